What follows belongs to an exercise in optimizing a design on an open flow for small area, a short achievable clock period and few clock cycles; a production flow would make more cautious choices. RTL that was checked went through simulation tests only; none was proved equivalent to the original. The runs stand in the order in which they began. Some may have run side by side, so a run need not build on the results above it, and the first need not be the original design. Some runs may be left out. An edit can pass the tests and still lose a function that they never use. The RTL of runs 6 to 13, 19 to 21, 23, 24, 26, 28, 29, 36, 37, 41 and 45 was laid out without a check of its function. In runs 6 to 45 the design's own scripts or RTL, not TritonCTS, make the clock network. No driver is modelled on the clock port, so clock power and skew are understated where the tree is cut down; a real chip needs a root buffer or a tree. No activity file was given, so power comes from the tool's default toggle rates.

==> flow/design.v <==
`timescale 1ps/1ps
module Conv(
    input clk,
    input rst,
	input in_st,
    input [7:0] din,
    output reg [15:0] dout ,
    output reg out_st
);
reg start_conv, load_data_status;
reg [7:0] input_feature [0:63];
reg [5:0] data_counter ;
reg [19:0] conv_result [0:35];  
reg [19:0] temp[0:8];
reg [2:0] line, row;
reg cycle ;
reg [5:0] output_counter ;
reg output_data_status;
wire [7:0] fixed_kernel [0:8] ;
assign fixed_kernel[0] = 8'b00001000;  
assign fixed_kernel[1] = 8'b00010000;  
assign fixed_kernel[2] = 8'b00001000;  
assign fixed_kernel[3] = 8'b00010000;  
assign fixed_kernel[4] = 8'b00100000;  
assign fixed_kernel[5] = 8'b00010000;  
assign fixed_kernel[6] = 8'b00001000;  
assign fixed_kernel[7] = 8'b00010000;  
assign fixed_kernel[8] = 8'b00001000;  
always @(posedge clk) begin
	if( load_data_status == 1'b1 ) begin
        input_feature[data_counter] <= din;
    end
end
always @ (posedge clk) begin
    if (start_conv == 1'b1) begin
        if (cycle == 0) begin
            temp[0] <= input_feature[line*8+row] * fixed_kernel[0];
            temp[1] <= input_feature[line*8+row+1] * fixed_kernel[1];
            temp[2] <= input_feature[line*8+row+2] * fixed_kernel[2];
            temp[3] <= input_feature[(line+1)*8+row] * fixed_kernel[3];
            temp[4] <= input_feature[(line+1)*8+row+1] * fixed_kernel[4];
            temp[5] <= input_feature[(line+1)*8+row+2] * fixed_kernel[5];
            temp[6] <= input_feature[(line+2)*8+row] * fixed_kernel[6];
            temp[7] <= input_feature[(line+2)*8+row+1] * fixed_kernel[7];
            temp[8] <= input_feature[(line+2)*8+row+2] * fixed_kernel[8];
        end
        else begin
            conv_result[line*6+row] <= temp[0] + temp[1] + temp[2] + temp[3] + temp[4] + temp[5] + temp[6] + temp[7] + temp[8];
        end
    end
end
always @(posedge clk) begin
    if (rst) begin
        load_data_status <= 1'b0;
        start_conv <= 1'b0;
        data_counter <= 6'b000000;
        line <= 3'b000;
        row <= 3'b000;
        cycle <= 1'b0;
        out_st <= 1'b0;
        output_data_status <= 1'b0;
        output_counter <= 6'b000000;
    end
    else begin
        if( load_data_status == 1'b1 ) begin  
            if (data_counter == 63) begin
                data_counter <= 6'b000000;
                load_data_status <= 1'b0;
                start_conv <= 1'b1;
            end
            else begin
                data_counter <= data_counter + 1;
            end
        end
        else if ( in_st == 1'b1 && start_conv == 1'b0 ) begin  
            load_data_status <= 1'b1;
            data_counter <= 6'b000000;
            line <= 3'b000;
            row <= 3'b000;
            cycle <= 1'b0;
        end
        if (start_conv == 1'b1) begin
            if (cycle == 1) begin
                if (row < 5) begin
                    row <= row + 1;
                end
                else begin
                    row <= 0;
                    if (line < 5) begin
                        line <= line + 1;
                    end
                    else begin
                        line <= 0;
                        start_conv <= 1'b0;
                        out_st <= 1'b1;
                        output_data_status <= 1'b1;
                        output_counter <= 6'b000000;
                    end
                end
                cycle <= 0;
            end
            else begin
                cycle <= 1;
            end
        end
        if ( output_data_status == 1'b1 ) begin
            output_counter <= output_counter + 1;
            out_st <= 1'b0;
            if (output_counter == 35) begin  
                output_counter <= 6'b000000;
                output_data_status <= 1'b0;
            end
        end
    end
end
always @(posedge clk) begin
    if ( output_data_status == 1'b1 && !rst ) begin
        dout <= conv_result[output_counter][19:4];
    end
end
endmodule
==> flow/run.sh <==
#!/bin/bash
# synth_recipe.tcl (not shown) runs the flow's synth.tcl, then flattens the netlist and writes it again
# the make line also repeats each setting of config.mk as NAME=value (left out here)
make -C /OpenROAD-flow-scripts/flow DESIGN_CONFIG=/design/flow/config.mk WORK_HOME=/design/flow/orfs CLKGATE_MAP_FILE= SYNTH_SCRIPT=/design/flow/synth_recipe.tcl finish
==> flow/config.mk <==
export PLATFORM = sky130hd
export DESIGN_NAME = Conv
export DESIGN_NICKNAME = Conv
export VERILOG_FILES = /design/flow/design.v
export SDC_FILE = /design/flow/constraint.sdc
export NUM_CORES = 4
export LEC_CHECK = 0
export CAP_MARGIN = 20
export CORE_MARGIN = 2
export CORE_UTILIZATION = 40
export SLEW_MARGIN = 20
==> flow/constraint.sdc <==
create_clock -name core_clock -period 6.0 [get_ports {clk}]
set_input_delay 1.2000 -clock core_clock [delete_from_list [all_inputs] [get_ports {clk}]]
set_output_delay 1.2000 -clock core_clock [all_outputs]
set_load 0.01 [all_outputs]
==> flow_metrics.py, run 1 <==
metrics = {
    "worst_setup_path": {
        "r2r_cells": 16,
        "cp.arrival_ns": 5.45,
        "endpoint": "conv_result[18][14]",
        "critPathKind": "register to register",
        "startpoint": "temp[6][6]",
        "start_kind": "register",
        "endpoint_kind": "register",
        "rrSetupSlack_ns": 1.10,
        "cp_max_fo": 36,
        "r2r_start": "temp[6][6]",
        "timing.rr.end": "conv_result[18][14]",
        "cp.required_ns": 6.54,
    },
    "grt": {
        "grt_use_total_pct": 23.1,
        "grt_antenna_before_repair": 4,
        "grt_pass1_vias": 29600,
        "grt-ovfl-total": 0,
        "grt_max_degree": 119,
        "grt_pass1_wl_um": 224000,
    },
    "clocking": {
        "cts_setup_buffers": 0,
        "htree_levels": 3,
        "cts-root-buf": "clkbuf_16",
        "cts_inserted_buffers": 110,
        "cts_sinks": 1051,
        "clk_path_buf_depth": 3,
        "cts_hold_buf": 0,
        "path_clk_slew_ns": 0.06,
        "cts_tree": "yes",
        "clkLatencyLatePin_ns": 0.80,
        "post_cts_resized": 0,
    },
    "final_layout": {
        "area_delta_synth_final_pct": 11.7,
        "layout-drive-gt1-share_pct": 28.0,
        "fillers": 11300,
        "regArea_um2": 31400,
        "multi_input_area_um2": 20300,
        "layout.nets": 3292,
    },
    "placement": {
        "dpl.hpwl_um": 108000,
        "io_buffer_count": 23,
        "gpl.final_weighted_congestion": 1.03,
    },
    "sta": {
        "setup_viol_count_final": 0,
        "rsz0062_at_grt": "no",
        "max_slew_margin_pct": 26.1,
        "drv_slew": 0,
        "finalCritPeriodShare_pct": 81.7,
        "min_period_ns": 4.90,
        "hold_viol_final": 0,
        "finalSetupTns_ns": 0,
        "fin_skew_ns": 0.0742,
        "tightestPinTransition_ns": 1.11,
        "fmax_mhz": 204,
    },
    "detailed_routing": {
        "drtIter0Drc": 4410,
        "viasPerCell": 6.08,
        "wl_um": 156000,
        "drc": 0,
        "vias": 30700,
        "dr.pass1.iters": 6,
        "wire_per_inst_um": 31.0,
        "ant_nets": 0,
    },
    "logic_synthesis": {
        "ys.flop_type": "edfxtp_1",
        "syn_inst": 3151,
        "mappedNetlistArea_um2": 52900,
        "yosysUniqueCellTypes": 56,
        "synth-seq-cells": 1051,
        "synthArstFlopShare_pct": 0,
        "synth-edff-count": 1028,
        "yosys_warnings": 2,
        "seq_area_frac_synth_pct": 59.2,
        "syn_area_per_cell_um2": 16.8,
    },
    "run_status": {
        "status": "no timing/DRC/antenna violations",
    },
    "floorplanning": {
        "die_area_um2": 135000,
        "die_x_um": 368,
        "core_area_um2": 131000,
        "io_pins": 28,
        "start_util_pct": 40.3,
        "die_h_um": 368,
        "rows": 133,
    },
    "run": {
        "drv_cap": 0,
    },
    "worst_hold_path": {
        "min_path_type": "register to register",
    },
}
[critical path, cell delays in order, from the launching register on]
cell and delay [ns]:
edfxtp_1 0.41, fa_1 0.59, fa_1 0.45, fa_1 0.54, inv_1 0.05, fa_1 0.42, inv_1 0.07, ha_1 0.17
inv_1 0.07, fa_1 0.48, nor2b_1 0.13, o21ai_0 0.11, a21boi_0 0.35, o21ai_0 0.16, a21oi_1 0.24, xor2_2 0.15
buf_4 0.32
[layer usage]
metal	GRT usage [%]	part of all wire (%)	up-vias
met3	4.60	8.1	251
li1	-	-	12800
met5	0	0	-
met2	35.4	46	1355
met4	8.20	3.8	0
met1	32.9	42	16300
[synth_stat cells, types with 22 or more instances]
cell      number  share of area (%)
edfxtp_1    1028                 58
mux4_2       497                 21
nand2_1      292                2.1
nor2_1       188                1.3
mux2i_1      146                2.8
inv_1        106               0.75
o21ai_0       85               0.80
clkbuf_1      84               0.60
mux2_2        71                1.5
buf_2         56               0.53
fa_1          55                2.1
nand3_1       52               0.49
a21oi_1       51               0.48
o211ai_1      42               0.60
o221ai_1      35               0.58
xnor2_1       28               0.46
ha_1          27               0.64
buf_1         26               0.18
buf_4         26               0.37
o22a_1        26               0.43
dfxtp_1       23               0.87
a22oi_1       22               0.31
[cells by family (layout without fill, tap and decap cells)]
kind of cell,after synthesis,count (layout),synth area share (%)
and+or+nand+nor,617,617,4.91
buffers and inverters,321,456,2.89
other,1,5,0.00708
muxes,721,721,25.6
xor gates and xnor gates,40,40,0.676
AOI/OAI and AO/OA,318,318,4.01
adders and majority gates,82,82,2.72
DFF,1051,1051,59.2
[worst min-delay path by stage]
stage                       from      to  slack [ns]  cells past startpoint
after detailed placement  out_st  out_st        0.54                      2
after floorplan           out_st  out_st        0.51                      2
after global routing      out_st  out_st        0.58                      2
final                     out_st  out_st        0.54                      2
after global placement    out_st  out_st        0.51                      2
after CTS                 out_st  out_st        0.55                      2
[final cells by class]
| class | instances | area share (%) |
|---|---|---|
| diodes | 1 | 0.00423 |
| clock buffers | 121 | 4.72 |
| clock inverters | 81 | 1.56 |
| inverters | 108 | 0.690 |
| multi-input cells | 1782 | 34.3 |
| flip-flops and latches | 1051 | 53.0 |
| well taps | 1755 | 3.71 |
| repair buffers | 146 | 2.03 |
[sequential cells by signal (all words and copies together) (netlist names)]
signal	flops
load_data_status	1
data_counter	6
dout	12
conv_result	432
start_conv	1
output_counter	6
line	3
cycle	1
out_st	1
output_data_status	1
row	3
temp	72
input_feature	512
[cell usage in the layout, fill, tap and decap left out, types with 55 or more instances in the layout]
cell and instances:
mux2i_1 146, buf_4 116, inv_1 104, mux2_2 71, edfxtp_1 1028, o21ai_0 85, nand2_1 292, nor2_1 180
mux4_2 497, fa_1 55, clkbuf_16 110
[through the flow]
stage | cell area, um^2 | utilization [%] | hold slack [ns] | setup slack [ns] | std cells
after global placement | 55400 | 42.1 | 0.514 | 1.07 | 4839
after detailed placement | 55400 | 42.1 | 0.539 | 0.949 | 4840
after CTS | 59100 | 45.0 | 0.548 | 0.982 | 5042
final | 59100 | 45.0 | 0.543 | 1.10 | 5045
after floorplan | 52900 | - | 0.510 | 0.770 | 3154
after global routing | 59100 | 45.0 | 0.579 | 0.773 | 5044
Testbench counts, summed over its fixed seeds: cycles 13,536.
Power of run 1 is not shown: the default activity estimate is doubtful for this run.
==> run 2: changes to the inputs <==
==> flow/design.v (replaced) <==
`timescale 1ps/1ps
module Conv(
    input clk,
    input rst,
    input in_st,
    input [7:0] din,
    output reg [15:0] dout,
    output reg out_st
);
reg [7:0] pix [0:16];
reg [9:0] vreg, va, vb;
reg [10:0] r_sr [0:10];
reg [6:0] cnt;
integer i;
always @(posedge clk) begin
    pix[0] <= din;
    for (i = 1; i < 17; i = i + 1)
        pix[i] <= pix[i-1];
    vreg <= {2'b00, pix[0]} + {1'b0, pix[8], 1'b0} + {2'b00, pix[16]};
    va <= vreg;
    vb <= va;
    r_sr[0] <= ({2'b00, vreg} + {1'b0, va, 1'b0} + {2'b00, vb}) >> 1;
    for (i = 1; i < 11; i = i + 1)
        r_sr[i] <= r_sr[i-1];
end
reg [10:0] rsel;
always @(*) begin
    if (cnt >= 7'd32 && cnt < 7'd38)      rsel = r_sr[10];
    else if (cnt >= 7'd38 && cnt < 7'd44) rsel = r_sr[8];
    else if (cnt >= 7'd44 && cnt < 7'd50) rsel = r_sr[6];
    else if (cnt >= 7'd50 && cnt < 7'd56) rsel = r_sr[4];
    else if (cnt >= 7'd56 && cnt < 7'd62) rsel = r_sr[2];
    else                                   rsel = r_sr[0];
end
always @(posedge clk) begin
    dout <= {5'b00000, rsel};
end
always @(posedge clk) begin
    if (rst) begin
        cnt <= 7'd0;
        out_st <= 1'b0;
    end
    else begin
        if (in_st)
            cnt <= 7'd1;
        else if (cnt != 7'd0)
            cnt <= cnt + 7'd1;
        out_st <= (cnt == 7'd31);
    end
end
endmodule
==> flow_metrics.py, run 2 <==
metrics = {
    "clocking": {
        "clkLatencyLatePin_ns": 0.52,
        "cts_sinks": 306,
        "cts_hold_buf": 0,
        "htree_levels": 1,
        "cts_inserted_buffers": 27,
        "post_cts_resized": 0,
        "cts_setup_buffers": 0,
        "clk_path_buf_depth": 3,
        "path_clk_slew_ns": 0.06,
        "cts-root-buf": "clkbuf_16",
        "cts_tree": "yes",
    },
    "logic_synthesis": {
        "yosysUniqueCellTypes": 46,
        "synth_compound_gate_area_share_pct": 6.24,
        "syn_area_per_cell_um2": 14.8,
        "synth.top_cell.area_share_pct": 76.4,
        "ys.flop_type": "dfxtp_1",
        "synthMuxAreaShare_pct": 1.50,
        "synth-seq-cells": 306,
        "synth_most_common_cell": "dfxtp_1",
        "synth_common_cells": "dfxtp_1 (306), nor2_1 (32), a21oi_1 (22)",
        "yosys_warnings": 3,
        "syn_inst": 543,
        "synth-xor-area-share_pct": 1.75,
        "netlist.top_cell.by_area": "dfxtp_1",
        "synthSimpleGateAreaFrac_pct": 4.32,
        "synthArstFlopShare_pct": 0,
        "seq_area_frac_synth_pct": 76.4,
        "synth_area_leaders": "dfxtp_1 (76%), fa_1 (4.5%), ha_1 (3.3%)",
        "synth_top_family_by_area": "adder cells",
        "synthAdderAreaFrac_pct": 7.77,
        "mappedNetlistArea_um2": 8020,
        "synth-edff-count": 0,
    },
    "placement": {
        "gpl.final_weighted_congestion": 0.716,
        "placed_cells": 821,
        "placed_area_um2": 8490,
        "io_buffer_count": 22,
        "dp_slack_ns": 3.46,
        "dpl.hpwl_um": 6660,
    },
    "sta": {
        "drv_slew": 0,
        "max_slew_margin_pct": 50.3,
        "rsz0062_at_grt": "no",
        "finalCritPeriodShare_pct": 43.0,
        "hold_ws_ns": 0.321,
        "setup_viol_count_final": 0,
        "setup_ws_ns": 3.42,
        "fmax_mhz": 388,
        "hold_viol_final": 0,
        "fin_skew_ns": 0.0118,
        "finalSetupTns_ns": 0,
        "tightestPinTransition_ns": 0.743,
        "min_period_ns": 2.58,
    },
    "final_layout": {
        "layout-drive-gt1-share_pct": 10.3,
        "fin_util_pct": 48.3,
        "reg_top3": "pix: 136 flops, r_sr: 121 flops, dout: 11 flops",
        "layout_commonest_cell": "dfxtp_1",
        "design_area_um2": 9470,
        "layout.nets": 635,
        "area_delta_synth_final_pct": 18.1,
        "final_cells": 869,
        "top_register": "pix",
        "largest_register_ffs": 136,
        "n_antenna_cell": 0,
        "final_cell_mix": "dfxtp_1 (306), nor2_1 (32), clkbuf_16 (27)",
    },
    "detailed_routing": {
        "wire_per_inst_um": 11.9,
        "wl_met2_um": 4700,
        "viasPerCell": 4.29,
        "routed.top_layer": "met4",
        "wl_met3_um": 477,
        "wl_um": 10400,
        "wl_met1_um": 4860,
        "ant_nets": 0,
        "vias": 3724,
        "drtIter0Drc": 124,
        "dr.pass1.iters": 4,
        "drc": 0,
    },
    "worst_setup_path": {
        "r2r_cells": 9,
        "cpLargestDelayFamily": "buffers and inverters",
        "cp_max_fo": 1,
        "cp_cell_sequence": "clkdlybuf4s50_1",
        "cp.buffers_inverters": 1,
        "endpoint_kind": "primary output",
        "cp.required_ns": 4.80,
        "cpPeakStageDelay_ns": 0.53,
        "cp_num_cells": 1,
        "cp_slowest_cell": "clkdlybuf4s50_1",
        "critPathKind": "register to primary output",
        "start_kind": "register",
        "cp.arrival_ns": 1.38,
    },
    "grt": {
        "grt_pass1_wl_um": 18100,
        "grt_use_total_pct": 10.1,
        "grt-ovfl-total": 0,
        "grt_max_degree": 23,
        "grt_pass1_vias": 3935,
        "grt_antenna_before_repair": 0,
    },
    "worst_hold_path": {
        "whs_path_depth": 0,
        "min_path_type": "register to register",
    },
    "power": {
        "power_density_nw_per_um2": 599,
        "finalPower_mw": 5.67,
        "p_clk_share_pct": 31.9,
        "netSwitchingPower_mw": 1.42,
        "p_leak_nw": 3.86,
        "p_seq_share_pct": 50.2,
        "pwr-share-comb_pct": 17.9,
        "switching_share_pct": 25.0,
        "vdd_drop_max_uv": 293,
        "power.internal_mw": 4.25,
    },
    "floorplanning": {
        "start_util_pct": 40.9,
        "rows": 51,
        "die_x_um": 146,
        "die_h_um": 146,
        "die_area_um2": 21200,
        "io_pins": 28,
        "core_area_um2": 19600,
    },
    "run": {
        "drv_cap": 0,
    },
    "run_status": {
        "status": "no timing/DRC/antenna violations",
    },
}
[run 2: cell count changes after synthesis, sizes merged, moves of 78 or more]
cell	previous run	this run
nor2	188	32
clkbuf	84	1
buf	129	13
o21ai	91	7
inv	107	16
dfxtp	23	306
mux2	78	0
edfxtp	1028	0
mux4	497	0
mux2i	146	12
nand2	292	12
[run 2: power by group through the flow]
stage                     clock network [mW]  logic, mW  registers (mW)
after global routing                    1.95       1.15            2.92
after detailed placement                   0      0.998            2.90
after CTS                               1.86       1.02            2.86
after floorplan                            0      0.731            2.85
after global placement                     0      0.979            2.86
final                                   1.81       1.02            2.85
[run 2: routing by layer]
layer | up-vias | track usage (%)
met2 | 73 | 16.8
met5 | - | 0
met4 | 0 | 4.12
met1 | 1744 | 12.3
met3 | 30 | 3.01
li1 | 1877 | -
[run 2: cells by family (layout without fill, tap and decap cells)]
logic type                 after synthesis  in the layout
DFF                                    306            306
and+or+nand+nor                         69             69
buffers and inverters                   30             87
adders and majority gates               39             39
xor gates and xnor gates                16             16
AOI/OAI and AO/OA                       70             70
other                                    1              5
muxes                                   12             12
[run 2: area by class of cell]
class	instances	area, um^2
fillers	1726	10100
flip-flops and latches	306	6130
multi-input cells	211	1750
clock buffers	37	813
well taps	265	332
repair buffers	23	228
clock inverters	11	161
inverters	16	60.1
[run 2: worst paths after layout]
kind / endpoint / slack, ns / from
worst max register to register: r_sr[0][8] / 3.44 / vreg[1]
worst min-delay path: r_sr[4][1] / 0.32 / r_sr[3][1]
worst max-delay path: dout[3] / 3.42 / dout[3]
worst min register to register: r_sr[4][1] / 0.32 / r_sr[3][1]
Testbench counts for the RTL of run 2, summed over its fixed seeds: cycles 6,272.
==> run 3: changes to the inputs <==
--- a/flow/config.mk
+++ b/flow/config.mk
@@ -9,3 +9,4 @@
 export CORE_MARGIN = 2
 export CORE_UTILIZATION = 40
+export SETUP_SLACK_MARGIN = 4.0
 export SLEW_MARGIN = 20
==> flow_metrics.py, run 3 <==
metrics = {
    "detailed_routing": {
        "dr.pass1.iters": 4,
        "drc": 0,
        "viasPerCell": 4.28,
        "ant_nets": 0,
        "vias": 3761,
        "wl_um": 10500,
        "drtIter0Drc": 94,
        "wire_per_inst_um": 12.0,
    },
    "final_layout": {
        "area_delta_synth_final_pct": 20.3,
        "layout_commonest_cell": "dfxtp_1",
        "layout.nets": 642,
        "largest_register_ffs": 136,
        "fillers": 1700,
        "n_antenna_cell": 0,
        "top_register": "pix",
        "reg_top3": "pix: 136 flops, r_sr: 121 flops, dout: 11 flops",
        "multi_input_area_um2": 1850,
        "layout-drive-gt1-share_pct": 18.8,
        "regArea_um2": 6140,
        "final_cell_mix": "dfxtp_1 (297), nor2_1 (29), clkbuf_16 (27)",
    },
    "sta": {
        "hold_viol_final": 0,
        "rsz0062_at_grt": "yes",
        "tightestPinTransition_ns": 0.680,
        "max_slew_margin_pct": 54.7,
        "fin_skew_ns": 0.00810,
        "drv_slew": 0,
        "fmax_mhz": 450,
        "min_period_ns": 2.22,
        "finalSetupTns_ns": 0,
        "setup_viol_count_final": 0,
        "finalCritPeriodShare_pct": 37.1,
    },
    "clocking": {
        "cts_sinks": 306,
        "cts_inserted_buffers": 27,
        "clkLatencyLatePin_ns": 0.52,
        "path_clk_slew_ns": 0.06,
        "cts_tree": "yes",
        "cts_hold_buf": 0,
        "clk_path_buf_depth": 3,
        "htree_levels": 1,
        "cts-root-buf": "clkbuf_16",
    },
    "power": {
        "vdd_drop_max_uv": 295,
        "p_leak_nw": 3.92,
        "finalPower_mw": 5.87,
        "power_density_nw_per_um2": 609,
    },
    "logic_synthesis": {
        "yosysUniqueCellTypes": 46,
        "netlist.top_cell.by_area": "dfxtp_1",
        "synth-edff-count": 0,
        "yosys_warnings": 3,
        "syn_inst": 543,
        "synth.top_cell.area_share_pct": 76.4,
        "seq_area_frac_synth_pct": 76.4,
        "mappedNetlistArea_um2": 8020,
        "synth_most_common_cell": "dfxtp_1",
        "synthArstFlopShare_pct": 0,
        "synth_area_leaders": "dfxtp_1 (76%), fa_1 (4.5%), ha_1 (3.3%)",
        "ys.flop_type": "dfxtp_1",
        "synth_common_cells": "dfxtp_1 (306), nor2_1 (32), a21oi_1 (22)",
        "syn_area_per_cell_um2": 14.8,
        "synth-seq-cells": 306,
    },
    "grt": {
        "grt_max_degree": 23,
        "grt_pass1_vias": 3900,
        "grt_pass1_wl_um": 18000,
        "grt_use_total_pct": 10.2,
        "grt_antenna_before_repair": 0,
        "grt-ovfl-total": 0,
    },
    "run_status": {
        "status": "no timing/DRC/antenna violations",
    },
    "worst_setup_path": {
        "cpLargestDelayFamily": "adder cells",
        "cp_cell_sequence": "fa_1 > ha_2 > inv_2 > fa_2 > nor2b_2 > o21ai_2 > a21boi_2 > o31a_1 > o22a_1",
        "cpPeakStageDelay_ns": 0.54,
        "cp_slowest_cell": "fa_1",
        "start_kind": "register",
        "cp.arrival_ns": 2.69,
        "cp.required_ns": 6.47,
        "endpoint_kind": "register",
        "cp.buffers_inverters": 1,
        "critPathKind": "register to register",
        "cp_max_fo": 3,
    },
    "placement": {
        "gpl.final_weighted_congestion": 0.709,
        "io_buffer_count": 22,
        "dpl.hpwl_um": 6550,
    },
    "floorplanning": {
        "die_h_um": 146,
        "die_x_um": 146,
        "core_area_um2": 19600,
        "die_area_um2": 21200,
        "io_pins": 28,
        "start_util_pct": 40.9,
        "rows": 51,
    },
    "run": {
        "drv_cap": 0,
    },
    "worst_hold_path": {
        "min_path_type": "register to register",
    },
}
run 3: worst paths after layout:
path / startpoint / endpoint / slack [ns] / cells after the start
max: pix[16][1] / vreg[9] / 3.78 / 9
min: r_sr[3][3] / r_sr[4][3] / 0.32 / 0
max reg2reg: pix[16][1] / vreg[9] / 3.78 / 9
min reg2reg: r_sr[3][3] / r_sr[4][3] / 0.32 / 0
run 3: layout make-up:
cell class / count / share of cell area (%)
Sequential cell: 306 / 63.7
Clock inverter: 14 / 2.41
Clock buffer: 36 / 7.98
Timing Repair Buffer: 30 / 2.71
Inverter: 16 / 0.623
Multi-Input combinational cell: 211 / 19.2
Tap cell: 265 / 3.44
run 3: logic make-up after synthesis:
kind of cell | count (synthesis) | share of synthesized area [%]
other | 1 | 0.0468
and+or+nand+nor | 69 | 4.32
xor gates and xnor gates | 16 | 1.75
muxes | 12 | 1.50
buffers and inverters | 30 | 1.95
DFF | 306 | 76.4
AOI/OAI and AO/OA | 70 | 6.24
adders and majority gates | 39 | 7.77
run 3: timing repair:
action	in CTS	in global routing
resized for setup	61	18
setup endpoints to repair	34	23
pin swaps	26	9
buffers inserted	6	1
run 3: metal layers:
metal	share of wire (%)	routed length [um]	vias to the layer above	track usage [%]
li1	-	-	1899	-
met1	48	5060	1775	12.9
met2	44	4610	58	16.3
met3	4.5	471	29	3.04
met4	3.4	353	0	4.12
met5	0	0	-	0
run 3: metrics by stage:
step | hold WS (ns) | worst slack [ns] | std cells | cell area (um^2) | util, %
2_1_floorplan | 0.310 | 3.92 | 547 | 8060 | -
3_3_place_gp | 0.310 | 3.79 | 821 | 8520 | 43.5
3_5_place_dp | 0.312 | 3.76 | 821 | 8520 | 43.5
4_1_cts | 0.325 | 3.77 | 877 | 9570 | 48.9
5_1_grt | 0.330 | 3.67 | 878 | 9640 | 49.2
6_report | 0.322 | 3.78 | 878 | 9640 | 49.2
run 3: report_power, final:
group          total, mW  internal [mW]  switching, mW  leakage [nW]
registers           2.85           2.64          0.206          2.58
clock network       1.87           1.16          0.709         0.489
logic               1.15          0.577          0.575         0.856
total               5.87           4.38           1.49          3.92
==> run 4: changes to the inputs <==
--- a/flow/config.mk
+++ b/flow/config.mk
@@ -9,4 +9,6 @@
 export CORE_MARGIN = 2
 export CORE_UTILIZATION = 40
+export CTS_BUF_LIST = sky130_fd_sc_hd__clkbuf_8
+export CTS_CLUSTER_SIZE = 30
 export SETUP_SLACK_MARGIN = 4.0
 export SLEW_MARGIN = 20
==> flow_metrics.py, run 4 <==
metrics = {
    "worst_hold_path": {
        "whs_path_depth": 0,
        "hp-start": "r_sr[1][5]",
        "min_path_type": "register to register",
        "holdPathEnd": "r_sr[2][5]",
    },
    "sta": {
        "setup_ws_ns": 3.75,
        "min_period_ns": 2.25,
        "hold_ws_ns": 0.312,
        "tightestPinTransition_ns": 0.668,
        "setup_viol_count_final": 0,
        "fin_skew_ns": 0.0183,
        "rsz0062_at_grt": "yes",
        "drv_slew": 0,
        "hold_viol_final": 0,
        "fmax_mhz": 445,
        "finalCritPeriodShare_pct": 37.5,
        "finalSetupTns_ns": 0,
        "max_slew_margin_pct": 55.4,
    },
    "final_layout": {
        "top_register": "pix",
        "fillers": 1732,
        "layout.nets": 657,
        "reg_top3": "pix: 136 flops, r_sr: 121 flops, dout: 11 flops",
        "area_delta_synth_final_pct": 19.5,
        "final_cell_mix": "dfxtp_1 (296), clkbuf_8 (58), nor2_1 (31)",
        "layout-drive-gt1-share_pct": 20.7,
        "largest_register_ffs": 136,
        "n_antenna_cell": 0,
        "layout_commonest_cell": "dfxtp_1",
        "design_area_um2": 9580,
    },
    "worst_setup_path": {
        "cpPeakStageDelay_ns": 0.54,
        "r2r_cells": 9,
        "critPathKind": "register to register",
        "cp.buffers_inverters": 1,
        "r2r_start": "pix[16][1]",
        "cp.arrival_ns": 2.70,
        "cp_max_fo": 3,
        "endpoint_kind": "register",
        "rrSetupSlack_ns": 3.75,
        "cpLargestDelayFamily": "adder cells",
        "timing.rr.end": "vreg[9]",
        "cp.required_ns": 6.45,
        "cp_slowest_cell": "fa_1",
        "cp_cell_sequence": "fa_1 > ha_2 > inv_2 > fa_2 > nor2b_2 > o21ai_2 > a21boi_2 > o31a_1 > o22a_1",
        "start_kind": "register",
    },
    "clocking": {
        "htree_levels": 2,
        "cts_hold_buf": 0,
        "cts_inserted_buffers": 44,
        "cts-root-buf": "clkbuf_8",
        "cts_tree": "yes",
        "cts_sinks": 306,
        "clkLatencyLatePin_ns": 0.53,
        "path_clk_slew_ns": 0.06,
        "clk_path_buf_depth": 3,
    },
    "logic_synthesis": {
        "synth-seq-cells": 306,
        "syn_inst": 543,
        "mappedNetlistArea_um2": 8020,
        "syn_area_per_cell_um2": 14.8,
        "netlist.top_cell.by_area": "dfxtp_1",
        "yosysUniqueCellTypes": 46,
        "synth_common_cells": "dfxtp_1 (306), nor2_1 (32), a21oi_1 (22)",
        "synth.top_cell.area_share_pct": 76.4,
        "synth-edff-count": 0,
        "synthArstFlopShare_pct": 0,
        "yosys_warnings": 3,
        "synth_most_common_cell": "dfxtp_1",
        "seq_area_frac_synth_pct": 76.4,
        "synth_area_leaders": "dfxtp_1 (76%), fa_1 (4.5%), ha_1 (3.3%)",
        "ys.flop_type": "dfxtp_1",
    },
    "placement": {
        "dpl.hpwl_um": 6550,
        "io_buffer_count": 22,
        "placed_area_um2": 8520,
        "gpl.final_weighted_congestion": 0.709,
        "dp_slack_ns": 3.76,
    },
    "detailed_routing": {
        "drc": 0,
        "wire_per_inst_um": 11.7,
        "viasPerCell": 4.23,
        "dr.pass1.iters": 4,
        "wl_met1_um": 5000,
        "wl_um": 10600,
        "wl_met2_um": 4880,
        "wl_met3_um": 448,
        "drtIter0Drc": 96,
        "vias": 3828,
        "routed.top_layer": "met4",
        "ant_nets": 0,
    },
    "grt": {
        "grt_max_degree": 23,
        "grt_pass1_wl_um": 18300,
        "grt_antenna_before_repair": 0,
        "grt_use_total_pct": 10.5,
        "grt_pass1_vias": 4076,
        "grt-ovfl-total": 0,
    },
    "floorplanning": {
        "io_pins": 28,
        "core_area_um2": 19600,
        "die_x_um": 146,
        "rows": 51,
        "die_h_um": 146,
        "die_area_um2": 21200,
        "start_util_pct": 40.9,
    },
    "run": {
        "drv_cap": 0,
    },
    "run_status": {
        "status": "no timing/DRC/antenna violations",
    },
    "power": {
        "vdd_drop_max_uv": 242,
        "power_density_nw_per_um2": 598,
        "p_leak_nw": 3.96,
    },
}
run 4: metrics by stage:
stage	power [mW]	std cells	utilization (%)
final	5.72	904	48.9
after global routing	6.08	904	48.9
after CTS	5.75	903	48.6
after detailed placement	3.93	821	43.5
after global placement	3.88	821	43.5
after floorplan	3.62	547	-
run 4: worst max path at each step:
stage,endpoint,depth (start not counted),start
4_1_cts,r_sr[0][6],9,vb[1]
3_3_place_gp,vreg[9],9,pix[0][1]
5_1_grt,vreg[9],9,pix[16][1]
3_5_place_dp,vreg[9],9,pix[0][1]
6_report,vreg[9],9,pix[16][1]
2_1_floorplan,vreg[9],9,pix[0][1]
run 4: routing by layer:
metal,track usage [%],vias to the layer above
met3,3.29,26
li1,-,1937
met2,16.8,57
met4,5.64,0
met5,0,-
met1,12.6,1808
run 4: worst reg2reg max path, cell delays in order (launching register included):
cell and delay (ns):
dfxtp_2 0.32, fa_1 0.54, ha_2 0.19, inv_2 0.04, fa_2 0.34, nor2b_2 0.16
o21ai_2 0.08, a21boi_2 0.17, o31a_1 0.18, o22a_1 0.15
run 4: cell families after synthesis:
group                    after synthesis  synth area share [%]
flip-flops                           306                  76.4
AO/OA/AOI/OAI                         70                  6.24
AND/OR/NAND/NOR                       69                  4.32
adder cells (fa/ha/maj)               39                  7.77
multiplexers                          12                  1.50
buffers and inverters                 30                  1.95
XOR/XNOR                              16                  1.75
other                                  1                0.0468
run 4: area by class of cell:
| class | count | area [um^2] | area share (%) |
|---|---|---|---|
| sequential | 306 | 6140 | 64.1 |
| multi-input combinational | 211 | 1850 | 19.3 |
| timing repair buffer | 28 | 236 | 2.47 |
| inverter | 16 | 60.1 | 0.627 |
| clock buffer | 58 | 798 | 8.33 |
| tap | 265 | 332 | 3.46 |
| clock inverter | 20 | 168 | 1.75 |
run 4: power by group:
| part | switching [mW] | internal, mW |
|---|---|---|
| Clock | 0.706 | 0.996 |
| Sequential | 0.206 | 2.64 |
| Combinational | 0.576 | 0.598 |
run 4: timing repair:
item                                    4_1_cts  5_1_grt
endpoints found under the setup margin       34       23
setup buffers                                 4        1
gates cloned                                  0        0
resized for setup                            62       12
pin swaps                                    26       12
==> run 5: changes to the inputs <==
--- a/flow/config.mk
+++ b/flow/config.mk
@@ -9,6 +9,7 @@
 export CORE_MARGIN = 2
 export CORE_UTILIZATION = 40
-export CTS_BUF_LIST = sky130_fd_sc_hd__clkbuf_8
-export CTS_CLUSTER_SIZE = 30
+export CTS_BUF_LIST = sky130_fd_sc_hd__clkbuf_4 sky130_fd_sc_hd__clkbuf_8 sky130_fd_sc_hd__clkbuf_16
+export CTS_CLUSTER_DIAMETER = 60
+export CTS_CLUSTER_SIZE = 25
 export SETUP_SLACK_MARGIN = 4.0
 export SLEW_MARGIN = 20
==> flow_metrics.py, run 5 <==
metrics = {
    "sta": {
        "max_slew_margin_pct": 55.6,
        "hold_viol_final": 0,
        "tightestPinTransition_ns": 0.666,
        "drv_slew": 0,
        "setup_viol_count_final": 0,
        "fin_skew_ns": 0.0139,
        "min_period_ns": 2.20,
        "rsz0062_at_grt": "yes",
        "finalCritPeriodShare_pct": 36.7,
        "fmax_mhz": 454,
        "finalSetupTns_ns": 0,
    },
    "grt": {
        "grt_use_total_pct": 9.72,
        "grt-busiest-layer": "met2",
        "grt_pass1_wl_um": 17300,
        "use_met2_pct": 16.1,
        "grt-ovfl-total": 0,
        "grt_max_degree": 26,
        "use_met1_pct": 12.5,
        "grt_pass1_vias": 3739,
        "grt_use_met3_pct": 2.54,
        "grt_antenna_before_repair": 0,
    },
    "logic_synthesis": {
        "mappedNetlistArea_um2": 8020,
        "netlist.top_cell.by_area": "dfxtp_1",
        "synth.top_cell.area_share_pct": 76.4,
        "synth-edff-count": 0,
        "ys.flop_type": "dfxtp_1",
        "synthArstFlopShare_pct": 0,
        "yosysUniqueCellTypes": 46,
        "synth-seq-cells": 306,
        "syn_area_per_cell_um2": 14.8,
        "synth_area_leaders": "dfxtp_1 (76%), fa_1 (4.5%), ha_1 (3.3%)",
        "synth_most_common_cell": "dfxtp_1",
        "syn_inst": 543,
        "synth_common_cells": "dfxtp_1 (306), nor2_1 (32), a21oi_1 (22)",
        "seq_area_frac_synth_pct": 76.4,
        "yosys_warnings": 3,
    },
    "clocking": {
        "cts_tree": "yes",
        "path_clk_slew_ns": 0.09,
        "cts-root-buf": "clkbuf_16",
        "cts_inserted_buffers": 16,
        "clk_path_buf_depth": 3,
        "clkLatencyLatePin_ns": 0.48,
        "cts_sinks": 306,
        "htree_levels": 1,
    },
    "placement": {
        "placed_area_um2": 8520,
        "dpl.hpwl_um": 6550,
        "io_buffer_count": 22,
        "gpl.final_weighted_congestion": 0.709,
    },
    "final_layout": {
        "top_register": "pix",
        "layout-drive-gt1-share_pct": 14.7,
        "final_cell_mix": "dfxtp_1 (296), nor2_1 (30), a21oi_1 (20)",
        "reg_top3": "pix: 136 flops, r_sr: 121 flops, dout: 11 flops",
        "largest_register_ffs": 136,
        "layout.nets": 630,
        "layout_commonest_cell": "dfxtp_1",
        "area_delta_synth_final_pct": 13.8,
        "design_area_um2": 9120,
        "n_antenna_cell": 0,
        "fillers": 1756,
    },
    "detailed_routing": {
        "viasPerCell": 4.32,
        "vias": 3665,
        "ant_nets": 0,
        "dr.pass1.iters": 4,
        "drc": 0,
        "wire_per_inst_um": 11.9,
        "drtIter0Drc": 93,
        "wl_um": 10100,
    },
    "floorplanning": {
        "die_area_um2": 21200,
        "rows": 51,
        "die_x_um": 146,
        "start_util_pct": 40.9,
        "io_pins": 28,
        "die_h_um": 146,
        "core_area_um2": 19600,
    },
    "power": {
        "power_density_nw_per_um2": 565,
        "vdd_drop_max_uv": 276,
        "p_leak_nw": 3.67,
    },
    "worst_setup_path": {
        "cp_max_fo": 3,
        "critPathKind": "register to register",
        "endpoint_kind": "register",
        "start_kind": "register",
        "cp.required_ns": 6.43,
        "cp.arrival_ns": 2.63,
    },
    "run": {
        "drv_cap": 0,
    },
    "worst_hold_path": {
        "min_path_type": "register to register",
    },
    "run_status": {
        "status": "no timing/DRC/antenna violations",
    },
}
==> run 5: cell counts after synthesis <==
No cell type changed its count.
==> run 5: worst max-delay path, stage by stage (launching register included) <==
cell	delay, ns
dfxtp_2	0.33
fa_1	0.54
ha_2	0.19
inv_2	0.04
fa_2	0.34
nor2b_2	0.16
o21ai_2	0.08
a21boi_2	0.17
o31a_1	0.17
o22a_1	0.13
==> run 5: timing repair <==
item / CTS / global route
endpoints found under the hold margin: 0 / 0
hold buffers: 0 / 0
pin swaps: 25 / 15
setup buffers: 4 / 2
setup endpoints to repair: 34 / 23
gates resized for setup: 64 / 10
==> run 5: routing by layer <==
layer | wire length [um] | vias up
met5 | 0 | -
met4 | 286 | 0
met3 | 354 | 19
met2 | 4580 | 50
met1 | 4890 | 1731
li1 | - | 1865
==> run 5: worst paths after layout <==
check	end	cells after the start	start	slack, ns
worst max register to register	vreg[9]	9	pix[16][1]	3.80
worst min-delay path	r_sr[2][3]	0	r_sr[1][3]	0.32
worst min register to register	r_sr[2][3]	0	r_sr[1][3]	0.32
worst max-delay path	vreg[9]	9	pix[16][1]	3.80
==> run 5: final cells by class <==
cell class / instances / area [um^2] / share of cell area [%]
inverters: 16 / 60.1 / 0.659
clock buffers: 18 / 433 / 4.75
clock inverters: 4 / 75.1 / 0.823
multi-input cells: 211 / 1840 / 20.2
repair buffers: 29 / 244 / 2.68
flip-flops and latches: 306 / 6140 / 67.3
well taps: 265 / 332 / 3.64
==> run 5: report_power, final <==
part | switching (mW) | total (mW) | leakage [nW] | internal, mW
Sequential | 0.205 | 2.84 | 2.58 | 2.64
Clock | 0.580 | 1.19 | 0.243 | 0.606
Combinational | 0.568 | 1.13 | 0.850 | 0.561
==> run 5: cell families (layout without fill, tap and decap cells) <==
family / Yosys count / in the layout / synth area share, %
fa+ha+maj: 39 / 39 / 7.77
compound gates: 70 / 70 / 6.24
other cells: 1 / 5 / 0.0468
xor+xnor: 16 / 16 / 1.75
mux: 12 / 12 / 1.50
buf+inv: 30 / 67 / 1.95
simple gates: 69 / 69 / 4.32
flops: 306 / 306 / 76.4
==> run 5: metrics by stage <==
step	utilization [%]	hold WS, ns	setup slack [ns]	cells	power (mW)
2_1_floorplan	-	0.310	3.92	547	3.62
3_3_place_gp	43.5	0.310	3.79	821	3.88
3_5_place_dp	43.5	0.312	3.76	821	3.93
4_1_cts	46.3	0.316	3.78	847	5.19
5_1_grt	46.6	0.324	3.69	849	5.48
6_report	46.6	0.320	3.80	849	5.16
==> run 6: changes to the inputs <==
--- a/flow/design.v
+++ b/flow/design.v
@@ -8,6 +8,7 @@
     output reg out_st
 );
-reg [7:0] pix [0:16];
-reg [9:0] vreg, va, vb;
+reg [7:0] pix [0:15];
+reg [9:0] upart, vreg, va;
+reg [11:0] hpart;
 reg [10:0] r_sr [0:10];
 reg [6:0] cnt;
@@ -15,10 +16,11 @@
 always @(posedge clk) begin
     pix[0] <= din;
-    for (i = 1; i < 17; i = i + 1)
+    for (i = 1; i < 16; i = i + 1)
         pix[i] <= pix[i-1];
-    vreg <= {2'b00, pix[0]} + {1'b0, pix[8], 1'b0} + {2'b00, pix[16]};
+    upart <= {1'b0, pix[7], 1'b0} + {2'b00, pix[15]};
+    vreg <= upart + {2'b00, pix[0]};
     va <= vreg;
-    vb <= va;
-    r_sr[0] <= ({2'b00, vreg} + {1'b0, va, 1'b0} + {2'b00, vb}) >> 1;
+    hpart <= {1'b0, vreg, 1'b0} + {2'b00, va};
+    r_sr[0] <= (hpart + {2'b00, vreg}) >> 1;
     for (i = 1; i < 11; i = i + 1)
         r_sr[i] <= r_sr[i-1];
==> flow/flow/run.sh (new file) <==
#!/bin/bash
# Standard ORFS layout, except that the clock tree is built by flow/mantree.tcl
# (one root buffer driving a few leaf buffers) instead of ORFS's CTS.
set -euo pipefail
HERE=$(cd "$(dirname "${BASH_SOURCE[0]}")" && pwd)
export PRE_CTS_TCL=$HERE/pre_cts.tcl
export MT_NX=2 MT_NY=5 MT_LEAF=sky130_fd_sc_hd__clkbuf_16
bash standard.sh finish > orfs_flow.log 2>&1
==> flow/flow/mantree.tcl (new file) <==
# Two-level clock tree built by hand: the clock port drives one root buffer,
# which drives NLEAF leaf buffers, each feeding a balanced cluster of flip-flops
# (split by x into columns, then by y within each column).
proc mantree_build {} {
  set nleafx [expr {[info exists ::env(MT_NX)] ? $::env(MT_NX) : 2}]
  set nleafy [expr {[info exists ::env(MT_NY)] ? $::env(MT_NY) : 5}]
  set leafm  [expr {[info exists ::env(MT_LEAF)] ? $::env(MT_LEAF) : "sky130_fd_sc_hd__clkbuf_16"}]
  set rootm  [expr {[info exists ::env(MT_ROOT)] ? $::env(MT_ROOT) : "sky130_fd_sc_hd__clkbuf_16"}]
  set db [ord::get_db]
  set block [ord::get_db_block]
  set clknet [$block findNet clk]
  set vdd [$block findNet VDD]
  set vss [$block findNet VSS]
  set sinks {}
  foreach it [$clknet getITerms] {
    set inst [$it getInst]
    set bb [$inst getBBox]
    set x [expr {([$bb xMin] + [$bb xMax]) / 2}]
    set y [expr {([$bb yMin] + [$bb yMax]) / 2}]
    lappend sinks [list $x $y $it]
  }
  set n [llength $sinks]
  puts "mantree: $n clock sinks, $nleafx x $nleafy leaves"
  # columns by x
  set sx [lsort -integer -index 0 $sinks]
  set groups {}
  for {set c 0} {$c < $nleafx} {incr c} {
    set a [expr {$c * $n / $nleafx}]
    set b [expr {($c + 1) * $n / $nleafx - 1}]
    set col [lsort -integer -index 1 [lrange $sx $a $b]]
    set m [llength $col]
    for {set r 0} {$r < $nleafy} {incr r} {
      set a2 [expr {$r * $m / $nleafy}]
      set b2 [expr {($r + 1) * $m / $nleafy - 1}]
      lappend groups [lrange $col $a2 $b2]
    }
  }
  set lm [$db findMaster $leafm]
  set rm [$db findMaster $rootm]
  set rootnet [odb::dbNet_create $block clknet_root]
  $rootnet setSigType CLOCK
  set k 0
  set sumx 0; set sumy 0
  foreach g $groups {
    set gx 0; set gy 0
    foreach s $g { incr gx [lindex $s 0]; incr gy [lindex $s 1] }
    set gx [expr {$gx / [llength $g]}]
    set gy [expr {$gy / [llength $g]}]
    set buf [odb::dbInst_create $block $lm clkbuf_leaf_$k]
    $buf setLocation [expr {$gx - [$lm getWidth] / 2}] [expr {$gy - [$lm getHeight] / 2}]
    $buf setPlacementStatus PLACED
    [$buf findITerm VPWR] connect $vdd
    [$buf findITerm VPB] connect $vdd
    [$buf findITerm VGND] connect $vss
    [$buf findITerm VNB] connect $vss
    set net [odb::dbNet_create $block clknet_leaf_$k]
    $net setSigType CLOCK
    [$buf findITerm A] connect $rootnet
    [$buf findITerm X] connect $net
    foreach s $g {
      set it [lindex $s 2]
      $it disconnect
      $it connect $net
    }
    incr sumx $gx; incr sumy $gy
    incr k
  }
  set rx [expr {$sumx / $k}]
  set ry [expr {$sumy / $k}]
  set root [odb::dbInst_create $block $rm clkbuf_root]
  $root setLocation [expr {$rx - [$rm getWidth] / 2}] [expr {$ry - [$rm getHeight] / 2}]
  $root setPlacementStatus PLACED
  [$root findITerm VPWR] connect $vdd
  [$root findITerm VPB] connect $vdd
  [$root findITerm VGND] connect $vss
  [$root findITerm VNB] connect $vss
  [$root findITerm A] connect $clknet
  [$root findITerm X] connect $rootnet
  $clknet setSigType CLOCK
  puts "mantree: root at $rx $ry, $k leaves"
}
==> flow/flow/pre_cts.tcl (new file) <==
# Runs before ORFS's CTS step: build the two-level clock tree by hand, then
# make the step's clock_tree_synthesis call only switch to propagated clocks.
source [file join [file dirname [info script]] mantree.tcl]
mantree_build
rename clock_tree_synthesis {}
proc clock_tree_synthesis {args} {
  puts "clock tree built by mantree.tcl; skipping clock_tree_synthesis $args"
  set_propagated_clock [all_clocks]
}
==> flow/standard.sh (new file) <==
#!/bin/bash
# synth_recipe.tcl (not shown) runs the flow's synth.tcl, then flattens the netlist and writes it again
# the make line also repeats each setting of config.mk as NAME=value (left out here)
make -C /OpenROAD-flow-scripts/flow DESIGN_CONFIG=/design/flow/config.mk WORK_HOME=/design/flow/orfs CLKGATE_MAP_FILE= SYNTH_SCRIPT=/design/flow/synth_recipe.tcl "${@:-finish}"
--- a/flow/config.mk
+++ b/flow/config.mk
@@ -9,7 +9,4 @@
 export CORE_MARGIN = 2
 export CORE_UTILIZATION = 40
-export CTS_BUF_LIST = sky130_fd_sc_hd__clkbuf_4 sky130_fd_sc_hd__clkbuf_8 sky130_fd_sc_hd__clkbuf_16
-export CTS_CLUSTER_DIAMETER = 60
-export CTS_CLUSTER_SIZE = 25
 export SETUP_SLACK_MARGIN = 4.0
 export SLEW_MARGIN = 20
removed: flow/run.sh
==> flow_metrics.py, run 6 <==
metrics = {
    "sta": {
        "setup_viol_count_final": 0,
        "fmax_mhz": 486,
        "fin_skew_ns": 0.00933,
        "hold_ws_ns": 0.331,
        "tightestPinTransition_ns": 0.518,
        "rsz0062_at_grt": "yes",
        "finalSetupTns_ns": 0,
        "max_slew_margin_pct": 65.4,
        "min_period_ns": 2.06,
        "hold_viol_final": 0,
        "finalCritPeriodShare_pct": 34.3,
        "drv_slew": 0,
    },
    "worst_setup_path": {
        "endpoint_kind": "primary output",
        "cpLargestDelayFamily": "flip-flops",
        "start_kind": "register",
        "cp.required_ns": 4.80,
        "cp_cell_sequence": "buf_6",
        "cp.buffers_inverters": 1,
        "cp_max_fo": 1,
        "cpPeakStageDelay_ns": 0.34,
        "cp.arrival_ns": 0.86,
        "cp_slowest_cell": "dfxtp_2",
        "critPathKind": "register to primary output",
    },
    "worst_hold_path": {
        "min_path_type": "register to register",
    },
    "run_status": {
        "status": "no timing/DRC/antenna violations",
    },
    "logic_synthesis": {
        "synthArstFlopShare_pct": 0,
        "synth_compound_gate_area_share_pct": 8.44,
        "yosys_warnings": 3,
        "synth_common_cells": "dfxtp_1 (310), nor2_1 (42), ha_1 (35)",
        "synth-edff-count": 0,
        "synth.top_cell.area_share_pct": 72.7,
        "synth_area_leaders": "dfxtp_1 (73%), ha_1 (5.1%), xnor2_1 (2.4%)",
        "yosysUniqueCellTypes": 50,
        "synth-seq-cells": 310,
        "syn_area_per_cell_um2": 13.4,
        "synthSimpleGateAreaFrac_pct": 5.85,
        "mappedNetlistArea_um2": 8540,
        "synth_top_family_by_area": "compound AO/OA/AOI/OAI gates",
        "seq_area_frac_synth_pct": 72.7,
        "netlist.top_cell.by_area": "dfxtp_1",
        "synthMuxAreaShare_pct": 1.76,
        "ys.flop_type": "dfxtp_1",
        "synth_most_common_cell": "dfxtp_1",
        "synthAdderAreaFrac_pct": 6.07,
        "synth-xor-area-share_pct": 3.38,
        "syn_inst": 638,
    },
    "power": {
        "p_leak_nw": 3.85,
        "switching_share_pct": 26.7,
        "power_density_nw_per_um2": 518,
        "vdd_drop_max_uv": 207,
        "power.internal_mw": 3.56,
        "p_clk_share_pct": 18.0,
        "p_seq_share_pct": 60.0,
        "pwr-share-comb_pct": 22.0,
        "netSwitchingPower_mw": 1.29,
    },
    "final_layout": {
        "largest_register_ffs": 128,
        "layout.nets": 716,
        "final_cell_mix": "dfxtp_1 (303), nor2_1 (42), ha_1 (35)",
        "layout-drive-gt1-share_pct": 8.89,
        "layout_commonest_cell": "dfxtp_1",
        "top_register": "pix",
        "multi_input_area_um2": 2240,
        "area_delta_synth_final_pct": 9.65,
        "fillers": 1886,
        "regArea_um2": 6210,
        "reg_top3": "pix: 128 flops, r_sr: 121 flops, hpart: 12 flops",
        "n_antenna_cell": 0,
    },
    "detailed_routing": {
        "drtIter0Drc": 125,
        "wire_per_inst_um": 12.1,
        "ant_nets": 0,
        "wl_um": 11400,
        "dr.pass1.iters": 4,
        "vias": 4227,
        "viasPerCell": 4.50,
        "drc": 0,
    },
    "placement": {
        "io_buffer_count": 22,
        "gpl.final_weighted_congestion": 0.766,
        "dpl.hpwl_um": 7920,
    },
    "grt": {
        "grt_antenna_before_repair": 0,
        "grt_pass1_wl_um": 19300,
        "grt_use_total_pct": 10.0,
        "grt_pass1_vias": 4234,
        "grt_max_degree": 32,
        "grt-ovfl-total": 0,
    },
    "floorplanning": {
        "core_area_um2": 21000,
        "start_util_pct": 40.6,
        "io_pins": 28,
        "die_area_um2": 22500,
        "die_h_um": 150,
        "rows": 53,
        "die_x_um": 150,
    },
    "clocking": {
        "clkLatencyLatePin_ns": 0.41,
        "path_clk_slew_ns": 0.11,
        "cts_hold_buf": 0,
    },
    "run": {
        "drv_cap": 0,
    },
}
-- run 6: cell types whose count changed in the layout (fill, tap and decap cells not counted), sizes merged, moves of 6 or more --
cell    delta
nor3       +6
nand2      +7
fa        -14
a21oi     +14
xor2       +8
ha        +14
a211o      +7
o22a       -9
nor2      +10
xnor2      +9
o21ai      +9
o221a      -8
clkbuf     -7
o22ai      +7
-- run 6: repair_timing --
item                                    in CTS  in global routing
buffers inserted                             2                  1
endpoints found under the setup margin      25                 21
resized for setup                           60                 10
pin swaps                                    4                  3
cloned                                       0                  0
hold endpoints to repair                     0                  0
-- run 6: path summary, 6_finish.rpt --
check / from / end / slack (ns) / cells after the start
hold / removal: r_sr[7][6] / r_sr[8][6] / 0.33 / 0
setup reg to reg: vreg[0] / r_sr[0][9] / 4.02 / 7
hold reg to reg: r_sr[7][6] / r_sr[8][6] / 0.33 / 0
setup / recovery: dout[8] / dout[8] / 3.94 / 1
-- run 6: kinds of logic (layout without fill, tap and decap cells) --
family	after synthesis	in the layout
DFF	310	310
and+or+nand+nor	103	103
other	1	5
xor gates and xnor gates	33	33
adders and majority gates	39	39
AOI/OAI and AO/OA	107	107
buffers and inverters	30	52
muxes	15	15
-- run 6: metrics by stage --
| stage | util, % | cell area, um^2 | setup WS, ns | total power, mW | std cells |
|---|---|---|---|---|---|
| 3_3_place_gp | 43.0 | 9040 | 3.76 | 3.96 | 925 |
| 5_1_grt | 44.6 | 9370 | 3.89 | 5.16 | 939 |
| 2_1_floorplan | - | 8570 | 4.06 | 3.71 | 642 |
| 6_report | 44.6 | 9370 | 3.94 | 4.85 | 939 |
| 4_1_cts | 44.4 | 9330 | 3.90 | 4.89 | 938 |
| 3_5_place_dp | 43.1 | 9050 | 3.87 | 4.02 | 925 |
-- run 6: layout make-up --
type | instances | area share [%]
plain buffers | 11 | 2.94
inverters | 14 | 0.561
multi-input cells | 302 | 23.9
flip-flops and latches | 310 | 66.4
well taps | 275 | 3.67
repair buffers | 27 | 2.58
-- run 6: per-layer routing --
metal  share of wire, %  global-route usage (%)
met1                 48                    12.8
met2                 47                    18.6
met3                2.7                   0.848
met4                2.2                    2.08
met5                  0                       0
-- run 6: power by group through the flow --
stage / sequential (mW) / clock, mW / combinational, mW
3_3_place_gp: 2.94 / 0 / 1.02
5_1_grt: 2.98 / 0.986 / 1.20
4_1_cts: 2.92 / 0.910 / 1.06
6_report: 2.91 / 0.873 / 1.07
2_1_floorplan: 2.90 / 0 / 0.805
3_5_place_dp: 2.96 / 0 / 1.06
==> run 7: changes to the inputs <==
--- a/flow/flow/run.sh
+++ b/flow/flow/run.sh
@@ -5,4 +5,4 @@
 HERE=$(cd "$(dirname "${BASH_SOURCE[0]}")" && pwd)
 export PRE_CTS_TCL=$HERE/pre_cts.tcl
-export MT_NX=2 MT_NY=5 MT_LEAF=sky130_fd_sc_hd__clkbuf_16
+export MT_NX=4 MT_NY=4 MT_LEAF=sky130_fd_sc_hd__clkbuf_8
 bash standard.sh finish > orfs_flow.log 2>&1
==> flow_metrics.py, run 7 <==
metrics = {
    "run_status": {
        "status": "no timing/DRC/antenna violations",
    },
    "final_layout": {
        "layout.nets": 722,
        "reg_top3": "pix: 128 flops, r_sr: 121 flops, hpart: 12 flops",
        "n_antenna_cell": 0,
        "layout_commonest_cell": "dfxtp_1",
        "final_cell_mix": "dfxtp_1 (303), nor2_1 (42), ha_1 (35)",
        "layout-drive-gt1-share_pct": 9.55,
        "area_delta_synth_final_pct": 9.27,
        "top_register": "pix",
        "largest_register_ffs": 128,
    },
    "grt": {
        "grt_pass1_vias": 4295,
        "grt_use_total_pct": 10.1,
        "grt-ovfl-total": 0,
        "grt_pass1_wl_um": 19400,
        "grt_antenna_before_repair": 0,
        "grt_max_degree": 23,
    },
    "run": {
        "drv_cap": 0,
    },
    "sta": {
        "finalSetupTns_ns": 0,
        "drv_slew": 0,
        "finalCritPeriodShare_pct": 34.4,
        "hold_viol_final": 0,
        "setup_viol_count_final": 0,
        "tightestPinTransition_ns": 0.530,
        "min_period_ns": 2.07,
        "fin_skew_ns": 0.0165,
        "rsz0062_at_grt": "yes",
        "fmax_mhz": 484,
        "max_slew_margin_pct": 64.5,
    },
    "power": {
        "power.internal_mw": 3.50,
        "p_clk_share_pct": 17.0,
        "p_seq_share_pct": 60.8,
        "netSwitchingPower_mw": 1.30,
        "switching_share_pct": 27.0,
        "power_density_nw_per_um2": 513,
        "vdd_drop_max_uv": 219,
        "finalPower_mw": 4.79,
        "p_leak_nw": 3.84,
        "pwr-share-comb_pct": 22.3,
    },
    "logic_synthesis": {
        "synth_most_common_cell": "dfxtp_1",
        "syn_inst": 638,
        "seq_area_frac_synth_pct": 72.7,
        "synthAdderAreaFrac_pct": 6.07,
        "yosys_warnings": 3,
        "syn_area_per_cell_um2": 13.4,
        "synthSimpleGateAreaFrac_pct": 5.85,
        "ys.flop_type": "dfxtp_1",
        "synth-xor-area-share_pct": 3.38,
        "netlist.top_cell.by_area": "dfxtp_1",
        "synth_area_leaders": "dfxtp_1 (73%), ha_1 (5.1%), xnor2_1 (2.4%)",
        "synthArstFlopShare_pct": 0,
        "synthMuxAreaShare_pct": 1.76,
        "synth_top_family_by_area": "compound AO/OA/AOI/OAI gates",
        "synth-edff-count": 0,
        "synth_common_cells": "dfxtp_1 (310), nor2_1 (42), ha_1 (35)",
        "yosysUniqueCellTypes": 50,
        "synth.top_cell.area_share_pct": 72.7,
        "synth_compound_gate_area_share_pct": 8.44,
        "synth-seq-cells": 310,
        "mappedNetlistArea_um2": 8540,
    },
    "worst_setup_path": {
        "cp_slowest_cell": "dfxtp_2",
        "cpLargestDelayFamily": "flip-flops",
        "cp.required_ns": 4.80,
        "cpPeakStageDelay_ns": 0.34,
        "cp.arrival_ns": 0.87,
        "critPathKind": "register to primary output",
        "cp_max_fo": 1,
        "cp_num_cells": 1,
        "r2r_cells": 7,
        "endpoint": "dout[8]",
        "r2r_start": "vreg[0]",
        "start_kind": "register",
        "cp.buffers_inverters": 1,
        "endpoint_kind": "primary output",
        "cp_cell_sequence": "buf_6",
        "timing.rr.end": "r_sr[0][9]",
        "rrSetupSlack_ns": 4.02,
        "startpoint": "dout[8]",
    },
    "floorplanning": {
        "io_pins": 28,
        "die_x_um": 150,
        "core_area_um2": 21000,
        "rows": 53,
        "die_area_um2": 22500,
        "die_h_um": 150,
        "start_util_pct": 40.6,
    },
    "detailed_routing": {
        "ant_nets": 0,
        "wire_per_inst_um": 12.2,
        "drtIter0Drc": 136,
        "drc": 0,
        "viasPerCell": 4.51,
        "wl_um": 11500,
        "vias": 4262,
        "dr.pass1.iters": 5,
    },
    "clocking": {
        "cts_hold_buf": 0,
        "path_clk_slew_ns": 0.11,
        "clkLatencyLatePin_ns": 0.42,
    },
    "placement": {
        "io_buffer_count": 22,
        "dpl.hpwl_um": 7920,
        "gpl.final_weighted_congestion": 0.766,
    },
    "worst_hold_path": {
        "min_path_type": "register to register",
    },
}
==> run 7: worst min path at each step <==
stage                from         end  slack, ns  cells after the start
6_report       pix[11][7]  pix[12][7]       0.33                      0
5_1_grt        pix[12][2]  pix[13][2]       0.33                      0
3_3_place_gp   r_sr[7][3]  r_sr[8][3]       0.31                      0
4_1_cts        pix[12][2]  pix[13][2]       0.33                      0
2_1_floorplan       va[0]    hpart[0]       0.31                      0
3_5_place_dp   pix[11][0]  pix[12][0]       0.31                      0
==> run 7: timing repair <==
| action | 4_1_cts | 5_1_grt |
|---|---|---|
| gates cloned | 0 | 0 |
| pin swaps | 4 | 2 |
| endpoints found under the hold margin | 0 | 0 |
| setup endpoints to repair | 25 | 20 |
| gates resized for setup | 61 | 8 |
| setup buffers | 2 | 1 |
==> run 7: power groups by stage <==
| stage | sequential (mW) | clock [mW] | combinational [mW] |
|---|---|---|---|
| 2_1_floorplan | 2.90 | 0 | 0.805 |
| 3_3_place_gp | 2.94 | 0 | 1.02 |
| 3_5_place_dp | 2.96 | 0 | 1.06 |
| 4_1_cts | 2.92 | 0.859 | 1.06 |
| 5_1_grt | 2.98 | 0.929 | 1.20 |
| 6_report | 2.91 | 0.812 | 1.07 |
==> run 7: cell families after synthesis <==
| logic type | Yosys count |
|---|---|
| buffers and inverters | 30 |
| muxes | 15 |
| DFF | 310 |
| and+or+nand+nor | 103 |
| other | 1 |
| xor gates and xnor gates | 33 |
| AOI/OAI and AO/OA | 107 |
| adders and majority gates | 39 |
==> run 7: layer usage <==
| metal | vias up | part of all wire, % | track usage (%) |
|---|---|---|---|
| met5 | - | 0 | 0 |
| met4 | 0 | 3.1 | 2.64 |
| met3 | 29 | 3.0 | 1.00 |
| met2 | 49 | 47 | 18.6 |
| met1 | 1988 | 47 | 12.7 |
| li1 | 2196 | - | - |
==> run 7: metrics by stage <==
stage / hold slack [ns] / cells / setup WS, ns / utilization [%] / instance area (um^2)
2_1_floorplan: 0.310 / 642 / 4.06 / - / 8570
3_3_place_gp: 0.310 / 925 / 3.76 / 43.0 / 9040
3_5_place_dp: 0.312 / 925 / 3.87 / 43.1 / 9050
4_1_cts: 0.325 / 944 / 3.90 / 44.3 / 9300
5_1_grt: 0.335 / 945 / 3.89 / 44.4 / 9330
6_report: 0.331 / 945 / 3.93 / 44.4 / 9330
==> run 7: area by class of cell <==
class | count | area, um^2
plain buffers | 17 | 245
fillers | 1890 | 11700
inverters | 14 | 52.6
well taps | 275 | 344
multi-input cells | 302 | 2230
repair buffers | 27 | 241
flip-flops and latches | 310 | 6210
==> run 7: worst reg2reg max path: stages (launching register included) <==
cell      delay, ns
dfxtp_2        0.35
and2_1         0.16
fa_2           0.35
a211oi_2       0.19
o21bai_1       0.11
or4_4          0.43
a41oi_2        0.20
xnor2_1        0.13
==> run 8: changes to the inputs <==
--- a/flow/flow/run.sh
+++ b/flow/flow/run.sh
@@ -5,4 +5,4 @@
 HERE=$(cd "$(dirname "${BASH_SOURCE[0]}")" && pwd)
 export PRE_CTS_TCL=$HERE/pre_cts.tcl
-export MT_NX=4 MT_NY=4 MT_LEAF=sky130_fd_sc_hd__clkbuf_8
+export MT_NX=4 MT_NY=4 MT_NROOT=4 MT_LEAF=sky130_fd_sc_hd__clkbuf_8 MT_ROOT=sky130_fd_sc_hd__clkbuf_8
 bash standard.sh finish > orfs_flow.log 2>&1
--- a/flow/flow/mantree.tcl
+++ b/flow/flow/mantree.tcl
@@ -1,5 +1,2 @@
-# Two-level clock tree built by hand: the clock port drives one root buffer,
-# which drives NLEAF leaf buffers, each feeding a balanced cluster of flip-flops
-# (split by x into columns, then by y within each column).
 proc mantree_build {} {
   set nleafx [expr {[info exists ::env(MT_NX)] ? $::env(MT_NX) : 2}]
@@ -7,4 +4,5 @@
   set leafm  [expr {[info exists ::env(MT_LEAF)] ? $::env(MT_LEAF) : "sky130_fd_sc_hd__clkbuf_16"}]
   set rootm  [expr {[info exists ::env(MT_ROOT)] ? $::env(MT_ROOT) : "sky130_fd_sc_hd__clkbuf_16"}]
+  set nroot  [expr {[info exists ::env(MT_NROOT)] ? $::env(MT_NROOT) : 1}]
   set db [ord::get_db]
   set block [ord::get_db_block]
@@ -38,9 +36,15 @@
   set lm [$db findMaster $leafm]
   set rm [$db findMaster $rootm]
-  set rootnet [odb::dbNet_create $block clknet_root]
-  $rootnet setSigType CLOCK
+  set rootnets {}
+  for {set q 0} {$q < $nroot} {incr q} {
+    set rn [odb::dbNet_create $block clknet_root_$q]
+    $rn setSigType CLOCK
+    lappend rootnets $rn
+    set sumx($q) 0; set sumy($q) 0; set cnt($q) 0
+  }
   set k 0
-  set sumx 0; set sumy 0
   foreach g $groups {
+    set q [expr {($k / $nleafy) * $nroot / $nleafx}]
+    set rootnet [lindex $rootnets $q]
     set gx 0; set gy 0
     foreach s $g { incr gx [lindex $s 0]; incr gy [lindex $s 1] }
@@ -63,10 +67,12 @@
       $it connect $net
     }
-    incr sumx $gx; incr sumy $gy
+    incr sumx($q) $gx; incr sumy($q) $gy; incr cnt($q)
     incr k
   }
-  set rx [expr {$sumx / $k}]
-  set ry [expr {$sumy / $k}]
-  set root [odb::dbInst_create $block $rm clkbuf_root]
+  for {set q 0} {$q < $nroot} {incr q} {
+  set rootnet [lindex $rootnets $q]
+  set rx [expr {$sumx($q) / $cnt($q)}]
+  set ry [expr {$sumy($q) / $cnt($q)}]
+  set root [odb::dbInst_create $block $rm clkbuf_root_$q]
   $root setLocation [expr {$rx - [$rm getWidth] / 2}] [expr {$ry - [$rm getHeight] / 2}]
   $root setPlacementStatus PLACED
@@ -77,5 +83,6 @@
   [$root findITerm A] connect $clknet
   [$root findITerm X] connect $rootnet
+  puts "mantree: root $q at $rx $ry, $cnt($q) leaves"
+  }
   $clknet setSigType CLOCK
-  puts "mantree: root at $rx $ry, $k leaves"
 }
--- a/flow/config.mk
+++ b/flow/config.mk
@@ -8,5 +8,5 @@
 export CAP_MARGIN = 20
 export CORE_MARGIN = 2
-export CORE_UTILIZATION = 40
-export SETUP_SLACK_MARGIN = 4.0
+export CORE_UTILIZATION = 55
+export SETUP_SLACK_MARGIN = 4.3
 export SLEW_MARGIN = 20
==> flow_metrics.py, run 8 <==
metrics = {
    "logic_synthesis": {
        "yosys_warnings": 3,
        "netlist.top_cell.by_area": "dfxtp_1",
        "syn_area_per_cell_um2": 13.4,
        "synthArstFlopShare_pct": 0,
        "synth_area_leaders": "dfxtp_1 (73%), ha_1 (5.1%), xnor2_1 (2.4%)",
        "yosysUniqueCellTypes": 50,
        "seq_area_frac_synth_pct": 72.7,
        "ys.flop_type": "dfxtp_1",
        "synth-seq-cells": 310,
        "synth_common_cells": "dfxtp_1 (310), nor2_1 (42), ha_1 (35)",
        "synth.top_cell.area_share_pct": 72.7,
        "synth-edff-count": 0,
        "mappedNetlistArea_um2": 8540,
        "synth_most_common_cell": "dfxtp_1",
        "syn_inst": 638,
    },
    "detailed_routing": {
        "vias": 4360,
        "wl_met2_um": 5860,
        "wl_um": 12200,
        "dr.pass1.iters": 4,
        "wire_per_inst_um": 13.9,
        "routed.top_layer": "met4",
        "viasPerCell": 4.99,
        "ant_nets": 0,
        "drtIter0Drc": 103,
        "drc": 0,
        "wl_met3_um": 251,
        "wl_met1_um": 5540,
    },
    "final_layout": {
        "layout_commonest_cell": "dfxtp_1",
        "area_delta_synth_final_pct": 12.1,
        "n_antenna_cell": 0,
        "largest_register_ffs": 128,
        "layout-drive-gt1-share_pct": 18.1,
        "reg_top3": "pix: 128 flops, r_sr: 121 flops, hpart: 12 flops",
        "fillers": 1156,
        "layout.nets": 737,
        "final_cell_mix": "dfxtp_1 (288), nor2_1 (41), ha_1 (27)",
        "top_register": "pix",
        "fin_util_pct": 63.0,
    },
    "worst_setup_path": {
        "startpoint": "dout[9]",
        "cpPeakStageDelay_ns": 0.34,
        "cp_slowest_cell": "dfxtp_2",
        "cp.buffers_inverters": 1,
        "r2r_start": "vreg[0]",
        "cpLargestDelayFamily": "flip-flops",
        "cp_max_fo": 1,
        "start_kind": "register",
        "critPathKind": "register to primary output",
        "cp.required_ns": 4.80,
        "cp_cell_sequence": "buf_6",
        "cp.arrival_ns": 0.78,
        "endpoint_kind": "primary output",
    },
    "grt": {
        "grt_pass1_wl_um": 20200,
        "grt-ovfl-total": 0,
        "grt_antenna_before_repair": 0,
        "grt_pass1_vias": 4407,
        "grt_use_total_pct": 14.6,
        "grt_max_degree": 23,
    },
    "power": {
        "netSwitchingPower_mw": 1.32,
        "p_seq_share_pct": 59.5,
        "pwr-share-comb_pct": 23.6,
        "vdd_drop_max_uv": 269,
        "switching_share_pct": 26.9,
        "p_leak_nw": 3.93,
        "p_clk_share_pct": 17.0,
        "power.internal_mw": 3.59,
        "power_density_nw_per_um2": 513,
    },
    "floorplanning": {
        "core_area_um2": 15200,
        "start_util_pct": 56.2,
        "rows": 45,
        "io_pins": 28,
        "die_x_um": 129,
        "die_area_um2": 16500,
        "die_h_um": 129,
    },
    "worst_hold_path": {
        "min_path_type": "register to register",
        "hp-start": "pix[11][4]",
    },
    "sta": {
        "drv_slew": 0,
        "hold_viol_final": 0,
        "setup_viol_count_final": 0,
        "finalSetupTns_ns": 0,
        "rsz0062_at_grt": "yes",
        "fmax_mhz": 505,
        "finalCritPeriodShare_pct": 33.0,
        "fin_skew_ns": 0.0278,
        "min_period_ns": 1.98,
    },
    "run_status": {
        "status": "no timing/DRC/antenna violations",
    },
    "run": {
        "drv_cap": 0,
    },
    "placement": {
        "gpl.final_weighted_congestion": 0.752,
        "io_buffer_count": 22,
        "dpl.hpwl_um": 7710,
    },
    "clocking": {
        "cts_hold_buf": 0,
        "clkLatencyLatePin_ns": 0.33,
        "path_clk_slew_ns": 0.11,
    },
}
[run 8: cell counts after synthesis]
Identical to the previous run, type by type.
[run 8: metal layers]
layer | vias up | track usage [%]
met4 | 0 | 5.37
met2 | 63 | 27.0
met5 | - | 0
met1 | 2027 | 18.0
li1 | 2237 | -
met3 | 33 | 0.915
[run 8: logic make-up (layout without fill, tap and decap cells)]
logic type / after synthesis / count (layout) / synth area share, %
xor gates and xnor gates: 33 / 33 / 3.38
other: 1 / 5 / 0.0439
AOI/OAI and AO/OA: 107 / 107 / 8.44
buffers and inverters: 30 / 69 / 1.80
adders and majority gates: 39 / 39 / 6.07
muxes: 15 / 15 / 1.76
and+or+nand+nor: 103 / 107 / 5.85
DFF: 310 / 310 / 72.7
[run 8: final cells by class]
cell class | instances | area (um^2) | area share (%)
well taps | 188 | 235 | 2.46
inverters | 14 | 52.6 | 0.549
flip-flops and latches | 310 | 6250 | 65.3
repair buffers | 35 | 315 | 3.29
multi-input cells | 306 | 2450 | 25.6
plain buffers | 20 | 275 | 2.87
[run 8: path summary, 6_finish.rpt]
path              depth (start not counted)  slack (ns)         end
setup / recovery                          1        4.02     dout[9]
hold / removal                            0        0.31  pix[12][4]
setup reg to reg                          7        4.04  r_sr[0][9]
hold reg to reg                           0        0.31  pix[12][4]
[run 8: power by group through the flow]
| stage | combinational (mW) | sequential [mW] | clock (mW) |
|---|---|---|---|
| floorplan | 0.812 | 2.90 | 0 |
| global placement | 1.03 | 2.94 | 0 |
| detailed placement | 1.06 | 2.97 | 0 |
| CTS | 1.12 | 2.93 | 0.875 |
| global route | 1.30 | 2.99 | 0.942 |
| finish | 1.16 | 2.92 | 0.833 |
[run 8: per-stage QoR]
step / instance area (um^2) / hold WS (ns) / setup WS (ns) / total power, mW / cells
2_1_floorplan: 8580 / 0.310 / 4.14 / 3.71 / 642
3_3_place_gp: 8950 / 0.310 / 3.69 / 3.97 / 838
3_5_place_dp: 8960 / 0.312 / 3.86 / 4.02 / 838
4_1_cts: 9460 / 0.309 / 4.01 / 4.92 / 870
5_1_grt: 9580 / 0.325 / 3.96 / 5.23 / 873
6_report: 9580 / 0.309 / 4.02 / 4.91 / 873
[run 8: timing repair]
action / in CTS / in global routing
gates cloned: 3 / 1
setup buffers: 9 / 2
gates resized for setup: 106 / 27
endpoints found under the setup margin: 43 / 38
pin swaps: 18 / 9
==> run 9: changes to the inputs <==
--- a/flow/config.mk
+++ b/flow/config.mk
@@ -8,5 +8,5 @@
 export CAP_MARGIN = 20
 export CORE_MARGIN = 2
-export CORE_UTILIZATION = 55
-export SETUP_SLACK_MARGIN = 4.3
+export CORE_UTILIZATION = 40
+export SETUP_SLACK_MARGIN = 4.0
 export SLEW_MARGIN = 20
==> flow_metrics.py, run 9 <==
metrics = {
    "run_status": {
        "status": "no timing/DRC/antenna violations",
    },
    "grt": {
        "grt_max_degree": 23,
        "grt-busiest-layer": "met2",
        "use_met2_pct": 18.6,
        "grt_use_met3_pct": 0.727,
        "grt_pass1_vias": 4316,
        "grt_use_total_pct": 10.1,
        "use_met1_pct": 12.7,
        "grt-ovfl-total": 0,
        "grt_pass1_wl_um": 19400,
        "grt_antenna_before_repair": 0,
    },
    "floorplanning": {
        "start_util_pct": 40.6,
        "die_area_um2": 22500,
        "io_pins": 28,
        "rows": 53,
        "die_h_um": 150,
        "core_area_um2": 21000,
        "die_x_um": 150,
    },
    "power": {
        "vdd_drop_max_uv": 219,
        "power_density_nw_per_um2": 514,
        "p_leak_nw": 3.85,
        "finalPower_mw": 4.81,
    },
    "sta": {
        "fin_skew_ns": 0.0332,
        "finalCritPeriodShare_pct": 33.1,
        "hold_ws_ns": 0.312,
        "fmax_mhz": 504,
        "min_period_ns": 1.98,
        "rsz0062_at_grt": "yes",
        "max_slew_margin_pct": 64.9,
        "hold_viol_final": 0,
        "tightestPinTransition_ns": 0.525,
        "setup_viol_count_final": 0,
        "drv_slew": 0,
        "finalSetupTns_ns": 0,
    },
    "final_layout": {
        "layout.nets": 725,
        "design_area_um2": 9350,
        "top_register": "pix",
        "layout-drive-gt1-share_pct": 10.4,
        "fillers": 1884,
        "area_delta_synth_final_pct": 9.42,
        "regArea_um2": 6220,
        "multi_input_area_um2": 2240,
        "n_antenna_cell": 0,
        "final_cell_mix": "dfxtp_1 (302), nor2_1 (42), ha_1 (34)",
        "final_cells": 948,
        "layout_commonest_cell": "dfxtp_1",
        "reg_top3": "pix: 128 flops, r_sr: 121 flops, hpart: 12 flops",
        "largest_register_ffs": 128,
    },
    "worst_setup_path": {
        "cp_slowest_cell": "dfxtp_2",
        "cp.buffers_inverters": 1,
        "cp_max_fo": 1,
        "endpoint_kind": "primary output",
        "cp.arrival_ns": 0.78,
        "start_kind": "register",
        "critPathKind": "register to primary output",
        "cp.required_ns": 4.80,
        "cpLargestDelayFamily": "flip-flops",
        "cp_cell_sequence": "buf_2",
        "cpPeakStageDelay_ns": 0.33,
    },
    "logic_synthesis": {
        "syn_area_per_cell_um2": 13.4,
        "synth_top_family_by_area": "compound AO/OA/AOI/OAI gates",
        "yosysUniqueCellTypes": 50,
        "synth-xor-area-share_pct": 3.38,
        "netlist.top_cell.by_area": "dfxtp_1",
        "synthSimpleGateAreaFrac_pct": 5.85,
        "seq_area_frac_synth_pct": 72.7,
        "synth-seq-cells": 310,
        "yosys_warnings": 3,
        "syn_inst": 638,
        "ys.flop_type": "dfxtp_1",
        "synth.top_cell.area_share_pct": 72.7,
        "synth-edff-count": 0,
        "synth_compound_gate_area_share_pct": 8.44,
        "synth_most_common_cell": "dfxtp_1",
        "synthMuxAreaShare_pct": 1.76,
        "mappedNetlistArea_um2": 8540,
        "synthArstFlopShare_pct": 0,
        "synth_common_cells": "dfxtp_1 (310), nor2_1 (42), ha_1 (35)",
        "synth_area_leaders": "dfxtp_1 (73%), ha_1 (5.1%), xnor2_1 (2.4%)",
        "synthAdderAreaFrac_pct": 6.07,
    },
    "worst_hold_path": {
        "min_path_type": "register to register",
    },
    "placement": {
        "gpl.final_weighted_congestion": 0.766,
        "placed_area_um2": 9050,
        "dpl.hpwl_um": 7920,
        "placed_cells": 925,
        "io_buffer_count": 22,
    },
    "detailed_routing": {
        "dr.pass1.iters": 4,
        "wl_um": 11500,
        "wire_per_inst_um": 12.2,
        "ant_nets": 0,
        "drc": 0,
        "drtIter0Drc": 131,
        "viasPerCell": 4.52,
        "vias": 4281,
    },
    "clocking": {
        "cts_hold_buf": 0,
        "path_clk_slew_ns": 0.12,
        "clkLatencyLatePin_ns": 0.33,
    },
    "run": {
        "drv_cap": 0,
    },
}
run 9: per-layer routing:
layer	routed length, um	vias up
met3	296	21
li1	-	2206
met1	5400	1990
met4	341	0
met2	5490	64
met5	0	-
run 9: stage by stage:
stage                     utilization, %  setup slack [ns]
final                               44.5              4.02
after global placement              43.0              3.76
after detailed placement            43.1              3.87
after CTS                           44.3              3.91
after global routing                44.5              3.94
after floorplan                        -              4.06
run 9: final cells by class:
class                      instances  share of cell area [%]
inverter                          14                   0.562
sequential                       310                    66.5
multi-input combinational        302                    24.0
tap                              275                    3.68
timing repair buffer              27                    2.32
buffer                            20                    2.95
run 9: power by group:
| group | leakage (nW) | internal, mW | switching [mW] |
|---|---|---|---|
| registers | 2.61 | 2.69 | 0.221 |
| logic | 1.09 | 0.523 | 0.534 |
| clock network | 0.144 | 0.305 | 0.533 |
| total | 3.85 | 3.52 | 1.29 |
run 9: repair_timing:
| action | CTS | global route |
|---|---|---|
| buffers inserted | 2 | 1 |
| pin swaps | 4 | 2 |
| resized for setup | 58 | 10 |
| setup endpoints to repair | 26 | 11 |
| hold endpoints to repair | 0 | 0 |
run 9: worst paths after layout:
check                to  cells past startpoint       start  slack, ns
min          pix[13][2]                      0  pix[12][2]       0.31
max reg2reg  r_sr[0][9]                      7     vreg[0]       4.02
min reg2reg  pix[13][2]                      0  pix[12][2]       0.31
max             dout[8]                      1     dout[8]       4.02
run 9: cells by family after synthesis:
logic type / Yosys count
multiplexers: 15
AND/OR/NAND/NOR: 103
flip-flops: 310
other: 1
adder cells (fa/ha/maj): 39
buffers and inverters: 30
AO/OA/AOI/OAI: 107
XOR/XNOR: 33
==> run 10: changes to the inputs <==
==> flow/design.v (replaced) <==
`timescale 1ps/1ps
module Conv(
    input clk,
    input rst,
    input in_st,
    input [7:0] din,
    output reg [15:0] dout,
    output reg out_st
);
reg [7:0] pix [0:14];
reg [9:0] upart, vreg, va;
reg [11:0] hpart;
reg [10:0] r_sr [0:10];
reg [6:0] cnt;
integer i;
always @(posedge clk) begin
    pix[0] <= din;
    for (i = 1; i < 15; i = i + 1)
        pix[i] <= pix[i-1];
    upart <= {1'b0, pix[6], 1'b0} + {2'b00, pix[14]};
    vreg <= upart + {2'b00, din};
    va <= vreg;
    hpart <= {1'b0, vreg, 1'b0} + {2'b00, va};
    r_sr[0] <= (hpart + {2'b00, vreg}) >> 1;
    for (i = 1; i < 11; i = i + 1)
        r_sr[i] <= r_sr[i-1];
end
reg [10:0] rsel;
always @(*) begin
    if (cnt >= 7'd31 && cnt < 7'd37)      rsel = r_sr[10];
    else if (cnt >= 7'd37 && cnt < 7'd43) rsel = r_sr[8];
    else if (cnt >= 7'd43 && cnt < 7'd49) rsel = r_sr[6];
    else if (cnt >= 7'd49 && cnt < 7'd55) rsel = r_sr[4];
    else if (cnt >= 7'd55 && cnt < 7'd61) rsel = r_sr[2];
    else                                   rsel = r_sr[0];
end
always @(posedge clk) begin
    dout <= {5'b00000, rsel};
end
always @(posedge clk) begin
    if (rst) begin
        cnt <= 7'd0;
        out_st <= 1'b0;
    end
    else begin
        if (in_st)
            cnt <= 7'd1;
        else if (cnt != 7'd0)
            cnt <= cnt + 7'd1;
        out_st <= (cnt == 7'd30);
    end
end
endmodule
==> flow/flow/run.sh (replaced) <==
#!/bin/bash
# Standard ORFS layout, except that the clock tree is built by flow/mantree.tcl
# (four root buffers, each driving four leaf buffers) instead of ORFS's CTS,
# and synthesis leaves adders to ABC instead of mapping them to full-adder cells.
set -euo pipefail
HERE=$(cd "$(dirname "${BASH_SOURCE[0]}")" && pwd)
export PRE_CTS_TCL=$HERE/pre_cts.tcl
export MT_NX=4 MT_NY=4 MT_NROOT=4 MT_LEAF=sky130_fd_sc_hd__clkbuf_8 MT_ROOT=sky130_fd_sc_hd__clkbuf_8
bash standard.sh finish ADDER_MAP_FILE= > orfs_flow.log 2>&1
--- a/flow/config.mk
+++ b/flow/config.mk
@@ -6,4 +6,5 @@
 export NUM_CORES = 4
 export LEC_CHECK = 0
+export ABC_AREA = 1
 export CAP_MARGIN = 20
 export CORE_MARGIN = 2
==> flow_metrics.py, run 10 <==
metrics = {
    "logic_synthesis": {
        "synth-edff-count": 0,
        "yosys_warnings": 3,
        "ys.flop_type": "dfxtp_1",
        "synth-seq-cells": 302,
        "synth_most_common_cell": "dfxtp_1",
        "synthArstFlopShare_pct": 0,
        "synth.top_cell.area_share_pct": 70.9,
        "seq_area_frac_synth_pct": 70.9,
        "mappedNetlistArea_um2": 8530,
        "yosysUniqueCellTypes": 31,
        "netlist.top_cell.by_area": "dfxtp_1",
        "synth_common_cells": "dfxtp_1 (302), nand2_1 (137), inv_1 (73)",
        "syn_inst": 810,
        "syn_area_per_cell_um2": 10.5,
        "synth_area_leaders": "dfxtp_1 (71%), nand2_1 (6.0%), xor2_1 (3.3%)",
    },
    "run": {
        "drv_cap": 0,
    },
    "grt": {
        "grt_pass1_vias": 4578,
        "use_met2_pct": 19.1,
        "grt_max_degree": 23,
        "grt_antenna_before_repair": 0,
        "grt_use_met3_pct": 0.793,
        "grt-busiest-layer": "met2",
        "use_met1_pct": 13.0,
        "grt-ovfl-total": 0,
        "grt_pass1_wl_um": 20000,
        "grt_use_total_pct": 10.4,
    },
    "floorplanning": {
        "die_area_um2": 22500,
        "die_x_um": 150,
        "die_h_um": 150,
        "rows": 53,
        "io_pins": 28,
        "core_area_um2": 21000,
        "start_util_pct": 40.7,
    },
    "detailed_routing": {
        "vias": 4759,
        "wire_per_inst_um": 10.4,
        "drc": 0,
        "wl_um": 11700,
        "drtIter0Drc": 221,
        "ant_nets": 0,
        "dr.pass1.iters": 4,
        "viasPerCell": 4.23,
    },
    "worst_setup_path": {
        "cpLargestDelayFamily": "flip-flops",
        "cp.required_ns": 4.80,
        "cp.arrival_ns": 0.76,
        "start_kind": "register",
        "cpPeakStageDelay_ns": 0.32,
        "cp.buffers_inverters": 1,
        "critPathKind": "register to primary output",
        "cp_max_fo": 1,
        "endpoint_kind": "primary output",
        "cp_slowest_cell": "dfxtp_1",
        "cp_cell_sequence": "buf_2",
    },
    "sta": {
        "finalSetupTns_ns": 0,
        "hold_viol_final": 0,
        "min_period_ns": 1.96,
        "rsz0062_at_grt": "yes",
        "finalCritPeriodShare_pct": 32.7,
        "fin_skew_ns": 0.0243,
        "setup_viol_count_final": 0,
        "fmax_mhz": 510,
        "drv_slew": 0,
    },
    "power": {
        "vdd_drop_max_uv": 266,
        "p_leak_nw": 4.25,
        "power_density_nw_per_um2": 477,
    },
    "worst_hold_path": {
        "min_path_type": "register to register",
    },
    "placement": {
        "gpl.final_weighted_congestion": 0.774,
        "io_buffer_count": 22,
        "dpl.hpwl_um": 8040,
        "placed_cells": 1095,
    },
    "run_status": {
        "status": "no timing/DRC/antenna violations",
    },
    "clocking": {
        "clkLatencyLatePin_ns": 0.33,
        "path_clk_slew_ns": 0.11,
    },
    "final_layout": {
        "final_cell_mix": "dfxtp_1 (302), nand2_1 (120), inv_1 (69)",
        "layout.nets": 863,
        "n_antenna_cell": 0,
        "reg_top3": "r_sr: 121 flops, pix: 120 flops, hpart: 12 flops",
        "top_register": "r_sr",
        "layout-drive-gt1-share_pct": 14.2,
        "area_delta_synth_final_pct": 10.6,
        "largest_register_ffs": 121,
        "final_cells": 1125,
        "layout_commonest_cell": "dfxtp_1",
    },
}
==> run 10: layout make-up <==
| type | instances | area, um^2 |
|---|---|---|
| well taps | 275 | 344 |
| plain buffers | 20 | 275 |
| flip-flops and latches | 302 | 6050 |
| multi-input cells | 417 | 2250 |
| inverters | 78 | 300 |
| repair buffers | 33 | 225 |
| fillers | 2038 | 11500 |
==> run 10: worst paths after layout <==
check	start	end	slack, ns	depth (start not counted)
max	dout[0]	dout[0]	4.04	1
max reg2reg	cnt[1]	dout[9]	4.20	11
min reg2reg	pix[1][0]	pix[2][0]	0.33	0
min	pix[1][0]	pix[2][0]	0.33	0
==> run 10: per-stage QoR <==
stage	instance area (um^2)	util [%]	power, mW	hold WS [ns]	setup WS [ns]
after global routing	9440	45.1	4.82	0.329	3.98
after CTS	9330	44.5	4.54	0.324	3.97
after floorplan	8590	-	3.46	0.310	3.86
after global placement	9050	43.2	3.70	0.310	3.06
after detailed placement	9050	43.2	3.73	0.312	3.04
final	9440	45.1	4.51	0.325	4.04
==> run 10: kinds of logic after synthesis <==
group,share of synthesized area (%)
AOI/OAI and AO/OA,5.53
xor gates and xnor gates,3.80
buffers and inverters,4.78
DFF,70.9
other,0.0439
and+or+nand+nor,15.0
==> run 10: power by group <==
part	switching (mW)	leakage [nW]	internal [mW]	total (mW)
sequential	0.207	2.54	2.60	2.81
clock	0.533	0.144	0.305	0.838
combinational	0.509	1.56	0.352	0.861
total	1.25	4.25	3.26	4.51
==> run 10: what timing repair did <==
| action | CTS | global route |
|---|---|---|
| setup buffers | 6 | 4 |
| pin swaps | 16 | 17 |
| hold buffers | 0 | 0 |
| gates resized for setup | 84 | 28 |
| endpoints found under the setup margin | 28 | 20 |
==> run 10: per-layer routing <==
layer	part of all wire (%)	vias to the layer above
li1	-	2586
met1	47	2095
met2	48	52
met3	2.3	26
met4	3.4	0
met5	0	-
==> run 11: changes to the inputs <==
--- a/flow/config.mk
+++ b/flow/config.mk
@@ -6,5 +6,4 @@
 export NUM_CORES = 4
 export LEC_CHECK = 0
-export ABC_AREA = 1
 export CAP_MARGIN = 20
 export CORE_MARGIN = 2
==> flow_metrics.py, run 11 <==
metrics = {
    "detailed_routing": {
        "wl_um": 11200,
        "viasPerCell": 4.51,
        "vias": 4270,
        "dr.pass1.iters": 4,
        "drc": 0,
        "ant_nets": 0,
        "drtIter0Drc": 178,
        "wire_per_inst_um": 11.8,
    },
    "logic_synthesis": {
        "synthArstFlopShare_pct": 0,
        "synth-edff-count": 0,
        "syn_area_per_cell_um2": 12.9,
        "netlist.top_cell.by_area": "dfxtp_1",
        "mappedNetlistArea_um2": 8370,
        "synth_area_leaders": "dfxtp_1 (72%), xnor2_1 (6.1%), nor2_1 (1.9%)",
        "yosys_warnings": 3,
        "seq_area_frac_synth_pct": 72.2,
        "synth.top_cell.area_share_pct": 72.2,
        "yosysUniqueCellTypes": 49,
        "syn_inst": 651,
        "synth-seq-cells": 302,
        "synth_common_cells": "dfxtp_1 (302), xnor2_1 (58), nor2_1 (42)",
        "ys.flop_type": "dfxtp_1",
        "synth_most_common_cell": "dfxtp_1",
    },
    "sta": {
        "drv_slew": 0,
        "min_period_ns": 2.12,
        "rsz0062_at_grt": "yes",
        "finalSetupTns_ns": 0,
        "finalCritPeriodShare_pct": 35.3,
        "hold_viol_final": 0,
        "fmax_mhz": 472,
        "fin_skew_ns": 0.0128,
        "setup_viol_count_final": 0,
    },
    "worst_setup_path": {
        "cpLargestDelayFamily": "compound AO/OA/AOI/OAI gates",
        "r2r_cells": 6,
        "cpPeakStageDelay_ns": 0.31,
        "r2r_start": "cnt[0]",
        "cp.required_ns": 6.22,
        "cp.arrival_ns": 2.34,
        "critPathKind": "primary input to register",
        "start_kind": "primary input",
        "cp_max_fo": 4,
        "timing.rr.end": "dout[10]",
        "cp.buffers_inverters": 1,
        "cp_slowest_cell": "maj3_2",
        "rrSetupSlack_ns": 4.12,
        "cp_cell_sequence": "buf_12 > a31oi_4 > o311ai_4 > a22oi_2 > o21ai_4 > maj3_2 > xnor2_1",
        "endpoint_kind": "register",
        "cp_num_cells": 7,
    },
    "final_layout": {
        "regArea_um2": 6050,
        "fillers": 1803,
        "final_cell_mix": "dfxtp_1 (296), xnor2_1 (57), nor2_1 (41)",
        "largest_register_ffs": 121,
        "n_antenna_cell": 0,
        "top_register": "r_sr",
        "layout_commonest_cell": "dfxtp_1",
        "area_delta_synth_final_pct": 10.4,
        "final_cells": 946,
        "layout.nets": 689,
        "layout-drive-gt1-share_pct": 13.6,
        "reg_top3": "r_sr: 121 flops, pix: 120 flops, hpart: 12 flops",
        "multi_input_area_um2": 2270,
    },
    "power": {
        "netSwitchingPower_mw": 1.23,
        "finalPower_mw": 4.64,
        "p_clk_share_pct": 17.8,
        "switching_share_pct": 26.5,
        "power_density_nw_per_um2": 502,
        "vdd_drop_max_uv": 272,
        "p_seq_share_pct": 63.6,
        "power.internal_mw": 3.41,
        "p_leak_nw": 3.61,
        "pwr-share-comb_pct": 18.6,
    },
    "floorplanning": {
        "start_util_pct": 41.1,
        "die_h_um": 149,
        "die_x_um": 149,
        "rows": 52,
        "core_area_um2": 20400,
        "io_pins": 28,
        "die_area_um2": 22100,
    },
    "placement": {
        "io_buffer_count": 22,
        "placed_cells": 918,
        "dpl.hpwl_um": 7410,
        "gpl.final_weighted_congestion": 0.726,
    },
    "clocking": {
        "path_clk_slew_ns": 0.11,
        "clkLatencyLatePin_ns": 0.32,
        "cts_hold_buf": 0,
    },
    "worst_hold_path": {
        "holdPathEnd": "pix[8][4]",
        "min_path_type": "register to register",
        "hp-start": "pix[7][4]",
        "whs_path_depth": 0,
    },
    "grt": {
        "grt_antenna_before_repair": 0,
        "grt_pass1_wl_um": 18800,
        "grt_use_total_pct": 9.93,
        "grt_pass1_vias": 4165,
        "grt_max_degree": 20,
        "grt-ovfl-total": 0,
    },
    "run_status": {
        "status": "no timing/DRC/antenna violations",
    },
    "run": {
        "drv_cap": 0,
    },
}
-- run 11: cell count changes after synthesis, moves of 12 or more --
cell	change
o21ai_1	+27
nand3_1	-26
mux2i_1	+12
a22oi_1	+13
inv_1	-66
a31oi_1	+13
nor2_1	-30
o21ai_0	-16
xnor2_1	+53
xor2_1	-18
nand2_1	-114
a21oi_1	-23
-- run 11: logic make-up after synthesis --
kind of cell	share of synthesized area, %
simple gates	6.35
mux	1.57
buf+inv	2.47
xor+xnor	7.53
flops	72.2
fa+ha+maj	1.37
compound gates	8.44
other cells	0.0448
-- run 11: area by class of cell --
type,instances,share of cell area [%]
buffer,20,2.98
tap,270,3.66
timing repair buffer,31,2.97
multi-input combinational,316,24.6
sequential,302,65.5
inverter,7,0.284
-- run 11: per-layer routing --
| layer | up-vias | share of wire (%) | track usage, % |
|---|---|---|---|
| met1 | 1986 | 45 | 12.4 |
| met2 | 55 | 50 | 18.4 |
| met5 | - | 0 | 0 |
| met3 | 24 | 2.4 | 0.706 |
| met4 | 0 | 3.0 | 3.00 |
| li1 | 2205 | - | - |
-- run 11: what timing repair did --
action | in CTS | in global routing
gates cloned | 1 | 0
pin swaps | 10 | 9
gates resized for setup | 94 | 16
setup buffers | 3 | 4
endpoints found under the setup margin | 31 | 21
endpoints found under the hold margin | 0 | 0
-- run 11: power by group through the flow --
| stage | Sequential [mW] | Clock (mW) | Combinational, mW |
|---|---|---|---|
| after floorplan | 2.89 | 0 | 0.748 |
| after global placement | 2.96 | 0 | 0.863 |
| after detailed placement | 3.00 | 0 | 0.880 |
| after CTS | 2.96 | 0.867 | 0.856 |
| after global routing | 3.03 | 0.934 | 0.969 |
| final | 2.95 | 0.827 | 0.861 |
-- run 11: stage by stage --
step	area [um^2]	setup WS, ns	utilization [%]	hold WS, ns
after global routing	9240	3.82	45.4	0.340
after detailed placement	8820	2.88	43.3	0.312
after CTS	9140	3.84	44.9	0.323
after floorplan	8430	3.76	-	0.310
after global placement	8820	2.91	43.3	0.310
final	9240	3.88	45.4	0.329
-- run 11: worst max path at each step --
stage,start,end,slack [ns]
after floorplan,din[0],vreg[7],3.76
after global placement,din[0],vreg[7],2.91
after detailed placement,din[0],vreg[7],2.88
after CTS,din[1],vreg[7],3.84
after global routing,din[0],vreg[7],3.82
final,din[0],vreg[7],3.88
-- run 11: worst register-to-register path, cell delays in order (launching register included) --
cell	delay, ns
dfxtp_1	0.50
nand3_1	0.26
or3_1	0.52
a21oi_4	0.23
buf_12	0.15
a22oi_1	0.09
o21ai_1	0.08
==> run 12: changes to the inputs <==
==> flow/design.v (replaced) <==
`timescale 1ps/1ps
module Conv(
    input clk,
    input rst,
    input in_st,
    input [7:0] din,
    output reg [15:0] dout,
    output reg out_st
);
reg [7:0] pix [0:15];
reg [9:0] upart, vreg, va;
reg [11:0] hpart;
reg [10:0] r_sr [0:10];
reg [6:0] cnt;
integer i;
always @(posedge clk) begin
    pix[0] <= din;
    for (i = 1; i < 16; i = i + 1)
        pix[i] <= pix[i-1];
    upart <= {1'b0, pix[7], 1'b0} + {2'b00, pix[15]};
    vreg <= upart + {2'b00, pix[0]};
    va <= vreg;
    hpart <= {1'b0, vreg, 1'b0} + {2'b00, va};
    r_sr[0] <= (hpart + {2'b00, vreg}) >> 1;
    for (i = 1; i < 11; i = i + 1)
        r_sr[i] <= r_sr[i-1];
end
reg [10:0] rsel;
always @(*) begin
    if (cnt >= 7'd32 && cnt < 7'd38)      rsel = r_sr[10];
    else if (cnt >= 7'd38 && cnt < 7'd44) rsel = r_sr[8];
    else if (cnt >= 7'd44 && cnt < 7'd50) rsel = r_sr[6];
    else if (cnt >= 7'd50 && cnt < 7'd56) rsel = r_sr[4];
    else if (cnt >= 7'd56 && cnt < 7'd62) rsel = r_sr[2];
    else                                   rsel = r_sr[0];
end
always @(posedge clk) begin
    dout <= {5'b00000, rsel};
end
always @(posedge clk) begin
    if (rst) begin
        cnt <= 7'd0;
        out_st <= 1'b0;
    end
    else begin
        if (in_st)
            cnt <= 7'd1;
        else if (cnt != 7'd0)
            cnt <= cnt + 7'd1;
        out_st <= (cnt == 7'd31);
    end
end
endmodule
==> flow_metrics.py, run 12 <==
metrics = {
    "worst_setup_path": {
        "cp_cell_sequence": "buf_6",
        "cp.buffers_inverters": 1,
        "cp_max_fo": 1,
        "cp.required_ns": 4.80,
        "timing.rr.end": "hpart[7]",
        "cp.arrival_ns": 0.78,
        "cpPeakStageDelay_ns": 0.34,
        "critPathKind": "register to primary output",
        "rrSetupSlack_ns": 4.07,
        "endpoint_kind": "primary output",
        "r2r_cells": 6,
        "r2r_start": "vreg[1]",
        "cpLargestDelayFamily": "flip-flops",
        "cp_slowest_cell": "dfxtp_2",
        "start_kind": "register",
    },
    "grt": {
        "grt_antenna_before_repair": 0,
        "grt_pass1_vias": 4089,
        "grt_pass1_wl_um": 19200,
        "grt-ovfl-total": 0,
        "grt_max_degree": 23,
        "grt_use_total_pct": 10.3,
    },
    "logic_synthesis": {
        "synth_most_common_cell": "dfxtp_1",
        "synth_area_leaders": "dfxtp_1 (74%), xnor2_1 (6.1%), nor2_1 (2.2%)",
        "netlist.top_cell.by_area": "dfxtp_1",
        "synth.top_cell.area_share_pct": 74.2,
        "synthArstFlopShare_pct": 0,
        "synth-edff-count": 0,
        "seq_area_frac_synth_pct": 74.2,
        "synth-seq-cells": 310,
        "yosys_warnings": 3,
        "mappedNetlistArea_um2": 8360,
        "syn_inst": 631,
        "yosysUniqueCellTypes": 49,
        "synth_common_cells": "dfxtp_1 (310), xnor2_1 (58), nor2_1 (48)",
        "syn_area_per_cell_um2": 13.3,
        "ys.flop_type": "dfxtp_1",
    },
    "detailed_routing": {
        "wire_per_inst_um": 12.0,
        "vias": 4179,
        "wl_um": 11200,
        "dr.pass1.iters": 4,
        "viasPerCell": 4.48,
        "ant_nets": 0,
        "drc": 0,
        "drtIter0Drc": 135,
    },
    "sta": {
        "drv_slew": 0,
        "finalSetupTns_ns": 0,
        "setup_viol_count_final": 0,
        "hold_viol_final": 0,
        "max_slew_margin_pct": 64.3,
        "fin_skew_ns": 0.0130,
        "tightestPinTransition_ns": 0.522,
        "fmax_mhz": 506,
        "rsz0062_at_grt": "yes",
        "min_period_ns": 1.98,
        "finalCritPeriodShare_pct": 33.0,
    },
    "final_layout": {
        "layout-drive-gt1-share_pct": 14.0,
        "layout_commonest_cell": "dfxtp_1",
        "reg_top3": "pix: 128 flops, r_sr: 121 flops, hpart: 12 flops",
        "layout.nets": 676,
        "n_antenna_cell": 0,
        "largest_register_ffs": 128,
        "top_register": "pix",
        "fillers": 1822,
        "area_delta_synth_final_pct": 10.2,
        "final_cell_mix": "dfxtp_1 (292), xnor2_1 (58), nor2_1 (47)",
    },
    "power": {
        "netSwitchingPower_mw": 1.20,
        "power_density_nw_per_um2": 510,
        "switching_share_pct": 25.5,
        "pwr-share-comb_pct": 18.0,
        "finalPower_mw": 4.70,
        "vdd_drop_max_uv": 205,
        "power.internal_mw": 3.50,
        "p_seq_share_pct": 64.2,
        "p_leak_nw": 3.62,
        "p_clk_share_pct": 17.8,
    },
    "worst_hold_path": {
        "whs_path_depth": 0,
        "min_path_type": "register to register",
        "hp-start": "pix[13][3]",
        "holdPathEnd": "pix[14][3]",
    },
    "placement": {
        "io_buffer_count": 22,
        "dpl.hpwl_um": 6760,
        "gpl.final_weighted_congestion": 0.692,
    },
    "clocking": {
        "cts_hold_buf": 0,
        "path_clk_slew_ns": 0.11,
        "clkLatencyLatePin_ns": 0.32,
    },
    "floorplanning": {
        "die_x_um": 149,
        "rows": 52,
        "die_area_um2": 22100,
        "die_h_um": 149,
        "io_pins": 28,
        "start_util_pct": 41.1,
        "core_area_um2": 20400,
    },
    "run_status": {
        "status": "no timing/DRC/antenna violations",
    },
    "run": {
        "drv_cap": 0,
    },
}
-- run 12: timing repair --
item	4_1_cts	5_1_grt
endpoints found under the setup margin	31	28
gates resized for setup	67	20
setup buffers	2	5
cloned	2	0
pin swaps	4	5
-- run 12: worst reg2reg max path, stage by stage (launching register included) --
cell      delay, ns
dfxtp_4        0.39
o211ai_2       0.18
a31oi_2        0.14
maj3_2         0.35
maj3_2         0.34
maj3_2         0.32
xnor2_1        0.12
-- run 12: stage by stage --
stage / hold WS [ns] / utilization [%] / cells / setup WS, ns / cell area (um^2)
finish: 0.322 / 45.3 / 933 / 4.02 / 9220
global route: 0.333 / 45.3 / 933 / 3.94 / 9220
CTS: 0.321 / 44.8 / 928 / 4.00 / 9120
detailed placement: 0.312 / 43.3 / 904 / 3.68 / 8820
global placement: 0.310 / 43.3 / 904 / 3.73 / 8820
floorplan: 0.310 / - / 635 / 4.05 / 8380
-- run 12: layout make-up --
type / instances / area [um^2] / area share (%)
inverter: 1 / 3.75 / 0.0407
tap: 270 / 338 / 3.66
sequential: 310 / 6230 / 67.6
multi-input combinational: 302 / 2130 / 23.1
buffer: 20 / 275 / 2.99
timing repair buffer: 30 / 245 / 2.66
-- run 12: cell families after synthesis --
kind of cell	count (synthesis)	share of synthesized area [%]
compound gates	72	6.36
fa+ha+maj	10	1.24
other cells	1	0.0448
simple gates	116	5.97
buf+inv	25	1.51
xor+xnor	74	7.75
mux	23	2.92
flops	310	74.2
-- run 12: worst max path at each step --
stage / start / end / slack, ns / depth (start not counted)
floorplan: vreg[1] / hpart[7] / 4.05 / 7
global placement: cnt[5] / dout[10] / 3.73 / 6
detailed placement: cnt[4] / dout[0] / 3.68 / 6
CTS: dout[8] / dout[8] / 4.00 / 1
global route: pix[0][0] / vreg[8] / 3.94 / 7
finish: dout[8] / dout[8] / 4.02 / 1
-- run 12: power by group through the flow --
| stage | Sequential (mW) | Combinational (mW) | Clock (mW) |
|---|---|---|---|
| 6_report | 3.02 | 0.846 | 0.838 |
| 5_1_grt | 3.10 | 0.949 | 0.953 |
| 4_1_cts | 3.02 | 0.817 | 0.870 |
| 3_5_place_dp | 3.06 | 0.831 | 0 |
| 3_3_place_gp | 3.03 | 0.806 | 0 |
| 2_1_floorplan | 2.94 | 0.705 | 0 |
-- run 12: layer usage --
layer / GRT usage, % / wire length, um / up-vias / share of wire, %
met5: 0 / 0 / - / 0
met2: 18.7 / 5430 / 53 / 49
li1: - / - / 2140 / -
met4: 3.00 / 375 / 0 / 3.4
met3: 0.675 / 283 / 23 / 2.5
met1: 13.3 / 5070 / 1963 / 45
==> run 13: changes to the inputs <==
--- a/flow/config.mk
+++ b/flow/config.mk
@@ -6,4 +6,5 @@
 export NUM_CORES = 4
 export LEC_CHECK = 0
+export ABC_AREA = 1
 export CAP_MARGIN = 20
 export CORE_MARGIN = 2
==> flow_metrics.py, run 13 <==
metrics = {
    "final_layout": {
        "largest_register_ffs": 128,
        "fin_util_pct": 44.3,
        "final_cells": 1180,
        "layout.nets": 913,
        "top_register": "pix",
        "reg_top3": "pix: 128 flops, r_sr: 121 flops, hpart: 12 flops",
        "n_antenna_cell": 0,
        "layout_commonest_cell": "dfxtp_1",
        "layout-drive-gt1-share_pct": 7.33,
        "area_delta_synth_final_pct": 9.12,
        "final_cell_mix": "dfxtp_1 (307), nand2_1 (141), nor2_1 (98)",
        "fillers": 2099,
    },
    "detailed_routing": {
        "viasPerCell": 4.32,
        "ant_nets": 0,
        "drtIter0Drc": 215,
        "wire_per_inst_um": 11.1,
        "vias": 5100,
        "drc": 0,
        "dr.pass1.iters": 6,
        "wl_um": 13200,
    },
    "floorplanning": {
        "io_pins": 28,
        "core_area_um2": 21800,
        "start_util_pct": 40.6,
        "rows": 54,
        "die_x_um": 153,
        "die_area_um2": 23300,
        "die_h_um": 153,
    },
    "sta": {
        "tightestPinTransition_ns": 0.617,
        "fmax_mhz": 509,
        "finalSetupTns_ns": 0,
        "finalCritPeriodShare_pct": 32.8,
        "rsz0062_at_grt": "yes",
        "drv_slew": 0,
        "hold_viol_final": 0,
        "hold_ws_ns": 0.319,
        "max_slew_margin_pct": 58.5,
        "min_period_ns": 1.97,
        "fin_skew_ns": 0.0190,
        "setup_viol_count_final": 0,
    },
    "grt": {
        "grt-busiest-layer": "met2",
        "grt_use_total_pct": 11.1,
        "use_met1_pct": 15.7,
        "grt_antenna_before_repair": 0,
        "grt_pass1_wl_um": 22500,
        "grt-ovfl-total": 0,
        "use_met2_pct": 18.4,
        "grt_max_degree": 25,
        "grt_use_met3_pct": 0.825,
        "grt_pass1_vias": 4959,
    },
    "placement": {
        "io_buffer_count": 22,
        "placed_cells": 1157,
        "dpl.hpwl_um": 9070,
        "gpl.final_weighted_congestion": 0.794,
    },
    "run_status": {
        "status": "no timing/DRC/antenna violations",
    },
    "worst_setup_path": {
        "cp.buffers_inverters": 1,
        "start_kind": "register",
        "cpPeakStageDelay_ns": 0.33,
        "cp_cell_sequence": "buf_6",
        "r2r_start": "cnt[6]",
        "cp_max_fo": 1,
        "endpoint_kind": "primary output",
        "rrSetupSlack_ns": 4.18,
        "r2r_cells": 9,
        "cp.required_ns": 4.80,
        "cpLargestDelayFamily": "flip-flops",
        "timing.rr.end": "dout[8]",
        "cp.arrival_ns": 0.77,
        "startpoint": "dout[6]",
        "critPathKind": "register to primary output",
        "cp_slowest_cell": "dfxtp_2",
    },
    "logic_synthesis": {
        "synth-seq-cells": 310,
        "synth_area_leaders": "dfxtp_1 (70%), nand2_1 (6.0%), nor2_1 (4.3%)",
        "synth_most_common_cell": "dfxtp_1",
        "netlist.top_cell.by_area": "dfxtp_1",
        "yosysUniqueCellTypes": 29,
        "synthArstFlopShare_pct": 0,
        "yosys_warnings": 3,
        "syn_inst": 865,
        "syn_area_per_cell_um2": 10.2,
        "synth_common_cells": "dfxtp_1 (310), nand2_1 (142), nor2_1 (100)",
        "ys.flop_type": "dfxtp_1",
        "mappedNetlistArea_um2": 8820,
        "seq_area_frac_synth_pct": 70.3,
        "synth.top_cell.area_share_pct": 70.3,
        "synth-edff-count": 0,
    },
    "power": {
        "p_clk_share_pct": 18.3,
        "vdd_drop_max_uv": 174,
        "netSwitchingPower_mw": 1.33,
        "pwr-share-comb_pct": 19.9,
        "p_seq_share_pct": 61.8,
        "switching_share_pct": 28.6,
        "power.internal_mw": 3.32,
        "power_density_nw_per_um2": 483,
        "p_leak_nw": 4.33,
    },
    "clocking": {
        "cts_hold_buf": 0,
        "path_clk_slew_ns": 0.12,
        "clkLatencyLatePin_ns": 0.33,
    },
    "run": {
        "drv_cap": 0,
    },
    "worst_hold_path": {
        "min_path_type": "register to register",
        "holdPathEnd": "pix[6][5]",
        "hp-start": "pix[5][5]",
        "whs_path_depth": 0,
    },
}
## run 13: cell count changes after synthesis, sizes merged, moves of 12 or more
cell   previous run  this run
xnor2            58        13
o21ai             7        23
a21oi             9        32
or2               4        19
nor2             48       103
inv               1        77
a31oi            21         5
nand3             2        76
nand2            41       143
mux2i            12         0
## run 13: final cells by class
class / instances / area [um^2] / share of cell area (%)
Tap cell: 280 / 350 / 3.64
Inverter: 79 / 298 / 3.09
Multi-Input combinational cell: 468 / 2310 / 24.0
Sequential cell: 310 / 6210 / 64.5
Buffer: 20 / 275 / 2.86
Timing Repair Buffer: 23 / 186 / 1.94
## run 13: kinds of logic after synthesis
logic type             synth area share [%]
other                                0.0425
AND/OR/NAND/NOR                        18.0
buffers and inverters                  4.30
flip-flops                             70.3
XOR/XNOR                               3.57
AO/OA/AOI/OAI                          3.77
## run 13: worst register-to-register path, stage by stage (launching register included)
cell and delay (ns):
dfxtp_1 0.44, inv_1 0.12, nand2_2 0.11, nor2_4 0.09
nor2_2 0.29, nand3_2 0.28, nand3_1 0.21, nand2_1 0.07
nand3_1 0.06, nand2_1 0.06
## run 13: stage by stage
step | setup WS [ns] | cell area, um^2 | power (mW)
2_1_floorplan | 4.15 | 8840 | 3.58
3_3_place_gp | 3.66 | 9330 | 3.86
3_5_place_dp | 3.61 | 9330 | 3.89
4_1_cts | 4.01 | 9560 | 4.70
5_1_grt | 3.99 | 9630 | 4.99
6_report | 4.03 | 9630 | 4.66
## run 13: power by group through the flow
stage / clock, mW / sequential, mW / combinational (mW)
2_1_floorplan: 0 / 2.88 / 0.699
3_3_place_gp: 0 / 2.91 / 0.949
3_5_place_dp: 0 / 2.93 / 0.955
4_1_cts: 0.890 / 2.88 / 0.925
5_1_grt: 0.959 / 2.96 / 1.08
6_report: 0.850 / 2.88 / 0.928
## run 13: how the worst max path moves through the flow
stage / cells after the start / to
after floorplan: 3 / cnt[2]
after global placement: 6 / dout[5]
after detailed placement: 6 / dout[2]
after CTS: 1 / dout[6]
after global routing: 1 / dout[4]
final: 1 / dout[6]
## run 13: metal layers
metal	share of wire (%)	routed length (um)
met1	51	6700
met2	43	5690
met3	2.3	309
met4	3.4	450
met5	0	0
## run 13: repair_timing
item | in CTS | in global routing
pin swaps | 0 | 2
setup endpoints to repair | 22 | 21
resized for setup | 54 | 9
gates cloned | 0 | 2
buffers inserted | 0 | 1
==> run 14: changes to the inputs <==
==> flow/design.v (replaced) <==
`timescale 1ps/1ps
module Conv(
    input clk,
    input rst,
    input in_st,
    input [7:0] din,
    output reg [15:0] dout,
    output reg out_st
);
reg [7:0] pix [0:15];
reg [9:0] upart, vreg, va;
reg [11:0] hpart;
reg [10:0] r_sr [0:9];
wire [11:0] hfull = hpart + {2'b00, vreg};
wire [10:0] hsum = hfull[11:1];
reg [6:0] cnt;
integer i;
always @(posedge clk) begin
    pix[0] <= din;
    for (i = 1; i < 16; i = i + 1)
        pix[i] <= pix[i-1];
    upart <= {1'b0, pix[7], 1'b0} + {2'b00, pix[15]};
    vreg <= upart + {2'b00, pix[0]};
    va <= vreg;
    hpart <= {1'b0, vreg, 1'b0} + {2'b00, va};
    r_sr[0] <= hsum;
    for (i = 1; i < 10; i = i + 1)
        r_sr[i] <= r_sr[i-1];
end
reg [10:0] rsel;
always @(*) begin
    if (cnt >= 7'd31 && cnt < 7'd37)      rsel = r_sr[9];
    else if (cnt >= 7'd37 && cnt < 7'd43) rsel = r_sr[7];
    else if (cnt >= 7'd43 && cnt < 7'd49) rsel = r_sr[5];
    else if (cnt >= 7'd49 && cnt < 7'd55) rsel = r_sr[3];
    else if (cnt >= 7'd55 && cnt < 7'd61) rsel = r_sr[1];
    else                                   rsel = hsum;
end
always @(posedge clk) begin
    dout <= {5'b00000, rsel};
end
always @(posedge clk) begin
    if (rst) begin
        cnt <= 7'd0;
        out_st <= 1'b0;
    end
    else begin
        if (in_st)
            cnt <= 7'd1;
        else if (cnt != 7'd0)
            cnt <= cnt + 7'd1;
        out_st <= (cnt == 7'd30);
    end
end
endmodule
--- a/flow/config.mk
+++ b/flow/config.mk
@@ -6,5 +6,4 @@
 export NUM_CORES = 4
 export LEC_CHECK = 0
-export ABC_AREA = 1
 export CAP_MARGIN = 20
 export CORE_MARGIN = 2
==> flow_metrics.py, run 14 <==
metrics = {
    "grt": {
        "grt_pass1_vias": 4460,
        "grt_antenna_before_repair": 0,
        "grt-ovfl-total": 0,
        "grt_pass1_wl_um": 20800,
        "grt_max_degree": 20,
        "grt_use_total_pct": 11.2,
    },
    "detailed_routing": {
        "wire_per_inst_um": 13.1,
        "drc": 0,
        "wl_um": 13000,
        "drtIter0Drc": 186,
        "vias": 4574,
        "viasPerCell": 4.63,
        "dr.pass1.iters": 4,
        "ant_nets": 0,
    },
    "floorplanning": {
        "die_x_um": 148,
        "rows": 52,
        "start_util_pct": 40.9,
        "die_h_um": 148,
        "core_area_um2": 20200,
        "io_pins": 28,
        "die_area_um2": 21800,
    },
    "placement": {
        "placed_area_um2": 8750,
        "dpl.hpwl_um": 8150,
        "gpl.final_weighted_congestion": 0.821,
        "placed_cells": 927,
        "io_buffer_count": 22,
    },
    "logic_synthesis": {
        "syn_inst": 654,
        "synthArstFlopShare_pct": 0,
        "synth_common_cells": "dfxtp_1 (299), xnor2_1 (49), nand2_1 (40)",
        "seq_area_frac_synth_pct": 72.4,
        "synth_most_common_cell": "dfxtp_1",
        "synth-edff-count": 0,
        "yosys_warnings": 3,
        "syn_area_per_cell_um2": 12.6,
        "netlist.top_cell.by_area": "dfxtp_1",
        "ys.flop_type": "dfxtp_1",
        "synth-seq-cells": 299,
        "synth_area_leaders": "dfxtp_1 (72%), xnor2_1 (5.2%), xor2_1 (2.5%)",
        "mappedNetlistArea_um2": 8270,
        "synth.top_cell.area_share_pct": 72.4,
        "yosysUniqueCellTypes": 57,
    },
    "sta": {
        "hold_viol_final": 0,
        "finalCritPeriodShare_pct": 36.5,
        "rsz0062_at_grt": "yes",
        "tightestPinTransition_ns": 0.503,
        "fmax_mhz": 456,
        "finalSetupTns_ns": 0,
        "min_period_ns": 2.19,
        "max_slew_margin_pct": 66.2,
        "setup_viol_count_final": 0,
        "drv_slew": 0,
        "fin_skew_ns": 0.0162,
    },
    "worst_setup_path": {
        "endpoint_kind": "register",
        "cpLargestDelayFamily": "adder cells",
        "cp_max_fo": 2,
        "start_kind": "register",
        "cp.required_ns": 6.23,
        "cp.buffers_inverters": 0,
        "critPathKind": "register to register",
        "path_common_cell": "maj3_2",
        "cp_slowest_cell": "dfxtp_2",
        "cp.arrival_ns": 2.42,
        "cpPeakStageDelay_ns": 0.34,
        "cp_cell_sequence": "a22oi_2 > o31ai_4 > maj3_2 > maj3_2 > maj3_2 > maj3_2 > xor2_1",
    },
    "power": {
        "power.internal_mw": 3.62,
        "p_seq_share_pct": 56.9,
        "p_leak_nw": 3.88,
        "p_clk_share_pct": 16.1,
        "power_density_nw_per_um2": 520,
        "pwr-share-comb_pct": 27.0,
        "switching_share_pct": 29.6,
        "vdd_drop_max_uv": 229,
        "netSwitchingPower_mw": 1.52,
    },
    "final_layout": {
        "n_antenna_cell": 0,
        "final_cell_mix": "dfxtp_1 (266), xnor2_1 (47), buf_4 (38)",
        "layout.nets": 731,
        "layout-drive-gt1-share_pct": 26.5,
        "regArea_um2": 6060,
        "final_cells": 988,
        "fillers": 1735,
        "area_delta_synth_final_pct": 19.5,
        "top_register": "pix",
        "largest_register_ffs": 128,
        "reg_top3": "pix: 128 flops, r_sr: 110 flops, hpart: 12 flops",
        "design_area_um2": 9880,
        "multi_input_area_um2": 2690,
        "layout_commonest_cell": "dfxtp_1",
    },
    "clocking": {
        "cts_hold_buf": 0,
        "path_clk_slew_ns": 0.11,
        "clkLatencyLatePin_ns": 0.32,
    },
    "run": {
        "drv_cap": 0,
    },
    "run_status": {
        "status": "no timing/DRC/antenna violations",
    },
    "worst_hold_path": {
        "min_path_type": "register to register",
    },
}
-- run 14: final cells by class --
cell class                      instances  area share (%)
Inverter                                7           0.266
Timing Repair Buffer                   63            4.97
Multi-Input combinational cell        329            27.2
Buffer                                 20            2.78
Sequential cell                       299            61.3
Tap cell                              270            3.42
-- run 14: path summary, 6_finish.rpt --
check,from,to,slack [ns],cells after the start
max,pix[15][1],upart[8],3.81,7
min,pix[12][4],pix[13][4],0.32,0
max reg2reg,pix[15][1],upart[8],3.81,7
min reg2reg,pix[12][4],pix[13][4],0.32,0
-- run 14: logic make-up after synthesis --
kind of cell             after synthesis  share of synthesized area (%)
multiplexers                           6                          0.786
other                                  1                         0.0453
AO/OA/AOI/OAI                        109                           9.04
flip-flops                           299                           72.4
buffers and inverters                 30                           1.69
XOR/XNOR                              73                           7.73
AND/OR/NAND/NOR                      126                           7.08
adder cells (fa/ha/maj)               10                           1.27
-- run 14: power by group through the flow --
stage          Sequential [mW]  Clock, mW  Combinational (mW)
4_1_cts                   2.91      0.860                1.24
2_1_floorplan             2.83          0               0.853
6_report                  2.93      0.826                1.39
5_1_grt                   2.99      0.928                1.53
3_5_place_dp              2.93          0                1.09
3_3_place_gp              2.91          0                1.07
-- run 14: per-layer routing --
layer | track usage [%] | part of all wire [%] | up-vias
li1 | - | - | 2323
met1 | 14.7 | 46 | 2167
met2 | 19.7 | 48 | 56
met3 | 0.802 | 2.2 | 28
met4 | 3.62 | 3.5 | 0
met5 | 0 | 0 | -
-- run 14: metrics by stage --
step           setup slack (ns)  utilization [%]  total power, mW  hold WS (ns)
4_1_cts                    3.78             46.6             5.01         0.321
3_5_place_dp               3.51             43.3             4.02         0.312
5_1_grt                    3.74             48.8             5.45         0.339
3_3_place_gp               3.58             43.3             3.98         0.310
2_1_floorplan              3.89                -             3.68         0.310
6_report                   3.81             48.8             5.14         0.325
-- run 14: what timing repair did --
action,CTS,global route
hold endpoints to repair,0,0
pin swaps,12,21
resized for setup,134,63
setup endpoints to repair,32,22
buffers inserted,17,24
-- run 14: worst register-to-register path: cells and delay by family (launching register included) --
family / cells / cell delay [ns]
XOR/XNOR: 1 / 0.14
adder cells (fa/ha/maj): 4 / 1.28
AO/OA/AOI/OAI: 2 / 0.34
flip-flops: 1 / 0.34
Testbench counts for the RTL of run 14, summed over its fixed seeds: cycles 6,264.
==> run 15: changes to the inputs <==
--- a/flow/config.mk
+++ b/flow/config.mk
@@ -6,4 +6,5 @@
 export NUM_CORES = 4
 export LEC_CHECK = 0
+export ABC_AREA = 1
 export CAP_MARGIN = 20
 export CORE_MARGIN = 2
==> flow_metrics.py, run 15 <==
metrics = {
    "sta": {
        "hold_ws_ns": 0.311,
        "min_period_ns": 1.96,
        "rsz0062_at_grt": "yes",
        "fmax_mhz": 510,
        "drv_slew": 0,
        "setup_viol_count_final": 0,
        "hold_viol_final": 0,
        "fin_skew_ns": 0.0288,
        "finalCritPeriodShare_pct": 32.6,
        "finalSetupTns_ns": 0,
        "setup_ws_ns": 4.04,
    },
    "final_layout": {
        "area_delta_synth_final_pct": 9.33,
        "n_antenna_cell": 0,
        "final_cell_mix": "dfxtp_1 (298), nand2_1 (191), inv_1 (70)",
        "fillers": 2002,
        "layout-drive-gt1-share_pct": 10.6,
        "layout.nets": 865,
        "top_register": "pix",
        "layout_commonest_cell": "dfxtp_1",
        "largest_register_ffs": 128,
        "reg_top3": "pix: 128 flops, r_sr: 110 flops, hpart: 12 flops",
        "final_cells": 1127,
    },
    "grt": {
        "grt_pass1_vias": 4353,
        "grt-ovfl-total": 0,
        "grt_antenna_before_repair": 0,
        "grt_pass1_wl_um": 18900,
        "grt_max_degree": 22,
        "grt_use_total_pct": 9.86,
    },
    "worst_setup_path": {
        "cpPeakStageDelay_ns": 0.33,
        "cp_slowest_cell": "dfxtp_2",
        "cp_cell_sequence": "buf_6",
        "cpLargestDelayFamily": "flip-flops",
        "cp_max_fo": 1,
        "critPathKind": "register to primary output",
        "start_kind": "register",
        "endpoint_kind": "primary output",
        "cp.buffers_inverters": 1,
        "cp.required_ns": 4.80,
        "cp.arrival_ns": 0.76,
    },
    "logic_synthesis": {
        "synth.top_cell.area_share_pct": 70.6,
        "syn_area_per_cell_um2": 10.4,
        "seq_area_frac_synth_pct": 70.6,
        "synth-edff-count": 0,
        "yosysUniqueCellTypes": 34,
        "synth-seq-cells": 299,
        "synth_most_common_cell": "dfxtp_1",
        "mappedNetlistArea_um2": 8480,
        "synth_area_leaders": "dfxtp_1 (71%), nand2_1 (8.5%), xor2_1 (3.9%)",
        "syn_inst": 812,
        "yosys_warnings": 3,
        "synth_common_cells": "dfxtp_1 (299), nand2_1 (191), inv_1 (70)",
        "synthArstFlopShare_pct": 0,
        "ys.flop_type": "dfxtp_1",
        "netlist.top_cell.by_area": "dfxtp_1",
    },
    "power": {
        "switching_share_pct": 29.8,
        "p_seq_share_pct": 59.0,
        "finalPower_mw": 4.66,
        "p_clk_share_pct": 17.9,
        "power.internal_mw": 3.27,
        "netSwitchingPower_mw": 1.39,
        "pwr-share-comb_pct": 23.1,
        "power_density_nw_per_um2": 503,
        "vdd_drop_max_uv": 226,
        "p_leak_nw": 4.25,
    },
    "floorplanning": {
        "die_x_um": 150,
        "die_h_um": 150,
        "rows": 53,
        "core_area_um2": 20900,
        "die_area_um2": 22400,
        "io_pins": 28,
        "start_util_pct": 40.6,
    },
    "clocking": {
        "clkLatencyLatePin_ns": 0.33,
        "cts_hold_buf": 0,
        "path_clk_slew_ns": 0.11,
    },
    "detailed_routing": {
        "drc": 0,
        "wl_um": 10900,
        "dr.pass1.iters": 4,
        "vias": 4682,
        "drtIter0Drc": 188,
        "viasPerCell": 4.15,
        "wire_per_inst_um": 9.63,
        "ant_nets": 0,
    },
    "run_status": {
        "status": "no timing/DRC/antenna violations",
    },
    "run": {
        "drv_cap": 0,
    },
    "worst_hold_path": {
        "min_path_type": "register to register",
    },
    "placement": {
        "placed_cells": 1100,
        "gpl.final_weighted_congestion": 0.760,
        "dp_slack_ns": 3.72,
        "dpl.hpwl_um": 7500,
        "io_buffer_count": 22,
    },
}
[run 15: area by class of cell]
class	count	area, um^2	share of cell area, %
Timing Repair Buffer	29	231	2.50
Inverter	78	293	3.16
Sequential cell	299	5990	64.6
Buffer	20	275	2.97
Multi-Input combinational cell	426	2140	23.0
Tap cell	275	344	3.71
[run 15: logic make-up after synthesis]
family | count (synthesis) | synth area share [%]
flops | 299 | 70.6
buf+inv | 91 | 4.59
other cells | 1 | 0.0442
compound gates | 56 | 3.93
simple gates | 321 | 16.1
xor+xnor | 44 | 4.72
[run 15: per-stage QoR]
step,util [%],area [um^2]
final,44.4,9270
after global routing,44.4,9270
after CTS,44.0,9190
after detailed placement,42.9,8960
after global placement,42.9,8960
after floorplan,-,8490
[run 15: final timing paths]
path	start	slack [ns]	to	cells after the start
worst max-delay path	dout[3]	4.04	dout[3]	1
worst min-delay path	pix[8][4]	0.31	pix[9][4]	0
worst max register to register	cnt[6]	4.21	dout[10]	7
worst min register to register	pix[8][4]	0.31	pix[9][4]	0
[run 15: power groups by stage]
stage	registers, mW	logic, mW	clock network, mW
6_report	2.75	1.08	0.833
5_1_grt	2.82	1.26	0.945
4_1_cts	2.76	1.09	0.876
3_5_place_dp	2.81	1.12	0
3_3_place_gp	2.78	1.11	0
2_1_floorplan	2.77	0.831	0
[run 15: timing repair]
item / CTS / global route
pin swaps: 0 / 2
setup endpoints to repair: 22 / 17
cloned: 0 / 0
setup buffers: 0 / 7
resized for setup: 49 / 4
[run 15: routing by layer]
metal / wire length, um / global-route usage, %
met5: 0 / 0
met4: 440 / 3.29
met3: 260 / 0.732
met2: 4910 / 17.4
met1: 5240 / 12.8
==> run 16: changes to the inputs <==
==> flow/flow/run.sh (replaced) <==
#!/bin/bash
# Standard ORFS layout with these changes:
#  - the clock tree is built by flow/mantree.tcl (four root buffers, each
#    driving four leaf buffers) instead of ORFS's CTS;
#  - synthesis leaves adders to ABC instead of mapping them to full-adder cells;
#  - ports are buffered with the smallest buffer (timing repair resizes them);
#  - non-critical gates are downsized after global routing.
set -euo pipefail
HERE=$(cd "$(dirname "${BASH_SOURCE[0]}")" && pwd)
export PRE_CTS_TCL=$HERE/pre_cts.tcl
export MT_NX=4 MT_NY=4 MT_NROOT=4 MT_LEAF=sky130_fd_sc_hd__clkbuf_8 MT_ROOT=sky130_fd_sc_hd__clkbuf_8
bash standard.sh finish ADDER_MAP_FILE= RECOVER_POWER=${RECOVER:-100} \
  "BUFFER_PORTS_ARGS=-buffer_cell sky130_fd_sc_hd__buf_1" > orfs_flow.log 2>&1
==> flow_metrics.py, run 16 <==
metrics = {
    "floorplanning": {
        "die_h_um": 150,
        "rows": 53,
        "start_util_pct": 40.6,
        "io_pins": 28,
        "die_x_um": 150,
        "die_area_um2": 22400,
        "core_area_um2": 20900,
    },
    "logic_synthesis": {
        "synthMuxAreaShare_pct": 0,
        "synth_most_common_cell": "dfxtp_1",
        "synth_common_cells": "dfxtp_1 (299), nand2_1 (191), inv_1 (70)",
        "synth-xor-area-share_pct": 4.72,
        "synthAdderAreaFrac_pct": 0,
        "syn_area_per_cell_um2": 10.4,
        "synth-seq-cells": 299,
        "synth_compound_gate_area_share_pct": 3.93,
        "synth.top_cell.area_share_pct": 70.6,
        "yosys_warnings": 3,
        "synth-edff-count": 0,
        "synth_area_leaders": "dfxtp_1 (71%), nand2_1 (8.5%), xor2_1 (3.9%)",
        "mappedNetlistArea_um2": 8480,
        "syn_inst": 812,
        "netlist.top_cell.by_area": "dfxtp_1",
        "synthSimpleGateAreaFrac_pct": 16.1,
        "seq_area_frac_synth_pct": 70.6,
        "synthArstFlopShare_pct": 0,
        "synth_top_family_by_area": "simple AND/OR/NAND/NOR gates",
        "yosysUniqueCellTypes": 34,
        "ys.flop_type": "dfxtp_1",
    },
    "power": {
        "switching_share_pct": 29.8,
        "pwr-share-comb_pct": 22.3,
        "finalPower_mw": 4.62,
        "power_density_nw_per_um2": 507,
        "power.internal_mw": 3.24,
        "p_seq_share_pct": 59.7,
        "netSwitchingPower_mw": 1.37,
        "vdd_drop_max_uv": 258,
        "p_leak_nw": 4.17,
        "p_clk_share_pct": 17.9,
    },
    "clocking": {
        "cts_hold_buf": 0,
        "path_clk_slew_ns": 0.11,
        "clkLatencyLatePin_ns": 0.33,
    },
    "detailed_routing": {
        "vias": 4628,
        "drtIter0Drc": 193,
        "viasPerCell": 4.11,
        "wl_um": 11000,
        "dr.pass1.iters": 4,
        "drc": 0,
        "ant_nets": 0,
        "wire_per_inst_um": 9.81,
    },
    "worst_setup_path": {
        "cp.arrival_ns": 2.86,
        "cp.required_ns": 6.22,
        "cp_slowest_cell": "a21oi_1",
        "cp_cell_sequence": "nand2_1 > nor2_1 > clkinv_1 > nor2_1 > inv_1 > a21oi_1 > inv_1 > o21ai_0 > inv_1 > nand2_1 > nand2_1",
        "timing.rr.end": "dout[9]",
        "startpoint": "cnt[1]",
        "cp_max_fo": 12,
        "endpoint": "dout[9]",
        "r2r_cells": 11,
        "rrSetupSlack_ns": 3.36,
        "r2r_start": "cnt[1]",
        "start_kind": "register",
        "cpPeakStageDelay_ns": 0.69,
        "critPathKind": "register to register",
        "endpoint_kind": "register",
    },
    "placement": {
        "placed_cells": 1100,
        "placed_area_um2": 8820,
        "dpl.hpwl_um": 7540,
        "gpl.final_weighted_congestion": 0.819,
        "dp_slack_ns": 3.95,
        "io_buffer_count": 22,
    },
    "final_layout": {
        "final_cell_mix": "dfxtp_1 (298), nand2_1 (196), inv_1 (72)",
        "layout_commonest_cell": "dfxtp_1",
        "multi_input_area_um2": 2070,
        "layout-drive-gt1-share_pct": 7.05,
        "area_delta_synth_final_pct": 7.41,
        "fin_util_pct": 43.6,
        "reg_top3": "pix: 128 flops, r_sr: 110 flops, hpart: 12 flops",
        "regArea_um2": 5990,
        "n_antenna_cell": 0,
        "design_area_um2": 9100,
        "fillers": 2020,
        "layout.nets": 864,
        "top_register": "pix",
        "final_cells": 1126,
        "largest_register_ffs": 128,
    },
    "grt": {
        "grt_max_degree": 22,
        "grt_use_total_pct": 9.89,
        "grt_pass1_vias": 4372,
        "grt_pass1_wl_um": 18900,
        "grt-ovfl-total": 0,
        "grt_antenna_before_repair": 0,
    },
    "worst_hold_path": {
        "min_path_type": "register to register",
    },
    "run_status": {
        "status": "no timing/DRC/antenna violations",
    },
    "sta": {
        "hold_ws_ns": 0.313,
        "hold_viol_final": 0,
        "max_slew_margin_pct": 42.4,
        "setup_ws_ns": 3.36,
        "rsz0062_at_grt": "no",
        "finalSetupTns_ns": 0,
        "fmax_mhz": 379,
        "fin_skew_ns": 0.0223,
        "tightestPinTransition_ns": 0.864,
        "min_period_ns": 2.64,
        "finalCritPeriodShare_pct": 44.0,
        "drv_slew": 0,
        "setup_viol_count_final": 0,
    },
    "run": {
        "drv_cap": 0,
    },
}
==> run 16: changes by cell type in the layout (fill, tap and decap cells not counted), sizes merged <==
| cell | delta |
|---|---|
| clkbuf | +11 |
| clkdlybuf4s50 | -10 |
| buf | -2 |
| clkinv | +1 |
| inv | -1 |
==> run 16: routing by layer <==
| metal | track usage, % | wire [um] | up-vias |
|---|---|---|---|
| met3 | 0.671 | 223 | 27 |
| li1 | - | - | 2538 |
| met4 | 3.14 | 377 | 0 |
| met2 | 17.7 | 5060 | 46 |
| met5 | 0 | 0 | - |
| met1 | 12.8 | 5380 | 2017 |
==> run 16: power by group through the flow <==
stage | combinational [mW] | sequential [mW] | clock (mW)
global route | 1.22 | 2.83 | 0.936
finish | 1.03 | 2.76 | 0.827
CTS | 1.08 | 2.77 | 0.869
detailed placement | 1.07 | 2.82 | 0
floorplan | 0.831 | 2.77 | 0
global placement | 1.06 | 2.79 | 0
==> run 16: worst max-delay path: cells and delay by family (launching register included) <==
family	cells	cell delay, ns
and+or+nand+nor	5	0.68
DFF	1	0.41
buffers and inverters	4	0.59
AOI/OAI and AO/OA	2	0.85
==> run 16: final cells by class <==
cell class,instances,share of cell area [%]
Timing Repair Buffer,28,1.50
Tap cell,275,3.78
Sequential cell,299,65.8
Multi-Input combinational cell,426,22.7
Inverter,78,3.22
Buffer,20,3.02
==> run 16: worst min path at each step <==
stage          cells past startpoint       start          to
2_1_floorplan                      0       va[0]    hpart[0]
3_3_place_gp                       0  r_sr[6][3]  r_sr[7][3]
3_5_place_dp                       0  pix[13][2]  pix[14][2]
4_1_cts                            0   pix[8][4]   pix[9][4]
5_1_grt                            0  pix[13][2]  pix[14][2]
6_report                           0   pix[8][4]   pix[9][4]
==> run 16: kinds of logic (layout without fill, tap and decap cells) <==
kind of cell / count (synthesis) / in the layout
simple gates: 321 / 321
flops: 299 / 299
buf+inv: 91 / 126
compound gates: 56 / 56
xor+xnor: 44 / 44
other cells: 1 / 5
==> run 16: repair_timing <==
action	in CTS	in global routing
resized for setup	6	17
pin swaps	0	1
buffers inserted	0	6
endpoints found under the setup margin	13	20
endpoints found under the hold margin	0	0
==> run 17: changes to the inputs <==
==> flow/flow/run.sh (replaced) <==
#!/bin/bash
# Standard ORFS layout with these changes:
#  - the clock tree is built by flow/mantree.tcl (four root buffers, each
#    driving four leaf buffers) instead of ORFS's CTS;
#  - synthesis (flow/synth.tcl, the standard script with one hook) maps logic
#    with the ABC script flow/abc.script and leaves adders to ABC instead of
#    mapping them to full-adder cells. Registers are untouched.
set -euo pipefail
HERE=$(cd "$(dirname "${BASH_SOURCE[0]}")" && pwd)
export PRE_CTS_TCL=$HERE/pre_cts.tcl
export MT_NX=4 MT_NY=4 MT_NROOT=4 MT_LEAF=sky130_fd_sc_hd__clkbuf_8 MT_ROOT=sky130_fd_sc_hd__clkbuf_8
export MY_ABC_SCRIPT=$HERE/abc.script
bash standard.sh finish ADDER_MAP_FILE= SYNTH_SCRIPT=$HERE/synth.tcl > orfs_flow.log 2>&1
==> flow/flow/abc.script (new file) <==
strash
dch
map -D 1400
topo
stime -c
buffer -c
upsize -c
dnsize -c
--- a/flow/flow/mantree.tcl
+++ b/flow/flow/mantree.tcl
@@ -45,6 +45,11 @@
   set k 0
   foreach g $groups {
-    set q [expr {($k / $nleafy) * $nroot / $nleafx}]
-    set rootnet [lindex $rootnets $q]
+    if {$nroot == 0} {
+      set q 0
+      set rootnet $clknet
+    } else {
+      set q [expr {($k / $nleafy) * $nroot / $nleafx}]
+      set rootnet [lindex $rootnets $q]
+    }
     set gx 0; set gy 0
     foreach s $g { incr gx [lindex $s 0]; incr gy [lindex $s 1] }
@@ -67,5 +72,5 @@
       $it connect $net
     }
-    incr sumx($q) $gx; incr sumy($q) $gy; incr cnt($q)
+    if {$nroot > 0} { incr sumx($q) $gx; incr sumy($q) $gy; incr cnt($q) }
     incr k
   }
==> flow/flow/synth.tcl (new file) <==
proc synth {args} { yosys synth -nofsm -noshare {*}$args }
# Run ABC with the script MY_ABC_SCRIPT names instead of the one ORFS picks.
proc abc {args} {
  set i [lsearch -exact $args -script]
  if {$i >= 0 && [info exists ::env(MY_ABC_SCRIPT)] && $::env(MY_ABC_SCRIPT) ne ""} {
    lset args [expr {$i + 1}] $::env(MY_ABC_SCRIPT)
  }
  yosys abc {*}$args
}
source $::env(SCRIPTS_DIR)/synth.tcl
# left out here: clear keep_hierarchy, flatten, clean up, hide names made inside functions, write 1_2_yosys.v
==> flow_metrics.py, run 17 <==
metrics = {
    "run_status": {
        "status": "no timing/DRC/antenna violations",
    },
    "power": {
        "power_density_nw_per_um2": 515,
        "vdd_drop_max_uv": 259,
        "pwr-share-comb_pct": 24.9,
        "p_clk_share_pct": 17.1,
        "switching_share_pct": 29.7,
        "p_seq_share_pct": 58.0,
        "p_leak_nw": 3.95,
        "power.internal_mw": 3.39,
        "netSwitchingPower_mw": 1.43,
        "finalPower_mw": 4.82,
    },
    "logic_synthesis": {
        "netlist.top_cell.by_area": "dfxtp_1",
        "synth_common_cells": "dfxtp_1 (299), nand2_1 (82), nor2_1 (81)",
        "syn_inst": 705,
        "yosysUniqueCellTypes": 52,
        "seq_area_frac_synth_pct": 72.9,
        "synth-edff-count": 0,
        "ys.flop_type": "dfxtp_1",
        "synth_area_leaders": "dfxtp_1 (73%), nand2_1 (3.7%), nor2_1 (3.7%)",
        "synth.top_cell.area_share_pct": 72.9,
        "yosys_warnings": 3,
        "mappedNetlistArea_um2": 8210,
        "synth-seq-cells": 299,
        "synth_most_common_cell": "dfxtp_1",
        "syn_area_per_cell_um2": 11.6,
        "synthArstFlopShare_pct": 0,
    },
    "detailed_routing": {
        "viasPerCell": 4.40,
        "ant_nets": 0,
        "drtIter0Drc": 213,
        "dr.pass1.iters": 4,
        "wire_per_inst_um": 11.8,
        "wl_um": 12200,
        "vias": 4534,
        "drc": 0,
    },
    "clocking": {
        "clkLatencyLatePin_ns": 0.32,
        "path_clk_slew_ns": 0.11,
    },
    "floorplanning": {
        "die_x_um": 147,
        "die_area_um2": 21700,
        "rows": 52,
        "io_pins": 28,
        "core_area_um2": 20200,
        "die_h_um": 147,
        "start_util_pct": 40.7,
    },
    "sta": {
        "finalSetupTns_ns": 0,
        "finalCritPeriodShare_pct": 33.1,
        "hold_ws_ns": 0.323,
        "fmax_mhz": 503,
        "setup_viol_count_final": 0,
        "rsz0062_at_grt": "yes",
        "drv_slew": 0,
        "min_period_ns": 1.99,
        "hold_viol_final": 0,
        "fin_skew_ns": 0.0107,
    },
    "worst_setup_path": {
        "cp_max_fo": 4,
        "cp_slowest_cell": "dfxtp_2",
        "start_kind": "register",
        "cp_cell_sequence": "or2_4 > nand2_4 > inv_2 > nand2_1 > o221ai_1 > a21oi_2 > or2_1 > nand3_2 > a221oi_2 > o21ai_1 > a22o_1",
        "cp.required_ns": 6.22,
        "rrSetupSlack_ns": 4.01,
        "cp.arrival_ns": 2.20,
        "cpPeakStageDelay_ns": 0.35,
        "cp.buffers_inverters": 1,
        "critPathKind": "register to register",
        "cpLargestDelayFamily": "compound AO/OA/AOI/OAI gates",
        "endpoint_kind": "register",
    },
    "final_layout": {
        "largest_register_ffs": 128,
        "fillers": 1857,
        "final_cell_mix": "dfxtp_1 (271), nor2_1 (71), nand2_1 (68)",
        "design_area_um2": 9370,
        "layout-drive-gt1-share_pct": 22.8,
        "n_antenna_cell": 0,
        "fin_util_pct": 46.5,
        "layout.nets": 773,
        "layout_commonest_cell": "dfxtp_1",
        "reg_top3": "pix: 128 flops, r_sr: 110 flops, hpart: 12 flops",
        "area_delta_synth_final_pct": 14.1,
        "top_register": "pix",
    },
    "grt": {
        "grt_use_total_pct": 10.9,
        "grt-ovfl-total": 0,
        "grt_max_degree": 20,
        "grt_pass1_vias": 4452,
        "grt_pass1_wl_um": 20300,
        "grt_antenna_before_repair": 0,
    },
    "placement": {
        "placed_area_um2": 8710,
        "io_buffer_count": 22,
        "gpl.final_weighted_congestion": 0.902,
        "dpl.hpwl_um": 7870,
    },
    "worst_hold_path": {
        "min_path_type": "register to register",
    },
    "run": {
        "drv_cap": 0,
    },
}
[run 17: changes by cell type after synthesis, sizes merged, moves of 5 or more]
| cell | change |
|---|---|
| nor2 | +21 |
| inv | -28 |
| nand3 | -19 |
| nand2 | -114 |
| a21oi | +13 |
| and2 | +5 |
| xor2 | -8 |
| xnor2 | +6 |
[run 17: power by group through the flow]
stage	sequential (mW)	clock [mW]	combinational [mW]
5_1_grt	2.86	0.931	1.34
3_5_place_dp	2.83	0	1.11
3_3_place_gp	2.81	0	1.08
6_report	2.79	0.827	1.20
4_1_cts	2.79	0.860	1.11
2_1_floorplan	2.77	0	0.825
[run 17: worst paths after layout]
| check | from | to | depth (start not counted) |
|---|---|---|---|
| max reg2reg | vreg[7] | dout[8] | 11 |
| min reg2reg | pix[11][4] | pix[12][4] | 0 |
| min | pix[11][4] | pix[12][4] | 0 |
| max | vreg[7] | dout[8] | 11 |
[run 17: kinds of logic (layout without fill, tap and decap cells)]
group                      count (synthesis)  after routing  synth area share [%]
and+or+nand+nor                          209            209                  11.7
xor gates and xnor gates                  42             42                  4.48
DFF                                      299            299                  72.9
other                                      1              5                0.0457
adders and majority gates                  3              3                 0.411
AOI/OAI and AO/OA                         86             86                  7.12
buffers and inverters                     65            116                  3.31
[run 17: per-layer routing]
metal	GRT usage (%)	up-vias	share of wire [%]
met5	0	-	0
met4	3.41	0	3.5
met3	0.994	30	3.0
met2	19.8	81	48
met1	13.7	2109	46
li1	-	2314	-
[run 17: repair_timing]
item / in CTS / in global routing
setup endpoints to repair: 23 / 19
pin swaps: 4 / 21
gates cloned: 1 / 0
hold buffers: 0 / 0
setup buffers: 7 / 14
gates resized for setup: 91 / 48
[run 17: through the flow]
step / worst slack, ns / cells
6_report: 4.01 / 1030
5_1_grt: 3.86 / 1030
4_1_cts: 3.99 / 1016
3_5_place_dp: 3.45 / 988
3_3_place_gp: 3.73 / 988
2_1_floorplan: 4.14 / 709
[run 17: layout make-up]
type	count	area [um^2]	share of cell area (%)
plain buffers	20	275	2.94
inverters	52	209	2.23
multi-input cells	345	2180	23.2
flip-flops and latches	299	6020	64.3
well taps	270	338	3.61
repair buffers	43	340	3.63
repair inverters	1	7.51	0.0801
==> run 18: changes to the inputs <==
==> flow/flow/abc.script (replaced) <==
strash
dch
amap
topo
stime -c
buffer -c
upsize -c
dnsize -c
==> flow_metrics.py, run 18 <==
metrics = {
    "logic_synthesis": {
        "yosysUniqueCellTypes": 41,
        "yosys_warnings": 3,
        "ys.flop_type": "dfxtp_1",
        "synth-edff-count": 0,
        "syn_area_per_cell_um2": 12.0,
        "mappedNetlistArea_um2": 7810,
        "synth_common_cells": "dfxtp_1 (299), nand2_1 (59), nor2_1 (51), o21ai_0 (51), a21oi_1 (48)",
        "synth_most_common_cell": "dfxtp_1",
        "synth.top_cell.area_share_pct": 76.7,
        "synth-seq-cells": 299,
        "synthArstFlopShare_pct": 0,
        "seq_area_frac_synth_pct": 76.7,
        "syn_inst": 648,
        "netlist.top_cell.by_area": "dfxtp_1",
        "synth_area_leaders": "dfxtp_1 (77%), o21ai_0 (3.3%), a21oi_1 (3.1%)",
    },
    "final_layout": {
        "largest_register_ffs": 128,
        "final_cell_mix": "dfxtp_1 (275), buf_4 (63), nand2_1 (52)",
        "n_antenna_cell": 0,
        "top_register": "pix",
        "regArea_um2": 6040,
        "fillers": 1681,
        "layout.nets": 764,
        "layout_commonest_cell": "dfxtp_1",
        "multi_input_area_um2": 2170,
        "design_area_um2": 9680,
        "area_delta_synth_final_pct": 24.0,
        "reg_top3": "pix: 128 flops, r_sr: 110 flops, hpart: 12 flops",
        "layout-drive-gt1-share_pct": 32.8,
    },
    "worst_hold_path": {
        "whs_path_depth": 0,
        "holdPathEnd": "pix[12][3]",
        "hp-start": "pix[11][3]",
        "min_path_type": "register to register",
    },
    "sta": {
        "setup_viol_count_final": 0,
        "finalCritPeriodShare_pct": 39.3,
        "hold_viol_final": 0,
        "rsz0062_at_grt": "yes",
        "setup_ws_ns": 3.64,
        "fmax_mhz": 424,
        "finalSetupTns_ns": 0,
        "drv_slew": 0,
        "fin_skew_ns": 0.0254,
        "min_period_ns": 2.36,
    },
    "grt": {
        "grt_antenna_before_repair": 0,
        "grt-ovfl-total": 0,
        "grt_pass1_vias": 4508,
        "grt_use_total_pct": 11.2,
        "grt_pass1_wl_um": 19700,
        "grt_max_degree": 20,
    },
    "run_status": {
        "status": "no timing/DRC/antenna violations",
    },
    "placement": {
        "placed_area_um2": 8330,
        "dpl.hpwl_um": 6910,
        "gpl.final_weighted_congestion": 0.824,
        "dp_slack_ns": 3.14,
        "io_buffer_count": 22,
    },
    "detailed_routing": {
        "dr.pass1.iters": 4,
        "drc": 0,
        "drtIter0Drc": 143,
        "viasPerCell": 4.48,
        "wire_per_inst_um": 11.8,
        "ant_nets": 0,
        "wl_um": 11900,
        "vias": 4548,
    },
    "worst_setup_path": {
        "r2r_cells": 15,
        "critPathKind": "register to register",
        "cp.arrival_ns": 2.57,
        "cp_slowest_cell": "dfxtp_4",
        "endpoint_kind": "register",
        "cp_max_fo": 3,
        "rrSetupSlack_ns": 3.64,
        "r2r_start": "vreg[1]",
        "start_kind": "register",
        "timing.rr.end": "dout[10]",
        "cp_cell_sequence": "nand2_4 > o21ai_2 > nor2_2 > inv_2 > a211oi_4 > a221oi_2 > buf_4 > o31ai_4 > nand2_2 > nand2_2 > o21ai_2 > o221a_1 > o21ai_1 > a31oi_1 > a22o_1",
        "cp.required_ns": 6.21,
        "cpPeakStageDelay_ns": 0.38,
    },
    "floorplanning": {
        "core_area_um2": 19300,
        "die_h_um": 144,
        "rows": 51,
        "start_util_pct": 40.4,
        "die_area_um2": 20700,
        "die_x_um": 144,
        "io_pins": 28,
    },
    "clocking": {
        "cts_hold_buf": 0,
        "path_clk_slew_ns": 0.11,
        "clkLatencyLatePin_ns": 0.33,
    },
    "power": {
        "p_leak_nw": 3.90,
        "vdd_drop_max_uv": 223,
        "power_density_nw_per_um2": 473,
    },
    "run": {
        "drv_cap": 0,
    },
}
[run 18: cell count changes after synthesis, moves of 6 or more]
cell	delta
nand2_1	-23
o21ai_0	+35
inv_1	-17
nor2b_1	+7
a21oi_1	+22
a21oi_2	-6
nor2_1	-30
xor2_1	-32
o21a_1	+11
a31oi_1	+7
xnor2_1	-10
[run 18: worst max-delay path, delay by kind of cell, from the launching register on]
family | cells | cell delay (ns)
flip-flops | 1 | 0.38
AND/OR/NAND/NOR | 4 | 0.35
AO/OA/AOI/OAI | 9 | 1.30
buffers and inverters | 2 | 0.23
[run 18: logic make-up (layout without fill, tap and decap cells)]
family | after synthesis | count (layout) | synth area share [%]
flops | 299 | 299 | 76.7
compound gates | 169 | 169 | 13.8
other cells | 1 | 5 | 0.0480
buf+inv | 46 | 144 | 2.47
simple gates | 133 | 134 | 7.00
[run 18: metal layers]
| metal | track usage [%] | vias up | share of wire (%) |
|---|---|---|---|
| li1 | - | 2365 | - |
| met1 | 13.8 | 2093 | 45 |
| met2 | 20.9 | 60 | 50 |
| met3 | 0.766 | 30 | 2.1 |
| met4 | 3.35 | 0 | 3.1 |
| met5 | 0 | - | 0 |
[run 18: cell type report]
class | instances | area share, %
Multi-Input combinational cell | 308 | 22.4
Sequential cell | 299 | 62.4
Inverter | 32 | 1.37
Timing Repair inverter | 1 | 0.0776
Timing Repair Buffer | 91 | 7.46
Tap cell | 265 | 3.43
Buffer | 20 | 2.84
[run 18: worst max-delay path by stage]
stage | startpoint | depth (start not counted) | endpoint | slack [ns]
6_report | vreg[1] | 15 | dout[10] | 3.64
5_1_grt | vreg[3] | 12 | dout[8] | 3.50
4_1_cts | vreg[0] | 14 | dout[10] | 3.63
3_5_place_dp | cnt[3] | 9 | dout[0] | 3.14
3_3_place_gp | cnt[3] | 9 | dout[0] | 3.30
2_1_floorplan | vreg[1] | 14 | dout[10] | 3.91
[run 18: timing repair]
action / CTS / global route
endpoints found under the setup margin: 33 / 29
buffers inserted: 43 / 25
gates cloned: 2 / 0
hold endpoints to repair: 0 / 0
pin swaps: 38 / 36
resized for setup: 146 / 86
[run 18: metrics by stage]
step                instances  utilization [%]  hold WS (ns)  power [mW]
floorplan                 652                -         0.310        3.21
global placement          926             43.1         0.310        3.41
detailed placement        926             43.1         0.312        3.46
CTS                       991             47.6         0.313        4.46
global route             1016             50.1         0.316        4.84
finish                   1016             50.1         0.311        4.58
[run 18: power breakdown]
group	internal, mW	switching [mW]
Clock	0.304	0.511
Combinational	0.542	0.527
Sequential	2.50	0.197
==> run 19: changes to the inputs <==
==> flow/design.v (replaced) <==
`timescale 1ps/1ps
module Conv(
    input clk,
    input rst,
    input in_st,
    input [7:0] din,
    output reg [15:0] dout,
    output reg out_st
);
reg [7:0] pix [0:14];
reg [9:0] upart, vreg, va;
reg [11:0] hpart;
reg [10:0] r_sr [0:9];
wire [11:0] hfull = hpart + {2'b00, vreg};
wire [10:0] hsum = hfull[11:1];
reg [6:0] cnt;
integer i;
always @(posedge clk) begin
    pix[0] <= din;
    for (i = 1; i < 15; i = i + 1)
        pix[i] <= pix[i-1];
    upart <= {1'b0, pix[6], 1'b0} + {2'b00, pix[14]};
    vreg <= upart + {2'b00, din};
    va <= vreg;
    hpart <= {1'b0, vreg, 1'b0} + {2'b00, va};
    r_sr[0] <= hsum;
    for (i = 1; i < 10; i = i + 1)
        r_sr[i] <= r_sr[i-1];
end
reg [10:0] rsel;
always @(*) begin
    if (cnt >= 7'd30 && cnt < 7'd36)      rsel = r_sr[9];
    else if (cnt >= 7'd36 && cnt < 7'd42) rsel = r_sr[7];
    else if (cnt >= 7'd42 && cnt < 7'd48) rsel = r_sr[5];
    else if (cnt >= 7'd48 && cnt < 7'd54) rsel = r_sr[3];
    else if (cnt >= 7'd54 && cnt < 7'd60) rsel = r_sr[1];
    else                                   rsel = hsum;
end
always @(posedge clk) begin
    dout <= {5'b00000, rsel};
end
always @(posedge clk) begin
    if (rst) begin
        cnt <= 7'd0;
        out_st <= 1'b0;
    end
    else begin
        if (in_st)
            cnt <= 7'd1;
        else if (cnt != 7'd0)
            cnt <= cnt + 7'd1;
        out_st <= (cnt == 7'd29);
    end
end
endmodule
==> flow/flow/run.sh (replaced) <==
#!/bin/bash
# Standard ORFS layout, except that the clock tree is built by flow/mantree.tcl
# (four root buffers, each driving four leaf buffers) instead of ORFS's CTS,
# and synthesis leaves adders to ABC instead of mapping them to full-adder cells.
set -euo pipefail
HERE=$(cd "$(dirname "${BASH_SOURCE[0]}")" && pwd)
export PRE_CTS_TCL=$HERE/pre_cts.tcl
export MT_NX=4 MT_NY=4 MT_NROOT=4 MT_LEAF=sky130_fd_sc_hd__clkbuf_8 MT_ROOT=sky130_fd_sc_hd__clkbuf_8
bash standard.sh finish ADDER_MAP_FILE= > orfs_flow.log 2>&1
--- a/flow/flow/mantree.tcl
+++ b/flow/flow/mantree.tcl
@@ -45,11 +45,6 @@
   set k 0
   foreach g $groups {
-    if {$nroot == 0} {
-      set q 0
-      set rootnet $clknet
-    } else {
-      set q [expr {($k / $nleafy) * $nroot / $nleafx}]
-      set rootnet [lindex $rootnets $q]
-    }
+    set q [expr {($k / $nleafy) * $nroot / $nleafx}]
+    set rootnet [lindex $rootnets $q]
     set gx 0; set gy 0
     foreach s $g { incr gx [lindex $s 0]; incr gy [lindex $s 1] }
@@ -72,5 +67,5 @@
       $it connect $net
     }
-    if {$nroot > 0} { incr sumx($q) $gx; incr sumy($q) $gy; incr cnt($q) }
+    incr sumx($q) $gx; incr sumy($q) $gy; incr cnt($q)
     incr k
   }
removed: flow/flow/abc.script
removed: flow/flow/synth.tcl
==> flow_metrics.py, run 19 <==
metrics = {
    "power": {
        "vdd_drop_max_uv": 273,
        "finalPower_mw": 4.58,
        "p_leak_nw": 4.23,
        "power_density_nw_per_um2": 495,
    },
    "floorplanning": {
        "rows": 52,
        "die_x_um": 148,
        "start_util_pct": 40.9,
        "core_area_um2": 20200,
        "die_area_um2": 21800,
        "die_h_um": 148,
        "io_pins": 28,
    },
    "logic_synthesis": {
        "syn_inst": 810,
        "netlist.top_cell.by_area": "dfxtp_1",
        "yosys_warnings": 3,
        "syn_area_per_cell_um2": 10.2,
        "synth-seq-cells": 291,
        "synth_area_leaders": "dfxtp_1 (70%), nand2_1 (9.3%), xor2_1 (3.4%)",
        "synthArstFlopShare_pct": 0,
        "seq_area_frac_synth_pct": 70.4,
        "synth.top_cell.area_share_pct": 70.4,
        "synth_most_common_cell": "dfxtp_1",
        "synth_common_cells": "dfxtp_1 (291), nand2_1 (206), nor2_1 (71)",
        "mappedNetlistArea_um2": 8270,
        "yosysUniqueCellTypes": 39,
        "synth-edff-count": 0,
        "ys.flop_type": "dfxtp_1",
    },
    "worst_hold_path": {
        "min_path_type": "register to register",
        "whs_path_depth": 0,
        "hp-start": "pix[5][3]",
        "holdPathEnd": "pix[6][3]",
    },
    "placement": {
        "gpl.final_weighted_congestion": 0.798,
        "placed_area_um2": 8830,
        "dpl.hpwl_um": 7480,
        "io_buffer_count": 22,
    },
    "final_layout": {
        "layout_commonest_cell": "dfxtp_1",
        "top_register": "pix",
        "area_delta_synth_final_pct": 11.9,
        "layout.nets": 874,
        "final_cell_mix": "dfxtp_1 (288), nand2_1 (196), inv_1 (65)",
        "design_area_um2": 9250,
        "reg_top3": "pix: 120 flops, r_sr: 110 flops, hpart: 12 flops",
        "layout-drive-gt1-share_pct": 12.3,
        "largest_register_ffs": 120,
        "n_antenna_cell": 0,
    },
    "sta": {
        "rsz0062_at_grt": "yes",
        "finalSetupTns_ns": 0,
        "setup_viol_count_final": 0,
        "min_period_ns": 2.04,
        "fin_skew_ns": 0.0168,
        "drv_slew": 0,
        "finalCritPeriodShare_pct": 34.0,
        "fmax_mhz": 491,
        "hold_viol_final": 0,
    },
    "worst_setup_path": {
        "cp_max_fo": 3,
        "cp_cell_sequence": "buf_12 > nand2_8 > nand2_4 > o21ai_4 > nand2_1 > nand2_2 > a21oi_4 > inv_2 > nand3_2 > a21boi_2 > xor2_1",
        "cp.arrival_ns": 2.30,
        "critPathKind": "primary input to register",
        "timing.rr.end": "dout[0]",
        "cp.required_ns": 6.26,
        "cpPeakStageDelay_ns": 0.16,
        "cpLargestDelayFamily": "compound AO/OA/AOI/OAI gates",
        "start_kind": "primary input",
        "endpoint_kind": "register",
        "cp.buffers_inverters": 2,
        "rrSetupSlack_ns": 4.15,
        "cp_slowest_cell": "o21ai_4",
        "r2r_start": "cnt[3]",
        "r2r_cells": 10,
    },
    "grt": {
        "use_met1_pct": 13.4,
        "grt_antenna_before_repair": 0,
        "use_met2_pct": 18.1,
        "grt_use_met3_pct": 0.772,
        "grt_max_degree": 21,
        "grt-busiest-layer": "met2",
        "grt-ovfl-total": 0,
        "grt_pass1_vias": 4412,
        "grt_pass1_wl_um": 19300,
        "grt_use_total_pct": 10.2,
    },
    "clocking": {
        "clkLatencyLatePin_ns": 0.32,
        "path_clk_slew_ns": 0.11,
    },
    "detailed_routing": {
        "wire_per_inst_um": 9.79,
        "vias": 4726,
        "viasPerCell": 4.18,
        "wl_um": 11100,
        "dr.pass1.iters": 6,
        "drtIter0Drc": 198,
        "ant_nets": 0,
        "drc": 0,
    },
    "run": {
        "drv_cap": 0,
    },
    "run_status": {
        "status": "no timing/DRC/antenna violations",
    },
}
[run 19: cell count changes after synthesis, sizes merged, moves of 23 or more]
cell	change
a21oi	-31
inv	+42
nand2	+146
nand3	+23
o21ai	-30
xor2	+32
[run 19: routing by layer]
layer  vias up  share of wire (%)  wire length, um
li1       2581                  -                -
met1      2067                 48             5350
met2        52                 46             5080
met3        26                2.5              272
met4         0                3.4              375
met5         -                  0                0
[run 19: worst max-delay path by stage]
| stage | startpoint | end | slack, ns | cells after the start |
|---|---|---|---|---|
| after floorplan | din[1] | vreg[7] | 3.80 | 11 |
| after detailed placement | din[1] | vreg[7] | 2.96 | 12 |
| after global placement | din[1] | vreg[7] | 2.99 | 12 |
| final | din[1] | vreg[9] | 3.96 | 11 |
| after global routing | din[1] | vreg[9] | 3.89 | 11 |
| after CTS | din[1] | vreg[9] | 3.98 | 11 |
[run 19: area by class of cell]
type                       count  area [um^2]
fill                        1934        11000
sequential                   291         5830
multi-input combinational    436         2250
tap                          270          338
inverter                      75          290
timing repair buffer          39          275
buffer                        20          275
[run 19: logic make-up after synthesis]
| kind of cell | after synthesis | share of synthesized area, % |
|---|---|---|
| DFF | 291 | 70.4 |
| xor gates and xnor gates | 38 | 4.02 |
| AOI/OAI and AO/OA | 64 | 4.63 |
| and+or+nand+nor | 329 | 16.4 |
| buffers and inverters | 87 | 4.42 |
| other | 1 | 0.0453 |
[run 19: power breakdown]
part,switching (mW),internal (mW),leakage (nW),total [mW]
clock network,0.511,0.305,0.144,0.815
registers,0.186,2.49,2.45,2.68
logic,0.659,0.427,1.63,1.09
[run 19: per-stage QoR]
| stage | std cells | util, % | hold slack [ns] | setup WS [ns] |
|---|---|---|---|---|
| after floorplan | 814 | - | 0.310 | 3.80 |
| after global placement | 1094 | 43.6 | 0.310 | 2.99 |
| final | 1131 | 45.7 | 0.327 | 3.96 |
| after CTS | 1125 | 45.4 | 0.323 | 3.98 |
| after global routing | 1131 | 45.7 | 0.333 | 3.89 |
| after detailed placement | 1094 | 43.6 | 0.312 | 2.96 |
[run 19: repair_timing]
item,4_1_cts,5_1_grt
setup buffers,11,6
pin swaps,16,15
gates resized for setup,105,14
cloned,0,0
hold buffers,0,0
endpoints found under the setup margin,30,17
==> run 20: changes to the inputs <==
==> flow/design.v (replaced) <==
`timescale 1ps/1ps
module Conv(
    input clk,
    input rst,
    input in_st,
    input [7:0] din,
    output reg [15:0] dout,
    output reg out_st
);
reg [7:0] pix [0:15];
reg [9:0] upart, vreg, va;
reg [11:0] hpart;
reg [10:0] r_sr [0:9];
wire [12:0] hfull = add12(hpart, {2'b00, vreg});
wire [10:0] hsum = hfull[11:1];
reg [6:0] cnt;
integer i;
function [12:0] add12;
    input [11:0] a;
    input [11:0] b;
    integer i, k;
    reg [2:0] s0, s1;
    reg k0, k1, c, p;
    begin
        c = 1'b0;
        for (k = 0; k < 4; k = k + 1) begin
            k0 = 1'b0;
            k1 = 1'b1;
            for (i = 0; i < 3; i = i + 1) begin
                p = a[3*k+i] ^ b[3*k+i];
                s0[i] = p ^ k0;
                s1[i] = p ^ k1;
                k0 = (a[3*k+i] & b[3*k+i]) | (k0 & p);
                k1 = (a[3*k+i] & b[3*k+i]) | (k1 & p);
            end
            add12[3*k +: 3] = c ? s1 : s0;
            c = c ? k1 : k0;
        end
        add12[12] = c;
    end
endfunction
always @(posedge clk) begin
    pix[0] <= din;
    for (i = 1; i < 16; i = i + 1)
        pix[i] <= pix[i-1];
    upart <= add12({3'b000, pix[7], 1'b0}, {4'b0000, pix[15]});
    vreg <= add12({2'b00, upart}, {4'b0000, pix[0]});
    va <= vreg;
    hpart <= add12({1'b0, vreg, 1'b0}, {2'b00, va});
    r_sr[0] <= hsum;
    for (i = 1; i < 10; i = i + 1)
        r_sr[i] <= r_sr[i-1];
end
reg [10:0] rsel;
always @(*) begin
    if (cnt >= 7'd31 && cnt < 7'd37)      rsel = r_sr[9];
    else if (cnt >= 7'd37 && cnt < 7'd43) rsel = r_sr[7];
    else if (cnt >= 7'd43 && cnt < 7'd49) rsel = r_sr[5];
    else if (cnt >= 7'd49 && cnt < 7'd55) rsel = r_sr[3];
    else if (cnt >= 7'd55 && cnt < 7'd61) rsel = r_sr[1];
    else                                   rsel = hsum;
end
always @(posedge clk) begin
    dout <= {5'b00000, rsel};
end
always @(posedge clk) begin
    if (rst) begin
        cnt <= 7'd0;
        out_st <= 1'b0;
    end
    else begin
        if (in_st)
            cnt <= 7'd1;
        else if (cnt != 7'd0)
            cnt <= cnt + 7'd1;
        out_st <= (cnt == 7'd30);
    end
end
endmodule
==> flow_metrics.py, run 20 <==
metrics = {
    "run_status": {
        "status": "no timing/DRC/antenna violations",
    },
    "sta": {
        "rsz0062_at_grt": "yes",
        "setup_ws_ns": 3.90,
        "setup_viol_count_final": 0,
        "hold_viol_final": 0,
        "finalSetupTns_ns": 0,
        "drv_slew": 0,
        "finalCritPeriodShare_pct": 35.0,
        "fmax_mhz": 476,
        "min_period_ns": 2.10,
        "fin_skew_ns": 0.0154,
    },
    "logic_synthesis": {
        "synthAdderAreaFrac_pct": 0.538,
        "syn_area_per_cell_um2": 11.8,
        "synth_common_cells": "dfxtp_1 (299), nand2_1 (111), nor2_1 (53)",
        "syn_inst": 672,
        "synth_top_family_by_area": "simple AND/OR/NAND/NOR gates",
        "yosys_warnings": 3,
        "yosysUniqueCellTypes": 31,
        "synthArstFlopShare_pct": 0,
        "synthMuxAreaShare_pct": 0,
        "synth_area_leaders": "dfxtp_1 (76%), nand2_1 (5.3%), xor2_1 (3.9%)",
        "ys.flop_type": "dfxtp_1",
        "seq_area_frac_synth_pct": 75.7,
        "synth.top_cell.area_share_pct": 75.7,
        "netlist.top_cell.by_area": "dfxtp_1",
        "synth_compound_gate_area_share_pct": 4.23,
        "synth-seq-cells": 299,
        "synth-edff-count": 0,
        "synthSimpleGateAreaFrac_pct": 10.8,
        "mappedNetlistArea_um2": 7900,
        "synth-xor-area-share_pct": 5.98,
        "synth_most_common_cell": "dfxtp_1",
    },
    "grt": {
        "grt-ovfl-total": 0,
        "grt-busiest-layer": "met2",
        "grt_pass1_vias": 4129,
        "grt_max_degree": 22,
        "grt_antenna_before_repair": 0,
        "grt_use_total_pct": 10.0,
        "grt_pass1_wl_um": 17800,
        "use_met2_pct": 18.0,
        "use_met1_pct": 12.8,
        "grt_use_met3_pct": 0.762,
    },
    "worst_setup_path": {
        "cpPeakStageDelay_ns": 0.37,
        "cp.required_ns": 6.25,
        "startpoint": "vreg[0]",
        "cp_cell_sequence": "buf_4 > nand2_4 > o21ai_4 > nor2_2 > nor2_1 > maj3_2 > nand2_2 > nand3_2 > nand3_2 > nand2_2 > maj3_2 > o21bai_4 > xor2_1",
        "endpoint_kind": "register",
        "rrSetupSlack_ns": 3.90,
        "timing.rr.end": "hpart[10]",
        "cp_max_fo": 3,
        "cp.arrival_ns": 2.35,
        "r2r_cells": 13,
        "start_kind": "register",
        "cp_slowest_cell": "dfxtp_4",
        "critPathKind": "register to register",
        "r2r_start": "vreg[0]",
        "endpoint": "hpart[10]",
    },
    "floorplanning": {
        "die_x_um": 145,
        "start_util_pct": 40.7,
        "die_area_um2": 20900,
        "rows": 51,
        "io_pins": 28,
        "die_h_um": 145,
        "core_area_um2": 19400,
    },
    "worst_hold_path": {
        "min_path_type": "register to register",
    },
    "final_layout": {
        "layout_commonest_cell": "dfxtp_1",
        "layout.nets": 739,
        "final_cell_mix": "dfxtp_1 (288), nand2_1 (100), nor2_1 (44)",
        "reg_top3": "pix: 128 flops, r_sr: 110 flops, hpart: 12 flops",
        "n_antenna_cell": 0,
        "area_delta_synth_final_pct": 14.1,
        "largest_register_ffs": 128,
        "layout-drive-gt1-share_pct": 17.1,
        "top_register": "pix",
    },
    "detailed_routing": {
        "ant_nets": 0,
        "drtIter0Drc": 130,
        "wl_um": 10300,
        "vias": 4159,
        "wire_per_inst_um": 10.4,
        "dr.pass1.iters": 5,
        "viasPerCell": 4.20,
        "drc": 0,
    },
    "placement": {
        "dp_slack_ns": 3.53,
        "dpl.hpwl_um": 6520,
        "io_buffer_count": 22,
        "gpl.final_weighted_congestion": 0.730,
    },
    "power": {
        "power_density_nw_per_um2": 521,
        "vdd_drop_max_uv": 240,
        "p_leak_nw": 3.84,
    },
    "clocking": {
        "path_clk_slew_ns": 0.11,
        "clkLatencyLatePin_ns": 0.32,
    },
    "run": {
        "drv_cap": 0,
    },
}
-- run 20: cell count changes after synthesis, moves of 4 or more --
cell	change
nand3_2	+5
nand2_1	-95
a21oi_1	-5
nor2_1	-18
or2_0	-7
o21ai_0	+12
inv_1	-36
dfxtp_1	+8
clkbuf_1	+4
xnor2_1	+13
inv_2	-4
nand2_2	+4
nand3_1	-10
-- run 20: per-stage QoR --
stage | cell area, um^2 | total power, mW | utilization, % | hold slack, ns | cells
after floorplan | 7920 | 3.50 | - | 0.310 | 676
after global placement | 8410 | 3.75 | 43.3 | 0.310 | 951
after detailed placement | 8410 | 3.79 | 43.3 | 0.312 | 951
after CTS | 8790 | 4.66 | 45.3 | 0.321 | 980
after global routing | 9010 | 5.04 | 46.5 | 0.327 | 991
final | 9010 | 4.70 | 46.5 | 0.316 | 991
-- run 20: kinds of logic after synthesis --
group	count (synthesis)
compound gates	61
xor+xnor	54
fa+ha+maj	4
buf+inv	50
flops	299
other cells	1
simple gates	203
-- run 20: metal layers --
layer,part of all wire (%),wire [um]
met1,46,4680
met2,49,5040
met3,2.5,257
met4,3.0,306
met5,0,0
-- run 20: how the worst min path moves through the flow --
| stage | slack, ns | end | start | depth (start not counted) |
|---|---|---|---|---|
| after CTS | 0.32 | pix[7][4] | pix[6][4] | 0 |
| after global placement | 0.31 | r_sr[5][5] | r_sr[4][5] | 0 |
| final | 0.32 | pix[7][4] | pix[6][4] | 0 |
| after floorplan | 0.31 | hpart[0] | va[0] | 0 |
| after global routing | 0.33 | pix[7][4] | pix[6][4] | 0 |
| after detailed placement | 0.31 | hpart[0] | va[0] | 0 |
-- run 20: final cells by class --
class / count / area, um^2
Buffer: 20 / 275
Fill cell: 1788 / 10400
Inverter: 37 / 151
Multi-Input combinational cell: 327 / 1920
Sequential cell: 299 / 6010
Tap cell: 265 / 332
Timing Repair Buffer: 41 / 310
Timing Repair inverter: 2 / 15.0
-- run 20: timing repair --
| action | in CTS | in global routing |
|---|---|---|
| setup buffers | 9 | 9 |
| pin swaps | 11 | 16 |
| gates cloned | 0 | 2 |
| setup endpoints to repair | 25 | 21 |
| gates resized for setup | 76 | 50 |
| hold buffers | 0 | 0 |
-- run 20: report_power, final --
group	switching (mW)	internal, mW	total (mW)
Sequential	0.218	2.57	2.79
Combinational	0.595	0.497	1.09
Clock	0.513	0.305	0.818
Total	1.33	3.37	4.70
-- run 20: critical path: cells and delay by family (launching register included) --
| family | cells | cell delay (ns) |
|---|---|---|
| AO/OA/AOI/OAI | 2 | 0.21 |
| XOR/XNOR | 1 | 0.16 |
| adder cells (fa/ha/maj) | 2 | 0.66 |
| buffers and inverters | 1 | 0.15 |
| flip-flops | 1 | 0.37 |
| AND/OR/NAND/NOR | 7 | 0.50 |
==> run 21: changes to the inputs <==
--- a/flow/design.v
+++ b/flow/design.v
@@ -20,19 +20,19 @@
     input [11:0] b;
     integer i, k;
-    reg [2:0] s0, s1;
+    reg [3:0] s0, s1;
     reg k0, k1, c, p;
     begin
         c = 1'b0;
-        for (k = 0; k < 4; k = k + 1) begin
+        for (k = 0; k < 3; k = k + 1) begin
             k0 = 1'b0;
             k1 = 1'b1;
-            for (i = 0; i < 3; i = i + 1) begin
-                p = a[3*k+i] ^ b[3*k+i];
+            for (i = 0; i < 4; i = i + 1) begin
+                p = a[4*k+i] ^ b[4*k+i];
                 s0[i] = p ^ k0;
                 s1[i] = p ^ k1;
-                k0 = (a[3*k+i] & b[3*k+i]) | (k0 & p);
-                k1 = (a[3*k+i] & b[3*k+i]) | (k1 & p);
+                k0 = (a[4*k+i] & b[4*k+i]) | (k0 & p);
+                k1 = (a[4*k+i] & b[4*k+i]) | (k1 & p);
             end
-            add12[3*k +: 3] = c ? s1 : s0;
+            add12[4*k +: 4] = c ? s1 : s0;
             c = c ? k1 : k0;
         end
==> flow_metrics.py, run 21 <==
metrics = {
    "grt": {
        "grt-busiest-layer": "met2",
        "use_met1_pct": 12.8,
        "grt_pass1_wl_um": 17700,
        "grt_max_degree": 20,
        "use_met2_pct": 16.1,
        "grt_pass1_vias": 3980,
        "grt_use_total_pct": 9.56,
        "grt_antenna_before_repair": 0,
        "grt-ovfl-total": 0,
        "grt_use_met3_pct": 1.10,
    },
    "power": {
        "switching_share_pct": 28.1,
        "power_density_nw_per_um2": 513,
        "p_seq_share_pct": 58.6,
        "p_leak_nw": 3.97,
        "netSwitchingPower_mw": 1.35,
        "pwr-share-comb_pct": 24.3,
        "vdd_drop_max_uv": 257,
        "power.internal_mw": 3.45,
        "p_clk_share_pct": 17.1,
    },
    "logic_synthesis": {
        "yosysUniqueCellTypes": 35,
        "synth-edff-count": 0,
        "synth.top_cell.area_share_pct": 75.2,
        "synth_most_common_cell": "dfxtp_1",
        "synthArstFlopShare_pct": 0,
        "synth_area_leaders": "dfxtp_1 (75%), nand2_1 (5.1%), xor2_1 (4.8%)",
        "ys.flop_type": "dfxtp_1",
        "syn_area_per_cell_um2": 12.0,
        "mappedNetlistArea_um2": 7960,
        "synth-seq-cells": 299,
        "seq_area_frac_synth_pct": 75.2,
        "synth_common_cells": "dfxtp_1 (299), nand2_1 (109), nor2_1 (48)",
        "yosys_warnings": 3,
        "syn_inst": 664,
        "netlist.top_cell.by_area": "dfxtp_1",
    },
    "placement": {
        "dpl.hpwl_um": 6660,
        "gpl.final_weighted_congestion": 0.702,
        "io_buffer_count": 22,
    },
    "worst_setup_path": {
        "cp_slowest_cell": "dfxtp_1",
        "timing.rr.end": "dout[10]",
        "endpoint": "dout[10]",
        "r2r_start": "hpart[1]",
        "cp_max_fo": 3,
        "cp.required_ns": 6.23,
        "start_kind": "register",
        "cp_cell_sequence": "nor2_2 > o21ai_2 > nand2_1 > nand2_2 > nand2_2 > nand3_2 > nand3_2 > nand2_2 > nand2_2 > nand2_2 > nand2_2 > nand3_2 > nand3_2 > nand2_2 > nand2_2 > nand2_2 > nand3_2 > nand2_2 > nand2_2 > nand2_2 > nand2_1 > nand2_1 > nand2_1",
        "critPathKind": "register to register",
        "cpLargestDelayFamily": "simple AND/OR/NAND/NOR gates",
        "startpoint": "hpart[1]",
        "r2r_cells": 23,
        "cpPeakStageDelay_ns": 0.38,
        "path_common_cell": "nand2_2",
        "cp_num_cells": 23,
        "rrSetupSlack_ns": 3.92,
        "endpoint_kind": "register",
        "cp.arrival_ns": 2.31,
        "cp.buffers_inverters": 0,
    },
    "floorplanning": {
        "die_x_um": 145,
        "start_util_pct": 40.8,
        "core_area_um2": 19500,
        "io_pins": 28,
        "rows": 51,
        "die_area_um2": 21000,
        "die_h_um": 145,
    },
    "detailed_routing": {
        "wl_um": 10700,
        "ant_nets": 0,
        "vias": 4294,
        "viasPerCell": 4.25,
        "drtIter0Drc": 104,
        "dr.pass1.iters": 4,
        "drc": 0,
        "wire_per_inst_um": 10.6,
    },
    "final_layout": {
        "largest_register_ffs": 128,
        "layout.nets": 759,
        "area_delta_synth_final_pct": 17.5,
        "layout_commonest_cell": "dfxtp_1",
        "final_cell_mix": "dfxtp_1 (275), nand2_1 (89), buf_4 (48)",
        "fillers": 1749,
        "top_register": "pix",
        "reg_top3": "pix: 128 flops, r_sr: 110 flops, hpart: 12 flops",
        "fin_util_pct": 47.9,
        "layout-drive-gt1-share_pct": 26.1,
        "n_antenna_cell": 0,
    },
    "worst_hold_path": {
        "hp-start": "pix[13][3]",
        "min_path_type": "register to register",
    },
    "sta": {
        "min_period_ns": 2.08,
        "finalSetupTns_ns": 0,
        "fmax_mhz": 480,
        "setup_viol_count_final": 0,
        "drv_slew": 0,
        "fin_skew_ns": 0.0199,
        "finalCritPeriodShare_pct": 34.7,
        "rsz0062_at_grt": "yes",
        "hold_viol_final": 0,
    },
    "run": {
        "drv_cap": 0,
    },
    "run_status": {
        "status": "no timing/DRC/antenna violations",
    },
    "clocking": {
        "cts_hold_buf": 0,
        "path_clk_slew_ns": 0.11,
        "clkLatencyLatePin_ns": 0.33,
    },
}
[run 21: power by group through the flow]
stage | clock network [mW] | registers (mW) | logic, mW
floorplan | 0 | 2.80 | 0.690
global placement | 0 | 2.83 | 0.917
detailed placement | 0 | 2.85 | 0.947
CTS | 0.854 | 2.81 | 1.03
global route | 0.931 | 2.88 | 1.32
finish | 0.823 | 2.81 | 1.17
[run 21: cells by family after synthesis]
kind of cell / Yosys count / share of synthesized area [%]
DFF: 299 / 75.2
AOI/OAI and AO/OA: 65 / 4.53
other: 1 / 0.0471
buffers and inverters: 43 / 2.91
and+or+nand+nor: 194 / 10.3
adders and majority gates: 5 / 0.660
xor gates and xnor gates: 57 / 6.37
[run 21: worst min-delay path by stage]
stage | slack (ns) | cells past startpoint | endpoint
2_1_floorplan | 0.31 | 0 | hpart[0]
3_3_place_gp | 0.31 | 0 | r_sr[3][2]
3_5_place_dp | 0.31 | 0 | pix[6][6]
4_1_cts | 0.32 | 0 | pix[12][5]
5_1_grt | 0.33 | 0 | pix[12][5]
6_report | 0.32 | 0 | pix[14][3]
[run 21: layer usage]
layer	share of wire (%)	wire length (um)
met4	3.8	405
met3	3.5	373
met2	46	4920
met1	47	5000
met5	0	0
[run 21: per-stage QoR]
stage / area, um^2 / hold WS, ns / instances / setup WS, ns / power (mW)
finish: 9360 / 0.321 / 1011 / 3.92 / 4.80
CTS: 8930 / 0.321 / 983 / 3.87 / 4.69
global route: 9360 / 0.332 / 1011 / 3.69 / 5.13
floorplan: 7980 / 0.310 / 668 / 4.06 / 3.49
global placement: 8410 / 0.310 / 942 / 3.29 / 3.74
detailed placement: 8410 / 0.312 / 942 / 3.08 / 3.80
[run 21: timing repair]
item                       in CTS  in global routing
setup endpoints to repair      30                 26
gates resized for setup        98                 78
hold endpoints to repair        0                  0
buffers inserted               21                 28
pin swaps                      13                 40
[run 21: area by class of cell]
type	count	area, um^2	share of cell area (%)
flip-flops and latches	299	6030	64.5
multi-input cells	326	2030	21.7
repair buffers	71	557	5.95
well taps	265	332	3.54
plain buffers	20	275	2.94
inverters	30	130	1.39
==> run 22: changes to the inputs <==
--- a/flow/design.v
+++ b/flow/design.v
@@ -52,13 +52,14 @@
         r_sr[i] <= r_sr[i-1];
 end
-reg [10:0] rsel;
+wire row5 = (cnt < 7'd31) || (cnt >= 7'd61);
+reg [10:0] rdel;
 always @(*) begin
-    if (cnt >= 7'd31 && cnt < 7'd37)      rsel = r_sr[9];
-    else if (cnt >= 7'd37 && cnt < 7'd43) rsel = r_sr[7];
-    else if (cnt >= 7'd43 && cnt < 7'd49) rsel = r_sr[5];
-    else if (cnt >= 7'd49 && cnt < 7'd55) rsel = r_sr[3];
-    else if (cnt >= 7'd55 && cnt < 7'd61) rsel = r_sr[1];
-    else                                   rsel = hsum;
+    if (cnt < 7'd37)      rdel = r_sr[9];
+    else if (cnt < 7'd43) rdel = r_sr[7];
+    else if (cnt < 7'd49) rdel = r_sr[5];
+    else if (cnt < 7'd55) rdel = r_sr[3];
+    else                  rdel = r_sr[1];
 end
+wire [10:0] rsel = row5 ? hsum : rdel;
 always @(posedge clk) begin
     dout <= {5'b00000, rsel};
==> flow_metrics.py, run 22 <==
metrics = {
    "power": {
        "finalPower_mw": 4.50,
        "switching_share_pct": 27.7,
        "p_seq_share_pct": 62.3,
        "p_clk_share_pct": 18.4,
        "pwr-share-comb_pct": 19.3,
        "power.internal_mw": 3.25,
        "p_leak_nw": 3.80,
        "vdd_drop_max_uv": 199,
        "power_density_nw_per_um2": 507,
        "netSwitchingPower_mw": 1.25,
    },
    "logic_synthesis": {
        "synth-seq-cells": 299,
        "syn_area_per_cell_um2": 12.0,
        "synthArstFlopShare_pct": 0,
        "ys.flop_type": "dfxtp_1",
        "yosys_warnings": 3,
        "netlist.top_cell.by_area": "dfxtp_1",
        "seq_area_frac_synth_pct": 75.7,
        "syn_inst": 657,
        "synth_common_cells": "dfxtp_1 (299), nand2_1 (101), nor2_1 (44)",
        "mappedNetlistArea_um2": 7910,
        "yosysUniqueCellTypes": 38,
        "synth.top_cell.area_share_pct": 75.7,
        "synth_most_common_cell": "dfxtp_1",
        "synth-edff-count": 0,
        "synth_area_leaders": "dfxtp_1 (76%), nand2_1 (4.8%), xor2_1 (4.7%)",
    },
    "worst_setup_path": {
        "cp_max_fo": 6,
        "start_kind": "primary input",
        "cp.arrival_ns": 2.23,
        "endpoint_kind": "register",
        "cp.required_ns": 6.24,
        "critPathKind": "primary input to register",
        "startpoint": "in_st",
        "r2r_start": "cnt[5]",
    },
    "floorplanning": {
        "core_area_um2": 19500,
        "start_util_pct": 40.6,
        "die_area_um2": 20900,
        "die_x_um": 145,
        "io_pins": 28,
        "rows": 51,
        "die_h_um": 145,
    },
    "clocking": {
        "path_clk_slew_ns": 0.12,
        "clkLatencyLatePin_ns": 0.32,
    },
    "placement": {
        "placed_cells": 937,
        "gpl.final_weighted_congestion": 0.834,
        "dpl.hpwl_um": 6970,
        "io_buffer_count": 22,
    },
    "final_layout": {
        "reg_top3": "pix: 128 flops, r_sr: 110 flops, hpart: 12 flops",
        "layout.nets": 717,
        "layout-drive-gt1-share_pct": 14.2,
        "top_register": "pix",
        "final_cells": 969,
        "n_antenna_cell": 0,
        "largest_register_ffs": 128,
        "area_delta_synth_final_pct": 12.1,
        "final_cell_mix": "dfxtp_1 (292), nand2_1 (99), xor2_1 (42)",
        "layout_commonest_cell": "dfxtp_1",
    },
    "detailed_routing": {
        "viasPerCell": 4.28,
        "drtIter0Drc": 178,
        "wl_um": 11400,
        "ant_nets": 0,
        "wire_per_inst_um": 11.7,
        "dr.pass1.iters": 4,
        "drc": 0,
        "vias": 4151,
    },
    "sta": {
        "fin_skew_ns": 0.0193,
        "max_slew_margin_pct": 60.4,
        "tightestPinTransition_ns": 0.593,
        "rsz0062_at_grt": "yes",
        "hold_viol_final": 0,
        "setup_viol_count_final": 0,
        "finalSetupTns_ns": 0,
        "finalCritPeriodShare_pct": 33.1,
        "min_period_ns": 1.99,
        "fmax_mhz": 503,
        "drv_slew": 0,
    },
    "grt": {
        "grt_use_total_pct": 10.3,
        "grt_antenna_before_repair": 0,
        "grt_pass1_vias": 4057,
        "grt_max_degree": 22,
        "grt_pass1_wl_um": 18000,
        "grt-ovfl-total": 0,
    },
    "run_status": {
        "status": "no timing/DRC/antenna violations",
    },
    "run": {
        "drv_cap": 0,
    },
    "worst_hold_path": {
        "min_path_type": "register to register",
        "hp-start": "pix[6][2]",
    },
}
==> run 22: cell count changes after synthesis, moves of 4 or more <==
cell and change:
o22ai_1 +6, inv_1 +8, o21ai_0 -10, clkbuf_8 -5, nor2_1 -4, o211ai_1 +8, nand2_1 -8
==> run 22: cell type report <==
cell class	instances	area (um^2)
Inverter	40	163
Tap cell	265	332
Timing Repair inverter	2	13.8
Fill cell	1785	10600
Multi-Input combinational cell	310	1830
Buffer	20	275
Timing Repair Buffer	33	253
Sequential cell	299	6000
==> run 22: kinds of logic after synthesis <==
group                    synth area share [%]
AO/OA/AOI/OAI                            5.20
XOR/XNOR                                 6.19
adder cells (fa/ha/maj)                 0.396
buffers and inverters                    2.85
flip-flops                               75.7
multiplexers                            0.127
other                                  0.0474
AND/OR/NAND/NOR                          9.51
==> run 22: worst paths after layout <==
path | end | cells after the start | slack [ns]
worst max-delay path | cnt[2] | 3 | 4.01
worst min-delay path | pix[7][2] | 0 | 0.32
worst max register to register | dout[0] | 11 | 4.09
worst min register to register | pix[7][2] | 0 | 0.32
==> run 22: through the flow <==
step	instance area [um^2]	utilization, %	hold slack (ns)	worst slack (ns)
6_report	8870	45.6	0.317	4.01
4_1_cts	8660	44.5	0.322	4.00
3_3_place_gp	8420	43.3	0.310	3.77
3_5_place_dp	8420	43.3	0.312	3.68
2_1_floorplan	7920	-	0.310	4.14
5_1_grt	8870	45.6	0.329	3.91
==> run 22: routing by layer <==
layer | vias up | share of wire, % | track usage (%) | wire length (um)
met3 | 36 | 3.2 | 0.894 | 365
met4 | 0 | 4.1 | 3.68 | 466
met2 | 80 | 46 | 18.0 | 5290
met5 | - | 0 | 0 | 0
li1 | 2137 | - | - | -
met1 | 1898 | 46 | 13.5 | 5260
==> run 22: repair_timing <==
action | 4_1_cts | 5_1_grt
pin swaps | 0 | 8
buffers inserted | 0 | 9
cloned | 0 | 3
resized for setup | 56 | 40
endpoints found under the setup margin | 22 | 24
hold buffers | 0 | 0
==> run 22: worst max-delay path, cell delays in order <==
cell and delay [ns]:
clkdlybuf4s50_1 0.43, or2_2 0.37, nor3_1 0.23
==> run 22: power groups by stage <==
stage / Combinational [mW] / Clock [mW] / Sequential, mW
4_1_cts: 0.804 / 0.854 / 2.80
2_1_floorplan: 0.600 / 0 / 2.80
6_report: 0.870 / 0.828 / 2.80
3_5_place_dp: 0.836 / 0 / 2.85
3_3_place_gp: 0.816 / 0 / 2.82
5_1_grt: 0.994 / 0.930 / 2.87
Testbench counts for the RTL of run 22, summed over its fixed seeds: cycles 6,264.
==> run 23: changes to the inputs <==
--- a/flow/design.v
+++ b/flow/design.v
@@ -12,5 +12,5 @@
 reg [11:0] hpart;
 reg [10:0] r_sr [0:9];
-wire [12:0] hfull = add12(hpart, {2'b00, vreg});
+wire [11:0] hfull = hpart + {2'b00, vreg};
 wire [10:0] hsum = hfull[11:1];
 reg [6:0] cnt;
@@ -47,5 +47,5 @@
     vreg <= add12({2'b00, upart}, {4'b0000, pix[0]});
     va <= vreg;
-    hpart <= add12({1'b0, vreg, 1'b0}, {2'b00, va});
+    hpart <= {1'b0, vreg, 1'b0} + {2'b00, va};
     r_sr[0] <= hsum;
     for (i = 1; i < 10; i = i + 1)
==> flow_metrics.py, run 23 <==
metrics = {
    "detailed_routing": {
        "wl_met3_um": 340,
        "viasPerCell": 4.25,
        "wl_um": 11700,
        "dr.pass1.iters": 4,
        "wl_met1_um": 5620,
        "vias": 4498,
        "ant_nets": 0,
        "wire_per_inst_um": 11.1,
        "drtIter0Drc": 134,
        "drc": 0,
        "wl_met2_um": 5400,
        "routed.top_layer": "met4",
    },
    "worst_setup_path": {
        "cp_max_fo": 1,
        "startpoint": "dout[1]",
        "cp.required_ns": 4.80,
        "r2r_start": "cnt[5]",
        "cp_slowest_cell": "dfxtp_1",
        "start_kind": "register",
        "cpLargestDelayFamily": "flip-flops",
        "cp_cell_sequence": "buf_2",
        "cpPeakStageDelay_ns": 0.33,
        "critPathKind": "register to primary output",
        "cp.buffers_inverters": 1,
        "endpoint_kind": "primary output",
        "cp.arrival_ns": 0.78,
    },
    "clocking": {
        "cts_hold_buf": 0,
        "clkLatencyLatePin_ns": 0.32,
        "path_clk_slew_ns": 0.10,
    },
    "floorplanning": {
        "die_area_um2": 22000,
        "die_h_um": 148,
        "io_pins": 28,
        "rows": 52,
        "start_util_pct": 40.9,
        "core_area_um2": 20400,
        "die_x_um": 148,
    },
    "sta": {
        "max_slew_margin_pct": 58.0,
        "hold_viol_final": 0,
        "tightestPinTransition_ns": 0.628,
        "fin_skew_ns": 0.0163,
        "drv_slew": 0,
        "finalCritPeriodShare_pct": 33.0,
        "finalSetupTns_ns": 0,
        "min_period_ns": 1.98,
        "fmax_mhz": 505,
        "rsz0062_at_grt": "yes",
        "setup_viol_count_final": 0,
    },
    "logic_synthesis": {
        "netlist.top_cell.by_area": "dfxtp_1",
        "seq_area_frac_synth_pct": 71.8,
        "synth_most_common_cell": "dfxtp_1",
        "synth-seq-cells": 299,
        "yosysUniqueCellTypes": 40,
        "synth-edff-count": 0,
        "syn_inst": 751,
        "synth_area_leaders": "dfxtp_1 (72%), nand2_1 (5.4%), xor2_1 (3.6%)",
        "mappedNetlistArea_um2": 8340,
        "synth.top_cell.area_share_pct": 71.8,
        "synthArstFlopShare_pct": 0,
        "ys.flop_type": "dfxtp_1",
        "synth_common_cells": "dfxtp_1 (299), nand2_1 (120), inv_1 (56)",
        "yosys_warnings": 3,
        "syn_area_per_cell_um2": 11.1,
    },
    "power": {
        "power_density_nw_per_um2": 509,
        "p_seq_share_pct": 59.7,
        "p_clk_share_pct": 17.7,
        "pwr-share-comb_pct": 22.7,
        "netSwitchingPower_mw": 1.39,
        "p_leak_nw": 4.00,
        "switching_share_pct": 29.7,
        "power.internal_mw": 3.28,
        "vdd_drop_max_uv": 220,
        "finalPower_mw": 4.66,
    },
    "grt": {
        "grt_pass1_wl_um": 18900,
        "grt-ovfl-total": 0,
        "grt_use_total_pct": 10.2,
        "grt_pass1_vias": 4198,
        "grt_antenna_before_repair": 0,
        "grt_max_degree": 23,
    },
    "final_layout": {
        "final_cells": 1058,
        "layout-drive-gt1-share_pct": 12.4,
        "final_cell_mix": "dfxtp_1 (295), nand2_1 (119), inv_1 (55)",
        "n_antenna_cell": 0,
        "design_area_um2": 9160,
        "top_register": "pix",
        "layout_commonest_cell": "dfxtp_1",
        "area_delta_synth_final_pct": 9.91,
        "fillers": 1899,
        "layout.nets": 801,
        "reg_top3": "pix: 128 flops, r_sr: 110 flops, hpart: 12 flops",
        "largest_register_ffs": 128,
    },
    "placement": {
        "placed_cells": 1033,
        "dpl.hpwl_um": 7600,
        "gpl.final_weighted_congestion": 0.767,
        "io_buffer_count": 22,
        "placed_area_um2": 8840,
    },
    "run_status": {
        "status": "no timing/DRC/antenna violations",
    },
    "worst_hold_path": {
        "min_path_type": "register to register",
        "hp-start": "pix[14][2]",
    },
    "run": {
        "drv_cap": 0,
    },
}
[run 23: through the flow]
stage / setup slack [ns] / utilization (%) / hold slack, ns
2_1_floorplan: 4.14 / - / 0.310
5_1_grt: 3.97 / 45.0 / 0.328
3_5_place_dp: 3.49 / 43.4 / 0.312
4_1_cts: 4.00 / 44.7 / 0.318
3_3_place_gp: 3.63 / 43.4 / 0.310
6_report: 4.02 / 45.0 / 0.321
[run 23: area by class of cell]
cell class | count | area, um^2 | share of cell area [%]
inverters | 65 | 248 | 2.70
flip-flops and latches | 299 | 5990 | 65.4
repair buffers | 27 | 216 | 2.36
well taps | 270 | 338 | 3.69
multi-input cells | 377 | 2090 | 22.9
plain buffers | 20 | 275 | 3.00
[run 23: timing repair]
action | 4_1_cts | 5_1_grt
resized for setup | 56 | 7
setup endpoints to repair | 23 | 17
buffers inserted | 0 | 3
pin swaps | 0 | 1
gates cloned | 0 | 2
[run 23: power by group through the flow]
stage	registers (mW)	clock network [mW]	logic, mW
2_1_floorplan	2.79	0	0.799
4_1_cts	2.79	0.865	1.07
6_report	2.78	0.824	1.06
3_5_place_dp	2.84	0	1.09
5_1_grt	2.85	0.932	1.21
3_3_place_gp	2.82	0	1.08
[run 23: cell families after synthesis]
family | Yosys count | share of synthesized area [%]
and+or+nand+nor | 228 | 12.2
DFF | 299 | 71.8
AOI/OAI and AO/OA | 95 | 6.68
buffers and inverters | 81 | 4.04
other | 1 | 0.0450
xor gates and xnor gates | 47 | 5.21
[run 23: worst reg2reg max path, stage by stage, from the launching register on]
cell	delay, ns
dfxtp_1	0.42
nand2_1	0.15
nand2_2	0.17
a31oi_2	0.57
a21oi_1	0.07
o21ai_1	0.12
nand2_1	0.07
o211ai_1	0.08
nand2_1	0.06
[run 23: per-layer routing]
metal / vias to the layer above / global-route usage [%]
met5: - / 0
met3: 22 / 0.675
met1: 2006 / 14.1
met2: 58 / 17.2
li1: 2412 / -
met4: 0 / 2.86
[run 23: final timing paths]
check                to  slack [ns]  cells past startpoint
max             dout[1]        4.02                      1
min          pix[15][2]        0.32                      0
max reg2reg     dout[3]        4.19                      8
min reg2reg  pix[15][2]        0.32                      0
==> run 24: changes to the inputs <==
--- a/flow/design.v
+++ b/flow/design.v
@@ -8,9 +8,9 @@
     output reg out_st
 );
-reg [7:0] pix [0:15];
+reg [7:0] pix [0:14];
 reg [9:0] upart, vreg, va;
 reg [11:0] hpart;
 reg [10:0] r_sr [0:9];
-wire [11:0] hfull = hpart + {2'b00, vreg};
+wire [12:0] hfull = add12(hpart, {2'b00, vreg});
 wire [10:0] hsum = hfull[11:1];
 reg [6:0] cnt;
@@ -42,21 +42,21 @@
 always @(posedge clk) begin
     pix[0] <= din;
-    for (i = 1; i < 16; i = i + 1)
+    for (i = 1; i < 15; i = i + 1)
         pix[i] <= pix[i-1];
-    upart <= add12({3'b000, pix[7], 1'b0}, {4'b0000, pix[15]});
-    vreg <= add12({2'b00, upart}, {4'b0000, pix[0]});
+    upart <= add12({3'b000, pix[6], 1'b0}, {4'b0000, pix[14]});
+    vreg <= add12({2'b00, upart}, {4'b0000, din});
     va <= vreg;
-    hpart <= {1'b0, vreg, 1'b0} + {2'b00, va};
+    hpart <= add12({1'b0, vreg, 1'b0}, {2'b00, va});
     r_sr[0] <= hsum;
     for (i = 1; i < 10; i = i + 1)
         r_sr[i] <= r_sr[i-1];
 end
-wire row5 = (cnt < 7'd31) || (cnt >= 7'd61);
+wire row5 = (cnt < 7'd30) || (cnt >= 7'd60);
 reg [10:0] rdel;
 always @(*) begin
-    if (cnt < 7'd37)      rdel = r_sr[9];
-    else if (cnt < 7'd43) rdel = r_sr[7];
-    else if (cnt < 7'd49) rdel = r_sr[5];
-    else if (cnt < 7'd55) rdel = r_sr[3];
+    if (cnt < 7'd36)      rdel = r_sr[9];
+    else if (cnt < 7'd42) rdel = r_sr[7];
+    else if (cnt < 7'd48) rdel = r_sr[5];
+    else if (cnt < 7'd54) rdel = r_sr[3];
     else                  rdel = r_sr[1];
 end
@@ -75,5 +75,5 @@
         else if (cnt != 7'd0)
             cnt <= cnt + 7'd1;
-        out_st <= (cnt == 7'd30);
+        out_st <= (cnt == 7'd29);
     end
 end
==> flow/flow/run.sh (replaced) <==
#!/bin/bash
# Standard ORFS layout with these changes:
#  - the clock tree is built by flow/mantree.tcl (four root buffers, each
#    driving four leaf buffers) instead of ORFS's CTS;
#  - synthesis leaves adders to ABC instead of mapping them to full-adder cells;
#  - every input and output port gets a buf_2 buffer (instead of the slow
#    delay buffer buffer_ports picks by default); timing repair may resize it.
set -euo pipefail
HERE=$(cd "$(dirname "${BASH_SOURCE[0]}")" && pwd)
export PRE_CTS_TCL=$HERE/pre_cts.tcl
export MT_NX=4 MT_NY=4 MT_NROOT=4 MT_LEAF=sky130_fd_sc_hd__clkbuf_8 MT_ROOT=sky130_fd_sc_hd__clkbuf_8
bash standard.sh finish ADDER_MAP_FILE= \
  "BUFFER_PORTS_ARGS=-buffer_cell sky130_fd_sc_hd__buf_2" > orfs_flow.log 2>&1
--- a/flow/flow/mantree.tcl
+++ b/flow/flow/mantree.tcl
@@ -45,6 +45,11 @@
   set k 0
   foreach g $groups {
-    set q [expr {($k / $nleafy) * $nroot / $nleafx}]
-    set rootnet [lindex $rootnets $q]
+    if {$nroot == 0} {
+      set q 0
+      set rootnet $clknet
+    } else {
+      set q [expr {($k / $nleafy) * $nroot / $nleafx}]
+      set rootnet [lindex $rootnets $q]
+    }
     set gx 0; set gy 0
     foreach s $g { incr gx [lindex $s 0]; incr gy [lindex $s 1] }
@@ -67,5 +72,5 @@
       $it connect $net
     }
-    incr sumx($q) $gx; incr sumy($q) $gy; incr cnt($q)
+    if {$nroot > 0} { incr sumx($q) $gx; incr sumy($q) $gy; incr cnt($q) }
     incr k
   }
==> flow_metrics.py, run 24 <==
metrics = {
    "run_status": {
        "status": "no timing/DRC/antenna violations",
    },
    "placement": {
        "io_buffer_count": 22,
        "placed_area_um2": 8110,
        "dpl.hpwl_um": 6790,
        "gpl.final_weighted_congestion": 0.753,
    },
    "logic_synthesis": {
        "mappedNetlistArea_um2": 7720,
        "syn_area_per_cell_um2": 12.0,
        "synth-seq-cells": 291,
        "synth.top_cell.area_share_pct": 75.5,
        "synth-edff-count": 0,
        "synth_common_cells": "dfxtp_1 (291), nand2_1 (108), nand3_1 (43)",
        "yosys_warnings": 3,
        "synth_area_leaders": "dfxtp_1 (75%), nand2_1 (5.3%), xor2_1 (4.7%)",
        "netlist.top_cell.by_area": "dfxtp_1",
        "yosysUniqueCellTypes": 32,
        "seq_area_frac_synth_pct": 75.5,
        "ys.flop_type": "dfxtp_1",
        "synthArstFlopShare_pct": 0,
        "syn_inst": 644,
        "synth_most_common_cell": "dfxtp_1",
    },
    "worst_setup_path": {
        "cpPeakStageDelay_ns": 0.33,
        "critPathKind": "primary input to register",
        "cp.buffers_inverters": 1,
        "path_common_cell": "nand2_1",
        "cp_slowest_cell": "maj3_2",
        "cpLargestDelayFamily": "simple AND/OR/NAND/NOR gates",
        "start_kind": "primary input",
        "cp.required_ns": 6.22,
        "cp_max_fo": 3,
        "cp.arrival_ns": 2.61,
        "endpoint_kind": "register",
        "cp_cell_sequence": "buf_8 > nor2_4 > o21ai_4 > maj3_2 > a21boi_2 > nand2_1 > nand3_2 > nand2_2 > nand2_1 > nand2_1 > nand2_1 > nand2_2 > xor2_1",
    },
    "final_layout": {
        "layout_commonest_cell": "dfxtp_1",
        "design_area_um2": 8580,
        "area_delta_synth_final_pct": 11.2,
        "top_register": "pix",
        "n_antenna_cell": 0,
        "final_cell_mix": "dfxtp_1 (284), nand2_1 (99), xor2_1 (40)",
        "layout.nets": 698,
        "largest_register_ffs": 120,
        "fin_util_pct": 45.6,
        "layout-drive-gt1-share_pct": 15.0,
        "reg_top3": "pix: 120 flops, r_sr: 110 flops, hpart: 12 flops",
    },
    "power": {
        "p_seq_share_pct": 62.3,
        "p_clk_share_pct": 18.4,
        "power_density_nw_per_um2": 514,
        "power.internal_mw": 3.20,
        "vdd_drop_max_uv": 243,
        "p_leak_nw": 3.64,
        "pwr-share-comb_pct": 19.4,
        "netSwitchingPower_mw": 1.21,
        "switching_share_pct": 27.4,
    },
    "sta": {
        "rsz0062_at_grt": "yes",
        "hold_viol_final": 0,
        "fin_skew_ns": 0.0142,
        "drv_slew": 0,
        "finalCritPeriodShare_pct": 39.8,
        "finalSetupTns_ns": 0,
        "setup_viol_count_final": 0,
        "fmax_mhz": 418,
        "min_period_ns": 2.39,
    },
    "detailed_routing": {
        "drc": 0,
        "drtIter0Drc": 206,
        "ant_nets": 0,
        "wl_um": 10600,
        "dr.pass1.iters": 4,
        "viasPerCell": 4.38,
        "vias": 4143,
        "wire_per_inst_um": 11.2,
    },
    "floorplanning": {
        "rows": 50,
        "io_pins": 28,
        "die_x_um": 143,
        "core_area_um2": 18800,
        "die_area_um2": 20400,
        "die_h_um": 143,
        "start_util_pct": 41.0,
    },
    "worst_hold_path": {
        "min_path_type": "register to register",
    },
    "clocking": {
        "clkLatencyLatePin_ns": 0.32,
        "path_clk_slew_ns": 0.10,
        "cts_hold_buf": 0,
    },
    "grt": {
        "grt_pass1_wl_um": 17700,
        "grt_use_total_pct": 10.3,
        "grt_pass1_vias": 3972,
        "grt_max_degree": 23,
        "grt-ovfl-total": 0,
        "grt_antenna_before_repair": 0,
    },
    "run": {
        "drv_cap": 0,
    },
}
==> run 24: cell types whose count changed after synthesis, sizes merged, moves of 5 or more <==
cell	previous run	this run
inv	65	24
o21ai	43	28
clkbuf	2	8
nor2	57	30
nand2	140	117
dfxtp	299	291
a31oi	6	1
nand3	16	47
buf	14	8
a21oi	32	4
==> run 24: worst paths after layout <==
path | startpoint | end | slack [ns] | cells past startpoint
min | pix[8][7] | pix[9][7] | 0.32 | 0
max | din[1] | vreg[8] | 3.61 | 13
min reg2reg | pix[8][7] | pix[9][7] | 0.32 | 0
max reg2reg | vreg[1] | r_sr[0][10] | 4.12 | 16
==> run 24: through the flow <==
step           power, mW  hold slack (ns)  std cells  worst slack [ns]
6_report            4.41            0.321        945              3.61
3_5_place_dp        3.61            0.312        915              3.19
3_3_place_gp        3.57            0.310        915              3.19
4_1_cts             4.43            0.327        940              3.61
2_1_floorplan       3.37            0.310        648              3.46
5_1_grt             4.70            0.332        945              3.49
==> run 24: layer usage <==
layer,vias up,wire length [um],track usage [%]
met4,0,377,4.06
met1,1940,4940,13.6
li1,2106,-,-
met5,-,0,0
met3,25,352,0.704
met2,72,4940,17.8
==> run 24: worst reg2reg max path: cells and delay by family (launching register included) <==
family           cells  cell delay, ns
AND/OR/NAND/NOR     15            1.22
flip-flops           1            0.39
AO/OA/AOI/OAI        1            0.17
==> run 24: cells by family after synthesis <==
logic type | count (synthesis) | synth area share [%]
buffers and inverters | 40 | 2.22
other | 1 | 0.0486
AND/OR/NAND/NOR | 204 | 11.7
AO/OA/AOI/OAI | 50 | 3.84
XOR/XNOR | 55 | 6.24
flip-flops | 291 | 75.5
adder cells (fa/ha/maj) | 3 | 0.405
==> run 24: what timing repair did <==
| item | CTS | global route |
|---|---|---|
| pin swaps | 11 | 9 |
| endpoints found under the hold margin | 0 | 0 |
| gates resized for setup | 10 | 27 |
| buffers inserted | 5 | 5 |
| setup endpoints to repair | 17 | 28 |
==> run 24: final cells by class <==
cell class              instances  area (um^2)
inverters                      24         96.3
flip-flops and latches        291         5840
well taps                     260          325
fillers                      1738        10200
repair buffers                 33          215
plain buffers                  20          275
multi-input cells             317         1830
==> run 24: power by group through the flow <==
stage / clock network (mW) / logic, mW / registers (mW)
detailed placement: 0 / 0.820 / 2.79
global route: 0.913 / 0.969 / 2.81
finish: 0.809 / 0.853 / 2.75
global placement: 0 / 0.801 / 2.77
floorplan: 0 / 0.633 / 2.74
CTS: 0.848 / 0.830 / 2.75
==> run 25: changes to the inputs <==
--- a/flow/design.v
+++ b/flow/design.v
@@ -8,5 +8,5 @@
     output reg out_st
 );
-reg [7:0] pix [0:14];
+reg [7:0] pix [0:15];
 reg [9:0] upart, vreg, va;
 reg [11:0] hpart;
@@ -42,8 +42,8 @@
 always @(posedge clk) begin
     pix[0] <= din;
-    for (i = 1; i < 15; i = i + 1)
+    for (i = 1; i < 16; i = i + 1)
         pix[i] <= pix[i-1];
-    upart <= add12({3'b000, pix[6], 1'b0}, {4'b0000, pix[14]});
-    vreg <= add12({2'b00, upart}, {4'b0000, din});
+    upart <= add12({3'b000, pix[7], 1'b0}, {4'b0000, pix[15]});
+    vreg <= add12({2'b00, upart}, {4'b0000, pix[0]});
     va <= vreg;
     hpart <= add12({1'b0, vreg, 1'b0}, {2'b00, va});
@@ -52,11 +52,11 @@
         r_sr[i] <= r_sr[i-1];
 end
-wire row5 = (cnt < 7'd30) || (cnt >= 7'd60);
+wire row5 = (cnt < 7'd31) || (cnt >= 7'd61);
 reg [10:0] rdel;
 always @(*) begin
-    if (cnt < 7'd36)      rdel = r_sr[9];
-    else if (cnt < 7'd42) rdel = r_sr[7];
-    else if (cnt < 7'd48) rdel = r_sr[5];
-    else if (cnt < 7'd54) rdel = r_sr[3];
+    if (cnt < 7'd37)      rdel = r_sr[9];
+    else if (cnt < 7'd43) rdel = r_sr[7];
+    else if (cnt < 7'd49) rdel = r_sr[5];
+    else if (cnt < 7'd55) rdel = r_sr[3];
     else                  rdel = r_sr[1];
 end
@@ -75,5 +75,5 @@
         else if (cnt != 7'd0)
             cnt <= cnt + 7'd1;
-        out_st <= (cnt == 7'd29);
+        out_st <= (cnt == 7'd30);
     end
 end
--- a/flow/config.mk
+++ b/flow/config.mk
@@ -10,4 +10,4 @@
 export CORE_MARGIN = 2
 export CORE_UTILIZATION = 40
-export SETUP_SLACK_MARGIN = 4.0
+export SETUP_SLACK_MARGIN = 4.06
 export SLEW_MARGIN = 20
==> flow_metrics.py, run 25 <==
metrics = {
    "worst_setup_path": {
        "cp.buffers_inverters": 1,
        "r2r_start": "cnt[2]",
        "startpoint": "dout[6]",
        "critPathKind": "register to primary output",
        "rrSetupSlack_ns": 4.13,
        "cpPeakStageDelay_ns": 0.38,
        "r2r_cells": 10,
        "cp_slowest_cell": "dfxtp_2",
        "cp.arrival_ns": 0.80,
        "start_kind": "register",
        "cp.required_ns": 4.80,
        "timing.rr.end": "dout[8]",
        "cp_cell_sequence": "buf_6",
        "cp_max_fo": 1,
        "endpoint_kind": "primary output",
        "cpLargestDelayFamily": "flip-flops",
    },
    "sta": {
        "rsz0062_at_grt": "yes",
        "fin_skew_ns": 0.0164,
        "finalSetupTns_ns": 0,
        "setup_ws_ns": 4.00,
        "setup_viol_count_final": 0,
        "finalCritPeriodShare_pct": 33.3,
        "drv_slew": 0,
        "hold_viol_final": 0,
        "fmax_mhz": 500,
        "min_period_ns": 2.00,
    },
    "grt": {
        "grt-ovfl-total": 0,
        "grt_use_total_pct": 10.4,
        "grt_max_degree": 22,
        "grt_antenna_before_repair": 0,
        "grt_pass1_vias": 4000,
        "grt_pass1_wl_um": 17900,
    },
    "final_layout": {
        "top_register": "pix",
        "design_area_um2": 8960,
        "n_antenna_cell": 0,
        "layout-drive-gt1-share_pct": 18.2,
        "final_cell_mix": "dfxtp_1 (281), nand2_1 (96), xor2_1 (40)",
        "layout_commonest_cell": "dfxtp_1",
        "reg_top3": "pix: 128 flops, r_sr: 110 flops, hpart: 12 flops",
        "area_delta_synth_final_pct": 13.3,
        "largest_register_ffs": 128,
        "fillers": 1755,
        "layout.nets": 720,
    },
    "logic_synthesis": {
        "synth-edff-count": 0,
        "mappedNetlistArea_um2": 7910,
        "synth.top_cell.area_share_pct": 75.7,
        "yosysUniqueCellTypes": 38,
        "synth_most_common_cell": "dfxtp_1",
        "synth-seq-cells": 299,
        "syn_area_per_cell_um2": 12.0,
        "synthArstFlopShare_pct": 0,
        "yosys_warnings": 3,
        "seq_area_frac_synth_pct": 75.7,
        "syn_inst": 657,
        "ys.flop_type": "dfxtp_1",
        "synth_common_cells": "dfxtp_1 (299), nand2_1 (101), nor2_1 (44)",
        "netlist.top_cell.by_area": "dfxtp_1",
        "synth_area_leaders": "dfxtp_1 (76%), nand2_1 (4.8%), xor2_1 (4.7%)",
    },
    "detailed_routing": {
        "drtIter0Drc": 117,
        "viasPerCell": 4.34,
        "wire_per_inst_um": 11.9,
        "vias": 4215,
        "wl_um": 11600,
        "drc": 0,
        "ant_nets": 0,
        "dr.pass1.iters": 4,
    },
    "floorplanning": {
        "rows": 51,
        "die_x_um": 145,
        "start_util_pct": 40.6,
        "io_pins": 28,
        "die_h_um": 145,
        "core_area_um2": 19500,
        "die_area_um2": 20900,
    },
    "power": {
        "vdd_drop_max_uv": 241,
        "power_density_nw_per_um2": 507,
        "p_leak_nw": 3.85,
    },
    "run": {
        "drv_cap": 0,
    },
    "clocking": {
        "path_clk_slew_ns": 0.11,
        "clkLatencyLatePin_ns": 0.33,
    },
    "worst_hold_path": {
        "holdPathEnd": "pix[4][0]",
        "whs_path_depth": 0,
        "min_path_type": "register to register",
        "hp-start": "pix[3][0]",
    },
    "placement": {
        "io_buffer_count": 22,
        "placed_area_um2": 8300,
        "gpl.final_weighted_congestion": 0.837,
        "dpl.hpwl_um": 7220,
        "dp_slack_ns": 3.61,
    },
    "run_status": {
        "status": "no timing/DRC/antenna violations",
    },
}
[run 25: worst max path at each step]
stage / end / slack (ns) / depth (start not counted)
6_report: dout[6] / 4.00 / 1
5_1_grt: dout[8] / 3.97 / 1
4_1_cts: dout[2] / 3.99 / 1
3_5_place_dp: dout[4] / 3.61 / 9
3_3_place_gp: dout[3] / 3.81 / 9
2_1_floorplan: cnt[5] / 4.14 / 3
[run 25: routing by layer]
layer / up-vias / global-route usage (%) / wire (um)
met4: 0 / 3.73 / 441
met5: - / 0 / 0
met3: 37 / 0.828 / 358
met2: 75 / 17.8 / 5330
li1: 2148 / - / -
met1: 1955 / 13.8 / 5420
[run 25: layout make-up]
class                   instances  area [um^2]  area share (%)
well taps                     265          332            3.70
flip-flops and latches        299         6020            67.1
repair buffers                 37          317            3.53
multi-input cells             310         1850            20.7
inverters                      40          163            1.82
plain buffers                  20          275            3.07
repair inverters                1         5.00          0.0559
[run 25: per-stage QoR]
stage	std cells	util, %	power [mW]	hold slack, ns
after floorplan	661	-	3.40	0.310
after global routing	972	46.0	4.82	0.327
after CTS	957	44.5	4.52	0.321
after global placement	936	42.7	3.62	0.311
final	972	46.0	4.54	0.317
after detailed placement	936	42.7	3.67	0.312
[run 25: cell families after synthesis]
family,share of synthesized area (%)
multiplexers,0.127
adder cells (fa/ha/maj),0.396
XOR/XNOR,6.19
AND/OR/NAND/NOR,9.51
flip-flops,75.7
buffers and inverters,2.85
other,0.0474
AO/OA/AOI/OAI,5.20
[run 25: power by group]
group	switching, mW	internal (mW)
registers	0.256	2.58
clock network	0.525	0.305
logic	0.484	0.392
[run 25: repair_timing]
item                       in CTS  in global routing
cloned                          0                  2
pin swaps                       1                 12
buffers inserted                1                 13
resized for setup              20                 50
hold buffers                    0                  0
setup endpoints to repair      25                 34
Testbench counts for the RTL of run 25, summed over its fixed seeds: cycles 6,264.
==> run 26: changes to the inputs <==
--- a/flow/design.v
+++ b/flow/design.v
@@ -8,5 +8,5 @@
     output reg out_st
 );
-reg [7:0] pix [0:15];
+reg [7:0] pix [0:14];
 reg [9:0] upart, vreg, va;
 reg [11:0] hpart;
@@ -42,8 +42,8 @@
 always @(posedge clk) begin
     pix[0] <= din;
-    for (i = 1; i < 16; i = i + 1)
+    for (i = 1; i < 15; i = i + 1)
         pix[i] <= pix[i-1];
-    upart <= add12({3'b000, pix[7], 1'b0}, {4'b0000, pix[15]});
-    vreg <= add12({2'b00, upart}, {4'b0000, pix[0]});
+    upart <= add12({3'b000, pix[6], 1'b0}, {4'b0000, pix[14]});
+    vreg <= upart + {2'b00, din};
     va <= vreg;
     hpart <= add12({1'b0, vreg, 1'b0}, {2'b00, va});
@@ -52,11 +52,11 @@
         r_sr[i] <= r_sr[i-1];
 end
-wire row5 = (cnt < 7'd31) || (cnt >= 7'd61);
+wire row5 = (cnt < 7'd30) || (cnt >= 7'd60);
 reg [10:0] rdel;
 always @(*) begin
-    if (cnt < 7'd37)      rdel = r_sr[9];
-    else if (cnt < 7'd43) rdel = r_sr[7];
-    else if (cnt < 7'd49) rdel = r_sr[5];
-    else if (cnt < 7'd55) rdel = r_sr[3];
+    if (cnt < 7'd36)      rdel = r_sr[9];
+    else if (cnt < 7'd42) rdel = r_sr[7];
+    else if (cnt < 7'd48) rdel = r_sr[5];
+    else if (cnt < 7'd54) rdel = r_sr[3];
     else                  rdel = r_sr[1];
 end
@@ -75,5 +75,5 @@
         else if (cnt != 7'd0)
             cnt <= cnt + 7'd1;
-        out_st <= (cnt == 7'd30);
+        out_st <= (cnt == 7'd29);
     end
 end
--- a/flow/config.mk
+++ b/flow/config.mk
@@ -10,4 +10,4 @@
 export CORE_MARGIN = 2
 export CORE_UTILIZATION = 40
-export SETUP_SLACK_MARGIN = 4.06
+export SETUP_SLACK_MARGIN = 4.0
 export SLEW_MARGIN = 20
==> flow_metrics.py, run 26 <==
metrics = {
    "run_status": {
        "status": "no timing/DRC/antenna violations",
    },
    "detailed_routing": {
        "ant_nets": 0,
        "drtIter0Drc": 167,
        "wl_um": 10400,
        "wire_per_inst_um": 11.0,
        "drc": 0,
        "vias": 4081,
        "dr.pass1.iters": 4,
        "viasPerCell": 4.30,
    },
    "worst_setup_path": {
        "r2r_start": "vreg[1]",
        "cp.arrival_ns": 2.52,
        "critPathKind": "primary input to register",
        "cp_max_fo": 3,
        "cp.required_ns": 6.22,
        "endpoint_kind": "register",
        "start_kind": "primary input",
        "startpoint": "din[1]",
    },
    "floorplanning": {
        "die_h_um": 143,
        "die_x_um": 143,
        "rows": 50,
        "io_pins": 28,
        "core_area_um2": 18800,
        "die_area_um2": 20500,
        "start_util_pct": 41.1,
    },
    "final_layout": {
        "regArea_um2": 5840,
        "largest_register_ffs": 120,
        "layout-drive-gt1-share_pct": 18.0,
        "fillers": 1685,
        "n_antenna_cell": 0,
        "fin_util_pct": 46.6,
        "layout_commonest_cell": "dfxtp_1",
        "final_cells": 948,
        "top_register": "pix",
        "design_area_um2": 8770,
        "reg_top3": "pix: 120 flops, r_sr: 110 flops, hpart: 12 flops",
        "final_cell_mix": "dfxtp_1 (281), nand2_1 (82), xor2_1 (40)",
        "area_delta_synth_final_pct": 13.3,
        "multi_input_area_um2": 1900,
        "layout.nets": 701,
    },
    "power": {
        "power_density_nw_per_um2": 511,
        "finalPower_mw": 4.48,
        "p_leak_nw": 3.77,
        "vdd_drop_max_uv": 213,
    },
    "logic_synthesis": {
        "ys.flop_type": "dfxtp_1",
        "netlist.top_cell.by_area": "dfxtp_1",
        "synth-seq-cells": 291,
        "seq_area_frac_synth_pct": 75.3,
        "synth.top_cell.area_share_pct": 75.3,
        "mappedNetlistArea_um2": 7740,
        "synth_most_common_cell": "dfxtp_1",
        "synth_common_cells": "dfxtp_1 (291), nand2_1 (94), xor2_1 (41)",
        "syn_inst": 633,
        "synthArstFlopShare_pct": 0,
        "synth-edff-count": 0,
        "syn_area_per_cell_um2": 12.2,
        "synth_area_leaders": "dfxtp_1 (75%), xor2_1 (4.6%), nand2_1 (4.6%)",
        "yosysUniqueCellTypes": 41,
        "yosys_warnings": 3,
    },
    "worst_hold_path": {
        "hp-start": "pix[5][7]",
        "min_path_type": "register to register",
    },
    "sta": {
        "tightestPinTransition_ns": 0.673,
        "fin_skew_ns": 0.0156,
        "finalSetupTns_ns": 0,
        "drv_slew": 0,
        "finalCritPeriodShare_pct": 38.3,
        "min_period_ns": 2.30,
        "rsz0062_at_grt": "yes",
        "hold_viol_final": 0,
        "max_slew_margin_pct": 55.1,
        "setup_viol_count_final": 0,
        "hold_ws_ns": 0.322,
        "setup_ws_ns": 3.70,
        "fmax_mhz": 435,
    },
    "run": {
        "drv_cap": 0,
    },
    "placement": {
        "gpl.final_weighted_congestion": 0.814,
        "dp_slack_ns": 3.15,
        "dpl.hpwl_um": 6730,
        "io_buffer_count": 22,
        "placed_area_um2": 8150,
        "placed_cells": 908,
    },
    "clocking": {
        "path_clk_slew_ns": 0.10,
        "clkLatencyLatePin_ns": 0.32,
    },
    "grt": {
        "grt_pass1_wl_um": 17500,
        "grt_pass1_vias": 3903,
        "grt_antenna_before_repair": 0,
        "grt-ovfl-total": 0,
        "grt_max_degree": 21,
        "grt_use_total_pct": 10.1,
    },
}
## run 26: cell count changes in the layout (fill, tap and decap cells not counted), moves of 5 or more
cell      previous run  this run
nand2_1             96        82
buf_6               11         4
o21ai_0             20         9
a211oi_1             2         7
nor2_2               7         0
o22ai_1              7         0
a21oi_1             14         9
buf_4               13        20
dfxtp_2             15         8
o21ai_1              4        22
buf_2               11        17
inv_1               34        25
## run 26: routing by layer
metal / wire (um) / up-vias / GRT usage (%)
li1: - / 2092 / -
met1: 4850 / 1897 / 14.0
met2: 4900 / 63 / 17.0
met3: 279 / 29 / 0.671
met4: 398 / 0 / 3.44
met5: 0 / - / 0
## run 26: worst paths after layout
| kind | end | slack (ns) | cells after the start |
|---|---|---|---|
| setup / recovery | vreg[9] | 3.70 | 15 |
| hold / removal | pix[6][7] | 0.32 | 0 |
| setup reg to reg | dout[10] | 4.12 | 18 |
| hold reg to reg | pix[6][7] | 0.32 | 0 |
## run 26: cell type report
type	instances	share of cell area, %
sequential	291	66.6
inverter	29	1.28
timing repair buffer	43	3.60
buffer	20	3.14
multi-input combinational	305	21.6
tap	260	3.71
## run 26: worst max-delay path, cell delays in order
cell and delay, ns:
buf_8 0.11, xnor2_4 0.12, o21ai_2 0.15, nand2_1 0.08, nand2_2 0.08, nand2_2 0.05
nand2_2 0.08, nand2_2 0.06, nand2_4 0.08, o21bai_4 0.06, a21oi_2 0.14, nand2_1 0.07
nand2_2 0.08, nand2_2 0.05, xnor2_1 0.11
## run 26: power breakdown
group | total, mW | switching [mW] | internal, mW | leakage [nW]
Combinational | 0.915 | 0.494 | 0.420 | 1.17
Clock | 0.802 | 0.498 | 0.304 | 0.144
Sequential | 2.77 | 0.237 | 2.53 | 2.45
## run 26: cells by family (layout without fill, tap and decap cells)
logic type / Yosys count / after routing / synth area share, %
compound gates: 67 / 67 / 5.33
xor+xnor: 57 / 57 / 6.79
other cells: 1 / 5 / 0.0484
flops: 291 / 291 / 75.3
simple gates: 169 / 169 / 9.34
fa+ha+maj: 2 / 2 / 0.259
mux: 5 / 5 / 0.647
buf+inv: 41 / 92 / 2.33
## run 26: repair_timing
item                                   in CTS  in global routing
endpoints found under the hold margin       0                  0
hold buffers                                0                  0
buffers inserted                            7                 13
setup endpoints to repair                  15                 23
pin swaps                                   9                 18
cloned                                      0                  0
gates resized for setup                    16                 39
==> run 27: changes to the inputs <==
--- a/flow/design.v
+++ b/flow/design.v
@@ -8,5 +8,5 @@
     output reg out_st
 );
-reg [7:0] pix [0:14];
+reg [7:0] pix [0:15];
 reg [9:0] upart, vreg, va;
 reg [11:0] hpart;
@@ -42,8 +42,8 @@
 always @(posedge clk) begin
     pix[0] <= din;
-    for (i = 1; i < 15; i = i + 1)
+    for (i = 1; i < 16; i = i + 1)
         pix[i] <= pix[i-1];
-    upart <= add12({3'b000, pix[6], 1'b0}, {4'b0000, pix[14]});
-    vreg <= upart + {2'b00, din};
+    upart <= add12({3'b000, pix[7], 1'b0}, {4'b0000, pix[15]});
+    vreg <= add12({2'b00, upart}, {4'b0000, pix[0]});
     va <= vreg;
     hpart <= add12({1'b0, vreg, 1'b0}, {2'b00, va});
@@ -52,11 +52,11 @@
         r_sr[i] <= r_sr[i-1];
 end
-wire row5 = (cnt < 7'd30) || (cnt >= 7'd60);
+wire row5 = (cnt < 7'd31) || (cnt >= 7'd61);
 reg [10:0] rdel;
 always @(*) begin
-    if (cnt < 7'd36)      rdel = r_sr[9];
-    else if (cnt < 7'd42) rdel = r_sr[7];
-    else if (cnt < 7'd48) rdel = r_sr[5];
-    else if (cnt < 7'd54) rdel = r_sr[3];
+    if (cnt < 7'd37)      rdel = r_sr[9];
+    else if (cnt < 7'd43) rdel = r_sr[7];
+    else if (cnt < 7'd49) rdel = r_sr[5];
+    else if (cnt < 7'd55) rdel = r_sr[3];
     else                  rdel = r_sr[1];
 end
@@ -75,5 +75,5 @@
         else if (cnt != 7'd0)
             cnt <= cnt + 7'd1;
-        out_st <= (cnt == 7'd29);
+        out_st <= (cnt == 7'd30);
     end
 end
==> flow_metrics.py, run 27 <==
metrics = {
    "final_layout": {
        "design_area_um2": 8820,
        "final_cell_mix": "dfxtp_1 (284), nand2_1 (99), xor2_1 (42)",
        "reg_top3": "pix: 128 flops, r_sr: 110 flops, hpart: 12 flops",
        "layout.nets": 714,
        "n_antenna_cell": 0,
        "fin_util_pct": 45.3,
        "area_delta_synth_final_pct": 11.6,
        "layout-drive-gt1-share_pct": 15.3,
        "layout_commonest_cell": "dfxtp_1",
        "largest_register_ffs": 128,
        "top_register": "pix",
        "final_cells": 966,
    },
    "grt": {
        "grt_max_degree": 22,
        "grt_use_total_pct": 10.4,
        "grt_pass1_vias": 3978,
        "grt-ovfl-total": 0,
        "grt_antenna_before_repair": 0,
        "grt_pass1_wl_um": 17800,
    },
    "sta": {
        "fmax_mhz": 501,
        "hold_viol_final": 0,
        "min_period_ns": 1.99,
        "finalSetupTns_ns": 0,
        "fin_skew_ns": 0.0154,
        "setup_viol_count_final": 0,
        "rsz0062_at_grt": "yes",
        "finalCritPeriodShare_pct": 33.2,
        "drv_slew": 0,
    },
    "power": {
        "vdd_drop_max_uv": 240,
        "switching_share_pct": 27.7,
        "finalPower_mw": 4.51,
        "p_leak_nw": 3.80,
        "netSwitchingPower_mw": 1.25,
        "power_density_nw_per_um2": 511,
        "p_clk_share_pct": 18.3,
        "p_seq_share_pct": 62.7,
        "power.internal_mw": 3.26,
        "pwr-share-comb_pct": 19.0,
    },
    "worst_setup_path": {
        "cp.arrival_ns": 0.79,
        "r2r_cells": 8,
        "cp.required_ns": 4.80,
        "start_kind": "register",
        "cp_max_fo": 1,
        "endpoint_kind": "primary output",
        "cp_num_cells": 1,
        "endpoint": "dout[6]",
        "cp_cell_sequence": "buf_6",
        "cpLargestDelayFamily": "flip-flops",
        "critPathKind": "register to primary output",
        "r2r_start": "cnt[6]",
        "startpoint": "dout[6]",
        "cpPeakStageDelay_ns": 0.37,
        "rrSetupSlack_ns": 4.10,
        "timing.rr.end": "dout[0]",
        "cp.buffers_inverters": 1,
        "cp_slowest_cell": "dfxtp_2",
    },
    "run_status": {
        "status": "no timing/DRC/antenna violations",
    },
    "placement": {
        "io_buffer_count": 22,
        "placed_area_um2": 8300,
        "dpl.hpwl_um": 7220,
        "gpl.final_weighted_congestion": 0.837,
        "placed_cells": 936,
    },
    "floorplanning": {
        "die_area_um2": 20900,
        "die_x_um": 145,
        "io_pins": 28,
        "die_h_um": 145,
        "rows": 51,
        "start_util_pct": 40.6,
        "core_area_um2": 19500,
    },
    "logic_synthesis": {
        "seq_area_frac_synth_pct": 75.7,
        "synth_area_leaders": "dfxtp_1 (76%), nand2_1 (4.8%), xor2_1 (4.7%)",
        "synth_common_cells": "dfxtp_1 (299), nand2_1 (101), nor2_1 (44)",
        "yosys_warnings": 3,
        "synthArstFlopShare_pct": 0,
        "synth-seq-cells": 299,
        "syn_area_per_cell_um2": 12.0,
        "syn_inst": 657,
        "synth-edff-count": 0,
        "synth_most_common_cell": "dfxtp_1",
        "yosysUniqueCellTypes": 38,
        "netlist.top_cell.by_area": "dfxtp_1",
        "mappedNetlistArea_um2": 7910,
        "ys.flop_type": "dfxtp_1",
        "synth.top_cell.area_share_pct": 75.7,
    },
    "detailed_routing": {
        "wire_per_inst_um": 11.6,
        "vias": 4162,
        "drtIter0Drc": 101,
        "dr.pass1.iters": 4,
        "viasPerCell": 4.31,
        "wl_um": 11200,
        "drc": 0,
        "ant_nets": 0,
    },
    "worst_hold_path": {
        "min_path_type": "register to register",
    },
    "run": {
        "drv_cap": 0,
    },
    "clocking": {
        "path_clk_slew_ns": 0.11,
        "clkLatencyLatePin_ns": 0.32,
        "cts_hold_buf": 0,
    },
}
run 27: repair_timing:
action	in CTS	in global routing
buffers inserted	0	8
cloned	0	2
pin swaps	0	5
gates resized for setup	14	33
setup endpoints to repair	15	30
hold endpoints to repair	0	0
run 27: cells by family (layout without fill, tap and decap cells):
| group | Yosys count | after routing | synth area share [%] |
|---|---|---|---|
| mux | 1 | 1 | 0.127 |
| buf+inv | 53 | 92 | 2.85 |
| simple gates | 178 | 178 | 9.51 |
| xor+xnor | 55 | 55 | 6.19 |
| compound gates | 67 | 68 | 5.20 |
| fa+ha+maj | 3 | 3 | 0.396 |
| flops | 299 | 299 | 75.7 |
| other cells | 1 | 5 | 0.0474 |
run 27: power groups by stage:
stage | Clock [mW] | Sequential (mW) | Combinational (mW)
2_1_floorplan | 0 | 2.80 | 0.600
3_3_place_gp | 0 | 2.84 | 0.782
3_5_place_dp | 0 | 2.86 | 0.809
5_1_grt | 0.922 | 2.89 | 0.972
6_report | 0.827 | 2.83 | 0.857
4_1_cts | 0.852 | 2.83 | 0.826
run 27: layout make-up:
cell class / instances / area (um^2)
Fill cell: 1772 / 10600
Sequential cell: 299 / 6010
Multi-Input combinational cell: 310 / 1800
Tap cell: 265 / 332
Buffer: 20 / 275
Timing Repair Buffer: 31 / 246
Inverter: 40 / 159
Timing Repair inverter: 1 / 5.00
run 27: worst min path at each step:
| stage | slack, ns | endpoint | startpoint | cells after the start |
|---|---|---|---|---|
| detailed placement | 0.31 | r_sr[7][7] | r_sr[6][7] | 0 |
| finish | 0.32 | pix[9][0] | pix[8][0] | 0 |
| CTS | 0.32 | pix[15][6] | pix[14][6] | 0 |
| floorplan | 0.31 | hpart[0] | va[0] | 0 |
| global placement | 0.31 | r_sr[1][0] | r_sr[0][0] | 0 |
| global route | 0.33 | pix[13][7] | pix[12][7] | 0 |
run 27: routing by layer:
metal | up-vias | track usage [%] | share of wire, %
met4 | 0 | 3.73 | 3.8
met1 | 1931 | 13.8 | 48
met5 | - | 0 | 0
li1 | 2141 | - | -
met2 | 57 | 17.7 | 45
met3 | 33 | 0.828 | 2.6
run 27: metrics by stage:
step,setup WS [ns],hold slack (ns)
after floorplan,4.14,0.310
after global placement,3.81,0.311
after detailed placement,3.61,0.312
after CTS,3.99,0.321
after global routing,3.95,0.327
final,4.01,0.318
Testbench counts for the RTL of run 27, summed over its fixed seeds: cycles 6,264.
==> run 28: changes to the inputs <==
--- a/flow/design.v
+++ b/flow/design.v
@@ -8,5 +8,5 @@
     output reg out_st
 );
-reg [7:0] pix [0:15];
+reg [7:0] pix [0:14];
 reg [9:0] upart, vreg, va;
 reg [11:0] hpart;
@@ -16,4 +16,6 @@
 reg [6:0] cnt;
 integer i;
+wire [9:0] vsum;
+ConvVAdd u_vadd(.u(upart), .d(din), .s(vsum));
 function [12:0] add12;
     input [11:0] a;
@@ -42,8 +44,8 @@
 always @(posedge clk) begin
     pix[0] <= din;
-    for (i = 1; i < 16; i = i + 1)
+    for (i = 1; i < 15; i = i + 1)
         pix[i] <= pix[i-1];
-    upart <= add12({3'b000, pix[7], 1'b0}, {4'b0000, pix[15]});
-    vreg <= add12({2'b00, upart}, {4'b0000, pix[0]});
+    upart <= add12({3'b000, pix[6], 1'b0}, {4'b0000, pix[14]});
+    vreg <= vsum;
     va <= vreg;
     hpart <= add12({1'b0, vreg, 1'b0}, {2'b00, va});
@@ -52,11 +54,11 @@
         r_sr[i] <= r_sr[i-1];
 end
-wire row5 = (cnt < 7'd31) || (cnt >= 7'd61);
+wire row5 = (cnt < 7'd30) || (cnt >= 7'd60);
 reg [10:0] rdel;
 always @(*) begin
-    if (cnt < 7'd37)      rdel = r_sr[9];
-    else if (cnt < 7'd43) rdel = r_sr[7];
-    else if (cnt < 7'd49) rdel = r_sr[5];
-    else if (cnt < 7'd55) rdel = r_sr[3];
+    if (cnt < 7'd36)      rdel = r_sr[9];
+    else if (cnt < 7'd42) rdel = r_sr[7];
+    else if (cnt < 7'd48) rdel = r_sr[5];
+    else if (cnt < 7'd54) rdel = r_sr[3];
     else                  rdel = r_sr[1];
 end
@@ -75,6 +77,13 @@
         else if (cnt != 7'd0)
             cnt <= cnt + 7'd1;
-        out_st <= (cnt == 7'd30);
+        out_st <= (cnt == 7'd29);
     end
 end
 endmodule
+module ConvVAdd(
+    input [9:0] u,
+    input [7:0] d,
+    output [9:0] s
+);
+assign s = u + {2'b00, d};
+endmodule
--- a/flow/config.mk
+++ b/flow/config.mk
@@ -12,2 +12,3 @@
 export SETUP_SLACK_MARGIN = 4.0
 export SLEW_MARGIN = 20
+export SYNTH_HIERARCHICAL = 1
==> flow_metrics.py, run 28 <==
metrics = {
    "run_status": {
        "status": "no timing/DRC/antenna violations",
    },
    "final_layout": {
        "area_delta_synth_final_pct": 12.4,
        "final_cell_mix": "dfxtp_1 (278), nand2_1 (104), nor2_1 (46)",
        "top_register": "pix",
        "largest_register_ffs": 120,
        "layout-drive-gt1-share_pct": 18.6,
        "layout.nets": 760,
        "layout_commonest_cell": "dfxtp_1",
        "n_antenna_cell": 0,
        "fin_util_pct": 46.1,
        "reg_top3": "pix: 120 flops, r_sr: 110 flops, hpart: 12 flops",
    },
    "grt": {
        "grt_antenna_before_repair": 0,
        "grt_max_degree": 21,
        "grt-ovfl-total": 0,
        "grt_use_total_pct": 10.6,
        "grt_pass1_wl_um": 19400,
        "grt_pass1_vias": 4244,
    },
    "logic_synthesis": {
        "synthArstFlopShare_pct": 0,
        "yosys_warnings": 9,
        "synth.top_cell.area_share_pct": 72.5,
        "synth-edff-count": 0,
        "syn_inst": 697,
        "mappedNetlistArea_um2": 8040,
        "synth-seq-cells": 291,
        "synth_most_common_cell": "dfxtp_1",
        "syn_area_per_cell_um2": 11.5,
        "synth_common_cells": "dfxtp_1 (291), nand2_1 (104), nor2_1 (50)",
        "yosysUniqueCellTypes": 41,
        "netlist.top_cell.by_area": "dfxtp_1",
        "synth_area_leaders": "dfxtp_1 (72%), nand2_1 (4.9%), xor2_1 (3.7%)",
        "seq_area_frac_synth_pct": 72.5,
        "ys.flop_type": "dfxtp_1",
    },
    "worst_setup_path": {
        "r2r_start": "cnt[3]",
        "cp_max_fo": 1,
        "critPathKind": "register to primary output",
        "startpoint": "dout[0]",
        "endpoint_kind": "primary output",
        "cp_slowest_cell": "dfxtp_2",
        "cp.arrival_ns": 0.79,
        "cpPeakStageDelay_ns": 0.35,
        "start_kind": "register",
        "cp.required_ns": 4.80,
        "cpLargestDelayFamily": "flip-flops",
        "cp.buffers_inverters": 1,
        "cp_cell_sequence": "buf_6",
    },
    "power": {
        "power_density_nw_per_um2": 489,
        "p_leak_nw": 3.94,
        "vdd_drop_max_uv": 246,
    },
    "floorplanning": {
        "start_util_pct": 41.0,
        "die_area_um2": 21300,
        "die_x_um": 146,
        "die_h_um": 146,
        "rows": 51,
        "core_area_um2": 19600,
        "io_pins": 28,
    },
    "sta": {
        "rsz0062_at_grt": "yes",
        "min_period_ns": 1.99,
        "finalCritPeriodShare_pct": 33.1,
        "finalSetupTns_ns": 0,
        "fmax_mhz": 503,
        "fin_skew_ns": 0.0212,
        "drv_slew": 0,
        "setup_viol_count_final": 0,
        "hold_viol_final": 0,
    },
    "detailed_routing": {
        "viasPerCell": 4.39,
        "vias": 4442,
        "wire_per_inst_um": 11.7,
        "drc": 0,
        "drtIter0Drc": 150,
        "ant_nets": 0,
        "dr.pass1.iters": 4,
        "wl_um": 11900,
    },
    "placement": {
        "dpl.hpwl_um": 7720,
        "io_buffer_count": 22,
        "gpl.final_weighted_congestion": 0.798,
    },
    "clocking": {
        "path_clk_slew_ns": 0.11,
        "clkLatencyLatePin_ns": 0.32,
    },
    "run": {
        "drv_cap": 0,
    },
    "worst_hold_path": {
        "hp-start": "pix[13][2]",
        "min_path_type": "register to register",
    },
}
==> run 28: kinds of logic (layout without fill, tap and decap cells) <==
| family | after synthesis | count (layout) | synth area share (%) |
|---|---|---|---|
| multiplexers | 6 | 6 | 0.747 |
| XOR/XNOR | 47 | 47 | 5.21 |
| adder cells (fa/ha/maj) | 2 | 2 | 0.249 |
| flip-flops | 291 | 291 | 72.5 |
| other | 1 | 5 | 0.0466 |
| AND/OR/NAND/NOR | 219 | 220 | 12.7 |
| buffers and inverters | 57 | 102 | 2.97 |
| AO/OA/AOI/OAI | 74 | 74 | 5.57 |
==> run 28: through the flow <==
| stage | instances | instance area (um^2) | total power [mW] | hold WS, ns | setup WS, ns |
|---|---|---|---|---|---|
| after floorplan | 701 | 8060 | 3.30 | 0.310 | 4.02 |
| after global placement | 977 | 8430 | 3.53 | 0.310 | 3.80 |
| after detailed placement | 977 | 8430 | 3.55 | 0.312 | 3.73 |
| after CTS | 1001 | 8770 | 4.37 | 0.317 | 3.99 |
| after global routing | 1012 | 9040 | 4.70 | 0.322 | 3.93 |
| final | 1012 | 9040 | 4.42 | 0.312 | 4.01 |
==> run 28: routing by layer <==
metal | routed length (um) | vias up | global-route usage, % | share of wire (%)
met5 | 0 | - | 0 | 0
met4 | 418 | 0 | 3.68 | 3.5
met3 | 269 | 29 | 0.752 | 2.3
met2 | 5770 | 57 | 18.8 | 49
met1 | 5400 | 2073 | 13.6 | 46
li1 | - | 2283 | - | -
==> run 28: area by class of cell <==
class	count	area, um^2
Buffer	20	275
Timing Repair inverter	1	7.51
Fill cell	1808	10600
Inverter	45	180
Sequential cell	291	5840
Multi-Input combinational cell	354	2120
Timing Repair Buffer	36	278
Tap cell	265	332
==> run 28: final timing paths <==
kind,end,cells after the start,slack (ns)
worst min register to register,pix[14][2],0,0.31
worst min-delay path,pix[14][2],0,0.31
worst max register to register,dout[4],9,4.12
worst max-delay path,dout[0],1,4.01
==> run 28: timing repair <==
action	4_1_cts	5_1_grt
setup endpoints to repair	19	27
hold buffers	0	0
pin swaps	0	5
resized for setup	15	43
setup buffers	4	9
gates cloned	0	2
==> run 28: modules after synthesis, one instance, submodules excluded <==
module	times used	cells inside	cell area (um^2)
Conv	1	592	7460
ConvVAdd	1	105	576
==> run 28: power by group <==
part           switching, mW  internal, mW  total, mW
logic                  0.478         0.391      0.869
clock network          0.503         0.304      0.808
registers              0.237          2.51       2.75
total                   1.22          3.20       4.42
==> run 29: changes to the inputs <==
--- a/flow/design.v
+++ b/flow/design.v
@@ -12,5 +12,6 @@
 reg [11:0] hpart;
 reg [10:0] r_sr [0:9];
-wire [12:0] hfull = add12(hpart, {2'b00, vreg});
+wire [12:0] hfull;
+ConvHAdd u_hadd(.a(hpart), .b(vreg), .s(hfull));
 wire [10:0] hsum = hfull[11:1];
 reg [6:0] cnt;
@@ -18,4 +19,8 @@
 wire [9:0] vsum;
 ConvVAdd u_vadd(.u(upart), .d(din), .s(vsum));
+wire [9:0] usum;
+ConvUAdd u_uadd(.a(pix[6]), .b(pix[14]), .s(usum));
+wire [11:0] hpsum;
+ConvPAdd u_padd(.a(vreg), .b(va), .s(hpsum));
 function [12:0] add12;
     input [11:0] a;
@@ -46,8 +51,8 @@
     for (i = 1; i < 15; i = i + 1)
         pix[i] <= pix[i-1];
-    upart <= add12({3'b000, pix[6], 1'b0}, {4'b0000, pix[14]});
+    upart <= usum;
     vreg <= vsum;
     va <= vreg;
-    hpart <= add12({1'b0, vreg, 1'b0}, {2'b00, va});
+    hpart <= hpsum;
     r_sr[0] <= hsum;
     for (i = 1; i < 10; i = i + 1)
@@ -88,2 +93,23 @@
 assign s = u + {2'b00, d};
 endmodule
+module ConvHAdd(
+    input [11:0] a,
+    input [9:0] b,
+    output [12:0] s
+);
+assign s = a + {2'b00, b};
+endmodule
+module ConvUAdd(
+    input [7:0] a,
+    input [7:0] b,
+    output [9:0] s
+);
+assign s = {1'b0, a, 1'b0} + {2'b00, b};
+endmodule
+module ConvPAdd(
+    input [9:0] a,
+    input [9:0] b,
+    output [11:0] s
+);
+assign s = {1'b0, a, 1'b0} + {2'b00, b};
+endmodule
--- a/flow/config.mk
+++ b/flow/config.mk
@@ -6,5 +6,4 @@
 export NUM_CORES = 4
 export LEC_CHECK = 0
-export ABC_AREA = 1
 export CAP_MARGIN = 20
 export CORE_MARGIN = 2
==> flow_metrics.py, run 29 <==
metrics = {
    "floorplanning": {
        "die_area_um2": 21900,
        "die_h_um": 148,
        "io_pins": 28,
        "die_x_um": 148,
        "start_util_pct": 40.9,
        "core_area_um2": 20300,
        "rows": 52,
    },
    "final_layout": {
        "final_cell_mix": "dfxtp_1 (278), xnor2_1 (42), nand2_1 (37)",
        "area_delta_synth_final_pct": 12.1,
        "layout_commonest_cell": "dfxtp_1",
        "reg_top3": "pix: 120 flops, r_sr: 110 flops, hpart: 12 flops",
        "final_cells": 956,
        "top_register": "pix",
        "design_area_um2": 9300,
        "fin_util_pct": 45.8,
        "layout.nets": 699,
        "layout-drive-gt1-share_pct": 18.5,
        "largest_register_ffs": 120,
        "n_antenna_cell": 0,
    },
    "worst_setup_path": {
        "path_common_cell": "maj3_2",
        "start_kind": "primary input",
        "cp_slowest_cell": "maj3_2",
        "cpLargestDelayFamily": "adder cells",
        "cp_max_fo": 5,
        "cp_cell_sequence": "buf_6 > o22a_4 > a221oi_4 > a21oi_4 > maj3_2 > maj3_2 > xor2_1",
        "rrSetupSlack_ns": 3.67,
        "cp.arrival_ns": 2.72,
        "cpPeakStageDelay_ns": 0.33,
        "cp.buffers_inverters": 1,
        "critPathKind": "primary input to register",
        "cp.required_ns": 6.21,
        "endpoint_kind": "register",
    },
    "logic_synthesis": {
        "yosys_warnings": 11,
        "syn_inst": 648,
        "mappedNetlistArea_um2": 8300,
        "syn_area_per_cell_um2": 12.8,
    },
    "grt": {
        "grt_pass1_wl_um": 21600,
        "grt-ovfl-total": 0,
        "grt_antenna_before_repair": 0,
        "grt_max_degree": 20,
        "grt_pass1_vias": 4463,
        "grt_use_total_pct": 11.7,
    },
    "sta": {
        "max_slew_margin_pct": 52.7,
        "drv_slew": 0,
        "fin_skew_ns": 0.00824,
        "tightestPinTransition_ns": 0.709,
        "setup_viol_count_final": 0,
        "fmax_mhz": 398,
        "hold_viol_final": 0,
        "finalSetupTns_ns": 0,
        "finalCritPeriodShare_pct": 41.9,
        "min_period_ns": 2.51,
        "rsz0062_at_grt": "yes",
    },
    "detailed_routing": {
        "vias": 4513,
        "drtIter0Drc": 200,
        "dr.pass1.iters": 4,
        "wire_per_inst_um": 13.9,
        "ant_nets": 0,
        "viasPerCell": 4.72,
        "drc": 0,
        "wl_um": 13300,
    },
    "placement": {
        "gpl.final_weighted_congestion": 0.761,
        "io_buffer_count": 22,
        "dpl.hpwl_um": 8250,
        "placed_area_um2": 8600,
        "placed_cells": 917,
    },
    "clocking": {
        "clkLatencyLatePin_ns": 0.32,
        "cts_hold_buf": 0,
        "path_clk_slew_ns": 0.10,
    },
    "power": {
        "power_density_nw_per_um2": 536,
        "vdd_drop_max_uv": 222,
        "p_leak_nw": 3.63,
    },
    "run": {
        "drv_cap": 0,
    },
    "run_status": {
        "status": "no timing/DRC/antenna violations",
    },
    "worst_hold_path": {
        "min_path_type": "register to register",
    },
}
## run 29: power breakdown
group	internal (mW)	switching, mW	total (mW)
combinational	0.654	0.646	1.30
sequential	2.54	0.335	2.88
clock	0.304	0.505	0.810
total	3.50	1.49	4.99
## run 29: path summary, 6_finish.rpt
path	from	to	cells after the start
hold reg to reg	pix[5][3]	pix[6][3]	0
setup / recovery	din[2]	vreg[6]	7
hold / removal	pix[5][3]	pix[6][3]	0
setup reg to reg	vreg[6]	dout[9]	7
## run 29: worst reg2reg max path, delay by kind of cell (launching register included)
kind | cells | cell delay, ns
AOI/OAI and AO/OA | 5 | 1.19
xor gates and xnor gates | 1 | 0.18
DFF | 1 | 0.62
and+or+nand+nor | 1 | 0.27
## run 29: timing repair
action,CTS,global route
endpoints found under the setup margin,25,23
gates resized for setup,34,28
pin swaps,8,15
buffers inserted,5,14
cloned,0,0
## run 29: area by class of cell
type,count,area [um^2]
plain buffers,20,275
fillers,1817,11000
inverters,3,11.3
multi-input cells,330,2500
flip-flops and latches,291,5860
well taps,270,338
repair buffers,42,310
## run 29: per-stage QoR
step	setup slack, ns	power, mW	hold slack, ns
2_1_floorplan	3.35	3.73	0.310
3_3_place_gp	3.14	3.95	0.310
3_5_place_dp	3.08	4.02	0.312
4_1_cts	3.46	4.90	0.331
5_1_grt	3.44	5.29	0.339
6_report	3.49	4.99	0.328
## run 29: layer usage
layer / track usage, % / share of wire [%] / vias up
met2: 20.6 / 47 / 77
met3: 0.741 / 2.6 / 30
met5: 0 / 0 / -
met4: 4.05 / 2.9 / 0
li1: - / - / 2284
met1: 15.4 / 47 / 2122
==> run 30: changes to the inputs <==
==> flow/design.v (replaced) <==
`timescale 1ps/1ps
module Conv(
    input clk,
    input rst,
    input in_st,
    input [7:0] din,
    output reg [15:0] dout,
    output reg out_st
);
reg [7:0] pix [0:15];
reg [9:0] upart, vreg, va;
reg [11:0] hpart;
reg [10:0] r_sr [0:9];
wire [12:0] hfull = add12(hpart, {2'b00, vreg});
wire [10:0] hsum = hfull[11:1];
reg [6:0] cnt;
integer i;
function [12:0] add12;
    input [11:0] a;
    input [11:0] b;
    integer i, k;
    reg [3:0] s0, s1;
    reg k0, k1, c, p;
    begin
        c = 1'b0;
        for (k = 0; k < 3; k = k + 1) begin
            k0 = 1'b0;
            k1 = 1'b1;
            for (i = 0; i < 4; i = i + 1) begin
                p = a[4*k+i] ^ b[4*k+i];
                s0[i] = p ^ k0;
                s1[i] = p ^ k1;
                k0 = (a[4*k+i] & b[4*k+i]) | (k0 & p);
                k1 = (a[4*k+i] & b[4*k+i]) | (k1 & p);
            end
            add12[4*k +: 4] = c ? s1 : s0;
            c = c ? k1 : k0;
        end
        add12[12] = c;
    end
endfunction
always @(posedge clk) begin
    pix[0] <= din;
    for (i = 1; i < 16; i = i + 1)
        pix[i] <= pix[i-1];
    upart <= add12({3'b000, pix[7], 1'b0}, {4'b0000, pix[15]});
    vreg <= add12({2'b00, upart}, {4'b0000, pix[0]});
    va <= vreg;
    hpart <= add12({1'b0, vreg, 1'b0}, {2'b00, va});
    r_sr[0] <= hsum;
    for (i = 1; i < 10; i = i + 1)
        r_sr[i] <= r_sr[i-1];
end
wire row5 = (cnt < 7'd31) || (cnt >= 7'd61);
reg [10:0] rdel;
always @(*) begin
    if (cnt < 7'd37)      rdel = r_sr[9];
    else if (cnt < 7'd43) rdel = r_sr[7];
    else if (cnt < 7'd49) rdel = r_sr[5];
    else if (cnt < 7'd55) rdel = r_sr[3];
    else                  rdel = r_sr[1];
end
wire [10:0] rsel = row5 ? hsum : rdel;
always @(posedge clk) begin
    dout <= {5'b00000, rsel};
end
always @(posedge clk) begin
    if (rst) begin
        cnt <= 7'd0;
        out_st <= 1'b0;
    end
    else begin
        if (in_st)
            cnt <= 7'd1;
        else if (cnt != 7'd0)
            cnt <= cnt + 7'd1;
        out_st <= (cnt == 7'd30);
    end
end
endmodule
--- a/flow/config.mk
+++ b/flow/config.mk
@@ -6,8 +6,8 @@
 export NUM_CORES = 4
 export LEC_CHECK = 0
+export ABC_AREA = 1
 export CAP_MARGIN = 20
 export CORE_MARGIN = 2
-export CORE_UTILIZATION = 40
+export CORE_UTILIZATION = 55
 export SETUP_SLACK_MARGIN = 4.0
 export SLEW_MARGIN = 20
-export SYNTH_HIERARCHICAL = 1
==> flow_metrics.py, run 30 <==
metrics = {
    "grt": {
        "grt_max_degree": 22,
        "grt_antenna_before_repair": 0,
        "grt_use_total_pct": 13.2,
        "grt_pass1_vias": 3758,
        "grt-ovfl-total": 0,
        "grt_pass1_wl_um": 16600,
    },
    "detailed_routing": {
        "dr.pass1.iters": 4,
        "wl_um": 10300,
        "vias": 4077,
        "wire_per_inst_um": 11.7,
        "drc": 0,
        "drtIter0Drc": 191,
        "viasPerCell": 4.64,
        "ant_nets": 0,
    },
    "final_layout": {
        "layout_commonest_cell": "dfxtp_1",
        "layout-drive-gt1-share_pct": 13.6,
        "largest_register_ffs": 128,
        "fillers": 1151,
        "top_register": "pix",
        "fin_util_pct": 61.7,
        "design_area_um2": 8630,
        "n_antenna_cell": 0,
        "area_delta_synth_final_pct": 9.13,
        "layout.nets": 711,
        "reg_top3": "pix: 128 flops, r_sr: 110 flops, hpart: 12 flops",
        "final_cell_mix": "dfxtp_1 (292), nand2_1 (100), xor2_1 (42)",
    },
    "worst_setup_path": {
        "cp_cell_sequence": "buf_2",
        "start_kind": "register",
        "cp_slowest_cell": "dfxtp_1",
        "cp_max_fo": 1,
        "cp.arrival_ns": 0.78,
        "critPathKind": "register to primary output",
        "cpPeakStageDelay_ns": 0.33,
        "cp.buffers_inverters": 1,
        "cpLargestDelayFamily": "flip-flops",
        "cp.required_ns": 4.80,
        "endpoint_kind": "primary output",
    },
    "power": {
        "vdd_drop_max_uv": 297,
        "finalPower_mw": 4.45,
        "power_density_nw_per_um2": 516,
        "p_leak_nw": 3.78,
    },
    "logic_synthesis": {
        "syn_area_per_cell_um2": 12.0,
        "synth-seq-cells": 299,
        "yosysUniqueCellTypes": 38,
        "netlist.top_cell.by_area": "dfxtp_1",
        "syn_inst": 657,
        "mappedNetlistArea_um2": 7910,
        "synth.top_cell.area_share_pct": 75.7,
        "synth_common_cells": "dfxtp_1 (299), nand2_1 (101), nor2_1 (44)",
        "synth_most_common_cell": "dfxtp_1",
        "seq_area_frac_synth_pct": 75.7,
        "synthArstFlopShare_pct": 0,
        "synth_area_leaders": "dfxtp_1 (76%), nand2_1 (4.8%), xor2_1 (4.7%)",
        "yosys_warnings": 3,
        "synth-edff-count": 0,
        "ys.flop_type": "dfxtp_1",
    },
    "sta": {
        "rsz0062_at_grt": "yes",
        "hold_ws_ns": 0.309,
        "min_period_ns": 1.98,
        "finalCritPeriodShare_pct": 33.0,
        "fmax_mhz": 505,
        "setup_viol_count_final": 0,
        "drv_slew": 0,
        "finalSetupTns_ns": 0,
        "hold_viol_final": 0,
        "fin_skew_ns": 0.0214,
    },
    "clocking": {
        "clkLatencyLatePin_ns": 0.33,
        "path_clk_slew_ns": 0.12,
    },
    "run": {
        "drv_cap": 0,
    },
    "floorplanning": {
        "io_pins": 28,
        "rows": 43,
        "die_area_um2": 15400,
        "die_h_um": 124,
        "start_util_pct": 56.5,
        "core_area_um2": 14000,
        "die_x_um": 124,
    },
    "placement": {
        "dpl.hpwl_um": 6700,
        "gpl.final_weighted_congestion": 0.827,
        "placed_area_um2": 8200,
        "io_buffer_count": 22,
    },
    "run_status": {
        "status": "no timing/DRC/antenna violations",
    },
    "worst_hold_path": {
        "min_path_type": "register to register",
    },
}
run 30: cells by family (layout without fill, tap and decap cells):
logic type      count (synthesis)  in the layout  synth area share (%)
fa+ha+maj                       3              3                 0.396
other cells                     1              5                0.0474
simple gates                  178            178                  9.51
mux                             1              1                 0.127
buf+inv                        53             90                  2.85
compound gates                 67             67                  5.20
xor+xnor                       55             55                  6.19
flops                         299            299                  75.7
run 30: timing repair:
| item | 4_1_cts | 5_1_grt |
|---|---|---|
| buffers inserted | 0 | 5 |
| hold buffers | 0 | 0 |
| endpoints found under the setup margin | 12 | 23 |
| gates cloned | 0 | 1 |
| gates resized for setup | 4 | 32 |
| pin swaps | 0 | 11 |
| endpoints found under the hold margin | 0 | 0 |
run 30: final timing paths:
kind | start | endpoint | slack [ns] | cells after the start
setup / recovery | dout[10] | dout[10] | 4.02 | 1
hold / removal | pix[6][5] | pix[7][5] | 0.31 | 0
setup reg to reg | cnt[6] | dout[8] | 4.12 | 7
hold reg to reg | pix[6][5] | pix[7][5] | 0.31 | 0
run 30: per-stage QoR:
step / setup slack, ns / instances
floorplan: 4.14 / 661
global route: 3.91 / 878
global placement: 3.93 / 852
finish: 4.02 / 878
detailed placement: 3.81 / 852
CTS: 4.01 / 872
run 30: power breakdown:
group          total (mW)  switching (mW)  internal (mW)  leakage [nW]
sequential           2.80           0.225           2.57          2.52
combinational       0.833           0.467          0.366          1.11
clock               0.822           0.517          0.305         0.144
total                4.45            1.21           3.24          3.78
run 30: final cells by class:
class	count	area, um^2	share of cell area (%)
sequential	299	6000	69.5
multi-input combinational	309	1790	20.8
buffer	20	275	3.19
tap	180	225	2.61
timing repair buffer	30	184	2.13
inverter	40	153	1.77
run 30: per-layer routing:
metal	up-vias	wire length, um	part of all wire [%]	GRT usage, %
met4	0	416	4.0	4.85
met5	-	0	0	0
met1	1854	4890	48	18.2
li1	2126	-	-	-
met2	70	4640	45	22.2
met3	27	328	3.2	0.824
Testbench counts for the RTL of run 30, summed over its fixed seeds: cycles 6,264.
==> run 31: changes to the inputs <==
--- a/flow/design.v
+++ b/flow/design.v
@@ -53,12 +53,11 @@
 end
 wire row5 = (cnt < 7'd31) || (cnt >= 7'd61);
-reg [10:0] rdel;
-always @(*) begin
-    if (cnt < 7'd37)      rdel = r_sr[9];
-    else if (cnt < 7'd43) rdel = r_sr[7];
-    else if (cnt < 7'd49) rdel = r_sr[5];
-    else if (cnt < 7'd55) rdel = r_sr[3];
-    else                  rdel = r_sr[1];
-end
+wire s0 = (cnt < 7'd37);
+wire s1 = !s0 && (cnt < 7'd43);
+wire s2 = (cnt >= 7'd43) && (cnt < 7'd49);
+wire s3 = (cnt >= 7'd49) && (cnt < 7'd55);
+wire s4 = (cnt >= 7'd55);
+wire [10:0] rdel = ({11{s0}} & r_sr[9]) | ({11{s1}} & r_sr[7]) | ({11{s2}} & r_sr[5])
+                 | ({11{s3}} & r_sr[3]) | ({11{s4}} & r_sr[1]);
 wire [10:0] rsel = row5 ? hsum : rdel;
 always @(posedge clk) begin
==> flow_metrics.py, run 31 <==
metrics = {
    "run_status": {
        "status": "no timing/DRC/antenna violations",
    },
    "sta": {
        "finalSetupTns_ns": 0,
        "fmax_mhz": 505,
        "hold_viol_final": 0,
        "fin_skew_ns": 0.0199,
        "setup_viol_count_final": 0,
        "drv_slew": 0,
        "rsz0062_at_grt": "yes",
        "min_period_ns": 1.98,
        "finalCritPeriodShare_pct": 33.0,
    },
    "final_layout": {
        "n_antenna_cell": 0,
        "final_cell_mix": "dfxtp_1 (286), nand2_1 (105), xor2_1 (40)",
        "layout-drive-gt1-share_pct": 18.0,
        "final_cells": 873,
        "reg_top3": "pix: 128 flops, r_sr: 110 flops, hpart: 12 flops",
        "top_register": "pix",
        "largest_register_ffs": 128,
        "fin_util_pct": 62.9,
        "layout.nets": 706,
        "area_delta_synth_final_pct": 11.6,
        "layout_commonest_cell": "dfxtp_1",
    },
    "worst_setup_path": {
        "start_kind": "register",
        "cpLargestDelayFamily": "flip-flops",
        "critPathKind": "register to primary output",
        "cp.arrival_ns": 0.78,
        "cpPeakStageDelay_ns": 0.36,
        "cp_max_fo": 1,
        "cp.buffers_inverters": 1,
        "startpoint": "dout[8]",
        "cp.required_ns": 4.80,
        "cp_slowest_cell": "dfxtp_2",
        "cp_cell_sequence": "buf_6",
        "endpoint_kind": "primary output",
        "r2r_start": "cnt[6]",
    },
    "detailed_routing": {
        "drc": 0,
        "wire_per_inst_um": 12.1,
        "vias": 4068,
        "drtIter0Drc": 207,
        "viasPerCell": 4.66,
        "dr.pass1.iters": 4,
        "wl_um": 10600,
        "wl_met3_um": 252,
        "routed.top_layer": "met4",
        "ant_nets": 0,
        "wl_met2_um": 4890,
        "wl_met1_um": 5050,
    },
    "logic_synthesis": {
        "yosys_warnings": 3,
        "synth_area_leaders": "dfxtp_1 (77%), nand2_1 (5.1%), xor2_1 (4.6%)",
        "synth_most_common_cell": "dfxtp_1",
        "yosysUniqueCellTypes": 37,
        "seq_area_frac_synth_pct": 76.5,
        "synthArstFlopShare_pct": 0,
        "synth-seq-cells": 299,
        "synth-edff-count": 0,
        "mappedNetlistArea_um2": 7820,
        "syn_inst": 635,
        "syn_area_per_cell_um2": 12.3,
        "netlist.top_cell.by_area": "dfxtp_1",
        "ys.flop_type": "dfxtp_1",
        "synth.top_cell.area_share_pct": 76.5,
        "synth_common_cells": "dfxtp_1 (299), nand2_1 (107), xor2_1 (41)",
    },
    "grt": {
        "grt_pass1_wl_um": 16900,
        "grt_antenna_before_repair": 0,
        "grt_max_degree": 20,
        "grt-ovfl-total": 0,
        "grt_use_total_pct": 13.5,
        "grt_pass1_vias": 3851,
    },
    "power": {
        "p_leak_nw": 3.76,
        "vdd_drop_max_uv": 292,
        "power_density_nw_per_um2": 518,
    },
    "placement": {
        "placed_cells": 831,
        "gpl.final_weighted_congestion": 0.824,
        "io_buffer_count": 22,
        "dpl.hpwl_um": 6750,
    },
    "floorplanning": {
        "core_area_um2": 13900,
        "start_util_pct": 56.4,
        "rows": 43,
        "die_area_um2": 15200,
        "die_x_um": 123,
        "io_pins": 28,
        "die_h_um": 123,
    },
    "worst_hold_path": {
        "hp-start": "pix[13][2]",
        "min_path_type": "register to register",
    },
    "run": {
        "drv_cap": 0,
    },
    "clocking": {
        "path_clk_slew_ns": 0.11,
        "clkLatencyLatePin_ns": 0.32,
        "cts_hold_buf": 0,
    },
}
[run 31: changes by cell type in the layout (fill, tap and decap cells not counted), sizes merged, moves of 3 or more]
cell    delta
inv       -11
a32o       +3
o22ai      -7
a31oi      +6
o21ai     -19
o211ai     -8
a21oi      -6
nor2       -4
nand2      +6
a221oi     +8
buf       +17
nand3     +10
[run 31: cell type report]
class / count / area [um^2]
multi-input cells: 298 / 1760
flip-flops and latches: 299 / 6010
well taps: 180 / 225
inverters: 29 / 116
repair buffers: 47 / 347
plain buffers: 20 / 275
fillers: 1127 / 5150
[run 31: metrics by stage]
stage | setup slack (ns) | hold slack, ns | total power, mW | area (um^2)
3_5_place_dp | 3.73 | 0.312 | 3.67 | 8120
5_1_grt | 3.96 | 0.323 | 4.80 | 8730
3_3_place_gp | 3.80 | 0.310 | 3.63 | 8120
6_report | 4.02 | 0.316 | 4.52 | 8730
2_1_floorplan | 4.15 | 0.310 | 3.42 | 7840
4_1_cts | 3.99 | 0.309 | 4.49 | 8460
[run 31: cells by family after synthesis]
logic type | Yosys count | share of synthesized area [%]
buffers and inverters | 42 | 2.42
adders and majority gates | 3 | 0.416
xor gates and xnor gates | 55 | 6.25
DFF | 299 | 76.5
AOI/OAI and AO/OA | 42 | 3.77
and+or+nand+nor | 193 | 10.6
other | 1 | 0.0479
[run 31: worst paths after layout]
| kind | endpoint | slack, ns | cells past startpoint |
|---|---|---|---|
| min reg2reg | pix[14][2] | 0.32 | 0 |
| max reg2reg | dout[9] | 4.12 | 9 |
| min | pix[14][2] | 0.32 | 0 |
| max | dout[8] | 4.02 | 1 |
[run 31: repair_timing]
item / CTS / global route
setup buffers: 3 / 19
setup endpoints to repair: 15 / 22
resized for setup: 16 / 37
pin swaps: 0 / 11
[run 31: metal layers]
metal	vias up	global-route usage, %
li1	2107	-
met1	1882	17.8
met2	57	23.7
met3	22	0.830
met4	0	4.47
met5	-	0
[run 31: power by group]
part / switching [mW] / leakage, nW / total [mW] / internal, mW
Clock: 0.514 / 0.144 / 0.819 / 0.305
Sequential: 0.252 / 2.52 / 2.83 / 2.58
Combinational: 0.465 / 1.09 / 0.871 / 0.405
Total: 1.23 / 3.76 / 4.52 / 3.29
Testbench counts for the RTL of run 31, summed over its fixed seeds: cycles 6,264.
==> run 32: changes to the inputs <==
--- a/flow/design.v
+++ b/flow/design.v
@@ -53,11 +53,12 @@
 end
 wire row5 = (cnt < 7'd31) || (cnt >= 7'd61);
-wire s0 = (cnt < 7'd37);
-wire s1 = !s0 && (cnt < 7'd43);
-wire s2 = (cnt >= 7'd43) && (cnt < 7'd49);
-wire s3 = (cnt >= 7'd49) && (cnt < 7'd55);
-wire s4 = (cnt >= 7'd55);
-wire [10:0] rdel = ({11{s0}} & r_sr[9]) | ({11{s1}} & r_sr[7]) | ({11{s2}} & r_sr[5])
-                 | ({11{s3}} & r_sr[3]) | ({11{s4}} & r_sr[1]);
+reg [10:0] rdel;
+always @(*) begin
+    if (cnt < 7'd37)      rdel = r_sr[9];
+    else if (cnt < 7'd43) rdel = r_sr[7];
+    else if (cnt < 7'd49) rdel = r_sr[5];
+    else if (cnt < 7'd55) rdel = r_sr[3];
+    else                  rdel = r_sr[1];
+end
 wire [10:0] rsel = row5 ? hsum : rdel;
 always @(posedge clk) begin
--- a/flow/config.mk
+++ b/flow/config.mk
@@ -9,5 +9,5 @@
 export CAP_MARGIN = 20
 export CORE_MARGIN = 2
-export CORE_UTILIZATION = 55
+export CORE_UTILIZATION = 65
 export SETUP_SLACK_MARGIN = 4.0
 export SLEW_MARGIN = 20
==> flow_metrics.py, run 32 <==
metrics = {
    "sta": {
        "hold_ws_ns": 0.325,
        "finalCritPeriodShare_pct": 32.9,
        "fmax_mhz": 507,
        "setup_viol_count_final": 0,
        "drv_slew": 0,
        "fin_skew_ns": 0.0137,
        "hold_viol_final": 0,
        "setup_ws_ns": 4.03,
        "finalSetupTns_ns": 0,
        "rsz0062_at_grt": "yes",
        "min_period_ns": 1.97,
    },
    "power": {
        "power_density_nw_per_um2": 518,
        "finalPower_mw": 4.47,
        "vdd_drop_max_uv": 295,
        "p_leak_nw": 3.79,
    },
    "placement": {
        "placed_area_um2": 8160,
        "dpl.hpwl_um": 6870,
        "gpl.final_weighted_congestion": 0.837,
        "placed_cells": 819,
        "io_buffer_count": 22,
        "dp_slack_ns": 3.73,
    },
    "worst_setup_path": {
        "cp_cell_sequence": "buf_2",
        "rrSetupSlack_ns": 4.11,
        "cp_max_fo": 1,
        "cpPeakStageDelay_ns": 0.33,
        "start_kind": "register",
        "cp.required_ns": 4.80,
        "cp_slowest_cell": "dfxtp_2",
        "endpoint_kind": "primary output",
        "cpLargestDelayFamily": "flip-flops",
        "critPathKind": "register to primary output",
        "cp.arrival_ns": 0.77,
        "cp.buffers_inverters": 1,
    },
    "floorplanning": {
        "core_area_um2": 12000,
        "die_h_um": 114,
        "die_x_um": 114,
        "io_pins": 28,
        "start_util_pct": 66.1,
        "die_area_um2": 13100,
        "rows": 40,
    },
    "logic_synthesis": {
        "syn_inst": 657,
        "syn_area_per_cell_um2": 12.0,
        "netlist.top_cell.by_area": "dfxtp_1",
        "synth.top_cell.area_share_pct": 75.7,
        "synth_common_cells": "dfxtp_1 (299), nand2_1 (101), nor2_1 (44)",
        "mappedNetlistArea_um2": 7910,
        "synthArstFlopShare_pct": 0,
        "seq_area_frac_synth_pct": 75.7,
        "synth_most_common_cell": "dfxtp_1",
        "synth-edff-count": 0,
        "ys.flop_type": "dfxtp_1",
        "synth_area_leaders": "dfxtp_1 (76%), nand2_1 (4.8%), xor2_1 (4.7%)",
        "synth-seq-cells": 299,
        "yosysUniqueCellTypes": 38,
        "yosys_warnings": 3,
    },
    "final_layout": {
        "final_cell_mix": "dfxtp_1 (290), nand2_1 (97), xor2_1 (41)",
        "final_cells": 848,
        "fin_util_pct": 72.1,
        "layout_commonest_cell": "dfxtp_1",
        "reg_top3": "pix: 128 flops, r_sr: 110 flops, hpart: 12 flops",
        "layout-drive-gt1-share_pct": 15.1,
        "layout.nets": 714,
        "largest_register_ffs": 128,
        "area_delta_synth_final_pct": 9.02,
        "top_register": "pix",
        "design_area_um2": 8620,
        "n_antenna_cell": 0,
    },
    "worst_hold_path": {
        "min_path_type": "register to register",
    },
    "detailed_routing": {
        "wl_um": 10600,
        "wire_per_inst_um": 12.5,
        "viasPerCell": 4.82,
        "dr.pass1.iters": 4,
        "drc": 0,
        "drtIter0Drc": 327,
        "vias": 4086,
        "ant_nets": 0,
    },
    "run_status": {
        "status": "no timing/DRC/antenna violations",
    },
    "clocking": {
        "clkLatencyLatePin_ns": 0.32,
        "cts_hold_buf": 0,
        "path_clk_slew_ns": 0.11,
    },
    "grt": {
        "grt_pass1_wl_um": 17400,
        "grt_use_total_pct": 16.0,
        "grt_antenna_before_repair": 0,
        "grt_max_degree": 22,
        "grt-ovfl-total": 0,
        "grt_pass1_vias": 3974,
    },
    "run": {
        "drv_cap": 0,
    },
}
-- run 32: cell type report --
cell class                 instances  area [um^2]
multi-input combinational        309         1800
inverter                          40          163
timing repair buffer              32          195
fill                             842         3340
sequential                       299         6000
timing repair inverter             1         5.00
tap                              147          184
buffer                            20          275
-- run 32: layer usage --
metal | up-vias | share of wire (%) | GRT usage [%] | wire length, um
met4 | 0 | 3.2 | 5.69 | 342
met1 | 1860 | 48 | 21.4 | 5040
met5 | - | 0 | 0 | 0
met3 | 28 | 2.6 | 1.22 | 278
li1 | 2124 | - | - | -
met2 | 74 | 46 | 27.7 | 4900
-- run 32: power by group --
part / switching (mW) / total (mW) / leakage (nW) / internal, mW
logic: 0.487 / 0.844 / 1.13 / 0.356
registers: 0.233 / 2.81 / 2.52 / 2.58
clock network: 0.510 / 0.815 / 0.144 / 0.305
-- run 32: final timing paths --
| check | cells past startpoint | end | startpoint |
|---|---|---|---|
| setup / recovery | 1 | dout[8] | dout[8] |
| hold / removal | 0 | r_sr[5][1] | r_sr[4][1] |
| setup reg to reg | 16 | r_sr[0][10] | vreg[1] |
| hold reg to reg | 0 | r_sr[5][1] | r_sr[4][1] |
-- run 32: cells by family after synthesis --
| kind of cell | share of synthesized area (%) |
|---|---|
| other | 0.0474 |
| and+or+nand+nor | 9.51 |
| buffers and inverters | 2.85 |
| adders and majority gates | 0.396 |
| AOI/OAI and AO/OA | 5.20 |
| muxes | 0.127 |
| xor gates and xnor gates | 6.19 |
| DFF | 75.7 |
-- run 32: what timing repair did --
item / 4_1_cts / 5_1_grt
buffers inserted: 0 / 8
resized for setup: 4 / 37
pin swaps: 0 / 5
setup endpoints to repair: 12 / 20
gates cloned: 0 / 1
Testbench counts for the RTL of run 32, summed over its fixed seeds: cycles 6,264.
==> run 33: changes to the inputs <==
--- a/flow/design.v
+++ b/flow/design.v
@@ -53,12 +53,11 @@
 end
 wire row5 = (cnt < 7'd31) || (cnt >= 7'd61);
-reg [10:0] rdel;
-always @(*) begin
-    if (cnt < 7'd37)      rdel = r_sr[9];
-    else if (cnt < 7'd43) rdel = r_sr[7];
-    else if (cnt < 7'd49) rdel = r_sr[5];
-    else if (cnt < 7'd55) rdel = r_sr[3];
-    else                  rdel = r_sr[1];
-end
+wire s0 = (cnt < 7'd37);
+wire s1 = !s0 && (cnt < 7'd43);
+wire s2 = (cnt >= 7'd43) && (cnt < 7'd49);
+wire s3 = (cnt >= 7'd49) && (cnt < 7'd55);
+wire s4 = (cnt >= 7'd55);
+wire [10:0] rdel = ({11{s0}} & r_sr[9]) | ({11{s1}} & r_sr[7]) | ({11{s2}} & r_sr[5])
+                 | ({11{s3}} & r_sr[3]) | ({11{s4}} & r_sr[1]);
 wire [10:0] rsel = row5 ? hsum : rdel;
 always @(posedge clk) begin
--- a/flow/config.mk
+++ b/flow/config.mk
@@ -9,5 +9,5 @@
 export CAP_MARGIN = 20
 export CORE_MARGIN = 2
-export CORE_UTILIZATION = 65
+export CORE_UTILIZATION = 75
 export SETUP_SLACK_MARGIN = 4.0
 export SLEW_MARGIN = 20
==> flow_metrics.py, run 33 <==
metrics = {
    "power": {
        "power_density_nw_per_um2": 528,
        "p_leak_nw": 3.73,
        "vdd_drop_max_uv": 369,
    },
    "detailed_routing": {
        "drtIter0Drc": 180,
        "wire_per_inst_um": 15.6,
        "wl_um": 12800,
        "drc": 0,
        "viasPerCell": 5.21,
        "ant_nets": 0,
        "vias": 4269,
        "dr.pass1.iters": 4,
    },
    "placement": {
        "io_buffer_count": 22,
        "placed_cells": 785,
        "gpl.final_weighted_congestion": 0.859,
        "dpl.hpwl_um": 7470,
    },
    "sta": {
        "fin_skew_ns": 0.0223,
        "drv_slew": 0,
        "fmax_mhz": 506,
        "finalSetupTns_ns": 0,
        "setup_viol_count_final": 0,
        "hold_viol_final": 0,
        "min_period_ns": 1.98,
        "finalCritPeriodShare_pct": 33.0,
        "rsz0062_at_grt": "yes",
        "hold_ws_ns": 0.322,
    },
    "logic_synthesis": {
        "synth_most_common_cell": "dfxtp_1",
        "synth_common_cells": "dfxtp_1 (299), nand2_1 (107), xor2_1 (41)",
        "synthArstFlopShare_pct": 0,
        "ys.flop_type": "dfxtp_1",
        "synth-edff-count": 0,
        "synth_area_leaders": "dfxtp_1 (77%), nand2_1 (5.1%), xor2_1 (4.6%)",
        "netlist.top_cell.by_area": "dfxtp_1",
        "yosysUniqueCellTypes": 37,
        "syn_inst": 635,
        "synth-seq-cells": 299,
        "synth.top_cell.area_share_pct": 76.5,
        "seq_area_frac_synth_pct": 76.5,
        "syn_area_per_cell_um2": 12.3,
        "mappedNetlistArea_um2": 7820,
        "yosys_warnings": 3,
    },
    "final_layout": {
        "final_cells": 819,
        "layout.nets": 696,
        "layout-drive-gt1-share_pct": 18.3,
        "final_cell_mix": "dfxtp_1 (283), nand2_1 (102), xor2_1 (41)",
        "n_antenna_cell": 0,
        "largest_register_ffs": 128,
        "top_register": "pix",
        "area_delta_synth_final_pct": 10.4,
        "multi_input_area_um2": 1800,
        "reg_top3": "pix: 128 flops, r_sr: 110 flops, hpart: 12 flops",
        "fillers": 515,
        "layout_commonest_cell": "dfxtp_1",
        "fin_util_pct": 84.4,
        "regArea_um2": 6010,
    },
    "worst_setup_path": {
        "rrSetupSlack_ns": 4.03,
        "r2r_start": "cnt[4]",
        "endpoint_kind": "primary output",
        "cp.buffers_inverters": 1,
        "timing.rr.end": "dout[1]",
        "cp.required_ns": 4.80,
        "cp_cell_sequence": "buf_2",
        "cp_max_fo": 1,
        "cpPeakStageDelay_ns": 0.33,
        "cp.arrival_ns": 0.78,
        "cpLargestDelayFamily": "flip-flops",
        "start_kind": "register",
        "critPathKind": "register to primary output",
        "cp_slowest_cell": "dfxtp_1",
        "r2r_cells": 8,
    },
    "worst_hold_path": {
        "holdPathEnd": "upart[0]",
        "whs_path_depth": 0,
        "min_path_type": "register to register",
        "hp-start": "pix[15][0]",
    },
    "floorplanning": {
        "die_x_um": 106,
        "die_h_um": 106,
        "io_pins": 28,
        "start_util_pct": 76.5,
        "die_area_um2": 11300,
        "rows": 37,
        "core_area_um2": 10200,
    },
    "grt": {
        "grt-ovfl-total": 0,
        "grt_antenna_before_repair": 0,
        "grt_pass1_wl_um": 19300,
        "grt_pass1_vias": 4285,
        "grt_max_degree": 20,
        "grt_use_total_pct": 20.9,
    },
    "clocking": {
        "path_clk_slew_ns": 0.10,
        "clkLatencyLatePin_ns": 0.32,
        "cts_hold_buf": 0,
    },
    "run_status": {
        "status": "no timing/DRC/antenna violations",
    },
    "run": {
        "drv_cap": 0,
    },
}
[run 33: cell count changes after synthesis, sizes merged, moves of 3 or more]
cell and change:
nor2 -4, a21oi -6, inv -9, o21ai -19, o211ai -8, a31oi +6
a221oi +8, o22ai -7, nand2 +6, nand3 +10, a32o +3
[run 33: cells by family (layout without fill, tap and decap cells)]
logic type / Yosys count / after routing / synth area share [%]
other: 1 / 5 / 0.0479
AOI/OAI and AO/OA: 42 / 42 / 3.77
DFF: 299 / 299 / 76.5
and+or+nand+nor: 193 / 193 / 10.6
buffers and inverters: 42 / 86 / 2.42
xor gates and xnor gates: 55 / 55 / 6.25
adders and majority gates: 3 / 3 / 0.416
[run 33: layer usage]
metal / global-route usage (%) / wire (um) / vias up
li1: - / - / 2089
met1: 26.6 / 5330 / 2027
met2: 38.2 / 6670 / 113
met3: 1.53 / 387 / 40
met4: 6.67 / 393 / 0
met5: 0 / 0 / -
[run 33: through the flow]
stage	instance area (um^2)	total power [mW]	worst slack, ns
after floorplan	7840	3.42	4.15
after global placement	8050	3.60	3.42
after detailed placement	8050	3.67	3.33
after CTS	8420	4.48	4.00
after global routing	8630	4.78	3.89
final	8630	4.55	4.02
[run 33: worst max-delay path by stage]
| stage | slack [ns] | cells past startpoint | startpoint | end |
|---|---|---|---|---|
| 5_1_grt | 3.89 | 10 | cnt[2] | dout[9] |
| 4_1_cts | 4.00 | 13 | pix[0][1] | vreg[9] |
| 6_report | 4.02 | 1 | dout[10] | dout[10] |
| 2_1_floorplan | 4.15 | 3 | in_st | cnt[2] |
| 3_5_place_dp | 3.33 | 11 | cnt[2] | dout[10] |
| 3_3_place_gp | 3.42 | 11 | cnt[2] | dout[10] |
[run 33: power breakdown]
| part | internal [mW] | switching, mW | leakage (nW) | total (mW) |
|---|---|---|---|---|
| clock | 0.305 | 0.522 | 0.144 | 0.827 |
| sequential | 2.58 | 0.265 | 2.52 | 2.84 |
| combinational | 0.386 | 0.498 | 1.06 | 0.883 |
| total | 3.27 | 1.28 | 3.73 | 4.55 |
[run 33: timing repair]
item                       CTS  global route
cloned                       0             0
setup endpoints to repair   14            23
pin swaps                    2            11
buffers inserted             5             9
gates resized for setup     16            47
[run 33: worst reg2reg max path, stage by stage (launching register included)]
cell,delay [ns]
dfxtp_2,0.36
inv_1,0.20
o21ai_1,0.18
a21oi_1,0.18
inv_2,0.09
buf_4,0.18
a32o_1,0.22
a221oi_1,0.29
a31oi_1,0.15
[run 33: area by class of cell]
class                   instances  share of cell area, %
repair buffers                 37                   3.06
plain buffers                  20                   3.19
multi-input cells             298                   20.9
inverters                      29                   1.30
well taps                     136                   1.97
flip-flops and latches        299                   69.6
Testbench counts for the RTL of run 33, summed over its fixed seeds: cycles 6,264.
==> run 34: changes to the inputs <==
--- a/flow/config.mk
+++ b/flow/config.mk
@@ -9,5 +9,5 @@
 export CAP_MARGIN = 20
 export CORE_MARGIN = 2
-export CORE_UTILIZATION = 75
+export CORE_UTILIZATION = 65
 export SETUP_SLACK_MARGIN = 4.0
 export SLEW_MARGIN = 20
==> flow_metrics.py, run 34 <==
metrics = {
    "run_status": {
        "status": "no timing/DRC/antenna violations",
    },
    "logic_synthesis": {
        "synth-seq-cells": 299,
        "syn_area_per_cell_um2": 12.3,
        "yosysUniqueCellTypes": 37,
        "synth.top_cell.area_share_pct": 76.5,
        "synthArstFlopShare_pct": 0,
        "synth_area_leaders": "dfxtp_1 (77%), nand2_1 (5.1%), xor2_1 (4.6%)",
        "seq_area_frac_synth_pct": 76.5,
        "syn_inst": 635,
        "synth_common_cells": "dfxtp_1 (299), nand2_1 (107), xor2_1 (41)",
        "mappedNetlistArea_um2": 7820,
        "yosys_warnings": 3,
        "synth-edff-count": 0,
        "ys.flop_type": "dfxtp_1",
        "netlist.top_cell.by_area": "dfxtp_1",
        "synth_most_common_cell": "dfxtp_1",
    },
    "grt": {
        "grt-ovfl-total": 0,
        "grt_max_degree": 20,
        "grt_pass1_vias": 3905,
        "grt_pass1_wl_um": 17700,
        "grt_antenna_before_repair": 0,
        "grt_use_total_pct": 16.6,
    },
    "worst_setup_path": {
        "cp_slowest_cell": "dfxtp_2",
        "cp.arrival_ns": 0.78,
        "cp_max_fo": 1,
        "cp.buffers_inverters": 1,
        "cpLargestDelayFamily": "flip-flops",
        "cp_cell_sequence": "buf_6",
        "cpPeakStageDelay_ns": 0.35,
        "cp_num_cells": 1,
        "r2r_cells": 11,
        "critPathKind": "register to primary output",
        "cp.required_ns": 4.80,
        "start_kind": "register",
        "endpoint_kind": "primary output",
    },
    "worst_hold_path": {
        "whs_path_depth": 0,
        "min_path_type": "register to register",
    },
    "floorplanning": {
        "start_util_pct": 65.9,
        "io_pins": 28,
        "core_area_um2": 11900,
        "die_h_um": 114,
        "die_area_um2": 12900,
        "die_x_um": 114,
        "rows": 40,
    },
    "final_layout": {
        "final_cell_mix": "dfxtp_1 (288), nand2_1 (106), xor2_1 (41)",
        "largest_register_ffs": 128,
        "final_cells": 827,
        "reg_top3": "pix: 128 flops, r_sr: 110 flops, hpart: 12 flops",
        "multi_input_area_um2": 1760,
        "area_delta_synth_final_pct": 9.37,
        "layout-drive-gt1-share_pct": 15.6,
        "fillers": 833,
        "n_antenna_cell": 0,
        "layout_commonest_cell": "dfxtp_1",
        "layout.nets": 693,
        "top_register": "pix",
        "regArea_um2": 6000,
    },
    "run": {
        "drv_cap": 0,
    },
    "power": {
        "power_density_nw_per_um2": 521,
        "p_leak_nw": 3.69,
        "vdd_drop_max_uv": 300,
    },
    "detailed_routing": {
        "wl_um": 10600,
        "drtIter0Drc": 186,
        "viasPerCell": 4.96,
        "drc": 0,
        "dr.pass1.iters": 4,
        "wire_per_inst_um": 12.9,
        "vias": 4104,
        "ant_nets": 0,
    },
    "placement": {
        "placed_cells": 796,
        "dpl.hpwl_um": 6700,
        "io_buffer_count": 22,
        "gpl.final_weighted_congestion": 0.746,
    },
    "sta": {
        "finalCritPeriodShare_pct": 32.9,
        "fin_skew_ns": 0.0172,
        "fmax_mhz": 506,
        "drv_slew": 0,
        "rsz0062_at_grt": "yes",
        "setup_viol_count_final": 0,
        "min_period_ns": 1.98,
        "hold_viol_final": 0,
        "finalSetupTns_ns": 0,
    },
    "clocking": {
        "path_clk_slew_ns": 0.10,
        "clkLatencyLatePin_ns": 0.32,
    },
}
## run 34: worst paths after layout
check / from / to / slack [ns]
worst max-delay path: dout[8] / dout[8] / 4.02
worst min-delay path: pix[6][7] / pix[7][7] / 0.32
worst max register to register: cnt[0] / dout[0] / 4.12
worst min register to register: pix[6][7] / pix[7][7] / 0.32
## run 34: area by class of cell
class | instances | share of cell area, %
plain buffers | 20 | 3.22
inverters | 29 | 1.36
multi-input cells | 298 | 20.6
flip-flops and latches | 299 | 70.1
repair buffers | 34 | 2.53
well taps | 147 | 2.15
## run 34: report_power, final
part / internal, mW / leakage (nW) / total (mW) / switching (mW)
Combinational: 0.371 / 1.02 / 0.826 / 0.454
Sequential: 2.58 / 2.52 / 2.82 / 0.242
Clock: 0.305 / 0.144 / 0.812 / 0.507
## run 34: cells by family (layout without fill, tap and decap cells)
| family | count (synthesis) | in the layout | synth area share, % |
|---|---|---|---|
| adders and majority gates | 3 | 3 | 0.416 |
| other | 1 | 5 | 0.0479 |
| DFF | 299 | 299 | 76.5 |
| and+or+nand+nor | 193 | 193 | 10.6 |
| xor gates and xnor gates | 55 | 55 | 6.25 |
| buffers and inverters | 42 | 83 | 2.42 |
| AOI/OAI and AO/OA | 42 | 42 | 3.77 |
## run 34: layer usage
metal / wire, um / share of wire, % / global-route usage [%]
met1: 4890 / 46 / 21.7
met2: 5000 / 47 / 29.7
met3: 367 / 3.5 / 1.12
met4: 372 / 3.5 / 5.20
met5: 0 / 0 / 0
## run 34: what timing repair did
| item | 4_1_cts | 5_1_grt |
|---|---|---|
| hold buffers | 0 | 0 |
| endpoints found under the hold margin | 0 | 0 |
| setup buffers | 5 | 6 |
| resized for setup | 15 | 26 |
| endpoints found under the setup margin | 13 | 21 |
| pin swaps | 2 | 4 |
## run 34: through the flow
| step | hold WS [ns] | total power, mW | setup slack (ns) | utilization [%] | instance area [um^2] |
|---|---|---|---|---|---|
| after floorplan | 0.310 | 3.42 | 4.15 | - | 7840 |
| after global placement | 0.309 | 3.61 | 3.37 | 67.9 | 8060 |
| after global routing | 0.319 | 4.74 | 3.95 | 72.1 | 8560 |
| after CTS | 0.314 | 4.46 | 4.00 | 71.1 | 8430 |
| final | 0.321 | 4.46 | 4.02 | 72.1 | 8560 |
| after detailed placement | 0.312 | 3.65 | 3.20 | 67.9 | 8060 |
==> run 35: changes to the inputs <==
--- a/flow/config.mk
+++ b/flow/config.mk
@@ -12,2 +12,3 @@
 export SETUP_SLACK_MARGIN = 4.0
 export SLEW_MARGIN = 20
+export TNS_END_PERCENT = 5
==> flow_metrics.py, run 35 <==
metrics = {
    "floorplanning": {
        "rows": 40,
        "die_area_um2": 12900,
        "die_x_um": 114,
        "io_pins": 28,
        "core_area_um2": 11900,
        "start_util_pct": 65.9,
        "die_h_um": 114,
    },
    "power": {
        "p_leak_nw": 3.68,
        "power_density_nw_per_um2": 521,
        "finalPower_mw": 4.43,
        "vdd_drop_max_uv": 300,
    },
    "worst_setup_path": {
        "cp.arrival_ns": 0.81,
        "cp_max_fo": 1,
        "cpLargestDelayFamily": "flip-flops",
        "endpoint_kind": "primary output",
        "cp_cell_sequence": "buf_2",
        "cp.required_ns": 4.80,
        "cpPeakStageDelay_ns": 0.36,
        "cp_slowest_cell": "dfxtp_1",
        "cp.buffers_inverters": 1,
        "critPathKind": "register to primary output",
        "start_kind": "register",
    },
    "logic_synthesis": {
        "synth_compound_gate_area_share_pct": 3.77,
        "mappedNetlistArea_um2": 7820,
        "synth_common_cells": "dfxtp_1 (299), nand2_1 (107), xor2_1 (41)",
        "syn_area_per_cell_um2": 12.3,
        "yosys_warnings": 3,
        "synthMuxAreaShare_pct": 0,
        "synthSimpleGateAreaFrac_pct": 10.6,
        "synth_most_common_cell": "dfxtp_1",
        "yosysUniqueCellTypes": 37,
        "synth-xor-area-share_pct": 6.25,
        "netlist.top_cell.by_area": "dfxtp_1",
        "synth_top_family_by_area": "simple AND/OR/NAND/NOR gates",
        "synthAdderAreaFrac_pct": 0.416,
        "ys.flop_type": "dfxtp_1",
        "synth-seq-cells": 299,
        "seq_area_frac_synth_pct": 76.5,
        "synth-edff-count": 0,
        "synth_area_leaders": "dfxtp_1 (77%), nand2_1 (5.1%), xor2_1 (4.6%)",
        "syn_inst": 635,
        "synth.top_cell.area_share_pct": 76.5,
        "synthArstFlopShare_pct": 0,
    },
    "final_layout": {
        "n_antenna_cell": 0,
        "layout_commonest_cell": "dfxtp_1",
        "area_delta_synth_final_pct": 8.73,
        "final_cells": 827,
        "fillers": 846,
        "largest_register_ffs": 128,
        "reg_top3": "pix: 128 flops, r_sr: 110 flops, hpart: 12 flops",
        "regArea_um2": 5990,
        "fin_util_pct": 71.7,
        "layout.nets": 693,
        "final_cell_mix": "dfxtp_1 (295), nand2_1 (107), xor2_1 (41)",
        "layout-drive-gt1-share_pct": 13.4,
        "multi_input_area_um2": 1740,
        "top_register": "pix",
        "design_area_um2": 8510,
    },
    "sta": {
        "setup_viol_count_final": 0,
        "finalCritPeriodShare_pct": 33.6,
        "tightestPinTransition_ns": 0.502,
        "fin_skew_ns": 0.0168,
        "max_slew_margin_pct": 66.4,
        "finalSetupTns_ns": 0,
        "drv_slew": 0,
        "rsz0062_at_grt": "yes",
        "hold_viol_final": 0,
        "fmax_mhz": 497,
        "min_period_ns": 2.01,
    },
    "clocking": {
        "cts_hold_buf": 0,
        "clkLatencyLatePin_ns": 0.32,
        "path_clk_slew_ns": 0.10,
    },
    "placement": {
        "placed_area_um2": 8060,
        "gpl.final_weighted_congestion": 0.746,
        "io_buffer_count": 22,
        "placed_cells": 796,
        "dpl.hpwl_um": 6700,
    },
    "grt": {
        "grt_pass1_wl_um": 17300,
        "grt-ovfl-total": 0,
        "grt_antenna_before_repair": 0,
        "grt_max_degree": 20,
        "grt_use_total_pct": 16.2,
        "grt_pass1_vias": 3828,
    },
    "detailed_routing": {
        "wl_um": 10600,
        "drtIter0Drc": 238,
        "ant_nets": 0,
        "dr.pass1.iters": 4,
        "wire_per_inst_um": 12.8,
        "drc": 0,
        "viasPerCell": 4.94,
        "vias": 4084,
    },
    "worst_hold_path": {
        "min_path_type": "register to register",
    },
    "run_status": {
        "status": "no timing/DRC/antenna violations",
    },
    "run": {
        "drv_cap": 0,
    },
}
-- run 35: cell counts after synthesis --
No cell type changed its count.
-- run 35: cell families (layout without fill, tap and decap cells) --
logic type      after synthesis  in the layout
compound gates               42             42
xor+xnor                     55             55
fa+ha+maj                     3              3
buf+inv                      42             83
flops                       299            299
other cells                   1              5
simple gates                193            193
-- run 35: layer usage --
layer | wire length (um) | up-vias | track usage, %
li1 | - | 2089 | -
met1 | 4860 | 1873 | 21.5
met2 | 5030 | 97 | 29.1
met3 | 348 | 25 | 0.956
met4 | 357 | 0 | 4.80
met5 | 0 | - | 0
-- run 35: final timing paths --
check	start	endpoint	slack (ns)	depth (start not counted)
worst max-delay path	dout[8]	dout[8]	3.99	1
worst min-delay path	pix[6][7]	pix[7][7]	0.32	0
worst max register to register	cnt[4]	dout[1]	4.12	8
worst min register to register	pix[6][7]	pix[7][7]	0.32	0
-- run 35: report_power, final --
part	leakage, nW	switching, mW	internal, mW
clock	0.144	0.506	0.304
sequential	2.52	0.240	2.57
combinational	1.01	0.447	0.356
-- run 35: per-stage QoR --
step	worst slack [ns]	hold slack, ns
floorplan	4.15	0.310
finish	3.99	0.321
CTS	3.86	0.314
global placement	3.37	0.309
global route	3.93	0.319
detailed placement	3.20	0.312
-- run 35: what timing repair did --
item,CTS,global route
buffers inserted,1,10
hold endpoints to repair,0,0
pin swaps,1,3
resized for setup,9,17
setup endpoints to repair,13,21
-- run 35: area by class of cell --
class	count	area share, %
Inverter	29	1.32
Buffer	20	3.24
Tap cell	147	2.16
Sequential cell	299	70.5
Multi-Input combinational cell	298	20.4
Timing Repair Buffer	34	2.40
==> run 36: changes to the inputs <==
--- a/flow/design.v
+++ b/flow/design.v
@@ -10,8 +10,9 @@
 reg [7:0] pix [0:15];
 reg [9:0] upart, vreg, va;
-reg [11:0] hpart;
+reg [10:0] hpart;
+reg hodd;
 reg [10:0] r_sr [0:9];
-wire [12:0] hfull = add12(hpart, {2'b00, vreg});
-wire [10:0] hsum = hfull[11:1];
+wire [12:0] hfull = add12({1'b0, hpart}, {3'b000, vreg[9:1]}, hodd & vreg[0]);
+wire [10:0] hsum = hfull[10:0];
 reg [6:0] cnt;
 integer i;
@@ -19,9 +20,10 @@
     input [11:0] a;
     input [11:0] b;
+    input ci;
     integer i, k;
     reg [3:0] s0, s1;
     reg k0, k1, c, p;
     begin
-        c = 1'b0;
+        c = ci;
         for (k = 0; k < 3; k = k + 1) begin
             k0 = 1'b0;
@@ -44,8 +46,9 @@
     for (i = 1; i < 16; i = i + 1)
         pix[i] <= pix[i-1];
-    upart <= add12({3'b000, pix[7], 1'b0}, {4'b0000, pix[15]});
-    vreg <= add12({2'b00, upart}, {4'b0000, pix[0]});
+    upart <= add12({3'b000, pix[7], 1'b0}, {4'b0000, pix[15]}, 1'b0);
+    vreg <= add12({2'b00, upart}, {4'b0000, pix[0]}, 1'b0);
     va <= vreg;
-    hpart <= add12({1'b0, vreg, 1'b0}, {2'b00, va});
+    hpart <= add12({2'b00, vreg}, {3'b000, va[9:1]}, 1'b0);
+    hodd <= va[0];
     r_sr[0] <= hsum;
     for (i = 1; i < 10; i = i + 1)
--- a/flow/config.mk
+++ b/flow/config.mk
@@ -12,3 +12,2 @@
 export SETUP_SLACK_MARGIN = 4.0
 export SLEW_MARGIN = 20
-export TNS_END_PERCENT = 5
==> flow_metrics.py, run 36 <==
metrics = {
    "logic_synthesis": {
        "yosys_warnings": 3,
        "syn_area_per_cell_um2": 12.4,
        "synth-edff-count": 0,
        "seq_area_frac_synth_pct": 76.8,
        "synth_area_leaders": "dfxtp_1 (77%), nand2_1 (5.2%), xor2_1 (4.9%)",
        "synth_common_cells": "dfxtp_1 (299), nand2_1 (107), xor2_1 (44)",
        "synthArstFlopShare_pct": 0,
        "synth-seq-cells": 299,
        "syn_inst": 626,
        "yosysUniqueCellTypes": 34,
        "synth.top_cell.area_share_pct": 76.8,
        "ys.flop_type": "dfxtp_1",
        "synth_most_common_cell": "dfxtp_1",
        "mappedNetlistArea_um2": 7790,
        "netlist.top_cell.by_area": "dfxtp_1",
    },
    "detailed_routing": {
        "ant_nets": 0,
        "dr.pass1.iters": 4,
        "wire_per_inst_um": 12.9,
        "drtIter0Drc": 255,
        "viasPerCell": 4.95,
        "vias": 4033,
        "wl_um": 10500,
        "drc": 0,
    },
    "final_layout": {
        "largest_register_ffs": 128,
        "n_antenna_cell": 0,
        "layout-drive-gt1-share_pct": 17.1,
        "layout.nets": 685,
        "final_cell_mix": "dfxtp_1 (288), nand2_1 (103), xor2_1 (43)",
        "fillers": 799,
        "reg_top3": "pix: 128 flops, r_sr: 110 flops",
        "layout_commonest_cell": "dfxtp_1",
        "final_cells": 815,
        "area_delta_synth_final_pct": 9.51,
        "top_register": "pix",
    },
    "power": {
        "vdd_drop_max_uv": 312,
        "p_leak_nw": 3.70,
        "finalPower_mw": 4.49,
        "power_density_nw_per_um2": 527,
    },
    "sta": {
        "setup_viol_count_final": 0,
        "finalCritPeriodShare_pct": 32.9,
        "drv_slew": 0,
        "min_period_ns": 1.97,
        "finalSetupTns_ns": 0,
        "fmax_mhz": 507,
        "rsz0062_at_grt": "yes",
        "hold_viol_final": 0,
        "fin_skew_ns": 0.0218,
    },
    "grt": {
        "grt_use_total_pct": 16.3,
        "grt_antenna_before_repair": 0,
        "grt_pass1_vias": 3894,
        "grt_max_degree": 20,
        "grt_pass1_wl_um": 17600,
        "grt-ovfl-total": 0,
    },
    "floorplanning": {
        "io_pins": 28,
        "rows": 39,
        "core_area_um2": 11600,
        "start_util_pct": 67.4,
        "die_h_um": 113,
        "die_area_um2": 12900,
        "die_x_um": 113,
    },
    "worst_setup_path": {
        "start_kind": "register",
        "cp.required_ns": 4.80,
        "cp_max_fo": 1,
        "rrSetupSlack_ns": 4.06,
        "cp_cell_sequence": "buf_6",
        "cp_slowest_cell": "dfxtp_2",
        "endpoint_kind": "primary output",
        "cpPeakStageDelay_ns": 0.34,
        "cp.arrival_ns": 0.77,
        "cp.buffers_inverters": 1,
        "critPathKind": "register to primary output",
        "cpLargestDelayFamily": "flip-flops",
    },
    "clocking": {
        "clkLatencyLatePin_ns": 0.32,
        "path_clk_slew_ns": 0.11,
        "cts_hold_buf": 0,
    },
    "worst_hold_path": {
        "min_path_type": "register to register",
    },
    "placement": {
        "dpl.hpwl_um": 6610,
        "io_buffer_count": 22,
        "placed_cells": 782,
        "gpl.final_weighted_congestion": 0.803,
    },
    "run_status": {
        "status": "no timing/DRC/antenna violations",
    },
    "run": {
        "drv_cap": 0,
    },
}
run 36: what timing repair did:
item                       CTS  global route
pin swaps                    1             8
setup endpoints to repair   14            24
gates resized for setup      8            32
hold endpoints to repair     0             0
buffers inserted             1            12
run 36: metal layers:
metal,vias to the layer above,track usage [%],part of all wire (%)
met2,81,28.1,47
met3,32,1.01,2.3
met5,-,0,0
li1,2045,-,-
met4,0,5.12,3.3
met1,1875,22.2,47
run 36: layout make-up:
cell class | count | area (um^2) | area share (%)
plain buffers | 20 | 275 | 3.23
inverters | 30 | 115 | 1.35
multi-input cells | 288 | 1740 | 20.4
flip-flops and latches | 299 | 6000 | 70.4
well taps | 143 | 179 | 2.10
repair buffers | 35 | 220 | 2.58
run 36: cells by family (layout without fill, tap and decap cells):
group,Yosys count,after routing,synth area share [%]
flops,299,299,76.8
simple gates,178,178,9.73
xor+xnor,56,56,6.58
compound gates,46,46,4.06
buf+inv,43,85,2.34
fa+ha+maj,3,3,0.401
other cells,1,5,0.0481
run 36: worst paths after layout:
path,endpoint,depth (start not counted),startpoint
worst min register to register,pix[6][2],0,pix[5][2]
worst min-delay path,pix[6][2],0,pix[5][2]
worst max-delay path,dout[1],1,dout[1]
worst max register to register,hpart[9],13,vreg[1]
run 36: power breakdown:
group | total (mW) | switching [mW] | leakage (nW) | internal (mW)
registers | 2.83 | 0.247 | 2.52 | 2.58
clock network | 0.819 | 0.514 | 0.144 | 0.305
logic | 0.848 | 0.463 | 1.04 | 0.385
run 36: stage by stage:
step           hold WS (ns)  utilization (%)  setup WS, ns  cell area [um^2]
4_1_cts               0.315             72.2          4.00              8350
3_3_place_gp          0.310             69.4          3.41              8030
6_report              0.313             73.8          4.03              8530
3_5_place_dp          0.312             69.4          3.27              8030
5_1_grt               0.324             73.8          3.91              8530
2_1_floorplan         0.310                -          4.15              7810
==> run 37: changes to the inputs <==
--- a/flow/config.mk
+++ b/flow/config.mk
@@ -10,4 +10,6 @@
 export CORE_MARGIN = 2
 export CORE_UTILIZATION = 65
+export GPL_ROUTABILITY_DRIVEN = 0
+export GPL_TIMING_DRIVEN = 0
 export SETUP_SLACK_MARGIN = 4.0
 export SLEW_MARGIN = 20
==> flow_metrics.py, run 37 <==
metrics = {
    "worst_setup_path": {
        "cp.arrival_ns": 0.77,
        "cpLargestDelayFamily": "flip-flops",
        "cp_slowest_cell": "dfxtp_2",
        "endpoint_kind": "primary output",
        "cp_cell_sequence": "buf_2",
        "cp_max_fo": 1,
        "cpPeakStageDelay_ns": 0.33,
        "cp.required_ns": 4.80,
        "critPathKind": "register to primary output",
        "cp.buffers_inverters": 1,
        "start_kind": "register",
    },
    "detailed_routing": {
        "vias": 4011,
        "drtIter0Drc": 225,
        "dr.pass1.iters": 4,
        "drc": 0,
        "wl_um": 10600,
        "wire_per_inst_um": 12.8,
        "ant_nets": 0,
        "viasPerCell": 4.86,
    },
    "logic_synthesis": {
        "netlist.top_cell.by_area": "dfxtp_1",
        "ys.flop_type": "dfxtp_1",
        "synthArstFlopShare_pct": 0,
        "syn_area_per_cell_um2": 12.4,
        "yosysUniqueCellTypes": 34,
        "synth-edff-count": 0,
        "mappedNetlistArea_um2": 7790,
        "syn_inst": 626,
        "synth_area_leaders": "dfxtp_1 (77%), nand2_1 (5.2%), xor2_1 (4.9%)",
        "seq_area_frac_synth_pct": 76.8,
        "synth_most_common_cell": "dfxtp_1",
        "synth-seq-cells": 299,
        "yosys_warnings": 3,
        "synth_common_cells": "dfxtp_1 (299), nand2_1 (107), xor2_1 (44)",
        "synth.top_cell.area_share_pct": 76.8,
    },
    "grt": {
        "grt_use_total_pct": 16.1,
        "grt_antenna_before_repair": 0,
        "grt_pass1_wl_um": 17300,
        "grt_max_degree": 20,
        "grt_pass1_vias": 3981,
        "grt-ovfl-total": 0,
    },
    "sta": {
        "setup_viol_count_final": 0,
        "finalSetupTns_ns": 0,
        "setup_ws_ns": 4.03,
        "drv_slew": 0,
        "min_period_ns": 1.97,
        "fin_skew_ns": 0.0201,
        "rsz0062_at_grt": "yes",
        "fmax_mhz": 507,
        "hold_ws_ns": 0.313,
        "hold_viol_final": 0,
        "finalCritPeriodShare_pct": 32.9,
    },
    "floorplanning": {
        "start_util_pct": 67.4,
        "core_area_um2": 11600,
        "rows": 39,
        "io_pins": 28,
        "die_x_um": 113,
        "die_h_um": 113,
        "die_area_um2": 12900,
    },
    "power": {
        "netSwitchingPower_mw": 1.23,
        "power_density_nw_per_um2": 522,
        "vdd_drop_max_uv": 338,
        "p_clk_share_pct": 18.2,
        "pwr-share-comb_pct": 18.9,
        "p_leak_nw": 3.76,
        "p_seq_share_pct": 62.8,
        "power.internal_mw": 3.27,
        "switching_share_pct": 27.3,
    },
    "run_status": {
        "status": "no timing/DRC/antenna violations",
    },
    "clocking": {
        "clkLatencyLatePin_ns": 0.32,
        "path_clk_slew_ns": 0.11,
        "cts_hold_buf": 0,
    },
    "final_layout": {
        "area_delta_synth_final_pct": 10.4,
        "largest_register_ffs": 128,
        "n_antenna_cell": 0,
        "layout_commonest_cell": "dfxtp_1",
        "layout-drive-gt1-share_pct": 18.9,
        "multi_input_area_um2": 1750,
        "layout.nets": 696,
        "reg_top3": "pix: 128 flops, r_sr: 110 flops",
        "final_cell_mix": "dfxtp_1 (289), nand2_1 (99), xor2_1 (43)",
        "top_register": "pix",
        "fillers": 789,
        "regArea_um2": 6010,
    },
    "placement": {
        "io_buffer_count": 22,
        "dpl.hpwl_um": 6870,
        "dp_slack_ns": 3.77,
    },
    "worst_hold_path": {
        "min_path_type": "register to register",
    },
    "run": {
        "drv_cap": 0,
    },
}
==> run 37: cell counts after synthesis <==
Identical to the previous run, type by type.
==> run 37: repair_timing <==
item,4_1_cts,5_1_grt
pin swaps,0,15
resized for setup,9,46
setup endpoints to repair,12,21
endpoints found under the hold margin,0,0
buffers inserted,0,11
==> run 37: power by group through the flow <==
stage                     clock network [mW]  logic (mW)  registers, mW
after floorplan                            0       0.603           2.81
after global placement                     0       0.757           2.83
after detailed placement                   0       0.787           2.86
after CTS                              0.846       0.794           2.82
after global routing                   0.905       0.963           2.89
final                                  0.819       0.851           2.82
==> run 37: path summary, 6_finish.rpt <==
kind / slack (ns) / end / cells past startpoint / startpoint
max: 4.03 / dout[3] / 1 / dout[3]
max reg2reg: 4.07 / hpart[9] / 13 / vreg[1]
min reg2reg: 0.31 / pix[13][5] / 0 / pix[12][5]
min: 0.31 / pix[13][5] / 0 / pix[12][5]
==> run 37: layer usage <==
layer	vias to the layer above	global-route usage (%)	share of wire (%)	wire length, um
met2	57	29.3	49	5210
li1	2065	-	-	-
met1	1861	20.3	45	4740
met4	0	5.93	4.0	420
met5	-	0	0	0
met3	28	1.06	2.1	219
==> run 37: cell type report <==
class | count | share of cell area [%]
buffer | 33 | 4.17
inverter | 30 | 1.31
multi-input combinational | 288 | 20.3
sequential | 299 | 69.8
tap | 143 | 2.08
timing repair buffer | 33 | 2.31
==> run 37: logic make-up (layout without fill, tap and decap cells) <==
family	Yosys count	after routing	synth area share [%]
other	1	5	0.0481
and+or+nand+nor	178	178	9.73
buffers and inverters	43	96	2.34
adders and majority gates	3	3	0.401
AOI/OAI and AO/OA	46	46	4.06
xor gates and xnor gates	56	56	6.58
DFF	299	299	76.8
==> run 37: stage by stage <==
step	power, mW	util, %	std cells	area [um^2]
after global routing	4.76	74.4	826	8600
after floorplan	3.41	-	630	7810
after detailed placement	3.64	70.0	795	8100
after CTS	4.46	72.6	815	8390
final	4.49	74.4	826	8600
after global placement	3.58	70.0	795	8100
==> run 38: changes to the inputs <==
--- a/flow/design.v
+++ b/flow/design.v
@@ -10,9 +10,8 @@
 reg [7:0] pix [0:15];
 reg [9:0] upart, vreg, va;
-reg [10:0] hpart;
-reg hodd;
+reg [11:0] hpart;
 reg [10:0] r_sr [0:9];
-wire [12:0] hfull = add12({1'b0, hpart}, {3'b000, vreg[9:1]}, hodd & vreg[0]);
-wire [10:0] hsum = hfull[10:0];
+wire [12:0] hfull = add12(hpart, {2'b00, vreg});
+wire [10:0] hsum = hfull[11:1];
 reg [6:0] cnt;
 integer i;
@@ -20,10 +19,9 @@
     input [11:0] a;
     input [11:0] b;
-    input ci;
     integer i, k;
     reg [3:0] s0, s1;
     reg k0, k1, c, p;
     begin
-        c = ci;
+        c = 1'b0;
         for (k = 0; k < 3; k = k + 1) begin
             k0 = 1'b0;
@@ -46,9 +44,8 @@
     for (i = 1; i < 16; i = i + 1)
         pix[i] <= pix[i-1];
-    upart <= add12({3'b000, pix[7], 1'b0}, {4'b0000, pix[15]}, 1'b0);
-    vreg <= add12({2'b00, upart}, {4'b0000, pix[0]}, 1'b0);
+    upart <= add12({3'b000, pix[7], 1'b0}, {4'b0000, pix[15]});
+    vreg <= add12({2'b00, upart}, {4'b0000, pix[0]});
     va <= vreg;
-    hpart <= add12({2'b00, vreg}, {3'b000, va[9:1]}, 1'b0);
-    hodd <= va[0];
+    hpart <= add12({1'b0, vreg, 1'b0}, {2'b00, va});
     r_sr[0] <= hsum;
     for (i = 1; i < 10; i = i + 1)
==> flow_metrics.py, run 38 <==
metrics = {
    "logic_synthesis": {
        "ys.flop_type": "dfxtp_1",
        "syn_area_per_cell_um2": 12.3,
        "netlist.top_cell.by_area": "dfxtp_1",
        "seq_area_frac_synth_pct": 76.5,
        "yosysUniqueCellTypes": 37,
        "synth_common_cells": "dfxtp_1 (299), nand2_1 (107), xor2_1 (41)",
        "synth_area_leaders": "dfxtp_1 (77%), nand2_1 (5.1%), xor2_1 (4.6%)",
        "synth.top_cell.area_share_pct": 76.5,
        "mappedNetlistArea_um2": 7820,
        "synth_most_common_cell": "dfxtp_1",
        "synth-seq-cells": 299,
        "synth-edff-count": 0,
        "synthArstFlopShare_pct": 0,
        "yosys_warnings": 3,
        "syn_inst": 635,
    },
    "clocking": {
        "path_clk_slew_ns": 0.10,
        "cts_hold_buf": 0,
        "clkLatencyLatePin_ns": 0.32,
    },
    "worst_setup_path": {
        "start_kind": "register",
        "startpoint": "dout[6]",
        "cp_slowest_cell": "dfxtp_1",
        "r2r_cells": 7,
        "cp.buffers_inverters": 1,
        "r2r_start": "cnt[4]",
        "rrSetupSlack_ns": 4.09,
        "timing.rr.end": "dout[7]",
        "cpLargestDelayFamily": "flip-flops",
        "critPathKind": "register to primary output",
        "cpPeakStageDelay_ns": 0.33,
        "cp_cell_sequence": "buf_2",
        "cp.arrival_ns": 0.77,
        "cp.required_ns": 4.80,
        "cp_num_cells": 1,
        "endpoint_kind": "primary output",
        "cp_max_fo": 1,
        "endpoint": "dout[6]",
    },
    "final_layout": {
        "multi_input_area_um2": 1760,
        "regArea_um2": 6000,
        "largest_register_ffs": 128,
        "area_delta_synth_final_pct": 9.31,
        "fillers": 844,
        "layout-drive-gt1-share_pct": 14.0,
        "layout.nets": 697,
        "layout_commonest_cell": "dfxtp_1",
        "reg_top3": "pix: 128 flops, r_sr: 110 flops, hpart: 12 flops",
        "final_cell_mix": "dfxtp_1 (295), nand2_1 (106), xor2_1 (40)",
        "top_register": "pix",
        "n_antenna_cell": 0,
    },
    "sta": {
        "setup_ws_ns": 4.03,
        "setup_viol_count_final": 0,
        "fin_skew_ns": 0.0162,
        "rsz0062_at_grt": "yes",
        "drv_slew": 0,
        "fmax_mhz": 508,
        "finalSetupTns_ns": 0,
        "hold_viol_final": 0,
        "finalCritPeriodShare_pct": 32.8,
        "min_period_ns": 1.97,
    },
    "detailed_routing": {
        "wire_per_inst_um": 12.5,
        "wl_um": 10400,
        "dr.pass1.iters": 4,
        "ant_nets": 0,
        "vias": 4043,
        "drtIter0Drc": 183,
        "drc": 0,
        "viasPerCell": 4.87,
    },
    "grt": {
        "grt_pass1_wl_um": 16700,
        "grt_max_degree": 20,
        "grt_use_total_pct": 15.5,
        "grt-ovfl-total": 0,
        "grt_antenna_before_repair": 0,
        "grt_pass1_vias": 3813,
    },
    "placement": {
        "io_buffer_count": 22,
        "dp_slack_ns": 3.86,
        "dpl.hpwl_um": 6970,
    },
    "floorplanning": {
        "core_area_um2": 11900,
        "die_x_um": 114,
        "start_util_pct": 65.9,
        "die_area_um2": 12900,
        "rows": 40,
        "die_h_um": 114,
        "io_pins": 28,
    },
    "worst_hold_path": {
        "hp-start": "pix[6][5]",
        "min_path_type": "register to register",
    },
    "power": {
        "switching_share_pct": 27.3,
        "vdd_drop_max_uv": 301,
        "p_seq_share_pct": 62.8,
        "p_clk_share_pct": 18.2,
        "p_leak_nw": 3.70,
        "power_density_nw_per_um2": 524,
        "power.internal_mw": 3.26,
        "netSwitchingPower_mw": 1.22,
        "pwr-share-comb_pct": 19.0,
    },
    "run_status": {
        "status": "no timing/DRC/antenna violations",
    },
    "run": {
        "drv_cap": 0,
    },
}
## run 38: how the worst min path moves through the flow
| stage | depth (start not counted) | endpoint | slack [ns] |
|---|---|---|---|
| 6_report | 0 | pix[7][5] | 0.32 |
| 5_1_grt | 0 | pix[7][4] | 0.33 |
| 4_1_cts | 0 | pix[7][5] | 0.32 |
| 3_5_place_dp | 0 | r_sr[9][3] | 0.31 |
| 3_3_place_gp | 0 | r_sr[7][5] | 0.31 |
| 2_1_floorplan | 0 | hpart[0] | 0.31 |
## run 38: area by class of cell
class | instances | area share, %
Inverter | 29 | 1.27
Sequential cell | 299 | 70.1
Buffer | 33 | 4.27
Timing Repair Buffer | 25 | 1.55
Multi-Input combinational cell | 298 | 20.6
Tap cell | 147 | 2.15
## run 38: cells by family after synthesis
| group | share of synthesized area (%) |
|---|---|
| buffers and inverters | 2.42 |
| DFF | 76.5 |
| AOI/OAI and AO/OA | 3.77 |
| and+or+nand+nor | 10.6 |
| other | 0.0479 |
| adders and majority gates | 0.416 |
| xor gates and xnor gates | 6.25 |
## run 38: through the flow
step | instances | hold slack [ns] | power, mW | area, um^2 | util (%)
after floorplan | 639 | 0.310 | 3.42 | 7840 | -
after global placement | 808 | 0.310 | 3.60 | 8130 | 68.6
after detailed placement | 808 | 0.312 | 3.66 | 8130 | 68.6
after CTS | 828 | 0.323 | 4.46 | 8420 | 71.0
after global routing | 831 | 0.330 | 4.74 | 8550 | 72.1
final | 831 | 0.321 | 4.48 | 8550 | 72.1
## run 38: power groups by stage
stage | Clock, mW | Sequential [mW] | Combinational [mW]
floorplan | 0 | 2.80 | 0.623
global placement | 0 | 2.82 | 0.784
detailed placement | 0 | 2.86 | 0.806
CTS | 0.841 | 2.81 | 0.810
global route | 0.906 | 2.88 | 0.960
finish | 0.817 | 2.81 | 0.850
## run 38: timing repair
action                                  4_1_cts  5_1_grt
hold endpoints to repair                      0        0
pin swaps                                     0       10
endpoints found under the setup margin        7       21
gates resized for setup                       4       36
buffers inserted                              0        3
## run 38: per-layer routing
layer | global-route usage [%] | vias to the layer above | share of wire [%]
met5 | 0 | - | 0
met4 | 4.72 | 0 | 3.3
met3 | 0.956 | 23 | 2.2
met2 | 27.8 | 69 | 49
met1 | 20.4 | 1858 | 46
li1 | - | 2093 | -
Testbench counts for the RTL of run 38, summed over its fixed seeds: cycles 6,264.
==> run 39: changes to the inputs <==
--- a/flow/config.mk
+++ b/flow/config.mk
@@ -12,4 +12,4 @@
 export GPL_ROUTABILITY_DRIVEN = 0
 export GPL_TIMING_DRIVEN = 0
-export SETUP_SLACK_MARGIN = 4.0
+export SETUP_SLACK_MARGIN = 4.04
 export SLEW_MARGIN = 20
==> flow_metrics.py, run 39 <==
metrics = {
    "worst_hold_path": {
        "min_path_type": "register to register",
    },
    "power": {
        "p_leak_nw": 3.73,
        "power.internal_mw": 3.28,
        "vdd_drop_max_uv": 299,
        "pwr-share-comb_pct": 19.3,
        "p_seq_share_pct": 62.6,
        "p_clk_share_pct": 18.0,
        "switching_share_pct": 27.3,
        "netSwitchingPower_mw": 1.23,
        "power_density_nw_per_um2": 524,
    },
    "floorplanning": {
        "core_area_um2": 11900,
        "die_h_um": 114,
        "io_pins": 28,
        "start_util_pct": 65.9,
        "rows": 40,
        "die_area_um2": 12900,
        "die_x_um": 114,
    },
    "sta": {
        "setup_ws_ns": 4.04,
        "finalCritPeriodShare_pct": 32.6,
        "hold_ws_ns": 0.325,
        "setup_viol_count_final": 0,
        "rsz0062_at_grt": "yes",
        "drv_slew": 0,
        "min_period_ns": 1.96,
        "hold_viol_final": 0,
        "finalSetupTns_ns": 0,
        "fin_skew_ns": 0.0114,
        "fmax_mhz": 510,
    },
    "logic_synthesis": {
        "synth-xor-area-share_pct": 6.25,
        "synthAdderAreaFrac_pct": 0.416,
        "syn_inst": 635,
        "ys.flop_type": "dfxtp_1",
        "synth_area_leaders": "dfxtp_1 (77%), nand2_1 (5.1%), xor2_1 (4.6%)",
        "mappedNetlistArea_um2": 7820,
        "seq_area_frac_synth_pct": 76.5,
        "yosys_warnings": 3,
        "synth_top_family_by_area": "simple AND/OR/NAND/NOR gates",
        "yosysUniqueCellTypes": 37,
        "synthSimpleGateAreaFrac_pct": 10.6,
        "synth-seq-cells": 299,
        "synth.top_cell.area_share_pct": 76.5,
        "synth-edff-count": 0,
        "synth_most_common_cell": "dfxtp_1",
        "syn_area_per_cell_um2": 12.3,
        "synthMuxAreaShare_pct": 0,
        "netlist.top_cell.by_area": "dfxtp_1",
        "synth_compound_gate_area_share_pct": 3.77,
        "synth_common_cells": "dfxtp_1 (299), nand2_1 (107), xor2_1 (41)",
        "synthArstFlopShare_pct": 0,
    },
    "run_status": {
        "status": "no timing/DRC/antenna violations",
    },
    "worst_setup_path": {
        "rrSetupSlack_ns": 4.11,
        "cpPeakStageDelay_ns": 0.34,
        "cp_cell_sequence": "buf_6",
        "cp.buffers_inverters": 1,
        "cp_slowest_cell": "dfxtp_2",
        "cp_max_fo": 1,
        "cp.arrival_ns": 0.76,
        "start_kind": "register",
        "cpLargestDelayFamily": "flip-flops",
        "cp.required_ns": 4.80,
        "critPathKind": "register to primary output",
        "endpoint_kind": "primary output",
    },
    "final_layout": {
        "final_cells": 832,
        "area_delta_synth_final_pct": 10.1,
        "layout_commonest_cell": "dfxtp_1",
        "reg_top3": "pix: 128 flops, r_sr: 110 flops, hpart: 12 flops",
        "layout.nets": 698,
        "top_register": "pix",
        "final_cell_mix": "dfxtp_1 (289), nand2_1 (104), xor2_1 (40)",
        "layout-drive-gt1-share_pct": 15.9,
        "n_antenna_cell": 0,
        "fillers": 832,
        "largest_register_ffs": 128,
    },
    "grt": {
        "grt_max_degree": 20,
        "grt_use_total_pct": 15.5,
        "grt_pass1_wl_um": 16700,
        "grt_antenna_before_repair": 0,
        "grt-ovfl-total": 0,
        "grt_pass1_vias": 3808,
    },
    "detailed_routing": {
        "ant_nets": 0,
        "dr.pass1.iters": 4,
        "vias": 4066,
        "drc": 0,
        "wl_um": 10400,
        "drtIter0Drc": 230,
        "viasPerCell": 4.89,
        "wire_per_inst_um": 12.5,
    },
    "placement": {
        "dp_slack_ns": 3.86,
        "io_buffer_count": 22,
        "placed_cells": 808,
        "dpl.hpwl_um": 6970,
    },
    "clocking": {
        "clkLatencyLatePin_ns": 0.32,
        "path_clk_slew_ns": 0.10,
    },
    "run": {
        "drv_cap": 0,
    },
}
[run 39: cell counts after synthesis]
Identical to the previous run, type by type.
[run 39: repair_timing]
| item | in CTS | in global routing |
|---|---|---|
| endpoints found under the setup margin | 16 | 32 |
| resized for setup | 10 | 46 |
| hold buffers | 0 | 0 |
| pin swaps | 0 | 14 |
| setup buffers | 0 | 4 |
[run 39: cell families after synthesis]
logic type                 after synthesis
DFF                                    299
and+or+nand+nor                        193
xor gates and xnor gates                55
AOI/OAI and AO/OA                       42
buffers and inverters                   42
adders and majority gates                3
other                                    1
[run 39: worst paths after layout]
path                                 from        end  depth (start not counted)
worst max-delay path              dout[6]    dout[6]                          1
worst max register to register     cnt[6]    dout[2]                          6
worst min register to register  pix[6][5]  pix[7][5]                          0
worst min-delay path            pix[6][5]  pix[7][5]                          0
[run 39: stage by stage]
| step | cell area [um^2] | utilization [%] | total power [mW] |
|---|---|---|---|
| floorplan | 7840 | - | 3.42 |
| global placement | 8130 | 68.6 | 3.60 |
| detailed placement | 8130 | 68.6 | 3.66 |
| CTS | 8440 | 71.1 | 4.47 |
| global route | 8610 | 72.6 | 4.77 |
| finish | 8610 | 72.6 | 4.51 |
[run 39: layout make-up]
cell class	instances	area (um^2)	share of cell area, %
Multi-Input combinational cell	298	1790	20.8
Timing Repair Buffer	26	153	1.77
Buffer	33	367	4.26
Inverter	29	109	1.26
Sequential cell	299	6010	69.8
Tap cell	147	184	2.14
[run 39: worst register-to-register path, delay by kind of cell (launching register included)]
kind / cells / cell delay [ns]
buf+inv: 1 / 0.25
compound gates: 4 / 0.75
flops: 1 / 0.38
simple gates: 1 / 0.38
[run 39: power groups by stage]
stage	Clock, mW	Combinational [mW]	Sequential [mW]
2_1_floorplan	0	0.623	2.80
3_3_place_gp	0	0.784	2.82
3_5_place_dp	0	0.806	2.86
4_1_cts	0.841	0.814	2.82
5_1_grt	0.906	0.982	2.88
6_report	0.813	0.872	2.82
[run 39: metal layers]
metal  GRT usage, %  routed length [um]  part of all wire, %
met5              0                   0                    0
met4           4.72                 323                  3.1
met3          0.956                 275                  2.6
met2           27.8                5040                   48
met1           20.4                4770                   46
==> run 40: changes to the inputs <==
--- a/flow/config.mk
+++ b/flow/config.mk
@@ -6,5 +6,5 @@
 export NUM_CORES = 4
 export LEC_CHECK = 0
-export ABC_AREA = 1
+export ABC_AREA = 0
 export CAP_MARGIN = 20
 export CORE_MARGIN = 2
@@ -12,4 +12,4 @@
 export GPL_ROUTABILITY_DRIVEN = 0
 export GPL_TIMING_DRIVEN = 0
-export SETUP_SLACK_MARGIN = 4.04
+export SETUP_SLACK_MARGIN = 4.0
 export SLEW_MARGIN = 20
==> flow_metrics.py, run 40 <==
metrics = {
    "power": {
        "finalPower_mw": 5.01,
        "p_leak_nw": 3.64,
        "p_seq_share_pct": 57.3,
        "pwr-share-comb_pct": 26.5,
        "switching_share_pct": 27.7,
        "netSwitchingPower_mw": 1.39,
        "power.internal_mw": 3.62,
        "p_clk_share_pct": 16.2,
        "power_density_nw_per_um2": 546,
        "vdd_drop_max_uv": 290,
    },
    "grt": {
        "grt-ovfl-total": 0,
        "grt_pass1_wl_um": 18600,
        "grt_use_total_pct": 17.2,
        "grt_max_degree": 20,
        "grt_pass1_vias": 4080,
        "grt_antenna_before_repair": 0,
    },
    "logic_synthesis": {
        "synth_compound_gate_area_share_pct": 7.55,
        "synth_top_family_by_area": "XOR/XNOR gates",
        "netlist.top_cell.by_area": "dfxtp_1",
        "synthArstFlopShare_pct": 0,
        "synth-edff-count": 0,
        "synthMuxAreaShare_pct": 0,
        "synth_most_common_cell": "dfxtp_1",
        "synthSimpleGateAreaFrac_pct": 5.21,
        "synth.top_cell.area_share_pct": 75.5,
        "mappedNetlistArea_um2": 7930,
        "synth-xor-area-share_pct": 8.07,
        "yosysUniqueCellTypes": 48,
        "yosys_warnings": 3,
        "synth_area_leaders": "dfxtp_1 (76%), xnor2_1 (6.4%), xor2_1 (1.7%)",
        "ys.flop_type": "dfxtp_1",
        "syn_inst": 585,
        "seq_area_frac_synth_pct": 75.5,
        "synthAdderAreaFrac_pct": 2.10,
        "syn_area_per_cell_um2": 13.5,
        "synth_common_cells": "dfxtp_1 (299), xnor2_1 (58), nor2_1 (31)",
        "synth-seq-cells": 299,
    },
    "worst_setup_path": {
        "cp.required_ns": 6.22,
        "startpoint": "pix[15][1]",
        "r2r_start": "pix[15][1]",
        "critPathKind": "register to register",
        "start_kind": "register",
        "cp.arrival_ns": 2.45,
        "endpoint_kind": "register",
        "cp_max_fo": 4,
    },
    "final_layout": {
        "final_cell_mix": "dfxtp_1 (283), xnor2_1 (52), buf_4 (32)",
        "largest_register_ffs": 128,
        "layout-drive-gt1-share_pct": 24.8,
        "layout_commonest_cell": "dfxtp_1",
        "reg_top3": "pix: 128 flops, r_sr: 110 flops, hpart: 12 flops",
        "design_area_um2": 9170,
        "n_antenna_cell": 0,
        "area_delta_synth_final_pct": 15.7,
        "top_register": "pix",
        "layout.nets": 675,
    },
    "floorplanning": {
        "die_h_um": 114,
        "die_area_um2": 13100,
        "core_area_um2": 12000,
        "start_util_pct": 66.3,
        "die_x_um": 114,
        "rows": 40,
        "io_pins": 28,
    },
    "sta": {
        "max_slew_margin_pct": 56.3,
        "min_period_ns": 2.23,
        "rsz0062_at_grt": "yes",
        "finalCritPeriodShare_pct": 37.1,
        "setup_viol_count_final": 0,
        "finalSetupTns_ns": 0,
        "hold_ws_ns": 0.313,
        "tightestPinTransition_ns": 0.655,
        "fin_skew_ns": 0.0244,
        "drv_slew": 0,
        "hold_viol_final": 0,
        "fmax_mhz": 449,
    },
    "detailed_routing": {
        "vias": 4177,
        "ant_nets": 0,
        "drtIter0Drc": 216,
        "wl_um": 11600,
        "viasPerCell": 5.16,
        "wire_per_inst_um": 14.3,
        "drc": 0,
        "dr.pass1.iters": 4,
    },
    "placement": {
        "dpl.hpwl_um": 7120,
        "io_buffer_count": 22,
        "placed_area_um2": 8290,
    },
    "run_status": {
        "status": "no timing/DRC/antenna violations",
    },
    "run": {
        "drv_cap": 0,
    },
    "clocking": {
        "path_clk_slew_ns": 0.10,
        "clkLatencyLatePin_ns": 0.32,
    },
    "worst_hold_path": {
        "hp-start": "pix[14][5]",
        "min_path_type": "register to register",
    },
}
==> run 40: changes by cell type after synthesis, sizes merged, moves of 13 or more <==
cell   delta
nand2    -86
xnor2    +45
inv      -27
xor2     -27
nand3    -22
a22oi    +16
maj3     +13
==> run 40: power by group through the flow <==
stage | Sequential [mW] | Clock [mW] | Combinational (mW)
4_1_cts | 2.86 | 0.839 | 1.11
3_3_place_gp | 2.86 | 0 | 0.932
2_1_floorplan | 2.83 | 0 | 0.741
6_report | 2.87 | 0.814 | 1.33
5_1_grt | 2.93 | 0.908 | 1.44
3_5_place_dp | 2.89 | 0 | 0.955
==> run 40: worst paths after layout <==
kind | end | slack (ns) | cells after the start
min | pix[15][5] | 0.31 | 0
min reg2reg | pix[15][5] | 0.31 | 0
max | upart[8] | 3.77 | 7
max reg2reg | upart[8] | 3.77 | 7
==> run 40: layout make-up <==
type	count	area (um^2)
fill	751	2790
sequential	299	6010
timing repair buffer	53	382
multi-input combinational	264	2160
inverter	2	7.51
tap	147	184
buffer	44	429
==> run 40: worst max-delay path, cell delays in order (launching register included) <==
cell	delay, ns
dfxtp_4	0.38
a31oi_4	0.22
o31ai_4	0.08
maj3_2	0.33
maj3_2	0.33
maj3_2	0.33
maj3_2	0.32
xor2_1	0.14
==> run 40: kinds of logic after synthesis <==
kind of cell / count (synthesis)
other: 1
XOR/XNOR: 73
flip-flops: 299
adder cells (fa/ha/maj): 16
AO/OA/AOI/OAI: 82
buffers and inverters: 26
AND/OR/NAND/NOR: 88
==> run 40: per-layer routing <==
metal / GRT usage (%) / part of all wire (%)
met1: 21.6 / 44
met2: 30.9 / 51
met3: 1.32 / 2.4
met4: 6.67 / 3.0
met5: 0 / 0
==> run 40: stage by stage <==
step                setup WS, ns  util (%)  cells
finish                      3.77      76.7    809
global route                3.69      76.7    809
CTS                         3.78      74.3    797
detailed placement          3.24      69.3    758
global placement            3.23      69.3    758
floorplan                   3.86         -    589
==> run 40: what timing repair did <==
action / CTS / global route
setup buffers: 19 / 12
resized for setup: 48 / 58
hold buffers: 0 / 0
pin swaps: 17 / 30
setup endpoints to repair: 21 / 28
==> run 41: changes to the inputs <==
--- a/flow/design.v
+++ b/flow/design.v
@@ -10,8 +10,9 @@
 reg [7:0] pix [0:15];
 reg [9:0] upart, vreg, va;
-reg [11:0] hpart;
+reg [10:0] hpart;
+reg hodd;
 reg [10:0] r_sr [0:9];
-wire [12:0] hfull = add12(hpart, {2'b00, vreg});
-wire [10:0] hsum = hfull[11:1];
+wire [12:0] hfull = add12({1'b0, hpart}, {3'b000, vreg[9:1]}, hodd & vreg[0]);
+wire [10:0] hsum = hfull[10:0];
 reg [6:0] cnt;
 integer i;
@@ -19,9 +20,10 @@
     input [11:0] a;
     input [11:0] b;
+    input ci;
     integer i, k;
     reg [3:0] s0, s1;
     reg k0, k1, c, p;
     begin
-        c = 1'b0;
+        c = ci;
         for (k = 0; k < 3; k = k + 1) begin
             k0 = 1'b0;
@@ -44,8 +46,9 @@
     for (i = 1; i < 16; i = i + 1)
         pix[i] <= pix[i-1];
-    upart <= add12({3'b000, pix[7], 1'b0}, {4'b0000, pix[15]});
-    vreg <= add12({2'b00, upart}, {4'b0000, pix[0]});
+    upart <= add12({3'b000, pix[7], 1'b0}, {4'b0000, pix[15]}, 1'b0);
+    vreg <= add12({2'b00, upart}, {4'b0000, pix[0]}, 1'b0);
     va <= vreg;
-    hpart <= add12({1'b0, vreg, 1'b0}, {2'b00, va});
+    hpart <= add12({2'b00, vreg}, {3'b000, va[9:1]}, 1'b0);
+    hodd <= va[0];
     r_sr[0] <= hsum;
     for (i = 1; i < 10; i = i + 1)
--- a/flow/config.mk
+++ b/flow/config.mk
@@ -6,5 +6,5 @@
 export NUM_CORES = 4
 export LEC_CHECK = 0
-export ABC_AREA = 0
+export ABC_AREA = 1
 export CAP_MARGIN = 20
 export CORE_MARGIN = 2
@@ -12,4 +12,4 @@
 export GPL_ROUTABILITY_DRIVEN = 0
 export GPL_TIMING_DRIVEN = 0
-export SETUP_SLACK_MARGIN = 4.0
+export SETUP_SLACK_MARGIN = 4.04
 export SLEW_MARGIN = 20
==> flow_metrics.py, run 41 <==
metrics = {
    "sta": {
        "finalSetupTns_ns": 0,
        "rsz0062_at_grt": "yes",
        "finalCritPeriodShare_pct": 32.8,
        "setup_ws_ns": 4.03,
        "setup_viol_count_final": 0,
        "min_period_ns": 1.97,
        "fin_skew_ns": 0.0196,
        "hold_ws_ns": 0.313,
        "hold_viol_final": 0,
        "fmax_mhz": 508,
        "drv_slew": 0,
    },
    "placement": {
        "dpl.hpwl_um": 6870,
        "placed_area_um2": 8100,
        "dp_slack_ns": 3.77,
        "io_buffer_count": 22,
    },
    "floorplanning": {
        "die_h_um": 113,
        "io_pins": 28,
        "die_x_um": 113,
        "core_area_um2": 11600,
        "start_util_pct": 67.4,
        "rows": 39,
        "die_area_um2": 12900,
    },
    "power": {
        "p_leak_nw": 3.79,
        "vdd_drop_max_uv": 338,
        "finalPower_mw": 4.55,
        "power_density_nw_per_um2": 525,
    },
    "worst_setup_path": {
        "cp.required_ns": 4.80,
        "cp_num_cells": 1,
        "startpoint": "dout[4]",
        "cpPeakStageDelay_ns": 0.34,
        "r2r_cells": 21,
        "cp_slowest_cell": "dfxtp_2",
        "endpoint_kind": "primary output",
        "critPathKind": "register to primary output",
        "start_kind": "register",
        "cp.arrival_ns": 0.77,
        "cp.buffers_inverters": 1,
        "cp_max_fo": 1,
        "cpLargestDelayFamily": "flip-flops",
        "cp_cell_sequence": "buf_6",
        "r2r_start": "vreg[1]",
    },
    "logic_synthesis": {
        "yosysUniqueCellTypes": 34,
        "yosys_warnings": 3,
        "synthMuxAreaShare_pct": 0,
        "synth-seq-cells": 299,
        "ys.flop_type": "dfxtp_1",
        "syn_area_per_cell_um2": 12.4,
        "synthArstFlopShare_pct": 0,
        "synth-xor-area-share_pct": 6.58,
        "netlist.top_cell.by_area": "dfxtp_1",
        "synth_common_cells": "dfxtp_1 (299), nand2_1 (107), xor2_1 (44)",
        "synth-edff-count": 0,
        "mappedNetlistArea_um2": 7790,
        "synthSimpleGateAreaFrac_pct": 9.73,
        "syn_inst": 626,
        "synth_area_leaders": "dfxtp_1 (77%), nand2_1 (5.2%), xor2_1 (4.9%)",
        "synth_compound_gate_area_share_pct": 4.06,
        "synth.top_cell.area_share_pct": 76.8,
        "seq_area_frac_synth_pct": 76.8,
        "synth_top_family_by_area": "simple AND/OR/NAND/NOR gates",
        "synthAdderAreaFrac_pct": 0.401,
        "synth_most_common_cell": "dfxtp_1",
    },
    "final_layout": {
        "layout_commonest_cell": "dfxtp_1",
        "layout-drive-gt1-share_pct": 20.3,
        "n_antenna_cell": 0,
        "design_area_um2": 8680,
        "area_delta_synth_final_pct": 11.4,
        "layout.nets": 699,
        "final_cell_mix": "dfxtp_1 (286), nand2_1 (97), xor2_1 (43)",
        "top_register": "pix",
        "largest_register_ffs": 128,
        "reg_top3": "pix: 128 flops, r_sr: 110 flops",
    },
    "detailed_routing": {
        "viasPerCell": 4.86,
        "dr.pass1.iters": 4,
        "ant_nets": 0,
        "wire_per_inst_um": 13.1,
        "vias": 4028,
        "drc": 0,
        "drtIter0Drc": 212,
        "wl_um": 10900,
    },
    "grt": {
        "grt-ovfl-total": 0,
        "grt_antenna_before_repair": 0,
        "grt_pass1_vias": 4003,
        "grt_pass1_wl_um": 17400,
        "grt_max_degree": 20,
        "grt_use_total_pct": 16.3,
    },
    "run": {
        "drv_cap": 0,
    },
    "worst_hold_path": {
        "hp-start": "pix[12][5]",
        "whs_path_depth": 0,
        "min_path_type": "register to register",
    },
    "run_status": {
        "status": "no timing/DRC/antenna violations",
    },
    "clocking": {
        "path_clk_slew_ns": 0.11,
        "clkLatencyLatePin_ns": 0.32,
    },
}
## run 41: cells by family after synthesis
| family | Yosys count |
|---|---|
| compound gates | 46 |
| xor+xnor | 56 |
| fa+ha+maj | 3 |
| buf+inv | 43 |
| flops | 299 |
| other cells | 1 |
| simple gates | 178 |
## run 41: path summary, 6_finish.rpt
kind / to / slack (ns)
max: dout[4] / 4.03
min: pix[13][5] / 0.31
max reg2reg: dout[10] / 4.09
min reg2reg: pix[13][5] / 0.31
## run 41: routing by layer
layer | routed length, um | global-route usage (%) | vias up
li1 | - | - | 2071
met1 | 4870 | 20.4 | 1873
met2 | 5400 | 29.8 | 55
met3 | 202 | 1.06 | 29
met4 | 405 | 5.93 | 0
met5 | 0 | 0 | -
## run 41: layout make-up
class,count,area (um^2)
Timing Repair Buffer,36,228
Multi-Input combinational cell,288,1790
Sequential cell,299,6010
Inverter,30,113
Fill cell,771,2890
Tap cell,143,179
Buffer,33,359
## run 41: repair_timing
item | CTS | global route
pin swaps | 5 | 16
hold buffers | 0 | 0
resized for setup | 18 | 51
gates cloned | 0 | 0
buffers inserted | 4 | 10
endpoints found under the setup margin | 24 | 31
## run 41: through the flow
step           util, %  instances
2_1_floorplan        -        630
3_3_place_gp      70.0        795
3_5_place_dp      70.0        795
4_1_cts           73.1        819
5_1_grt           75.0        829
6_report          75.0        829
## run 41: worst reg2reg max path, cell delays in order (launching register included)
cell and delay [ns]:
dfxtp_4 0.38, inv_2 0.04, nand2_2 0.07, nand2_2 0.05, nand2_2 0.07, nand2_2 0.05
nand2_2 0.07, nand2_2 0.05, nand2_2 0.08, nand2_2 0.06, nand3_2 0.08, nand3_2 0.07
nand2_2 0.09, nand2_2 0.07, nand2_4 0.08, nand2_4 0.06, nand3_4 0.09, nand3_2 0.08
nand2_1 0.09, nand2_2 0.07, nand2_2 0.07, nand2_2 0.05
## run 41: where the power goes
group          internal (mW)  total [mW]  switching (mW)
registers               2.58        2.83           0.247
clock network          0.305       0.821           0.517
logic                  0.416       0.907           0.491
total                   3.30        4.55            1.25
==> run 42: changes to the inputs <==
--- a/flow/design.v
+++ b/flow/design.v
@@ -15,5 +15,6 @@
 wire [12:0] hfull = add12({1'b0, hpart}, {3'b000, vreg[9:1]}, hodd & vreg[0]);
 wire [10:0] hsum = hfull[10:0];
-reg [6:0] cnt;
+reg [3:0] chi;
+reg [2:0] clo;
 integer i;
 function [12:0] add12;
@@ -55,10 +56,10 @@
         r_sr[i] <= r_sr[i-1];
 end
-wire row5 = (cnt < 7'd31) || (cnt >= 7'd61);
-wire s0 = (cnt < 7'd37);
-wire s1 = !s0 && (cnt < 7'd43);
-wire s2 = (cnt >= 7'd43) && (cnt < 7'd49);
-wire s3 = (cnt >= 7'd49) && (cnt < 7'd55);
-wire s4 = (cnt >= 7'd55);
+wire s0 = (chi == 4'd5);
+wire s1 = (chi == 4'd6);
+wire s2 = (chi == 4'd7);
+wire s3 = (chi == 4'd8);
+wire s4 = (chi == 4'd9);
+wire row5 = !(s0 | s1 | s2 | s3 | s4);
 wire [10:0] rdel = ({11{s0}} & r_sr[9]) | ({11{s1}} & r_sr[7]) | ({11{s2}} & r_sr[5])
                  | ({11{s3}} & r_sr[3]) | ({11{s4}} & r_sr[1]);
@@ -69,13 +70,22 @@
 always @(posedge clk) begin
     if (rst) begin
-        cnt <= 7'd0;
+        chi <= 4'd15;
+        clo <= 3'd0;
         out_st <= 1'b0;
     end
     else begin
-        if (in_st)
-            cnt <= 7'd1;
-        else if (cnt != 7'd0)
-            cnt <= cnt + 7'd1;
-        out_st <= (cnt == 7'd30);
+        if (in_st) begin
+            chi <= 4'd0;
+            clo <= 3'd0;
+        end
+        else if (chi != 4'd15) begin
+            if (clo == 3'd5) begin
+                clo <= 3'd0;
+                chi <= chi + 4'd1;
+            end
+            else
+                clo <= clo + 3'd1;
+        end
+        out_st <= (chi == 4'd4) && (clo == 3'd5);
     end
 end
--- a/flow/config.mk
+++ b/flow/config.mk
@@ -12,4 +12,4 @@
 export GPL_ROUTABILITY_DRIVEN = 0
 export GPL_TIMING_DRIVEN = 0
-export SETUP_SLACK_MARGIN = 4.04
+export SETUP_SLACK_MARGIN = 4.0
 export SLEW_MARGIN = 20
==> flow_metrics.py, run 42 <==
metrics = {
    "final_layout": {
        "regArea_um2": 6000,
        "final_cell_mix": "dfxtp_1 (292), nand2_1 (77), xor2_1 (44)",
        "area_delta_synth_final_pct": 10.6,
        "layout_commonest_cell": "dfxtp_1",
        "fillers": 802,
        "reg_top3": "pix: 128 flops, r_sr: 110 flops",
        "n_antenna_cell": 0,
        "layout.nets": 696,
        "top_register": "pix",
        "fin_util_pct": 74.3,
        "layout-drive-gt1-share_pct": 16.1,
        "final_cells": 826,
        "design_area_um2": 8590,
        "multi_input_area_um2": 1740,
        "largest_register_ffs": 128,
    },
    "sta": {
        "max_slew_margin_pct": 54.6,
        "tightestPinTransition_ns": 0.678,
        "rsz0062_at_grt": "yes",
        "fin_skew_ns": 0.0143,
        "fmax_mhz": 511,
        "min_period_ns": 1.96,
        "setup_ws_ns": 4.04,
        "hold_viol_final": 0,
        "drv_slew": 0,
        "setup_viol_count_final": 0,
        "finalSetupTns_ns": 0,
        "finalCritPeriodShare_pct": 32.6,
        "hold_ws_ns": 0.322,
    },
    "detailed_routing": {
        "wl_um": 9920,
        "drc": 0,
        "dr.pass1.iters": 4,
        "viasPerCell": 4.81,
        "ant_nets": 0,
        "drtIter0Drc": 214,
        "wire_per_inst_um": 12.0,
        "vias": 3974,
    },
    "logic_synthesis": {
        "yosys_warnings": 3,
        "syn_inst": 628,
        "mappedNetlistArea_um2": 7770,
        "netlist.top_cell.by_area": "dfxtp_1",
        "seq_area_frac_synth_pct": 77.0,
        "synth_area_leaders": "dfxtp_1 (77%), xor2_1 (5.2%), nand2_1 (4.3%)",
        "synth-seq-cells": 299,
        "synthArstFlopShare_pct": 0,
        "syn_area_per_cell_um2": 12.4,
        "synth_common_cells": "dfxtp_1 (299), nand2_1 (88), xor2_1 (46)",
        "yosysUniqueCellTypes": 37,
        "synth.top_cell.area_share_pct": 77.0,
        "synth-edff-count": 0,
        "synth_most_common_cell": "dfxtp_1",
        "ys.flop_type": "dfxtp_1",
    },
    "clocking": {
        "path_clk_slew_ns": 0.10,
        "clkLatencyLatePin_ns": 0.32,
        "cts_hold_buf": 0,
    },
    "floorplanning": {
        "die_x_um": 113,
        "start_util_pct": 67.2,
        "rows": 39,
        "die_h_um": 113,
        "core_area_um2": 11600,
        "die_area_um2": 12800,
        "io_pins": 28,
    },
    "grt": {
        "grt_antenna_before_repair": 0,
        "grt_max_degree": 20,
        "grt_use_total_pct": 15.1,
        "grt_pass1_vias": 3742,
        "grt-ovfl-total": 0,
        "grt_pass1_wl_um": 16400,
    },
    "placement": {
        "placed_area_um2": 8070,
        "placed_cells": 797,
        "dp_slack_ns": 3.97,
        "dpl.hpwl_um": 6660,
        "io_buffer_count": 22,
    },
    "worst_setup_path": {
        "start_kind": "register",
        "cpLargestDelayFamily": "flip-flops",
        "cp_max_fo": 1,
        "cp.arrival_ns": 0.76,
        "cp_cell_sequence": "buf_2",
        "endpoint_kind": "primary output",
        "critPathKind": "register to primary output",
        "cp.buffers_inverters": 1,
        "cp_slowest_cell": "dfxtp_1",
        "cpPeakStageDelay_ns": 0.33,
        "cp.required_ns": 4.80,
    },
    "run_status": {
        "status": "no timing/DRC/antenna violations",
    },
    "power": {
        "p_leak_nw": 3.80,
        "finalPower_mw": 4.53,
        "vdd_drop_max_uv": 317,
        "power_density_nw_per_um2": 527,
    },
    "worst_hold_path": {
        "min_path_type": "register to register",
    },
    "run": {
        "drv_cap": 0,
    },
}
[run 42: cell types whose count changed in the layout (fill, tap and decap cells not counted), moves of 6 or more]
cell / change
a22oi_1: -12
buf_4: -7
inv_1: +17
dfxtp_1: +6
nand3_1: +24
nand2_1: -20
o21ai_0: +14
dfxtp_2: -6
[run 42: what timing repair did]
action,CTS,global route
pin swaps,0,14
buffers inserted,0,9
setup endpoints to repair,5,17
gates cloned,0,0
gates resized for setup,5,44
[run 42: kinds of logic (layout without fill, tap and decap cells)]
family / after synthesis / after routing / synth area share [%]
flip-flops: 299 / 299 / 77.0
AND/OR/NAND/NOR: 174 / 174 / 9.86
XOR/XNOR: 55 / 55 / 6.20
buffers and inverters: 53 / 104 / 2.82
AO/OA/AOI/OAI: 43 / 43 / 3.62
adder cells (fa/ha/maj): 3 / 3 / 0.403
other: 1 / 5 / 0.0483
[run 42: worst paths after layout]
kind | startpoint | end | slack [ns] | cells after the start
hold / removal | pix[10][5] | pix[11][5] | 0.32 | 0
setup / recovery | dout[1] | dout[1] | 4.04 | 1
setup reg to reg | vreg[0] | dout[10] | 4.08 | 21
hold reg to reg | pix[10][5] | pix[11][5] | 0.32 | 0
[run 42: per-layer routing]
metal	track usage (%)	vias up	routed length [um]
met1	20.4	1838	4720
li1	-	2072	-
met3	0.857	20	162
met2	26.5	44	4760
met5	0	-	0
met4	4.31	0	284
[run 42: power by group]
group,switching (mW),internal [mW]
Sequential,0.234,2.57
Clock,0.506,0.305
Combinational,0.499,0.406
Total,1.24,3.29
[run 42: layout make-up]
cell class,instances,area share (%)
flip-flops and latches,299,69.9
multi-input cells,280,20.2
plain buffers,31,3.92
well taps,143,2.08
repair buffers,31,2.07
inverters,42,1.84
Testbench counts for the RTL of run 42, summed over its fixed seeds: cycles 6,264.
==> run 43: changes to the inputs <==
--- a/flow/config.mk
+++ b/flow/config.mk
@@ -10,6 +10,4 @@
 export CORE_MARGIN = 2
 export CORE_UTILIZATION = 65
-export GPL_ROUTABILITY_DRIVEN = 0
-export GPL_TIMING_DRIVEN = 0
 export SETUP_SLACK_MARGIN = 4.0
 export SLEW_MARGIN = 20
==> flow_metrics.py, run 43 <==
metrics = {
    "run_status": {
        "status": "no timing/DRC/antenna violations",
    },
    "floorplanning": {
        "start_util_pct": 67.2,
        "die_h_um": 113,
        "die_area_um2": 12800,
        "die_x_um": 113,
        "core_area_um2": 11600,
        "rows": 39,
        "io_pins": 28,
    },
    "sta": {
        "finalSetupTns_ns": 0,
        "hold_viol_final": 0,
        "setup_viol_count_final": 0,
        "min_period_ns": 1.98,
        "drv_slew": 0,
        "rsz0062_at_grt": "yes",
        "fmax_mhz": 506,
        "fin_skew_ns": 0.0211,
        "finalCritPeriodShare_pct": 32.9,
    },
    "grt": {
        "grt_pass1_wl_um": 17300,
        "grt_antenna_before_repair": 0,
        "grt_pass1_vias": 3856,
        "grt-ovfl-total": 0,
        "grt_max_degree": 23,
        "grt_use_total_pct": 15.9,
    },
    "clocking": {
        "path_clk_slew_ns": 0.10,
        "clkLatencyLatePin_ns": 0.32,
    },
    "logic_synthesis": {
        "netlist.top_cell.by_area": "dfxtp_1",
        "synth-xor-area-share_pct": 6.20,
        "synth_common_cells": "dfxtp_1 (299), nand2_1 (88), xor2_1 (46)",
        "synth_top_family_by_area": "simple AND/OR/NAND/NOR gates",
        "synth_most_common_cell": "dfxtp_1",
        "yosys_warnings": 3,
        "synthMuxAreaShare_pct": 0,
        "synthArstFlopShare_pct": 0,
        "synth_area_leaders": "dfxtp_1 (77%), xor2_1 (5.2%), nand2_1 (4.3%)",
        "synth.top_cell.area_share_pct": 77.0,
        "syn_inst": 628,
        "synth-edff-count": 0,
        "synthAdderAreaFrac_pct": 0.403,
        "ys.flop_type": "dfxtp_1",
        "synth_compound_gate_area_share_pct": 3.62,
        "yosysUniqueCellTypes": 37,
        "syn_area_per_cell_um2": 12.4,
        "mappedNetlistArea_um2": 7770,
        "synth-seq-cells": 299,
        "synthSimpleGateAreaFrac_pct": 9.86,
        "seq_area_frac_synth_pct": 77.0,
    },
    "worst_hold_path": {
        "min_path_type": "register to register",
    },
    "detailed_routing": {
        "wl_met2_um": 4830,
        "drtIter0Drc": 265,
        "vias": 3974,
        "routed.top_layer": "met4",
        "drc": 0,
        "wl_met3_um": 207,
        "wl_um": 10100,
        "dr.pass1.iters": 4,
        "ant_nets": 0,
        "wl_met1_um": 4700,
        "viasPerCell": 4.89,
        "wire_per_inst_um": 12.4,
    },
    "final_layout": {
        "top_register": "pix",
        "final_cell_mix": "dfxtp_1 (288), nand2_1 (80), xor2_1 (44)",
        "layout.nets": 683,
        "layout_commonest_cell": "dfxtp_1",
        "area_delta_synth_final_pct": 9.37,
        "design_area_um2": 8500,
        "reg_top3": "pix: 128 flops, r_sr: 110 flops",
        "n_antenna_cell": 0,
        "largest_register_ffs": 128,
        "layout-drive-gt1-share_pct": 15.5,
    },
    "worst_setup_path": {
        "cp_slowest_cell": "dfxtp_2",
        "cpPeakStageDelay_ns": 0.33,
        "critPathKind": "register to primary output",
        "cp.arrival_ns": 0.78,
        "endpoint_kind": "primary output",
        "rrSetupSlack_ns": 4.10,
        "cp_cell_sequence": "buf_2",
        "cp.required_ns": 4.80,
        "cp.buffers_inverters": 1,
        "cpLargestDelayFamily": "flip-flops",
        "cp_max_fo": 1,
        "start_kind": "register",
    },
    "placement": {
        "io_buffer_count": 22,
        "gpl.final_weighted_congestion": 0.833,
        "placed_area_um2": 8020,
        "dpl.hpwl_um": 6800,
    },
    "run": {
        "drv_cap": 0,
    },
    "power": {
        "power_density_nw_per_um2": 531,
        "p_leak_nw": 3.75,
        "vdd_drop_max_uv": 384,
    },
}
[run 43: through the flow]
step	std cells	hold WS, ns	worst slack (ns)	utilization (%)	total power [mW]
floorplan	632	0.310	4.21	-	3.38
global placement	787	0.310	3.85	69.3	3.58
detailed placement	787	0.312	3.75	69.3	3.63
CTS	807	0.315	4.00	71.9	4.43
global route	813	0.317	3.90	73.5	4.79
finish	813	0.314	4.02	73.5	4.51
[run 43: cell families after synthesis]
group | count (synthesis)
and+or+nand+nor | 174
DFF | 299
buffers and inverters | 53
adders and majority gates | 3
xor gates and xnor gates | 55
AOI/OAI and AO/OA | 43
other | 1
[run 43: layout make-up]
type                    instances  area (um^2)
plain buffers                  20          275
fillers                       823         3070
inverters                      42          158
multi-input cells             280         1700
flip-flops and latches        299         6010
well taps                     143          179
repair buffers                 29          181
[run 43: timing repair]
action                                 CTS  global route
setup endpoints to repair               17            26
endpoints found under the hold margin    0             0
hold buffers                             0             0
pin swaps                                0            10
setup buffers                            0             6
resized for setup                       12            39
[run 43: routing by layer]
layer	track usage, %	vias up
met4	5.20	0
met2	27.9	60
met5	0	-
li1	-	2045
met1	21.3	1842
met3	1.07	27
[run 43: path summary, 6_finish.rpt]
kind	start	end	cells after the start
max reg2reg	vreg[2]	dout[10]	18
min	pix[14][2]	pix[15][2]	0
min reg2reg	pix[14][2]	pix[15][2]	0
max	dout[1]	dout[1]	1
[run 43: power breakdown]
| group | leakage, nW | switching, mW | internal (mW) |
|---|---|---|---|
| logic | 1.08 | 0.486 | 0.385 |
| registers | 2.52 | 0.253 | 2.58 |
| clock network | 0.144 | 0.502 | 0.304 |
| total | 3.75 | 1.24 | 3.27 |
==> run 44: changes to the inputs <==
--- a/flow/config.mk
+++ b/flow/config.mk
@@ -9,5 +9,5 @@
 export CAP_MARGIN = 20
 export CORE_MARGIN = 2
-export CORE_UTILIZATION = 65
+export CORE_UTILIZATION = 70
 export SETUP_SLACK_MARGIN = 4.0
 export SLEW_MARGIN = 20
==> flow_metrics.py, run 44 <==
metrics = {
    "final_layout": {
        "n_antenna_cell": 0,
        "regArea_um2": 6010,
        "final_cell_mix": "dfxtp_1 (287), nand2_1 (78), xor2_1 (45)",
        "layout-drive-gt1-share_pct": 15.8,
        "layout_commonest_cell": "dfxtp_1",
        "layout.nets": 683,
        "largest_register_ffs": 128,
        "design_area_um2": 8490,
        "top_register": "pix",
        "multi_input_area_um2": 1700,
        "reg_top3": "pix: 128 flops, r_sr: 110 flops",
        "final_cells": 810,
        "area_delta_synth_final_pct": 9.28,
        "fillers": 664,
    },
    "grt": {
        "grt_antenna_before_repair": 0,
        "grt_pass1_wl_um": 16600,
        "grt_max_degree": 20,
        "grt_use_total_pct": 17.2,
        "grt_pass1_vias": 3747,
        "grt-ovfl-total": 0,
    },
    "floorplanning": {
        "die_area_um2": 12000,
        "core_area_um2": 10800,
        "die_x_um": 109,
        "rows": 38,
        "io_pins": 28,
        "start_util_pct": 71.7,
        "die_h_um": 109,
    },
    "detailed_routing": {
        "viasPerCell": 4.92,
        "ant_nets": 0,
        "drc": 0,
        "drtIter0Drc": 219,
        "vias": 3982,
        "wl_um": 10400,
        "wire_per_inst_um": 12.9,
        "dr.pass1.iters": 4,
    },
    "logic_synthesis": {
        "synth_most_common_cell": "dfxtp_1",
        "synth_area_leaders": "dfxtp_1 (77%), xor2_1 (5.2%), nand2_1 (4.3%)",
        "synth.top_cell.area_share_pct": 77.0,
        "seq_area_frac_synth_pct": 77.0,
        "mappedNetlistArea_um2": 7770,
        "netlist.top_cell.by_area": "dfxtp_1",
        "synth_common_cells": "dfxtp_1 (299), nand2_1 (88), xor2_1 (46)",
        "yosys_warnings": 3,
        "yosysUniqueCellTypes": 37,
        "syn_inst": 628,
        "syn_area_per_cell_um2": 12.4,
        "ys.flop_type": "dfxtp_1",
        "synth-edff-count": 0,
        "synthArstFlopShare_pct": 0,
        "synth-seq-cells": 299,
    },
    "placement": {
        "dp_slack_ns": 3.74,
        "placed_cells": 784,
        "placed_area_um2": 8020,
        "io_buffer_count": 22,
        "gpl.final_weighted_congestion": 0.914,
        "dpl.hpwl_um": 7050,
    },
    "worst_setup_path": {
        "timing.rr.end": "dout[10]",
        "r2r_cells": 21,
        "cp.buffers_inverters": 1,
        "cp_cell_sequence": "buf_2",
        "r2r_start": "vreg[0]",
        "rrSetupSlack_ns": 4.11,
        "start_kind": "register",
        "cp.required_ns": 4.80,
        "cp_slowest_cell": "dfxtp_1",
        "cpPeakStageDelay_ns": 0.36,
        "cp_max_fo": 1,
        "cpLargestDelayFamily": "flip-flops",
        "critPathKind": "register to primary output",
        "endpoint_kind": "primary output",
        "cp.arrival_ns": 0.80,
    },
    "clocking": {
        "clkLatencyLatePin_ns": 0.31,
        "path_clk_slew_ns": 0.11,
        "cts_hold_buf": 0,
    },
    "power": {
        "p_leak_nw": 3.74,
        "finalPower_mw": 4.51,
        "power_density_nw_per_um2": 532,
        "vdd_drop_max_uv": 330,
    },
    "sta": {
        "min_period_ns": 2.00,
        "setup_viol_count_final": 0,
        "fin_skew_ns": 0.0173,
        "hold_viol_final": 0,
        "fmax_mhz": 499,
        "finalSetupTns_ns": 0,
        "tightestPinTransition_ns": 0.750,
        "finalCritPeriodShare_pct": 33.4,
        "rsz0062_at_grt": "yes",
        "drv_slew": 0,
        "setup_ws_ns": 4.00,
        "max_slew_margin_pct": 49.8,
    },
    "worst_hold_path": {
        "min_path_type": "register to register",
        "whs_path_depth": 0,
        "hp-start": "pix[14][2]",
        "holdPathEnd": "pix[15][2]",
    },
    "run": {
        "drv_cap": 0,
    },
    "run_status": {
        "status": "no timing/DRC/antenna violations",
    },
}
[run 44: timing repair]
item	in CTS	in global routing
setup buffers	1	5
setup endpoints to repair	18	26
pin swaps	1	10
endpoints found under the hold margin	0	0
resized for setup	11	40
[run 44: how the worst max path moves through the flow]
stage              from        to  cells past startpoint
2_1_floorplan   vreg[2]  dout[10]                     18
3_3_place_gp     chi[2]   dout[6]                      6
3_5_place_dp     chi[2]   dout[6]                      6
4_1_cts        dout[10]  dout[10]                      1
5_1_grt         vreg[0]  dout[10]                     21
6_report       dout[10]  dout[10]                      1
[run 44: cells by family after synthesis]
kind of cell / count (synthesis) / share of synthesized area [%]
XOR/XNOR: 55 / 6.20
AND/OR/NAND/NOR: 174 / 9.86
adder cells (fa/ha/maj): 3 / 0.403
other: 1 / 0.0483
buffers and inverters: 53 / 2.82
AO/OA/AOI/OAI: 43 / 3.62
flip-flops: 299 / 77.0
[run 44: metal layers]
metal	GRT usage [%]	vias to the layer above	wire (um)
met5	0	-	0
met4	5.15	0	269
met3	1.19	24	220
met2	31.0	60	5110
met1	22.3	1843	4820
li1	-	2055	-
[run 44: through the flow]
step / hold WS, ns / utilization [%]
2_1_floorplan: 0.310 / -
6_report: 0.317 / 78.3
4_1_cts: 0.317 / 76.8
3_3_place_gp: 0.310 / 73.9
5_1_grt: 0.322 / 78.3
3_5_place_dp: 0.312 / 73.9
[run 44: layout make-up]
| cell class | instances | area share [%] |
|---|---|---|
| tap | 140 | 2.06 |
| inverter | 42 | 1.86 |
| buffer | 20 | 3.24 |
| multi-input combinational | 280 | 20.0 |
| sequential | 299 | 70.7 |
| timing repair buffer | 29 | 2.06 |
[run 44: where the power goes]
group	internal [mW]	leakage [nW]	switching [mW]
clock network	0.304	0.144	0.502
registers	2.58	2.52	0.255
logic	0.384	1.07	0.490
total	3.27	3.74	1.25
==> run 45: changes to the inputs <==
--- a/flow/design.v
+++ b/flow/design.v
@@ -8,5 +8,5 @@
     output reg out_st
 );
-reg [7:0] pix [0:15];
+reg [7:0] pix [0:14];
 reg [9:0] upart, vreg, va;
 reg [10:0] hpart;
@@ -18,4 +18,6 @@
 reg [2:0] clo;
 integer i;
+wire [9:0] vsum;
+ConvVAdd u_vadd(.u(upart), .d(din), .s(vsum));
 function [12:0] add12;
     input [11:0] a;
@@ -45,8 +47,8 @@
 always @(posedge clk) begin
     pix[0] <= din;
-    for (i = 1; i < 16; i = i + 1)
+    for (i = 1; i < 15; i = i + 1)
         pix[i] <= pix[i-1];
-    upart <= add12({3'b000, pix[7], 1'b0}, {4'b0000, pix[15]}, 1'b0);
-    vreg <= add12({2'b00, upart}, {4'b0000, pix[0]}, 1'b0);
+    upart <= add12({3'b000, pix[6], 1'b0}, {4'b0000, pix[14]}, 1'b0);
+    vreg <= vsum;
     va <= vreg;
     hpart <= add12({2'b00, vreg}, {3'b000, va[9:1]}, 1'b0);
@@ -77,5 +79,5 @@
         if (in_st) begin
             chi <= 4'd0;
-            clo <= 3'd0;
+            clo <= 3'd1;
         end
         else if (chi != 4'd15) begin
@@ -91,2 +93,9 @@
 end
 endmodule
+module ConvVAdd(
+    input [9:0] u,
+    input [7:0] d,
+    output [9:0] s
+);
+assign s = u + {2'b00, d};
+endmodule
--- a/flow/config.mk
+++ b/flow/config.mk
@@ -9,5 +9,6 @@
 export CAP_MARGIN = 20
 export CORE_MARGIN = 2
-export CORE_UTILIZATION = 70
+export CORE_UTILIZATION = 65
 export SETUP_SLACK_MARGIN = 4.0
 export SLEW_MARGIN = 20
+export SYNTH_HIERARCHICAL = 1
==> flow_metrics.py, run 45 <==
metrics = {
    "sta": {
        "setup_viol_count_final": 0,
        "rsz0062_at_grt": "yes",
        "min_period_ns": 1.97,
        "hold_viol_final": 0,
        "max_slew_margin_pct": 48.1,
        "finalSetupTns_ns": 0,
        "finalCritPeriodShare_pct": 32.9,
        "fmax_mhz": 507,
        "fin_skew_ns": 0.0233,
        "tightestPinTransition_ns": 0.776,
        "drv_slew": 0,
    },
    "logic_synthesis": {
        "syn_inst": 687,
        "synth_area_leaders": "dfxtp_1 (73%), nand2_1 (5.6%), xor2_1 (3.6%)",
        "synth.top_cell.area_share_pct": 73.3,
        "synth_compound_gate_area_share_pct": 4.27,
        "netlist.top_cell.by_area": "dfxtp_1",
        "synthArstFlopShare_pct": 0,
        "synthSimpleGateAreaFrac_pct": 13.5,
        "synth_most_common_cell": "dfxtp_1",
        "synth_common_cells": "dfxtp_1 (291), nand2_1 (118), inv_1 (50)",
        "synth-seq-cells": 291,
        "mappedNetlistArea_um2": 7940,
        "yosysUniqueCellTypes": 42,
        "synth-edff-count": 0,
        "seq_area_frac_synth_pct": 73.3,
        "synthMuxAreaShare_pct": 0,
        "ys.flop_type": "dfxtp_1",
        "synthAdderAreaFrac_pct": 0.268,
        "yosys_warnings": 9,
        "synth_top_family_by_area": "simple AND/OR/NAND/NOR gates",
        "syn_area_per_cell_um2": 11.6,
        "synth-xor-area-share_pct": 5.13,
    },
    "detailed_routing": {
        "wl_um": 10700,
        "drc": 0,
        "routed.top_layer": "met4",
        "wire_per_inst_um": 12.3,
        "dr.pass1.iters": 6,
        "drtIter0Drc": 260,
        "wl_met2_um": 5200,
        "viasPerCell": 4.87,
        "ant_nets": 0,
        "wl_met1_um": 4890,
        "vias": 4262,
        "wl_met3_um": 193,
    },
    "floorplanning": {
        "rows": 40,
        "io_pins": 28,
        "start_util_pct": 66.4,
        "die_area_um2": 13100,
        "core_area_um2": 12000,
        "die_x_um": 115,
        "die_h_um": 115,
    },
    "worst_setup_path": {
        "cp.required_ns": 4.80,
        "timing.rr.end": "dout[10]",
        "cpLargestDelayFamily": "flip-flops",
        "cp_max_fo": 1,
        "critPathKind": "register to primary output",
        "r2r_start": "vreg[1]",
        "cp.arrival_ns": 0.77,
        "endpoint_kind": "primary output",
        "r2r_cells": 21,
        "start_kind": "register",
        "cp.buffers_inverters": 1,
        "cp_slowest_cell": "dfxtp_1",
        "cpPeakStageDelay_ns": 0.33,
        "cp_num_cells": 1,
        "rrSetupSlack_ns": 4.07,
        "cp_cell_sequence": "buf_2",
    },
    "worst_hold_path": {
        "whs_path_depth": 0,
        "holdPathEnd": "pix[12][1]",
        "hp-start": "pix[11][1]",
        "min_path_type": "register to register",
    },
    "grt": {
        "grt-ovfl-total": 0,
        "grt_max_degree": 20,
        "grt_use_total_pct": 16.4,
        "grt_pass1_vias": 4147,
        "grt_antenna_before_repair": 0,
        "grt_pass1_wl_um": 18000,
    },
    "clocking": {
        "cts_hold_buf": 0,
        "clkLatencyLatePin_ns": 0.32,
        "path_clk_slew_ns": 0.10,
    },
    "placement": {
        "dpl.hpwl_um": 7480,
        "gpl.final_weighted_congestion": 0.815,
        "io_buffer_count": 22,
    },
    "final_layout": {
        "top_register": "pix",
        "reg_top3": "pix: 120 flops, r_sr: 110 flops",
        "area_delta_synth_final_pct": 8.47,
        "n_antenna_cell": 0,
        "largest_register_ffs": 120,
        "layout_commonest_cell": "dfxtp_1",
        "layout.nets": 741,
        "final_cell_mix": "dfxtp_1 (283), nand2_1 (107), inv_1 (49)",
        "layout-drive-gt1-share_pct": 17.6,
    },
    "run": {
        "drv_cap": 0,
    },
    "power": {
        "finalPower_mw": 4.33,
        "power_density_nw_per_um2": 503,
        "p_leak_nw": 3.87,
        "vdd_drop_max_uv": 298,
    },
    "run_status": {
        "status": "no timing/DRC/antenna violations",
    },
}
## run 45: cell type report
| class | instances | area, um^2 |
|---|---|---|
| inverter | 58 | 218 |
| tap | 147 | 184 |
| timing repair buffer | 27 | 173 |
| sequential | 291 | 5840 |
| multi-input combinational | 332 | 1930 |
| fill | 829 | 3340 |
| buffer | 20 | 275 |
## run 45: repair_timing
item,in CTS,in global routing
resized for setup,5,33
setup endpoints to repair,14,23
setup buffers,0,5
cloned,0,0
pin swaps,0,13
## run 45: per-layer routing
layer | up-vias | global-route usage (%)
met5 | - | 0
met4 | 0 | 6.18
met3 | 30 | 0.900
met2 | 57 | 29.9
met1 | 1966 | 20.5
li1 | 2209 | -
## run 45: metrics by stage
stage,std cells,area [um^2],worst slack [ns],hold WS [ns],utilization [%]
floorplan,691,7960,4.02,0.310,-
CTS,870,8480,4.00,0.324,70.9
finish,875,8620,4.03,0.315,72.0
detailed placement,850,8200,3.67,0.312,68.5
global placement,850,8200,3.77,0.309,68.5
global route,875,8620,3.90,0.331,72.0
## run 45: worst max path at each step
stage / from / endpoint / slack, ns
after detailed placement: chi[2] / dout[10] / 3.67
after global placement: chi[2] / dout[10] / 3.77
after global routing: vreg[1] / dout[10] / 3.90
after CTS: chi[2] / dout[0] / 4.00
final: dout[4] / dout[4] / 4.03
after floorplan: din[6] / vreg[9] / 4.02
## run 45: logic make-up (layout without fill, tap and decap cells)
kind of cell | after synthesis | count (layout)
adders and majority gates | 2 | 2
AOI/OAI and AO/OA | 52 | 52
buffers and inverters | 68 | 105
DFF | 291 | 291
and+or+nand+nor | 229 | 229
xor gates and xnor gates | 44 | 44
other | 1 | 5
## run 45: power breakdown
part | total, mW | internal, mW | leakage (nW) | switching (mW)
Clock | 0.803 | 0.304 | 0.144 | 0.498
Combinational | 0.802 | 0.341 | 1.28 | 0.461
Sequential | 2.73 | 2.50 | 2.45 | 0.226
## run 45: modules after synthesis (local to each module, per instance)
module | flip-flops and latches | area, um^2
Conv | 291 | 7370
ConvVAdd | 0 | 576

==> re-timing with driven ports <==
Ports are ideal in the flow. The routed layouts listed here were re-timed in OpenROAD.
Step 1 assumes that a clkbuf_16 drives the clock port and a buf_2 every other input.
Step 2 also shifts input and output timing later by t, the mid clock arrival at the registers, as if the neighbouring blocks saw the same clock.
Slacks: ideal ports / drivers / drivers and shift; pairs: ideal ports / drivers.
run	t, ns	setup WS [ns]	worst hold slack (ns)
run 1	0.836	1.096 / 1.096 / 1.096	0.543 / 0.543 / 0.543
run 2	0.559	3.422 / 3.380 / 3.435	0.321 / 0.321 / 0.321
run 3	0.561	3.776 / 3.776 / 3.776	0.322 / 0.322 / 0.322
run 4	0.555	3.752 / 3.752 / 3.752	0.312 / 0.312 / 0.312
run 5	0.517	3.798 / 3.798 / 3.795	0.320 / 0.320 / 0.320
run 6	0.445	3.942 / 3.904 / 3.856	0.331 / 0.331 / 0.331
run 7	0.453	3.933 / 3.892 / 3.850	0.331 / 0.331 / 0.331
run 8	0.377	4.019 / 3.959 / 4.042	0.309 / 0.309 / 0.309
run 9	0.382	4.017 / 3.953 / 3.845	0.312 / 0.312 / 0.312
run 10	0.387	4.041 / 3.973 / 3.677	0.325 / 0.326 / 0.326
run 11	0.381	3.881 / 3.903 / 3.522	0.329 / 0.329 / 0.329
run 12	0.380	4.022 / 3.958 / 3.781	0.322 / 0.322 / 0.322
run 13	0.394	4.034 / 3.964 / 3.694	0.319 / 0.319 / 0.319
run 14	0.378	3.809 / 3.809 / 3.699	0.325 / 0.325 / 0.325
run 15	0.380	4.041 / 3.978 / 3.727	0.311 / 0.311 / 0.311
run 16	0.377	3.361 / 3.361 / 3.361	0.313 / 0.313 / 0.313
run 17	0.382	4.012 / 3.956 / 3.682	0.323 / 0.323 / 0.323
run 18	0.377	3.642 / 3.642 / 3.642	0.311 / 0.311 / 0.311
run 19	0.379	3.962 / 3.976 / 3.598	0.327 / 0.327 / 0.327
run 20	0.373	3.899 / 3.899 / 3.702	0.316 / 0.316 / 0.316
run 21	0.380	3.916 / 3.916 / 3.707	0.321 / 0.321 / 0.321
run 22	0.376	4.013 / 3.968 / 3.674	0.317 / 0.317 / 0.317
run 23	0.379	4.019 / 3.955 / 3.801	0.321 / 0.321 / 0.321
run 24	0.369	3.609 / 3.626 / 3.256	0.321 / 0.321 / 0.321
run 25	0.380	3.999 / 3.935 / 4.058	0.317 / 0.317 / 0.317
run 26	0.374	3.701 / 3.727 / 3.353	0.322 / 0.322 / 0.322
run 27	0.382	4.005 / 3.940 / 4.061	0.318 / 0.318 / 0.318
run 28	0.371	4.011 / 3.952 / 3.737	0.312 / 0.312 / 0.312
run 29	0.374	3.486 / 3.517 / 3.143	0.328 / 0.328 / 0.328
run 30	0.378	4.021 / 3.958 / 4.039	0.309 / 0.309 / 0.309
run 31	0.371	4.019 / 3.960 / 4.044	0.316 / 0.316 / 0.316
run 32	0.369	4.028 / 3.970 / 4.042	0.325 / 0.325 / 0.325
run 33	0.368	4.022 / 3.967 / 4.027	0.322 / 0.322 / 0.322
run 34	0.367	4.023 / 3.966 / 4.060	0.321 / 0.321 / 0.321
run 35	0.366	3.986 / 3.929 / 4.071	0.321 / 0.321 / 0.321
run 36	0.368	4.027 / 3.968 / 4.025	0.313 / 0.313 / 0.313
run 37	0.368	4.028 / 3.970 / 3.976	0.313 / 0.313 / 0.313
run 38	0.370	4.033 / 3.974 / 3.954	0.321 / 0.321 / 0.321
run 39	0.367	4.041 / 3.983 / 3.947	0.325 / 0.325 / 0.325
run 40	0.368	3.774 / 3.774 / 3.774	0.313 / 0.313 / 0.313
run 41	0.369	4.031 / 3.972 / 3.965	0.313 / 0.313 / 0.313
run 42	0.367	4.043 / 3.985 / 4.079	0.322 / 0.322 / 0.322
run 43	0.369	4.025 / 3.963 / 4.102	0.314 / 0.314 / 0.314
run 44	0.361	3.997 / 3.941 / 4.106	0.317 / 0.317 / 0.317
run 45	0.370	4.026 / 3.968 / 3.784	0.315 / 0.316 / 0.316
After both steps setup and hold are still met in every run listed.
